Source: an optimization exercise on an open RTL-to-GDS flow (aim: small area, a short achievable clock period and few clock cycles per item). Production flows keep margins and buffers that such runs may drop.
At most, simulation tests tie the RTL to the original design; equivalence was not proved.
Runs are listed by start time; runs that overlapped did not see each other's results, and the first one shown may already differ from the original design.
Some runs may be left out. An edit can pass the tests and still lose a function that they never use.
For runs 2 to 4, 8 to 15, 19, 20, 28 and 29, only the layout was checked, not whether the RTL still works.
Power figures rest on the tool's default switching activity, not on a simulated workload.

$ cat design/flow/design.v
module dffen(q,d,clk,reset,en);
   parameter N = 1;
   input logic [N-1:0] d;
   input logic 	       clk;
   input logic 	       reset;
   input logic 	       en;
   output logic [N-1:0] q;
   always_ff@(posedge clk)
     begin
	if(reset)
	  begin
	     q <= 1'b0;
	  end
	else
	  begin
	     q <= en ? d : q;
	  end
     end  
endmodule  
module shiftregbit(clk,reset,b,valid,out);
   input logic clk;
   input logic reset;
   input logic b;
   input logic valid;
   parameter W = 32;
   output logic [W-1:0] out;
   for(genvar i = 0; i < W; i = i + 1)
     begin : sr
	if(i==0)
	  begin
	     dffen #(.N(1)) ff (.clk(clk), .reset(reset), .en(valid), .d(b), .q(out[0]));
	  end
	else
	  begin
	     dffen #(.N(1)) ff (.clk(clk), .reset(reset), .en(valid), .d(out[i-1]), .q(out[i]));	     
	  end
     end
endmodule
module divider(clk,
	       reset,
	       srcA,
	       srcB,
	       rob_ptr_in,
	       hilo_prf_ptr_in,	     
	       is_signed_div,
	       start_div,
	       y,
	       rob_ptr_out,
	       hilo_prf_ptr_out,
	       ready,
	       complete
	       );
   parameter LG_W = 5;
   localparam W = 1<<LG_W;
   localparam W2 = 2*W;
   input logic clk;
   input logic reset;
   input logic [W-1:0] srcA;
   input logic [W-1:0] srcB;
   input logic [5-1:0] rob_ptr_in;
   input logic [2-1:0] hilo_prf_ptr_in;
   input logic 	      is_signed_div;
   input logic 	      start_div;
   output logic [W2-1:0] y;
   output logic [5-1:0] rob_ptr_out;
   output logic [2-1:0] hilo_prf_ptr_out;
   output logic        ready;
   output logic        complete;
   typedef enum logic [2:0] {IDLE = 'd0,
			     INPUT_SIGN = 'd1,
			     DIVIDE = 'd2,
			     PACK_OUTPUT = 'd3,
			     OUTPUT_SIGN = 'd4,
			     WAIT_FOR_WB = 'd5} state_t;
   state_t r_state, n_state;
   logic 	r_is_signed, n_is_signed;
   logic 	r_sign, n_sign;
   logic 	r_rem_sign, n_rem_sign;
   logic [5-1:0] r_rob_ptr, n_rob_ptr;
   logic [2-1:0] r_hilo_prf_ptr, n_hilo_prf_ptr;
   logic [W-1:0] 		    r_A, n_A, r_B, n_B;
   logic [W2-1:0] 		    r_Y, n_Y;
   logic [W2-1:0] 		    r_D, n_D, r_R, n_R;
   logic [W-1:0] 		    t_ss;
   logic [LG_W-1:0] 		    r_idx, n_idx;
   logic 			    t_bit,t_valid;
   always_ff@(posedge clk)
     begin
	if(reset)
	  begin
	     r_state <= IDLE;
	     r_rob_ptr <= 'd0;
	     r_hilo_prf_ptr <= 'd0;
	     r_is_signed <= 1'b0;
	     r_sign <= 1'b0;
	     r_rem_sign <= 1'b0;
	     r_A <= 'd0;
	     r_B <= 'd0;
	     r_Y <= 'd0;
	     r_D <= 'd0;
	     r_R <= 'd0;
	     r_idx <= 'd0;
	  end
	else
	  begin
	     r_state <= n_state;
	     r_rob_ptr <= n_rob_ptr;
	     r_hilo_prf_ptr <= n_hilo_prf_ptr;
	     r_is_signed <= n_is_signed;
	     r_sign <= n_sign;
	     r_rem_sign <= n_rem_sign;
	     r_A <= n_A;
	     r_B <= n_B;
	     r_Y <= n_Y;
	     r_D <= n_D;
	     r_R <= n_R;
	     r_idx <= n_idx;
	  end
     end
   shiftregbit #(.W(W)) ss
     (.clk(clk), .reset(reset), .b(t_bit), .valid(t_valid), .out(t_ss));
   always_comb
     begin
	n_rob_ptr = r_rob_ptr;
	n_hilo_prf_ptr = r_hilo_prf_ptr;
	n_state = r_state;
	n_is_signed = r_is_signed;
	n_sign = r_sign;
	n_rem_sign = r_rem_sign;
	n_A = r_A;
	n_B = r_B;
	n_Y = r_Y;
	n_D = r_D;
	n_R = r_R;
	n_idx = r_idx;
	t_bit = 1'b0;
	t_valid = 1'b0;
	ready = (r_state == IDLE) & !start_div;
	rob_ptr_out = r_rob_ptr;
	hilo_prf_ptr_out = r_hilo_prf_ptr;
	y = r_Y;
	complete = 1'b0;
	unique case (r_state)
	  IDLE:
	    begin
	       if(start_div)
		 begin
		    n_rob_ptr = rob_ptr_in;
		    n_hilo_prf_ptr = hilo_prf_ptr_in;
		    n_is_signed = is_signed_div;
		    n_state = INPUT_SIGN;
		    n_A = srcA;
		    n_B = srcB;
		 end
	    end
	  INPUT_SIGN:
	    begin
	       if(r_is_signed)
		 begin
		    n_sign = r_A[W-1] ^ r_B[W-1];
		    n_rem_sign = r_A[W-1];
		    n_A = r_A[W-1] ? ((~r_A) + 'd1) : r_A;
		    n_B = r_B[W-1] ? ((~r_B) + 'd1) : r_B;
		 end
	       else
		 begin
		    n_sign = 1'b0;
		    n_rem_sign = 1'b0;
		 end
	       n_D = {n_B, {W{1'b0}}};
	       n_R = {{W{1'b0}}, n_A};
	       n_idx = W-1;
	       n_state = DIVIDE;
	    end
	  DIVIDE:
	    begin
	       if({r_R[W2-2:0], 1'b0} >= r_D)
		 begin
		    n_R = {r_R[W2-2:0], 1'b0} - r_D;
		    t_bit = 1'b1;
		    t_valid = 1'b1;		    
		 end
	       else
		 begin
		    n_R = {r_R[W2-2:0], 1'b0};
		    t_bit = 1'b0;
		    t_valid = 1'b1;
		 end
	       n_state = (r_idx == 'd0) ? PACK_OUTPUT : DIVIDE;
	       n_idx = r_idx - 'd1;
	    end  
	  PACK_OUTPUT:
	    begin
	       n_state = OUTPUT_SIGN;
	       n_Y[W-1:0] = t_ss;
	       n_Y[W2-1:W] = n_R[W2-1:W];
	    end
	  OUTPUT_SIGN:
	    begin
	       if(r_is_signed && r_sign)
		 begin
		    n_Y[W-1:0] = ((~r_Y[W-1:0]) +'d1);
		 end
	       if(r_is_signed && r_rem_sign)
		 begin
		    n_Y[W2-1:W] = ((~r_Y[W2-1:W]) + 'd1);
		 end
	       n_state = WAIT_FOR_WB;
	    end
	  WAIT_FOR_WB:
	    begin
	       complete =1'b1;
	       n_state = IDLE;
	    end
	  default:
	    begin
	    end
	endcase  
     end  
endmodule  
module mips_div64(
  input  logic         clk,
  input  logic         reset,
  input  logic [63:0]  srcA,
  input  logic [63:0]  srcB,
  input  logic [4:0]   rob_ptr_in,
  input  logic [1:0]   hilo_prf_ptr_in,
  input  logic         is_signed_div,
  input  logic         start_div,
  output logic [127:0] y,
  output logic [4:0]   rob_ptr_out,
  output logic [1:0]   hilo_prf_ptr_out,
  output logic         ready,
  output logic         complete
);
   divider #(.LG_W(6)) d64 (
     .clk(clk),
     .reset(reset),
     .srcA(srcA),
     .srcB(srcB),
     .rob_ptr_in(rob_ptr_in),
     .hilo_prf_ptr_in(hilo_prf_ptr_in),
     .is_signed_div(is_signed_div),
     .start_div(start_div),
     .y(y),
     .rob_ptr_out(rob_ptr_out),
     .hilo_prf_ptr_out(hilo_prf_ptr_out),
     .ready(ready),
     .complete(complete)
   );
endmodule
$ cat design/flow/config.mk
export PLATFORM = sky130hd
export DESIGN_NAME = mips_div64
export DESIGN_NICKNAME = mips_div64
export VERILOG_FILES = /design/flow/design.v
export SDC_FILE = /design/flow/constraint.sdc
export NUM_CORES = 4
export LEC_CHECK = 0
export CAP_MARGIN = 20
export CORE_MARGIN = 2
export CORE_UTILIZATION = 40
export SLEW_MARGIN = 20
$ cat design/flow/run.sh
#!/bin/bash
# synth_recipe.tcl (not shown) runs the flow's synth.tcl, then flattens the netlist and writes it again
# the make line also repeats each setting of config.mk as NAME=value (left out here)
make -C /OpenROAD-flow-scripts/flow DESIGN_CONFIG=/design/flow/config.mk WORK_HOME=/design/flow/orfs CLKGATE_MAP_FILE= SYNTH_SCRIPT=/design/flow/synth_recipe.tcl finish
$ cat design/flow/constraint.sdc
create_clock -name core_clock -period 4.0 [get_ports {clk}]
set_input_delay 0.8000 -clock core_clock [delete_from_list [all_inputs] [get_ports {clk}]]
set_output_delay 0.8000 -clock core_clock [all_outputs]
set_load 0.01 [all_outputs]
==> impl_metrics.yaml, run 1 <==
min_path:
  hp-start: "d64.r_D[116]$_SDFFE_PP0P_"
  hold_depth: 2
  min_path_type: "register to register"
  hold_path_end: "d64.r_D[116]$_SDFFE_PP0P_"
timing:
  slew_viol_final: 0
  worst_clock_skew_ps: 24.1
  fin_hold_ws_ps: 450
  worstMarginPinSlew_ps: 937
  finalCritPeriodShare: 0.938
  period_needed_ps: 3750
  finalHoldViolations: 0
  tns_ps: 0
  setup-violations-final: 0
  fmax_ghz: 0.266
  relSlewSlack: 0.373
  rsz0062_at_grt: "no"
synth:
  ys_types: 75
  async_flop_share: 0
  synthFlopType: "dfxtp_1"
  synth_largest_area_cell: "dfxtp_1"
  ys.warnings.count: 2
  netlist_top_cells_count: "nor2_1 (645), nand2_1 (617), dfxtp_1 (531)"
  synth_edf_count: 0
  synthTopCellsByArea: "dfxtp_1 (35%), a21oi_1 (8.2%), nor2_1 (7.9%), nand2_1 (7.6%), o21ai_0 (3.9%)"
  ys_ff_latch: 531
  synth_cells: 4254
  synth_area_per_cell_um2: 7.21
  syn-cell-area_mm2: 0.0307
  synth_seq_area_share: 0.347
  yosys.area.top_type_share: 0.347
  synth_most_common_cell: "nor2_1"
power:
  finalPower_mw: 17.6
  ir_drop_v: 0.000394
  leakage_nw: 13.6
  p_per_area_mw_per_mm2: 483
detailed_routing:
  vias_per_cell: 5.79
  vias: 31500
  drtPass1Iterations: 8
  wl_um: 105000
  ant_nets: 0
  drc: 0
  wl_per_cell_um: 19.3
  drt-initial-drc-count: 2772
critical_path:
  worstPathCellList: "ha_1 -> nand4_1 -> nor2_1 -> a2111oi_0 -> o21ai_1 -> a311oi_1 -> o21bai_1 -> a21o_1 -> a41oi_1 -> buf_4 -> o21ai_0 -> a222oi_1 -> nand2_1"
  reg2reg_depth: 13
  crit_type: "register to register"
  cp_max_fo: 5
  worst_path_max_delay_cell: "dfxtp_1"
  r2r_end: "d64.r_R[119]$_SDFFE_PP0P_"
  cp_data_required_time_ps: 4510
  cp_slowest_stage_delay_ps: 490
  r2r_start: "d64.r_R[72]$_SDFFE_PP0P_"
  worstPathArrival_ps: 4270
  ff2ff_setup_slack_ps: 250
  endpoint_kind: "register"
  setup.worst_path.start_class: "register"
clocking:
  htreeDepth: 2
  numClockSinks: 531
  worstSkewPairLatency_ps: 650
  root_buffer: "clkbuf_16"
  tritoncts: "built"
  postCtsSetupBuffers: 0
  clk_path_buf_depth: 3
  path_clk_slew_ps: 60
  numCtsBuffers: 61
place:
  io_buffer_count: 275
  place_congestion: 0.945
  dpl.hpwl_um: 74800
final_layout:
  fillers: 7646
  final_layout_size_suffix_gt1_frac: 0.0551
  antenna_cells: 0
  final_nets: 4576
  syn_to_final_growth_pct: 19.3
run_status:
  status: "complete, no violations"
die:
  ios: 276
  start_util: 0.404
  core_mm2: 0.0759
  die_area_mm2: 0.0789
  die_y_um: 281
  row_count: 101
  die-width_um: 281
grt:
  grt_pass1_vias: 28600
  overflow: 0
  antenna_found_initial: 1
  grt_pass1_wl_um: 164000
  grtUsageTotal: 0.257
  grt_start_max_net_pins: 184
run:
  drv_cap: 0
final cells by class:
type	count	area [um2]	share of cell area
Timing Repair Buffer	362	3570	0.0977
Sequential cell	531	10600	0.291
Clock inverter	28	364	0.00996
Inverter	94	353	0.00965
Tap cell	1030	1290	0.0352
Multi-Input combinational cell	3317	18600	0.509
Clock buffer	82	1750	0.0477
timing repair:
| item | 4_1_cts | 5_1_grt |
|---|---|---|
| endpoints found under the setup margin | 2 | 39 |
| hold buffers | 0 | 0 |
| gates resized for setup | 2 | 10 |
registers in the layout (all words and copies together) (netlist names), 2 cells and up:
signal and flops:
d64.r_D 64, d64.r_idx 6, d64.ss.sr.genblk1.ff.q 64, d64.r_hilo_prf_ptr 2
d64.r_Y 128, d64.r_R 128, d64.r_B 64, d64.r_rob_ptr 5
d64.r_A 64, d64.r_state 3
per-layer routing:
layer  track usage  up-vias  wire (um)
met1         0.390    14900      51700
met4        0.0522        2       1720
li1              -    15500          -
met2         0.387     1038      45100
met5             0        -          8
met3        0.0304      116       6590
power breakdown:
| part | internal (mW) | switching [mW] | total (mW) |
|---|---|---|---|
| sequential | 5.58 | 0.377 | 5.96 |
| clock | 3.51 | 2.41 | 5.91 |
| combinational | 2.31 | 3.46 | 5.77 |
through the flow:
step / std cells / setup slack, ps / utilization / area, um2
CTS: 5444 / 130 / 0.481 / 36500
floorplan: 4254 / 410 / - / 30700
detailed placement: 5334 / -44.3 / 0.453 / 34400
finish: 5444 / 247 / 0.481 / 36600
global placement: 5334 / -108 / 0.453 / 34400
global route: 5444 / 27.2 / 0.481 / 36600
layout by cell type, fill, tap and decap left out, types with 99 or more instances in the layout:
master / netlist / layout
nor3_1: 149 / 146
nand2_1: 617 / 615
xnor2_1: 109 / 109
o21ai_0: 236 / 233
dfxtp_1: 531 / 531
a211oi_1: 99 / 99
a21oi_1: 500 / 500
nor2_1: 645 / 642
clkdlybuf4s50_1: 0 / 274
a22oi_1: 145 / 145
worst max-delay path, delay by kind of cell, from the launching register on:
family,cells,cell delay (ps)
fa+ha+maj,1,350
flops,1,490
simple gates,3,340
buf+inv,1,180
compound gates,8,2270
logic make-up after synthesis:
family | Yosys count | share of synthesized area
DFF | 531 | 0.347
buffers and inverters | 406 | 0.0500
and+or+nand+nor | 1747 | 0.252
adders and majority gates | 70 | 0.0288
xor gates and xnor gates | 179 | 0.0511
muxes | 31 | 0.0102
AOI/OAI and AO/OA | 1290 | 0.262
worst max path at each step:
stage / start / to / slack (ps)
after floorplan: d64.r_R[63]$_SDFFE_PP0P_ / d64.r_R[79]$_SDFFE_PP0P_ / 410
after global placement: d64.r_Y[64]$_SDFFE_PP0P_ / d64.r_Y[96]$_SDFFE_PP0P_ / -110
after detailed placement: d64.r_Y[64]$_SDFFE_PP0P_ / d64.r_Y[112]$_SDFFE_PP0P_ / -40
after CTS: d64.r_Y[64]$_SDFFE_PP0P_ / d64.r_Y[112]$_SDFFE_PP0P_ / 130
after global routing: d64.r_R[63]$_SDFFE_PP0P_ / d64.r_R[126]$_SDFFE_PP0P_ / 30
final: d64.r_R[72]$_SDFFE_PP0P_ / d64.r_R[119]$_SDFFE_PP0P_ / 250
Testbench counts, summed over its fixed seeds: cycles 165,600, items 2,400.
==> inputs of run 2 (changes only) <==
==> design/flow/design.v (replaced) <==
module mips_div64(
  input  logic         clk,
  input  logic         reset,
  input  logic [63:0]  srcA,
  input  logic [63:0]  srcB,
  input  logic [4:0]   rob_ptr_in,
  input  logic [1:0]   hilo_prf_ptr_in,
  input  logic         is_signed_div,
  input  logic         start_div,
  output logic [127:0] y,
  output logic [4:0]   rob_ptr_out,
  output logic [1:0]   hilo_prf_ptr_out,
  output logic         ready,
  output logic         complete
);
   localparam integer LG_G = 2;
   localparam integer G = 1 << LG_G;
   localparam integer DW = 66 + G - 1;
   localparam logic [1:0] IDLE = 2'd0, SETUP = 2'd1, ITER = 2'd2, DONE = 2'd3;
   logic [1:0]    r_state;
   logic [64:0]   r_R;        
   logic [DW-1:0] r_D;        
   logic [63:0]   r_Q;        
   logic [7:0]    r_k;        
   logic [5:0]    r_cnt;
   logic          r_negA, r_qneg, r_zf, r_bz;
   logic [4:0]    r_rob;
   logic [1:0]    r_hilo;
   function automatic logic [6:0] clz64(input logic [63:0] x);
      logic [31:0] z1, c1;
      logic [15:0] z2; logic [31:0] c2;
      logic [7:0]  z3; logic [23:0] c3;
      logic [3:0]  z4; logic [15:0] c4;
      logic [1:0]  z5; logic [9:0]  c5;
      logic        z6; logic [5:0]  c6;
      for (int i = 0; i < 32; i++) begin
         z1[i] = ~(x[2*i+1] | x[2*i]);
         c1[i] = ~x[2*i+1];
      end
      for (int i = 0; i < 16; i++) begin
         z2[i] = z1[2*i+1] & z1[2*i];
         c2[2*i +: 2] = z1[2*i+1] ? {1'b1, c1[2*i]} : {1'b0, c1[2*i+1]};
      end
      for (int i = 0; i < 8; i++) begin
         z3[i] = z2[2*i+1] & z2[2*i];
         c3[3*i +: 3] = z2[2*i+1] ? {1'b1, c2[4*i +: 2]} : {1'b0, c2[4*i+2 +: 2]};
      end
      for (int i = 0; i < 4; i++) begin
         z4[i] = z3[2*i+1] & z3[2*i];
         c4[4*i +: 4] = z3[2*i+1] ? {1'b1, c3[6*i +: 3]} : {1'b0, c3[6*i+3 +: 3]};
      end
      for (int i = 0; i < 2; i++) begin
         z5[i] = z4[2*i+1] & z4[2*i];
         c5[5*i +: 5] = z4[2*i+1] ? {1'b1, c4[8*i +: 4]} : {1'b0, c4[8*i+4 +: 4]};
      end
      z6 = z5[1] & z5[0];
      c6 = z5[1] ? {1'b1, c5[4:0]} : {1'b0, c5[9:5]};
      clz64 = z6 ? 7'd64 : {1'b0, c6};
   endfunction
   logic       sA, sB, qn, bz;
   logic [6:0] lsA, lsB, lsB63;
   assign sA  = is_signed_div & srcA[63];
   assign sB  = is_signed_div & srcB[63];
   assign qn  = sA ^ sB;
   assign bz  = ~|srcB;
   assign lsA = clz64(srcA ^ {64{sA}});
   assign lsB = clz64(srcB ^ {64{sB}});
   assign lsB63 = lsB[6] ? 7'd63 : lsB;
   logic [DW-1:0] d_lv [LG_G:6];
   logic          fill;
   assign fill = ~r_qneg;
   assign d_lv[LG_G] = r_D;
   for (genvar l = LG_G; l < 6; l++) begin : g_sh
      assign d_lv[l+1] = r_k[l] ? {d_lv[l][DW-1-(1<<l):0], {(1<<l){fill}}} : d_lv[l];
   end
   logic [DW-1:0] sum;
   logic          acc;
   assign sum = {{(DW-65){r_R[64]}}, r_R} + r_D + {{(DW-1){1'b0}}, ~r_qneg};
   assign acc = sum[DW-1] ^ ~r_negA;
   logic exit_now;
   assign exit_now = r_bz | r_k[7];
   always_ff @(posedge clk) begin
      if (reset) begin
         r_state <= IDLE;
      end else begin
         case (r_state)
           IDLE:  if (start_div) r_state <= SETUP;
           SETUP: r_state <= exit_now ? IDLE : ITER;
           ITER:  if (r_cnt == 6'd0) r_state <= DONE;
           DONE:  r_state <= IDLE;
         endcase
      end
   end
   always_ff @(posedge clk) begin
      case (r_state)
        IDLE: begin
           if (start_div) begin
              r_R    <= {sA, srcA};
              r_D    <= {{(DW-64-G+1){sB}}, srcB, {(G-1){1'b0}}} ^ {DW{~qn}};
              r_Q    <= {64{qn ^ bz}};
              r_k    <= {1'b0, lsB63} - {1'b0, lsA} + {7'd0, sA};
              r_negA <= sA;
              r_qneg <= qn;
              r_zf   <= 1'b0;
              r_bz   <= bz;
              r_rob  <= rob_ptr_in;
              r_hilo <= hilo_prf_ptr_in;
           end
        end
        SETUP: begin
           r_D   <= d_lv[6];
           r_cnt <= r_k[5:0] | (G - 1);
        end
        ITER: begin
           if (acc) r_R <= sum[64:0];
           r_Q   <= {r_Q[62:0], acc ^ r_qneg};
           r_D   <= {r_D[DW-1], r_D[DW-1:1]};
           r_cnt <= r_cnt - 6'd1;
           if (r_negA && (sum == '0)) r_zf <= 1'b1;
        end
        default: ;
      endcase
   end
   assign complete         = (r_state == DONE) | ((r_state == SETUP) & exit_now);
   assign ready            = (r_state == IDLE) & ~start_div;
   assign y[127:64]        = r_R[63:0] & {64{~r_zf}};
   assign y[63:0]          = r_Q + {63'd0, r_qneg ^ r_zf};
   assign rob_ptr_out      = r_rob;
   assign hilo_prf_ptr_out = r_hilo;
endmodule
==> run 2 against run 1 <==
  * First-iteration DRC count decreased by 17%
  * Non-clock buffer count increased by 633
  * Design area decreased by 12%
  * Sequential power decreased by 36%
  * Combinational power increased by 77%
  * The layout now fails its checks (negative setup slack)
  * Largest power group is now combinational cells
  * Power decreased by 5.7%
  * Sequential share of layout area decreased by 8.5 points
  * Largest cell class unchanged
  * Setup slack got worse by 830 ps
==> impl_metrics.yaml, run 2 <==
final_layout:
  antenna_cells: 0
  final_cell_mix: "buf_4 (684), nand2_1 (292), edfxtp_1 (220)"
  largest_reg_flops: 69
  final_common_cell: "buf_4"
  reg_top3: "r_D (69), r_R (65), r_Q (64)"
  largest_register: "r_D"
  final_nets: 3716
  utilization: 0.599
  syn_to_final_growth_pct: 48.1
  final_layout_size_suffix_gt1_frac: 0.303
critical_path:
  endpoint: "r_zf$_DFFE_PP_"
  ff2ff_setup_slack_ps: -590
  cp_max_fo: 3
  r2r_start: "r_qneg$_DFFE_PP_"
  reg2reg_depth: 18
  r2r_end: "r_zf$_DFFE_PP_"
  cp_data_required_time_ps: 4310
  endpoint_kind: "register"
  crit_type: "register to register"
  setup.worst_path.start_class: "register"
  worstPathArrival_ps: 4890
  setup.worst_path.start: "r_qneg$_DFFE_PP_"
die:
  die_y_um: 237
  start_util: 0.404
  die_area_mm2: 0.0563
  core_mm2: 0.0538
  ios: 276
  die-width_um: 237
  row_count: 85
run:
  drv_cap: 0
power:
  p_per_area_mw_per_mm2: 516
  leakage_nw: 13.7
  ir_drop_v: 0.000430
  finalPower_mw: 16.6
synth:
  synth_seq_area_share: 0.305
  async_flop_share: 0
  synth_most_common_cell: "nand2_1"
  synthTopCellsByArea: "edfxtp_1 (30%), xnor2_1 (5.9%), a21oi_1 (5.2%), nand2_1 (5.2%), ha_1 (5.1%)"
  ys_types: 89
  synth_cells: 2633
  syn-cell-area_mm2: 0.0218
  ys_ff_latch: 222
  yosys.area.top_type_share: 0.304
  synth_area_per_cell_um2: 8.27
  synth_largest_area_cell: "edfxtp_1"
  netlist_top_cells_count: "nand2_1 (301), a21oi_1 (228), edfxtp_1 (220)"
  ys.warnings.count: 2
  synthFlopType: "edfxtp_1"
  synth_edf_count: 220
detailed_routing:
  drt-initial-drc-count: 2296
  drc: 0
  wl_per_cell_um: 23.0
  vias: 24700
  vias_per_cell: 5.87
  wl_um: 96600
  ant_nets: 0
  drtPass1Iterations: 7
grt:
  antenna_found_initial: 1
  overflow: 0
  grt_pass1_wl_um: 143000
  grtUsageTotal: 0.328
  grt_start_max_net_pins: 88
  grt_pass1_vias: 23600
clocking:
  htreeDepth: 1
  worstSkewPairLatency_ps: 620
  numClockSinks: 222
  path_clk_slew_ps: 60
  clk_path_buf_depth: 3
  tritoncts: "built"
  numCtsBuffers: 30
  root_buffer: "clkbuf_16"
timing:
  fin_hold_ws_ps: 571
  finalWorstSetupSlack_ps: -586
  fmax_ghz: 0.218
  slew_viol_final: 0
  period_needed_ps: 4590
  setup-violations-final: 93
  rsz0062_at_grt: "yes"
  worst_clock_skew_ps: 18.4
  finalHoldViolations: 0
  finalCritPeriodShare: 1.15
  relSlewSlack: 0.234
  worstMarginPinSlew_ps: 1140
  tns_ps: -40050
place:
  pre_cts_slack_ps: -1490
  place_congestion: 1.02
  io_buffer_count: 275
  dpl.hpwl_um: 76400
run_status:
  so_faults: "negative setup slack"
  status: "finished with violations"
min_path:
  min_path_type: "register to register"
-- run 2: worst max-delay path, stage by stage (launching register included) --
cell,delay (ps)
edfxtp_1,410
buf_6,160
fa_2,360
inv_2,70
fa_2,200
a21o_1,180
a221oi_4,100
or3b_4,410
and3_4,190
xnor2_1,160
a211o_1,260
or4_4,430
nor4_2,230
buf_4,170
nand4_1,200
nor4_2,210
buf_4,160
nand4b_1,110
o31ai_2,260
-- run 2: layout make-up --
| type | instances | area (um2) |
|---|---|---|
| multi-input combinational | 2180 | 15200 |
| clock inverter | 21 | 166 |
| inverter | 58 | 220 |
| tap | 696 | 871 |
| clock buffer | 34 | 766 |
| timing repair buffer | 995 | 8350 |
| fill | 4824 | 21600 |
| sequential | 222 | 6650 |
-- run 2: metal layers --
layer | routed length, um | vias up | global-route usage
met2 | 43900 | 1090 | 0.532
met5 | 0 | - | 0
met3 | 7470 | 202 | 0.0447
li1 | - | 11600 | -
met1 | 41100 | 11800 | 0.448
met4 | 4090 | 0 | 0.117
-- run 2: cells by family (layout without fill, tap and decap cells) --
logic type | after synthesis | count (layout) | synth area share
AO/OA/AOI/OAI | 788 | 788 | 0.233
flip-flops | 222 | 222 | 0.305
buffers and inverters | 231 | 1108 | 0.0408
AND/OR/NAND/NOR | 984 | 984 | 0.220
multiplexers | 125 | 125 | 0.0694
adder cells (fa/ha/maj) | 90 | 90 | 0.0524
XOR/XNOR | 193 | 193 | 0.0786
-- run 2: stage by stage --
stage | instances | cell area [um2]
after floorplan | 2633 | 21900
after global placement | 4108 | 30100
after detailed placement | 4109 | 30100
after CTS | 4196 | 31700
after global routing | 4206 | 32200
final | 4206 | 32200
-- run 2: worst min-delay path by stage --
stage | start | endpoint | cells past startpoint | slack, ps
after floorplan | register | register | 2 | 460
after global placement | r_Q[0]$_DFFE_PP_ | r_Q[1]$_DFFE_PP_ | 1 | 550
after detailed placement | r_Q[0]$_DFFE_PP_ | r_Q[1]$_DFFE_PP_ | 1 | 560
after CTS | r_Q[0]$_DFFE_PP_ | r_Q[1]$_DFFE_PP_ | 1 | 580
after global routing | r_Q[0]$_DFFE_PP_ | r_Q[1]$_DFFE_PP_ | 1 | 590
final | r_Q[0]$_DFFE_PP_ | r_Q[1]$_DFFE_PP_ | 1 | 570
-- run 2: where the power goes --
| group | internal [mW] | switching (mW) | total [mW] |
|---|---|---|---|
| combinational | 4.76 | 5.44 | 10.2 |
| clock | 1.44 | 1.16 | 2.60 |
| sequential | 3.20 | 0.638 | 3.83 |
| total | 9.40 | 7.24 | 16.6 |
-- run 2: timing repair --
action | 4_1_cts | 5_1_grt
pin swaps | 49 | 54
cloned | 3 | 1
buffers inserted | 29 | 13
resized for setup | 252 | 142
endpoints found under the setup margin | 117 | 119
hold buffers | 0 | 0
==> inputs of run 3 (changes only) <==
--- a/design/flow/design.v
+++ b/design/flow/design.v
@@ -21,9 +21,9 @@
    logic [64:0]   r_R;        
    logic [DW-1:0] r_D;        
    logic [63:0]   r_Q;        
-   logic [7:0]    r_k;        
+   logic [6:0]    r_lsA, r_lsB;
    logic [5:0]    r_cnt;
-   logic          r_negA, r_qneg, r_zf, r_bz;
+   logic          r_negA, r_qneg, r_inv, r_bz;
    logic [4:0]    r_rob;
    logic [1:0]    r_hilo;
    function automatic logic [6:0] clz64(input logic [63:0] x);
@@ -58,27 +58,35 @@
       clz64 = z6 ? 7'd64 : {1'b0, c6};
    endfunction
    logic       sA, sB, qn, bz;
-   logic [6:0] lsA, lsB, lsB63;
+   logic [6:0] lsB;
    assign sA  = is_signed_div & srcA[63];
    assign sB  = is_signed_div & srcB[63];
    assign qn  = sA ^ sB;
    assign bz  = ~|srcB;
-   assign lsA = clz64(srcA ^ {64{sA}});
    assign lsB = clz64(srcB ^ {64{sB}});
-   assign lsB63 = lsB[6] ? 7'd63 : lsB;
+   logic [7:0]    k;
+   logic          exit_now;
    logic [DW-1:0] d_lv [LG_G:6];
    logic          fill;
-   assign fill = ~r_qneg;
-   assign d_lv[LG_G] = r_D;
+   assign k        = {1'b0, r_lsB} - {1'b0, r_lsA} + {7'd0, r_negA};
+   assign exit_now = r_bz | k[7];
+   assign fill     = ~r_qneg;
+   assign d_lv[LG_G] = {r_D[DW-G:0], {(G-1){fill}}};
    for (genvar l = LG_G; l < 6; l++) begin : g_sh
-      assign d_lv[l+1] = r_k[l] ? {d_lv[l][DW-1-(1<<l):0], {(1<<l){fill}}} : d_lv[l];
+      assign d_lv[l+1] = k[l] ? {d_lv[l][DW-1-(1<<l):0], {(1<<l){fill}}} : d_lv[l];
    end
-   logic [DW-1:0] sum;
-   logic          acc;
-   assign sum = {{(DW-65){r_R[64]}}, r_R} + r_D + {{(DW-1){1'b0}}, ~r_qneg};
-   assign acc = sum[DW-1] ^ ~r_negA;
-   logic exit_now;
-   assign exit_now = r_bz | r_k[7];
+   logic [DW-1:0] xs, sum;
+   logic          cin, zero, acc;
+   assign xs  = {{(DW-65){r_R[64]}}, r_R};
+   assign cin = ~r_qneg;
+   assign sum = xs + r_D + {{(DW-1){1'b0}}, cin};
+   logic [DW-1:0] zt;
+   assign zt   = (xs ^ r_D) ^ {(xs[DW-2:0] | r_D[DW-2:0]), cin};
+   assign zero = ~|zt;
+   assign acc  = r_negA ? (sum[DW-1] | zero) : ~sum[DW-1];
+   logic start, inv_n;
+   assign start = (r_state == IDLE) & start_div;
+   assign inv_n = r_qneg & acc;
    always_ff @(posedge clk) begin
       if (reset) begin
          r_state <= IDLE;
@@ -92,39 +100,43 @@
       end
    end
    always_ff @(posedge clk) begin
-      case (r_state)
-        IDLE: begin
-           if (start_div) begin
-              r_R    <= {sA, srcA};
-              r_D    <= {{(DW-64-G+1){sB}}, srcB, {(G-1){1'b0}}} ^ {DW{~qn}};
-              r_Q    <= {64{qn ^ bz}};
-              r_k    <= {1'b0, lsB63} - {1'b0, lsA} + {7'd0, sA};
-              r_negA <= sA;
-              r_qneg <= qn;
-              r_zf   <= 1'b0;
-              r_bz   <= bz;
-              r_rob  <= rob_ptr_in;
-              r_hilo <= hilo_prf_ptr_in;
-           end
-        end
-        SETUP: begin
-           r_D   <= d_lv[6];
-           r_cnt <= r_k[5:0] | (G - 1);
-        end
-        ITER: begin
-           if (acc) r_R <= sum[64:0];
-           r_Q   <= {r_Q[62:0], acc ^ r_qneg};
-           r_D   <= {r_D[DW-1], r_D[DW-1:1]};
-           r_cnt <= r_cnt - 6'd1;
-           if (r_negA && (sum == '0)) r_zf <= 1'b1;
-        end
-        default: ;
-      endcase
+      if (start) begin
+         r_lsA  <= clz64(srcA ^ {64{sA}});
+         r_lsB  <= lsB[6] ? 7'd63 : lsB;
+         r_negA <= sA;
+         r_qneg <= qn;
+         r_bz   <= bz;
+         r_rob  <= rob_ptr_in;
+         r_hilo <= hilo_prf_ptr_in;
+      end
+      if (start)
+        r_R <= {sA, srcA};
+      else if (((r_state == SETUP) & r_qneg | (r_state == ITER)) & acc)
+        r_R <= sum[64:0];
+      if (r_state == SETUP) begin
+         r_inv <= inv_n;
+         r_cnt <= k[5:0] | (G - 1);
+      end else begin
+         r_cnt <= r_cnt - 6'd1;
+      end
+   end
+   always_ff @(posedge clk) begin
+      if (start)
+        r_D <= {{(DW-64){sB}}, srcB} ^ {DW{~qn}};
+      else if (r_state == SETUP)
+        r_D <= d_lv[6];
+      else
+        r_D <= {r_D[DW-1], r_D[DW-1:1]};
+      if (start)
+        r_Q <= bz ? (qn ? 64'd1 : '1) : '0;
+      else if (r_state == SETUP)
+        r_Q <= {64{inv_n}};
+      else
+        r_Q <= {r_Q[62:0], acc ^ r_inv};
    end
    assign complete         = (r_state == DONE) | ((r_state == SETUP) & exit_now);
    assign ready            = (r_state == IDLE) & ~start_div;
-   assign y[127:64]        = r_R[63:0] & {64{~r_zf}};
-   assign y[63:0]          = r_Q + {63'd0, r_qneg ^ r_zf};
+   assign y                = {r_R[63:0], r_Q};
    assign rob_ptr_out      = r_rob;
    assign hilo_prf_ptr_out = r_hilo;
 endmodule
==> run 3 against run 2 <==
  * Still fails the layout checks on negative setup slack
  * Fmax increased by 14%
  * Clock power down 3%
  * Sequential power rose by 13%
  * Hold slack worse by 150 ps
  * Register-to-register slack improved by 580 ps
  * Core utilization decreased by 8.9 points
  * Wire length is 4.0% lower
  * Largest power group unchanged
  * First-iteration DRC count shrank 5.8%
  * Design area decreased by 17%
  * Area after synthesis down 1.6%
  * Sequential share of layout area down 0.16 points
  * Combinational power up 62%
==> impl_metrics.yaml, run 3 <==
critical_path:
  worstPathCellList: "inv_1 -> ha_1 -> ha_1 -> and3b_1 -> o21a_1 -> buf_4 -> buf_4 -> or2_4 -> buf_6 -> mux2i_1 -> mux2_2 -> nor2_1 -> a211oi_1 -> a21oi_1 -> nand3_1 -> o21ai_1"
  worst_path_max_delay_cell: "edfxtp_1"
  cp_data_required_time_ps: 4270
  cp_slowest_stage_delay_ps: 480
  setup.worst_path.start_class: "register"
  critPathTopFamily: "compound AO/OA/AOI/OAI gates"
  crit_type: "register to register"
  endpoint_kind: "register"
  cp_max_fo: 21
  r2r_start: "r_lsA[1]$_SDFFCE_PP0P_"
  worstPathArrival_ps: 4280
  setup.worst_path.start: "r_lsA[1]$_SDFFCE_PP0P_"
  crit_buf_inv: 4
place:
  place_area_mm2: 0.0259
  place_congestion: 1.04
  io_buffer_count: 275
  dpl.hpwl_um: 76300
detailed_routing:
  drtPass1Iterations: 6
  drt-initial-drc-count: 2163
  vias_per_cell: 5.87
  ant_nets: 0
  wl_um: 92700
  drc: 0
  vias: 22000
  wl_per_cell_um: 24.7
grt:
  grt_start_max_net_pins: 72
  grtUsageTotal: 0.320
  grt_pass1_wl_um: 135000
  overflow: 0
  antenna_found_initial: 0
  grt_pass1_vias: 20700
synth:
  ys.warnings.count: 2
  synth_area_per_cell_um2: 7.87
  synthTopCellsByArea: "dfxtp_1 (13%), edfxtp_1 (13%), ha_1 (9.0%), mux2i_1 (6.4%), a21oi_1 (5.3%)"
  netlist_top_cells_count: "a21oi_1 (228), nand2_1 (221), nor2_1 (212)"
  ys_ff_latch: 230
  synth_seq_area_share: 0.257
  synthFlopType: "dfxtp_1"
  synth_cells: 2723
  synth_edf_count: 90
  syn-cell-area_mm2: 0.0214
  ys_types: 83
  yosys.area.top_type_share: 0.131
  synth_most_common_cell: "a21oi_1"
  async_flop_share: 0
  synth_largest_area_cell: "dfxtp_1"
timing:
  fmax_ghz: 0.249
  period_needed_ps: 4010
  worstMarginPinSlew_ps: 840
  worst_clock_skew_ps: 34.2
  finalHoldViolations: 0
  slew_viol_final: 0
  relSlewSlack: 0.440
  finalCritPeriodShare: 1.00
  finalWorstSetupSlack_ps: -9.04
  tns_ps: -9.04
  fin_hold_ws_ps: 423
  setup-violations-final: 1
  rsz0062_at_grt: "yes"
power:
  leakage_nw: 11.9
  p_per_area_mw_per_mm2: 868
  ir_drop_v: 0.000418
final_layout:
  final_common_cell: "clkdlybuf4s50_1"
  stdcell_area_mm2: 0.0269
  syn_to_final_growth_pct: 25.6
  final_layout_size_suffix_gt1_frac: 0.123
  largest_reg_flops: 69
  fillers: 5170
  largest_register: "r_D"
  final_nets: 3334
  antenna_cells: 0
  final_cell_mix: "clkdlybuf4s50_1 (274), buf_4 (248), a21oi_1 (226)"
  reg_top3: "r_D (69), r_R (65), r_Q (64)"
die:
  die-width_um: 235
  start_util: 0.406
  row_count: 84
  ios: 276
  core_mm2: 0.0528
  die_area_mm2: 0.0554
  die_y_um: 235
run_status:
  so_faults: "negative setup slack"
  status: "finished with violations"
min_path:
  min_path_type: "register to register"
  hp-start: "r_cnt[0]$_SDFF_PP1_"
clocking:
  htreeDepth: 1
  path_clk_slew_ps: 60
  root_buffer: "clkbuf_16"
  tritoncts: "built"
  numCtsBuffers: 28
  numClockSinks: 230
  worstSkewPairLatency_ps: 600
  clk_path_buf_depth: 3
  cts_hold_buffers: 0
run:
  drv_cap: 0
[run 3: cell types whose count changed in the layout (fill, tap and decap cells not counted), sizes merged, moves of 47 or more]
cell           change
edfxtp           -130
mux2              -47
ha                +66
dfxtp            +138
o221ai            -56
nand2             -79
buf              -488
clkdlybuf4s50     +79
inv              +138
nor2b             -70
mux2i             +94
[run 3: report_power, final]
part / leakage (nW) / switching [mW] / internal (mW)
combinational: 9.48 / 9.70 / 6.79
sequential: 2.03 / 0.796 / 3.53
clock: 0.437 / 1.11 / 1.42
total: 11.9 / 11.6 / 11.8
[run 3: timing repair]
item                                    in CTS  in global routing
endpoints found under the setup margin       2                  7
resized for setup                            8                 11
buffers inserted                             1                  4
pin swaps                                    2                  6
[run 3: logic make-up (layout without fill, tap and decap cells)]
family	Yosys count	after routing	synth area share
and+or+nand+nor	785	785	0.173
DFF	230	230	0.257
buffers and inverters	443	780	0.0949
xor gates and xnor gates	183	183	0.0748
AOI/OAI and AO/OA	760	760	0.225
adders and majority gates	156	156	0.0918
muxes	166	166	0.0834
[run 3: area by class of cell]
class / count / area (um2) / share of cell area
multi-input combinational: 2050 / 14000 / 0.522
sequential: 230 / 5510 / 0.205
timing repair buffer: 537 / 4880 / 0.181
tap: 688 / 861 / 0.0320
clock buffer: 38 / 769 / 0.0286
inverter: 192 / 723 / 0.0269
clock inverter: 13 / 124 / 0.00460
[run 3: worst paths after layout]
check,to,slack [ps],cells past startpoint
worst min register to register,r_cnt[0]$_SDFF_PP1_,420,1
worst max register to register,r_D[68]$_DFFE_PP_,-9,16
worst min-delay path,r_cnt[0]$_SDFF_PP1_,420,1
worst max-delay path,r_D[68]$_DFFE_PP_,-9,16
[run 3: per-layer routing]
layer | share of wire | vias up | GRT usage
met4 | 0.042 | 0 | 0.121
li1 | - | 10300 | -
met2 | 0.46 | 928 | 0.528
met3 | 0.066 | 148 | 0.0365
met5 | 0 | - | 0
met1 | 0.43 | 10700 | 0.428
[run 3: through the flow]
step	util	power (mW)	std cells	worst slack (ps)
CTS	0.509	23.0	3744	-60.2
floorplan	-	14.0	2723	9.42
detailed placement	0.491	20.4	3692	-212
finish	0.510	23.4	3748	-9.04
global placement	0.491	20.3	3692	-231
global route	0.510	24.6	3748	-57.0
==> inputs of run 4 (changes only) <==
--- a/design/flow/design.v
+++ b/design/flow/design.v
@@ -79,7 +79,7 @@
    logic          cin, zero, acc;
    assign xs  = {{(DW-65){r_R[64]}}, r_R};
    assign cin = ~r_qneg;
-   assign sum = xs + r_D + {{(DW-1){1'b0}}, cin};
+   sk_add #(.W(DW)) u_add (.a(xs), .b(r_D), .cin(cin), .s(sum));
    logic [DW-1:0] zt;
    assign zt   = (xs ^ r_D) ^ {(xs[DW-2:0] | r_D[DW-2:0]), cin};
    assign zero = ~|zt;
@@ -140,3 +140,26 @@
    assign rob_ptr_out      = r_rob;
    assign hilo_prf_ptr_out = r_hilo;
 endmodule
+module sk_add #(parameter integer W = 8)
+  (input logic [W-1:0] a, input logic [W-1:0] b, input logic cin,
+   output logic [W-1:0] s);
+   localparam integer N = W + 1;            
+   localparam integer L = $clog2(N);
+   logic [N-1:0] g [0:L];
+   logic [N-1:0] p [0:L];
+   assign g[0] = {a & b, cin};
+   assign p[0] = {a ^ b, 1'b0};
+   for (genvar l = 0; l < L; l++) begin : g_lv
+      for (genvar i = 0; i < N; i++) begin : g_b
+         if ((i >> l) & 1) begin : g_n
+            localparam integer J = ((i >> l) << l) - 1;
+            assign g[l+1][i] = g[l][i] | (p[l][i] & g[l][J]);
+            assign p[l+1][i] = p[l][i] & p[l][J];
+         end else begin : g_c
+            assign g[l+1][i] = g[l][i];
+            assign p[l+1][i] = p[l][i];
+         end
+      end
+   end
+   assign s = (a ^ b) ^ g[L][W-1:0];
+endmodule
==> run 4 against run 3 <==
  * Now clean on timing, DRC and antenna
  * Design area decreased by 6.1%
  * Final cell count down 7.3%
  * Power decreased by 16%
  * Non-clock buffer count shrank 112
  * Register-to-register slack better by 140 ps
  * Fmax is 3.2% higher
  * Wire length fell by 7.9%
  * Combinational power shrank 25%
  * Core utilization decreased by 0.76 points
  * Clock power grew 5%
  * Critical endpoint is now complete
==> impl_metrics.yaml, run 4 <==
run_status:
  status: "complete, no violations"
synth:
  ys_types: 79
  synthTopCellsByArea: "dfxtp_1 (14%), edfxtp_1 (13%), ha_1 (9.4%), mux2i_1 (5.6%), nand2_1 (5.3%)"
  ys.warnings.count: 5
  netlist_top_cells_count: "nand2_1 (286), nor2_1 (193), inv_1 (191)"
  synth_seq_area_share: 0.269
  synthFlopType: "dfxtp_1"
  syn-cell-area_mm2: 0.0204
  ys_ff_latch: 230
  synth_cells: 2533
  synth_area_per_cell_um2: 8.07
  synth_most_common_cell: "nand2_1"
  synth_edf_count: 90
  async_flop_share: 0
  synth_largest_area_cell: "dfxtp_1"
  yosys.area.top_type_share: 0.137
min_path:
  hold_depth: 1
  min_path_type: "register to register"
timing:
  setup-violations-final: 0
  rsz0062_at_grt: "yes"
  worst_clock_skew_ps: 20.1
  tns_ps: 0
  finalHoldViolations: 0
  finalCritPeriodShare: 0.971
  fmax_ghz: 0.258
  worstMarginPinSlew_ps: 1000
  relSlewSlack: 0.333
  period_needed_ps: 3880
  slew_viol_final: 0
final_layout:
  stdcell_area_mm2: 0.0253
  final_nets: 3078
  final_common_cell: "nand2_1"
  largest_register: "r_D"
  layoutNonFillerInstCount: 3474
  final_cell_mix: "nand2_1 (284), clkdlybuf4s50_1 (274), nor2_1 (189)"
  largest_reg_flops: 69
  reg_top3: "r_D (69), r_R (65), r_Q (64)"
  syn_to_final_growth_pct: 23.6
  final_layout_size_suffix_gt1_frac: 0.112
power:
  power.share.clock: 0.135
  ir_drop_v: 0.000421
  leakage_nw: 11.1
  power.net_switching_mw: 9.34
  combPwrFrac: 0.636
  switching_share: 0.477
  finalPower_mw: 19.6
  p_int_mw: 10.2
  p_per_area_mw_per_mm2: 774
  seqPwrFrac: 0.229
die:
  die-width_um: 230
  start_util: 0.407
  die_y_um: 230
  row_count: 82
  core_mm2: 0.0503
  ios: 276
  die_area_mm2: 0.0529
place:
  place_area_mm2: 0.0242
  dpl.hpwl_um: 68500
  dp.cells: 3410
  io_buffer_count: 275
  place_congestion: 1.02
critical_path:
  crit_type: "register to output pin"
  worstPathArrival_ps: 3080
  endpoint: "complete"
  cp_max_fo: 3
  cp_slowest_stage_delay_ps: 480
  worst_path_max_delay_cell: "edfxtp_1"
  endpoint_kind: "output pin"
  worstPathCellList: "ha_4 -> inv_1 -> ha_1 -> and3b_1 -> o21a_1 -> o21a_1 -> o21a_2 -> o21a_1 -> o21ai_2 -> a21oi_2 -> o21bai_1 -> buf_2"
  ff2ff_setup_slack_ps: 130
  setup.worst_path.start: "r_lsA[0]$_SDFFCE_PP0P_"
  crit_top_cell: "o21a_1"
  r2r_start: "r_lsA[0]$_SDFFCE_PP0P_"
  setup.worst_path.start_class: "register"
  reg2reg_depth: 15
  r2r_end: "r_D[65]$_DFF_P_"
  cp_data_required_time_ps: 3200
detailed_routing:
  vias: 20500
  vias_per_cell: 5.89
  ant_nets: 0
  wl_um: 85400
  drc: 0
  drtPass1Iterations: 7
  drt-initial-drc-count: 1803
  wl_per_cell_um: 24.6
grt:
  antenna_found_initial: 2
  grtUsageTotal: 0.313
  grt_start_max_net_pins: 112
  grt_pass1_wl_um: 125000
  overflow: 0
  grt_pass1_vias: 19600
clocking:
  root_buffer: "clkbuf_16"
  htreeDepth: 1
  cts_hold_buffers: 0
  worstSkewPairLatency_ps: 600
  numCtsBuffers: 29
  path_clk_slew_ps: 60
  numClockSinks: 230
  clk_path_buf_depth: 3
  tritoncts: "built"
run:
  drv_cap: 0
## run 4: cell count changes after synthesis, sizes merged, moves of 13 or more
| cell | change |
|---|---|
| nor2 | -20 |
| o21ai | -53 |
| buf | -39 |
| o31ai | +13 |
| nand4 | -21 |
| mux2 | -17 |
| nand3 | +46 |
| a21o | -67 |
| nand2 | +64 |
| o211ai | -14 |
| a21oi | -70 |
| a31oi | +13 |
| xor2 | -28 |
| mux2i | -23 |
## run 4: cell families after synthesis
| group | after synthesis | synth area share |
|---|---|---|
| simple gates | 855 | 0.208 |
| compound gates | 603 | 0.194 |
| buf+inv | 404 | 0.0894 |
| flops | 230 | 0.269 |
| fa+ha+maj | 161 | 0.101 |
| xor+xnor | 146 | 0.0625 |
| mux | 134 | 0.0756 |
## run 4: how the worst min path moves through the flow
stage	start	to
floorplan	r_cnt[0]$_SDFF_PP1_	r_cnt[0]$_SDFF_PP1_
global placement	r_cnt[0]$_SDFF_PP1_	r_cnt[0]$_SDFF_PP1_
finish	r_cnt[0]$_SDFF_PP1_	r_cnt[0]$_SDFF_PP1_
global route	r_cnt[0]$_SDFF_PP1_	r_cnt[0]$_SDFF_PP1_
detailed placement	r_cnt[0]$_SDFF_PP1_	r_cnt[0]$_SDFF_PP1_
CTS	r_cnt[0]$_SDFF_PP1_	r_cnt[0]$_SDFF_PP1_
## run 4: final cells by class
| class | instances | area [um2] |
|---|---|---|
| inverters | 193 | 727 |
| clock inverters | 10 | 71.3 |
| diodes | 1 | 2.50 |
| well taps | 672 | 841 |
| flip-flops and latches | 230 | 5510 |
| fillers | 4908 | 25000 |
| multi-input cells | 1899 | 13200 |
| clock buffers | 44 | 875 |
| repair buffers | 425 | 4020 |
## run 4: worst max-delay path: cells and delay by family, from the launching register on
| family | cells | cell delay, ps |
|---|---|---|
| fa+ha+maj | 2 | 410 |
| flops | 1 | 480 |
| buf+inv | 2 | 200 |
| simple gates | 1 | 180 |
| compound gates | 7 | 1190 |
## run 4: per-layer routing
layer  part of all wire  track usage  wire length, um
met1               0.42        0.417            35500
met2               0.47        0.517            39800
met3              0.076       0.0427             6500
met4              0.042        0.116             3560
met5            0.00014            0               12
## run 4: power groups by stage
stage / registers (mW) / logic [mW] / clock network, mW
5_1_grt: 4.55 / 13.3 / 2.76
4_1_cts: 4.47 / 12.2 / 2.68
3_5_place_dp: 4.52 / 12.1 / 0
2_1_floorplan: 4.19 / 7.61 / 0
3_3_place_gp: 4.50 / 12.0 / 0
6_report: 4.47 / 12.4 / 2.65
## run 4: per-stage QoR
step	util	hold WS, ps	setup WS [ps]
after floorplan	-	379	-9.42
after detailed placement	0.482	414	48.0
after CTS	0.501	427	33.2
after global routing	0.502	431	-35.5
final	0.502	418	117
after global placement	0.482	394	123
## run 4: what timing repair did
action                                  CTS  global route
endpoints found under the setup margin    1             1
pin swaps                                 1             9
setup buffers                             2             7
resized for setup                         5             6
==> inputs of run 5 (changes only) <==
--- a/design/flow/design.v
+++ b/design/flow/design.v
@@ -144,7 +144,8 @@
   (input logic [W-1:0] a, input logic [W-1:0] b, input logic cin,
    output logic [W-1:0] s);
    localparam integer N = W + 1;            
-   localparam integer L = $clog2(N);
+   localparam integer L = (N > 128) ? 8 : (N > 64) ? 7 : (N > 32) ? 6 : (N > 16) ? 5 :
+                          (N > 8) ? 4 : (N > 4) ? 3 : (N > 2) ? 2 : 1;
    logic [N-1:0] g [0:L];
    logic [N-1:0] p [0:L];
    assign g[0] = {a & b, cin};
==> run 5 against run 4 <==
  * Design area unchanged
  * Non-clock buffer count did not move
  * Highest routed layer unchanged
  * Clock-buffer cell count did not move
  * First-iteration DRC count did not move
  * Via count unchanged
  * Largest power group unchanged
  * Critical path type unchanged
  * Core utilization did not move
==> impl_metrics.yaml, run 5 <==
die:
  die_area_mm2: 0.0529
  core_mm2: 0.0503
  row_count: 82
  start_util: 0.407
  die-width_um: 230
  die_y_um: 230
  ios: 276
final_layout:
  reg_top3: "r_D (69), r_R (65), r_Q (64)"
  syn_to_final_growth_pct: 23.6
  largest_reg_flops: 69
  largest_register: "r_D"
  utilization: 0.502
  final_cell_mix: "nand2_1 (284), clkdlybuf4s50_1 (274), nor2_1 (189)"
  final_nets: 3078
  final_layout_size_suffix_gt1_frac: 0.112
  final_common_cell: "nand2_1"
clocking:
  htreeDepth: 1
  clk_path_buf_depth: 3
  path_clk_slew_ps: 60
  worstSkewPairLatency_ps: 600
  cts_hold_buffers: 0
  tritoncts: "built"
  numClockSinks: 230
  numCtsBuffers: 29
  root_buffer: "clkbuf_16"
detailed_routing:
  drt-initial-drc-count: 1803
  drc: 0
  ant_nets: 0
  wl_per_cell_um: 24.6
  vias_per_cell: 5.89
  wl_um: 85400
  vias: 20500
  drtPass1Iterations: 7
synth:
  syn-cell-area_mm2: 0.0204
  synth_edf_count: 90
  async_flop_share: 0
  ys.warnings.count: 5
  netlist_top_cells_count: "nand2_1 (286), nor2_1 (193), inv_1 (191)"
  synth_most_common_cell: "nand2_1"
  yosys.area.top_type_share: 0.137
  synthFlopType: "dfxtp_1"
  synth_largest_area_cell: "dfxtp_1"
  synthTopCellsByArea: "dfxtp_1 (14%), edfxtp_1 (13%), ha_1 (9.4%), mux2i_1 (5.6%), nand2_1 (5.3%)"
  synth_seq_area_share: 0.269
  ys_types: 79
  synth_cells: 2533
  ys_ff_latch: 230
  synth_area_per_cell_um2: 8.07
timing:
  period_needed_ps: 3880
  worstMarginPinSlew_ps: 1000
  relSlewSlack: 0.333
  setup-violations-final: 0
  slew_viol_final: 0
  worst_clock_skew_ps: 20.1
  fmax_ghz: 0.258
  rsz0062_at_grt: "yes"
  finalCritPeriodShare: 0.971
  finalHoldViolations: 0
run:
  drv_cap: 0
critical_path:
  crit_buf_inv: 2
  cp_max_fo: 3
  worst_path_max_delay_cell: "edfxtp_1"
  cp_data_required_time_ps: 3200
  critPathTopFamily: "compound AO/OA/AOI/OAI gates"
  worstPathArrival_ps: 3080
  ff2ff_setup_slack_ps: 130
  cp_slowest_stage_delay_ps: 480
  setup.worst_path.start_class: "register"
  worstPathCellList: "ha_4 -> inv_1 -> ha_1 -> and3b_1 -> o21a_1 -> o21a_1 -> o21a_2 -> o21a_1 -> o21ai_2 -> a21oi_2 -> o21bai_1 -> buf_2"
  crit_type: "register to output pin"
  endpoint_kind: "output pin"
  crit_top_cell: "o21a_1"
power:
  p_int_mw: 10.2
  p_per_area_mw_per_mm2: 774
  leakage_nw: 11.1
  switching_share: 0.477
  combPwrFrac: 0.636
  seqPwrFrac: 0.229
  power.share.clock: 0.135
  finalPower_mw: 19.6
  power.net_switching_mw: 9.34
  ir_drop_v: 0.000421
place:
  place_congestion: 1.02
  dpl.hpwl_um: 68500
  io_buffer_count: 275
grt:
  overflow: 0
  grt_pass1_wl_um: 125000
  antenna_found_initial: 2
  grtUsageTotal: 0.313
  grt_pass1_vias: 19600
  grt_start_max_net_pins: 112
min_path:
  min_path_type: "register to register"
run_status:
  status: "complete, no violations"
## run 5: repair_timing
action / in CTS / in global routing
setup endpoints to repair: 1 / 1
pin swaps: 1 / 9
setup buffers: 2 / 7
gates resized for setup: 5 / 6
## run 5: final cells by class
cell class                      count  area (um2)
Antenna cell                        1        2.50
Clock buffer                       44         875
Clock inverter                     10        71.3
Fill cell                        4908       25000
Inverter                          193         727
Multi-Input combinational cell   1899       13200
Sequential cell                   230        5510
Tap cell                          672         841
Timing Repair Buffer              425        4020
## run 5: through the flow
step	instance area [um2]	TNS [ps]	hold slack [ps]	std cells	setup slack, ps
2_1_floorplan	20500	-612	379	2533	-9.42
3_3_place_gp	24200	0	394	3410	123
3_5_place_dp	24200	0	414	3410	48.0
4_1_cts	25200	0	427	3466	33.2
5_1_grt	25300	-43.5	431	3473	-35.5
6_report	25300	0	418	3474	117
## run 5: cells by family (layout without fill, tap and decap cells)
| kind of cell | count (synthesis) | after routing | share of synthesized area |
|---|---|---|---|
| flops | 230 | 230 | 0.269 |
| buf+inv | 404 | 672 | 0.0894 |
| compound gates | 603 | 603 | 0.194 |
| mux | 134 | 134 | 0.0756 |
| xor+xnor | 146 | 146 | 0.0625 |
| simple gates | 855 | 855 | 0.208 |
| fa+ha+maj | 161 | 161 | 0.101 |
| other cells | 0 | 1 | 0 |
## run 5: power by group through the flow
| stage | logic (mW) | clock network [mW] | registers (mW) |
|---|---|---|---|
| 6_report | 12.4 | 2.65 | 4.47 |
| 4_1_cts | 12.2 | 2.68 | 4.47 |
| 2_1_floorplan | 7.61 | 0 | 4.19 |
| 5_1_grt | 13.3 | 2.76 | 4.55 |
| 3_5_place_dp | 12.1 | 0 | 4.52 |
| 3_3_place_gp | 12.0 | 0 | 4.50 |
## run 5: worst paths after layout
kind | depth (start not counted) | start | to
setup / recovery | 12 | r_lsA[0]$_SDFFCE_PP0P_ | complete
setup reg to reg | 15 | r_lsA[0]$_SDFFCE_PP0P_ | r_D[65]$_DFF_P_
hold reg to reg | 1 | r_cnt[0]$_SDFF_PP1_ | r_cnt[0]$_SDFF_PP1_
hold / removal | 1 | r_cnt[0]$_SDFF_PP1_ | r_cnt[0]$_SDFF_PP1_
## run 5: per-layer routing
metal | vias up | GRT usage | wire length, um
met5 | - | 0 | 12
met3 | 154 | 0.0427 | 6500
met2 | 901 | 0.517 | 39800
li1 | 9489 | - | -
met4 | 2 | 0.116 | 3560
met1 | 9917 | 0.417 | 35500
Testbench counts for the RTL of run 5, summed over its fixed seeds: cycles 34,505, items 2,400.
==> inputs of run 6 (changes only) <==
--- a/design/flow/config.mk
+++ b/design/flow/config.mk
@@ -8,4 +8,5 @@
 export CAP_MARGIN = 20
 export CORE_MARGIN = 2
 export CORE_UTILIZATION = 40
+export SETUP_SLACK_MARGIN = 1.5
 export SLEW_MARGIN = 20
==> run 6 against run 5 <==
  * Still clean on timing, DRC and antenna
  * Setup slack got worse by 27 ps
  * Core utilization rose by 10 points
  * First-iteration DRC count rose by 23%
  * Sequential share of layout area fell by 3.7 points
  * Design area rose by 21%
  * Final cell count rose by 5.7%
  * Wire length rose by 7.8%
  * Non-clock buffer count rose by 200
  * Clock power rose by 12%
  * Clock-buffer cell count fell by 8
  * Clock skew rose by 15 ps
  * Critical path type unchanged
==> impl_metrics.yaml, run 6 <==
timing:
  relSlewSlack: 0.283
  finalHoldViolations: 0
  rsz0062_at_grt: "yes"
  tns_ps: 0
  slew_viol_final: 0
  worst_clock_skew_ps: 34.9
  fin_hold_ws_ps: 412
  worstMarginPinSlew_ps: 1080
  fmax_ghz: 0.256
  finalWorstSetupSlack_ps: 89.8
  finalCritPeriodShare: 0.978
  period_needed_ps: 3910
  setup-violations-final: 0
power:
  finalPower_mw: 24.4
  p_per_area_mw_per_mm2: 800
  ir_drop_v: 0.000457
  leakage_nw: 13.2
min_path:
  hold_path_end: "r_cnt[0]$_SDFF_PP1_"
  hp-start: "r_cnt[0]$_SDFF_PP1_"
  min_path_type: "register to register"
  hold_depth: 1
critical_path:
  worstPathArrival_ps: 3110
  ff2ff_setup_slack_ps: 360
  reg2reg_depth: 14
  crit_top_cell: "o21a_1"
  cp_max_fo: 2
  r2r_start: "r_R[0]$_DFFE_PP_"
  r2r_end: "r_R[35]$_DFFE_PP_"
  cp_data_required_time_ps: 3200
  endpoint_kind: "output pin"
  cp_slowest_stage_delay_ps: 370
  worst_path_max_delay_cell: "edfxtp_1"
  crit_type: "register to output pin"
  worstPathCellList: "inv_1 -> ha_1 -> ha_1 -> and3b_1 -> o21a_1 -> o21a_1 -> o21a_2 -> o21a_1 -> o21ai_2 -> a21oi_1 -> o21bai_1 -> buf_2"
  setup.worst_path.start_class: "register"
clocking:
  root_buffer: "clkbuf_16"
  numCtsBuffers: 28
  worstSkewPairLatency_ps: 600
  path_clk_slew_ps: 60
  tritoncts: "built"
  clk_path_buf_depth: 3
  numClockSinks: 230
  htreeDepth: 1
  cts_hold_buffers: 0
final_layout:
  largest_register: "r_D"
  utilization: 0.607
  final_common_cell: "nand2_1"
  reg_top3: "r_D (69), r_R (65), r_Q (64)"
  final_layout_size_suffix_gt1_frac: 0.289
  stdcell_area_mm2: 0.0305
  antenna_cells: 0
  final_nets: 3279
  fillers: 4302
  layoutNonFillerInstCount: 3673
  final_cell_mix: "nand2_1 (270), clkdlybuf4s50_1 (232), buf_4 (212)"
  largest_reg_flops: 69
  syn_to_final_growth_pct: 49.3
synth:
  synth_edf_count: 90
  yosys-mux-area-fraction: 0.0756
  synthAdderAreaFrac: 0.101
  synth_top_family_by_area: "simple AND/OR/NAND/NOR gates"
  ys_types: 79
  netlist_top_cells_count: "nand2_1 (286), nor2_1 (193), inv_1 (191)"
  synth_area_per_cell_um2: 8.07
  synthFlopType: "dfxtp_1"
  yosys.area.top_type_share: 0.137
  synth-compound-area-share: 0.194
  ys_ff_latch: 230
  ys.warnings.count: 5
  synth_cells: 2533
  synth_most_common_cell: "nand2_1"
  yosys.area_share.simple: 0.208
  syn-cell-area_mm2: 0.0204
  synthTopCellsByArea: "dfxtp_1 (14%), edfxtp_1 (13%), ha_1 (9.4%), mux2i_1 (5.6%), nand2_1 (5.3%)"
  synth_largest_area_cell: "dfxtp_1"
  async_flop_share: 0
  yosys.area_share.xor_xnor: 0.0625
  synth_seq_area_share: 0.269
run:
  drv_cap: 0
detailed_routing:
  wl_per_cell_um: 25.1
  vias_per_cell: 5.98
  wl_um: 92100
  drt-initial-drc-count: 2221
  drc: 0
  ant_nets: 0
  vias: 22000
  drtPass1Iterations: 6
die:
  die_area_mm2: 0.0529
  ios: 276
  row_count: 82
  start_util: 0.407
  die-width_um: 230
  core_mm2: 0.0503
  die_y_um: 230
run_status:
  status: "complete, no violations"
place:
  place_area_mm2: 0.0245
  pre_cts_slack_ps: 152
  place_congestion: 1.02
  dp.cells: 3403
  dpl.hpwl_um: 66400
  io_buffer_count: 275
grt:
  antenna_found_initial: 0
  grtUsageTotal: 0.322
  grt_start_max_net_pins: 89
  overflow: 0
  grt_pass1_vias: 20400
  grt_pass1_wl_um: 130000
run 6: changes by cell type in the layout (fill, tap and decap cells not counted), moves of 42 or more:
cell             change
mux2i_4             +51
buf_6               +73
o21ai_0             -47
mux2i_1             -76
clkdlybuf4s50_1     -42
buf_4               +74
run 6: power by group:
group / internal, mW / total [mW] / switching [mW] / leakage (nW)
clock network: 1.79 / 2.98 / 1.19 / 0.535
registers: 3.53 / 4.45 / 0.912 / 2.03
logic: 7.90 / 17.0 / 9.09 / 10.6
total: 13.2 / 24.4 / 11.2 / 13.2
run 6: worst max path at each step:
stage / startpoint / endpoint / slack (ps)
final: r_lsA[1]$_SDFFCE_PP0P_ / complete / 90
after global routing: r_lsA[1]$_SDFFCE_PP0P_ / complete / 0.4
after CTS: r_lsA[1]$_SDFFCE_PP0P_ / complete / 90
after detailed placement: r_negA$_DFFE_PP_ / complete / 150
after global placement: r_lsB[1]$_SDFFCE_PP1P_ / complete / 160
after floorplan: r_qneg$_DFFE_PP_ / r_R[0]$_DFFE_PP_ / -7
run 6: critical path: cells and delay by family (launching register included):
kind / cells / cell delay [ps]
AO/OA/AOI/OAI: 7 / 1220
adder cells (fa/ha/maj): 2 / 480
buffers and inverters: 2 / 240
flip-flops: 1 / 370
AND/OR/NAND/NOR: 1 / 190
run 6: kinds of logic after synthesis:
| family | Yosys count |
|---|---|
| mux | 134 |
| simple gates | 855 |
| xor+xnor | 146 |
| buf+inv | 404 |
| compound gates | 603 |
| fa+ha+maj | 161 |
| flops | 230 |
run 6: metal layers:
| layer | share of wire | vias up | global-route usage |
|---|---|---|---|
| met3 | 0.087 | 266 | 0.0413 |
| met2 | 0.45 | 1140 | 0.519 |
| li1 | - | 9887 | - |
| met5 | 0 | - | 0 |
| met1 | 0.39 | 10700 | 0.424 |
| met4 | 0.065 | 0 | 0.160 |
run 6: layout make-up:
class	count	area, um2	share of cell area
Tap cell	672	841	0.0275
Timing Repair inverter	1	11.3	0.000369
Sequential cell	230	5530	0.181
Inverter	193	753	0.0247
Clock buffer	36	890	0.0291
Multi-Input combinational cell	1900	15600	0.511
Clock inverter	16	200	0.00656
Timing Repair Buffer	625	6690	0.219
run 6: what timing repair did:
action	in CTS	in global routing
gates resized for setup	223	415
setup buffers	88	101
pin swaps	57	162
hold endpoints to repair	0	0
gates cloned	18	11
setup endpoints to repair	274	280
==> inputs of run 7 (changes only) <==
--- a/design/flow/config.mk
+++ b/design/flow/config.mk
@@ -8,5 +8,5 @@
 export CAP_MARGIN = 20
 export CORE_MARGIN = 2
 export CORE_UTILIZATION = 40
-export SETUP_SLACK_MARGIN = 1.5
+export SETUP_SLACK_MARGIN = 1.0
 export SLEW_MARGIN = 20
==> run 7 against run 6 <==
  * Still clean on timing, DRC and antenna
  * Critical path depth stayed put
  * Synthesized cell count stayed put
  * Clock skew is 1.2 ps higher
  * Power is 1.6% higher
  * Design area hardly changed
  * Sequential cell count stayed put
  * Clock-buffer cell count is 2 higher
  * Area after synthesis stayed put
  * Hold slack better by 1.5 ps
  * First-iteration DRC count is 8.4% lower
  * Critical path type unchanged
  * Largest power group unchanged
==> impl_metrics.yaml, run 7 <==
run_status:
  status: "complete, no violations"
min_path:
  min_path_type: "register to register"
clocking:
  cts_hold_buffers: 0
  numCtsBuffers: 29
  numClockSinks: 230
  clk_path_buf_depth: 3
  worstSkewPairLatency_ps: 610
  tritoncts: "built"
  htreeDepth: 1
  root_buffer: "clkbuf_16"
  path_clk_slew_ps: 60
grt:
  antenna_found_initial: 1
  overflow: 0
  grtUsageTotal: 0.332
  grt_start_max_net_pins: 103
  grt_pass1_wl_um: 133000
  grt_pass1_vias: 20800
detailed_routing:
  drtPass1Iterations: 6
  drt-initial-drc-count: 2034
  vias: 21700
  drc: 0
  vias_per_cell: 5.90
  wl_per_cell_um: 25.2
  ant_nets: 0
  wl_um: 92700
final_layout:
  largest_register: "r_D"
  final_cell_mix: "clkdlybuf4s50_1 (272), nand2_1 (267), buf_4 (204)"
  syn_to_final_growth_pct: 49.2
  reg_top3: "r_D (69), r_R (65), r_Q (64)"
  final_layout_size_suffix_gt1_frac: 0.286
  antenna_cells: 0
  largest_reg_flops: 69
  final_nets: 3284
  final_common_cell: "clkdlybuf4s50_1"
  layoutNonFillerInstCount: 3679
die:
  die_y_um: 230
  ios: 276
  core_mm2: 0.0503
  die-width_um: 230
  row_count: 82
  die_area_mm2: 0.0529
  start_util: 0.407
place:
  place_congestion: 1.04
  dp.cells: 3406
  dpl.hpwl_um: 67700
  io_buffer_count: 275
timing:
  finalCritPeriodShare: 0.972
  tns_ps: 0
  slew_viol_final: 0
  setup-violations-final: 0
  worst_clock_skew_ps: 36.2
  rsz0062_at_grt: "yes"
  period_needed_ps: 3890
  worstMarginPinSlew_ps: 1060
  relSlewSlack: 0.293
  fmax_ghz: 0.257
  finalHoldViolations: 0
critical_path:
  setup.worst_path.start_class: "register"
  worst_path_max_delay_cell: "edfxtp_1"
  cp_slowest_stage_delay_ps: 390
  cp_max_fo: 2
  worstPathCellList: "inv_2 -> ha_4 -> ha_4 -> and3b_1 -> o21a_1 -> o21a_1 -> o21a_2 -> o21a_1 -> o21ai_2 -> a21oi_2 -> o21bai_1 -> buf_2"
  worstPathArrival_ps: 3090
  crit_type: "register to output pin"
  cp_data_required_time_ps: 3200
  crit_top_cell: "o21a_1"
  endpoint_kind: "output pin"
synth:
  ys_ff_latch: 230
  ys_types: 79
  yosys.area.top_type_share: 0.137
  synth_seq_area_share: 0.269
  ys.warnings.count: 5
  synth_edf_count: 90
  synth_largest_area_cell: "dfxtp_1"
  syn-cell-area_mm2: 0.0204
  synth_area_per_cell_um2: 8.07
  synth_cells: 2533
  synthTopCellsByArea: "dfxtp_1 (14%), edfxtp_1 (13%), ha_1 (9.4%), mux2i_1 (5.6%), nand2_1 (5.3%)"
  synthFlopType: "dfxtp_1"
  netlist_top_cells_count: "nand2_1 (286), nor2_1 (193), inv_1 (191)"
  async_flop_share: 0
  synth_most_common_cell: "nand2_1"
run:
  drv_cap: 0
power:
  p_per_area_mw_per_mm2: 813
  leakage_nw: 12.8
  ir_drop_v: 0.000599
-- run 7: final cells by class --
type | count | area [um2]
Fill cell | 4337 | 19800
Multi-Input combinational cell | 1899 | 15600
Tap cell | 672 | 841
Sequential cell | 230 | 5540
Timing Repair Buffer | 631 | 6810
Inverter | 193 | 731
Clock inverter | 16 | 165
Clock buffer | 38 | 853
-- run 7: what timing repair did --
action,CTS,global route
pin swaps,123,159
gates cloned,20,4
resized for setup,400,262
setup buffers,133,62
setup endpoints to repair,244,256
-- run 7: power by group --
part           leakage (nW)  switching [mW]  total, mW  internal, mW
registers              2.03           0.897       4.43          3.54
logic                  10.3            9.36       17.6          8.20
clock network         0.507            1.17       2.81          1.65
-- run 7: worst paths after layout --
path                                             start             endpoint  slack (ps)  cells past startpoint
worst min-delay path               r_cnt[0]$_SDFF_PP1_  r_cnt[0]$_SDFF_PP1_         410                      1
worst min register to register     r_cnt[0]$_SDFF_PP1_  r_cnt[0]$_SDFF_PP1_         410                      1
worst max register to register         r_D[28]$_DFF_P_     r_R[7]$_DFFE_PP_         290                     15
worst max-delay path            r_lsA[1]$_SDFFCE_PP0P_             complete         110                     12
-- run 7: kinds of logic (layout without fill, tap and decap cells) --
group / count (synthesis) / after routing / synth area share
mux: 134 / 134 / 0.0756
flops: 230 / 230 / 0.269
fa+ha+maj: 161 / 161 / 0.101
xor+xnor: 146 / 146 / 0.0625
simple gates: 855 / 855 / 0.208
buf+inv: 404 / 878 / 0.0894
compound gates: 603 / 603 / 0.194
-- run 7: per-layer routing --
layer | vias up | global-route usage | wire length (um)
met3 | 217 | 0.0588 | 7430
li1 | 9919 | - | -
met2 | 1038 | 0.536 | 42800
met4 | 2 | 0.162 | 5510
met1 | 10500 | 0.429 | 37000
met5 | - | 0 | 13
-- run 7: through the flow --
| stage | hold slack (ps) | cell area (um2) | power, mW | setup WS [ps] | util |
|---|---|---|---|---|---|
| after floorplan | 379 | 20700 | 12.0 | -8.16 | - |
| after global placement | 390 | 24300 | 16.6 | 135 | 0.484 |
| after detailed placement | 401 | 24300 | 16.7 | 98.3 | 0.484 |
| after CTS | 416 | 28800 | 22.6 | 101 | 0.573 |
| after global routing | 438 | 30500 | 25.8 | 22.2 | 0.607 |
| final | 414 | 30500 | 24.8 | 114 | 0.607 |
-- run 7: worst max-delay path: cells and delay by family (launching register included) --
kind / cells / cell delay (ps)
AOI/OAI and AO/OA: 7 / 1230
adders and majority gates: 2 / 430
buffers and inverters: 2 / 260
DFF: 1 / 390
and+or+nand+nor: 1 / 170
==> inputs of run 8 (changes only) <==
==> design/flow/design.v (replaced) <==
module mips_div64(
  input  logic         clk,
  input  logic         reset,
  input  logic [63:0]  srcA,
  input  logic [63:0]  srcB,
  input  logic [4:0]   rob_ptr_in,
  input  logic [1:0]   hilo_prf_ptr_in,
  input  logic         is_signed_div,
  input  logic         start_div,
  output logic [127:0] y,
  output logic [4:0]   rob_ptr_out,
  output logic [1:0]   hilo_prf_ptr_out,
  output logic         ready,
  output logic         complete
);
   localparam integer LG_G = 2;
   localparam integer G = 1 << LG_G;
   localparam integer DW = 66 + G - 1;
   localparam logic [1:0] IDLE = 2'd0, SETUP = 2'd1, ITER = 2'd2, DONE = 2'd3;
   logic [1:0]    r_state;
   logic [64:0]   r_R;        
   logic [DW-1:0] r_D;        
   logic [63:0]   r_Q;        
   logic [6:0]    r_lsA, r_lsB;
   logic [5:0]    r_cnt;
   logic          r_negA, r_qneg, r_inv, r_exit;
   logic          r_zf;       
   logic          r_zs;       
   logic [4:0]    r_rob;
   logic [1:0]    r_hilo;
   logic       sA, sB, qn, bz;
   logic [6:0] lsA, lsB, lsB63;
   assign sA    = is_signed_div & srcA[63];
   assign sB    = is_signed_div & srcB[63];
   assign qn    = sA ^ sB;
   assign bz    = ~|srcB;
   clz64 u_clzA (.x(sA ? {~srcA[62:0], 1'b1} : srcA), .n(lsA));
   clz64 u_clzB (.x(srcB ^ {64{sB}}), .n(lsB));
   assign lsB63 = {1'b0, lsB[5:0] | {6{lsB[6]}}};
   logic [7:0]    k;
   logic [DW-1:0] d_al;
   sk_add #(.W(8)) u_k (.a({1'b0, r_lsB}), .b(~{1'b0, r_lsA}), .cin(1'b1), .s(k));
   align_shl #(.W(DW), .LG_G(LG_G)) u_sh (.d(r_D), .k(k[5:0]), .fill(~r_qneg), .q(d_al));
   logic [DW-1:0] xs, sum;
   logic          cin, zero, acc;
   assign xs  = {{(DW-65){r_R[64]}}, r_R};
   assign cin = ~r_qneg;
   sk_add_z #(.W(DW)) u_add (.a(xs), .b(r_D), .cin(cin), .s(sum), .z(zero));
   logic fix;
   assign fix = r_zf | r_zs;
   assign acc = (sum[DW-1] ^ ~r_negA) & ~fix;
   logic start, inv_n, setup_sub;
   assign start     = (r_state == IDLE) & start_div;
   assign inv_n     = r_qneg & acc;
   assign setup_sub = (r_state == SETUP) & r_qneg & ~r_exit;
   always_ff @(posedge clk) begin
      if (reset) begin
         r_state <= IDLE;
      end else begin
         case (r_state)
           IDLE:  if (start_div) r_state <= SETUP;
           SETUP: r_state <= r_exit ? IDLE : ITER;
           ITER:  if (r_cnt == 6'd0) r_state <= DONE;
           DONE:  if (!r_zf) r_state <= IDLE;
         endcase
      end
   end
   always_ff @(posedge clk) begin
      if (start) begin
         r_lsA  <= lsA;
         r_lsB  <= lsB63;
         r_exit <= bz | (lsA > lsB63);
         r_negA <= sA;
         r_qneg <= qn;
         r_rob  <= rob_ptr_in;
         r_hilo <= hilo_prf_ptr_in;
      end
      if (start)
        r_R <= {sA, srcA};
      else if (fix)
        r_R <= '0;
      else if ((setup_sub | (r_state == ITER)) & acc)
        r_R <= sum[64:0];
      r_zs <= setup_sub & r_negA & zero;
      r_zf <= (r_state == ITER) & r_negA & zero;
      if (r_state == SETUP) begin
         r_inv <= inv_n;
         r_cnt <= k[5:0] | (G - 1);
      end else begin
         if (r_zs) r_inv <= 1'b1;
         r_cnt <= r_cnt - 6'd1;
      end
   end
   always_ff @(posedge clk) begin
      if (start)
        r_D <= {{(DW-64){sB}}, srcB} ^ {DW{~qn}};
      else if (r_state == SETUP)
        r_D <= d_al;
      else
        r_D <= {r_D[DW-1], r_D[DW-1:1]};
      if (start)
        r_Q <= bz ? (qn ? 64'd1 : '1) : '0;
      else if (r_state == SETUP)
        r_Q <= {64{inv_n}};
      else if (r_zs)
        r_Q <= '1;
      else if (r_zf & (r_state == DONE))
        r_Q <= {r_Q[63:1], ~r_inv};
      else if (r_zf)
        r_Q <= {r_Q[62:1], ~r_inv, r_inv};
      else
        r_Q <= {r_Q[62:0], acc ^ r_inv};
   end
   assign complete         = (r_state == DONE) & ~r_zf | ((r_state == SETUP) & r_exit);
   assign ready            = (r_state == IDLE) & ~start_div;
   assign y                = {r_R[63:0], r_Q};
   assign rob_ptr_out      = r_rob;
   assign hilo_prf_ptr_out = r_hilo;
endmodule
module clz64(input logic [63:0] x, output logic [6:0] n);
   logic [31:0] z1, c1;
   logic [15:0] z2; logic [31:0] c2;
   logic [7:0]  z3; logic [23:0] c3;
   logic [3:0]  z4; logic [15:0] c4;
   logic [1:0]  z5; logic [9:0]  c5;
   logic        z6; logic [5:0]  c6;
   always_comb begin
      for (int i = 0; i < 32; i++) begin
         z1[i] = ~(x[2*i+1] | x[2*i]);
         c1[i] = ~x[2*i+1];
      end
      for (int i = 0; i < 16; i++) begin
         z2[i] = z1[2*i+1] & z1[2*i];
         c2[2*i +: 2] = z1[2*i+1] ? {1'b1, c1[2*i]} : {1'b0, c1[2*i+1]};
      end
      for (int i = 0; i < 8; i++) begin
         z3[i] = z2[2*i+1] & z2[2*i];
         c3[3*i +: 3] = z2[2*i+1] ? {1'b1, c2[4*i +: 2]} : {1'b0, c2[4*i+2 +: 2]};
      end
      for (int i = 0; i < 4; i++) begin
         z4[i] = z3[2*i+1] & z3[2*i];
         c4[4*i +: 4] = z3[2*i+1] ? {1'b1, c3[6*i +: 3]} : {1'b0, c3[6*i+3 +: 3]};
      end
      for (int i = 0; i < 2; i++) begin
         z5[i] = z4[2*i+1] & z4[2*i];
         c5[5*i +: 5] = z4[2*i+1] ? {1'b1, c4[8*i +: 4]} : {1'b0, c4[8*i+4 +: 4]};
      end
      z6 = z5[1] & z5[0];
      c6 = z5[1] ? {1'b1, c5[4:0]} : {1'b0, c5[9:5]};
      n  = z6 ? 7'd64 : {1'b0, c6};
   end
endmodule
module align_shl #(parameter integer W = 8, parameter integer LG_G = 2)
  (input logic [W-1:0] d, input logic [5:0] k, input logic fill,
   output logic [W-1:0] q);
   localparam integer G = 1 << LG_G;
   logic [W-1:0] lv [LG_G:6];
   assign lv[LG_G] = {d[W-G:0], {(G-1){fill}}};
   for (genvar l = LG_G; l < 6; l++) begin : g_sh
      assign lv[l+1] = k[l] ? {lv[l][W-1-(1<<l):0], {(1<<l){fill}}} : lv[l];
   end
   assign q = lv[6];
endmodule
module sk_add #(parameter integer W = 8)
  (input logic [W-1:0] a, input logic [W-1:0] b, input logic cin,
   output logic [W-1:0] s);
   localparam integer N = W + 1;            
   localparam integer L = (N > 128) ? 8 : (N > 64) ? 7 : (N > 32) ? 6 : (N > 16) ? 5 :
                          (N > 8) ? 4 : (N > 4) ? 3 : (N > 2) ? 2 : 1;
   logic [N-1:0] g [0:L];
   logic [N-1:0] p [0:L];
   assign g[0] = {a & b, cin};
   assign p[0] = {a ^ b, 1'b0};
   for (genvar l = 0; l < L; l++) begin : g_lv
      for (genvar i = 0; i < N; i++) begin : g_b
         if ((i >> l) & 1) begin : g_n
            localparam integer J = ((i >> l) << l) - 1;
            assign g[l+1][i] = g[l][i] | (p[l][i] & g[l][J]);
            assign p[l+1][i] = p[l][i] & p[l][J];
         end else begin : g_c
            assign g[l+1][i] = g[l][i];
            assign p[l+1][i] = p[l][i];
         end
      end
   end
   assign s = (a ^ b) ^ g[L][W-1:0];
endmodule
module sk_add_z #(parameter integer W = 8)
  (input logic [W-1:0] a, input logic [W-1:0] b, input logic cin,
   output logic [W-1:0] s, output logic z);
   localparam integer N = W + 1;            
   localparam integer L = (N > 128) ? 8 : (N > 64) ? 7 : (N > 32) ? 6 : (N > 16) ? 5 :
                          (N > 8) ? 4 : (N > 4) ? 3 : (N > 2) ? 2 : 1;
   logic [N-1:0] g [0:L];
   logic [N-1:0] p [0:L];
   assign g[0] = {a & b, cin};
   assign p[0] = {a ^ b, 1'b0};
   for (genvar l = 0; l < L; l++) begin : g_lv
      for (genvar i = 0; i < N; i++) begin : g_b
         if ((i >> l) & 1) begin : g_n
            localparam integer J = ((i >> l) << l) - 1;
            assign g[l+1][i] = g[l][i] | (p[l][i] & g[l][J]);
            assign p[l+1][i] = p[l][i] & p[l][J];
         end else begin : g_c
            assign g[l+1][i] = g[l][i];
            assign p[l+1][i] = p[l][i];
         end
      end
   end
   assign s = (a ^ b) ^ g[L][W-1:0];
   assign z = ~|s;
endmodule
--- a/design/flow/config.mk
+++ b/design/flow/config.mk
@@ -8,5 +8,5 @@
 export CAP_MARGIN = 20
 export CORE_MARGIN = 2
 export CORE_UTILIZATION = 40
-export SETUP_SLACK_MARGIN = 1.0
 export SLEW_MARGIN = 20
+export SYNTH_HIERARCHICAL = 1
==> run 8 against run 7 <==
  * The layout now fails its checks (negative setup slack)
  * Sequential cell count is 1 higher
  * Non-clock buffer count is 407 higher
  * Power is 11% higher
  * Clock-buffer cell count is 3 higher
  * Synthesized cell count is 5.7% lower
  * Fmax is 32% lower
  * Design area is 5.4% higher
  * Core utilization is 0.62 points higher
  * First-iteration DRC count is 5.3% lower
  * Highest routed layer is now met4
==> impl_metrics.yaml, run 8 <==
detailed_routing:
  drc: 0
  drt-initial-drc-count: 1926
  ant_nets: 0
  wl_per_cell_um: 23.4
  vias_per_cell: 5.79
  vias: 22800
  drtPass1Iterations: 6
  wl_um: 92100
synth:
  syn-cell-area_mm2: 0.0212
  ys.warnings.count: 16
  synth_area_per_cell_um2: 8.87
  synth_cells: 2388
critical_path:
  ff2ff_setup_slack_ps: -1740
  cp_data_required_time_ps: 4520
  setup.worst_path.start_class: "register"
  cp_max_fo: 4
  worstPathArrival_ps: 6270
  crit_type: "register to register"
  endpoint_kind: "register"
timing:
  period_needed_ps: 5740
  fmax_ghz: 0.174
  fin_hold_ws_ps: 418
  finalWorstSetupSlack_ps: -1740
  finalHoldViolations: 0
  finalCritPeriodShare: 1.44
  worst_clock_skew_ps: 20.0
  slew_viol_final: 0
  worstMarginPinSlew_ps: 911
  rsz0062_at_grt: "yes"
  relSlewSlack: 0.393
  setup-violations-final: 132
final_layout:
  final_layout_size_suffix_gt1_frac: 0.348
  final_common_cell: "buf_4"
  largest_reg_flops: 69
  antenna_cells: 0
  largest_register: "r_D"
  syn_to_final_growth_pct: 51.7
  reg_top3: "r_D (69), r_R (65), r_Q (64)"
  layoutNonFillerInstCount: 3931
  stdcell_area_mm2: 0.0321
  fillers: 4431
  final_nets: 3453
  final_cell_mix: "buf_4 (708), clkdlybuf4s50_1 (271), a21oi_1 (226)"
clocking:
  numClockSinks: 231
  root_buffer: "clkbuf_16"
  worstSkewPairLatency_ps: 590
  tritoncts: "built"
  path_clk_slew_ps: 60
  clk_path_buf_depth: 3
  numCtsBuffers: 28
  cts_hold_buffers: 0
  htreeDepth: 1
place:
  dpl.hpwl_um: 67900
  dp.cells: 3823
  place_area_mm2: 0.0293
  place_congestion: 0.981
  io_buffer_count: 275
die:
  start_util: 0.404
  core_mm2: 0.0524
  row_count: 84
  ios: 276
  die_area_mm2: 0.0548
  die_y_um: 234
  die-width_um: 234
power:
  p_per_area_mw_per_mm2: 857
  leakage_nw: 13.1
  ir_drop_v: 0.000520
grt:
  antenna_found_initial: 0
  overflow: 0
  grtUsageTotal: 0.326
  grt_pass1_vias: 22600
  grt_pass1_wl_um: 136000
  grt_start_max_net_pins: 176
run_status:
  status: "finished with violations"
  so_faults: "negative setup slack"
run:
  drv_cap: 0
min_path:
  min_path_type: "register to register"
==> run 8: cell types whose count changed in the layout (fill, tap and decap cells not counted), moves of 66 or more <==
cell | previous run | this run
buf_4 | 204 | 708
xnor2_1 | 84 | 150
a21oi_1 | 121 | 226
buf_6 | 74 | 8
nand2_1 | 267 | 143
a22o_1 | 1 | 71
inv_1 | 181 | 72
nor2_1 | 178 | 100
==> run 8: area by class of cell <==
class                   instances  area (um2)  share of cell area
multi-input cells            1848       14700               0.456
repair buffers               1038        9230               0.287
flip-flops and latches        231        6150               0.191
well taps                     688         861              0.0268
clock buffers                  41         852              0.0265
inverters                      74         283             0.00880
clock inverters                11         110             0.00342
==> run 8: worst paths after layout <==
path                             from                  end  cells after the start
setup / recovery    r_R[27]$_DFFE_PP_         r_zs$_DFF_P_                     22
hold / removal    r_cnt[0]$_SDFF_PP1_  r_cnt[0]$_SDFF_PP1_                      1
setup reg to reg    r_R[27]$_DFFE_PP_         r_zs$_DFF_P_                     22
hold reg to reg   r_cnt[0]$_SDFF_PP1_  r_cnt[0]$_SDFF_PP1_                      1
==> run 8: per-layer routing <==
layer / up-vias / share of wire / GRT usage
li1: 10700 / - / -
met1: 11100 / 0.40 / 0.406
met2: 832 / 0.48 / 0.552
met3: 197 / 0.056 / 0.0355
met4: 0 / 0.062 / 0.175
met5: - / 0 / 0
==> run 8: stage by stage <==
| step | util | setup WS, ps | TNS (ps) | power [mW] |
|---|---|---|---|---|
| global route | 0.613 | -1970 | -72310 | 29.1 |
| global placement | 0.558 | -1950 | -69480 | 22.5 |
| CTS | 0.603 | -1820 | -60730 | 26.8 |
| finish | 0.613 | -1740 | -55690 | 27.6 |
| detailed placement | 0.558 | -2070 | -80290 | 22.8 |
| floorplan | - | -1330 | -76710 | 14.3 |
==> run 8: where the power goes <==
group	switching, mW	internal, mW	leakage [nW]
clock	1.10	1.55	0.474
sequential	0.816	3.87	2.29
combinational	9.84	10.4	10.4
total	11.7	15.8	13.1
==> run 8: what timing repair did <==
action / CTS / global route
endpoints found under the hold margin: 0 / 0
buffers inserted: 32 / 11
setup endpoints to repair: 133 / 143
resized for setup: 146 / 102
cloned: 19 / 3
pin swaps: 32 / 28
==> run 8: critical path: stages, from the launching register on <==
cell and delay [ps]:
edfxtp_1 400, ha_1 340, and4_4 200, and2_1 170, a221o_1 350, o21ai_4 210
a21oi_2 80, o211ai_1 250, a21boi_2 90, or2_4 260, fa_2 480, or4_4 430
nor3_2 160, nand4_1 110, a2111oi_2 210, or4b_4 510, nor4_4 150, nand4b_1 180
nor4_2 240, buf_4 160, nand4_1 160, a2111oi_4 330, and3_1 200
==> inputs of run 9 (changes only) <==
--- a/design/flow/config.mk
+++ b/design/flow/config.mk
@@ -9,4 +9,3 @@
 export CORE_MARGIN = 2
 export CORE_UTILIZATION = 40
 export SLEW_MARGIN = 20
-export SYNTH_HIERARCHICAL = 1
==> run 9 against run 8 <==
  * Still fails the layout checks on negative setup slack
  * Area after synthesis is 9.2% lower
  * Synthesized cell count is 3.8% lower
  * Via count is 6.3% lower
  * Global-route usage is 0.071 points lower
  * Die area is 9.0% lower
  * Clock power hardly changed
  * Hold slack hardly changed
  * Register-to-register slack better by 810 ps
  * Setup slack better by 810 ps
  * Fmax is 16% higher
  * Sequential cell count stayed put
  * Sequential power is 4% higher
==> impl_metrics.yaml, run 9 <==
run_status:
  status: "finished with violations"
  so_faults: "negative setup slack"
timing:
  rsz0062_at_grt: "yes"
  setup-violations-final: 77
  worstMarginPinSlew_ps: 1060
  fin_hold_ws_ps: 417
  fmax_ghz: 0.203
  period_needed_ps: 4930
  finalWorstSetupSlack_ps: -930
  finalHoldViolations: 0
  worst_clock_skew_ps: 20.4
  finalCritPeriodShare: 1.23
  relSlewSlack: 0.277
  slew_viol_final: 0
  tns_ps: -12030
synth:
  synth_edf_count: 152
  ys_types: 85
  synth_largest_area_cell: "edfxtp_1"
  async_flop_share: 0
  synth_area_per_cell_um2: 8.38
  syn-cell-area_mm2: 0.0192
  synthFlopType: "edfxtp_1"
  synthTopCellsByArea: "edfxtp_1 (24%), dfxtp_1 (8.2%), a21oi_1 (6.2%), mux2i_1 (5.8%), ha_1 (5.5%)"
  synth_cells: 2297
  ys_ff_latch: 231
  ys.warnings.count: 10
  netlist_top_cells_count: "nand2_1 (254), a21oi_1 (238), o21ai_0 (153)"
  yosys.area.top_type_share: 0.237
  synth_most_common_cell: "nand2_1"
  synth_seq_area_share: 0.319
power:
  p_per_area_mw_per_mm2: 879
  ir_drop_v: 0.000733
  leakage_nw: 12.1
  finalPower_mw: 25.4
clocking:
  tritoncts: "built"
  numCtsBuffers: 28
  htreeDepth: 1
  numClockSinks: 231
  cts_hold_buffers: 0
  path_clk_slew_ps: 60
  clk_path_buf_depth: 3
  worstSkewPairLatency_ps: 570
  root_buffer: "clkbuf_16"
detailed_routing:
  drc: 0
  ant_nets: 0
  wl_um: 85500
  vias_per_cell: 5.77
  wl_per_cell_um: 23.1
  vias: 21300
  drtPass1Iterations: 6
  drt-initial-drc-count: 2115
min_path:
  min_path_type: "register to register"
critical_path:
  cp_data_required_time_ps: 4480
  cp_max_fo: 5
  crit_type: "register to register"
  worst_path_max_delay_cell: "fa_2"
  cp_slowest_stage_delay_ps: 530
  setup.worst_path.start_class: "register"
  endpoint_kind: "register"
  worstPathCellList: "ha_4 -> a21oi_1 -> o22ai_1 -> a221oi_1 -> buf_4 -> o211ai_1 -> a21oi_2 -> nand2_1 -> inv_1 -> fa_2 -> nand4_1 -> a21oi_2 -> o2111ai_1 -> nor4_2 -> o2111ai_1 -> a211o_1 -> nand4bb_4 -> a2111oi_4 -> buf_4 -> nand4_1 -> or4_4 -> nor4_2"
  worstPathArrival_ps: 5410
grt:
  use_met2: 0.537
  grt_pass1_wl_um: 124000
  overflow: 0
  grtUsageTotal: 0.325
  antenna_found_initial: 0
  grt_use_met1: 0.445
  grt_pass1_vias: 20200
  gr-usage-met3: 0.0375
  grt_start_max_net_pins: 98
  grt.busiest_layer: "met2"
final_layout:
  final_layout_size_suffix_gt1_frac: 0.276
  final_common_cell: "buf_4"
  antenna_cells: 0
  largest_register: "r_D"
  regArea_mm2: 0.00615
  fillers: 4200
  final_cell_mix: "buf_4 (629), clkdlybuf4s50_1 (271), nand2_1 (249)"
  syn_to_final_growth_pct: 50.0
  final_nets: 3293
  reg_top3: "r_D (69), r_R (65), r_Q (64)"
  multiInputGateArea_mm2: 0.0125
  largest_reg_flops: 69
place:
  io_buffer_count: 275
  place_congestion: 0.960
  dpl.hpwl_um: 65600
run:
  drv_cap: 0
die:
  core_mm2: 0.0476
  ios: 276
  row_count: 80
  die-width_um: 223
  start_util: 0.404
  die_area_mm2: 0.0499
  die_y_um: 223
## run 9: cells by family (layout without fill, tap and decap cells)
group,Yosys count,in the layout,synth area share
compound gates,750,750,0.252
xor+xnor,130,130,0.0592
fa+ha+maj,92,92,0.0629
buf+inv,282,1069,0.0681
flops,231,231,0.319
mux,122,122,0.0688
simple gates,690,690,0.170
## run 9: cell type report
cell class / instances / share of cell area
Multi-Input combinational cell: 1784 / 0.433
Tap cell: 615 / 0.0267
Inverter: 72 / 0.00988
Clock buffer: 38 / 0.0288
Clock inverter: 14 / 0.00364
Timing Repair Buffer: 945 / 0.285
Sequential cell: 231 / 0.213
## run 9: report_power, final
group | internal (mW) | total [mW] | switching [mW] | leakage [nW]
clock | 1.52 | 2.62 | 1.11 | 0.466
combinational | 8.67 | 17.9 | 9.19 | 9.38
sequential | 3.93 | 4.87 | 0.940 | 2.29
## run 9: worst max-delay path: cells and delay by family (launching register included)
| kind | cells | cell delay (ps) |
|---|---|---|
| compound gates | 10 | 1770 |
| fa+ha+maj | 2 | 850 |
| buf+inv | 3 | 390 |
| flops | 1 | 440 |
| simple gates | 7 | 1380 |
## run 9: metal layers
metal  wire [um]  share of wire
met5           0              0
met4        3020          0.035
met3        4830          0.057
met2       40300           0.47
met1       37300           0.44
## run 9: timing repair
item / CTS / global route
setup endpoints to repair: 3 / 133
cloned: 1 / 10
resized for setup: 106 / 33
pin swaps: 51 / 11
setup buffers: 20 / 12
## run 9: path summary, 6_finish.rpt
kind	slack [ps]	depth (start not counted)	endpoint	start
max	-930	22	r_zs$_DFF_P_	r_R[50]$_DFFE_PP_
min	420	1	r_cnt[0]$_SDFF_PP1_	r_cnt[0]$_SDFF_PP1_
max reg2reg	-930	22	r_zs$_DFF_P_	r_R[50]$_DFFE_PP_
min reg2reg	420	1	r_cnt[0]$_SDFF_PP1_	r_cnt[0]$_SDFF_PP1_
## run 9: stage by stage
step	area [um2]	utilization	setup slack, ps	instances
after floorplan	19300	-	-552	2297
after global placement	26800	0.563	-1340	3607
after detailed placement	26800	0.563	-1460	3607
after CTS	28400	0.596	-918	3679
after global routing	28900	0.606	-1170	3699
final	28900	0.606	-930	3699
==> inputs of run 10 (changes only) <==
==> design/flow/flow/run.sh (new file) <==
#!/bin/bash
# Standard ORFS layout (standard.sh), with two changes to how it is
# made: port buffers use the smallest buffer cell, and after global routing
# non-critical gates are downsized (ORFS's RECOVER_POWER step).
set -euo pipefail
export BUFFER_PORTS_ARGS="-buffer_cell sky130_fd_sc_hd__buf_1"
export RECOVER_POWER=100
bash standard.sh > standard_flow.log 2>&1
==> design/flow/standard.sh (new file) <==
#!/bin/bash
# synth_recipe.tcl (not shown) runs the flow's synth.tcl, then flattens the netlist and writes it again
# the make line also repeats each setting of config.mk as NAME=value (left out here)
make -C /OpenROAD-flow-scripts/flow DESIGN_CONFIG=/design/flow/config.mk WORK_HOME=/design/flow/orfs CLKGATE_MAP_FILE= SYNTH_SCRIPT=/design/flow/synth_recipe.tcl "${@:-finish}"
removed: design/flow/run.sh
==> run 10 against run 9 <==
  * Die area did not move
  * Highest routed layer is now met5
  * Critical path depth fell by 1
  * The layout fails its checks (max-capacitance violations, max-slew violations, negative setup slack)
  * Setup slack got worse by 99 ps
==> impl_metrics.yaml, run 10 <==
clocking:
  tritoncts: "built"
  worstSkewPairLatency_ps: 590
  root_buffer: "clkbuf_16"
  numClockSinks: 231
  numCtsBuffers: 28
  path_clk_slew_ps: 70
  cts_hold_buffers: 0
  htreeDepth: 1
  clk_path_buf_depth: 3
place:
  io_buffer_count: 275
  dp.cells: 3553
  place_congestion: 0.987
  dpl.hpwl_um: 63600
timing:
  finalHoldViolations: 0
  finalWorstSetupSlack_ps: -1030
  worstMarginPinSlew_ps: 1880
  tns_ps: -33180
  setup-violations-final: 158
  fin_hold_ws_ps: 386
  period_needed_ps: 5030
  rsz0062_at_grt: "yes"
  slew_viol_final: 156
  fmax_ghz: 0.199
  relSlewSlack: -0.255
  finalCritPeriodShare: 1.26
  worst_clock_skew_ps: 12.9
die:
  start_util: 0.404
  row_count: 80
  die_y_um: 223
  die_area_mm2: 0.0499
  ios: 276
  core_mm2: 0.0476
  die-width_um: 223
synth:
  synth_area_per_cell_um2: 8.38
  ys.warnings.count: 10
  synthTopCellsByArea: "edfxtp_1 (24%), dfxtp_1 (8.2%), a21oi_1 (6.2%), mux2i_1 (5.8%), ha_1 (5.5%)"
  syn-cell-area_mm2: 0.0192
  synth_seq_area_share: 0.319
  ys_ff_latch: 231
  async_flop_share: 0
  synthFlopType: "edfxtp_1"
  synth_edf_count: 152
  synth_most_common_cell: "nand2_1"
  yosys.area.top_type_share: 0.237
  netlist_top_cells_count: "nand2_1 (254), a21oi_1 (238), o21ai_0 (153)"
  ys_types: 85
  synth_largest_area_cell: "edfxtp_1"
  synth_cells: 2297
final_layout:
  syn_to_final_growth_pct: 39.7
  largest_register: "r_D"
  final_layout_size_suffix_gt1_frac: 0.259
  final_cell_mix: "buf_4 (518), buf_1 (273), nand2_1 (248)"
  utilization: 0.564
  largest_reg_flops: 69
  layoutNonFillerInstCount: 3673
  final_nets: 3267
  final_common_cell: "buf_4"
  reg_top3: "r_D (69), r_R (65), r_Q (64)"
  antenna_cells: 0
run_status:
  so_faults: "max-capacitance violations, max-slew violations, negative setup slack"
  status: "finished with violations"
grt:
  grtUsageTotal: 0.311
  grt_pass1_wl_um: 119000
  grt_start_max_net_pins: 65
  antenna_found_initial: 1
  overflow: 0
  grt_pass1_vias: 19900
critical_path:
  ff2ff_setup_slack_ps: -1030
  cp_data_required_time_ps: 4520
  r2r_end: "r_zf$_DFF_P_"
  cp_max_fo: 2
  reg2reg_depth: 21
  crit_type: "register to register"
  setup.worst_path.start_class: "register"
  worstPathArrival_ps: 5540
  r2r_start: "r_R[16]$_DFFE_PP_"
  endpoint_kind: "register"
detailed_routing:
  drt-initial-drc-count: 2194
  drtPass1Iterations: 5
  ant_nets: 0
  vias_per_cell: 5.83
  vias: 21400
  wl_per_cell_um: 23.0
  drc: 0
  wl_um: 84300
power:
  p_per_area_mw_per_mm2: 898
  ir_drop_v: 0.000535
  leakage_nw: 11.2
  finalPower_mw: 24.1
min_path:
  hp-start: "rob_ptr_in[1]"
  hold_depth: 1
  min_path_type: "primary input to register"
  hold_path_end: "r_rob[1]$_DFFE_PP_"
run:
  drv_cap: 3
run 10: cell counts after synthesis:
No cell type changed its count.
run 10: layer usage:
metal,up-vias,track usage,wire (um),share of wire
met4,2,0.130,3940,0.047
li1,10000,-,-,-
met2,954,0.515,39500,0.47
met3,151,0.0348,5850,0.069
met5,-,0,12,0.00014
met1,10300,0.413,35000,0.42
run 10: kinds of logic after synthesis:
kind of cell | after synthesis | synth area share
muxes | 122 | 0.0688
DFF | 231 | 0.319
xor gates and xnor gates | 130 | 0.0592
buffers and inverters | 282 | 0.0681
adders and majority gates | 92 | 0.0629
AOI/OAI and AO/OA | 750 | 0.252
and+or+nand+nor | 690 | 0.170
run 10: final cells by class:
class                           count  area, um2
Multi-Input combinational cell   1786      12300
Tap cell                          615        769
Sequential cell                   231       6150
Inverter                           72        284
Timing Repair Buffer              917       6410
Clock inverter                     18        198
Clock buffer                       34        744
Fill cell                        4417      20800
run 10: worst max path at each step:
stage	startpoint	to	slack, ps	cells after the start
6_report	r_R[16]$_DFFE_PP_	r_zf$_DFF_P_	-1030	21
5_1_grt	r_R[16]$_DFFE_PP_	r_zf$_DFF_P_	-1240	21
4_1_cts	r_R[16]$_DFFE_PP_	r_zs$_DFF_P_	-980	21
3_5_place_dp	r_R[16]$_DFFE_PP_	r_zf$_DFF_P_	-1210	21
3_3_place_gp	r_R[16]$_DFFE_PP_	r_zf$_DFF_P_	-1000	21
2_1_floorplan	r_qneg$_DFFE_PP_	r_zf$_DFF_P_	-550	22
run 10: report_power, final:
group / internal, mW / total (mW) / switching (mW)
combinational: 7.60 / 16.7 / 9.09
sequential: 3.93 / 4.77 / 0.841
clock: 1.53 / 2.68 / 1.15
total: 13.1 / 24.1 / 11.1
run 10: metrics by stage:
step                      area, um2  setup slack [ps]
final                         26900             -1030
after global routing          26900             -1240
after CTS                     25800              -976
after detailed placement      24700             -1210
after global placement        24700              -997
after floorplan               19300              -552
run 10: worst max-delay path: stages (launching register included):
cell,delay [ps]
edfxtp_1,430
ha_4,240
a21o_1,190
a311o_1,380
a211o_1,340
a21o_1,220
o211ai_1,240
nand2_1,120
inv_2,80
fa_2,210
nand4_1,130
a21oi_2,170
o2111ai_1,120
nor4_1,260
o2111ai_1,160
a211o_1,250
nand4bb_1,180
a2111oi_2,260
buf_4,200
nand4_1,90
or4_4,530
nor3_2,150
run 10: timing repair:
action / CTS / global route
pin swaps: 11 / 35
gates resized for setup: 27 / 95
setup buffers: 11 / 31
gates cloned: 1 / 25
hold endpoints to repair: 0 / 0
setup endpoints to repair: 5 / 135
==> inputs of run 11 (changes only) <==
--- a/design/flow/design.v
+++ b/design/flow/design.v
@@ -1,3 +1,1395 @@
+module pp_nand2(input logic a, input logic b, output logic y);
+   assign y = ~(a & b);
+endmodule
+module pp_nor2(input logic a, input logic b, output logic y);
+   assign y = ~(a | b);
+endmodule
+module pp_inv(input logic a, output logic y);
+   assign y = ~a;
+endmodule
+module pp_aoi21(input logic a1, input logic a2, input logic b1, output logic y);
+   assign y = ~((a1 & a2) | b1);
+endmodule
+module pp_oai21(input logic a1, input logic a2, input logic b1, output logic y);
+   assign y = ~((a1 | a2) & b1);
+endmodule
+module pp_xor2(input logic a, input logic b, output logic y);
+   assign y = a ^ b;
+endmodule
+module pp_xnor2(input logic a, input logic b, output logic y);
+   assign y = ~(a ^ b);
+endmodule
+module pp_nand3(input logic a, input logic b, input logic c, output logic y);
+   assign y = ~(a & b & c);
+endmodule
+module pp_nor3(input logic a, input logic b, input logic c, output logic y);
+   assign y = ~(a | b | c);
+endmodule
+module pp_add69(input logic [68:0] a, input logic [68:0] b, input logic cin,
+   output logic [68:0] s, output logic zn);
+   logic gn0_1;
+   logic tn0_1;
+   logic gn0_2;
+   logic tn0_2;
+   logic gn0_3;
+   logic tn0_3;
+   logic gn0_4;
+   logic tn0_4;
+   logic gn0_5;
+   logic tn0_5;
+   logic gn0_6;
+   logic tn0_6;
+   logic gn0_7;
+   logic tn0_7;
+   logic gn0_8;
+   logic tn0_8;
+   logic gn0_9;
+   logic tn0_9;
+   logic gn0_10;
+   logic tn0_10;
+   logic gn0_11;
+   logic tn0_11;
+   logic gn0_12;
+   logic tn0_12;
+   logic gn0_13;
+   logic tn0_13;
+   logic gn0_14;
+   logic tn0_14;
+   logic gn0_15;
+   logic tn0_15;
+   logic gn0_16;
+   logic tn0_16;
+   logic gn0_17;
+   logic tn0_17;
+   logic gn0_18;
+   logic tn0_18;
+   logic gn0_19;
+   logic tn0_19;
+   logic gn0_20;
+   logic tn0_20;
+   logic gn0_21;
+   logic tn0_21;
+   logic gn0_22;
+   logic tn0_22;
+   logic gn0_23;
+   logic tn0_23;
+   logic gn0_24;
+   logic tn0_24;
+   logic gn0_25;
+   logic tn0_25;
+   logic gn0_26;
+   logic tn0_26;
+   logic gn0_27;
+   logic tn0_27;
+   logic gn0_28;
+   logic tn0_28;
+   logic gn0_29;
+   logic tn0_29;
+   logic gn0_30;
+   logic tn0_30;
+   logic gn0_31;
+   logic tn0_31;
+   logic gn0_32;
+   logic tn0_32;
+   logic gn0_33;
+   logic tn0_33;
+   logic gn0_34;
+   logic tn0_34;
+   logic gn0_35;
+   logic tn0_35;
+   logic gn0_36;
+   logic tn0_36;
+   logic gn0_37;
+   logic tn0_37;
+   logic gn0_38;
+   logic tn0_38;
+   logic gn0_39;
+   logic tn0_39;
+   logic gn0_40;
+   logic tn0_40;
+   logic gn0_41;
+   logic tn0_41;
+   logic gn0_42;
+   logic tn0_42;
+   logic gn0_43;
+   logic tn0_43;
+   logic gn0_44;
+   logic tn0_44;
+   logic gn0_45;
+   logic tn0_45;
+   logic gn0_46;
+   logic tn0_46;
+   logic gn0_47;
+   logic tn0_47;
+   logic gn0_48;
+   logic tn0_48;
+   logic gn0_49;
+   logic tn0_49;
+   logic gn0_50;
+   logic tn0_50;
+   logic gn0_51;
+   logic tn0_51;
+   logic gn0_52;
+   logic tn0_52;
+   logic gn0_53;
+   logic tn0_53;
+   logic gn0_54;
+   logic tn0_54;
+   logic gn0_55;
+   logic tn0_55;
+   logic gn0_56;
+   logic tn0_56;
+   logic gn0_57;
+   logic tn0_57;
+   logic gn0_58;
+   logic tn0_58;
+   logic gn0_59;
+   logic tn0_59;
+   logic gn0_60;
+   logic tn0_60;
+   logic gn0_61;
+   logic tn0_61;
+   logic gn0_62;
+   logic tn0_62;
+   logic gn0_63;
+   logic tn0_63;
+   logic gn0_64;
+   logic tn0_64;
+   logic gn0_65;
+   logic tn0_65;
+   logic gn0_66;
+   logic tn0_66;
+   logic gn0_67;
+   logic tn0_67;
+   logic gn0_68;
+   logic tn0_68;
+   logic gn0_69;
+   logic tn0_69;
+   logic gi_138;
+   logic g1_1;
+   logic g1_3;
+   logic t1_3;
+   logic g1_5;
+   logic t1_5;
+   logic g1_7;
+   logic t1_7;
+   logic g1_9;
+   logic t1_9;
+   logic g1_11;
+   logic t1_11;
+   logic g1_13;
+   logic t1_13;
+   logic g1_15;
+   logic t1_15;
+   logic g1_17;
+   logic t1_17;
+   logic g1_19;
+   logic t1_19;
+   logic g1_21;
+   logic t1_21;
+   logic g1_23;
+   logic t1_23;
+   logic g1_25;
+   logic t1_25;
+   logic g1_27;
+   logic t1_27;
+   logic g1_29;
+   logic t1_29;
+   logic g1_31;
+   logic t1_31;
+   logic g1_33;
+   logic t1_33;
+   logic g1_35;
+   logic t1_35;
+   logic g1_37;
+   logic t1_37;
+   logic g1_39;
+   logic t1_39;
+   logic g1_41;
+   logic t1_41;
+   logic g1_43;
+   logic t1_43;
+   logic g1_45;
+   logic t1_45;
+   logic g1_47;
+   logic t1_47;
+   logic g1_49;
+   logic t1_49;
+   logic g1_51;
+   logic t1_51;
+   logic g1_53;
+   logic t1_53;
+   logic g1_55;
+   logic t1_55;
+   logic g1_57;
+   logic t1_57;
+   logic g1_59;
+   logic t1_59;
+   logic g1_61;
+   logic t1_61;
+   logic g1_63;
+   logic t1_63;
+   logic g1_65;
+   logic t1_65;
+   logic g1_67;
+   logic t1_67;
+   logic g1_69;
+   logic t1_69;
+   logic gi_208;
+   logic g2_2;
+   logic g2_3;
+   logic gi_211;
+   logic ti_212;
+   logic g2_6;
+   logic t2_6;
+   logic g2_7;
+   logic t2_7;
+   logic gi_217;
+   logic ti_218;
+   logic g2_10;
+   logic t2_10;
+   logic g2_11;
+   logic t2_11;
+   logic gi_223;
+   logic ti_224;
+   logic g2_14;
+   logic t2_14;
+   logic g2_15;
+   logic t2_15;
+   logic gi_229;
+   logic ti_230;
+   logic g2_18;
+   logic t2_18;
+   logic g2_19;
+   logic t2_19;
+   logic gi_235;
+   logic ti_236;
+   logic g2_22;
+   logic t2_22;
+   logic g2_23;
+   logic t2_23;
+   logic gi_241;
+   logic ti_242;
+   logic g2_26;
+   logic t2_26;
+   logic g2_27;
+   logic t2_27;
+   logic gi_247;
+   logic ti_248;
+   logic g2_30;
+   logic t2_30;
+   logic g2_31;
+   logic t2_31;
+   logic gi_253;
+   logic ti_254;
+   logic g2_34;
+   logic t2_34;
+   logic g2_35;
+   logic t2_35;
+   logic gi_259;
+   logic ti_260;
+   logic g2_38;
+   logic t2_38;
+   logic g2_39;
+   logic t2_39;
+   logic gi_265;
+   logic ti_266;
+   logic g2_42;
+   logic t2_42;
+   logic g2_43;
+   logic t2_43;
+   logic gi_271;
+   logic ti_272;
+   logic g2_46;
+   logic t2_46;
+   logic g2_47;
+   logic t2_47;
+   logic gi_277;
+   logic ti_278;
+   logic g2_50;
+   logic t2_50;
+   logic g2_51;
+   logic t2_51;
+   logic gi_283;
+   logic ti_284;
+   logic g2_54;
+   logic t2_54;
+   logic g2_55;
+   logic t2_55;
+   logic gi_289;
+   logic ti_290;
+   logic g2_58;
+   logic t2_58;
+   logic g2_59;
+   logic t2_59;
+   logic gi_295;
+   logic ti_296;
+   logic g2_62;
+   logic t2_62;
+   logic g2_63;
+   logic t2_63;
+   logic gi_301;
+   logic ti_302;
+   logic g2_66;
+   logic t2_66;
+   logic g2_67;
+   logic t2_67;
+   logic g3_4;
+   logic gi_308;
+   logic g3_5;
+   logic g3_6;
+   logic g3_7;
+   logic g3_12;
+   logic t3_12;
+   logic gi_314;
+   logic ti_315;
+   logic g3_13;
+   logic t3_13;
+   logic g3_14;
+   logic t3_14;
+   logic g3_15;
+   logic t3_15;
+   logic g3_20;
+   logic t3_20;
+   logic gi_324;
+   logic ti_325;
+   logic g3_21;
+   logic t3_21;
+   logic g3_22;
+   logic t3_22;
+   logic g3_23;
+   logic t3_23;
+   logic g3_28;
+   logic t3_28;
+   logic gi_334;
+   logic ti_335;
+   logic g3_29;
+   logic t3_29;
+   logic g3_30;
+   logic t3_30;
+   logic g3_31;
+   logic t3_31;
+   logic g3_36;
+   logic t3_36;
+   logic gi_344;
+   logic ti_345;
+   logic g3_37;
+   logic t3_37;
+   logic g3_38;
+   logic t3_38;
+   logic g3_39;
+   logic t3_39;
+   logic g3_44;
+   logic t3_44;
+   logic gi_354;
+   logic ti_355;
+   logic g3_45;
+   logic t3_45;
+   logic g3_46;
+   logic t3_46;
+   logic g3_47;
+   logic t3_47;
+   logic g3_52;
+   logic t3_52;
+   logic gi_364;
+   logic ti_365;
+   logic g3_53;
+   logic t3_53;
+   logic g3_54;
+   logic t3_54;
+   logic g3_55;
+   logic t3_55;
+   logic g3_60;
+   logic t3_60;
+   logic gi_374;
+   logic ti_375;
+   logic g3_61;
+   logic t3_61;
+   logic g3_62;
+   logic t3_62;
+   logic g3_63;
+   logic t3_63;
+   logic g3_68;
+   logic t3_68;
+   logic gi_384;
+   logic ti_385;
+   logic g3_69;
+   logic t3_69;
+   logic gi_388;
+   logic g4_8;
+   logic g4_9;
+   logic g4_10;
+   logic g4_11;
+   logic g4_12;
+   logic g4_13;
+   logic g4_14;
+   logic g4_15;
+   logic gi_397;
+   logic ti_398;
+   logic g4_24;
+   logic t4_24;
+   logic g4_25;
+   logic t4_25;
+   logic g4_26;
+   logic t4_26;
+   logic g4_27;
+   logic t4_27;
+   logic g4_28;
+   logic t4_28;
+   logic g4_29;
+   logic t4_29;
+   logic g4_30;
+   logic t4_30;
+   logic g4_31;
+   logic t4_31;
+   logic gi_415;
+   logic ti_416;
+   logic g4_40;
+   logic t4_40;
+   logic g4_41;
+   logic t4_41;
+   logic g4_42;
+   logic t4_42;
+   logic g4_43;
+   logic t4_43;
+   logic g4_44;
+   logic t4_44;
+   logic g4_45;
+   logic t4_45;
+   logic g4_46;
+   logic t4_46;
+   logic g4_47;
+   logic t4_47;
+   logic gi_433;
+   logic ti_434;
+   logic g4_56;
+   logic t4_56;
+   logic g4_57;
+   logic t4_57;
+   logic g4_58;
+   logic t4_58;
+   logic g4_59;
+   logic t4_59;
+   logic g4_60;
+   logic t4_60;
+   logic g4_61;
+   logic t4_61;
+   logic g4_62;
+   logic t4_62;
+   logic g4_63;
+   logic t4_63;
+   logic g5_16;
+   logic gi_452;
+   logic g5_17;
+   logic g5_18;
+   logic g5_19;
+   logic g5_20;
+   logic g5_21;
+   logic g5_22;
+   logic g5_23;
+   logic g5_24;
+   logic g5_25;
+   logic g5_26;
+   logic g5_27;
+   logic g5_28;
+   logic g5_29;
+   logic g5_30;
+   logic g5_31;
+   logic g5_48;
+   logic t5_48;
+   logic gi_470;
+   logic ti_471;
+   logic g5_49;
+   logic t5_49;
+   logic g5_50;
+   logic t5_50;
+   logic g5_51;
+   logic t5_51;
+   logic g5_52;
+   logic t5_52;
+   logic g5_53;
+   logic t5_53;
+   logic g5_54;
+   logic t5_54;
+   logic g5_55;
+   logic t5_55;
+   logic g5_56;
+   logic t5_56;
+   logic g5_57;
+   logic t5_57;
+   logic g5_58;
+   logic t5_58;
+   logic g5_59;
+   logic t5_59;
+   logic g5_60;
+   logic t5_60;
+   logic g5_61;
+   logic t5_61;
+   logic g5_62;
+   logic t5_62;
+   logic g5_63;
+   logic t5_63;
+   logic gi_502;
+   logic g6_32;
+   logic g6_33;
+   logic g6_34;
+   logic g6_35;
+   logic g6_36;
+   logic g6_37;
+   logic g6_38;
+   logic g6_39;
+   logic g6_40;
+   logic g6_41;
+   logic g6_42;
+   logic g6_43;
+   logic g6_44;
+   logic g6_45;
+   logic g6_46;
+   logic g6_47;
+   logic g6_48;
+   logic g6_49;
+   logic g6_50;
+   logic g6_51;
+   logic g6_52;
+   logic g6_53;
+   logic g6_54;
+   logic g6_55;
+   logic g6_56;
+   logic g6_57;
+   logic g6_58;
+   logic g6_59;
+   logic g6_60;
+   logic g6_61;
+   logic g6_62;
+   logic g6_63;
+   logic g7_64;
+   logic gi_536;
+   logic g7_65;
+   logic g7_66;
+   logic g7_67;
+   logic g7_68;
+   logic g7_69;
+   logic p_0;
+   logic p_1;
+   logic p_2;
+   logic p_3;
+   logic p_4;
+   logic p_5;
+   logic p_6;
+   logic p_7;
+   logic p_8;
+   logic p_9;
+   logic p_10;
+   logic p_11;
+   logic p_12;
+   logic p_13;
+   logic p_14;
+   logic p_15;
+   logic p_16;
+   logic p_17;
+   logic p_18;
+   logic p_19;
+   logic p_20;
+   logic p_21;
+   logic p_22;
+   logic p_23;
+   logic p_24;
+   logic p_25;
+   logic p_26;
+   logic p_27;
+   logic p_28;
+   logic p_29;
+   logic p_30;
+   logic p_31;
+   logic p_32;
+   logic p_33;
+   logic p_34;
+   logic p_35;
+   logic p_36;
+   logic p_37;
+   logic p_38;
+   logic p_39;
+   logic p_40;
+   logic p_41;
+   logic p_42;
+   logic p_43;
+   logic p_44;
+   logic p_45;
+   logic p_46;
+   logic p_47;
+   logic p_48;
+   logic p_49;
+   logic p_50;
+   logic p_51;
+   logic p_52;
+   logic p_53;
+   logic p_54;
+   logic p_55;
+   logic p_56;
+   logic p_57;
+   logic p_58;
+   logic p_59;
+   logic p_60;
+   logic p_61;
+   logic p_62;
+   logic p_63;
+   logic p_64;
+   logic p_65;
+   logic p_66;
+   logic p_67;
+   logic p_68;
+   logic zt_1;
+   logic zt_2;
+   logic zt_3;
+   logic zt_4;
+   logic zt_5;
+   logic zt_6;
+   logic zt_7;
+   logic zt_8;
+   logic zt_9;
+   logic zt_10;
+   logic zt_11;
+   logic zt_12;
+   logic zt_13;
+   logic zt_14;
+   logic zt_15;
+   logic zt_16;
+   logic zt_17;
+   logic zt_18;
+   logic zt_19;
+   logic zt_20;
+   logic zt_21;
+   logic zt_22;
+   logic zt_23;
+   logic zt_24;
+   logic zt_25;
+   logic zt_26;
+   logic zt_27;
+   logic zt_28;
+   logic zt_29;
+   logic zt_30;
+   logic zt_31;
+   logic zt_32;
+   logic zt_33;
+   logic zt_34;
+   logic zt_35;
+   pp_nand2 u_pp_nand2_1 (.a(a[0]), .b(b[0]), .y(gn0_1));
+   pp_nor2 u_pp_nor2_1 (.a(a[0]), .b(b[0]), .y(tn0_1));
+   pp_nand2 u_pp_nand2_2 (.a(a[1]), .b(b[1]), .y(gn0_2));
+   pp_nor2 u_pp_nor2_2 (.a(a[1]), .b(b[1]), .y(tn0_2));
+   pp_nand2 u_pp_nand2_3 (.a(a[2]), .b(b[2]), .y(gn0_3));
+   pp_nor2 u_pp_nor2_3 (.a(a[2]), .b(b[2]), .y(tn0_3));
+   pp_nand2 u_pp_nand2_4 (.a(a[3]), .b(b[3]), .y(gn0_4));
+   pp_nor2 u_pp_nor2_4 (.a(a[3]), .b(b[3]), .y(tn0_4));
+   pp_nand2 u_pp_nand2_5 (.a(a[4]), .b(b[4]), .y(gn0_5));
+   pp_nor2 u_pp_nor2_5 (.a(a[4]), .b(b[4]), .y(tn0_5));
+   pp_nand2 u_pp_nand2_6 (.a(a[5]), .b(b[5]), .y(gn0_6));
+   pp_nor2 u_pp_nor2_6 (.a(a[5]), .b(b[5]), .y(tn0_6));
+   pp_nand2 u_pp_nand2_7 (.a(a[6]), .b(b[6]), .y(gn0_7));
+   pp_nor2 u_pp_nor2_7 (.a(a[6]), .b(b[6]), .y(tn0_7));
+   pp_nand2 u_pp_nand2_8 (.a(a[7]), .b(b[7]), .y(gn0_8));
+   pp_nor2 u_pp_nor2_8 (.a(a[7]), .b(b[7]), .y(tn0_8));
+   pp_nand2 u_pp_nand2_9 (.a(a[8]), .b(b[8]), .y(gn0_9));
+   pp_nor2 u_pp_nor2_9 (.a(a[8]), .b(b[8]), .y(tn0_9));
+   pp_nand2 u_pp_nand2_10 (.a(a[9]), .b(b[9]), .y(gn0_10));
+   pp_nor2 u_pp_nor2_10 (.a(a[9]), .b(b[9]), .y(tn0_10));
+   pp_nand2 u_pp_nand2_11 (.a(a[10]), .b(b[10]), .y(gn0_11));
+   pp_nor2 u_pp_nor2_11 (.a(a[10]), .b(b[10]), .y(tn0_11));
+   pp_nand2 u_pp_nand2_12 (.a(a[11]), .b(b[11]), .y(gn0_12));
+   pp_nor2 u_pp_nor2_12 (.a(a[11]), .b(b[11]), .y(tn0_12));
+   pp_nand2 u_pp_nand2_13 (.a(a[12]), .b(b[12]), .y(gn0_13));
+   pp_nor2 u_pp_nor2_13 (.a(a[12]), .b(b[12]), .y(tn0_13));
+   pp_nand2 u_pp_nand2_14 (.a(a[13]), .b(b[13]), .y(gn0_14));
+   pp_nor2 u_pp_nor2_14 (.a(a[13]), .b(b[13]), .y(tn0_14));
+   pp_nand2 u_pp_nand2_15 (.a(a[14]), .b(b[14]), .y(gn0_15));
+   pp_nor2 u_pp_nor2_15 (.a(a[14]), .b(b[14]), .y(tn0_15));
+   pp_nand2 u_pp_nand2_16 (.a(a[15]), .b(b[15]), .y(gn0_16));
+   pp_nor2 u_pp_nor2_16 (.a(a[15]), .b(b[15]), .y(tn0_16));
+   pp_nand2 u_pp_nand2_17 (.a(a[16]), .b(b[16]), .y(gn0_17));
+   pp_nor2 u_pp_nor2_17 (.a(a[16]), .b(b[16]), .y(tn0_17));
+   pp_nand2 u_pp_nand2_18 (.a(a[17]), .b(b[17]), .y(gn0_18));
+   pp_nor2 u_pp_nor2_18 (.a(a[17]), .b(b[17]), .y(tn0_18));
+   pp_nand2 u_pp_nand2_19 (.a(a[18]), .b(b[18]), .y(gn0_19));
+   pp_nor2 u_pp_nor2_19 (.a(a[18]), .b(b[18]), .y(tn0_19));
+   pp_nand2 u_pp_nand2_20 (.a(a[19]), .b(b[19]), .y(gn0_20));
+   pp_nor2 u_pp_nor2_20 (.a(a[19]), .b(b[19]), .y(tn0_20));
+   pp_nand2 u_pp_nand2_21 (.a(a[20]), .b(b[20]), .y(gn0_21));
+   pp_nor2 u_pp_nor2_21 (.a(a[20]), .b(b[20]), .y(tn0_21));
+   pp_nand2 u_pp_nand2_22 (.a(a[21]), .b(b[21]), .y(gn0_22));
+   pp_nor2 u_pp_nor2_22 (.a(a[21]), .b(b[21]), .y(tn0_22));
+   pp_nand2 u_pp_nand2_23 (.a(a[22]), .b(b[22]), .y(gn0_23));
+   pp_nor2 u_pp_nor2_23 (.a(a[22]), .b(b[22]), .y(tn0_23));
+   pp_nand2 u_pp_nand2_24 (.a(a[23]), .b(b[23]), .y(gn0_24));
+   pp_nor2 u_pp_nor2_24 (.a(a[23]), .b(b[23]), .y(tn0_24));
+   pp_nand2 u_pp_nand2_25 (.a(a[24]), .b(b[24]), .y(gn0_25));
+   pp_nor2 u_pp_nor2_25 (.a(a[24]), .b(b[24]), .y(tn0_25));
+   pp_nand2 u_pp_nand2_26 (.a(a[25]), .b(b[25]), .y(gn0_26));
+   pp_nor2 u_pp_nor2_26 (.a(a[25]), .b(b[25]), .y(tn0_26));
+   pp_nand2 u_pp_nand2_27 (.a(a[26]), .b(b[26]), .y(gn0_27));
+   pp_nor2 u_pp_nor2_27 (.a(a[26]), .b(b[26]), .y(tn0_27));
+   pp_nand2 u_pp_nand2_28 (.a(a[27]), .b(b[27]), .y(gn0_28));
+   pp_nor2 u_pp_nor2_28 (.a(a[27]), .b(b[27]), .y(tn0_28));
+   pp_nand2 u_pp_nand2_29 (.a(a[28]), .b(b[28]), .y(gn0_29));
+   pp_nor2 u_pp_nor2_29 (.a(a[28]), .b(b[28]), .y(tn0_29));
+   pp_nand2 u_pp_nand2_30 (.a(a[29]), .b(b[29]), .y(gn0_30));
+   pp_nor2 u_pp_nor2_30 (.a(a[29]), .b(b[29]), .y(tn0_30));
+   pp_nand2 u_pp_nand2_31 (.a(a[30]), .b(b[30]), .y(gn0_31));
+   pp_nor2 u_pp_nor2_31 (.a(a[30]), .b(b[30]), .y(tn0_31));
+   pp_nand2 u_pp_nand2_32 (.a(a[31]), .b(b[31]), .y(gn0_32));
+   pp_nor2 u_pp_nor2_32 (.a(a[31]), .b(b[31]), .y(tn0_32));
+   pp_nand2 u_pp_nand2_33 (.a(a[32]), .b(b[32]), .y(gn0_33));
+   pp_nor2 u_pp_nor2_33 (.a(a[32]), .b(b[32]), .y(tn0_33));
+   pp_nand2 u_pp_nand2_34 (.a(a[33]), .b(b[33]), .y(gn0_34));
+   pp_nor2 u_pp_nor2_34 (.a(a[33]), .b(b[33]), .y(tn0_34));
+   pp_nand2 u_pp_nand2_35 (.a(a[34]), .b(b[34]), .y(gn0_35));
+   pp_nor2 u_pp_nor2_35 (.a(a[34]), .b(b[34]), .y(tn0_35));
+   pp_nand2 u_pp_nand2_36 (.a(a[35]), .b(b[35]), .y(gn0_36));
+   pp_nor2 u_pp_nor2_36 (.a(a[35]), .b(b[35]), .y(tn0_36));
+   pp_nand2 u_pp_nand2_37 (.a(a[36]), .b(b[36]), .y(gn0_37));
+   pp_nor2 u_pp_nor2_37 (.a(a[36]), .b(b[36]), .y(tn0_37));
+   pp_nand2 u_pp_nand2_38 (.a(a[37]), .b(b[37]), .y(gn0_38));
+   pp_nor2 u_pp_nor2_38 (.a(a[37]), .b(b[37]), .y(tn0_38));
+   pp_nand2 u_pp_nand2_39 (.a(a[38]), .b(b[38]), .y(gn0_39));
+   pp_nor2 u_pp_nor2_39 (.a(a[38]), .b(b[38]), .y(tn0_39));
+   pp_nand2 u_pp_nand2_40 (.a(a[39]), .b(b[39]), .y(gn0_40));
+   pp_nor2 u_pp_nor2_40 (.a(a[39]), .b(b[39]), .y(tn0_40));
+   pp_nand2 u_pp_nand2_41 (.a(a[40]), .b(b[40]), .y(gn0_41));
+   pp_nor2 u_pp_nor2_41 (.a(a[40]), .b(b[40]), .y(tn0_41));
+   pp_nand2 u_pp_nand2_42 (.a(a[41]), .b(b[41]), .y(gn0_42));
+   pp_nor2 u_pp_nor2_42 (.a(a[41]), .b(b[41]), .y(tn0_42));
+   pp_nand2 u_pp_nand2_43 (.a(a[42]), .b(b[42]), .y(gn0_43));
+   pp_nor2 u_pp_nor2_43 (.a(a[42]), .b(b[42]), .y(tn0_43));
+   pp_nand2 u_pp_nand2_44 (.a(a[43]), .b(b[43]), .y(gn0_44));
+   pp_nor2 u_pp_nor2_44 (.a(a[43]), .b(b[43]), .y(tn0_44));
+   pp_nand2 u_pp_nand2_45 (.a(a[44]), .b(b[44]), .y(gn0_45));
+   pp_nor2 u_pp_nor2_45 (.a(a[44]), .b(b[44]), .y(tn0_45));
+   pp_nand2 u_pp_nand2_46 (.a(a[45]), .b(b[45]), .y(gn0_46));
+   pp_nor2 u_pp_nor2_46 (.a(a[45]), .b(b[45]), .y(tn0_46));
+   pp_nand2 u_pp_nand2_47 (.a(a[46]), .b(b[46]), .y(gn0_47));
+   pp_nor2 u_pp_nor2_47 (.a(a[46]), .b(b[46]), .y(tn0_47));
+   pp_nand2 u_pp_nand2_48 (.a(a[47]), .b(b[47]), .y(gn0_48));
+   pp_nor2 u_pp_nor2_48 (.a(a[47]), .b(b[47]), .y(tn0_48));
+   pp_nand2 u_pp_nand2_49 (.a(a[48]), .b(b[48]), .y(gn0_49));
+   pp_nor2 u_pp_nor2_49 (.a(a[48]), .b(b[48]), .y(tn0_49));
+   pp_nand2 u_pp_nand2_50 (.a(a[49]), .b(b[49]), .y(gn0_50));
+   pp_nor2 u_pp_nor2_50 (.a(a[49]), .b(b[49]), .y(tn0_50));
+   pp_nand2 u_pp_nand2_51 (.a(a[50]), .b(b[50]), .y(gn0_51));
+   pp_nor2 u_pp_nor2_51 (.a(a[50]), .b(b[50]), .y(tn0_51));
+   pp_nand2 u_pp_nand2_52 (.a(a[51]), .b(b[51]), .y(gn0_52));
+   pp_nor2 u_pp_nor2_52 (.a(a[51]), .b(b[51]), .y(tn0_52));
+   pp_nand2 u_pp_nand2_53 (.a(a[52]), .b(b[52]), .y(gn0_53));
+   pp_nor2 u_pp_nor2_53 (.a(a[52]), .b(b[52]), .y(tn0_53));
+   pp_nand2 u_pp_nand2_54 (.a(a[53]), .b(b[53]), .y(gn0_54));
+   pp_nor2 u_pp_nor2_54 (.a(a[53]), .b(b[53]), .y(tn0_54));
+   pp_nand2 u_pp_nand2_55 (.a(a[54]), .b(b[54]), .y(gn0_55));
+   pp_nor2 u_pp_nor2_55 (.a(a[54]), .b(b[54]), .y(tn0_55));
+   pp_nand2 u_pp_nand2_56 (.a(a[55]), .b(b[55]), .y(gn0_56));
+   pp_nor2 u_pp_nor2_56 (.a(a[55]), .b(b[55]), .y(tn0_56));
+   pp_nand2 u_pp_nand2_57 (.a(a[56]), .b(b[56]), .y(gn0_57));
+   pp_nor2 u_pp_nor2_57 (.a(a[56]), .b(b[56]), .y(tn0_57));
+   pp_nand2 u_pp_nand2_58 (.a(a[57]), .b(b[57]), .y(gn0_58));
+   pp_nor2 u_pp_nor2_58 (.a(a[57]), .b(b[57]), .y(tn0_58));
+   pp_nand2 u_pp_nand2_59 (.a(a[58]), .b(b[58]), .y(gn0_59));
+   pp_nor2 u_pp_nor2_59 (.a(a[58]), .b(b[58]), .y(tn0_59));
+   pp_nand2 u_pp_nand2_60 (.a(a[59]), .b(b[59]), .y(gn0_60));
+   pp_nor2 u_pp_nor2_60 (.a(a[59]), .b(b[59]), .y(tn0_60));
+   pp_nand2 u_pp_nand2_61 (.a(a[60]), .b(b[60]), .y(gn0_61));
+   pp_nor2 u_pp_nor2_61 (.a(a[60]), .b(b[60]), .y(tn0_61));
+   pp_nand2 u_pp_nand2_62 (.a(a[61]), .b(b[61]), .y(gn0_62));
+   pp_nor2 u_pp_nor2_62 (.a(a[61]), .b(b[61]), .y(tn0_62));
+   pp_nand2 u_pp_nand2_63 (.a(a[62]), .b(b[62]), .y(gn0_63));
+   pp_nor2 u_pp_nor2_63 (.a(a[62]), .b(b[62]), .y(tn0_63));
+   pp_nand2 u_pp_nand2_64 (.a(a[63]), .b(b[63]), .y(gn0_64));
+   pp_nor2 u_pp_nor2_64 (.a(a[63]), .b(b[63]), .y(tn0_64));
+   pp_nand2 u_pp_nand2_65 (.a(a[64]), .b(b[64]), .y(gn0_65));
+   pp_nor2 u_pp_nor2_65 (.a(a[64]), .b(b[64]), .y(tn0_65));
+   pp_nand2 u_pp_nand2_66 (.a(a[65]), .b(b[65]), .y(gn0_66));
+   pp_nor2 u_pp_nor2_66 (.a(a[65]), .b(b[65]), .y(tn0_66));
+   pp_nand2 u_pp_nand2_67 (.a(a[66]), .b(b[66]), .y(gn0_67));
+   pp_nor2 u_pp_nor2_67 (.a(a[66]), .b(b[66]), .y(tn0_67));
+   pp_nand2 u_pp_nand2_68 (.a(a[67]), .b(b[67]), .y(gn0_68));
+   pp_nor2 u_pp_nor2_68 (.a(a[67]), .b(b[67]), .y(tn0_68));
+   pp_nand2 u_pp_nand2_69 (.a(a[68]), .b(b[68]), .y(gn0_69));
+   pp_nor2 u_pp_nor2_69 (.a(a[68]), .b(b[68]), .y(tn0_69));
+   pp_inv u_pp_inv_1 (.a(cin), .y(gi_138));
+   pp_oai21 u_pp_oai21_1 (.a1(tn0_1), .a2(gi_138), .b1(gn0_1), .y(g1_1));
+   pp_oai21 u_pp_oai21_2 (.a1(tn0_3), .a2(gn0_2), .b1(gn0_3), .y(g1_3));
+   pp_nor2 u_pp_nor2_70 (.a(tn0_3), .b(tn0_2), .y(t1_3));
+   pp_oai21 u_pp_oai21_3 (.a1(tn0_5), .a2(gn0_4), .b1(gn0_5), .y(g1_5));
+   pp_nor2 u_pp_nor2_71 (.a(tn0_5), .b(tn0_4), .y(t1_5));
+   pp_oai21 u_pp_oai21_4 (.a1(tn0_7), .a2(gn0_6), .b1(gn0_7), .y(g1_7));
+   pp_nor2 u_pp_nor2_72 (.a(tn0_7), .b(tn0_6), .y(t1_7));
+   pp_oai21 u_pp_oai21_5 (.a1(tn0_9), .a2(gn0_8), .b1(gn0_9), .y(g1_9));
+   pp_nor2 u_pp_nor2_73 (.a(tn0_9), .b(tn0_8), .y(t1_9));
+   pp_oai21 u_pp_oai21_6 (.a1(tn0_11), .a2(gn0_10), .b1(gn0_11), .y(g1_11));
+   pp_nor2 u_pp_nor2_74 (.a(tn0_11), .b(tn0_10), .y(t1_11));
+   pp_oai21 u_pp_oai21_7 (.a1(tn0_13), .a2(gn0_12), .b1(gn0_13), .y(g1_13));
+   pp_nor2 u_pp_nor2_75 (.a(tn0_13), .b(tn0_12), .y(t1_13));
+   pp_oai21 u_pp_oai21_8 (.a1(tn0_15), .a2(gn0_14), .b1(gn0_15), .y(g1_15));
+   pp_nor2 u_pp_nor2_76 (.a(tn0_15), .b(tn0_14), .y(t1_15));
+   pp_oai21 u_pp_oai21_9 (.a1(tn0_17), .a2(gn0_16), .b1(gn0_17), .y(g1_17));
+   pp_nor2 u_pp_nor2_77 (.a(tn0_17), .b(tn0_16), .y(t1_17));
+   pp_oai21 u_pp_oai21_10 (.a1(tn0_19), .a2(gn0_18), .b1(gn0_19), .y(g1_19));
+   pp_nor2 u_pp_nor2_78 (.a(tn0_19), .b(tn0_18), .y(t1_19));
+   pp_oai21 u_pp_oai21_11 (.a1(tn0_21), .a2(gn0_20), .b1(gn0_21), .y(g1_21));
+   pp_nor2 u_pp_nor2_79 (.a(tn0_21), .b(tn0_20), .y(t1_21));
+   pp_oai21 u_pp_oai21_12 (.a1(tn0_23), .a2(gn0_22), .b1(gn0_23), .y(g1_23));
+   pp_nor2 u_pp_nor2_80 (.a(tn0_23), .b(tn0_22), .y(t1_23));
+   pp_oai21 u_pp_oai21_13 (.a1(tn0_25), .a2(gn0_24), .b1(gn0_25), .y(g1_25));
+   pp_nor2 u_pp_nor2_81 (.a(tn0_25), .b(tn0_24), .y(t1_25));
+   pp_oai21 u_pp_oai21_14 (.a1(tn0_27), .a2(gn0_26), .b1(gn0_27), .y(g1_27));
+   pp_nor2 u_pp_nor2_82 (.a(tn0_27), .b(tn0_26), .y(t1_27));
+   pp_oai21 u_pp_oai21_15 (.a1(tn0_29), .a2(gn0_28), .b1(gn0_29), .y(g1_29));
+   pp_nor2 u_pp_nor2_83 (.a(tn0_29), .b(tn0_28), .y(t1_29));
+   pp_oai21 u_pp_oai21_16 (.a1(tn0_31), .a2(gn0_30), .b1(gn0_31), .y(g1_31));
+   pp_nor2 u_pp_nor2_84 (.a(tn0_31), .b(tn0_30), .y(t1_31));
+   pp_oai21 u_pp_oai21_17 (.a1(tn0_33), .a2(gn0_32), .b1(gn0_33), .y(g1_33));
+   pp_nor2 u_pp_nor2_85 (.a(tn0_33), .b(tn0_32), .y(t1_33));
+   pp_oai21 u_pp_oai21_18 (.a1(tn0_35), .a2(gn0_34), .b1(gn0_35), .y(g1_35));
+   pp_nor2 u_pp_nor2_86 (.a(tn0_35), .b(tn0_34), .y(t1_35));
+   pp_oai21 u_pp_oai21_19 (.a1(tn0_37), .a2(gn0_36), .b1(gn0_37), .y(g1_37));
+   pp_nor2 u_pp_nor2_87 (.a(tn0_37), .b(tn0_36), .y(t1_37));
+   pp_oai21 u_pp_oai21_20 (.a1(tn0_39), .a2(gn0_38), .b1(gn0_39), .y(g1_39));
+   pp_nor2 u_pp_nor2_88 (.a(tn0_39), .b(tn0_38), .y(t1_39));
+   pp_oai21 u_pp_oai21_21 (.a1(tn0_41), .a2(gn0_40), .b1(gn0_41), .y(g1_41));
+   pp_nor2 u_pp_nor2_89 (.a(tn0_41), .b(tn0_40), .y(t1_41));
+   pp_oai21 u_pp_oai21_22 (.a1(tn0_43), .a2(gn0_42), .b1(gn0_43), .y(g1_43));
+   pp_nor2 u_pp_nor2_90 (.a(tn0_43), .b(tn0_42), .y(t1_43));
+   pp_oai21 u_pp_oai21_23 (.a1(tn0_45), .a2(gn0_44), .b1(gn0_45), .y(g1_45));
+   pp_nor2 u_pp_nor2_91 (.a(tn0_45), .b(tn0_44), .y(t1_45));
+   pp_oai21 u_pp_oai21_24 (.a1(tn0_47), .a2(gn0_46), .b1(gn0_47), .y(g1_47));
+   pp_nor2 u_pp_nor2_92 (.a(tn0_47), .b(tn0_46), .y(t1_47));
+   pp_oai21 u_pp_oai21_25 (.a1(tn0_49), .a2(gn0_48), .b1(gn0_49), .y(g1_49));
+   pp_nor2 u_pp_nor2_93 (.a(tn0_49), .b(tn0_48), .y(t1_49));
+   pp_oai21 u_pp_oai21_26 (.a1(tn0_51), .a2(gn0_50), .b1(gn0_51), .y(g1_51));
+   pp_nor2 u_pp_nor2_94 (.a(tn0_51), .b(tn0_50), .y(t1_51));
+   pp_oai21 u_pp_oai21_27 (.a1(tn0_53), .a2(gn0_52), .b1(gn0_53), .y(g1_53));
+   pp_nor2 u_pp_nor2_95 (.a(tn0_53), .b(tn0_52), .y(t1_53));
+   pp_oai21 u_pp_oai21_28 (.a1(tn0_55), .a2(gn0_54), .b1(gn0_55), .y(g1_55));
+   pp_nor2 u_pp_nor2_96 (.a(tn0_55), .b(tn0_54), .y(t1_55));
+   pp_oai21 u_pp_oai21_29 (.a1(tn0_57), .a2(gn0_56), .b1(gn0_57), .y(g1_57));
+   pp_nor2 u_pp_nor2_97 (.a(tn0_57), .b(tn0_56), .y(t1_57));
+   pp_oai21 u_pp_oai21_30 (.a1(tn0_59), .a2(gn0_58), .b1(gn0_59), .y(g1_59));
+   pp_nor2 u_pp_nor2_98 (.a(tn0_59), .b(tn0_58), .y(t1_59));
+   pp_oai21 u_pp_oai21_31 (.a1(tn0_61), .a2(gn0_60), .b1(gn0_61), .y(g1_61));
+   pp_nor2 u_pp_nor2_99 (.a(tn0_61), .b(tn0_60), .y(t1_61));
+   pp_oai21 u_pp_oai21_32 (.a1(tn0_63), .a2(gn0_62), .b1(gn0_63), .y(g1_63));
+   pp_nor2 u_pp_nor2_100 (.a(tn0_63), .b(tn0_62), .y(t1_63));
+   pp_oai21 u_pp_oai21_33 (.a1(tn0_65), .a2(gn0_64), .b1(gn0_65), .y(g1_65));
+   pp_nor2 u_pp_nor2_101 (.a(tn0_65), .b(tn0_64), .y(t1_65));
+   pp_oai21 u_pp_oai21_34 (.a1(tn0_67), .a2(gn0_66), .b1(gn0_67), .y(g1_67));
+   pp_nor2 u_pp_nor2_102 (.a(tn0_67), .b(tn0_66), .y(t1_67));
+   pp_oai21 u_pp_oai21_35 (.a1(tn0_69), .a2(gn0_68), .b1(gn0_69), .y(g1_69));
+   pp_nor2 u_pp_nor2_103 (.a(tn0_69), .b(tn0_68), .y(t1_69));
+   pp_inv u_pp_inv_2 (.a(g1_1), .y(gi_208));
+   pp_oai21 u_pp_oai21_36 (.a1(tn0_2), .a2(gi_208), .b1(gn0_2), .y(g2_2));
+   pp_aoi21 u_pp_aoi21_1 (.a1(t1_3), .a2(g1_1), .b1(g1_3), .y(g2_3));
+   pp_inv u_pp_inv_3 (.a(g1_5), .y(gi_211));
+   pp_inv u_pp_inv_4 (.a(t1_5), .y(ti_212));
+   pp_oai21 u_pp_oai21_37 (.a1(tn0_6), .a2(gi_211), .b1(gn0_6), .y(g2_6));
+   pp_nor2 u_pp_nor2_104 (.a(tn0_6), .b(ti_212), .y(t2_6));
+   pp_aoi21 u_pp_aoi21_2 (.a1(t1_7), .a2(g1_5), .b1(g1_7), .y(g2_7));
+   pp_nand2 u_pp_nand2_70 (.a(t1_7), .b(t1_5), .y(t2_7));
+   pp_inv u_pp_inv_5 (.a(g1_9), .y(gi_217));
+   pp_inv u_pp_inv_6 (.a(t1_9), .y(ti_218));
+   pp_oai21 u_pp_oai21_38 (.a1(tn0_10), .a2(gi_217), .b1(gn0_10), .y(g2_10));
+   pp_nor2 u_pp_nor2_105 (.a(tn0_10), .b(ti_218), .y(t2_10));
+   pp_aoi21 u_pp_aoi21_3 (.a1(t1_11), .a2(g1_9), .b1(g1_11), .y(g2_11));
+   pp_nand2 u_pp_nand2_71 (.a(t1_11), .b(t1_9), .y(t2_11));
+   pp_inv u_pp_inv_7 (.a(g1_13), .y(gi_223));
+   pp_inv u_pp_inv_8 (.a(t1_13), .y(ti_224));
+   pp_oai21 u_pp_oai21_39 (.a1(tn0_14), .a2(gi_223), .b1(gn0_14), .y(g2_14));
+   pp_nor2 u_pp_nor2_106 (.a(tn0_14), .b(ti_224), .y(t2_14));
+   pp_aoi21 u_pp_aoi21_4 (.a1(t1_15), .a2(g1_13), .b1(g1_15), .y(g2_15));
+   pp_nand2 u_pp_nand2_72 (.a(t1_15), .b(t1_13), .y(t2_15));
+   pp_inv u_pp_inv_9 (.a(g1_17), .y(gi_229));
+   pp_inv u_pp_inv_10 (.a(t1_17), .y(ti_230));
+   pp_oai21 u_pp_oai21_40 (.a1(tn0_18), .a2(gi_229), .b1(gn0_18), .y(g2_18));
+   pp_nor2 u_pp_nor2_107 (.a(tn0_18), .b(ti_230), .y(t2_18));
+   pp_aoi21 u_pp_aoi21_5 (.a1(t1_19), .a2(g1_17), .b1(g1_19), .y(g2_19));
+   pp_nand2 u_pp_nand2_73 (.a(t1_19), .b(t1_17), .y(t2_19));
+   pp_inv u_pp_inv_11 (.a(g1_21), .y(gi_235));
+   pp_inv u_pp_inv_12 (.a(t1_21), .y(ti_236));
+   pp_oai21 u_pp_oai21_41 (.a1(tn0_22), .a2(gi_235), .b1(gn0_22), .y(g2_22));
+   pp_nor2 u_pp_nor2_108 (.a(tn0_22), .b(ti_236), .y(t2_22));
+   pp_aoi21 u_pp_aoi21_6 (.a1(t1_23), .a2(g1_21), .b1(g1_23), .y(g2_23));
+   pp_nand2 u_pp_nand2_74 (.a(t1_23), .b(t1_21), .y(t2_23));
+   pp_inv u_pp_inv_13 (.a(g1_25), .y(gi_241));
+   pp_inv u_pp_inv_14 (.a(t1_25), .y(ti_242));
+   pp_oai21 u_pp_oai21_42 (.a1(tn0_26), .a2(gi_241), .b1(gn0_26), .y(g2_26));
+   pp_nor2 u_pp_nor2_109 (.a(tn0_26), .b(ti_242), .y(t2_26));
+   pp_aoi21 u_pp_aoi21_7 (.a1(t1_27), .a2(g1_25), .b1(g1_27), .y(g2_27));
+   pp_nand2 u_pp_nand2_75 (.a(t1_27), .b(t1_25), .y(t2_27));
+   pp_inv u_pp_inv_15 (.a(g1_29), .y(gi_247));
+   pp_inv u_pp_inv_16 (.a(t1_29), .y(ti_248));
+   pp_oai21 u_pp_oai21_43 (.a1(tn0_30), .a2(gi_247), .b1(gn0_30), .y(g2_30));
+   pp_nor2 u_pp_nor2_110 (.a(tn0_30), .b(ti_248), .y(t2_30));
+   pp_aoi21 u_pp_aoi21_8 (.a1(t1_31), .a2(g1_29), .b1(g1_31), .y(g2_31));
+   pp_nand2 u_pp_nand2_76 (.a(t1_31), .b(t1_29), .y(t2_31));
+   pp_inv u_pp_inv_17 (.a(g1_33), .y(gi_253));
+   pp_inv u_pp_inv_18 (.a(t1_33), .y(ti_254));
+   pp_oai21 u_pp_oai21_44 (.a1(tn0_34), .a2(gi_253), .b1(gn0_34), .y(g2_34));
+   pp_nor2 u_pp_nor2_111 (.a(tn0_34), .b(ti_254), .y(t2_34));
+   pp_aoi21 u_pp_aoi21_9 (.a1(t1_35), .a2(g1_33), .b1(g1_35), .y(g2_35));
+   pp_nand2 u_pp_nand2_77 (.a(t1_35), .b(t1_33), .y(t2_35));
+   pp_inv u_pp_inv_19 (.a(g1_37), .y(gi_259));
+   pp_inv u_pp_inv_20 (.a(t1_37), .y(ti_260));
+   pp_oai21 u_pp_oai21_45 (.a1(tn0_38), .a2(gi_259), .b1(gn0_38), .y(g2_38));
+   pp_nor2 u_pp_nor2_112 (.a(tn0_38), .b(ti_260), .y(t2_38));
+   pp_aoi21 u_pp_aoi21_10 (.a1(t1_39), .a2(g1_37), .b1(g1_39), .y(g2_39));
+   pp_nand2 u_pp_nand2_78 (.a(t1_39), .b(t1_37), .y(t2_39));
+   pp_inv u_pp_inv_21 (.a(g1_41), .y(gi_265));
+   pp_inv u_pp_inv_22 (.a(t1_41), .y(ti_266));
+   pp_oai21 u_pp_oai21_46 (.a1(tn0_42), .a2(gi_265), .b1(gn0_42), .y(g2_42));
+   pp_nor2 u_pp_nor2_113 (.a(tn0_42), .b(ti_266), .y(t2_42));
+   pp_aoi21 u_pp_aoi21_11 (.a1(t1_43), .a2(g1_41), .b1(g1_43), .y(g2_43));
+   pp_nand2 u_pp_nand2_79 (.a(t1_43), .b(t1_41), .y(t2_43));
+   pp_inv u_pp_inv_23 (.a(g1_45), .y(gi_271));
+   pp_inv u_pp_inv_24 (.a(t1_45), .y(ti_272));
+   pp_oai21 u_pp_oai21_47 (.a1(tn0_46), .a2(gi_271), .b1(gn0_46), .y(g2_46));
+   pp_nor2 u_pp_nor2_114 (.a(tn0_46), .b(ti_272), .y(t2_46));
+   pp_aoi21 u_pp_aoi21_12 (.a1(t1_47), .a2(g1_45), .b1(g1_47), .y(g2_47));
+   pp_nand2 u_pp_nand2_80 (.a(t1_47), .b(t1_45), .y(t2_47));
+   pp_inv u_pp_inv_25 (.a(g1_49), .y(gi_277));
+   pp_inv u_pp_inv_26 (.a(t1_49), .y(ti_278));
+   pp_oai21 u_pp_oai21_48 (.a1(tn0_50), .a2(gi_277), .b1(gn0_50), .y(g2_50));
+   pp_nor2 u_pp_nor2_115 (.a(tn0_50), .b(ti_278), .y(t2_50));
+   pp_aoi21 u_pp_aoi21_13 (.a1(t1_51), .a2(g1_49), .b1(g1_51), .y(g2_51));
+   pp_nand2 u_pp_nand2_81 (.a(t1_51), .b(t1_49), .y(t2_51));
+   pp_inv u_pp_inv_27 (.a(g1_53), .y(gi_283));
+   pp_inv u_pp_inv_28 (.a(t1_53), .y(ti_284));
+   pp_oai21 u_pp_oai21_49 (.a1(tn0_54), .a2(gi_283), .b1(gn0_54), .y(g2_54));
+   pp_nor2 u_pp_nor2_116 (.a(tn0_54), .b(ti_284), .y(t2_54));
+   pp_aoi21 u_pp_aoi21_14 (.a1(t1_55), .a2(g1_53), .b1(g1_55), .y(g2_55));
+   pp_nand2 u_pp_nand2_82 (.a(t1_55), .b(t1_53), .y(t2_55));
+   pp_inv u_pp_inv_29 (.a(g1_57), .y(gi_289));
+   pp_inv u_pp_inv_30 (.a(t1_57), .y(ti_290));
+   pp_oai21 u_pp_oai21_50 (.a1(tn0_58), .a2(gi_289), .b1(gn0_58), .y(g2_58));
+   pp_nor2 u_pp_nor2_117 (.a(tn0_58), .b(ti_290), .y(t2_58));
+   pp_aoi21 u_pp_aoi21_15 (.a1(t1_59), .a2(g1_57), .b1(g1_59), .y(g2_59));
+   pp_nand2 u_pp_nand2_83 (.a(t1_59), .b(t1_57), .y(t2_59));
+   pp_inv u_pp_inv_31 (.a(g1_61), .y(gi_295));
+   pp_inv u_pp_inv_32 (.a(t1_61), .y(ti_296));
+   pp_oai21 u_pp_oai21_51 (.a1(tn0_62), .a2(gi_295), .b1(gn0_62), .y(g2_62));
+   pp_nor2 u_pp_nor2_118 (.a(tn0_62), .b(ti_296), .y(t2_62));
+   pp_aoi21 u_pp_aoi21_16 (.a1(t1_63), .a2(g1_61), .b1(g1_63), .y(g2_63));
+   pp_nand2 u_pp_nand2_84 (.a(t1_63), .b(t1_61), .y(t2_63));
+   pp_inv u_pp_inv_33 (.a(g1_65), .y(gi_301));
+   pp_inv u_pp_inv_34 (.a(t1_65), .y(ti_302));
+   pp_oai21 u_pp_oai21_52 (.a1(tn0_66), .a2(gi_301), .b1(gn0_66), .y(g2_66));
+   pp_nor2 u_pp_nor2_119 (.a(tn0_66), .b(ti_302), .y(t2_66));
+   pp_aoi21 u_pp_aoi21_17 (.a1(t1_67), .a2(g1_65), .b1(g1_67), .y(g2_67));
+   pp_nand2 u_pp_nand2_85 (.a(t1_67), .b(t1_65), .y(t2_67));
+   pp_oai21 u_pp_oai21_53 (.a1(tn0_4), .a2(g2_3), .b1(gn0_4), .y(g3_4));
+   pp_inv u_pp_inv_35 (.a(g2_3), .y(gi_308));
+   pp_aoi21 u_pp_aoi21_18 (.a1(t1_5), .a2(gi_308), .b1(g1_5), .y(g3_5));
+   pp_aoi21 u_pp_aoi21_19 (.a1(t2_6), .a2(gi_308), .b1(g2_6), .y(g3_6));
+   pp_oai21 u_pp_oai21_54 (.a1(t2_7), .a2(g2_3), .b1(g2_7), .y(g3_7));
+   pp_oai21 u_pp_oai21_55 (.a1(tn0_12), .a2(g2_11), .b1(gn0_12), .y(g3_12));
+   pp_nor2 u_pp_nor2_120 (.a(tn0_12), .b(t2_11), .y(t3_12));
+   pp_inv u_pp_inv_36 (.a(g2_11), .y(gi_314));
+   pp_inv u_pp_inv_37 (.a(t2_11), .y(ti_315));
+   pp_aoi21 u_pp_aoi21_20 (.a1(t1_13), .a2(gi_314), .b1(g1_13), .y(g3_13));
+   pp_nand2 u_pp_nand2_86 (.a(t1_13), .b(ti_315), .y(t3_13));
+   pp_aoi21 u_pp_aoi21_21 (.a1(t2_14), .a2(gi_314), .b1(g2_14), .y(g3_14));
+   pp_nand2 u_pp_nand2_87 (.a(t2_14), .b(ti_315), .y(t3_14));
+   pp_oai21 u_pp_oai21_56 (.a1(t2_15), .a2(g2_11), .b1(g2_15), .y(g3_15));
+   pp_nor2 u_pp_nor2_121 (.a(t2_15), .b(t2_11), .y(t3_15));
+   pp_oai21 u_pp_oai21_57 (.a1(tn0_20), .a2(g2_19), .b1(gn0_20), .y(g3_20));
+   pp_nor2 u_pp_nor2_122 (.a(tn0_20), .b(t2_19), .y(t3_20));
+   pp_inv u_pp_inv_38 (.a(g2_19), .y(gi_324));
+   pp_inv u_pp_inv_39 (.a(t2_19), .y(ti_325));
+   pp_aoi21 u_pp_aoi21_22 (.a1(t1_21), .a2(gi_324), .b1(g1_21), .y(g3_21));
+   pp_nand2 u_pp_nand2_88 (.a(t1_21), .b(ti_325), .y(t3_21));
+   pp_aoi21 u_pp_aoi21_23 (.a1(t2_22), .a2(gi_324), .b1(g2_22), .y(g3_22));
+   pp_nand2 u_pp_nand2_89 (.a(t2_22), .b(ti_325), .y(t3_22));
+   pp_oai21 u_pp_oai21_58 (.a1(t2_23), .a2(g2_19), .b1(g2_23), .y(g3_23));
+   pp_nor2 u_pp_nor2_123 (.a(t2_23), .b(t2_19), .y(t3_23));
+   pp_oai21 u_pp_oai21_59 (.a1(tn0_28), .a2(g2_27), .b1(gn0_28), .y(g3_28));
+   pp_nor2 u_pp_nor2_124 (.a(tn0_28), .b(t2_27), .y(t3_28));
+   pp_inv u_pp_inv_40 (.a(g2_27), .y(gi_334));
+   pp_inv u_pp_inv_41 (.a(t2_27), .y(ti_335));
+   pp_aoi21 u_pp_aoi21_24 (.a1(t1_29), .a2(gi_334), .b1(g1_29), .y(g3_29));
+   pp_nand2 u_pp_nand2_90 (.a(t1_29), .b(ti_335), .y(t3_29));
+   pp_aoi21 u_pp_aoi21_25 (.a1(t2_30), .a2(gi_334), .b1(g2_30), .y(g3_30));
+   pp_nand2 u_pp_nand2_91 (.a(t2_30), .b(ti_335), .y(t3_30));
+   pp_oai21 u_pp_oai21_60 (.a1(t2_31), .a2(g2_27), .b1(g2_31), .y(g3_31));
+   pp_nor2 u_pp_nor2_125 (.a(t2_31), .b(t2_27), .y(t3_31));
+   pp_oai21 u_pp_oai21_61 (.a1(tn0_36), .a2(g2_35), .b1(gn0_36), .y(g3_36));
+   pp_nor2 u_pp_nor2_126 (.a(tn0_36), .b(t2_35), .y(t3_36));
+   pp_inv u_pp_inv_42 (.a(g2_35), .y(gi_344));
+   pp_inv u_pp_inv_43 (.a(t2_35), .y(ti_345));
+   pp_aoi21 u_pp_aoi21_26 (.a1(t1_37), .a2(gi_344), .b1(g1_37), .y(g3_37));
+   pp_nand2 u_pp_nand2_92 (.a(t1_37), .b(ti_345), .y(t3_37));
+   pp_aoi21 u_pp_aoi21_27 (.a1(t2_38), .a2(gi_344), .b1(g2_38), .y(g3_38));
+   pp_nand2 u_pp_nand2_93 (.a(t2_38), .b(ti_345), .y(t3_38));
+   pp_oai21 u_pp_oai21_62 (.a1(t2_39), .a2(g2_35), .b1(g2_39), .y(g3_39));
+   pp_nor2 u_pp_nor2_127 (.a(t2_39), .b(t2_35), .y(t3_39));
+   pp_oai21 u_pp_oai21_63 (.a1(tn0_44), .a2(g2_43), .b1(gn0_44), .y(g3_44));
+   pp_nor2 u_pp_nor2_128 (.a(tn0_44), .b(t2_43), .y(t3_44));
+   pp_inv u_pp_inv_44 (.a(g2_43), .y(gi_354));
+   pp_inv u_pp_inv_45 (.a(t2_43), .y(ti_355));
+   pp_aoi21 u_pp_aoi21_28 (.a1(t1_45), .a2(gi_354), .b1(g1_45), .y(g3_45));
+   pp_nand2 u_pp_nand2_94 (.a(t1_45), .b(ti_355), .y(t3_45));
+   pp_aoi21 u_pp_aoi21_29 (.a1(t2_46), .a2(gi_354), .b1(g2_46), .y(g3_46));
+   pp_nand2 u_pp_nand2_95 (.a(t2_46), .b(ti_355), .y(t3_46));
+   pp_oai21 u_pp_oai21_64 (.a1(t2_47), .a2(g2_43), .b1(g2_47), .y(g3_47));
+   pp_nor2 u_pp_nor2_129 (.a(t2_47), .b(t2_43), .y(t3_47));
+   pp_oai21 u_pp_oai21_65 (.a1(tn0_52), .a2(g2_51), .b1(gn0_52), .y(g3_52));
+   pp_nor2 u_pp_nor2_130 (.a(tn0_52), .b(t2_51), .y(t3_52));
+   pp_inv u_pp_inv_46 (.a(g2_51), .y(gi_364));
+   pp_inv u_pp_inv_47 (.a(t2_51), .y(ti_365));
+   pp_aoi21 u_pp_aoi21_30 (.a1(t1_53), .a2(gi_364), .b1(g1_53), .y(g3_53));
+   pp_nand2 u_pp_nand2_96 (.a(t1_53), .b(ti_365), .y(t3_53));
+   pp_aoi21 u_pp_aoi21_31 (.a1(t2_54), .a2(gi_364), .b1(g2_54), .y(g3_54));
+   pp_nand2 u_pp_nand2_97 (.a(t2_54), .b(ti_365), .y(t3_54));
+   pp_oai21 u_pp_oai21_66 (.a1(t2_55), .a2(g2_51), .b1(g2_55), .y(g3_55));
+   pp_nor2 u_pp_nor2_131 (.a(t2_55), .b(t2_51), .y(t3_55));
+   pp_oai21 u_pp_oai21_67 (.a1(tn0_60), .a2(g2_59), .b1(gn0_60), .y(g3_60));
+   pp_nor2 u_pp_nor2_132 (.a(tn0_60), .b(t2_59), .y(t3_60));
+   pp_inv u_pp_inv_48 (.a(g2_59), .y(gi_374));
+   pp_inv u_pp_inv_49 (.a(t2_59), .y(ti_375));
+   pp_aoi21 u_pp_aoi21_32 (.a1(t1_61), .a2(gi_374), .b1(g1_61), .y(g3_61));
+   pp_nand2 u_pp_nand2_98 (.a(t1_61), .b(ti_375), .y(t3_61));
+   pp_aoi21 u_pp_aoi21_33 (.a1(t2_62), .a2(gi_374), .b1(g2_62), .y(g3_62));
+   pp_nand2 u_pp_nand2_99 (.a(t2_62), .b(ti_375), .y(t3_62));
+   pp_oai21 u_pp_oai21_68 (.a1(t2_63), .a2(g2_59), .b1(g2_63), .y(g3_63));
+   pp_nor2 u_pp_nor2_133 (.a(t2_63), .b(t2_59), .y(t3_63));
+   pp_oai21 u_pp_oai21_69 (.a1(tn0_68), .a2(g2_67), .b1(gn0_68), .y(g3_68));
+   pp_nor2 u_pp_nor2_134 (.a(tn0_68), .b(t2_67), .y(t3_68));
+   pp_inv u_pp_inv_50 (.a(g2_67), .y(gi_384));
+   pp_inv u_pp_inv_51 (.a(t2_67), .y(ti_385));
+   pp_aoi21 u_pp_aoi21_34 (.a1(t1_69), .a2(gi_384), .b1(g1_69), .y(g3_69));
+   pp_nand2 u_pp_nand2_100 (.a(t1_69), .b(ti_385), .y(t3_69));
+   pp_inv u_pp_inv_52 (.a(g3_7), .y(gi_388));
+   pp_oai21 u_pp_oai21_70 (.a1(tn0_8), .a2(gi_388), .b1(gn0_8), .y(g4_8));
+   pp_aoi21 u_pp_aoi21_35 (.a1(t1_9), .a2(g3_7), .b1(g1_9), .y(g4_9));
+   pp_aoi21 u_pp_aoi21_36 (.a1(t2_10), .a2(g3_7), .b1(g2_10), .y(g4_10));
+   pp_oai21 u_pp_oai21_71 (.a1(t2_11), .a2(gi_388), .b1(g2_11), .y(g4_11));
+   pp_aoi21 u_pp_aoi21_37 (.a1(t3_12), .a2(g3_7), .b1(g3_12), .y(g4_12));
+   pp_oai21 u_pp_oai21_72 (.a1(t3_13), .a2(gi_388), .b1(g3_13), .y(g4_13));
+   pp_oai21 u_pp_oai21_73 (.a1(t3_14), .a2(gi_388), .b1(g3_14), .y(g4_14));
+   pp_aoi21 u_pp_aoi21_38 (.a1(t3_15), .a2(g3_7), .b1(g3_15), .y(g4_15));
+   pp_inv u_pp_inv_53 (.a(g3_23), .y(gi_397));
+   pp_inv u_pp_inv_54 (.a(t3_23), .y(ti_398));
+   pp_oai21 u_pp_oai21_74 (.a1(tn0_24), .a2(gi_397), .b1(gn0_24), .y(g4_24));
+   pp_nor2 u_pp_nor2_135 (.a(tn0_24), .b(ti_398), .y(t4_24));
+   pp_aoi21 u_pp_aoi21_39 (.a1(t1_25), .a2(g3_23), .b1(g1_25), .y(g4_25));
+   pp_nand2 u_pp_nand2_101 (.a(t1_25), .b(t3_23), .y(t4_25));
+   pp_aoi21 u_pp_aoi21_40 (.a1(t2_26), .a2(g3_23), .b1(g2_26), .y(g4_26));
+   pp_nand2 u_pp_nand2_102 (.a(t2_26), .b(t3_23), .y(t4_26));
+   pp_oai21 u_pp_oai21_75 (.a1(t2_27), .a2(gi_397), .b1(g2_27), .y(g4_27));
+   pp_nor2 u_pp_nor2_136 (.a(t2_27), .b(ti_398), .y(t4_27));
+   pp_aoi21 u_pp_aoi21_41 (.a1(t3_28), .a2(g3_23), .b1(g3_28), .y(g4_28));
+   pp_nand2 u_pp_nand2_103 (.a(t3_28), .b(t3_23), .y(t4_28));
+   pp_oai21 u_pp_oai21_76 (.a1(t3_29), .a2(gi_397), .b1(g3_29), .y(g4_29));
+   pp_nor2 u_pp_nor2_137 (.a(t3_29), .b(ti_398), .y(t4_29));
+   pp_oai21 u_pp_oai21_77 (.a1(t3_30), .a2(gi_397), .b1(g3_30), .y(g4_30));
+   pp_nor2 u_pp_nor2_138 (.a(t3_30), .b(ti_398), .y(t4_30));
+   pp_aoi21 u_pp_aoi21_42 (.a1(t3_31), .a2(g3_23), .b1(g3_31), .y(g4_31));
+   pp_nand2 u_pp_nand2_104 (.a(t3_31), .b(t3_23), .y(t4_31));
+   pp_inv u_pp_inv_55 (.a(g3_39), .y(gi_415));
+   pp_inv u_pp_inv_56 (.a(t3_39), .y(ti_416));
+   pp_oai21 u_pp_oai21_78 (.a1(tn0_40), .a2(gi_415), .b1(gn0_40), .y(g4_40));
+   pp_nor2 u_pp_nor2_139 (.a(tn0_40), .b(ti_416), .y(t4_40));
+   pp_aoi21 u_pp_aoi21_43 (.a1(t1_41), .a2(g3_39), .b1(g1_41), .y(g4_41));
+   pp_nand2 u_pp_nand2_105 (.a(t1_41), .b(t3_39), .y(t4_41));
+   pp_aoi21 u_pp_aoi21_44 (.a1(t2_42), .a2(g3_39), .b1(g2_42), .y(g4_42));
+   pp_nand2 u_pp_nand2_106 (.a(t2_42), .b(t3_39), .y(t4_42));
+   pp_oai21 u_pp_oai21_79 (.a1(t2_43), .a2(gi_415), .b1(g2_43), .y(g4_43));
+   pp_nor2 u_pp_nor2_140 (.a(t2_43), .b(ti_416), .y(t4_43));
+   pp_aoi21 u_pp_aoi21_45 (.a1(t3_44), .a2(g3_39), .b1(g3_44), .y(g4_44));
+   pp_nand2 u_pp_nand2_107 (.a(t3_44), .b(t3_39), .y(t4_44));
+   pp_oai21 u_pp_oai21_80 (.a1(t3_45), .a2(gi_415), .b1(g3_45), .y(g4_45));
+   pp_nor2 u_pp_nor2_141 (.a(t3_45), .b(ti_416), .y(t4_45));
+   pp_oai21 u_pp_oai21_81 (.a1(t3_46), .a2(gi_415), .b1(g3_46), .y(g4_46));
+   pp_nor2 u_pp_nor2_142 (.a(t3_46), .b(ti_416), .y(t4_46));
+   pp_aoi21 u_pp_aoi21_46 (.a1(t3_47), .a2(g3_39), .b1(g3_47), .y(g4_47));
+   pp_nand2 u_pp_nand2_108 (.a(t3_47), .b(t3_39), .y(t4_47));
+   pp_inv u_pp_inv_57 (.a(g3_55), .y(gi_433));
+   pp_inv u_pp_inv_58 (.a(t3_55), .y(ti_434));
+   pp_oai21 u_pp_oai21_82 (.a1(tn0_56), .a2(gi_433), .b1(gn0_56), .y(g4_56));
+   pp_nor2 u_pp_nor2_143 (.a(tn0_56), .b(ti_434), .y(t4_56));
+   pp_aoi21 u_pp_aoi21_47 (.a1(t1_57), .a2(g3_55), .b1(g1_57), .y(g4_57));
+   pp_nand2 u_pp_nand2_109 (.a(t1_57), .b(t3_55), .y(t4_57));
+   pp_aoi21 u_pp_aoi21_48 (.a1(t2_58), .a2(g3_55), .b1(g2_58), .y(g4_58));
+   pp_nand2 u_pp_nand2_110 (.a(t2_58), .b(t3_55), .y(t4_58));
+   pp_oai21 u_pp_oai21_83 (.a1(t2_59), .a2(gi_433), .b1(g2_59), .y(g4_59));
+   pp_nor2 u_pp_nor2_144 (.a(t2_59), .b(ti_434), .y(t4_59));
+   pp_aoi21 u_pp_aoi21_49 (.a1(t3_60), .a2(g3_55), .b1(g3_60), .y(g4_60));
+   pp_nand2 u_pp_nand2_111 (.a(t3_60), .b(t3_55), .y(t4_60));
+   pp_oai21 u_pp_oai21_84 (.a1(t3_61), .a2(gi_433), .b1(g3_61), .y(g4_61));
+   pp_nor2 u_pp_nor2_145 (.a(t3_61), .b(ti_434), .y(t4_61));
+   pp_oai21 u_pp_oai21_85 (.a1(t3_62), .a2(gi_433), .b1(g3_62), .y(g4_62));
+   pp_nor2 u_pp_nor2_146 (.a(t3_62), .b(ti_434), .y(t4_62));
+   pp_aoi21 u_pp_aoi21_50 (.a1(t3_63), .a2(g3_55), .b1(g3_63), .y(g4_63));
+   pp_nand2 u_pp_nand2_112 (.a(t3_63), .b(t3_55), .y(t4_63));
+   pp_oai21 u_pp_oai21_86 (.a1(tn0_16), .a2(g4_15), .b1(gn0_16), .y(g5_16));
+   pp_inv u_pp_inv_59 (.a(g4_15), .y(gi_452));
+   pp_aoi21 u_pp_aoi21_51 (.a1(t1_17), .a2(gi_452), .b1(g1_17), .y(g5_17));
+   pp_aoi21 u_pp_aoi21_52 (.a1(t2_18), .a2(gi_452), .b1(g2_18), .y(g5_18));
+   pp_oai21 u_pp_oai21_87 (.a1(t2_19), .a2(g4_15), .b1(g2_19), .y(g5_19));
+   pp_aoi21 u_pp_aoi21_53 (.a1(t3_20), .a2(gi_452), .b1(g3_20), .y(g5_20));
+   pp_oai21 u_pp_oai21_88 (.a1(t3_21), .a2(g4_15), .b1(g3_21), .y(g5_21));
+   pp_oai21 u_pp_oai21_89 (.a1(t3_22), .a2(g4_15), .b1(g3_22), .y(g5_22));
+   pp_aoi21 u_pp_aoi21_54 (.a1(t3_23), .a2(gi_452), .b1(g3_23), .y(g5_23));
+   pp_aoi21 u_pp_aoi21_55 (.a1(t4_24), .a2(gi_452), .b1(g4_24), .y(g5_24));
+   pp_oai21 u_pp_oai21_90 (.a1(t4_25), .a2(g4_15), .b1(g4_25), .y(g5_25));
+   pp_oai21 u_pp_oai21_91 (.a1(t4_26), .a2(g4_15), .b1(g4_26), .y(g5_26));
+   pp_aoi21 u_pp_aoi21_56 (.a1(t4_27), .a2(gi_452), .b1(g4_27), .y(g5_27));
+   pp_oai21 u_pp_oai21_92 (.a1(t4_28), .a2(g4_15), .b1(g4_28), .y(g5_28));
+   pp_aoi21 u_pp_aoi21_57 (.a1(t4_29), .a2(gi_452), .b1(g4_29), .y(g5_29));
+   pp_aoi21 u_pp_aoi21_58 (.a1(t4_30), .a2(gi_452), .b1(g4_30), .y(g5_30));
+   pp_oai21 u_pp_oai21_93 (.a1(t4_31), .a2(g4_15), .b1(g4_31), .y(g5_31));
+   pp_oai21 u_pp_oai21_94 (.a1(tn0_48), .a2(g4_47), .b1(gn0_48), .y(g5_48));
+   pp_nor2 u_pp_nor2_147 (.a(tn0_48), .b(t4_47), .y(t5_48));
+   pp_inv u_pp_inv_60 (.a(g4_47), .y(gi_470));
+   pp_inv u_pp_inv_61 (.a(t4_47), .y(ti_471));
+   pp_aoi21 u_pp_aoi21_59 (.a1(t1_49), .a2(gi_470), .b1(g1_49), .y(g5_49));
+   pp_nand2 u_pp_nand2_113 (.a(t1_49), .b(ti_471), .y(t5_49));
+   pp_aoi21 u_pp_aoi21_60 (.a1(t2_50), .a2(gi_470), .b1(g2_50), .y(g5_50));
+   pp_nand2 u_pp_nand2_114 (.a(t2_50), .b(ti_471), .y(t5_50));
+   pp_oai21 u_pp_oai21_95 (.a1(t2_51), .a2(g4_47), .b1(g2_51), .y(g5_51));
+   pp_nor2 u_pp_nor2_148 (.a(t2_51), .b(t4_47), .y(t5_51));
+   pp_aoi21 u_pp_aoi21_61 (.a1(t3_52), .a2(gi_470), .b1(g3_52), .y(g5_52));
+   pp_nand2 u_pp_nand2_115 (.a(t3_52), .b(ti_471), .y(t5_52));
+   pp_oai21 u_pp_oai21_96 (.a1(t3_53), .a2(g4_47), .b1(g3_53), .y(g5_53));
+   pp_nor2 u_pp_nor2_149 (.a(t3_53), .b(t4_47), .y(t5_53));
+   pp_oai21 u_pp_oai21_97 (.a1(t3_54), .a2(g4_47), .b1(g3_54), .y(g5_54));
+   pp_nor2 u_pp_nor2_150 (.a(t3_54), .b(t4_47), .y(t5_54));
+   pp_aoi21 u_pp_aoi21_62 (.a1(t3_55), .a2(gi_470), .b1(g3_55), .y(g5_55));
+   pp_nand2 u_pp_nand2_116 (.a(t3_55), .b(ti_471), .y(t5_55));
+   pp_aoi21 u_pp_aoi21_63 (.a1(t4_56), .a2(gi_470), .b1(g4_56), .y(g5_56));
+   pp_nand2 u_pp_nand2_117 (.a(t4_56), .b(ti_471), .y(t5_56));
+   pp_oai21 u_pp_oai21_98 (.a1(t4_57), .a2(g4_47), .b1(g4_57), .y(g5_57));
+   pp_nor2 u_pp_nor2_151 (.a(t4_57), .b(t4_47), .y(t5_57));
+   pp_oai21 u_pp_oai21_99 (.a1(t4_58), .a2(g4_47), .b1(g4_58), .y(g5_58));
+   pp_nor2 u_pp_nor2_152 (.a(t4_58), .b(t4_47), .y(t5_58));
+   pp_aoi21 u_pp_aoi21_64 (.a1(t4_59), .a2(gi_470), .b1(g4_59), .y(g5_59));
+   pp_nand2 u_pp_nand2_118 (.a(t4_59), .b(ti_471), .y(t5_59));
+   pp_oai21 u_pp_oai21_100 (.a1(t4_60), .a2(g4_47), .b1(g4_60), .y(g5_60));
+   pp_nor2 u_pp_nor2_153 (.a(t4_60), .b(t4_47), .y(t5_60));
+   pp_aoi21 u_pp_aoi21_65 (.a1(t4_61), .a2(gi_470), .b1(g4_61), .y(g5_61));
+   pp_nand2 u_pp_nand2_119 (.a(t4_61), .b(ti_471), .y(t5_61));
+   pp_aoi21 u_pp_aoi21_66 (.a1(t4_62), .a2(gi_470), .b1(g4_62), .y(g5_62));
+   pp_nand2 u_pp_nand2_120 (.a(t4_62), .b(ti_471), .y(t5_62));
+   pp_oai21 u_pp_oai21_101 (.a1(t4_63), .a2(g4_47), .b1(g4_63), .y(g5_63));
+   pp_nor2 u_pp_nor2_154 (.a(t4_63), .b(t4_47), .y(t5_63));
+   pp_inv u_pp_inv_62 (.a(g5_31), .y(gi_502));
+   pp_oai21 u_pp_oai21_102 (.a1(tn0_32), .a2(gi_502), .b1(gn0_32), .y(g6_32));
+   pp_aoi21 u_pp_aoi21_67 (.a1(t1_33), .a2(g5_31), .b1(g1_33), .y(g6_33));
+   pp_aoi21 u_pp_aoi21_68 (.a1(t2_34), .a2(g5_31), .b1(g2_34), .y(g6_34));
+   pp_oai21 u_pp_oai21_103 (.a1(t2_35), .a2(gi_502), .b1(g2_35), .y(g6_35));
+   pp_aoi21 u_pp_aoi21_69 (.a1(t3_36), .a2(g5_31), .b1(g3_36), .y(g6_36));
+   pp_oai21 u_pp_oai21_104 (.a1(t3_37), .a2(gi_502), .b1(g3_37), .y(g6_37));
+   pp_oai21 u_pp_oai21_105 (.a1(t3_38), .a2(gi_502), .b1(g3_38), .y(g6_38));
+   pp_aoi21 u_pp_aoi21_70 (.a1(t3_39), .a2(g5_31), .b1(g3_39), .y(g6_39));
+   pp_aoi21 u_pp_aoi21_71 (.a1(t4_40), .a2(g5_31), .b1(g4_40), .y(g6_40));
+   pp_oai21 u_pp_oai21_106 (.a1(t4_41), .a2(gi_502), .b1(g4_41), .y(g6_41));
+   pp_oai21 u_pp_oai21_107 (.a1(t4_42), .a2(gi_502), .b1(g4_42), .y(g6_42));
+   pp_aoi21 u_pp_aoi21_72 (.a1(t4_43), .a2(g5_31), .b1(g4_43), .y(g6_43));
+   pp_oai21 u_pp_oai21_108 (.a1(t4_44), .a2(gi_502), .b1(g4_44), .y(g6_44));
+   pp_aoi21 u_pp_aoi21_73 (.a1(t4_45), .a2(g5_31), .b1(g4_45), .y(g6_45));
+   pp_aoi21 u_pp_aoi21_74 (.a1(t4_46), .a2(g5_31), .b1(g4_46), .y(g6_46));
+   pp_oai21 u_pp_oai21_109 (.a1(t4_47), .a2(gi_502), .b1(g4_47), .y(g6_47));
+   pp_aoi21 u_pp_aoi21_75 (.a1(t5_48), .a2(g5_31), .b1(g5_48), .y(g6_48));
+   pp_oai21 u_pp_oai21_110 (.a1(t5_49), .a2(gi_502), .b1(g5_49), .y(g6_49));
+   pp_oai21 u_pp_oai21_111 (.a1(t5_50), .a2(gi_502), .b1(g5_50), .y(g6_50));
+   pp_aoi21 u_pp_aoi21_76 (.a1(t5_51), .a2(g5_31), .b1(g5_51), .y(g6_51));
+   pp_oai21 u_pp_oai21_112 (.a1(t5_52), .a2(gi_502), .b1(g5_52), .y(g6_52));
+   pp_aoi21 u_pp_aoi21_77 (.a1(t5_53), .a2(g5_31), .b1(g5_53), .y(g6_53));
+   pp_aoi21 u_pp_aoi21_78 (.a1(t5_54), .a2(g5_31), .b1(g5_54), .y(g6_54));
+   pp_oai21 u_pp_oai21_113 (.a1(t5_55), .a2(gi_502), .b1(g5_55), .y(g6_55));
+   pp_oai21 u_pp_oai21_114 (.a1(t5_56), .a2(gi_502), .b1(g5_56), .y(g6_56));
+   pp_aoi21 u_pp_aoi21_79 (.a1(t5_57), .a2(g5_31), .b1(g5_57), .y(g6_57));
+   pp_aoi21 u_pp_aoi21_80 (.a1(t5_58), .a2(g5_31), .b1(g5_58), .y(g6_58));
+   pp_oai21 u_pp_oai21_115 (.a1(t5_59), .a2(gi_502), .b1(g5_59), .y(g6_59));
+   pp_aoi21 u_pp_aoi21_81 (.a1(t5_60), .a2(g5_31), .b1(g5_60), .y(g6_60));
+   pp_oai21 u_pp_oai21_116 (.a1(t5_61), .a2(gi_502), .b1(g5_61), .y(g6_61));
+   pp_oai21 u_pp_oai21_117 (.a1(t5_62), .a2(gi_502), .b1(g5_62), .y(g6_62));
+   pp_aoi21 u_pp_aoi21_82 (.a1(t5_63), .a2(g5_31), .b1(g5_63), .y(g6_63));
+   pp_oai21 u_pp_oai21_118 (.a1(tn0_64), .a2(g6_63), .b1(gn0_64), .y(g7_64));
+   pp_inv u_pp_inv_63 (.a(g6_63), .y(gi_536));
+   pp_aoi21 u_pp_aoi21_83 (.a1(t1_65), .a2(gi_536), .b1(g1_65), .y(g7_65));
+   pp_aoi21 u_pp_aoi21_84 (.a1(t2_66), .a2(gi_536), .b1(g2_66), .y(g7_66));
+   pp_oai21 u_pp_oai21_119 (.a1(t2_67), .a2(g6_63), .b1(g2_67), .y(g7_67));
+   pp_aoi21 u_pp_aoi21_85 (.a1(t3_68), .a2(gi_536), .b1(g3_68), .y(g7_68));
+   pp_oai21 u_pp_oai21_120 (.a1(t3_69), .a2(g6_63), .b1(g3_69), .y(g7_69));
+   pp_xor2 u_pp_xor2_1 (.a(a[0]), .b(b[0]), .y(p_0));
+   pp_xor2 u_pp_xor2_2 (.a(p_0), .b(cin), .y(s[0]));
+   pp_xor2 u_pp_xor2_3 (.a(a[1]), .b(b[1]), .y(p_1));
+   pp_xor2 u_pp_xor2_4 (.a(p_1), .b(g1_1), .y(s[1]));
+   pp_xor2 u_pp_xor2_5 (.a(a[2]), .b(b[2]), .y(p_2));
+   pp_xor2 u_pp_xor2_6 (.a(p_2), .b(g2_2), .y(s[2]));
+   pp_xor2 u_pp_xor2_7 (.a(a[3]), .b(b[3]), .y(p_3));
+   pp_xnor2 u_pp_xnor2_1 (.a(p_3), .b(g2_3), .y(s[3]));
+   pp_xor2 u_pp_xor2_8 (.a(a[4]), .b(b[4]), .y(p_4));
+   pp_xor2 u_pp_xor2_9 (.a(p_4), .b(g3_4), .y(s[4]));
+   pp_xor2 u_pp_xor2_10 (.a(a[5]), .b(b[5]), .y(p_5));
+   pp_xnor2 u_pp_xnor2_2 (.a(p_5), .b(g3_5), .y(s[5]));
+   pp_xor2 u_pp_xor2_11 (.a(a[6]), .b(b[6]), .y(p_6));
+   pp_xnor2 u_pp_xnor2_3 (.a(p_6), .b(g3_6), .y(s[6]));
+   pp_xor2 u_pp_xor2_12 (.a(a[7]), .b(b[7]), .y(p_7));
+   pp_xor2 u_pp_xor2_13 (.a(p_7), .b(g3_7), .y(s[7]));
+   pp_xor2 u_pp_xor2_14 (.a(a[8]), .b(b[8]), .y(p_8));
+   pp_xor2 u_pp_xor2_15 (.a(p_8), .b(g4_8), .y(s[8]));
+   pp_xor2 u_pp_xor2_16 (.a(a[9]), .b(b[9]), .y(p_9));
+   pp_xnor2 u_pp_xnor2_4 (.a(p_9), .b(g4_9), .y(s[9]));
+   pp_xor2 u_pp_xor2_17 (.a(a[10]), .b(b[10]), .y(p_10));
+   pp_xnor2 u_pp_xnor2_5 (.a(p_10), .b(g4_10), .y(s[10]));
+   pp_xor2 u_pp_xor2_18 (.a(a[11]), .b(b[11]), .y(p_11));
+   pp_xor2 u_pp_xor2_19 (.a(p_11), .b(g4_11), .y(s[11]));
+   pp_xor2 u_pp_xor2_20 (.a(a[12]), .b(b[12]), .y(p_12));
+   pp_xnor2 u_pp_xnor2_6 (.a(p_12), .b(g4_12), .y(s[12]));
+   pp_xor2 u_pp_xor2_21 (.a(a[13]), .b(b[13]), .y(p_13));
+   pp_xor2 u_pp_xor2_22 (.a(p_13), .b(g4_13), .y(s[13]));
+   pp_xor2 u_pp_xor2_23 (.a(a[14]), .b(b[14]), .y(p_14));
+   pp_xor2 u_pp_xor2_24 (.a(p_14), .b(g4_14), .y(s[14]));
+   pp_xor2 u_pp_xor2_25 (.a(a[15]), .b(b[15]), .y(p_15));
+   pp_xnor2 u_pp_xnor2_7 (.a(p_15), .b(g4_15), .y(s[15]));
+   pp_xor2 u_pp_xor2_26 (.a(a[16]), .b(b[16]), .y(p_16));
+   pp_xor2 u_pp_xor2_27 (.a(p_16), .b(g5_16), .y(s[16]));
+   pp_xor2 u_pp_xor2_28 (.a(a[17]), .b(b[17]), .y(p_17));
+   pp_xnor2 u_pp_xnor2_8 (.a(p_17), .b(g5_17), .y(s[17]));
+   pp_xor2 u_pp_xor2_29 (.a(a[18]), .b(b[18]), .y(p_18));
+   pp_xnor2 u_pp_xnor2_9 (.a(p_18), .b(g5_18), .y(s[18]));
+   pp_xor2 u_pp_xor2_30 (.a(a[19]), .b(b[19]), .y(p_19));
+   pp_xor2 u_pp_xor2_31 (.a(p_19), .b(g5_19), .y(s[19]));
+   pp_xor2 u_pp_xor2_32 (.a(a[20]), .b(b[20]), .y(p_20));
+   pp_xnor2 u_pp_xnor2_10 (.a(p_20), .b(g5_20), .y(s[20]));
+   pp_xor2 u_pp_xor2_33 (.a(a[21]), .b(b[21]), .y(p_21));
+   pp_xor2 u_pp_xor2_34 (.a(p_21), .b(g5_21), .y(s[21]));
+   pp_xor2 u_pp_xor2_35 (.a(a[22]), .b(b[22]), .y(p_22));
+   pp_xor2 u_pp_xor2_36 (.a(p_22), .b(g5_22), .y(s[22]));
+   pp_xor2 u_pp_xor2_37 (.a(a[23]), .b(b[23]), .y(p_23));
+   pp_xnor2 u_pp_xnor2_11 (.a(p_23), .b(g5_23), .y(s[23]));
+   pp_xor2 u_pp_xor2_38 (.a(a[24]), .b(b[24]), .y(p_24));
+   pp_xnor2 u_pp_xnor2_12 (.a(p_24), .b(g5_24), .y(s[24]));
+   pp_xor2 u_pp_xor2_39 (.a(a[25]), .b(b[25]), .y(p_25));
+   pp_xor2 u_pp_xor2_40 (.a(p_25), .b(g5_25), .y(s[25]));
+   pp_xor2 u_pp_xor2_41 (.a(a[26]), .b(b[26]), .y(p_26));
+   pp_xor2 u_pp_xor2_42 (.a(p_26), .b(g5_26), .y(s[26]));
+   pp_xor2 u_pp_xor2_43 (.a(a[27]), .b(b[27]), .y(p_27));
+   pp_xnor2 u_pp_xnor2_13 (.a(p_27), .b(g5_27), .y(s[27]));
+   pp_xor2 u_pp_xor2_44 (.a(a[28]), .b(b[28]), .y(p_28));
+   pp_xor2 u_pp_xor2_45 (.a(p_28), .b(g5_28), .y(s[28]));
+   pp_xor2 u_pp_xor2_46 (.a(a[29]), .b(b[29]), .y(p_29));
+   pp_xnor2 u_pp_xnor2_14 (.a(p_29), .b(g5_29), .y(s[29]));
+   pp_xor2 u_pp_xor2_47 (.a(a[30]), .b(b[30]), .y(p_30));
+   pp_xnor2 u_pp_xnor2_15 (.a(p_30), .b(g5_30), .y(s[30]));
+   pp_xor2 u_pp_xor2_48 (.a(a[31]), .b(b[31]), .y(p_31));
+   pp_xor2 u_pp_xor2_49 (.a(p_31), .b(g5_31), .y(s[31]));
+   pp_xor2 u_pp_xor2_50 (.a(a[32]), .b(b[32]), .y(p_32));
+   pp_xor2 u_pp_xor2_51 (.a(p_32), .b(g6_32), .y(s[32]));
+   pp_xor2 u_pp_xor2_52 (.a(a[33]), .b(b[33]), .y(p_33));
+   pp_xnor2 u_pp_xnor2_16 (.a(p_33), .b(g6_33), .y(s[33]));
+   pp_xor2 u_pp_xor2_53 (.a(a[34]), .b(b[34]), .y(p_34));
+   pp_xnor2 u_pp_xnor2_17 (.a(p_34), .b(g6_34), .y(s[34]));
+   pp_xor2 u_pp_xor2_54 (.a(a[35]), .b(b[35]), .y(p_35));
+   pp_xor2 u_pp_xor2_55 (.a(p_35), .b(g6_35), .y(s[35]));
+   pp_xor2 u_pp_xor2_56 (.a(a[36]), .b(b[36]), .y(p_36));
+   pp_xnor2 u_pp_xnor2_18 (.a(p_36), .b(g6_36), .y(s[36]));
+   pp_xor2 u_pp_xor2_57 (.a(a[37]), .b(b[37]), .y(p_37));
+   pp_xor2 u_pp_xor2_58 (.a(p_37), .b(g6_37), .y(s[37]));
+   pp_xor2 u_pp_xor2_59 (.a(a[38]), .b(b[38]), .y(p_38));
+   pp_xor2 u_pp_xor2_60 (.a(p_38), .b(g6_38), .y(s[38]));
+   pp_xor2 u_pp_xor2_61 (.a(a[39]), .b(b[39]), .y(p_39));
+   pp_xnor2 u_pp_xnor2_19 (.a(p_39), .b(g6_39), .y(s[39]));
+   pp_xor2 u_pp_xor2_62 (.a(a[40]), .b(b[40]), .y(p_40));
+   pp_xnor2 u_pp_xnor2_20 (.a(p_40), .b(g6_40), .y(s[40]));
+   pp_xor2 u_pp_xor2_63 (.a(a[41]), .b(b[41]), .y(p_41));
+   pp_xor2 u_pp_xor2_64 (.a(p_41), .b(g6_41), .y(s[41]));
+   pp_xor2 u_pp_xor2_65 (.a(a[42]), .b(b[42]), .y(p_42));
+   pp_xor2 u_pp_xor2_66 (.a(p_42), .b(g6_42), .y(s[42]));
+   pp_xor2 u_pp_xor2_67 (.a(a[43]), .b(b[43]), .y(p_43));
+   pp_xnor2 u_pp_xnor2_21 (.a(p_43), .b(g6_43), .y(s[43]));
+   pp_xor2 u_pp_xor2_68 (.a(a[44]), .b(b[44]), .y(p_44));
+   pp_xor2 u_pp_xor2_69 (.a(p_44), .b(g6_44), .y(s[44]));
+   pp_xor2 u_pp_xor2_70 (.a(a[45]), .b(b[45]), .y(p_45));
+   pp_xnor2 u_pp_xnor2_22 (.a(p_45), .b(g6_45), .y(s[45]));
+   pp_xor2 u_pp_xor2_71 (.a(a[46]), .b(b[46]), .y(p_46));
+   pp_xnor2 u_pp_xnor2_23 (.a(p_46), .b(g6_46), .y(s[46]));
+   pp_xor2 u_pp_xor2_72 (.a(a[47]), .b(b[47]), .y(p_47));
+   pp_xor2 u_pp_xor2_73 (.a(p_47), .b(g6_47), .y(s[47]));
+   pp_xor2 u_pp_xor2_74 (.a(a[48]), .b(b[48]), .y(p_48));
+   pp_xnor2 u_pp_xnor2_24 (.a(p_48), .b(g6_48), .y(s[48]));
+   pp_xor2 u_pp_xor2_75 (.a(a[49]), .b(b[49]), .y(p_49));
+   pp_xor2 u_pp_xor2_76 (.a(p_49), .b(g6_49), .y(s[49]));
+   pp_xor2 u_pp_xor2_77 (.a(a[50]), .b(b[50]), .y(p_50));
+   pp_xor2 u_pp_xor2_78 (.a(p_50), .b(g6_50), .y(s[50]));
+   pp_xor2 u_pp_xor2_79 (.a(a[51]), .b(b[51]), .y(p_51));
+   pp_xnor2 u_pp_xnor2_25 (.a(p_51), .b(g6_51), .y(s[51]));
+   pp_xor2 u_pp_xor2_80 (.a(a[52]), .b(b[52]), .y(p_52));
+   pp_xor2 u_pp_xor2_81 (.a(p_52), .b(g6_52), .y(s[52]));
+   pp_xor2 u_pp_xor2_82 (.a(a[53]), .b(b[53]), .y(p_53));
+   pp_xnor2 u_pp_xnor2_26 (.a(p_53), .b(g6_53), .y(s[53]));
+   pp_xor2 u_pp_xor2_83 (.a(a[54]), .b(b[54]), .y(p_54));
+   pp_xnor2 u_pp_xnor2_27 (.a(p_54), .b(g6_54), .y(s[54]));
+   pp_xor2 u_pp_xor2_84 (.a(a[55]), .b(b[55]), .y(p_55));
+   pp_xor2 u_pp_xor2_85 (.a(p_55), .b(g6_55), .y(s[55]));
+   pp_xor2 u_pp_xor2_86 (.a(a[56]), .b(b[56]), .y(p_56));
+   pp_xor2 u_pp_xor2_87 (.a(p_56), .b(g6_56), .y(s[56]));
+   pp_xor2 u_pp_xor2_88 (.a(a[57]), .b(b[57]), .y(p_57));
+   pp_xnor2 u_pp_xnor2_28 (.a(p_57), .b(g6_57), .y(s[57]));
+   pp_xor2 u_pp_xor2_89 (.a(a[58]), .b(b[58]), .y(p_58));
+   pp_xnor2 u_pp_xnor2_29 (.a(p_58), .b(g6_58), .y(s[58]));
+   pp_xor2 u_pp_xor2_90 (.a(a[59]), .b(b[59]), .y(p_59));
+   pp_xor2 u_pp_xor2_91 (.a(p_59), .b(g6_59), .y(s[59]));
+   pp_xor2 u_pp_xor2_92 (.a(a[60]), .b(b[60]), .y(p_60));
+   pp_xnor2 u_pp_xnor2_30 (.a(p_60), .b(g6_60), .y(s[60]));
+   pp_xor2 u_pp_xor2_93 (.a(a[61]), .b(b[61]), .y(p_61));
+   pp_xor2 u_pp_xor2_94 (.a(p_61), .b(g6_61), .y(s[61]));
+   pp_xor2 u_pp_xor2_95 (.a(a[62]), .b(b[62]), .y(p_62));
+   pp_xor2 u_pp_xor2_96 (.a(p_62), .b(g6_62), .y(s[62]));
+   pp_xor2 u_pp_xor2_97 (.a(a[63]), .b(b[63]), .y(p_63));
+   pp_xnor2 u_pp_xnor2_31 (.a(p_63), .b(g6_63), .y(s[63]));
+   pp_xor2 u_pp_xor2_98 (.a(a[64]), .b(b[64]), .y(p_64));
+   pp_xor2 u_pp_xor2_99 (.a(p_64), .b(g7_64), .y(s[64]));
+   pp_xor2 u_pp_xor2_100 (.a(a[65]), .b(b[65]), .y(p_65));
+   pp_xnor2 u_pp_xnor2_32 (.a(p_65), .b(g7_65), .y(s[65]));
+   pp_xor2 u_pp_xor2_101 (.a(a[66]), .b(b[66]), .y(p_66));
+   pp_xnor2 u_pp_xnor2_33 (.a(p_66), .b(g7_66), .y(s[66]));
+   pp_xor2 u_pp_xor2_102 (.a(a[67]), .b(b[67]), .y(p_67));
+   pp_xor2 u_pp_xor2_103 (.a(p_67), .b(g7_67), .y(s[67]));
+   pp_xor2 u_pp_xor2_104 (.a(a[68]), .b(b[68]), .y(p_68));
+   pp_xnor2 u_pp_xnor2_34 (.a(p_68), .b(g7_68), .y(s[68]));
+   pp_nor3 u_pp_nor3_1 (.a(s[0]), .b(s[1]), .c(s[2]), .y(zt_1));
+   pp_nor3 u_pp_nor3_2 (.a(s[3]), .b(s[4]), .c(s[5]), .y(zt_2));
+   pp_nor3 u_pp_nor3_3 (.a(s[6]), .b(s[7]), .c(s[8]), .y(zt_3));
+   pp_nor3 u_pp_nor3_4 (.a(s[9]), .b(s[10]), .c(s[11]), .y(zt_4));
+   pp_nor3 u_pp_nor3_5 (.a(s[12]), .b(s[13]), .c(s[14]), .y(zt_5));
+   pp_nor3 u_pp_nor3_6 (.a(s[15]), .b(s[16]), .c(s[17]), .y(zt_6));
+   pp_nor3 u_pp_nor3_7 (.a(s[18]), .b(s[19]), .c(s[20]), .y(zt_7));
+   pp_nor3 u_pp_nor3_8 (.a(s[21]), .b(s[22]), .c(s[23]), .y(zt_8));
+   pp_nor3 u_pp_nor3_9 (.a(s[24]), .b(s[25]), .c(s[26]), .y(zt_9));
+   pp_nor3 u_pp_nor3_10 (.a(s[27]), .b(s[28]), .c(s[29]), .y(zt_10));
+   pp_nor3 u_pp_nor3_11 (.a(s[30]), .b(s[31]), .c(s[32]), .y(zt_11));
+   pp_nor3 u_pp_nor3_12 (.a(s[33]), .b(s[34]), .c(s[35]), .y(zt_12));
+   pp_nor3 u_pp_nor3_13 (.a(s[36]), .b(s[37]), .c(s[38]), .y(zt_13));
+   pp_nor3 u_pp_nor3_14 (.a(s[39]), .b(s[40]), .c(s[41]), .y(zt_14));
+   pp_nor3 u_pp_nor3_15 (.a(s[42]), .b(s[43]), .c(s[44]), .y(zt_15));
+   pp_nor3 u_pp_nor3_16 (.a(s[45]), .b(s[46]), .c(s[47]), .y(zt_16));
+   pp_nor3 u_pp_nor3_17 (.a(s[48]), .b(s[49]), .c(s[50]), .y(zt_17));
+   pp_nor3 u_pp_nor3_18 (.a(s[51]), .b(s[52]), .c(s[53]), .y(zt_18));
+   pp_nor3 u_pp_nor3_19 (.a(s[54]), .b(s[55]), .c(s[56]), .y(zt_19));
+   pp_nor3 u_pp_nor3_20 (.a(s[57]), .b(s[58]), .c(s[59]), .y(zt_20));
+   pp_nor3 u_pp_nor3_21 (.a(s[60]), .b(s[61]), .c(s[62]), .y(zt_21));
+   pp_nor3 u_pp_nor3_22 (.a(s[63]), .b(s[64]), .c(s[65]), .y(zt_22));
+   pp_nor3 u_pp_nor3_23 (.a(s[66]), .b(s[67]), .c(s[68]), .y(zt_23));
+   pp_nand3 u_pp_nand3_1 (.a(zt_1), .b(zt_2), .c(zt_3), .y(zt_24));
+   pp_nand3 u_pp_nand3_2 (.a(zt_4), .b(zt_5), .c(zt_6), .y(zt_25));
+   pp_nand3 u_pp_nand3_3 (.a(zt_7), .b(zt_8), .c(zt_9), .y(zt_26));
+   pp_nand3 u_pp_nand3_4 (.a(zt_10), .b(zt_11), .c(zt_12), .y(zt_27));
+   pp_nand3 u_pp_nand3_5 (.a(zt_13), .b(zt_14), .c(zt_15), .y(zt_28));
+   pp_nand3 u_pp_nand3_6 (.a(zt_16), .b(zt_17), .c(zt_18), .y(zt_29));
+   pp_nand3 u_pp_nand3_7 (.a(zt_19), .b(zt_20), .c(zt_21), .y(zt_30));
+   pp_nand2 u_pp_nand2_121 (.a(zt_22), .b(zt_23), .y(zt_31));
+   pp_nor3 u_pp_nor3_24 (.a(zt_24), .b(zt_25), .c(zt_26), .y(zt_32));
+   pp_nor3 u_pp_nor3_25 (.a(zt_27), .b(zt_28), .c(zt_29), .y(zt_33));
+   pp_nor2 u_pp_nor2_155 (.a(zt_30), .b(zt_31), .y(zt_34));
+   pp_nand3 u_pp_nand3_8 (.a(zt_32), .b(zt_33), .c(zt_34), .y(zt_35));
+   assign zn = zt_35;
+endmodule
 module mips_div64(
   input  logic         clk,
   input  logic         reset,
@@ -45,7 +1437,9 @@
    logic          cin, zero, acc;
    assign xs  = {{(DW-65){r_R[64]}}, r_R};
    assign cin = ~r_qneg;
-   sk_add_z #(.W(DW)) u_add (.a(xs), .b(r_D), .cin(cin), .s(sum), .z(zero));
+   logic zero_n;
+   pp_add69 u_add (.a(xs), .b(r_D), .cin(cin), .s(sum), .zn(zero_n));
+   assign zero = ~zero_n;
    logic fix;
    assign fix = r_zf | r_zs;
    assign acc = (sum[DW-1] ^ ~r_negA) & ~fix;
@@ -185,28 +1579,3 @@
    end
    assign s = (a ^ b) ^ g[L][W-1:0];
 endmodule
-module sk_add_z #(parameter integer W = 8)
-  (input logic [W-1:0] a, input logic [W-1:0] b, input logic cin,
-   output logic [W-1:0] s, output logic z);
-   localparam integer N = W + 1;            
-   localparam integer L = (N > 128) ? 8 : (N > 64) ? 7 : (N > 32) ? 6 : (N > 16) ? 5 :
-                          (N > 8) ? 4 : (N > 4) ? 3 : (N > 2) ? 2 : 1;
-   logic [N-1:0] g [0:L];
-   logic [N-1:0] p [0:L];
-   assign g[0] = {a & b, cin};
-   assign p[0] = {a ^ b, 1'b0};
-   for (genvar l = 0; l < L; l++) begin : g_lv
-      for (genvar i = 0; i < N; i++) begin : g_b
-         if ((i >> l) & 1) begin : g_n
-            localparam integer J = ((i >> l) << l) - 1;
-            assign g[l+1][i] = g[l][i] | (p[l][i] & g[l][J]);
-            assign p[l+1][i] = p[l][i] & p[l][J];
-         end else begin : g_c
-            assign g[l+1][i] = g[l][i];
-            assign p[l+1][i] = p[l][i];
-         end
-      end
-   end
-   assign s = (a ^ b) ^ g[L][W-1:0];
-   assign z = ~|s;
-endmodule
==> design/flow/run.sh (new file) <==
#!/bin/bash
# synth_recipe.tcl (not shown) runs the flow's synth.tcl, then flattens the netlist and writes it again
# the make line also repeats each setting of config.mk as NAME=value (left out here)
make -C /OpenROAD-flow-scripts/flow DESIGN_CONFIG=/design/flow/config.mk WORK_HOME=/design/flow/orfs CLKGATE_MAP_FILE= SYNTH_SCRIPT=/design/flow/synth_recipe.tcl finish
--- a/design/flow/config.mk
+++ b/design/flow/config.mk
@@ -9,3 +9,4 @@
 export CORE_MARGIN = 2
 export CORE_UTILIZATION = 40
 export SLEW_MARGIN = 20
+export SYNTH_HIERARCHICAL = 1
removed: design/flow/flow/run.sh
removed: design/flow/standard.sh
==> run 11 against run 10 <==
  * Sequential power decreased by 3%
  * Die area rose by 11%
  * Core utilization down 3.0 points
  * Sequential cell count is the same
  * Now clean on timing, DRC and antenna
  * Design area up 4.6%
  * Clock-buffer cell count rose by 7
  * Clock skew down 1.7 ps
  * Wire length decreased by 1.7%
  * Largest cell class unchanged
==> impl_metrics.yaml, run 11 <==
run_status:
  status: "complete, no violations"
power:
  switching_share: 0.463
  ir_drop_v: 0.000401
  finalPower_mw: 20.7
  power.net_switching_mw: 9.58
  combPwrFrac: 0.641
  p_per_area_mw_per_mm2: 736
  leakage_nw: 11.2
  p_int_mw: 11.1
  seqPwrFrac: 0.223
  power.share.clock: 0.136
critical_path:
  ff2ff_setup_slack_ps: 120
  endpoint_kind: "register"
  crit_buf_inv: 3
  cp_max_fo: 4
  critPathTopFamily: "adder cells"
  cp_slowest_stage_delay_ps: 840
  setup.worst_path.start_class: "register"
  cp_data_required_time_ps: 4440
  r2r_end: "r_D[63]$_DFF_P_"
  reg2reg_depth: 13
  worst_path_max_delay_cell: "fa_4"
  crit_top_cell: "buf_12"
  r2r_start: "r_lsB[0]$_DFFE_PP_"
  worstPathCellList: "inv_1 -> fa_1 -> nand2b_4 -> nand2b_1 -> a21o_2 -> fa_4 -> buf_12 -> buf_12 -> mux4_2 -> mux2_2 -> a221o_1 -> mux2i_1 -> o21ai_0"
  worstPathArrival_ps: 4320
  crit_type: "register to register"
detailed_routing:
  drtPass1Iterations: 8
  wl_per_cell_um: 22.1
  wl_um: 82900
  vias: 21600
  vias_per_cell: 5.76
  drc: 0
  drt-initial-drc-count: 1862
  ant_nets: 0
synth:
  synth_area_per_cell_um2: 8.25
  synth_cells: 2583
  syn-cell-area_mm2: 0.0213
  ys.warnings.count: 13
die:
  ios: 276
  die_area_mm2: 0.0551
  core_mm2: 0.0527
  die-width_um: 235
  row_count: 84
  die_y_um: 235
  start_util: 0.405
place:
  dpl.hpwl_um: 62500
  place_congestion: 0.999
  dp.cells: 3685
  io_buffer_count: 275
final_layout:
  final_nets: 3194
  syn_to_final_growth_pct: 32.0
  largest_register: "r_D"
  layoutNonFillerInstCount: 3752
  reg_top3: "r_D (69), r_R (65), r_Q (64)"
  fillers: 4835
  final_common_cell: "nand2_1"
  regArea_mm2: 0.00615
  final_layout_size_suffix_gt1_frac: 0.241
  utilization: 0.534
  final_cell_mix: "nand2_1 (377), buf_4 (340), clkdlybuf4s50_1 (272)"
  largest_reg_flops: 69
  antenna_cells: 0
  multiInputGateArea_mm2: 0.0138
timing:
  slew_viol_final: 0
  finalHoldViolations: 0
  worst_clock_skew_ps: 11.2
  fmax_ghz: 0.258
  finalCritPeriodShare: 0.971
  setup-violations-final: 0
  relSlewSlack: 0.434
  worstMarginPinSlew_ps: 850
  fin_hold_ws_ps: 407
  period_needed_ps: 3880
grt:
  grt_start_max_net_pins: 152
  grtUsageTotal: 0.286
  overflow: 0
  grt_pass1_vias: 20700
  grt_pass1_wl_um: 124000
  antenna_found_initial: 0
min_path:
  hold_depth: 1
  hold_path_end: "r_cnt[0]$_SDFF_PP1_"
  hp-start: "r_cnt[0]$_SDFF_PP1_"
  min_path_type: "register to register"
clocking:
  clk_path_buf_depth: 3
  numCtsBuffers: 30
  root_buffer: "clkbuf_16"
  path_clk_slew_ps: 60
  numClockSinks: 231
  tritoncts: "built"
  worstSkewPairLatency_ps: 590
  htreeDepth: 1
run:
  drv_cap: 0
## run 11: cell count changes in the layout (fill, tap and decap cells not counted), moves of 48 or more
cell	change
a211oi_1	-53
buf_4	-178
o21ai_1	+113
nor2_1	+82
ha_1	-68
clkbuf_4	-51
clkdlybuf4s50_1	+272
nand2_1	+129
a21oi_2	+79
a21oi_1	-53
xnor2_1	+94
o22ai_2	+48
mux2i_1	-71
buf_1	-273
## run 11: area by class of cell
class                           count  area share
Timing Repair Buffer              643       0.208
Multi-Input combinational cell   2021       0.491
Tap cell                          688      0.0306
Sequential cell                   231       0.219
Clock buffer                       41      0.0319
Clock inverter                     14     0.00432
Inverter                          114      0.0153
## run 11: repair_timing
| action | CTS | global route |
|---|---|---|
| endpoints found under the setup margin | 2 | 98 |
| hold buffers | 0 | 0 |
| gates resized for setup | 0 | 35 |
| pin swaps | 1 | 15 |
| setup buffers | 2 | 10 |
## run 11: power groups by stage
stage / Clock, mW / Combinational (mW) / Sequential, mW
detailed placement: 0 / 12.8 / 4.62
CTS: 2.86 / 12.9 / 4.58
finish: 2.82 / 13.3 / 4.61
global placement: 0 / 12.7 / 4.61
global route: 2.95 / 14.2 / 4.70
floorplan: 0 / 8.78 / 4.42
## run 11: worst max path at each step
stage	startpoint	to	slack, ps	cells past startpoint
floorplan	r_qneg$_DFFE_PP_	r_R[0]$_DFFE_PP_	-1010	13
CTS	r_lsB[0]$_DFFE_PP_	r_D[52]$_DFF_P_	20	15
finish	r_lsB[0]$_DFFE_PP_	r_D[63]$_DFF_P_	120	13
global placement	srcA[63]	r_exit$_DFFE_PP_	-540	16
global route	r_lsB[0]$_DFFE_PP_	r_D[57]$_DFF_P_	-1	16
detailed placement	is_signed_div	r_exit$_DFFE_PP_	-570	16
## run 11: per-stage QoR
stage	TNS [ps]	setup WS, ps	cell area (um2)
CTS	0	16.7	27900
detailed placement	-595	-575	26800
finish	0	118	28100
global placement	-585	-536	26800
floorplan	-65840	-1010	21400
global route	-2.17	-1.42	28100
## run 11: layer usage
metal | up-vias | track usage | wire length [um]
li1 | 10100 | - | -
met1 | 10400 | 0.390 | 35500
met4 | 0 | 0.0932 | 2720
met2 | 940 | 0.463 | 38200
met5 | - | 0 | 0
met3 | 151 | 0.0414 | 6500
==> inputs of run 12 (changes only) <==
==> design/flow/flow/run.sh (new file) <==
#!/bin/bash
# Standard ORFS layout (standard.sh) with one change to how it is
# made: the port buffers use the smallest buffer cell instead of the delay
# buffer buffer_ports picks by default.  All of make's output goes to
# standard_flow.log here.
set -euo pipefail
export BUFFER_PORTS_ARGS="-buffer_cell sky130_fd_sc_hd__buf_1"
bash standard.sh > standard_flow.log 2>&1
==> design/flow/standard.sh (new file) <==
#!/bin/bash
# synth_recipe.tcl (not shown) runs the flow's synth.tcl, then flattens the netlist and writes it again
# the make line also repeats each setting of config.mk as NAME=value (left out here)
make -C /OpenROAD-flow-scripts/flow DESIGN_CONFIG=/design/flow/config.mk WORK_HOME=/design/flow/orfs CLKGATE_MAP_FILE= SYNTH_SCRIPT=/design/flow/synth_recipe.tcl "${@:-finish}"
--- a/design/flow/config.mk
+++ b/design/flow/config.mk
@@ -8,5 +8,6 @@
 export CAP_MARGIN = 20
 export CORE_MARGIN = 2
 export CORE_UTILIZATION = 40
+export SETUP_SLACK_MARGIN = 0.6
 export SLEW_MARGIN = 20
 export SYNTH_HIERARCHICAL = 1
removed: design/flow/run.sh
==> run 12 against run 11 <==
  * Sequential power about the same
  * Area after synthesis unchanged
  * Still clean on timing, DRC and antenna
  * Largest cell class unchanged
  * Global-route usage rose by 0.61 points
  * Power grew 7.5%
  * Register-to-register slack improved by 180 ps
  * Core utilization rose by 1.1 points
  * Sequential cell count stayed put
  * Setup slack better by 180 ps
==> impl_metrics.yaml, run 12 <==
timing:
  tns_ps: 0
  finalHoldViolations: 0
  fin_hold_ws_ps: 385
  worstMarginPinSlew_ps: 815
  worst_clock_skew_ps: 18.0
  setup-violations-final: 0
  slew_viol_final: 0
  fmax_ghz: 0.270
  rsz0062_at_grt: "yes"
  relSlewSlack: 0.457
  period_needed_ps: 3700
  finalCritPeriodShare: 0.925
critical_path:
  cp_max_fo: 8
  cp_slowest_stage_delay_ps: 640
  setup.worst_path.start_class: "register"
  worstPathCellList: "inv_2 -> inv_2 -> fa_2 -> nand2b_4 -> nand2b_1 -> a21o_2 -> fa_4 -> buf_12 -> buf_12 -> mux2_4 -> mux2i_4 -> mux2i_2 -> buf_4 -> a221o_1 -> nand2_1 -> and3_1 -> a21oi_1"
  worstPathArrival_ps: 4170
  endpoint_kind: "register"
  crit_type: "register to register"
  cp_data_required_time_ps: 4470
  critPathTopFamily: "adder cells"
  crit_buf_inv: 5
  worst_path_max_delay_cell: "fa_4"
clocking:
  path_clk_slew_ps: 70
  numCtsBuffers: 30
  tritoncts: "built"
  root_buffer: "clkbuf_16"
  clk_path_buf_depth: 3
  worstSkewPairLatency_ps: 600
  htreeDepth: 1
  numClockSinks: 231
power:
  p_per_area_mw_per_mm2: 775
  ir_drop_v: 0.000519
  leakage_nw: 11.2
detailed_routing:
  wl_um: 87600
  drc: 0
  ant_nets: 0
  drt-initial-drc-count: 2125
  vias_per_cell: 5.96
  vias: 22600
  wl_per_cell_um: 23.1
  drtPass1Iterations: 6
die:
  die_area_mm2: 0.0551
  ios: 276
  core_mm2: 0.0527
  die_y_um: 235
  row_count: 84
  die-width_um: 235
  start_util: 0.405
final_layout:
  final_common_cell: "nand2_1"
  final_layout_size_suffix_gt1_frac: 0.330
  final_nets: 3237
  syn_to_final_growth_pct: 34.8
  layoutNonFillerInstCount: 3793
  antenna_cells: 0
  fillers: 4716
  largest_reg_flops: 69
  final_cell_mix: "nand2_1 (359), buf_4 (338), buf_1 (272)"
  reg_top3: "r_D (69), r_R (65), r_Q (64)"
  stdcell_area_mm2: 0.0287
  largest_register: "r_D"
run:
  drv_cap: 0
place:
  io_buffer_count: 275
  dp.cells: 3605
  place_area_mm2: 0.0247
  place_congestion: 1.02
  dpl.hpwl_um: 62600
grt:
  grt_pass1_vias: 21400
  grt_start_max_net_pins: 80
  grt_pass1_wl_um: 127000
  antenna_found_initial: 0
  overflow: 0
  grtUsageTotal: 0.292
synth:
  syn-cell-area_mm2: 0.0213
  synth_cells: 2583
  ys.warnings.count: 13
  synth_area_per_cell_um2: 8.25
min_path:
  min_path_type: "primary input to register"
run_status:
  status: "complete, no violations"
## run 12: worst reg2reg max path, cell delays in order (launching register included)
cell,delay [ps]
edfxtp_1,420
inv_2,80
inv_2,40
fa_2,350
nand2b_4,150
nand2b_1,60
a21o_2,120
fa_4,640
buf_12,190
buf_12,140
mux2_4,320
mux2i_4,170
mux2i_2,110
buf_4,160
a221o_1,330
nand2_1,80
and3_1,160
a21oi_1,40
## run 12: path summary, 6_finish.rpt
check                       from                  end  slack, ps  cells after the start
min reg2reg  r_cnt[0]$_SDFF_PP1_  r_cnt[0]$_SDFF_PP1_        410                      1
min                rob_ptr_in[1]   r_rob[1]$_DFFE_PP_        380                      1
max reg2reg   r_lsA[0]$_DFFE_PP_      r_D[54]$_DFF_P_        300                     17
max           r_lsA[0]$_DFFE_PP_      r_D[54]$_DFF_P_        300                     17
## run 12: timing repair
item | in CTS | in global routing
setup buffers | 77 | 43
hold buffers | 0 | 0
gates cloned | 7 | 8
gates resized for setup | 166 | 214
pin swaps | 47 | 78
setup endpoints to repair | 197 | 198
## run 12: final cells by class
type	instances	area, um2	area share
multi-input cells	2021	15300	0.533
flip-flops and latches	231	6180	0.215
clock buffers	38	855	0.0298
repair buffers	686	4940	0.172
well taps	688	861	0.0300
clock inverters	15	144	0.00501
inverters	114	430	0.0150
## run 12: routing by layer
layer | vias up | wire length (um) | GRT usage
li1 | 10200 | - | -
met5 | - | 0 | 0
met1 | 10900 | 35900 | 0.389
met2 | 1171 | 40100 | 0.468
met4 | 0 | 4610 | 0.138
met3 | 260 | 7010 | 0.0379
## run 12: report_power, final
group | switching, mW | internal, mW
logic | 8.36 | 6.45
clock network | 1.17 | 1.63
registers | 1.02 | 3.62
## run 12: stage by stage
stage	setup WS, ps	utilization	total power, mW
5_1_grt	193	0.545	23.3
6_report	299	0.545	22.3
3_5_place_dp	-161	0.470	16.8
4_1_cts	312	0.516	21.0
2_1_floorplan	-1010	-	13.2
3_3_place_gp	-59.5	0.470	16.6
==> inputs of run 13 (changes only) <==
--- a/design/flow/config.mk
+++ b/design/flow/config.mk
@@ -8,6 +8,6 @@
 export CAP_MARGIN = 20
 export CORE_MARGIN = 2
 export CORE_UTILIZATION = 40
-export SETUP_SLACK_MARGIN = 0.6
+export SETUP_SLACK_MARGIN = 1.2
 export SLEW_MARGIN = 20
 export SYNTH_HIERARCHICAL = 1
==> run 13 against run 12 <==
  * Area after synthesis stayed put
  * Fmax is essentially flat
  * Largest power group unchanged
  * Core utilization grew 2.6 points
  * Critical endpoint is now r_D[63]$_DFF_P_
  * Sequential power about the same
  * Sequential cell count did not move
  * Critical path depth is 5 lower
  * First-iteration DRC count down 4.6%
==> impl_metrics.yaml, run 13 <==
critical_path:
  r2r_start: "r_lsB[0]$_DFFE_PP_"
  endpoint_kind: "register"
  r2r_end: "r_D[63]$_DFF_P_"
  ff2ff_setup_slack_ps: 300
  cp_data_required_time_ps: 4450
  endpoint: "r_D[63]$_DFF_P_"
  crit_type: "register to register"
  cp_max_fo: 7
  worstPathArrival_ps: 4150
  setup.worst_path.start: "r_lsB[0]$_DFFE_PP_"
  setup.worst_path.start_class: "register"
  reg2reg_depth: 12
timing:
  finalCritPeriodShare: 0.925
  worstMarginPinSlew_ps: 1100
  slew_viol_final: 0
  tns_ps: 0
  finalHoldViolations: 0
  period_needed_ps: 3700
  fmax_ghz: 0.270
  worst_clock_skew_ps: 21.2
  relSlewSlack: 0.267
  setup-violations-final: 0
  rsz0062_at_grt: "yes"
die:
  row_count: 84
  ios: 276
  die_area_mm2: 0.0551
  die_y_um: 235
  start_util: 0.405
  core_mm2: 0.0527
  die-width_um: 235
clocking:
  path_clk_slew_ps: 60
  clk_path_buf_depth: 3
  root_buffer: "clkbuf_16"
  worstSkewPairLatency_ps: 590
  numClockSinks: 231
  numCtsBuffers: 29
  tritoncts: "built"
  htreeDepth: 1
final_layout:
  layoutNonFillerInstCount: 3847
  regArea_mm2: 0.00618
  final_layout_size_suffix_gt1_frac: 0.368
  reg_top3: "r_D (69), r_R (65), r_Q (64)"
  final_cell_mix: "nand2_1 (358), buf_4 (351), buf_1 (273)"
  multiInputGateArea_mm2: 0.0160
  largest_reg_flops: 69
  antenna_cells: 0
  largest_register: "r_D"
  final_nets: 3289
  syn_to_final_growth_pct: 41.2
  fillers: 4613
  final_common_cell: "nand2_1"
synth:
  synth_cells: 2583
  synth_area_per_cell_um2: 8.25
  ys.warnings.count: 13
  syn-cell-area_mm2: 0.0213
grt:
  grtUsageTotal: 0.306
  grt_start_max_net_pins: 74
  grt_pass1_wl_um: 133000
  antenna_found_initial: 0
  grt_pass1_vias: 22200
  overflow: 0
place:
  io_buffer_count: 275
  dp.cells: 3623
  dpl.hpwl_um: 63900
  place_congestion: 1.02
detailed_routing:
  drc: 0
  drtPass1Iterations: 6
  vias: 22900
  drt-initial-drc-count: 2027
  wl_um: 91000
  wl_per_cell_um: 23.7
  vias_per_cell: 5.95
  ant_nets: 0
power:
  leakage_nw: 11.7
  ir_drop_v: 0.000507
  p_per_area_mw_per_mm2: 765
  finalPower_mw: 23.0
run:
  drv_cap: 0
run_status:
  status: "complete, no violations"
min_path:
  min_path_type: "primary input to register"
## run 13: where the power goes
group | internal, mW | switching (mW)
Sequential | 3.62 | 1.03
Combinational | 6.94 | 8.64
Clock | 1.63 | 1.16
## run 13: what timing repair did
| item | in CTS | in global routing |
|---|---|---|
| setup buffers | 90 | 58 |
| cloned | 17 | 5 |
| pin swaps | 80 | 72 |
| resized for setup | 328 | 212 |
| hold buffers | 0 | 0 |
| endpoints found under the setup margin | 210 | 207 |
## run 13: final cells by class
| type | count | area share |
|---|---|---|
| Clock inverter | 17 | 0.00661 |
| Multi-Input combinational cell | 2021 | 0.532 |
| Clock buffer | 37 | 0.0258 |
| Sequential cell | 231 | 0.206 |
| Tap cell | 688 | 0.0286 |
| Inverter | 114 | 0.0146 |
| Timing Repair Buffer | 739 | 0.187 |
## run 13: worst min-delay path by stage
stage                         from             endpoint  slack (ps)  cells past startpoint
2_1_floorplan  r_cnt[0]$_SDFF_PP1_  r_cnt[0]$_SDFF_PP1_         370                      1
3_3_place_gp   r_cnt[0]$_SDFF_PP1_  r_cnt[0]$_SDFF_PP1_         380                      1
3_5_place_dp   r_cnt[0]$_SDFF_PP1_  r_cnt[0]$_SDFF_PP1_         390                      1
4_1_cts              rob_ptr_in[1]   r_rob[1]$_DFFE_PP_         370                      1
5_1_grt              rob_ptr_in[2]   r_rob[2]$_DFFE_PP_         390                      1
6_report             rob_ptr_in[2]   r_rob[2]$_DFFE_PP_         390                      1
## run 13: metrics by stage
stage | hold WS (ps) | util | setup slack (ps) | instance area (um2)
after floorplan | 371 | - | -1010 | 21900
after global placement | 382 | 0.472 | -175 | 24900
after detailed placement | 386 | 0.472 | -165 | 24900
after CTS | 367 | 0.542 | 379 | 28500
after global routing | 388 | 0.571 | 253 | 30100
final | 393 | 0.571 | 299 | 30100
## run 13: worst max-delay path, stage by stage (launching register included)
cell      delay (ps)
edfxtp_1         400
inv_2             70
fa_2             200
nand2b_4         130
nand2b_1          50
a21o_2           190
fa_4             890
buf_6            150
mux4_2           520
mux2_4           300
a221o_1          400
mux2i_1          190
o21ai_1           80
## run 13: layer usage
metal | up-vias | wire length [um] | global-route usage
li1 | 10300 | - | -
met1 | 11200 | 36800 | 0.402
met2 | 1161 | 42500 | 0.507
met3 | 253 | 7440 | 0.0437
met4 | 0 | 4370 | 0.124
met5 | - | 0 | 0
==> inputs of run 14 (changes only) <==
--- a/design/flow/design.v
+++ b/design/flow/design.v
@@ -1390,6 +1390,113 @@
    pp_nand3 u_pp_nand3_8 (.a(zt_32), .b(zt_33), .c(zt_34), .y(zt_35));
    assign zn = zt_35;
 endmodule
+module pp_add8(input logic [7:0] a, input logic [7:0] b, input logic cin,
+   output logic [7:0] s);
+   logic gn0_1;
+   logic tn0_1;
+   logic gn0_2;
+   logic tn0_2;
+   logic gn0_3;
+   logic tn0_3;
+   logic gn0_4;
+   logic tn0_4;
+   logic gn0_5;
+   logic tn0_5;
+   logic gn0_6;
+   logic tn0_6;
+   logic gn0_7;
+   logic tn0_7;
+   logic gn0_8;
+   logic tn0_8;
+   logic gi_16;
+   logic g1_1;
+   logic g1_3;
+   logic t1_3;
+   logic g1_5;
+   logic t1_5;
+   logic g1_7;
+   logic t1_7;
+   logic gi_24;
+   logic g2_2;
+   logic g2_3;
+   logic gi_27;
+   logic ti_28;
+   logic g2_6;
+   logic t2_6;
+   logic g2_7;
+   logic t2_7;
+   logic g3_4;
+   logic gi_34;
+   logic g3_5;
+   logic g3_6;
+   logic g3_7;
+   logic gi_38;
+   logic g4_8;
+   logic p_0;
+   logic p_1;
+   logic p_2;
+   logic p_3;
+   logic p_4;
+   logic p_5;
+   logic p_6;
+   logic p_7;
+   pp_nand2 u_pp_nand2_1 (.a(a[0]), .b(b[0]), .y(gn0_1));
+   pp_nor2 u_pp_nor2_1 (.a(a[0]), .b(b[0]), .y(tn0_1));
+   pp_nand2 u_pp_nand2_2 (.a(a[1]), .b(b[1]), .y(gn0_2));
+   pp_nor2 u_pp_nor2_2 (.a(a[1]), .b(b[1]), .y(tn0_2));
+   pp_nand2 u_pp_nand2_3 (.a(a[2]), .b(b[2]), .y(gn0_3));
+   pp_nor2 u_pp_nor2_3 (.a(a[2]), .b(b[2]), .y(tn0_3));
+   pp_nand2 u_pp_nand2_4 (.a(a[3]), .b(b[3]), .y(gn0_4));
+   pp_nor2 u_pp_nor2_4 (.a(a[3]), .b(b[3]), .y(tn0_4));
+   pp_nand2 u_pp_nand2_5 (.a(a[4]), .b(b[4]), .y(gn0_5));
+   pp_nor2 u_pp_nor2_5 (.a(a[4]), .b(b[4]), .y(tn0_5));
+   pp_nand2 u_pp_nand2_6 (.a(a[5]), .b(b[5]), .y(gn0_6));
+   pp_nor2 u_pp_nor2_6 (.a(a[5]), .b(b[5]), .y(tn0_6));
+   pp_nand2 u_pp_nand2_7 (.a(a[6]), .b(b[6]), .y(gn0_7));
+   pp_nor2 u_pp_nor2_7 (.a(a[6]), .b(b[6]), .y(tn0_7));
+   pp_nand2 u_pp_nand2_8 (.a(a[7]), .b(b[7]), .y(gn0_8));
+   pp_nor2 u_pp_nor2_8 (.a(a[7]), .b(b[7]), .y(tn0_8));
+   pp_inv u_pp_inv_1 (.a(cin), .y(gi_16));
+   pp_oai21 u_pp_oai21_1 (.a1(tn0_1), .a2(gi_16), .b1(gn0_1), .y(g1_1));
+   pp_oai21 u_pp_oai21_2 (.a1(tn0_3), .a2(gn0_2), .b1(gn0_3), .y(g1_3));
+   pp_nor2 u_pp_nor2_9 (.a(tn0_3), .b(tn0_2), .y(t1_3));
+   pp_oai21 u_pp_oai21_3 (.a1(tn0_5), .a2(gn0_4), .b1(gn0_5), .y(g1_5));
+   pp_nor2 u_pp_nor2_10 (.a(tn0_5), .b(tn0_4), .y(t1_5));
+   pp_oai21 u_pp_oai21_4 (.a1(tn0_7), .a2(gn0_6), .b1(gn0_7), .y(g1_7));
+   pp_nor2 u_pp_nor2_11 (.a(tn0_7), .b(tn0_6), .y(t1_7));
+   pp_inv u_pp_inv_2 (.a(g1_1), .y(gi_24));
+   pp_oai21 u_pp_oai21_5 (.a1(tn0_2), .a2(gi_24), .b1(gn0_2), .y(g2_2));
+   pp_aoi21 u_pp_aoi21_1 (.a1(t1_3), .a2(g1_1), .b1(g1_3), .y(g2_3));
+   pp_inv u_pp_inv_3 (.a(g1_5), .y(gi_27));
+   pp_inv u_pp_inv_4 (.a(t1_5), .y(ti_28));
+   pp_oai21 u_pp_oai21_6 (.a1(tn0_6), .a2(gi_27), .b1(gn0_6), .y(g2_6));
+   pp_nor2 u_pp_nor2_12 (.a(tn0_6), .b(ti_28), .y(t2_6));
+   pp_aoi21 u_pp_aoi21_2 (.a1(t1_7), .a2(g1_5), .b1(g1_7), .y(g2_7));
+   pp_nand2 u_pp_nand2_9 (.a(t1_7), .b(t1_5), .y(t2_7));
+   pp_oai21 u_pp_oai21_7 (.a1(tn0_4), .a2(g2_3), .b1(gn0_4), .y(g3_4));
+   pp_inv u_pp_inv_5 (.a(g2_3), .y(gi_34));
+   pp_aoi21 u_pp_aoi21_3 (.a1(t1_5), .a2(gi_34), .b1(g1_5), .y(g3_5));
+   pp_aoi21 u_pp_aoi21_4 (.a1(t2_6), .a2(gi_34), .b1(g2_6), .y(g3_6));
+   pp_oai21 u_pp_oai21_8 (.a1(t2_7), .a2(g2_3), .b1(g2_7), .y(g3_7));
+   pp_inv u_pp_inv_6 (.a(g3_7), .y(gi_38));
+   pp_oai21 u_pp_oai21_9 (.a1(tn0_8), .a2(gi_38), .b1(gn0_8), .y(g4_8));
+   pp_xor2 u_pp_xor2_1 (.a(a[0]), .b(b[0]), .y(p_0));
+   pp_xor2 u_pp_xor2_2 (.a(p_0), .b(cin), .y(s[0]));
+   pp_xor2 u_pp_xor2_3 (.a(a[1]), .b(b[1]), .y(p_1));
+   pp_xor2 u_pp_xor2_4 (.a(p_1), .b(g1_1), .y(s[1]));
+   pp_xor2 u_pp_xor2_5 (.a(a[2]), .b(b[2]), .y(p_2));
+   pp_xor2 u_pp_xor2_6 (.a(p_2), .b(g2_2), .y(s[2]));
+   pp_xor2 u_pp_xor2_7 (.a(a[3]), .b(b[3]), .y(p_3));
+   pp_xnor2 u_pp_xnor2_1 (.a(p_3), .b(g2_3), .y(s[3]));
+   pp_xor2 u_pp_xor2_8 (.a(a[4]), .b(b[4]), .y(p_4));
+   pp_xor2 u_pp_xor2_9 (.a(p_4), .b(g3_4), .y(s[4]));
+   pp_xor2 u_pp_xor2_10 (.a(a[5]), .b(b[5]), .y(p_5));
+   pp_xnor2 u_pp_xnor2_2 (.a(p_5), .b(g3_5), .y(s[5]));
+   pp_xor2 u_pp_xor2_11 (.a(a[6]), .b(b[6]), .y(p_6));
+   pp_xnor2 u_pp_xnor2_3 (.a(p_6), .b(g3_6), .y(s[6]));
+   pp_xor2 u_pp_xor2_12 (.a(a[7]), .b(b[7]), .y(p_7));
+   pp_xor2 u_pp_xor2_13 (.a(p_7), .b(g3_7), .y(s[7]));
+endmodule
 module mips_div64(
   input  logic         clk,
   input  logic         reset,
@@ -1413,15 +1520,17 @@
    logic [64:0]   r_R;        
    logic [DW-1:0] r_D;        
    logic [63:0]   r_Q;        
-   logic [6:0]    r_lsA, r_lsB;
+   logic [7:0]    r_k;        
    logic [5:0]    r_cnt;
-   logic          r_negA, r_qneg, r_inv, r_exit;
+   logic          r_negA, r_qneg, r_exit;
+   logic          r_z0;       
    logic          r_zf;       
    logic          r_zs;       
    logic [4:0]    r_rob;
    logic [1:0]    r_hilo;
    logic       sA, sB, qn, bz;
    logic [6:0] lsA, lsB, lsB63;
+   logic [7:0] k_in;
    assign sA    = is_signed_div & srcA[63];
    assign sB    = is_signed_div & srcB[63];
    assign qn    = sA ^ sB;
@@ -1429,10 +1538,9 @@
    clz64 u_clzA (.x(sA ? {~srcA[62:0], 1'b1} : srcA), .n(lsA));
    clz64 u_clzB (.x(srcB ^ {64{sB}}), .n(lsB));
    assign lsB63 = {1'b0, lsB[5:0] | {6{lsB[6]}}};
-   logic [7:0]    k;
+   pp_add8 u_k (.a({1'b0, lsB63}), .b(~{1'b0, lsA}), .cin(1'b1), .s(k_in));
    logic [DW-1:0] d_al;
-   sk_add #(.W(8)) u_k (.a({1'b0, r_lsB}), .b(~{1'b0, r_lsA}), .cin(1'b1), .s(k));
-   align_shl #(.W(DW), .LG_G(LG_G)) u_sh (.d(r_D), .k(k[5:0]), .fill(~r_qneg), .q(d_al));
+   align_shl #(.W(DW), .LG_G(LG_G)) u_sh (.d(r_D), .k(r_k[5:0]), .fill(~r_qneg), .q(d_al));
    logic [DW-1:0] xs, sum;
    logic          cin, zero, acc;
    assign xs  = {{(DW-65){r_R[64]}}, r_R};
@@ -1442,10 +1550,9 @@
    assign zero = ~zero_n;
    logic fix;
    assign fix = r_zf | r_zs;
-   assign acc = (sum[DW-1] ^ ~r_negA) & ~fix;
-   logic start, inv_n, setup_sub;
+   assign acc = (sum[DW-1] ^ ~r_negA) & ~fix & ~r_z0;
+   logic start, setup_sub;
    assign start     = (r_state == IDLE) & start_div;
-   assign inv_n     = r_qneg & acc;
    assign setup_sub = (r_state == SETUP) & r_qneg & ~r_exit;
    always_ff @(posedge clk) begin
       if (reset) begin
@@ -1454,16 +1561,15 @@
          case (r_state)
            IDLE:  if (start_div) r_state <= SETUP;
            SETUP: r_state <= r_exit ? IDLE : ITER;
-           ITER:  if (r_cnt == 6'd0) r_state <= DONE;
+           ITER:  if (r_z0 | (r_cnt == 6'd0)) r_state <= DONE;
            DONE:  if (!r_zf) r_state <= IDLE;
          endcase
       end
    end
    always_ff @(posedge clk) begin
       if (start) begin
-         r_lsA  <= lsA;
-         r_lsB  <= lsB63;
-         r_exit <= bz | (lsA > lsB63);
+         r_k    <= k_in;
+         r_exit <= bz | k_in[7];
          r_negA <= sA;
          r_qneg <= qn;
          r_rob  <= rob_ptr_in;
@@ -1476,14 +1582,12 @@
       else if ((setup_sub | (r_state == ITER)) & acc)
         r_R <= sum[64:0];
       r_zs <= setup_sub & r_negA & zero;
+      r_z0 <= setup_sub & ~acc & ~(r_negA & zero);
       r_zf <= (r_state == ITER) & r_negA & zero;
-      if (r_state == SETUP) begin
-         r_inv <= inv_n;
-         r_cnt <= k[5:0] | (G - 1);
-      end else begin
-         if (r_zs) r_inv <= 1'b1;
-         r_cnt <= r_cnt - 6'd1;
-      end
+      if (r_state == SETUP)
+        r_cnt <= r_k[5:0] | (G - 1);
+      else
+        r_cnt <= r_cnt - 6'd1;
    end
    always_ff @(posedge clk) begin
       if (start)
@@ -1495,15 +1599,15 @@
       if (start)
         r_Q <= bz ? (qn ? 64'd1 : '1) : '0;
       else if (r_state == SETUP)
-        r_Q <= {64{inv_n}};
-      else if (r_zs)
-        r_Q <= '1;
+        r_Q <= {64{r_qneg}};
+      else if (r_z0)
+        r_Q <= '0;
       else if (r_zf & (r_state == DONE))
-        r_Q <= {r_Q[63:1], ~r_inv};
+        r_Q <= {r_Q[63:1], ~r_qneg};
       else if (r_zf)
-        r_Q <= {r_Q[62:1], ~r_inv, r_inv};
+        r_Q <= {r_Q[62:1], ~r_qneg, r_qneg};
       else
-        r_Q <= {r_Q[62:0], acc ^ r_inv};
+        r_Q <= {r_Q[62:0], acc ^ r_qneg};
    end
    assign complete         = (r_state == DONE) & ~r_zf | ((r_state == SETUP) & r_exit);
    assign ready            = (r_state == IDLE) & ~start_div;
@@ -1555,27 +1659,3 @@
    end
    assign q = lv[6];
 endmodule
-module sk_add #(parameter integer W = 8)
-  (input logic [W-1:0] a, input logic [W-1:0] b, input logic cin,
-   output logic [W-1:0] s);
-   localparam integer N = W + 1;            
-   localparam integer L = (N > 128) ? 8 : (N > 64) ? 7 : (N > 32) ? 6 : (N > 16) ? 5 :
-                          (N > 8) ? 4 : (N > 4) ? 3 : (N > 2) ? 2 : 1;
-   logic [N-1:0] g [0:L];
-   logic [N-1:0] p [0:L];
-   assign g[0] = {a & b, cin};
-   assign p[0] = {a ^ b, 1'b0};
-   for (genvar l = 0; l < L; l++) begin : g_lv
-      for (genvar i = 0; i < N; i++) begin : g_b
-         if ((i >> l) & 1) begin : g_n
-            localparam integer J = ((i >> l) << l) - 1;
-            assign g[l+1][i] = g[l][i] | (p[l][i] & g[l][J]);
-            assign p[l+1][i] = p[l][i] & p[l][J];
-         end else begin : g_c
-            assign g[l+1][i] = g[l][i];
-            assign p[l+1][i] = p[l][i];
-         end
-      end
-   end
-   assign s = (a ^ b) ^ g[L][W-1:0];
-endmodule
==> run 14 against run 13 <==
  * Design area decreased by 13%
  * Clock skew about the same
  * First-iteration DRC count decreased by 7.3%
  * Sequential cell count decreased by 8
  * Critical endpoint is now r_exit$_DFFE_PP_
  * Area after synthesis decreased by 3.7%
  * Still clean on timing, DRC and antenna
  * Clock-buffer cell count increased by 6
  * Final cell count decreased by 4.3%
  * Setup slack improved by 290 ps
  * Via count decreased by 6.7%
  * Synthesized cell count decreased by 0.39%
==> impl_metrics.yaml, run 14 <==
grt:
  overflow: 0
  grtUsageTotal: 0.290
  grt_pass1_vias: 20400
  antenna_found_initial: 0
  grt_pass1_wl_um: 120000
  grt_start_max_net_pins: 136
place:
  place_congestion: 0.977
  io_buffer_count: 275
  dpl.hpwl_um: 59500
synth:
  synth_area_per_cell_um2: 7.97
  syn-cell-area_mm2: 0.0205
  ys.warnings.count: 10
  synth_cells: 2573
detailed_routing:
  wl_um: 81000
  ant_nets: 0
  vias: 21300
  drc: 0
  drt-initial-drc-count: 1879
  drtPass1Iterations: 5
  vias_per_cell: 5.80
  wl_per_cell_um: 22.0
power:
  finalPower_mw: 18.7
  power.share.clock: 0.148
  p_int_mw: 9.83
  p_per_area_mw_per_mm2: 711
  switching_share: 0.474
  power.net_switching_mw: 8.85
  ir_drop_v: 0.000428
  combPwrFrac: 0.622
  seqPwrFrac: 0.230
  leakage_nw: 10.2
die:
  die_y_um: 230
  die-width_um: 230
  ios: 276
  row_count: 82
  die_area_mm2: 0.0531
  core_mm2: 0.0504
  start_util: 0.407
critical_path:
  ff2ff_setup_slack_ps: 620
  critPathTopFamily: "buffers and inverters"
  crit_buf_inv: 10
  worstPathCellList: "buf_6 -> buf_12 -> nand2_8 -> buf_12 -> buf_6 -> buf_16 -> nand2_1 -> o21ai_2 -> nor4_2 -> buf_4 -> buf_4 -> buf_4 -> buf_4 -> o311ai_0 -> a21oi_1 -> o31ai_2 -> inv_2 -> nand2_2 -> o21ai_2 -> a21oi_4 -> o21ai_2 -> xor2_1 -> or2_4"
  cp_slowest_stage_delay_ps: 280
  endpoint_kind: "register"
  r2r_start: "r_qneg$_DFFE_PP_"
  setup.worst_path.start_class: "primary input"
  crit_type: "primary input to register"
  worst_path_max_delay_cell: "a21oi_1"
  worstPathArrival_ps: 3760
  cp_data_required_time_ps: 4350
  reg2reg_depth: 18
  crit_top_cell: "buf_4"
  cp_max_fo: 11
  r2r_end: "r_zs$_DFF_P_"
clocking:
  numClockSinks: 223
  root_buffer: "clkbuf_16"
  clk_path_buf_depth: 3
  cts_hold_buffers: 0
  path_clk_slew_ps: 60
  worstSkewPairLatency_ps: 590
  tritoncts: "built"
  numCtsBuffers: 29
  htreeDepth: 1
final_layout:
  reg_top3: "r_D (69), r_R (65), r_Q (64)"
  final_common_cell: "nand2_1"
  utilization: 0.522
  final_nets: 3129
  final_layout_size_suffix_gt1_frac: 0.265
  final_cell_mix: "nand2_1 (378), buf_1 (272), buf_4 (267)"
  largest_reg_flops: 69
  syn_to_final_growth_pct: 28.1
  largest_register: "r_D"
  antenna_cells: 0
min_path:
  min_path_type: "primary input to register"
  hold_depth: 2
  hold_path_end: "r_state[0]$_SDFFE_PP0P_"
  hp-start: "reset"
timing:
  relSlewSlack: 0.321
  finalCritPeriodShare: 0.853
  worstMarginPinSlew_ps: 1020
  period_needed_ps: 3410
  slew_viol_final: 0
  fmax_ghz: 0.293
  setup-violations-final: 0
  tns_ps: 0
  finalHoldViolations: 0
  rsz0062_at_grt: "yes"
  worst_clock_skew_ps: 21.7
run:
  drv_cap: 0
run_status:
  status: "complete, no violations"
-- run 14: what timing repair did --
item | CTS | global route
buffers inserted | 73 | 34
endpoints found under the setup margin | 104 | 97
pin swaps | 60 | 54
cloned | 12 | 2
gates resized for setup | 146 | 77
-- run 14: worst register-to-register path, cell delays in order (launching register included) --
cell and delay, ps:
edfxtp_1 500, inv_8 120, inv_4 40, o21ai_4 180, a21oi_4 80, o21ai_4 230, a21oi_4 120, o21ai_4 160
buf_12 150, clkinvlp_4 90, buf_6 170, o21ai_2 160, xor2_1 110, nor3_2 240, nand3_2 140, nor3_4 340
nand3_4 150, nor2b_4 150, nor3b_2 160
-- run 14: worst max-delay path by stage --
stage / from / endpoint / cells after the start
after global placement: is_signed_div / r_k[5]$_DFFE_PP_ / 18
after CTS: r_qneg$_DFFE_PP_ / r_R[21]$_DFFE_PP_ / 19
after floorplan: is_signed_div / r_exit$_DFFE_PP_ / 18
after global routing: r_R[9]$_DFFE_PP_ / r_R[48]$_DFFE_PP_ / 18
after detailed placement: is_signed_div / r_k[5]$_DFFE_PP_ / 18
final: is_signed_div / r_exit$_DFFE_PP_ / 23
-- run 14: cell type report --
type	count	area [um2]
inverters	108	432
clock inverters	11	106
well taps	672	841
repair buffers	588	3960
flip-flops and latches	223	5920
clock buffers	43	902
fillers	4754	24100
multi-input cells	2038	14100
-- run 14: per-stage QoR --
stage / cell area [um2] / setup WS (ps) / hold WS [ps] / std cells
floorplan: 21100 / 492 / 371 / 2576
global route: 26300 / 489 / 365 / 3683
global placement: 23300 / -70.4 / 387 / 3508
finish: 26300 / 589 / 375 / 3683
detailed placement: 23300 / -69.6 / 393 / 3508
CTS: 25700 / 664 / 347 / 3647
-- run 14: power by group through the flow --
stage / registers [mW] / logic, mW / clock network (mW)
finish: 4.29 / 11.6 / 2.76
global route: 4.37 / 12.4 / 2.87
CTS: 4.26 / 10.9 / 2.81
detailed placement: 4.33 / 9.96 / 0
global placement: 4.30 / 9.82 / 0
floorplan: 4.06 / 7.62 / 0
-- run 14: metal layers --
metal	vias to the layer above	GRT usage	part of all wire
li1	9942	-	-
met1	10200	0.356	0.40
met2	976	0.490	0.47
met3	231	0.0378	0.067
met4	0	0.163	0.065
met5	-	0	0
==> inputs of run 15 (changes only) <==
==> design/flow/design.v (replaced) <==
module mips_div64(
  input  logic         clk,
  input  logic         reset,
  input  logic [63:0]  srcA,
  input  logic [63:0]  srcB,
  input  logic [4:0]   rob_ptr_in,
  input  logic [1:0]   hilo_prf_ptr_in,
  input  logic         is_signed_div,
  input  logic         start_div,
  output logic [127:0] y,
  output logic [4:0]   rob_ptr_out,
  output logic [1:0]   hilo_prf_ptr_out,
  output logic         ready,
  output logic         complete
);
   localparam integer LG_G = 2;
   localparam integer G = 1 << LG_G;
   localparam integer DW = 66 + G - 1;
   localparam logic [1:0] IDLE = 2'd0, SETUP = 2'd1, ITER = 2'd2, DONE = 2'd3;
   logic [1:0]    r_state;
   logic [64:0]   r_R;        
   logic [DW-1:0] r_D;        
   logic [63:0]   r_Q;        
   logic [6:0]    r_lsA, r_lsB;
   logic [5:0]    r_cnt;
   logic          r_negA, r_qneg, r_inv, r_exit;
   logic [4:0]    r_rob;
   logic [1:0]    r_hilo;
   function automatic logic [6:0] clz64(input logic [63:0] x);
      logic [31:0] z1, c1;
      logic [15:0] z2; logic [31:0] c2;
      logic [7:0]  z3; logic [23:0] c3;
      logic [3:0]  z4; logic [15:0] c4;
      logic [1:0]  z5; logic [9:0]  c5;
      logic        z6; logic [5:0]  c6;
      for (int i = 0; i < 32; i++) begin
         z1[i] = ~(x[2*i+1] | x[2*i]);
         c1[i] = ~x[2*i+1];
      end
      for (int i = 0; i < 16; i++) begin
         z2[i] = z1[2*i+1] & z1[2*i];
         c2[2*i +: 2] = z1[2*i+1] ? {1'b1, c1[2*i]} : {1'b0, c1[2*i+1]};
      end
      for (int i = 0; i < 8; i++) begin
         z3[i] = z2[2*i+1] & z2[2*i];
         c3[3*i +: 3] = z2[2*i+1] ? {1'b1, c2[4*i +: 2]} : {1'b0, c2[4*i+2 +: 2]};
      end
      for (int i = 0; i < 4; i++) begin
         z4[i] = z3[2*i+1] & z3[2*i];
         c4[4*i +: 4] = z3[2*i+1] ? {1'b1, c3[6*i +: 3]} : {1'b0, c3[6*i+3 +: 3]};
      end
      for (int i = 0; i < 2; i++) begin
         z5[i] = z4[2*i+1] & z4[2*i];
         c5[5*i +: 5] = z4[2*i+1] ? {1'b1, c4[8*i +: 4]} : {1'b0, c4[8*i+4 +: 4]};
      end
      z6 = z5[1] & z5[0];
      c6 = z5[1] ? {1'b1, c5[4:0]} : {1'b0, c5[9:5]};
      clz64 = z6 ? 7'd64 : {1'b0, c6};
   endfunction
   logic       sA, sB, qn, bz;
   logic [6:0] lsA, lsB, lsB63;
   assign sA    = is_signed_div & srcA[63];
   assign sB    = is_signed_div & srcB[63];
   assign qn    = sA ^ sB;
   assign bz    = ~|srcB;
   assign lsA   = clz64(sA ? {~srcA[62:0], 1'b1} : srcA);
   assign lsB   = clz64(srcB ^ {64{sB}});
   assign lsB63 = {1'b0, lsB[5:0] | {6{lsB[6]}}};
   logic [7:0]    k;
   logic [DW-1:0] d_lv [LG_G:6];
   logic          fill;
   sk_add #(.W(8)) u_k (.a({1'b0, r_lsB}), .b(~{1'b0, r_lsA}), .cin(1'b1), .s(k));
   assign fill     = ~r_qneg;
   assign d_lv[LG_G] = {r_D[DW-G:0], {(G-1){fill}}};
   for (genvar l = LG_G; l < 6; l++) begin : g_sh
      assign d_lv[l+1] = k[l] ? {d_lv[l][DW-1-(1<<l):0], {(1<<l){fill}}} : d_lv[l];
   end
   logic [DW-1:0] xs, sum;
   logic          cin, zero, acc;
   assign xs  = {{(DW-65){r_R[64]}}, r_R};
   assign cin = ~r_qneg;
   sk_add #(.W(DW)) u_add (.a(xs), .b(r_D), .cin(cin), .s(sum));
   logic [DW-1:0] zt;
   assign zt   = (xs ^ r_D) ^ {(xs[DW-2:0] | r_D[DW-2:0]), cin};
   assign zero = ~|zt;
   assign acc  = r_negA ? (sum[DW-1] | zero) : ~sum[DW-1];
   logic start, inv_n;
   assign start = (r_state == IDLE) & start_div;
   assign inv_n = r_qneg & acc;
   always_ff @(posedge clk) begin
      if (reset) begin
         r_state <= IDLE;
      end else begin
         case (r_state)
           IDLE:  if (start_div) r_state <= SETUP;
           SETUP: r_state <= r_exit ? IDLE : ITER;
           ITER:  if (r_cnt == 6'd0) r_state <= DONE;
           DONE:  r_state <= IDLE;
         endcase
      end
   end
   always_ff @(posedge clk) begin
      if (start) begin
         r_lsA  <= lsA;
         r_lsB  <= lsB63;
         r_exit <= bz | (lsA > lsB63);
         r_negA <= sA;
         r_qneg <= qn;
         r_rob  <= rob_ptr_in;
         r_hilo <= hilo_prf_ptr_in;
      end
      if (start)
        r_R <= {sA, srcA};
      else if (((r_state == SETUP) & r_qneg | (r_state == ITER)) & acc)
        r_R <= sum[64:0];
      if (r_state == SETUP) begin
         r_inv <= inv_n;
         r_cnt <= k[5:0] | (G - 1);
      end else begin
         r_cnt <= r_cnt - 6'd1;
      end
   end
   always_ff @(posedge clk) begin
      if (start)
        r_D <= {{(DW-64){sB}}, srcB} ^ {DW{~qn}};
      else if (r_state == SETUP)
        r_D <= d_lv[6];
      else
        r_D <= {r_D[DW-1], r_D[DW-1:1]};
      if (start)
        r_Q <= bz ? (qn ? 64'd1 : '1) : '0;
      else if (r_state == SETUP)
        r_Q <= {64{inv_n}};
      else
        r_Q <= {r_Q[62:0], acc ^ r_inv};
   end
   assign complete         = (r_state == DONE) | ((r_state == SETUP) & r_exit);
   assign ready            = (r_state == IDLE) & ~start_div;
   assign y                = {r_R[63:0], r_Q};
   assign rob_ptr_out      = r_rob;
   assign hilo_prf_ptr_out = r_hilo;
endmodule
module sk_add #(parameter integer W = 8)
  (input logic [W-1:0] a, input logic [W-1:0] b, input logic cin,
   output logic [W-1:0] s);
   localparam integer N = W + 1;            
   localparam integer L = (N > 128) ? 8 : (N > 64) ? 7 : (N > 32) ? 6 : (N > 16) ? 5 :
                          (N > 8) ? 4 : (N > 4) ? 3 : (N > 2) ? 2 : 1;
   logic [N-1:0] g [0:L];
   logic [N-1:0] p [0:L];
   assign g[0] = {a & b, cin};
   assign p[0] = {a ^ b, 1'b0};
   for (genvar l = 0; l < L; l++) begin : g_lv
      for (genvar i = 0; i < N; i++) begin : g_b
         if ((i >> l) & 1) begin : g_n
            localparam integer J = ((i >> l) << l) - 1;
            assign g[l+1][i] = g[l][i] | (p[l][i] & g[l][J]);
            assign p[l+1][i] = p[l][i] & p[l][J];
         end else begin : g_c
            assign g[l+1][i] = g[l][i];
            assign p[l+1][i] = p[l][i];
         end
      end
   end
   assign s = (a ^ b) ^ g[L][W-1:0];
endmodule
--- a/design/flow/config.mk
+++ b/design/flow/config.mk
@@ -8,6 +8,4 @@
 export CAP_MARGIN = 20
 export CORE_MARGIN = 2
 export CORE_UTILIZATION = 40
-export SETUP_SLACK_MARGIN = 1.2
 export SLEW_MARGIN = 20
-export SYNTH_HIERARCHICAL = 1
==> run 15 against run 14 <==
  * Register-to-register slack worse by 480 ps
  * Non-clock buffer count is 69 higher
  * Still clean on timing, DRC and antenna
  * Setup slack worse by 480 ps
  * Design area is 5.4% lower
  * Combinational power is 22% higher
  * Wire length is 3.2% higher
  * Sequential cell count is 6 higher
  * Critical path type unchanged
  * Clock power is 3% higher
  * First-iteration DRC count is 7.1% higher
  * Critical endpoint unchanged
  * Clock skew is 4.9 ps higher
  * Clock-buffer cell count is 1 higher
  * Area after synthesis is 3.6% lower
==> impl_metrics.yaml, run 15 <==
timing:
  finalCritPeriodShare: 0.973
  worstMarginPinSlew_ps: 897
  period_needed_ps: 3890
  rsz0062_at_grt: "yes"
  worst_clock_skew_ps: 26.6
  setup-violations-final: 0
  fmax_ghz: 0.257
  finalWorstSetupSlack_ps: 108
  slew_viol_final: 0
  tns_ps: 0
  relSlewSlack: 0.402
  finalHoldViolations: 0
die:
  die_y_um: 226
  row_count: 81
  die_area_mm2: 0.0512
  core_mm2: 0.0488
  start_util: 0.405
  ios: 276
  die-width_um: 226
power:
  ir_drop_v: 0.000544
  power.share.clock: 0.132
  switching_share: 0.486
  seqPwrFrac: 0.207
  leakage_nw: 11.0
  p_per_area_mw_per_mm2: 864
  power.net_switching_mw: 10.4
  combPwrFrac: 0.660
  p_int_mw: 11.0
synth:
  ys_ff_latch: 229
  async_flop_share: 0
  synth_seq_area_share: 0.277
  synth_area_per_cell_um2: 8.08
  yosys.area.top_type_share: 0.142
  ys_types: 92
  syn-cell-area_mm2: 0.0198
  synth_cells: 2448
  synth_edf_count: 89
  ys.warnings.count: 8
  netlist_top_cells_count: "nand2_1 (286), a21oi_1 (206), nor2_1 (200)"
  synthTopCellsByArea: "dfxtp_1 (14%), edfxtp_1 (14%), ha_1 (9.6%), nand2_1 (5.4%), a21oi_1 (5.2%)"
  synth_most_common_cell: "nand2_1"
  synthFlopType: "dfxtp_1"
  synth_largest_area_cell: "dfxtp_1"
detailed_routing:
  wl_met1_um: 34200
  drtPass1Iterations: 6
  drc: 0
  vias_per_cell: 5.62
  ant_nets: 0
  wl_met2_um: 39100
  vias: 20400
  wl_um: 83600
  dr_wl_met3_um: 5980
  drt-initial-drc-count: 2013
  wl_per_cell_um: 23.0
  maxUsedRoutingLayer: "met4"
critical_path:
  crit_type: "primary input to register"
  cp_max_fo: 13
  worstPathArrival_ps: 4210
  cp_data_required_time_ps: 4320
  endpoint_kind: "register"
  setup.worst_path.start_class: "primary input"
  worstPathCellList: "buf_2 -> nand2_1 -> inv_4 -> buf_4 -> and3_1 -> a32oi_1 -> nand4b_1 -> buf_4 -> nand2_1 -> a21boi_0 -> o21ai_0 -> a21oi_1 -> ha_1 -> and3_1 -> a221o_1 -> a21oi_1 -> o31ai_1"
  worst_path_max_delay_cell: "a21boi_0"
  cp_slowest_stage_delay_ps: 490
  crit_buf_inv: 4
  critPathTopFamily: "compound AO/OA/AOI/OAI gates"
final_layout:
  stdcell_area_mm2: 0.0248
  final_common_cell: "buf_4"
  syn_to_final_growth_pct: 25.6
  final_nets: 3245
  largest_register: "r_D"
  utilization: 0.509
  fillers: 4855
  largest_reg_flops: 69
  final_layout_size_suffix_gt1_frac: 0.181
  antenna_cells: 0
  final_cell_mix: "buf_4 (369), nand2_1 (285), buf_1 (274)"
  reg_top3: "r_D (69), r_R (65), r_Q (64)"
  layoutNonFillerInstCount: 3633
clocking:
  worstSkewPairLatency_ps: 590
  numCtsBuffers: 29
  htreeDepth: 1
  clk_path_buf_depth: 3
  tritoncts: "built"
  numClockSinks: 229
  root_buffer: "clkbuf_16"
  path_clk_slew_ps: 60
grt:
  overflow: 0
  grtUsageTotal: 0.320
  grt_start_max_net_pins: 94
  grt_pass1_wl_um: 123000
  grt_pass1_vias: 19600
  antenna_found_initial: 1
run:
  drv_cap: 0
place:
  place_congestion: 1.05
  io_buffer_count: 275
  dpl.hpwl_um: 68200
  place_area_mm2: 0.0238
  dp.cells: 3578
  pre_cts_slack_ps: -674
run_status:
  status: "complete, no violations"
min_path:
  min_path_type: "primary input to register"
run 15: repair_timing:
item	in CTS	in global routing
gates resized for setup	1	12
pin swaps	0	6
setup endpoints to repair	1	90
hold buffers	0	0
setup buffers	0	1
run 15: logic make-up (layout without fill, tap and decap cells):
family,count (synthesis),count (layout),share of synthesized area
simple gates,770,770,0.178
compound gates,615,615,0.198
buf+inv,374,895,0.0864
flops,229,229,0.277
xor+xnor,171,171,0.0757
fa+ha+maj,160,160,0.104
mux,129,129,0.0805
run 15: power by group through the flow:
stage	clock (mW)	sequential [mW]	combinational, mW
2_1_floorplan	0	4.39	8.58
3_3_place_gp	0	4.48	13.6
3_5_place_dp	0	4.50	13.7
4_1_cts	2.87	4.46	13.9
5_1_grt	2.96	4.54	15.2
6_report	2.84	4.46	14.2
run 15: final timing paths:
| kind | slack, ps | startpoint | endpoint | cells after the start |
|---|---|---|---|---|
| hold reg to reg | 420 | r_cnt[0]$_SDFF_PP1_ | r_cnt[0]$_SDFF_PP1_ | 1 |
| setup reg to reg | 140 | r_D[50]$_DFF_P_ | r_R[49]$_DFFE_PP_ | 13 |
| hold / removal | 400 | hilo_prf_ptr_in[1] | r_hilo[1]$_DFFE_PP_ | 1 |
| setup / recovery | 110 | is_signed_div | r_exit$_DFFE_PP_ | 17 |
run 15: per-layer routing:
metal,GRT usage,up-vias
met3,0.0426,164
li1,-,9573
met2,0.524,850
met4,0.146,0
met5,0,-
met1,0.419,9832
run 15: area by class of cell:
cell class / count / area, um2 / share of cell area
inverters: 184 / 696 / 0.0280
multi-input cells: 1845 / 12800 / 0.514
well taps: 664 / 831 / 0.0334
repair buffers: 657 / 4060 / 0.163
flip-flops and latches: 229 / 5480 / 0.220
clock inverters: 10 / 143 / 0.00574
clock buffers: 44 / 885 / 0.0356
run 15: per-stage QoR:
step / hold WS [ps] / power, mW
after floorplan: 371 / 13.0
after global placement: 383 / 18.1
after detailed placement: 407 / 18.2
after CTS: 386 / 21.2
after global routing: 394 / 22.7
final: 403 / 21.5
--- run 16: outline of the changes from run 15 ---
design/flow/design.v: 166 -> 1667 lines; modules unchanged: 0
  pp_nand2: new, 3 lines
  pp_nor2: new, 3 lines
  pp_inv: new, 3 lines
  pp_aoi21: new, 3 lines
  pp_oai21: new, 3 lines
  pp_xor2: new, 3 lines
  pp_xnor2: new, 3 lines
  pp_nand3: new, 3 lines
  pp_nor3: new, 3 lines
  pp_mux2: new, 3 lines
  pp_add69: new, 1365 lines, shown in part
  pp_add8: new, 107 lines
  mips_div64: edited, 142 -> 121 lines
  clz64: new, 33 lines
  align_shl: new, 11 lines
  removed: sk_add
==> module pp_nand2 as of run 16 <==
module pp_nand2(input logic a, input logic b, output logic y);
   assign y = ~(a & b);
endmodule
==> module pp_nor2 as of run 16 <==
module pp_nor2(input logic a, input logic b, output logic y);
   assign y = ~(a | b);
endmodule
==> module pp_inv as of run 16 <==
module pp_inv(input logic a, output logic y);
   assign y = ~a;
endmodule
==> module pp_aoi21 as of run 16 <==
module pp_aoi21(input logic a1, input logic a2, input logic b1, output logic y);
   assign y = ~((a1 & a2) | b1);
endmodule
==> module pp_oai21 as of run 16 <==
module pp_oai21(input logic a1, input logic a2, input logic b1, output logic y);
   assign y = ~((a1 | a2) & b1);
endmodule
==> module pp_xor2 as of run 16 <==
module pp_xor2(input logic a, input logic b, output logic y);
   assign y = a ^ b;
endmodule
==> module pp_xnor2 as of run 16 <==
module pp_xnor2(input logic a, input logic b, output logic y);
   assign y = ~(a ^ b);
endmodule
==> module pp_nand3 as of run 16 <==
module pp_nand3(input logic a, input logic b, input logic c, output logic y);
   assign y = ~(a & b & c);
endmodule
==> module pp_nor3 as of run 16 <==
module pp_nor3(input logic a, input logic b, input logic c, output logic y);
   assign y = ~(a | b | c);
endmodule
==> module pp_mux2 as of run 16 <==
module pp_mux2(input logic s, input logic a, input logic b, output logic y);
   assign y = s ? a : b;
endmodule
==> module pp_add69 as of run 16, first 101 of 1365 lines <==
module pp_add69(input logic [68:0] a, input logic [68:0] b, input logic cin,
   output logic [68:0] s, output logic zn);
   logic gn0_1;
   logic tn0_1;
   logic gn0_2;
   logic tn0_2;
   logic gn0_3;
   logic tn0_3;
   logic gn0_4;
   logic tn0_4;
   logic gn0_5;
   logic tn0_5;
   logic gn0_6;
   logic tn0_6;
   logic gn0_7;
   logic tn0_7;
   logic gn0_8;
   logic tn0_8;
   logic gn0_9;
   logic tn0_9;
   logic gn0_10;
   logic tn0_10;
   logic gn0_11;
   logic tn0_11;
   logic gn0_12;
   logic tn0_12;
   logic gn0_13;
   logic tn0_13;
   logic gn0_14;
   logic tn0_14;
   logic gn0_15;
   logic tn0_15;
   logic gn0_16;
   logic tn0_16;
   logic gn0_17;
   logic tn0_17;
   logic gn0_18;
   logic tn0_18;
   logic gn0_19;
   logic tn0_19;
   logic gn0_20;
   logic tn0_20;
   logic gn0_21;
   logic tn0_21;
   logic gn0_22;
   logic tn0_22;
   logic gn0_23;
   logic tn0_23;
   logic gn0_24;
   logic tn0_24;
   logic gn0_25;
   logic tn0_25;
   logic gn0_26;
   logic tn0_26;
   logic gn0_27;
   logic tn0_27;
   logic gn0_28;
   logic tn0_28;
   logic gn0_29;
   logic tn0_29;
   logic gn0_30;
   logic tn0_30;
   logic gn0_31;
   logic tn0_31;
   logic gn0_32;
   logic tn0_32;
   logic gn0_33;
   logic tn0_33;
   logic gn0_34;
   logic tn0_34;
   logic gn0_35;
   logic tn0_35;
   logic gn0_36;
   logic tn0_36;
   logic gn0_37;
   logic tn0_37;
   logic gn0_38;
   logic tn0_38;
   logic gn0_39;
   logic tn0_39;
   logic gn0_40;
   logic tn0_40;
   logic gn0_41;
   logic tn0_41;
   logic gn0_42;
   logic tn0_42;
   logic gn0_43;
   logic tn0_43;
   logic gn0_44;
   logic tn0_44;
   logic gn0_45;
   logic tn0_45;
   logic gn0_46;
   logic tn0_46;
   logic gn0_47;
   logic tn0_47;
   logic gn0_48;
   logic tn0_48;
   logic gn0_49;
   logic tn0_49;
   logic gn0_50;
==> module pp_add8 as of run 16 <==
module pp_add8(input logic [7:0] a, input logic [7:0] b, input logic cin,
   output logic [7:0] s);
   logic gn0_1;
   logic tn0_1;
   logic gn0_2;
   logic tn0_2;
   logic gn0_3;
   logic tn0_3;
   logic gn0_4;
   logic tn0_4;
   logic gn0_5;
   logic tn0_5;
   logic gn0_6;
   logic tn0_6;
   logic gn0_7;
   logic tn0_7;
   logic gn0_8;
   logic tn0_8;
   logic gi_16;
   logic g1_1;
   logic g1_3;
   logic t1_3;
   logic g1_5;
   logic t1_5;
   logic g1_7;
   logic t1_7;
   logic gi_24;
   logic g2_2;
   logic g2_3;
   logic gi_27;
   logic ti_28;
   logic g2_6;
   logic t2_6;
   logic g2_7;
   logic t2_7;
   logic g3_4;
   logic gi_34;
   logic g3_5;
   logic g3_6;
   logic g3_7;
   logic gi_38;
   logic g4_8;
   logic p_0;
   logic p_1;
   logic p_2;
   logic p_3;
   logic p_4;
   logic p_5;
   logic p_6;
   logic p_7;
   pp_nand2 u_pp_nand2_1 (.a(a[0]), .b(b[0]), .y(gn0_1));
   pp_nor2 u_pp_nor2_1 (.a(a[0]), .b(b[0]), .y(tn0_1));
   pp_nand2 u_pp_nand2_2 (.a(a[1]), .b(b[1]), .y(gn0_2));
   pp_nor2 u_pp_nor2_2 (.a(a[1]), .b(b[1]), .y(tn0_2));
   pp_nand2 u_pp_nand2_3 (.a(a[2]), .b(b[2]), .y(gn0_3));
   pp_nor2 u_pp_nor2_3 (.a(a[2]), .b(b[2]), .y(tn0_3));
   pp_nand2 u_pp_nand2_4 (.a(a[3]), .b(b[3]), .y(gn0_4));
   pp_nor2 u_pp_nor2_4 (.a(a[3]), .b(b[3]), .y(tn0_4));
   pp_nand2 u_pp_nand2_5 (.a(a[4]), .b(b[4]), .y(gn0_5));
   pp_nor2 u_pp_nor2_5 (.a(a[4]), .b(b[4]), .y(tn0_5));
   pp_nand2 u_pp_nand2_6 (.a(a[5]), .b(b[5]), .y(gn0_6));
   pp_nor2 u_pp_nor2_6 (.a(a[5]), .b(b[5]), .y(tn0_6));
   pp_nand2 u_pp_nand2_7 (.a(a[6]), .b(b[6]), .y(gn0_7));
   pp_nor2 u_pp_nor2_7 (.a(a[6]), .b(b[6]), .y(tn0_7));
   pp_nand2 u_pp_nand2_8 (.a(a[7]), .b(b[7]), .y(gn0_8));
   pp_nor2 u_pp_nor2_8 (.a(a[7]), .b(b[7]), .y(tn0_8));
   pp_inv u_pp_inv_1 (.a(cin), .y(gi_16));
   pp_oai21 u_pp_oai21_1 (.a1(tn0_1), .a2(gi_16), .b1(gn0_1), .y(g1_1));
   pp_oai21 u_pp_oai21_2 (.a1(tn0_3), .a2(gn0_2), .b1(gn0_3), .y(g1_3));
   pp_nor2 u_pp_nor2_9 (.a(tn0_3), .b(tn0_2), .y(t1_3));
   pp_oai21 u_pp_oai21_3 (.a1(tn0_5), .a2(gn0_4), .b1(gn0_5), .y(g1_5));
   pp_nor2 u_pp_nor2_10 (.a(tn0_5), .b(tn0_4), .y(t1_5));
   pp_oai21 u_pp_oai21_4 (.a1(tn0_7), .a2(gn0_6), .b1(gn0_7), .y(g1_7));
   pp_nor2 u_pp_nor2_11 (.a(tn0_7), .b(tn0_6), .y(t1_7));
   pp_inv u_pp_inv_2 (.a(g1_1), .y(gi_24));
   pp_oai21 u_pp_oai21_5 (.a1(tn0_2), .a2(gi_24), .b1(gn0_2), .y(g2_2));
   pp_aoi21 u_pp_aoi21_1 (.a1(t1_3), .a2(g1_1), .b1(g1_3), .y(g2_3));
   pp_inv u_pp_inv_3 (.a(g1_5), .y(gi_27));
   pp_inv u_pp_inv_4 (.a(t1_5), .y(ti_28));
   pp_oai21 u_pp_oai21_6 (.a1(tn0_6), .a2(gi_27), .b1(gn0_6), .y(g2_6));
   pp_nor2 u_pp_nor2_12 (.a(tn0_6), .b(ti_28), .y(t2_6));
   pp_aoi21 u_pp_aoi21_2 (.a1(t1_7), .a2(g1_5), .b1(g1_7), .y(g2_7));
   pp_nand2 u_pp_nand2_9 (.a(t1_7), .b(t1_5), .y(t2_7));
   pp_oai21 u_pp_oai21_7 (.a1(tn0_4), .a2(g2_3), .b1(gn0_4), .y(g3_4));
   pp_inv u_pp_inv_5 (.a(g2_3), .y(gi_34));
   pp_aoi21 u_pp_aoi21_3 (.a1(t1_5), .a2(gi_34), .b1(g1_5), .y(g3_5));
   pp_aoi21 u_pp_aoi21_4 (.a1(t2_6), .a2(gi_34), .b1(g2_6), .y(g3_6));
   pp_oai21 u_pp_oai21_8 (.a1(t2_7), .a2(g2_3), .b1(g2_7), .y(g3_7));
   pp_inv u_pp_inv_6 (.a(g3_7), .y(gi_38));
   pp_oai21 u_pp_oai21_9 (.a1(tn0_8), .a2(gi_38), .b1(gn0_8), .y(g4_8));
   pp_xor2 u_pp_xor2_1 (.a(a[0]), .b(b[0]), .y(p_0));
   pp_xor2 u_pp_xor2_2 (.a(p_0), .b(cin), .y(s[0]));
   pp_xor2 u_pp_xor2_3 (.a(a[1]), .b(b[1]), .y(p_1));
   pp_xor2 u_pp_xor2_4 (.a(p_1), .b(g1_1), .y(s[1]));
   pp_xor2 u_pp_xor2_5 (.a(a[2]), .b(b[2]), .y(p_2));
   pp_xor2 u_pp_xor2_6 (.a(p_2), .b(g2_2), .y(s[2]));
   pp_xor2 u_pp_xor2_7 (.a(a[3]), .b(b[3]), .y(p_3));
   pp_xnor2 u_pp_xnor2_1 (.a(p_3), .b(g2_3), .y(s[3]));
   pp_xor2 u_pp_xor2_8 (.a(a[4]), .b(b[4]), .y(p_4));
   pp_xor2 u_pp_xor2_9 (.a(p_4), .b(g3_4), .y(s[4]));
   pp_xor2 u_pp_xor2_10 (.a(a[5]), .b(b[5]), .y(p_5));
   pp_xnor2 u_pp_xnor2_2 (.a(p_5), .b(g3_5), .y(s[5]));
   pp_xor2 u_pp_xor2_11 (.a(a[6]), .b(b[6]), .y(p_6));
   pp_xnor2 u_pp_xnor2_3 (.a(p_6), .b(g3_6), .y(s[6]));
   pp_xor2 u_pp_xor2_12 (.a(a[7]), .b(b[7]), .y(p_7));
   pp_xor2 u_pp_xor2_13 (.a(p_7), .b(g3_7), .y(s[7]));
endmodule
==> module mips_div64 as of run 16 <==
module mips_div64(
  input  logic         clk,
  input  logic         reset,
  input  logic [63:0]  srcA,
  input  logic [63:0]  srcB,
  input  logic [4:0]   rob_ptr_in,
  input  logic [1:0]   hilo_prf_ptr_in,
  input  logic         is_signed_div,
  input  logic         start_div,
  output logic [127:0] y,
  output logic [4:0]   rob_ptr_out,
  output logic [1:0]   hilo_prf_ptr_out,
  output logic         ready,
  output logic         complete
);
   localparam integer LG_G = 2;
   localparam integer G = 1 << LG_G;
   localparam integer DW = 66 + G - 1;
   localparam logic [1:0] IDLE = 2'd0, SETUP = 2'd1, ITER = 2'd2, DONE = 2'd3;
   logic [1:0]    r_state;
   logic [64:0]   r_R;        
   logic [DW-1:0] r_D;        
   logic [63:0]   r_Q;        
   logic [7:0]    r_k;        
   logic [5:0]    r_cnt;
   logic          r_negA, r_qneg, r_exit;
   logic          r_z0;       
   logic          r_zf;       
   logic          r_zs;       
   logic [4:0]    r_rob;
   logic [1:0]    r_hilo;
   logic       sA, sB, qn, bz;
   logic [6:0] lsA, lsB, lsB63;
   logic [7:0] k_in;
   assign sA    = is_signed_div & srcA[63];
   assign sB    = is_signed_div & srcB[63];
   assign qn    = sA ^ sB;
   assign bz    = ~|srcB;
   clz64 u_clzA (.x(sA ? {~srcA[62:0], 1'b1} : srcA), .n(lsA));
   clz64 u_clzB (.x(srcB ^ {64{sB}}), .n(lsB));
   assign lsB63 = {1'b0, lsB[5:0] | {6{lsB[6]}}};
   pp_add8 u_k (.a({1'b0, lsB63}), .b(~{1'b0, lsA}), .cin(1'b1), .s(k_in));
   logic [DW-1:0] d_al;
   align_shl #(.W(DW), .LG_G(LG_G)) u_sh (.d(r_D), .k(r_k[5:0]), .fill(~r_qneg), .q(d_al));
   logic [DW-1:0] xs, sum;
   logic          cin, zero, acc;
   assign xs  = {{(DW-65){r_R[64]}}, r_R};
   assign cin = ~r_qneg;
   logic zero_n;
   pp_add69 u_add (.a(xs), .b(r_D), .cin(cin), .s(sum), .zn(zero_n));
   assign zero = ~zero_n;
   logic fix;
   assign fix = r_zf | r_zs;
   assign acc = (sum[DW-1] ^ ~r_negA) & ~fix & ~r_z0;
   logic start, setup_sub;
   assign start     = (r_state == IDLE) & start_div;
   assign setup_sub = (r_state == SETUP) & r_qneg & ~r_exit;
   always_ff @(posedge clk) begin
      if (reset) begin
         r_state <= IDLE;
      end else begin
         case (r_state)
           IDLE:  if (start_div) r_state <= SETUP;
           SETUP: r_state <= r_exit ? IDLE : ITER;
           ITER:  if (r_z0 | (r_cnt == 6'd0)) r_state <= DONE;
           DONE:  if (!r_zf) r_state <= IDLE;
         endcase
      end
   end
   logic upd, en_neg, en_pos, en_R;
   assign upd    = (setup_sub | (r_state == ITER)) & ~fix & ~r_z0;
   assign en_neg = start | fix | (upd & r_negA);
   assign en_pos = start | fix | (upd & ~r_negA);
   pp_mux2 u_en (.s(sum[DW-1]), .a(en_neg), .b(en_pos), .y(en_R));
   always_ff @(posedge clk) begin
      r_k    <= k_in;
      r_exit <= bz | k_in[7];
   end
   always_ff @(posedge clk) begin
      if (start) begin
         r_negA <= sA;
         r_qneg <= qn;
         r_rob  <= rob_ptr_in;
         r_hilo <= hilo_prf_ptr_in;
      end
      if (en_R)
        r_R <= start ? {sA, srcA} : fix ? '0 : sum[64:0];
      r_zs <= setup_sub & r_negA & zero;
      r_zf <= (r_state == ITER) & r_negA & zero;
      r_z0 <= setup_sub & ~acc & ~(r_negA & zero);
      if (r_state == SETUP)
        r_cnt <= r_k[5:0] | (G - 1);
      else
        r_cnt <= r_cnt - 6'd1;
   end
   always_ff @(posedge clk) begin
      if (start)
        r_D <= {{(DW-64){sB}}, srcB} ^ {DW{~qn}};
      else if (r_state == SETUP)
        r_D <= d_al;
      else
        r_D <= {r_D[DW-1], r_D[DW-1:1]};
      if (start)
        r_Q <= bz ? (qn ? 64'd1 : '1) : '0;
      else if (r_state == SETUP)
        r_Q <= {64{r_qneg}};
      else if (r_z0)
        r_Q <= '0;
      else if (r_zf & (r_state == DONE))
        r_Q <= {r_Q[63:1], ~r_qneg};
      else if (r_zf)
        r_Q <= {r_Q[62:1], ~r_qneg, r_qneg};
      else
        r_Q <= {r_Q[62:0], acc ^ r_qneg};
   end
   assign complete         = (r_state == DONE) & ~r_zf | ((r_state == SETUP) & r_exit);
   assign ready            = (r_state == IDLE) & ~start_div;
   assign y                = {r_R[63:0], r_Q};
   assign rob_ptr_out      = r_rob;
   assign hilo_prf_ptr_out = r_hilo;
endmodule
==> module clz64 as of run 16 <==
module clz64(input logic [63:0] x, output logic [6:0] n);
   logic [31:0] z1, c1;
   logic [15:0] z2; logic [31:0] c2;
   logic [7:0]  z3; logic [23:0] c3;
   logic [3:0]  z4; logic [15:0] c4;
   logic [1:0]  z5; logic [9:0]  c5;
   logic        z6; logic [5:0]  c6;
   always_comb begin
      for (int i = 0; i < 32; i++) begin
         z1[i] = ~(x[2*i+1] | x[2*i]);
         c1[i] = ~x[2*i+1];
      end
      for (int i = 0; i < 16; i++) begin
         z2[i] = z1[2*i+1] & z1[2*i];
         c2[2*i +: 2] = z1[2*i+1] ? {1'b1, c1[2*i]} : {1'b0, c1[2*i+1]};
      end
      for (int i = 0; i < 8; i++) begin
         z3[i] = z2[2*i+1] & z2[2*i];
         c3[3*i +: 3] = z2[2*i+1] ? {1'b1, c2[4*i +: 2]} : {1'b0, c2[4*i+2 +: 2]};
      end
      for (int i = 0; i < 4; i++) begin
         z4[i] = z3[2*i+1] & z3[2*i];
         c4[4*i +: 4] = z3[2*i+1] ? {1'b1, c3[6*i +: 3]} : {1'b0, c3[6*i+3 +: 3]};
      end
      for (int i = 0; i < 2; i++) begin
         z5[i] = z4[2*i+1] & z4[2*i];
         c5[5*i +: 5] = z4[2*i+1] ? {1'b1, c4[8*i +: 4]} : {1'b0, c4[8*i+4 +: 4]};
      end
      z6 = z5[1] & z5[0];
      c6 = z5[1] ? {1'b1, c5[4:0]} : {1'b0, c5[9:5]};
      n  = z6 ? 7'd64 : {1'b0, c6};
   end
endmodule
==> module align_shl as of run 16 <==
module align_shl #(parameter integer W = 8, parameter integer LG_G = 2)
  (input logic [W-1:0] d, input logic [5:0] k, input logic fill,
   output logic [W-1:0] q);
   localparam integer G = 1 << LG_G;
   logic [W-1:0] lv [LG_G:6];
   assign lv[LG_G] = {d[W-G:0], {(G-1){fill}}};
   for (genvar l = LG_G; l < 6; l++) begin : g_sh
      assign lv[l+1] = k[l] ? {lv[l][W-1-(1<<l):0], {(1<<l){fill}}} : lv[l];
   end
   assign q = lv[6];
endmodule
--- a/design/flow/config.mk
+++ b/design/flow/config.mk
@@ -8,4 +8,6 @@
 export CAP_MARGIN = 20
 export CORE_MARGIN = 2
 export CORE_UTILIZATION = 40
+export SETUP_SLACK_MARGIN = 1.8
 export SLEW_MARGIN = 20
+export SYNTH_HIERARCHICAL = 1
==> run 16 against run 15 <==
  * Sequential cell count decreased by 6
  * Design area is 11% higher
  * Global-route usage decreased by 1.0 points
  * Final cell count shrank 0.33%
  * Core utilization up 3.3 points
  * Non-clock buffer count is 85 lower
  * Clock skew is 7.3 ps lower
  * Still clean
  * Largest cell class unchanged
  * Sequential share of layout area is 0.72 points lower
  * Die area increased by 4.1%
  * Setup slack gained 540 ps
  * Clock power decreased by 13%
==> impl_metrics.yaml, run 16 <==
run_status:
  status: "complete, no violations"
power:
  finalPower_mw: 22.0
  seqPwrFrac: 0.210
  p_per_area_mw_per_mm2: 795
  ir_drop_v: 0.000509
  power.net_switching_mw: 10.6
  combPwrFrac: 0.677
  leakage_nw: 10.2
  p_int_mw: 11.4
  power.share.clock: 0.112
  switching_share: 0.480
grt:
  grt_pass1_vias: 20800
  grt.busiest_layer: "met2"
  gr-usage-met3: 0.0419
  use_met2: 0.501
  grt_start_max_net_pins: 100
  overflow: 0
  grtUsageTotal: 0.310
  grt_pass1_wl_um: 127000
  antenna_found_initial: 1
  grt_use_met1: 0.381
final_layout:
  final_cell_mix: "buf_1 (242), nand2_1 (238), buf_4 (227)"
  antenna_cells: 0
  final_layout_size_suffix_gt1_frac: 0.323
  largest_register: "r_D"
  final_common_cell: "buf_1"
  final_nets: 3061
  syn_to_final_growth_pct: 34.5
  reg_top3: "r_D (69), r_R (65), r_Q (64)"
  largest_reg_flops: 69
timing:
  worst_clock_skew_ps: 19.3
  period_needed_ps: 3350
  finalCritPeriodShare: 0.837
  worstMarginPinSlew_ps: 825
  rsz0062_at_grt: "yes"
  fmax_ghz: 0.299
  relSlewSlack: 0.450
  fin_hold_ws_ps: 390
  slew_viol_final: 0
  finalWorstSetupSlack_ps: 650
  finalHoldViolations: 0
  setup-violations-final: 0
clocking:
  worstSkewPairLatency_ps: 580
  tritoncts: "built"
  path_clk_slew_ps: 60
  cts_hold_buffers: 0
  clk_path_buf_depth: 3
  htreeDepth: 1
  root_buffer: "clkbuf_16"
  numCtsBuffers: 27
  numClockSinks: 223
critical_path:
  endpoint_kind: "register"
  worstPathArrival_ps: 3800
  crit_buf_inv: 4
  crit_type: "register to register"
  cp_slowest_stage_delay_ps: 410
  worst_path_max_delay_cell: "dfxtp_1"
  worstPathCellList: "nor2_1 -> nor2_2 -> nand2_1 -> o21ai_4 -> a21oi_4 -> buf_12 -> o21ai_4 -> clkinvlp_4 -> buf_12 -> buf_6 -> o21ai_4 -> xor2_1 -> nor3_2 -> nand3_2 -> nor3_4 -> nand3_2 -> nand2b_4 -> nor4b_4"
  cp_data_required_time_ps: 4450
  crit_top_cell: "o21ai_4"
  setup.worst_path.start_class: "register"
  ff2ff_setup_slack_ps: 650
  critPathTopFamily: "simple AND/OR/NAND/NOR gates"
  cp_max_fo: 5
die:
  start_util: 0.403
  core_mm2: 0.0511
  ios: 276
  row_count: 83
  die_y_um: 231
  die_area_mm2: 0.0533
  die-width_um: 231
synth:
  synth_cells: 2519
  synth_area_per_cell_um2: 8.17
  ys.warnings.count: 10
  syn-cell-area_mm2: 0.0206
run:
  drv_cap: 0
detailed_routing:
  wl_per_cell_um: 23.9
  vias: 21800
  drc: 0
  wl_um: 86500
  vias_per_cell: 6.03
  ant_nets: 0
  drt-initial-drc-count: 2136
  drtPass1Iterations: 7
place:
  io_buffer_count: 275
  dpl.hpwl_um: 60900
  pre_cts_slack_ps: -93.8
  place_congestion: 0.964
min_path:
  min_path_type: "primary input to register"
-- run 16: final cells by class --
class	count	area [um2]
clock buffers	37	754
clock inverters	13	113
fillers	4643	23400
inverters	107	445
multi-input cells	1989	15500
flip-flops and latches	223	5910
well taps	680	851
repair buffers	572	4100
-- run 16: power by group through the flow --
| stage | Sequential, mW | Combinational [mW] | Clock, mW |
|---|---|---|---|
| 3_5_place_dp | 4.72 | 11.5 | 0 |
| 5_1_grt | 4.69 | 15.8 | 2.59 |
| 4_1_cts | 4.60 | 13.6 | 2.51 |
| 6_report | 4.63 | 14.9 | 2.47 |
| 2_1_floorplan | 4.28 | 8.82 | 0 |
| 3_3_place_gp | 4.69 | 11.3 | 0 |
-- run 16: worst paths after layout --
path	start	endpoint	cells past startpoint
hold reg to reg	r_cnt[0]$_SDFF_PN1_	r_cnt[0]$_SDFF_PN1_	1
setup reg to reg	r_D[3]$_DFF_P_	r_z0$_DFF_P_	18
setup / recovery	r_D[3]$_DFF_P_	r_z0$_DFF_P_	18
hold / removal	rob_ptr_in[4]	r_rob[4]$_DFFE_PP_	1
-- run 16: repair_timing --
item,CTS,global route
setup buffers,103,49
setup endpoints to repair,270,232
gates cloned,24,2
gates resized for setup,331,224
pin swaps,116,92
-- run 16: routing by layer --
layer  up-vias  wire length [um]
met5         -                11
met4         2              6950
met3       311              5970
met2      1113             40000
met1     10500             33600
li1       9910                 -
-- run 16: metrics by stage --
stage / cells / area (um2) / setup TNS (ps) / utilization
floorplan: 2522 / 21200 / 0 / -
global placement: 3393 / 22900 / -39.8 / 0.448
detailed placement: 3393 / 22900 / -193 / 0.448
CTS: 3570 / 26300 / 0 / 0.516
global route: 3621 / 27700 / 0 / 0.542
finish: 3621 / 27700 / 0 / 0.542
Testbench counts for the RTL of run 16, summed over its fixed seeds: cycles 34,487, items 2,400.
==> inputs of run 17 (changes only) <==
--- a/design/flow/config.mk
+++ b/design/flow/config.mk
@@ -8,6 +8,6 @@
 export CAP_MARGIN = 20
 export CORE_MARGIN = 2
 export CORE_UTILIZATION = 40
-export SETUP_SLACK_MARGIN = 1.8
+export SETUP_SLACK_MARGIN = 1.4
 export SLEW_MARGIN = 20
 export SYNTH_HIERARCHICAL = 1
==> run 17 against run 16 <==
  * Hold slack got worse by 21 ps
  * Sequential share of layout area grew 0.72 points
  * Power up 1.2%
  * Non-clock buffer count up 39
  * Fmax increased by 0.98%
  * Core utilization shrank 1.8 points
  * Clock power is about 20% higher
  * Design area is 3.4% lower
==> impl_metrics.yaml, run 17 <==
final_layout:
  final_layout_size_suffix_gt1_frac: 0.277
  utilization: 0.524
  fillers: 4804
  regArea_mm2: 0.00590
  multiInputGateArea_mm2: 0.0145
  final_common_cell: "buf_4"
  largest_register: "r_D"
  final_cell_mix: "buf_4 (283), buf_1 (272), nand2_1 (244)"
  reg_top3: "r_D (69), r_R (65), r_Q (64)"
  antenna_cells: 0
  syn_to_final_growth_pct: 29.9
  final_nets: 3100
  largest_reg_flops: 69
detailed_routing:
  drc: 0
  vias_per_cell: 5.93
  drtPass1Iterations: 6
  ant_nets: 0
  wl_per_cell_um: 23.0
  vias: 21700
  drt-initial-drc-count: 2226
  wl_um: 84400
timing:
  rsz0062_at_grt: "yes"
  worstMarginPinSlew_ps: 1130
  slew_viol_final: 0
  finalCritPeriodShare: 0.829
  finalHoldViolations: 0
  setup-violations-final: 0
  tns_ps: 0
  worst_clock_skew_ps: 12.1
  fin_hold_ws_ps: 369
  fmax_ghz: 0.301
  period_needed_ps: 3320
  relSlewSlack: 0.246
clocking:
  numCtsBuffers: 29
  tritoncts: "built"
  path_clk_slew_ps: 60
  numClockSinks: 223
  root_buffer: "clkbuf_16"
  clk_path_buf_depth: 3
  htreeDepth: 1
  worstSkewPairLatency_ps: 600
  cts_hold_buffers: 0
synth:
  synth_area_per_cell_um2: 8.17
  ys.warnings.count: 10
  synth_cells: 2519
  syn-cell-area_mm2: 0.0206
die:
  ios: 276
  die_y_um: 231
  core_mm2: 0.0511
  start_util: 0.403
  row_count: 83
  die_area_mm2: 0.0533
  die-width_um: 231
grt:
  grt_pass1_vias: 20100
  overflow: 0
  grt_start_max_net_pins: 163
  antenna_found_initial: 1
  grtUsageTotal: 0.298
  grt_pass1_wl_um: 123000
place:
  io_buffer_count: 275
  place_congestion: 0.994
  dpl.hpwl_um: 60200
power:
  p_per_area_mw_per_mm2: 833
  ir_drop_v: 0.000472
  leakage_nw: 10.1
critical_path:
  cp_max_fo: 6
  crit_type: "register to register"
  setup.worst_path.start_class: "register"
  endpoint_kind: "register"
  cp_data_required_time_ps: 4480
  worstPathArrival_ps: 3790
run_status:
  status: "complete, no violations"
run:
  drv_cap: 0
min_path:
  min_path_type: "primary input to register"
## run 17: worst max-delay path: stages, from the launching register on
cell and delay (ps):
dfxtp_1 430, nor2_1 120, nor2_2 220, nand2_1 120, nor2_1 210, a21oi_4 90
buf_12 140, o21ai_4 180, buf_12 170, buf_6 150, a21oi_2 70, xnor2_2 170
nor3_2 240, nand3_2 140, nor3_4 260, nand3_2 140, nand2b_4 180, nor4b_1 140
## run 17: worst paths after layout
check | start | slack, ps | end | depth (start not counted)
worst max register to register | r_D[11]$_DFF_P_ | 680 | r_z0$_DFF_P_ | 17
worst min register to register | r_cnt[0]$_SDFF_PN1_ | 410 | r_cnt[0]$_SDFF_PN1_ | 1
worst min-delay path | rob_ptr_in[3] | 370 | r_rob[3]$_DFFE_PP_ | 1
worst max-delay path | r_D[11]$_DFF_P_ | 680 | r_z0$_DFF_P_ | 17
## run 17: cell type report
class	count	share of cell area
multi-input combinational	1987	0.541
sequential	223	0.220
inverter	107	0.0161
clock inverter	19	0.0111
clock buffer	35	0.0280
tap	680	0.0318
timing repair buffer	611	0.152
## run 17: power by group
part           internal [mW]  switching [mW]
logic                   6.31            8.33
clock network           1.79            1.17
registers               3.56            1.14
total                   11.7            10.6
## run 17: stage by stage
stage | total power, mW | std cells | cell area (um2) | setup WS [ps]
final | 22.3 | 3662 | 26800 | 683
after global routing | 23.5 | 3662 | 26800 | 529
after CTS | 21.0 | 3601 | 25800 | 689
after detailed placement | 16.4 | 3474 | 23400 | -395
after global placement | 16.2 | 3474 | 23400 | -443
after floorplan | 13.1 | 2522 | 21100 | 587
## run 17: what timing repair did
action / in CTS / in global routing
pin swaps: 46 / 52
gates resized for setup: 166 / 123
setup buffers: 62 / 57
setup endpoints to repair: 131 / 210
cloned: 11 / 4
## run 17: metal layers
layer	GRT usage	up-vias	wire length, um
met5	0	-	0
met4	0.113	0	3800
met3	0.0500	207	7350
met2	0.476	1107	38000
met1	0.401	10400	35200
li1	-	9955	-
==> inputs of run 18 (changes only) <==
--- a/design/flow/config.mk
+++ b/design/flow/config.mk
@@ -7,7 +7,7 @@
 export LEC_CHECK = 0
 export CAP_MARGIN = 20
 export CORE_MARGIN = 2
-export CORE_UTILIZATION = 40
+export CORE_UTILIZATION = 60
 export SETUP_SLACK_MARGIN = 1.4
 export SLEW_MARGIN = 20
 export SYNTH_HIERARCHICAL = 1
==> run 18 against run 17 <==
  * Wire length fell by 5.6%
  * Final cell count fell by 8.9%
  * Clock-buffer cell count rose by 4
  * Clock skew fell by 0.53 ps
  * First-iteration DRC count rose by 15%
  * Critical path depth rose by 1
  * Synthesized cell count did not move
  * Combinational power fell by 7%
  * Sequential cell count did not move
==> impl_metrics.yaml, run 18 <==
clocking:
  path_clk_slew_ps: 60
  clk_path_buf_depth: 3
  root_buffer: "clkbuf_16"
  numClockSinks: 223
  worstSkewPairLatency_ps: 580
  numCtsBuffers: 27
  tritoncts: "built"
  cts_hold_buffers: 0
  htreeDepth: 1
final_layout:
  regArea_mm2: 0.00589
  utilization: 0.765
  final_cell_mix: "buf_1 (272), nand2_1 (247), buf_4 (201)"
  final_common_cell: "buf_1"
  multiInputGateArea_mm2: 0.0146
  largest_register: "r_D"
  layoutNonFillerInstCount: 3336
  syn_to_final_growth_pct: 25.2
  final_layout_size_suffix_gt1_frac: 0.253
  final_nets: 3006
  fillers: 2451
  stdcell_area_mm2: 0.0258
  largest_reg_flops: 69
  reg_top3: "r_D (69), r_R (65), r_Q (64)"
place:
  io_buffer_count: 275
  place_congestion: 0.986
  dpl.hpwl_um: 54200
  dp.cells: 3158
  place_area_mm2: 0.0225
  pre_cts_slack_ps: -106
die:
  die_area_mm2: 0.0358
  row_count: 67
  start_util: 0.611
  core_mm2: 0.0337
  die-width_um: 189
  ios: 276
  die_y_um: 189
detailed_routing:
  wl_per_cell_um: 23.9
  vias: 21900
  drc: 0
  drt-initial-drc-count: 2552
  vias_per_cell: 6.55
  drtPass1Iterations: 6
  ant_nets: 0
  wl_um: 79600
critical_path:
  crit_top_cell: "a21oi_4"
  r2r_end: "r_z0$_DFF_P_"
  cp_slowest_stage_delay_ps: 470
  setup.worst_path.start_class: "register"
  r2r_start: "r_R[1]$_DFFE_PP_"
  cp_data_required_time_ps: 4440
  worstPathCellList: "nor2_2 -> nor2_2 -> a21oi_4 -> o21ai_4 -> a21oi_4 -> o21ai_4 -> buf_12 -> a21oi_4 -> inv_2 -> a21oi_4 -> xnor2_4 -> buf_4 -> nor3_2 -> nand2_1 -> nor2_1 -> nand3_1 -> nand2b_4 -> nor4b_2"
  critPathTopFamily: "compound AO/OA/AOI/OAI gates"
  worstPathArrival_ps: 3840
  cp.depth: 18
  worst_path_max_delay_cell: "edfxtp_1"
  endpoint_kind: "register"
  crit_buf_inv: 3
  crit_type: "register to register"
  cp_max_fo: 9
  ff2ff_setup_slack_ps: 600
  reg2reg_depth: 18
run_status:
  status: "complete, no violations"
min_path:
  hold_path_end: "r_rob[3]$_DFFE_PP_"
  hp-start: "rob_ptr_in[3]"
  hold_depth: 1
  min_path_type: "primary input to register"
synth:
  synth_area_per_cell_um2: 8.17
  syn-cell-area_mm2: 0.0206
  ys.warnings.count: 10
  synth_cells: 2519
timing:
  rsz0062_at_grt: "yes"
  relSlewSlack: 0.315
  finalHoldViolations: 0
  slew_viol_final: 0
  tns_ps: 0
  worstMarginPinSlew_ps: 1030
  finalWorstSetupSlack_ps: 604
  fmax_ghz: 0.294
  period_needed_ps: 3400
  setup-violations-final: 0
  fin_hold_ws_ps: 391
  finalCritPeriodShare: 0.849
  worst_clock_skew_ps: 11.6
grt:
  grtUsageTotal: 0.411
  antenna_found_initial: 2
  overflow: 0
  grt_pass1_vias: 20100
  grt_start_max_net_pins: 102
  grt_pass1_wl_um: 115000
power:
  ir_drop_v: 0.000654
  p_per_area_mw_per_mm2: 810
  leakage_nw: 9.70
  finalPower_mw: 20.9
run:
  drv_cap: 0
-- run 18: cell count changes in the layout (fill, tap and decap cells not counted), moves of 9 or more --
| cell | before | now |
|---|---|---|
| buf_4 | 283 | 201 |
| o21ai_0 | 58 | 49 |
| xnor2_1 | 145 | 132 |
| o21ai_1 | 124 | 143 |
-- run 18: final cells by class --
type	count	area share
clock inverters	11	0.00476
flip-flops and latches	223	0.228
repair buffers	522	0.132
clock buffers	39	0.0312
inverters	107	0.0165
well taps	448	0.0217
diodes	2	0.000194
multi-input cells	1984	0.565
-- run 18: repair_timing --
item	CTS	global route
pin swaps	52	42
setup endpoints to repair	124	194
buffers inserted	85	25
resized for setup	176	104
cloned	10	6
-- run 18: power breakdown --
| group | switching (mW) | internal [mW] |
|---|---|---|
| clock network | 1.08 | 1.53 |
| registers | 1.09 | 3.55 |
| logic | 7.83 | 5.79 |
| total | 10.0 | 10.9 |
-- run 18: worst max-delay path by stage --
stage / slack, ps / start / end
2_1_floorplan: 590 / r_qneg$_DFFE_PP_ / r_z0$_DFF_P_
3_3_place_gp: -90 / is_signed_div / r_k[5]$_DFF_P_
3_5_place_dp: -110 / is_signed_div / r_exit$_DFF_P_
4_1_cts: 800 / r_qneg$_DFFE_PP_ / r_z0$_DFF_P_
5_1_grt: 560 / r_R[1]$_DFFE_PP_ / r_Q[0]$_DFF_P_
6_report: 600 / r_R[1]$_DFFE_PP_ / r_z0$_DFF_P_
-- run 18: routing by layer --
layer	wire [um]	vias to the layer above	track usage
met2	36300	1400	0.655
met5	27	-	0
li1	-	9780	-
met1	30200	10400	0.537
met4	4720	4	0.212
met3	8470	248	0.0730
==> inputs of run 19 (changes only) <==
--- a/design/flow/design.v
+++ b/design/flow/design.v
@@ -1531,6 +1531,29 @@
    logic          r_zs;       
    logic [4:0]    r_rob;
    logic [1:0]    r_hilo;
+   function automatic logic [6:0] clz64(input logic [63:0] x);
+      logic [15:0] v1; logic [31:0] c1;    
+      logic [3:0]  v2; logic [15:0] c2;    
+      logic        v3; logic [5:0]  c3;
+      for (int i = 0; i < 16; i++) begin
+         v1[i] = |x[4*i +: 4];
+         c1[2*i+1] = ~x[4*i+3] & ~x[4*i+2];
+         c1[2*i]   = ~x[4*i+3] & (x[4*i+2] | ~x[4*i+1]);
+      end
+      for (int i = 0; i < 4; i++) begin
+         v2[i] = |v1[4*i +: 4];
+         c2[4*i+3] = ~v1[4*i+3] & ~v1[4*i+2];
+         c2[4*i+2] = ~v1[4*i+3] & (v1[4*i+2] | ~v1[4*i+1]);
+         c2[4*i +: 2] = v1[4*i+3] ? c1[2*(4*i+3) +: 2] :
+                        v1[4*i+2] ? c1[2*(4*i+2) +: 2] :
+                        v1[4*i+1] ? c1[2*(4*i+1) +: 2] : c1[2*(4*i) +: 2];
+      end
+      v3 = |v2;
+      c3[5] = ~v2[3] & ~v2[2];
+      c3[4] = ~v2[3] & (v2[2] | ~v2[1]);
+      c3[3:0] = v2[3] ? c2[12 +: 4] : v2[2] ? c2[8 +: 4] : v2[1] ? c2[4 +: 4] : c2[0 +: 4];
+      clz64 = v3 ? {1'b0, c3} : 7'd64;
+   endfunction
    logic       sA, sB, qn, bz;
    logic [6:0] lsA, lsB, lsB63;
    logic [7:0] k_in;
@@ -1538,12 +1561,17 @@
    assign sB    = is_signed_div & srcB[63];
    assign qn    = sA ^ sB;
    assign bz    = ~|srcB;
-   clz64 u_clzA (.x(sA ? {~srcA[62:0], 1'b1} : srcA), .n(lsA));
-   clz64 u_clzB (.x(srcB ^ {64{sB}}), .n(lsB));
+   assign lsA   = clz64(sA ? {~srcA[62:0], 1'b1} : srcA);
+   assign lsB   = clz64(srcB ^ {64{sB}});
    assign lsB63 = {1'b0, lsB[5:0] | {6{lsB[6]}}};
    pp_add8 u_k (.a({1'b0, lsB63}), .b(~{1'b0, lsA}), .cin(1'b1), .s(k_in));
-   logic [DW-1:0] d_al;
-   align_shl #(.W(DW), .LG_G(LG_G)) u_sh (.d(r_D), .k(r_k[5:0]), .fill(~r_qneg), .q(d_al));
+   logic [DW-1:0] d_lv [LG_G:6];
+   logic          fill;
+   assign fill       = ~r_qneg;
+   assign d_lv[LG_G] = {r_D[DW-G:0], {(G-1){fill}}};
+   for (genvar l = LG_G; l < 6; l++) begin : g_sh
+      assign d_lv[l+1] = r_k[l] ? {d_lv[l][DW-1-(1<<l):0], {(1<<l){fill}}} : d_lv[l];
+   end
    logic [DW-1:0] xs, sum;
    logic          cin, zero, acc;
    assign xs  = {{(DW-65){r_R[64]}}, r_R};
@@ -1599,7 +1627,7 @@
       if (start)
         r_D <= {{(DW-64){sB}}, srcB} ^ {DW{~qn}};
       else if (r_state == SETUP)
-        r_D <= d_al;
+        r_D <= d_lv[6];
       else
         r_D <= {r_D[DW-1], r_D[DW-1:1]};
       if (start)
@@ -1621,47 +1649,3 @@
    assign rob_ptr_out      = r_rob;
    assign hilo_prf_ptr_out = r_hilo;
 endmodule
-module clz64(input logic [63:0] x, output logic [6:0] n);
-   logic [31:0] z1, c1;
-   logic [15:0] z2; logic [31:0] c2;
-   logic [7:0]  z3; logic [23:0] c3;
-   logic [3:0]  z4; logic [15:0] c4;
-   logic [1:0]  z5; logic [9:0]  c5;
-   logic        z6; logic [5:0]  c6;
-   always_comb begin
-      for (int i = 0; i < 32; i++) begin
-         z1[i] = ~(x[2*i+1] | x[2*i]);
-         c1[i] = ~x[2*i+1];
-      end
-      for (int i = 0; i < 16; i++) begin
-         z2[i] = z1[2*i+1] & z1[2*i];
-         c2[2*i +: 2] = z1[2*i+1] ? {1'b1, c1[2*i]} : {1'b0, c1[2*i+1]};
-      end
-      for (int i = 0; i < 8; i++) begin
-         z3[i] = z2[2*i+1] & z2[2*i];
-         c3[3*i +: 3] = z2[2*i+1] ? {1'b1, c2[4*i +: 2]} : {1'b0, c2[4*i+2 +: 2]};
-      end
-      for (int i = 0; i < 4; i++) begin
-         z4[i] = z3[2*i+1] & z3[2*i];
-         c4[4*i +: 4] = z3[2*i+1] ? {1'b1, c3[6*i +: 3]} : {1'b0, c3[6*i+3 +: 3]};
-      end
-      for (int i = 0; i < 2; i++) begin
-         z5[i] = z4[2*i+1] & z4[2*i];
-         c5[5*i +: 5] = z4[2*i+1] ? {1'b1, c4[8*i +: 4]} : {1'b0, c4[8*i+4 +: 4]};
-      end
-      z6 = z5[1] & z5[0];
-      c6 = z5[1] ? {1'b1, c5[4:0]} : {1'b0, c5[9:5]};
-      n  = z6 ? 7'd64 : {1'b0, c6};
-   end
-endmodule
-module align_shl #(parameter integer W = 8, parameter integer LG_G = 2)
-  (input logic [W-1:0] d, input logic [5:0] k, input logic fill,
-   output logic [W-1:0] q);
-   localparam integer G = 1 << LG_G;
-   logic [W-1:0] lv [LG_G:6];
-   assign lv[LG_G] = {d[W-G:0], {(G-1){fill}}};
-   for (genvar l = LG_G; l < 6; l++) begin : g_sh
-      assign lv[l+1] = k[l] ? {lv[l][W-1-(1<<l):0], {(1<<l){fill}}} : lv[l];
-   end
-   assign q = lv[6];
-endmodule
--- a/design/flow/config.mk
+++ b/design/flow/config.mk
@@ -7,7 +7,7 @@
 export LEC_CHECK = 0
 export CAP_MARGIN = 20
 export CORE_MARGIN = 2
-export CORE_UTILIZATION = 60
+export CORE_UTILIZATION = 40
 export SETUP_SLACK_MARGIN = 1.4
 export SLEW_MARGIN = 20
 export SYNTH_HIERARCHICAL = 1
==> run 19 against run 18 <==
  * Still clean
  * Critical path depth is 2 lower
  * Area after synthesis decreased by 2.7%
  * Clock-buffer cell count decreased by 6
  * Via count down 2.3%
  * Sequential share of layout area grew 0.46 points
  * Non-clock buffer count rose by 12
  * Power is 5.5% lower
  * Largest power group unchanged
==> impl_metrics.yaml, run 19 <==
run_status:
  status: "complete, no violations"
power:
  leakage_nw: 9.61
  ir_drop_v: 0.000486
  p_per_area_mw_per_mm2: 778
detailed_routing:
  drc: 0
  wl_per_cell_um: 23.4
  vias: 21400
  drt-initial-drc-count: 2154
  ant_nets: 0
  vias_per_cell: 6.02
  drtPass1Iterations: 6
  wl_um: 83100
timing:
  setup-violations-final: 0
  slew_viol_final: 0
  worstMarginPinSlew_ps: 1020
  tns_ps: 0
  finalWorstSetupSlack_ps: 669
  worst_clock_skew_ps: 19.6
  fmax_ghz: 0.300
  finalCritPeriodShare: 0.833
  finalHoldViolations: 0
  rsz0062_at_grt: "yes"
  relSlewSlack: 0.322
  period_needed_ps: 3330
place:
  dp.cells: 3375
  place_congestion: 0.983
  pre_cts_slack_ps: 115
  dpl.hpwl_um: 59600
  io_buffer_count: 275
final_layout:
  final_common_cell: "nand2_1"
  final_layout_size_suffix_gt1_frac: 0.255
  layoutNonFillerInstCount: 3545
  antenna_cells: 0
  reg_top3: "r_D (69), r_R (65), r_Q (64)"
  largest_reg_flops: 69
  largest_register: "r_D"
  utilization: 0.509
  multiInputGateArea_mm2: 0.0136
  final_cell_mix: "nand2_1 (267), buf_1 (262), nor2_1 (234)"
  syn_to_final_growth_pct: 26.6
  final_nets: 2992
  fillers: 4725
  regArea_mm2: 0.00591
clocking:
  root_buffer: "clkbuf_16"
  numClockSinks: 223
  worstSkewPairLatency_ps: 590
  tritoncts: "built"
  path_clk_slew_ps: 60
  clk_path_buf_depth: 3
  htreeDepth: 1
  numCtsBuffers: 28
critical_path:
  cp_slowest_stage_delay_ps: 470
  r2r_start: "r_R[5]$_DFFE_PP_"
  cp_data_required_time_ps: 4470
  worstPathCellList: "nor2_2 -> nor2_2 -> a21oi_2 -> o21ai_4 -> a21oi_4 -> buf_6 -> clkinvlp_4 -> buf_6 -> a21oi_4 -> xnor2_2 -> nor3_2 -> nand3_2 -> nor3_4 -> nand3_2 -> nand2b_4 -> and4b_1"
  setup.worst_path.start_class: "register"
  worstPathArrival_ps: 3810
  ff2ff_setup_slack_ps: 670
  worst_path_max_delay_cell: "edfxtp_1"
  endpoint_kind: "register"
  crit_type: "register to register"
  r2r_end: "r_z0$_DFF_P_"
  reg2reg_depth: 16
  cp_max_fo: 5
die:
  ios: 276
  die_area_mm2: 0.0519
  die_y_um: 228
  row_count: 82
  core_mm2: 0.0498
  start_util: 0.403
  die-width_um: 228
grt:
  grt_pass1_vias: 20300
  grtUsageTotal: 0.302
  grt_start_max_net_pins: 220
  antenna_found_initial: 0
  overflow: 0
  grt_pass1_wl_um: 123000
synth:
  synth_area_per_cell_um2: 8.03
  ys.warnings.count: 8
  synth_cells: 2494
  syn-cell-area_mm2: 0.0200
min_path:
  hold_path_end: "r_rob[2]$_DFFE_PP_"
  min_path_type: "primary input to register"
  hp-start: "rob_ptr_in[2]"
  hold_depth: 1
run:
  drv_cap: 0
[run 19: cell count changes in the layout (fill, tap and decap cells not counted), moves of 30 or more]
cell and change:
a31oi_1 +30, and2_1 -62, nor2_1 +42, o21ai_0 +78
o21ai_1 -40, o22ai_1 -65, xnor2_1 -37
[run 19: cell type report]
class,instances,area share
multi-input cells,1964,0.537
flip-flops and latches,223,0.233
repair buffers,534,0.139
well taps,672,0.0332
clock buffers,33,0.0308
inverters,99,0.0157
clock inverters,19,0.0104
repair inverters,1,0.000346
[run 19: how the worst max path moves through the flow]
stage,slack [ps],end,from
floorplan,630,r_z0$_DFF_P_,r_qneg$_DFFE_PP_
global placement,130,r_exit$_DFF_P_,is_signed_div
detailed placement,120,r_exit$_DFF_P_,is_signed_div
CTS,770,r_z0$_DFF_P_,r_R[8]$_DFFE_PP_
global route,630,r_z0$_DFF_P_,r_R[31]$_DFFE_PP_
finish,670,r_z0$_DFF_P_,r_R[5]$_DFFE_PP_
[run 19: repair_timing]
action                     4_1_cts  5_1_grt
pin swaps                       70       34
hold buffers                     0        0
setup endpoints to repair      214      117
gates resized for setup        169       89
cloned                          10        2
buffers inserted                60       44
[run 19: power by group]
group	total (mW)	switching [mW]	internal, mW
Combinational	12.3	7.22	5.12
Clock	2.89	1.16	1.74
Sequential	4.49	0.969	3.52
Total	19.7	9.34	10.4
[run 19: stage by stage]
step | hold slack, ps | total power [mW] | area (um2)
floorplan | 372 | 12.1 | 20300
global placement | 386 | 14.7 | 22100
detailed placement | 400 | 14.9 | 22100
CTS | 366 | 18.9 | 24500
global route | 382 | 20.8 | 25300
finish | 391 | 19.7 | 25300
[run 19: worst max-delay path: cells and delay by family, from the launching register on]
kind	cells	cell delay, ps
AO/OA/AOI/OAI	4	700
XOR/XNOR	1	100
buffers and inverters	3	470
flip-flops	1	470
AND/OR/NAND/NOR	8	1470
[run 19: metal layers]
metal  wire [um]  GRT usage  vias up  share of wire
li1            -          -     9759              -
met1       33100      0.380    10300           0.40
met2       38300      0.493     1045           0.46
met3        5520     0.0369      291          0.066
met4        6150      0.190        0          0.074
met5           0          0        -              0
==> inputs of run 20 (changes only) <==
--- a/design/flow/design.v
+++ b/design/flow/design.v
@@ -25,8 +25,8 @@
 module pp_nor3(input logic a, input logic b, input logic c, output logic y);
    assign y = ~(a | b | c);
 endmodule
-module pp_mux2(input logic s, input logic a, input logic b, output logic y);
-   assign y = s ? a : b;
+module pp_mux2i(input logic s, input logic a, input logic b, output logic y);
+   assign y = ~(s ? a : b);
 endmodule
 module pp_add69(input logic [68:0] a, input logic [68:0] b, input logic cin,
    output logic [68:0] s, output logic zn);
@@ -1601,7 +1601,7 @@
    assign upd    = (setup_sub | (r_state == ITER)) & ~fix & ~r_z0;
    assign en_neg = start | fix | (upd & r_negA);
    assign en_pos = start | fix | (upd & ~r_negA);
-   pp_mux2 u_en (.s(sum[DW-1]), .a(en_neg), .b(en_pos), .y(en_R));
+   pp_mux2i u_en (.s(sum[DW-1]), .a(~en_neg), .b(~en_pos), .y(en_R));
    always_ff @(posedge clk) begin
       r_k    <= k_in;
       r_exit <= bz | k_in[7];
==> run 20 against run 19 <==
  * Still clean
  * Final cell count grew 1.3%
  * Synthesized cell count is essentially flat
  * Wire length grew 2.2%
  * Core utilization grew 1.0 points
  * Register-to-register slack gained 20 ps
  * Non-clock buffer count grew 43
  * Sequential share of layout area shrank 0.52 points
  * Fmax grew 0.50%
  * Hold slack lost 1.2 ps
  * Sequential power grew 0.9%
  * Clock-buffer cell count grew 7
  * Critical path type unchanged
  * Largest power group unchanged
==> impl_metrics.yaml, run 20 <==
run_status:
  status: "complete, no violations"
clocking:
  numClockSinks: 223
  clk_path_buf_depth: 3
  numCtsBuffers: 29
  worstSkewPairLatency_ps: 600
  path_clk_slew_ps: 60
  htreeDepth: 1
  root_buffer: "clkbuf_16"
  cts_hold_buffers: 0
  tritoncts: "built"
run:
  drv_cap: 0
final_layout:
  largest_reg_flops: 69
  final_cell_mix: "nand2_1 (262), buf_1 (261), buf_4 (245)"
  final_layout_size_suffix_gt1_frac: 0.284
  largest_register: "r_D"
  syn_to_final_growth_pct: 28.6
  final_nets: 3036
  final_common_cell: "nand2_1"
  reg_top3: "r_D (69), r_R (65), r_Q (64)"
power:
  seqPwrFrac: 0.217
  power.net_switching_mw: 9.80
  combPwrFrac: 0.653
  ir_drop_v: 0.000615
  leakage_nw: 9.89
  p_int_mw: 11.0
  p_per_area_mw_per_mm2: 802
  power.share.clock: 0.129
  switching_share: 0.470
  finalPower_mw: 20.8
detailed_routing:
  wl_per_cell_um: 23.6
  vias_per_cell: 6.07
  drtPass1Iterations: 6
  drt-initial-drc-count: 2466
  wl_um: 84900
  ant_nets: 0
  drc: 0
  vias: 21800
die:
  die_y_um: 229
  row_count: 82
  start_util: 0.404
  die_area_mm2: 0.0523
  ios: 276
  die-width_um: 229
  core_mm2: 0.0500
critical_path:
  cp_max_fo: 6
  ff2ff_setup_slack_ps: 690
  worstPathArrival_ps: 3790
  cp_data_required_time_ps: 4470
  endpoint_kind: "register"
  r2r_start: "r_R[5]$_DFFE_PP_"
  crit_type: "register to register"
  r2r_end: "r_z0$_DFF_P_"
  reg2reg_depth: 17
  setup.worst_path.start_class: "register"
synth:
  synth_cells: 2495
  ys.warnings.count: 8
  syn-cell-area_mm2: 0.0202
  synth_area_per_cell_um2: 8.09
grt:
  antenna_found_initial: 1
  grtUsageTotal: 0.304
  grt_pass1_wl_um: 124000
  overflow: 0
  grt_pass1_vias: 20600
  grt_start_max_net_pins: 120
timing:
  fmax_ghz: 0.302
  fin_hold_ws_ps: 389
  worst_clock_skew_ps: 24.5
  period_needed_ps: 3310
  tns_ps: 0
  worstMarginPinSlew_ps: 1030
  rsz0062_at_grt: "yes"
  relSlewSlack: 0.310
  setup-violations-final: 0
  finalCritPeriodShare: 0.828
  finalHoldViolations: 0
  slew_viol_final: 0
min_path:
  min_path_type: "primary input to register"
  hold_depth: 1
  hp-start: "rob_ptr_in[2]"
  hold_path_end: "r_rob[2]$_DFFE_PP_"
place:
  dpl.hpwl_um: 59700
  io_buffer_count: 275
  place_congestion: 0.950
## run 20: layout make-up
type                       count  area, um2
fill                        4696      24000
timing repair inverter         1       7.51
sequential                   223       5910
inverter                     100        409
multi-input combinational   1963      13800
clock buffer                  40        818
clock inverter                14        133
timing repair buffer         577       3990
tap                          672        841
antenna                        2       5.00
## run 20: critical path, cell delays in order, from the launching register on
cell	delay, ps
edfxtp_1	390
nor2_2	70
nor2_1	180
nand2_1	140
o21ai_4	230
a21oi_4	90
buf_12	140
o21ai_4	210
clkinvlp_4	270
buf_6	220
o21ai_2	150
xor2_1	100
nor3_2	240
nand3_1	140
nor2_1	140
nand3_2	120
nand2b_4	180
and4b_1	190
## run 20: worst max path at each step
stage | cells past startpoint | from | to
6_report | 17 | r_R[5]$_DFFE_PP_ | r_z0$_DFF_P_
5_1_grt | 17 | r_R[9]$_DFFE_PP_ | r_z0$_DFF_P_
4_1_cts | 18 | r_qneg$_DFFE_PP_ | r_z0$_DFF_P_
3_5_place_dp | 14 | is_signed_div | r_exit$_DFF_P_
3_3_place_gp | 14 | is_signed_div | r_exit$_DFF_P_
2_1_floorplan | 12 | r_qneg$_DFFE_PP_ | r_R[0]$_DFFE_PP_
## run 20: power groups by stage
stage	combinational [mW]	sequential, mW	clock (mW)
after CTS	12.5	4.52	2.71
final	13.6	4.53	2.69
after detailed placement	10.3	4.59	0
after floorplan	7.84	4.25	0
after global routing	14.5	4.61	2.82
after global placement	10.1	4.57	0
## run 20: per-layer routing
layer	track usage	vias up	wire, um
li1	-	9847	-
met1	0.378	10500	33200
met2	0.500	1190	39300
met3	0.0413	294	6400
met4	0.191	0	6060
met5	0	-	0
## run 20: per-stage QoR
stage	instances	utilization	setup WS, ps	area, um2
detailed placement	3360	0.444	-108	22200
global route	3591	0.520	584	26000
CTS	3531	0.500	707	25000
global placement	3360	0.444	-30.7	22200
finish	3592	0.520	686	26000
floorplan	2498	-	-51.1	20400
## run 20: timing repair
action	4_1_cts	5_1_grt
gates cloned	14	1
resized for setup	188	116
setup buffers	103	58
pin swaps	79	57
endpoints found under the setup margin	179	120
==> inputs of run 21 (changes only) <==
--- a/design/flow/design.v
+++ b/design/flow/design.v
@@ -641,6 +641,75 @@
    logic p_66;
    logic p_67;
    logic p_68;
+   logic zb_0;
+   logic zb_1;
+   logic zb_2;
+   logic zb_3;
+   logic zb_4;
+   logic zb_5;
+   logic zb_6;
+   logic zb_7;
+   logic zb_8;
+   logic zb_9;
+   logic zb_10;
+   logic zb_11;
+   logic zb_12;
+   logic zb_13;
+   logic zb_14;
+   logic zb_15;
+   logic zb_16;
+   logic zb_17;
+   logic zb_18;
+   logic zb_19;
+   logic zb_20;
+   logic zb_21;
+   logic zb_22;
+   logic zb_23;
+   logic zb_24;
+   logic zb_25;
+   logic zb_26;
+   logic zb_27;
+   logic zb_28;
+   logic zb_29;
+   logic zb_30;
+   logic zb_31;
+   logic zb_32;
+   logic zb_33;
+   logic zb_34;
+   logic zb_35;
+   logic zb_36;
+   logic zb_37;
+   logic zb_38;
+   logic zb_39;
+   logic zb_40;
+   logic zb_41;
+   logic zb_42;
+   logic zb_43;
+   logic zb_44;
+   logic zb_45;
+   logic zb_46;
+   logic zb_47;
+   logic zb_48;
+   logic zb_49;
+   logic zb_50;
+   logic zb_51;
+   logic zb_52;
+   logic zb_53;
+   logic zb_54;
+   logic zb_55;
+   logic zb_56;
+   logic zb_57;
+   logic zb_58;
+   logic zb_59;
+   logic zb_60;
+   logic zb_61;
+   logic zb_62;
+   logic zb_63;
+   logic zb_64;
+   logic zb_65;
+   logic zb_66;
+   logic zb_67;
+   logic zb_68;
    logic zt_1;
    logic zt_2;
    logic zt_3;
@@ -1356,29 +1425,98 @@
    pp_xor2 u_pp_xor2_103 (.a(p_67), .b(g7_67), .y(s[67]));
    pp_xor2 u_pp_xor2_104 (.a(a[68]), .b(b[68]), .y(p_68));
    pp_xnor2 u_pp_xnor2_34 (.a(p_68), .b(g7_68), .y(s[68]));
-   pp_nor3 u_pp_nor3_1 (.a(s[0]), .b(s[1]), .c(s[2]), .y(zt_1));
-   pp_nor3 u_pp_nor3_2 (.a(s[3]), .b(s[4]), .c(s[5]), .y(zt_2));
-   pp_nor3 u_pp_nor3_3 (.a(s[6]), .b(s[7]), .c(s[8]), .y(zt_3));
-   pp_nor3 u_pp_nor3_4 (.a(s[9]), .b(s[10]), .c(s[11]), .y(zt_4));
-   pp_nor3 u_pp_nor3_5 (.a(s[12]), .b(s[13]), .c(s[14]), .y(zt_5));
-   pp_nor3 u_pp_nor3_6 (.a(s[15]), .b(s[16]), .c(s[17]), .y(zt_6));
-   pp_nor3 u_pp_nor3_7 (.a(s[18]), .b(s[19]), .c(s[20]), .y(zt_7));
-   pp_nor3 u_pp_nor3_8 (.a(s[21]), .b(s[22]), .c(s[23]), .y(zt_8));
-   pp_nor3 u_pp_nor3_9 (.a(s[24]), .b(s[25]), .c(s[26]), .y(zt_9));
-   pp_nor3 u_pp_nor3_10 (.a(s[27]), .b(s[28]), .c(s[29]), .y(zt_10));
-   pp_nor3 u_pp_nor3_11 (.a(s[30]), .b(s[31]), .c(s[32]), .y(zt_11));
-   pp_nor3 u_pp_nor3_12 (.a(s[33]), .b(s[34]), .c(s[35]), .y(zt_12));
-   pp_nor3 u_pp_nor3_13 (.a(s[36]), .b(s[37]), .c(s[38]), .y(zt_13));
-   pp_nor3 u_pp_nor3_14 (.a(s[39]), .b(s[40]), .c(s[41]), .y(zt_14));
-   pp_nor3 u_pp_nor3_15 (.a(s[42]), .b(s[43]), .c(s[44]), .y(zt_15));
-   pp_nor3 u_pp_nor3_16 (.a(s[45]), .b(s[46]), .c(s[47]), .y(zt_16));
-   pp_nor3 u_pp_nor3_17 (.a(s[48]), .b(s[49]), .c(s[50]), .y(zt_17));
-   pp_nor3 u_pp_nor3_18 (.a(s[51]), .b(s[52]), .c(s[53]), .y(zt_18));
-   pp_nor3 u_pp_nor3_19 (.a(s[54]), .b(s[55]), .c(s[56]), .y(zt_19));
-   pp_nor3 u_pp_nor3_20 (.a(s[57]), .b(s[58]), .c(s[59]), .y(zt_20));
-   pp_nor3 u_pp_nor3_21 (.a(s[60]), .b(s[61]), .c(s[62]), .y(zt_21));
-   pp_nor3 u_pp_nor3_22 (.a(s[63]), .b(s[64]), .c(s[65]), .y(zt_22));
-   pp_nor3 u_pp_nor3_23 (.a(s[66]), .b(s[67]), .c(s[68]), .y(zt_23));
+   pp_xor2 u_pp_xor2_105 (.a(p_0), .b(cin), .y(zb_0));
+   pp_xnor2 u_pp_xnor2_35 (.a(p_1), .b(tn0_1), .y(zb_1));
+   pp_xnor2 u_pp_xnor2_36 (.a(p_2), .b(tn0_2), .y(zb_2));
+   pp_xnor2 u_pp_xnor2_37 (.a(p_3), .b(tn0_3), .y(zb_3));
+   pp_xnor2 u_pp_xnor2_38 (.a(p_4), .b(tn0_4), .y(zb_4));
+   pp_xnor2 u_pp_xnor2_39 (.a(p_5), .b(tn0_5), .y(zb_5));
+   pp_xnor2 u_pp_xnor2_40 (.a(p_6), .b(tn0_6), .y(zb_6));
+   pp_xnor2 u_pp_xnor2_41 (.a(p_7), .b(tn0_7), .y(zb_7));
+   pp_xnor2 u_pp_xnor2_42 (.a(p_8), .b(tn0_8), .y(zb_8));
+   pp_xnor2 u_pp_xnor2_43 (.a(p_9), .b(tn0_9), .y(zb_9));
+   pp_xnor2 u_pp_xnor2_44 (.a(p_10), .b(tn0_10), .y(zb_10));
+   pp_xnor2 u_pp_xnor2_45 (.a(p_11), .b(tn0_11), .y(zb_11));
+   pp_xnor2 u_pp_xnor2_46 (.a(p_12), .b(tn0_12), .y(zb_12));
+   pp_xnor2 u_pp_xnor2_47 (.a(p_13), .b(tn0_13), .y(zb_13));
+   pp_xnor2 u_pp_xnor2_48 (.a(p_14), .b(tn0_14), .y(zb_14));
+   pp_xnor2 u_pp_xnor2_49 (.a(p_15), .b(tn0_15), .y(zb_15));
+   pp_xnor2 u_pp_xnor2_50 (.a(p_16), .b(tn0_16), .y(zb_16));
+   pp_xnor2 u_pp_xnor2_51 (.a(p_17), .b(tn0_17), .y(zb_17));
+   pp_xnor2 u_pp_xnor2_52 (.a(p_18), .b(tn0_18), .y(zb_18));
+   pp_xnor2 u_pp_xnor2_53 (.a(p_19), .b(tn0_19), .y(zb_19));
+   pp_xnor2 u_pp_xnor2_54 (.a(p_20), .b(tn0_20), .y(zb_20));
+   pp_xnor2 u_pp_xnor2_55 (.a(p_21), .b(tn0_21), .y(zb_21));
+   pp_xnor2 u_pp_xnor2_56 (.a(p_22), .b(tn0_22), .y(zb_22));
+   pp_xnor2 u_pp_xnor2_57 (.a(p_23), .b(tn0_23), .y(zb_23));
+   pp_xnor2 u_pp_xnor2_58 (.a(p_24), .b(tn0_24), .y(zb_24));
+   pp_xnor2 u_pp_xnor2_59 (.a(p_25), .b(tn0_25), .y(zb_25));
+   pp_xnor2 u_pp_xnor2_60 (.a(p_26), .b(tn0_26), .y(zb_26));
+   pp_xnor2 u_pp_xnor2_61 (.a(p_27), .b(tn0_27), .y(zb_27));
+   pp_xnor2 u_pp_xnor2_62 (.a(p_28), .b(tn0_28), .y(zb_28));
+   pp_xnor2 u_pp_xnor2_63 (.a(p_29), .b(tn0_29), .y(zb_29));
+   pp_xnor2 u_pp_xnor2_64 (.a(p_30), .b(tn0_30), .y(zb_30));
+   pp_xnor2 u_pp_xnor2_65 (.a(p_31), .b(tn0_31), .y(zb_31));
+   pp_xnor2 u_pp_xnor2_66 (.a(p_32), .b(tn0_32), .y(zb_32));
+   pp_xnor2 u_pp_xnor2_67 (.a(p_33), .b(tn0_33), .y(zb_33));
+   pp_xnor2 u_pp_xnor2_68 (.a(p_34), .b(tn0_34), .y(zb_34));
+   pp_xnor2 u_pp_xnor2_69 (.a(p_35), .b(tn0_35), .y(zb_35));
+   pp_xnor2 u_pp_xnor2_70 (.a(p_36), .b(tn0_36), .y(zb_36));
+   pp_xnor2 u_pp_xnor2_71 (.a(p_37), .b(tn0_37), .y(zb_37));
+   pp_xnor2 u_pp_xnor2_72 (.a(p_38), .b(tn0_38), .y(zb_38));
+   pp_xnor2 u_pp_xnor2_73 (.a(p_39), .b(tn0_39), .y(zb_39));
+   pp_xnor2 u_pp_xnor2_74 (.a(p_40), .b(tn0_40), .y(zb_40));
+   pp_xnor2 u_pp_xnor2_75 (.a(p_41), .b(tn0_41), .y(zb_41));
+   pp_xnor2 u_pp_xnor2_76 (.a(p_42), .b(tn0_42), .y(zb_42));
+   pp_xnor2 u_pp_xnor2_77 (.a(p_43), .b(tn0_43), .y(zb_43));
+   pp_xnor2 u_pp_xnor2_78 (.a(p_44), .b(tn0_44), .y(zb_44));
+   pp_xnor2 u_pp_xnor2_79 (.a(p_45), .b(tn0_45), .y(zb_45));
+   pp_xnor2 u_pp_xnor2_80 (.a(p_46), .b(tn0_46), .y(zb_46));
+   pp_xnor2 u_pp_xnor2_81 (.a(p_47), .b(tn0_47), .y(zb_47));
+   pp_xnor2 u_pp_xnor2_82 (.a(p_48), .b(tn0_48), .y(zb_48));
+   pp_xnor2 u_pp_xnor2_83 (.a(p_49), .b(tn0_49), .y(zb_49));
+   pp_xnor2 u_pp_xnor2_84 (.a(p_50), .b(tn0_50), .y(zb_50));
+   pp_xnor2 u_pp_xnor2_85 (.a(p_51), .b(tn0_51), .y(zb_51));
+   pp_xnor2 u_pp_xnor2_86 (.a(p_52), .b(tn0_52), .y(zb_52));
+   pp_xnor2 u_pp_xnor2_87 (.a(p_53), .b(tn0_53), .y(zb_53));
+   pp_xnor2 u_pp_xnor2_88 (.a(p_54), .b(tn0_54), .y(zb_54));
+   pp_xnor2 u_pp_xnor2_89 (.a(p_55), .b(tn0_55), .y(zb_55));
+   pp_xnor2 u_pp_xnor2_90 (.a(p_56), .b(tn0_56), .y(zb_56));
+   pp_xnor2 u_pp_xnor2_91 (.a(p_57), .b(tn0_57), .y(zb_57));
+   pp_xnor2 u_pp_xnor2_92 (.a(p_58), .b(tn0_58), .y(zb_58));
+   pp_xnor2 u_pp_xnor2_93 (.a(p_59), .b(tn0_59), .y(zb_59));
+   pp_xnor2 u_pp_xnor2_94 (.a(p_60), .b(tn0_60), .y(zb_60));
+   pp_xnor2 u_pp_xnor2_95 (.a(p_61), .b(tn0_61), .y(zb_61));
+   pp_xnor2 u_pp_xnor2_96 (.a(p_62), .b(tn0_62), .y(zb_62));
+   pp_xnor2 u_pp_xnor2_97 (.a(p_63), .b(tn0_63), .y(zb_63));
+   pp_xnor2 u_pp_xnor2_98 (.a(p_64), .b(tn0_64), .y(zb_64));
+   pp_xnor2 u_pp_xnor2_99 (.a(p_65), .b(tn0_65), .y(zb_65));
+   pp_xnor2 u_pp_xnor2_100 (.a(p_66), .b(tn0_66), .y(zb_66));
+   pp_xnor2 u_pp_xnor2_101 (.a(p_67), .b(tn0_67), .y(zb_67));
+   pp_xnor2 u_pp_xnor2_102 (.a(p_68), .b(tn0_68), .y(zb_68));
+   pp_nor3 u_pp_nor3_1 (.a(zb_0), .b(zb_1), .c(zb_2), .y(zt_1));
+   pp_nor3 u_pp_nor3_2 (.a(zb_3), .b(zb_4), .c(zb_5), .y(zt_2));
+   pp_nor3 u_pp_nor3_3 (.a(zb_6), .b(zb_7), .c(zb_8), .y(zt_3));
+   pp_nor3 u_pp_nor3_4 (.a(zb_9), .b(zb_10), .c(zb_11), .y(zt_4));
+   pp_nor3 u_pp_nor3_5 (.a(zb_12), .b(zb_13), .c(zb_14), .y(zt_5));
+   pp_nor3 u_pp_nor3_6 (.a(zb_15), .b(zb_16), .c(zb_17), .y(zt_6));
+   pp_nor3 u_pp_nor3_7 (.a(zb_18), .b(zb_19), .c(zb_20), .y(zt_7));
+   pp_nor3 u_pp_nor3_8 (.a(zb_21), .b(zb_22), .c(zb_23), .y(zt_8));
+   pp_nor3 u_pp_nor3_9 (.a(zb_24), .b(zb_25), .c(zb_26), .y(zt_9));
+   pp_nor3 u_pp_nor3_10 (.a(zb_27), .b(zb_28), .c(zb_29), .y(zt_10));
+   pp_nor3 u_pp_nor3_11 (.a(zb_30), .b(zb_31), .c(zb_32), .y(zt_11));
+   pp_nor3 u_pp_nor3_12 (.a(zb_33), .b(zb_34), .c(zb_35), .y(zt_12));
+   pp_nor3 u_pp_nor3_13 (.a(zb_36), .b(zb_37), .c(zb_38), .y(zt_13));
+   pp_nor3 u_pp_nor3_14 (.a(zb_39), .b(zb_40), .c(zb_41), .y(zt_14));
+   pp_nor3 u_pp_nor3_15 (.a(zb_42), .b(zb_43), .c(zb_44), .y(zt_15));
+   pp_nor3 u_pp_nor3_16 (.a(zb_45), .b(zb_46), .c(zb_47), .y(zt_16));
+   pp_nor3 u_pp_nor3_17 (.a(zb_48), .b(zb_49), .c(zb_50), .y(zt_17));
+   pp_nor3 u_pp_nor3_18 (.a(zb_51), .b(zb_52), .c(zb_53), .y(zt_18));
+   pp_nor3 u_pp_nor3_19 (.a(zb_54), .b(zb_55), .c(zb_56), .y(zt_19));
+   pp_nor3 u_pp_nor3_20 (.a(zb_57), .b(zb_58), .c(zb_59), .y(zt_20));
+   pp_nor3 u_pp_nor3_21 (.a(zb_60), .b(zb_61), .c(zb_62), .y(zt_21));
+   pp_nor3 u_pp_nor3_22 (.a(zb_63), .b(zb_64), .c(zb_65), .y(zt_22));
+   pp_nor3 u_pp_nor3_23 (.a(zb_66), .b(zb_67), .c(zb_68), .y(zt_23));
    pp_nand3 u_pp_nand3_1 (.a(zt_1), .b(zt_2), .c(zt_3), .y(zt_24));
    pp_nand3 u_pp_nand3_2 (.a(zt_4), .b(zt_5), .c(zt_6), .y(zt_25));
    pp_nand3 u_pp_nand3_3 (.a(zt_7), .b(zt_8), .c(zt_9), .y(zt_26));
@@ -1527,8 +1665,6 @@
    logic [5:0]    r_cnt;
    logic          r_negA, r_qneg, r_exit;
    logic          r_z0;       
-   logic          r_zf;       
-   logic          r_zs;       
    logic [4:0]    r_rob;
    logic [1:0]    r_hilo;
    function automatic logic [6:0] clz64(input logic [63:0] x);
@@ -1579,9 +1715,7 @@
    logic zero_n;
    pp_add69 u_add (.a(xs), .b(r_D), .cin(cin), .s(sum), .zn(zero_n));
    assign zero = ~zero_n;
-   logic fix;
-   assign fix = r_zf | r_zs;
-   assign acc = (sum[DW-1] ^ ~r_negA) & ~fix & ~r_z0;
+   assign acc = (r_negA ? (sum[DW-1] | zero) : ~sum[DW-1]) & ~r_z0;
    logic start, setup_sub;
    assign start     = (r_state == IDLE) & start_div;
    assign setup_sub = (r_state == SETUP) & r_qneg & ~r_exit;
@@ -1593,14 +1727,14 @@
            IDLE:  if (start_div) r_state <= SETUP;
            SETUP: r_state <= r_exit ? IDLE : ITER;
            ITER:  if (r_z0 | (r_cnt == 6'd0)) r_state <= DONE;
-           DONE:  if (!r_zf) r_state <= IDLE;
+           DONE:  r_state <= IDLE;
          endcase
       end
    end
    logic upd, en_neg, en_pos, en_R;
-   assign upd    = (setup_sub | (r_state == ITER)) & ~fix & ~r_z0;
-   assign en_neg = start | fix | (upd & r_negA);
-   assign en_pos = start | fix | (upd & ~r_negA);
+   assign upd    = (setup_sub | (r_state == ITER)) & ~r_z0;
+   assign en_neg = start | (upd & r_negA);
+   assign en_pos = start | (upd & (~r_negA | zero));
    pp_mux2i u_en (.s(sum[DW-1]), .a(~en_neg), .b(~en_pos), .y(en_R));
    always_ff @(posedge clk) begin
       r_k    <= k_in;
@@ -1614,10 +1748,8 @@
          r_hilo <= hilo_prf_ptr_in;
       end
       if (en_R)
-        r_R <= start ? {sA, srcA} : fix ? '0 : sum[64:0];
-      r_zs <= setup_sub & r_negA & zero;
-      r_zf <= (r_state == ITER) & r_negA & zero;
-      r_z0 <= setup_sub & ~acc & ~(r_negA & zero);
+        r_R <= start ? {sA, srcA} : sum[64:0];
+      r_z0 <= setup_sub & ~acc;
       if (r_state == SETUP)
         r_cnt <= r_k[5:0] | (G - 1);
       else
@@ -1636,14 +1768,10 @@
         r_Q <= {64{r_qneg}};
       else if (r_z0)
         r_Q <= '0;
-      else if (r_zf & (r_state == DONE))
-        r_Q <= {r_Q[63:1], ~r_qneg};
-      else if (r_zf)
-        r_Q <= {r_Q[62:1], ~r_qneg, r_qneg};
       else
         r_Q <= {r_Q[62:0], acc ^ r_qneg};
    end
-   assign complete         = (r_state == DONE) & ~r_zf | ((r_state == SETUP) & r_exit);
+   assign complete         = (r_state == DONE) | ((r_state == SETUP) & r_exit);
    assign ready            = (r_state == IDLE) & ~start_div;
    assign y                = {r_R[63:0], r_Q};
    assign rob_ptr_out      = r_rob;
--- a/design/flow/config.mk
+++ b/design/flow/config.mk
@@ -8,6 +8,6 @@
 export CAP_MARGIN = 20
 export CORE_MARGIN = 2
 export CORE_UTILIZATION = 40
-export SETUP_SLACK_MARGIN = 1.4
+export SETUP_SLACK_MARGIN = 1.0
 export SLEW_MARGIN = 20
 export SYNTH_HIERARCHICAL = 1
==> run 21 against run 20 <==
  * First-iteration DRC count shrank 20%
  * Final cell count grew 2.5%
  * Sequential share of layout area shrank 2.0 points
  * Power grew 9.0%
  * Clock-buffer cell count grew 4
  * Synthesized cell count grew 6.3%
  * Sequential power grew 11%
  * Register-to-register slack gained 140 ps
  * Core utilization shrank 1.3 points
  * Combinational power grew about 10%
  * Largest cell class unchanged
  * Highest routed layer unchanged
==> impl_metrics.yaml, run 21 <==
final_layout:
  syn_to_final_growth_pct: 25.8
  fillers: 4874
  final_layout_size_suffix_gt1_frac: 0.250
  reg_top3: "r_D (69), r_R (65), r_Q (64)"
  stdcell_area_mm2: 0.0253
  final_cell_mix: "nand2_1 (437), buf_1 (269), buf_4 (209)"
  largest_reg_flops: 69
  largest_register: "r_D"
  final_common_cell: "nand2_1"
  layoutNonFillerInstCount: 3682
  antenna_cells: 0
  final_nets: 3128
die:
  ios: 276
  core_mm2: 0.0499
  die_area_mm2: 0.0520
  start_util: 0.403
  row_count: 82
  die-width_um: 228
  die_y_um: 228
place:
  io_buffer_count: 275
  dp.cells: 3514
  place_area_mm2: 0.0221
  dpl.hpwl_um: 59300
  place_congestion: 0.951
power:
  p_per_area_mw_per_mm2: 899
  ir_drop_v: 0.000678
  leakage_nw: 9.50
clocking:
  worstSkewPairLatency_ps: 600
  tritoncts: "built"
  htreeDepth: 1
  clk_path_buf_depth: 3
  root_buffer: "clkbuf_16"
  numCtsBuffers: 29
  path_clk_slew_ps: 60
  cts_hold_buffers: 0
  numClockSinks: 221
timing:
  worstMarginPinSlew_ps: 798
  tns_ps: 0
  finalCritPeriodShare: 0.793
  slew_viol_final: 0
  period_needed_ps: 3170
  worst_clock_skew_ps: 17.2
  setup-violations-final: 0
  relSlewSlack: 0.466
  finalHoldViolations: 0
  rsz0062_at_grt: "yes"
  fmax_ghz: 0.315
run:
  drv_cap: 0
critical_path:
  worstPathArrival_ps: 3480
  cp_max_fo: 9
  crit_type: "register to register"
  reg2reg_depth: 13
  endpoint_kind: "register"
  cp_data_required_time_ps: 4310
  setup.worst_path.start_class: "register"
detailed_routing:
  wl_per_cell_um: 22.0
  wl_um: 81100
  drt-initial-drc-count: 1971
  ant_nets: 0
  vias: 21600
  vias_per_cell: 5.87
  drtPass1Iterations: 5
  drc: 0
synth:
  ys.warnings.count: 8
  synth_area_per_cell_um2: 7.58
  syn-cell-area_mm2: 0.0201
  synth_cells: 2651
run_status:
  status: "complete, no violations"
grt:
  grt_pass1_vias: 20600
  antenna_found_initial: 0
  overflow: 0
  grt_pass1_wl_um: 121000
  grtUsageTotal: 0.293
  grt_start_max_net_pins: 79
min_path:
  min_path_type: "primary input to register"
  hold_depth: 1
run 21: area by class of cell:
| cell class | instances | area (um2) | area share |
|---|---|---|---|
| clock inverter | 10 | 85.1 | 0.00337 |
| tap | 672 | 841 | 0.0333 |
| sequential | 221 | 5240 | 0.207 |
| inverter | 88 | 344 | 0.0136 |
| timing repair buffer | 516 | 3320 | 0.131 |
| clock buffer | 44 | 905 | 0.0358 |
| multi-input combinational | 2131 | 14500 | 0.575 |
run 21: per-layer routing:
metal  wire length (um)  GRT usage  up-vias
met2              38000      0.492      995
met1              32700      0.367    10300
li1                   -          -    10000
met4               4820      0.155        0
met5                  0          0        -
met3               5540     0.0381      235
run 21: power breakdown:
group | internal [mW] | switching, mW | total [mW]
Sequential | 3.62 | 1.41 | 5.02
Combinational | 6.45 | 8.52 | 15.0
Clock | 1.57 | 1.14 | 2.71
Total | 11.6 | 11.1 | 22.7
run 21: repair_timing:
| action | CTS | global route |
|---|---|---|
| pin swaps | 28 | 52 |
| setup endpoints to repair | 88 | 88 |
| endpoints found under the hold margin | 0 | 0 |
| setup buffers | 67 | 36 |
| cloned | 9 | 2 |
| resized for setup | 186 | 96 |
run 21: stage by stage:
stage / hold WS, ps / utilization / total power, mW / worst slack [ps]
after detailed placement: 392 / 0.443 / 17.2 / 38.3
after floorplan: 372 / - / 14.0 / -114
after CTS: 350 / 0.491 / 21.7 / 902
final: 374 / 0.507 / 22.7 / 826
after global routing: 366 / 0.507 / 24.0 / 722
after global placement: 384 / 0.443 / 17.0 / 95.7
run 21: critical path, cell delays in order, from the launching register on:
cell,delay (ps)
dfxtp_1,400
buf_4,210
xor2_1,290
xnor2_1,140
nor3_2,170
nand3_1,200
nor3_4,350
nand3_2,160
nand2_1,140
a21oi_1,110
mux2i_4,220
buf_12,210
buf_12,140
buf_16,130
run 21: final timing paths:
path,from,slack [ps],to
worst max-delay path,r_D[26]$_DFF_P_,830,r_R[10]$_DFFE_PP_
worst min-delay path,rob_ptr_in[0],370,r_rob[0]$_DFFE_PP_
worst max register to register,r_D[26]$_DFF_P_,830,r_R[10]$_DFFE_PP_
worst min register to register,r_cnt[0]$_SDFF_PN1_,400,r_cnt[0]$_SDFF_PN1_
Testbench counts for the RTL of run 21, summed over its fixed seeds: cycles 34,475, items 2,400.
==> inputs of run 22 (changes only) <==
--- a/design/flow/config.mk
+++ b/design/flow/config.mk
@@ -8,6 +8,6 @@
 export CAP_MARGIN = 20
 export CORE_MARGIN = 2
 export CORE_UTILIZATION = 40
-export SETUP_SLACK_MARGIN = 1.0
+export SETUP_SLACK_MARGIN = 1.4
 export SLEW_MARGIN = 20
 export SYNTH_HIERARCHICAL = 1
==> run 22 against run 21 <==
  * Critical path depth grew 1
  * Core utilization grew 1.3 points
  * Clock power is essentially flat
  * Clock-buffer cell count shrank 1
==> impl_metrics.yaml, run 22 <==
clocking:
  tritoncts: "built"
  numCtsBuffers: 29
  htreeDepth: 1
  path_clk_slew_ps: 70
  numClockSinks: 221
  worstSkewPairLatency_ps: 600
  root_buffer: "clkbuf_16"
  clk_path_buf_depth: 3
die:
  die-width_um: 228
  row_count: 82
  core_mm2: 0.0499
  die_y_um: 228
  start_util: 0.403
  ios: 276
  die_area_mm2: 0.0520
timing:
  relSlewSlack: 0.428
  slew_viol_final: 0
  worst_clock_skew_ps: 37.8
  fmax_ghz: 0.316
  worstMarginPinSlew_ps: 856
  finalCritPeriodShare: 0.791
  finalHoldViolations: 0
  fin_hold_ws_ps: 365
  setup-violations-final: 0
  period_needed_ps: 3160
  rsz0062_at_grt: "yes"
grt:
  grt_pass1_wl_um: 122000
  grt_start_max_net_pins: 99
  grtUsageTotal: 0.299
  antenna_found_initial: 2
  grt_pass1_vias: 20500
  overflow: 0
detailed_routing:
  drc: 0
  wl_met1_um: 33700
  maxUsedRoutingLayer: "met4"
  vias: 21900
  vias_per_cell: 5.92
  drtPass1Iterations: 6
  wl_per_cell_um: 22.7
  wl_met2_um: 39200
  dr_wl_met3_um: 6180
  drt-initial-drc-count: 2345
  ant_nets: 0
  wl_um: 84200
final_layout:
  reg_top3: "r_D (69), r_R (65), r_Q (64)"
  syn_to_final_growth_pct: 29.0
  largest_register: "r_D"
  final_common_cell: "nand2_1"
  final_layout_size_suffix_gt1_frac: 0.262
  final_cell_mix: "nand2_1 (436), buf_1 (264), buf_4 (210)"
  final_nets: 3154
  fillers: 4864
  regArea_mm2: 0.00526
  utilization: 0.520
  multiInputGateArea_mm2: 0.0147
  largest_reg_flops: 69
min_path:
  min_path_type: "primary input to register"
  hold_path_end: "r_rob[4]$_DFFE_PP_"
  hp-start: "rob_ptr_in[4]"
  hold_depth: 1
critical_path:
  endpoint_kind: "register"
  cp_slowest_stage_delay_ps: 500
  cp_data_required_time_ps: 4310
  worstPathArrival_ps: 3470
  cp_max_fo: 6
  worst_path_max_delay_cell: "dfxtp_1"
  worstPathCellList: "buf_4 -> xor2_1 -> xnor2_1 -> nor3_2 -> nand3_2 -> nor3_4 -> nand3_2 -> nand2_2 -> a21oi_1 -> mux2i_4 -> buf_6 -> buf_6 -> buf_16 -> buf_6"
  reg2reg_depth: 14
  r2r_end: "r_R[33]$_DFFE_PP_"
  r2r_start: "r_D[28]$_DFF_P_"
  ff2ff_setup_slack_ps: 840
  crit_type: "register to register"
  setup.worst_path.start_class: "register"
  crit_top_cell: "buf_6"
place:
  place_congestion: 0.979
  dpl.hpwl_um: 59400
  io_buffer_count: 275
run_status:
  status: "complete, no violations"
power:
  p_per_area_mw_per_mm2: 886
  ir_drop_v: 0.000657
  leakage_nw: 9.80
synth:
  synth_cells: 2651
  ys.warnings.count: 8
  syn-cell-area_mm2: 0.0201
  synth_area_per_cell_um2: 7.58
run:
  drv_cap: 0
[run 22: per-stage QoR]
step	TNS, ps	cells	worst slack [ps]	power, mW	instance area [um2]
after floorplan	-7420	2654	-114	14.0	20500
after global placement	0	3507	260	17.1	22200
after detailed placement	0	3507	81.9	17.3	22200
after CTS	0	3652	941	21.8	24800
after global routing	0	3708	778	24.2	25900
final	0	3708	835	23.0	25900
[run 22: what timing repair did]
action                                  in CTS  in global routing
resized for setup                          240                117
endpoints found under the setup margin     187                166
hold buffers                                 0                  0
cloned                                       5                 13
pin swaps                                   67                 43
setup buffers                               88                 41
[run 22: cell type report]
cell class                      count  area share
Sequential cell                   221       0.203
Tap cell                          672      0.0324
Timing Repair Buffer              542       0.147
Clock buffer                       43      0.0345
Clock inverter                      9     0.00352
Inverter                           88      0.0137
Antenna cell                        2    0.000193
Multi-Input combinational cell   2131       0.566
[run 22: routing by layer]
layer	track usage	vias up
met3	0.0405	234
met5	0	-
met2	0.494	1082
met4	0.158	0
met1	0.380	10500
li1	-	10100
[run 22: power by group]
part	leakage [nW]	switching, mW	internal, mW
Clock	0.486	1.13	1.61
Combinational	7.37	8.79	6.48
Sequential	1.95	1.34	3.63
Total	9.80	11.3	11.7
[run 22: worst max-delay path, delay by kind of cell (launching register included)]
family	cells	cell delay, ps
and+or+nand+nor	5	920
buffers and inverters	5	730
DFF	1	500
xor gates and xnor gates	2	410
muxes	1	220
AOI/OAI and AO/OA	1	110
[run 22: worst max-delay path by stage]
stage / startpoint / to / slack (ps) / cells after the start
global placement: srcB[21] / r_exit$_DFF_P_ / 260 / 15
CTS: is_signed_div / r_exit$_DFF_P_ / 940 / 17
finish: r_D[28]$_DFF_P_ / r_R[33]$_DFFE_PP_ / 840 / 14
global route: is_signed_div / r_k[5]$_DFF_P_ / 780 / 18
floorplan: r_qneg$_DFFE_PP_ / r_R[0]$_DFFE_PP_ / -110 / 13
detailed placement: is_signed_div / r_k[5]$_DFF_P_ / 80 / 15
==> inputs of run 23 (changes only) <==
--- a/design/flow/design.v
+++ b/design/flow/design.v
@@ -1690,17 +1690,19 @@
       c3[3:0] = v2[3] ? c2[12 +: 4] : v2[2] ? c2[8 +: 4] : v2[1] ? c2[4 +: 4] : c2[0 +: 4];
       clz64 = v3 ? {1'b0, c3} : 7'd64;
    endfunction
-   logic       sA, sB, qn, bz;
-   logic [6:0] lsA, lsB, lsB63;
-   logic [7:0] k_in;
+   logic        sA, sB, qn, bz, ubigA, ubigB;
+   logic [6:0]  cA, lsB0, lsB;
+   logic [7:0]  k_in;
    assign sA    = is_signed_div & srcA[63];
    assign sB    = is_signed_div & srcB[63];
    assign qn    = sA ^ sB;
    assign bz    = ~|srcB;
-   assign lsA   = clz64(sA ? {~srcA[62:0], 1'b1} : srcA);
-   assign lsB   = clz64(srcB ^ {64{sB}});
-   assign lsB63 = {1'b0, lsB[5:0] | {6{lsB[6]}}};
-   pp_add8 u_k (.a({1'b0, lsB63}), .b(~{1'b0, lsA}), .cin(1'b1), .s(k_in));
+   assign ubigA = ~is_signed_div & srcA[63];
+   assign ubigB = ~is_signed_div & srcB[63];
+   assign cA    = clz64({srcA[63:1] ^ srcA[62:0], 1'b1});
+   assign lsB0  = clz64({1'b0, srcB[63:1] ^ srcB[62:0]});
+   assign lsB   = ubigB ? 7'd0 : {1'b0, lsB0[5:0] | {6{lsB0[6]}}};
+   pp_add8 u_k (.a({1'b0, lsB}), .b(~{1'b0, cA & {7{~ubigA}}}), .cin(srcA[63]), .s(k_in));
    logic [DW-1:0] d_lv [LG_G:6];
    logic          fill;
    assign fill       = ~r_qneg;
@@ -1731,11 +1733,14 @@
          endcase
       end
    end
-   logic upd, en_neg, en_pos, en_R;
+   logic upd, en_neg, en_pos;
+   logic [3:0] en_R;
    assign upd    = (setup_sub | (r_state == ITER)) & ~r_z0;
    assign en_neg = start | (upd & r_negA);
    assign en_pos = start | (upd & (~r_negA | zero));
-   pp_mux2i u_en (.s(sum[DW-1]), .a(~en_neg), .b(~en_pos), .y(en_R));
+   for (genvar i = 0; i < 4; i++) begin : g_en
+      pp_mux2i u_en (.s(sum[DW-1]), .a(~en_neg), .b(~en_pos), .y(en_R[i]));
+   end
    always_ff @(posedge clk) begin
       r_k    <= k_in;
       r_exit <= bz | k_in[7];
@@ -1747,8 +1752,11 @@
          r_rob  <= rob_ptr_in;
          r_hilo <= hilo_prf_ptr_in;
       end
-      if (en_R)
-        r_R <= start ? {sA, srcA} : sum[64:0];
+      for (int i = 0; i < 4; i++)
+        if (en_R[i])
+          r_R[16*i +: 16] <= start ? srcA[16*i +: 16] : sum[16*i +: 16];
+      if (en_R[3])
+        r_R[64] <= start ? sA : sum[64];
       r_z0 <= setup_sub & ~acc;
       if (r_state == SETUP)
         r_cnt <= r_k[5:0] | (G - 1);
--- a/design/flow/config.mk
+++ b/design/flow/config.mk
@@ -8,6 +8,6 @@
 export CAP_MARGIN = 20
 export CORE_MARGIN = 2
 export CORE_UTILIZATION = 40
-export SETUP_SLACK_MARGIN = 1.4
+export SETUP_SLACK_MARGIN = 1.0
 export SLEW_MARGIN = 20
 export SYNTH_HIERARCHICAL = 1
==> run 23 against run 22 <==
  * Critical endpoint is now r_exit$_DFF_P_
  * Die area increased by 0.25%
  * Via count decreased by 5.9%
  * Sequential share of layout area increased by 0.57 points
  * Combinational power decreased by 16%
  * Fmax increased by 3.3%
  * Hold slack improved by 18 ps
  * Largest power group unchanged
  * First-iteration DRC count decreased by 35%
  * Critical path type is now primary input to register
  * Sequential cell count unchanged
  * Clock skew decreased by 21 ps
  * Final cell count decreased by 2.3%
  * Global-route usage decreased by 2.5 points
==> impl_metrics.yaml, run 23 <==
synth:
  synth_area_per_cell_um2: 7.80
  synth_cells: 2582
  ys.warnings.count: 8
  syn-cell-area_mm2: 0.0201
die:
  ios: 276
  start_util: 0.403
  row_count: 82
  core_mm2: 0.0500
  die_y_um: 228
  die-width_um: 228
  die_area_mm2: 0.0522
critical_path:
  worstPathCellList: "buf_1 -> or4_1 -> mux2_2 -> o32ai_1 -> a21oi_1 -> o21ai_1 -> buf_4 -> nand2_1 -> o21ai_2 -> a21oi_2 -> o21ai_1 -> xor2_1 -> nand2b_1"
  cp_data_required_time_ps: 4470
  critPathTopFamily: "compound AO/OA/AOI/OAI gates"
  crit_top_cell: "o21ai_1"
  setup.worst_path.start: "srcA[59]"
  cp_max_fo: 4
  crit_type: "primary input to register"
  worstPathArrival_ps: 3540
  crit_buf_inv: 2
  endpoint_kind: "register"
  worst_path_max_delay_cell: "or4_1"
  setup.worst_path.start_class: "primary input"
  r2r_start: "r_R[3]$_DFFE_PP_"
  cp_slowest_stage_delay_ps: 600
min_path:
  min_path_type: "primary input to register"
  hp-start: "rob_ptr_in[3]"
timing:
  slew_viol_final: 0
  rsz0062_at_grt: "yes"
  finalCritPeriodShare: 0.766
  worstMarginPinSlew_ps: 962
  fmax_ghz: 0.326
  setup-violations-final: 0
  relSlewSlack: 0.359
  period_needed_ps: 3060
  finalWorstSetupSlack_ps: 937
  worst_clock_skew_ps: 17.3
  finalHoldViolations: 0
detailed_routing:
  drtPass1Iterations: 6
  vias_per_cell: 5.70
  drc: 0
  wl_per_cell_um: 20.9
  ant_nets: 0
  wl_um: 75600
  vias: 20700
  drt-initial-drc-count: 1525
power:
  combPwrFrac: 0.644
  p_int_mw: 10.4
  power.share.clock: 0.123
  seqPwrFrac: 0.233
  p_per_area_mw_per_mm2: 789
  ir_drop_v: 0.000480
  switching_share: 0.479
  power.net_switching_mw: 9.52
  leakage_nw: 9.61
final_layout:
  utilization: 0.504
  final_nets: 3101
  final_cell_mix: "nand2_1 (402), buf_1 (259), buf_4 (214)"
  antenna_cells: 0
  syn_to_final_growth_pct: 25.0
  fillers: 4833
  largest_reg_flops: 69
  final_layout_size_suffix_gt1_frac: 0.254
  reg_top3: "r_D (69), r_R (65), r_Q (64)"
  largest_register: "r_D"
  final_common_cell: "nand2_1"
clocking:
  numCtsBuffers: 27
  root_buffer: "clkbuf_16"
  cts_hold_buffers: 0
  path_clk_slew_ps: 60
  numClockSinks: 221
  clk_path_buf_depth: 3
  tritoncts: "built"
  htreeDepth: 1
  worstSkewPairLatency_ps: 590
grt:
  grt_start_max_net_pins: 128
  antenna_found_initial: 0
  grtUsageTotal: 0.274
  grt_pass1_vias: 19700
  overflow: 0
  grt_pass1_wl_um: 113000
place:
  pre_cts_slack_ps: -23.7
  place_congestion: 0.938
  io_buffer_count: 275
  dpl.hpwl_um: 56200
run:
  drv_cap: 0
run_status:
  status: "complete, no violations"
==> run 23: power by group through the flow <==
stage | logic, mW | clock network, mW | registers (mW)
CTS | 11.9 | 2.47 | 4.58
global placement | 10.8 | 0 | 4.57
global route | 13.8 | 2.56 | 4.71
floorplan | 8.64 | 0 | 4.11
detailed placement | 11.0 | 0 | 4.60
finish | 12.8 | 2.44 | 4.63
==> run 23: per-layer routing <==
metal | wire [um] | share of wire | vias up | global-route usage
li1 | - | - | 9665 | -
met1 | 30100 | 0.40 | 9970 | 0.336
met2 | 36900 | 0.49 | 828 | 0.474
met3 | 4490 | 0.059 | 189 | 0.0326
met4 | 4100 | 0.054 | 0 | 0.136
met5 | 0 | 0 | - | 0
==> run 23: cell type report <==
type	count	area, um2	area share
repair buffers	510	3060	0.122
inverters	162	639	0.0254
well taps	672	841	0.0334
clock buffers	43	816	0.0324
flip-flops and latches	221	5250	0.209
multi-input cells	2007	14500	0.577
clock inverters	6	45.0	0.00179
==> run 23: worst paths after layout <==
kind	to	slack [ps]	cells after the start
max	r_exit$_DFF_P_	940	13
min	r_rob[3]$_DFFE_PP_	380	1
max reg2reg	r_R[14]$_DFFE_PP_	1010	14
min reg2reg	r_cnt[0]$_SDFF_PN1_	410	1
==> run 23: timing repair <==
action	CTS	global route
setup buffers	53	58
gates resized for setup	145	143
pin swaps	30	49
cloned	1	0
setup endpoints to repair	87	95
==> run 23: per-stage QoR <==
step	std cells	area, um2	power (mW)	TNS [ps]	hold slack (ps)
2_1_floorplan	2586	20500	12.8	0	371
3_3_place_gp	3458	22400	15.4	0	384
3_5_place_dp	3458	22400	15.6	-23.7	386
4_1_cts	3561	24200	18.9	0	356
5_1_grt	3621	25200	21.1	0	381
6_report	3621	25200	19.9	0	382
Testbench counts for the RTL of run 23, summed over its fixed seeds: cycles 34,475, items 2,400.
==> inputs of run 24 (changes only) <==
--- a/design/flow/config.mk
+++ b/design/flow/config.mk
@@ -8,6 +8,7 @@
 export CAP_MARGIN = 20
 export CORE_MARGIN = 2
 export CORE_UTILIZATION = 40
+export CTS_BUF_LIST = sky130_fd_sc_hd__clkbuf_4 sky130_fd_sc_hd__clkbuf_8
 export SETUP_SLACK_MARGIN = 1.0
 export SLEW_MARGIN = 20
 export SYNTH_HIERARCHICAL = 1
==> run 24 against run 23 <==
  * Still clean on timing, DRC and antenna
  * Clock skew rose by 30 ps
  * Sequential share of layout area decreased by 0.11 points
  * Non-clock buffer count fell by 1
  * First-iteration DRC count increased by 3.5%
  * Design area rose by 0.21%
  * Largest cell class unchanged
==> impl_metrics.yaml, run 24 <==
run_status:
  status: "complete, no violations"
timing:
  slew_viol_final: 0
  fmax_ghz: 0.329
  worst_clock_skew_ps: 47.7
  finalWorstSetupSlack_ps: 958
  rsz0062_at_grt: "yes"
  period_needed_ps: 3040
  finalHoldViolations: 0
  finalCritPeriodShare: 0.761
  worstMarginPinSlew_ps: 970
  relSlewSlack: 0.353
  tns_ps: 0
  setup-violations-final: 0
clocking:
  worstSkewPairLatency_ps: 640
  tritoncts: "built"
  root_buffer: "clkbuf_8"
  clk_path_buf_depth: 3
  numClockSinks: 221
  path_clk_slew_ps: 70
  htreeDepth: 2
  numCtsBuffers: 43
final_layout:
  reg_top3: "r_D (69), r_R (65), r_Q (64)"
  final_nets: 3116
  stdcell_area_mm2: 0.0252
  largest_register: "r_D"
  syn_to_final_growth_pct: 25.3
  final_common_cell: "nand2_1"
  utilization: 0.505
  final_layout_size_suffix_gt1_frac: 0.268
  final_cell_mix: "nand2_1 (405), buf_1 (246), buf_4 (217)"
  largest_reg_flops: 69
die:
  core_mm2: 0.0500
  die_y_um: 228
  row_count: 82
  die-width_um: 228
  ios: 276
  start_util: 0.403
  die_area_mm2: 0.0522
detailed_routing:
  ant_nets: 0
  wl_um: 76000
  drtPass1Iterations: 6
  drt-initial-drc-count: 1578
  drc: 0
  vias: 20700
  vias_per_cell: 5.68
  wl_per_cell_um: 20.8
grt:
  grt_start_max_net_pins: 128
  overflow: 0
  grt_pass1_vias: 19800
  antenna_found_initial: 2
  grtUsageTotal: 0.274
  grt_pass1_wl_um: 113000
power:
  p_per_area_mw_per_mm2: 784
  finalPower_mw: 19.8
  ir_drop_v: 0.000537
  leakage_nw: 9.68
place:
  place_area_mm2: 0.0224
  io_buffer_count: 275
  pre_cts_slack_ps: -23.7
  dpl.hpwl_um: 56200
  place_congestion: 0.938
critical_path:
  cp_slowest_stage_delay_ps: 480
  crit_buf_inv: 5
  worstPathArrival_ps: 3520
  r2r_end: "r_R[3]$_DFFE_PP_"
  cp_data_required_time_ps: 4480
  reg2reg_depth: 14
  crit_top_cell: "buf_4"
  worst_path_max_delay_cell: "or4_4"
  setup.worst_path.start_class: "primary input"
  worstPathCellList: "clkbuf_2 -> or4_4 -> o22a_1 -> nor4_4 -> buf_4 -> o311a_1 -> a32oi_2 -> a22oi_2 -> buf_6 -> nor2_4 -> o21ai_2 -> a21oi_2 -> buf_4 -> buf_4 -> xnor2_1"
  critPathTopFamily: "compound AO/OA/AOI/OAI gates"
  r2r_start: "r_R[16]$_DFFE_PP_"
  crit_type: "primary input to register"
  endpoint_kind: "register"
  cp_max_fo: 6
  ff2ff_setup_slack_ps: 970
min_path:
  hold_depth: 1
  hold_path_end: "r_rob[3]$_DFFE_PP_"
  hp-start: "rob_ptr_in[3]"
  min_path_type: "primary input to register"
run:
  drv_cap: 0
synth:
  synth_area_per_cell_um2: 7.80
  ys.warnings.count: 8
  syn-cell-area_mm2: 0.0201
  synth_cells: 2582
==> run 24: repair_timing <==
action / in CTS / in global routing
hold buffers: 0 / 0
hold endpoints to repair: 0 / 0
setup buffers: 56 / 54
resized for setup: 106 / 189
cloned: 1 / 0
endpoints found under the setup margin: 87 / 95
pin swaps: 17 / 47
==> run 24: how the worst max path moves through the flow <==
stage | start | endpoint | slack (ps) | cells after the start
after floorplan | r_qneg$_DFFE_PP_ | r_R[48]$_DFFE_PP_ | 710 | 12
after global placement | srcA[6] | r_exit$_DFF_P_ | 40 | 14
after detailed placement | srcA[6] | r_exit$_DFF_P_ | -20 | 14
after CTS | srcB[32] | r_exit$_DFF_P_ | 900 | 14
after global routing | srcB[55] | r_exit$_DFF_P_ | 840 | 15
final | srcA[33] | r_k[3]$_DFF_P_ | 960 | 15
==> run 24: layout make-up <==
class | count | area, um2
Inverter | 162 | 637
Tap cell | 672 | 841
Antenna cell | 1 | 2.50
Clock inverter | 13 | 111
Sequential cell | 221 | 5240
Multi-Input combinational cell | 2007 | 14500
Fill cell | 4862 | 24700
Clock buffer | 66 | 808
Timing Repair Buffer | 509 | 3060
==> run 24: power breakdown <==
part	switching (mW)	internal (mW)	leakage (nW)
Clock	1.11	1.37	0.497
Combinational	7.19	5.48	7.24
Sequential	1.23	3.40	1.95
Total	9.52	10.3	9.68
==> run 24: worst reg2reg max path: stages, from the launching register on <==
cell      delay, ps
edfxtp_1        450
nor2_4          190
o21ai_2         110
a21oi_2         180
o21ai_1         140
a21oi_2         200
o21ai_4         120
a21oi_4         170
inv_2            60
a21oi_4         200
xnor2_4         150
buf_6           140
mux2i_4         310
buf_6           150
buf_12          120
==> run 24: per-layer routing <==
layer  wire, um  vias to the layer above  GRT usage
li1           -                     9700          -
met1      29900                     9950      0.330
met2      36600                      867      0.470
met3       4850                      210     0.0399
met4       4600                        2      0.150
met5         13                        -          0
==> run 24: metrics by stage <==
stage               instances  hold slack, ps
global route             3650             330
CTS                      3594             288
global placement         3458             384
detailed placement       3458             386
finish                   3651             338
floorplan                2586             371
==> inputs of run 25 (changes only) <==
--- a/design/flow/config.mk
+++ b/design/flow/config.mk
@@ -8,7 +8,6 @@
 export CAP_MARGIN = 20
 export CORE_MARGIN = 2
 export CORE_UTILIZATION = 40
-export CTS_BUF_LIST = sky130_fd_sc_hd__clkbuf_4 sky130_fd_sc_hd__clkbuf_8
-export SETUP_SLACK_MARGIN = 1.0
+export SETUP_SLACK_MARGIN = 0.45
 export SLEW_MARGIN = 20
 export SYNTH_HIERARCHICAL = 1
==> run 25 against run 24 <==
  * Still clean on timing, DRC and antenna
  * First-iteration DRC count rose by 14%
  * Power shrank 7.8%
  * Synthesized cell count unchanged
  * Non-clock buffer count down 87
  * Critical endpoint is now r_exit$_DFF_P_
==> impl_metrics.yaml, run 25 <==
clocking:
  worstSkewPairLatency_ps: 570
  tritoncts: "built"
  path_clk_slew_ps: 60
  clk_path_buf_depth: 3
  cts_hold_buffers: 0
  htreeDepth: 1
  root_buffer: "clkbuf_16"
  numClockSinks: 221
  numCtsBuffers: 28
final_layout:
  largest_register: "r_D"
  largest_reg_flops: 69
  reg_top3: "r_D (69), r_R (65), r_Q (64)"
  layoutNonFillerInstCount: 3535
  syn_to_final_growth_pct: 15.5
  final_common_cell: "nand2_1"
  final_cell_mix: "nand2_1 (408), buf_1 (275), nor2_1 (240)"
  final_layout_size_suffix_gt1_frac: 0.153
  antenna_cells: 0
  final_nets: 3014
power:
  ir_drop_v: 0.000460
  p_per_area_mw_per_mm2: 783
  leakage_nw: 8.98
  finalPower_mw: 18.2
timing:
  tns_ps: 0
  worst_clock_skew_ps: 12.8
  relSlewSlack: 0.272
  slew_viol_final: 0
  period_needed_ps: 3400
  rsz0062_at_grt: "no"
  fmax_ghz: 0.294
  setup-violations-final: 0
  finalWorstSetupSlack_ps: 597
  worstMarginPinSlew_ps: 1090
  finalHoldViolations: 0
  finalCritPeriodShare: 0.851
grt:
  grt_pass1_vias: 19400
  grt_use_met1: 0.327
  grt_start_max_net_pins: 84
  grt.busiest_layer: "met2"
  use_met2: 0.458
  grtUsageTotal: 0.268
  antenna_found_initial: 0
  overflow: 0
  grt_pass1_wl_um: 111000
  gr-usage-met3: 0.0353
synth:
  synth_area_per_cell_um2: 7.80
  synth_cells: 2582
  ys.warnings.count: 8
  syn-cell-area_mm2: 0.0201
critical_path:
  cp_slowest_stage_delay_ps: 480
  reg2reg_depth: 13
  r2r_end: "r_R[37]$_DFFE_PP_"
  crit_type: "primary input to register"
  crit_buf_inv: 2
  worst_path_max_delay_cell: "or4_1"
  ff2ff_setup_slack_ps: 620
  worstPathArrival_ps: 3860
  cp_data_required_time_ps: 4450
  endpoint_kind: "register"
  r2r_start: "r_R[0]$_DFFE_PP_"
  crit_top_cell: "o21ai_1"
  setup.worst_path.start_class: "primary input"
  critPathTopFamily: "compound AO/OA/AOI/OAI gates"
  worstPathCellList: "buf_1 -> or4_1 -> o22ai_1 -> o21ai_0 -> o311ai_0 -> buf_4 -> a32oi_1 -> a22oi_2 -> nor2_1 -> o21ai_1 -> a21oi_2 -> o21ai_1 -> xor2_1 -> nand2b_1"
  cp_max_fo: 7
die:
  start_util: 0.403
  row_count: 82
  die-width_um: 228
  core_mm2: 0.0500
  die_y_um: 228
  ios: 276
  die_area_mm2: 0.0522
place:
  io_buffer_count: 275
  pre_cts_slack_ps: 82.2
  dp.cells: 3482
  place_congestion: 0.992
  dpl.hpwl_um: 56700
run_status:
  status: "complete, no violations"
detailed_routing:
  drc: 0
  vias: 20100
  wl_per_cell_um: 20.6
  wl_um: 72900
  vias_per_cell: 5.67
  ant_nets: 0
  drt-initial-drc-count: 1799
  drtPass1Iterations: 6
min_path:
  hold_depth: 1
  hp-start: "hilo_prf_ptr_in[0]"
  min_path_type: "primary input to register"
  hold_path_end: "r_hilo[0]$_DFFE_PP_"
run:
  drv_cap: 0
## run 25: per-layer routing
layer,share of wire,wire length [um]
met5,0,0
met4,0.061,4410
met3,0.064,4690
met2,0.48,34700
met1,0.40,29000
## run 25: stage by stage
stage                     cell area (um2)  utilization  hold WS [ps]
after floorplan                     20200            -           371
after global placement              22300        0.446           383
after detailed placement            22300        0.446           392
after CTS                           23200        0.465           356
after global routing                23300        0.466           372
final                               23300        0.466           395
## run 25: cell type report
type / instances / area (um2)
inverters: 162 / 611
fillers: 4999 / 26700
clock inverters: 9 / 90.1
multi-input cells: 2007 / 13500
well taps: 672 / 841
repair buffers: 422 / 2220
flip-flops and latches: 221 / 5180
clock buffers: 42 / 845
## run 25: worst max path at each step
stage,cells past startpoint,endpoint,startpoint,slack [ps]
after floorplan,12,r_R[48]$_DFFE_PP_,r_qneg$_DFFE_PP_,520
after global placement,14,r_exit$_DFF_P_,srcA[15],140
after detailed placement,14,r_exit$_DFF_P_,srcA[9],80
after CTS,16,r_Q[0]$_DFF_P_,r_R[0]$_DFFE_PP_,520
after global routing,16,r_Q[0]$_DFF_P_,r_R[5]$_DFFE_PP_,450
final,14,r_exit$_DFF_P_,srcA[9],600
## run 25: report_power, final
part           switching, mW  total (mW)  internal, mW
Combinational           6.66        11.2          4.53
Sequential              1.10        4.48          3.37
Clock                   1.03        2.56          1.52
Total                   8.80        18.2          9.43
## run 25: worst register-to-register path: stages (launching register included)
cell and delay [ps]:
edfxtp_1 470, nor2_1 200, o21ai_1 150, a21oi_2 270, o21ai_4 150, a21oi_2 280, o21ai_4 120, a21oi_2 230
inv_1 80, a21oi_2 240, xnor2_4 180, buf_4 210, mux2i_4 220, buf_4 270
## run 25: repair_timing
action,in CTS,in global routing
gates resized for setup,0,6
buffers inserted,0,2
setup endpoints to repair,0,13
==> inputs of run 26 (changes only) <==
--- a/design/flow/config.mk
+++ b/design/flow/config.mk
@@ -8,6 +8,7 @@
 export CAP_MARGIN = 20
 export CORE_MARGIN = 2
 export CORE_UTILIZATION = 40
-export SETUP_SLACK_MARGIN = 0.45
+export CTS_BUF_LIST = sky130_fd_sc_hd__clkbuf_4 sky130_fd_sc_hd__clkbuf_8
+export SETUP_SLACK_MARGIN = 0.7
 export SLEW_MARGIN = 20
 export SYNTH_HIERARCHICAL = 1
==> run 26 against run 25 <==
  * Sequential power rose by 2%
  * Core utilization rose by 0.83 points
  * Still clean on timing, DRC and antenna
  * Sequential share of layout area fell by 0.35 points
  * Non-clock buffer count fell by 3
  * Area after synthesis did not move
  * Power rose by 3.2%
  * Clock power rose by 5%
  * Largest cell class unchanged
  * First-iteration DRC count fell by 12%
  * Via count rose by 0.19%
==> impl_metrics.yaml, run 26 <==
min_path:
  hp-start: "hilo_prf_ptr_in[0]"
  hold_depth: 1
  min_path_type: "primary input to register"
  hold_path_end: "r_hilo[0]$_DFFE_PP_"
detailed_routing:
  vias_per_cell: 5.64
  ant_nets: 0
  drtPass1Iterations: 5
  wl_per_cell_um: 20.8
  drt-initial-drc-count: 1584
  wl_um: 73900
  drc: 0
  vias: 20100
critical_path:
  cp_max_fo: 4
  cp.depth: 14
  reg2reg_depth: 14
  crit_buf_inv: 2
  critPathTopFamily: "compound AO/OA/AOI/OAI gates"
  setup.worst_path.start_class: "primary input"
  worstPathArrival_ps: 3730
  crit_top_cell: "o21ai_1"
  r2r_start: "r_qneg$_DFFE_PP_"
  crit_type: "primary input to register"
  endpoint_kind: "register"
  cp_slowest_stage_delay_ps: 600
  ff2ff_setup_slack_ps: 830
  worstPathCellList: "buf_1 -> inv_1 -> ha_4 -> or4_1 -> a2111oi_2 -> o221ai_1 -> o211ai_1 -> a32o_1 -> nor2_1 -> o21ai_1 -> a21oi_2 -> o21ai_1 -> xor2_1 -> nand2b_1"
  cp_data_required_time_ps: 4520
  worst_path_max_delay_cell: "or4_1"
  r2r_end: "r_R[14]$_DFFE_PP_"
timing:
  worst_clock_skew_ps: 33.8
  setup-violations-final: 0
  finalHoldViolations: 0
  slew_viol_final: 0
  finalCritPeriodShare: 0.803
  rsz0062_at_grt: "no"
  tns_ps: 0
  fmax_ghz: 0.311
  period_needed_ps: 3210
  worstMarginPinSlew_ps: 1020
  relSlewSlack: 0.316
power:
  finalPower_mw: 18.8
  seqPwrFrac: 0.242
  power.share.clock: 0.143
  switching_share: 0.484
  ir_drop_v: 0.000469
  combPwrFrac: 0.615
  power.net_switching_mw: 9.11
  p_per_area_mw_per_mm2: 794
  leakage_nw: 9.05
  p_int_mw: 9.70
die:
  ios: 276
  die_y_um: 228
  start_util: 0.403
  die_area_mm2: 0.0522
  row_count: 82
  core_mm2: 0.0500
  die-width_um: 228
final_layout:
  final_nets: 3026
  antenna_cells: 0
  final_common_cell: "nand2_1"
  final_layout_size_suffix_gt1_frac: 0.185
  largest_reg_flops: 69
  final_cell_mix: "nand2_1 (408), buf_1 (274), nor2_1 (207)"
  reg_top3: "r_D (69), r_R (65), r_Q (64)"
  syn_to_final_growth_pct: 17.6
  largest_register: "r_D"
  utilization: 0.474
clocking:
  root_buffer: "clkbuf_8"
  worstSkewPairLatency_ps: 630
  cts_hold_buffers: 0
  numCtsBuffers: 43
  htreeDepth: 2
  numClockSinks: 221
  path_clk_slew_ps: 60
  clk_path_buf_depth: 3
  tritoncts: "built"
synth:
  ys.warnings.count: 8
  synth_area_per_cell_um2: 7.80
  syn-cell-area_mm2: 0.0201
  synth_cells: 2582
grt:
  grtUsageTotal: 0.272
  overflow: 0
  grt_start_max_net_pins: 152
  grt_pass1_wl_um: 111000
  antenna_found_initial: 1
  grt_pass1_vias: 19200
run_status:
  status: "complete, no violations"
run:
  drv_cap: 0
place:
  dpl.hpwl_um: 56400
  io_buffer_count: 275
  place_congestion: 0.939
[run 26: cell count changes in the layout (fill, tap and decap cells not counted), moves of 14 or more]
cell,before,now
clkbuf_4,0,14
nor2_2,1,29
nor2_1,240,207
clkbuf_8,7,51
clkbuf_16,29,0
[run 26: worst max path at each step]
stage                     start                end  slack (ps)
2_1_floorplan          srcB[46]     r_exit$_DFF_P_         710
3_3_place_gp            srcA[7]     r_exit$_DFF_P_         200
3_5_place_dp            srcB[4]     r_exit$_DFF_P_         130
4_1_cts        r_R[2]$_DFFE_PP_  r_R[11]$_DFFE_PP_         700
5_1_grt                srcB[55]     r_exit$_DFF_P_         690
6_report               srcB[24]     r_exit$_DFF_P_         790
[run 26: layout make-up]
type                            count  area [um2]
Timing Repair Buffer              419        2230
Clock inverter                     14         194
Multi-Input combinational cell   2007       13800
Inverter                          162         622
Sequential cell                   221        5190
Fill cell                        5025       26300
Clock buffer                       65         807
Tap cell                          672         841
[run 26: per-layer routing]
metal	routed length (um)	GRT usage	up-vias
li1	-	-	9523
met1	29700	0.330	9628
met2	35600	0.463	747
met3	4480	0.0419	194
met4	4130	0.146	0
met5	0	0	-
[run 26: power groups by stage]
stage | Sequential, mW | Combinational [mW] | Clock (mW)
after global routing | 4.63 | 12.6 | 2.85
final | 4.55 | 11.6 | 2.69
after global placement | 4.52 | 10.9 | 0
after CTS | 4.50 | 11.2 | 2.74
after detailed placement | 4.54 | 11.1 | 0
after floorplan | 4.11 | 8.62 | 0
[run 26: repair_timing]
| item | 4_1_cts | 5_1_grt |
|---|---|---|
| gates resized for setup | 3 | 58 |
| pin swaps | 0 | 10 |
| buffers inserted | 1 | 20 |
| endpoints found under the setup margin | 48 | 85 |
[run 26: metrics by stage]
step	cells	area [um2]	hold slack [ps]	setup slack, ps
2_1_floorplan	2586	20400	371	706
3_3_place_gp	3460	22300	387	202
3_5_place_dp	3460	22300	387	125
4_1_cts	3540	23400	292	702
5_1_grt	3560	23700	328	690
6_report	3560	23700	337	788
==> inputs of run 27 (changes only) <==
--- a/design/flow/config.mk
+++ b/design/flow/config.mk
@@ -8,7 +8,6 @@
 export CAP_MARGIN = 20
 export CORE_MARGIN = 2
 export CORE_UTILIZATION = 40
-export CTS_BUF_LIST = sky130_fd_sc_hd__clkbuf_4 sky130_fd_sc_hd__clkbuf_8
 export SETUP_SLACK_MARGIN = 0.7
 export SLEW_MARGIN = 20
 export SYNTH_HIERARCHICAL = 1
==> run 27 against run 26 <==
  * Synthesized cell count stayed put
  * Register-to-register slack hardly changed
  * Combinational power hardly changed
  * Critical endpoint unchanged
==> impl_metrics.yaml, run 27 <==
run_status:
  status: "complete, no violations"
critical_path:
  cp_max_fo: 4
  reg2reg_depth: 13
  crit_top_cell: "nor2_1"
  cp_data_required_time_ps: 4480
  ff2ff_setup_slack_ps: 840
  worstPathCellList: "buf_1 -> inv_1 -> ha_1 -> nor4_4 -> nand3_2 -> or4_4 -> mux2_4 -> a21oi_4 -> nor2_1 -> nor2_1 -> a21oi_2 -> o21ai_1 -> xor2_1 -> nand2b_1"
  crit_type: "primary input to register"
  crit_buf_inv: 2
  r2r_start: "r_D[3]$_DFF_P_"
  critPathTopFamily: "simple AND/OR/NAND/NOR gates"
  worst_path_max_delay_cell: "or4_4"
  r2r_end: "r_R[4]$_DFFE_PP_"
  cp_slowest_stage_delay_ps: 580
  worstPathArrival_ps: 3670
  setup.worst_path.start_class: "primary input"
  endpoint_kind: "register"
final_layout:
  layoutNonFillerInstCount: 3535
  final_cell_mix: "nand2_1 (408), buf_1 (274), nor2_1 (206)"
  largest_reg_flops: 69
  final_common_cell: "nand2_1"
  reg_top3: "r_D (69), r_R (65), r_Q (64)"
  regArea_mm2: 0.00520
  stdcell_area_mm2: 0.0237
  fillers: 5009
  multiInputGateArea_mm2: 0.0138
  final_layout_size_suffix_gt1_frac: 0.179
  largest_register: "r_D"
  final_nets: 3011
  syn_to_final_growth_pct: 17.5
die:
  row_count: 82
  die-width_um: 228
  start_util: 0.403
  die_y_um: 228
  die_area_mm2: 0.0522
  ios: 276
  core_mm2: 0.0500
place:
  dp.cells: 3460
  place_area_mm2: 0.0223
  place_congestion: 0.939
  dpl.hpwl_um: 56400
  io_buffer_count: 275
clocking:
  numCtsBuffers: 29
  worstSkewPairLatency_ps: 590
  path_clk_slew_ps: 60
  root_buffer: "clkbuf_16"
  numClockSinks: 221
  tritoncts: "built"
  htreeDepth: 1
  clk_path_buf_depth: 3
timing:
  setup-violations-final: 0
  worstMarginPinSlew_ps: 1050
  worst_clock_skew_ps: 18.2
  rsz0062_at_grt: "yes"
  finalHoldViolations: 0
  tns_ps: 0
  slew_viol_final: 0
  period_needed_ps: 3190
  finalCritPeriodShare: 0.798
  relSlewSlack: 0.298
  fmax_ghz: 0.313
synth:
  synth_cells: 2582
  syn-cell-area_mm2: 0.0201
  synth_area_per_cell_um2: 7.80
  ys.warnings.count: 8
power:
  p_int_mw: 9.68
  leakage_nw: 8.99
  ir_drop_v: 0.000457
  switching_share: 0.484
  p_per_area_mw_per_mm2: 792
  combPwrFrac: 0.615
  power.net_switching_mw: 9.07
  power.share.clock: 0.142
  seqPwrFrac: 0.243
min_path:
  hold_depth: 1
  hold_path_end: "r_hilo[0]$_DFFE_PP_"
  min_path_type: "primary input to register"
  hp-start: "hilo_prf_ptr_in[0]"
grt:
  overflow: 0
  grt_pass1_wl_um: 111000
  grt_start_max_net_pins: 152
  grt_pass1_vias: 19100
  antenna_found_initial: 1
  grtUsageTotal: 0.269
detailed_routing:
  wl_per_cell_um: 20.8
  wl_met2_um: 35700
  dr_wl_met3_um: 4490
  wl_met1_um: 29200
  drc: 0
  drt-initial-drc-count: 1601
  vias_per_cell: 5.66
  wl_um: 73400
  vias: 20000
  ant_nets: 0
  drtPass1Iterations: 5
  maxUsedRoutingLayer: "met5"
run:
  drv_cap: 0
[run 27: layout make-up]
| cell class | instances | area share |
|---|---|---|
| Multi-Input combinational cell | 2007 | 0.584 |
| Inverter | 162 | 0.0263 |
| Clock buffer | 38 | 0.0351 |
| Sequential cell | 221 | 0.220 |
| Timing Repair Buffer | 418 | 0.0939 |
| Clock inverter | 16 | 0.00592 |
| Tap cell | 672 | 0.0355 |
| Antenna cell | 1 | 0.000106 |
[run 27: timing repair]
item                       4_1_cts  5_1_grt
gates resized for setup          3       65
hold buffers                     0        0
buffers inserted                 1       19
setup endpoints to repair       48       87
pin swaps                        0       10
[run 27: power by group through the flow]
stage | combinational, mW | clock (mW) | sequential [mW]
floorplan | 8.62 | 0 | 4.11
global placement | 10.9 | 0 | 4.52
detailed placement | 11.1 | 0 | 4.54
CTS | 11.2 | 2.71 | 4.50
global route | 12.5 | 2.80 | 4.64
finish | 11.5 | 2.66 | 4.56
[run 27: per-layer routing]
layer  up-vias  track usage
li1       9507            -
met1      9560        0.330
met2       755        0.462
met3       174       0.0368
met4         2        0.136
met5         -            0
[run 27: stage by stage]
step / total power [mW] / setup WS (ps) / hold slack [ps] / utilization
finish: 18.8 / 809 / 372 / 0.474
global route: 20.0 / 665 / 375 / 0.474
CTS: 18.4 / 713 / 349 / 0.467
detailed placement: 15.6 / 125 / 387 / 0.447
global placement: 15.4 / 202 / 387 / 0.447
floorplan: 12.7 / 706 / 371 / -
[run 27: worst max path at each step]
stage / depth (start not counted) / endpoint / slack [ps] / from
6_report: 14 / r_exit$_DFF_P_ / 810 / srcB[15]
5_1_grt: 14 / r_exit$_DFF_P_ / 660 / srcB[55]
4_1_cts: 13 / r_R[6]$_DFFE_PP_ / 710 / r_D[15]$_DFF_P_
3_5_place_dp: 14 / r_exit$_DFF_P_ / 130 / srcB[4]
3_3_place_gp: 16 / r_exit$_DFF_P_ / 200 / srcA[7]
2_1_floorplan: 13 / r_exit$_DFF_P_ / 710 / srcB[46]
==> inputs of run 28 (changes only) <==
--- a/design/flow/design.v
+++ b/design/flow/design.v
@@ -1667,29 +1667,6 @@
    logic          r_z0;       
    logic [4:0]    r_rob;
    logic [1:0]    r_hilo;
-   function automatic logic [6:0] clz64(input logic [63:0] x);
-      logic [15:0] v1; logic [31:0] c1;    
-      logic [3:0]  v2; logic [15:0] c2;    
-      logic        v3; logic [5:0]  c3;
-      for (int i = 0; i < 16; i++) begin
-         v1[i] = |x[4*i +: 4];
-         c1[2*i+1] = ~x[4*i+3] & ~x[4*i+2];
-         c1[2*i]   = ~x[4*i+3] & (x[4*i+2] | ~x[4*i+1]);
-      end
-      for (int i = 0; i < 4; i++) begin
-         v2[i] = |v1[4*i +: 4];
-         c2[4*i+3] = ~v1[4*i+3] & ~v1[4*i+2];
-         c2[4*i+2] = ~v1[4*i+3] & (v1[4*i+2] | ~v1[4*i+1]);
-         c2[4*i +: 2] = v1[4*i+3] ? c1[2*(4*i+3) +: 2] :
-                        v1[4*i+2] ? c1[2*(4*i+2) +: 2] :
-                        v1[4*i+1] ? c1[2*(4*i+1) +: 2] : c1[2*(4*i) +: 2];
-      end
-      v3 = |v2;
-      c3[5] = ~v2[3] & ~v2[2];
-      c3[4] = ~v2[3] & (v2[2] | ~v2[1]);
-      c3[3:0] = v2[3] ? c2[12 +: 4] : v2[2] ? c2[8 +: 4] : v2[1] ? c2[4 +: 4] : c2[0 +: 4];
-      clz64 = v3 ? {1'b0, c3} : 7'd64;
-   endfunction
    logic        sA, sB, qn, bz, ubigA, ubigB;
    logic [6:0]  cA, lsB0, lsB;
    logic [7:0]  k_in;
@@ -1699,8 +1676,8 @@
    assign bz    = ~|srcB;
    assign ubigA = ~is_signed_div & srcA[63];
    assign ubigB = ~is_signed_div & srcB[63];
-   assign cA    = clz64({srcA[63:1] ^ srcA[62:0], 1'b1});
-   assign lsB0  = clz64({1'b0, srcB[63:1] ^ srcB[62:0]});
+   clz64 u_clzA (.x({srcA[63:1] ^ srcA[62:0], 1'b1}), .n(cA));
+   clz64 u_clzB (.x({1'b0, srcB[63:1] ^ srcB[62:0]}), .n(lsB0));
    assign lsB   = ubigB ? 7'd0 : {1'b0, lsB0[5:0] | {6{lsB0[6]}}};
    pp_add8 u_k (.a({1'b0, lsB}), .b(~{1'b0, cA & {7{~ubigA}}}), .cin(srcA[63]), .s(k_in));
    logic [DW-1:0] d_lv [LG_G:6];
@@ -1785,3 +1762,28 @@
    assign rob_ptr_out      = r_rob;
    assign hilo_prf_ptr_out = r_hilo;
 endmodule
+module clz64(input logic [63:0] x, output logic [6:0] n);
+always_comb begin : b
+   logic [15:0] v1; logic [31:0] c1;    
+   logic [3:0]  v2; logic [15:0] c2;    
+   logic        v3; logic [5:0]  c3;
+   for (int i = 0; i < 16; i++) begin
+      v1[i] = |x[4*i +: 4];
+      c1[2*i+1] = ~x[4*i+3] & ~x[4*i+2];
+      c1[2*i]   = ~x[4*i+3] & (x[4*i+2] | ~x[4*i+1]);
+   end
+   for (int i = 0; i < 4; i++) begin
+      v2[i] = |v1[4*i +: 4];
+      c2[4*i+3] = ~v1[4*i+3] & ~v1[4*i+2];
+      c2[4*i+2] = ~v1[4*i+3] & (v1[4*i+2] | ~v1[4*i+1]);
+      c2[4*i +: 2] = v1[4*i+3] ? c1[2*(4*i+3) +: 2] :
+                     v1[4*i+2] ? c1[2*(4*i+2) +: 2] :
+                     v1[4*i+1] ? c1[2*(4*i+1) +: 2] : c1[2*(4*i) +: 2];
+   end
+   v3 = |v2;
+   c3[5] = ~v2[3] & ~v2[2];
+   c3[4] = ~v2[3] & (v2[2] | ~v2[1]);
+   c3[3:0] = v2[3] ? c2[12 +: 4] : v2[2] ? c2[8 +: 4] : v2[1] ? c2[4 +: 4] : c2[0 +: 4];
+   n = v3 ? {1'b0, c3} : 7'd64;
+end
+endmodule
==> run 28 against run 27 <==
  * Still clean
  * Clock power shrank 2%
  * Largest cell class unchanged
  * Combinational power grew 22%
  * Design area grew 0.12%
  * Fmax grew 0.16%
  * Core utilization is essentially flat
==> impl_metrics.yaml, run 28 <==
die:
  die-width_um: 229
  row_count: 82
  start_util: 0.404
  die_y_um: 229
  ios: 276
  core_mm2: 0.0501
  die_area_mm2: 0.0524
place:
  io_buffer_count: 275
  place_congestion: 0.971
  dp.cells: 3452
  dpl.hpwl_um: 58200
  place_area_mm2: 0.0222
detailed_routing:
  drtPass1Iterations: 6
  wl_per_cell_um: 21.3
  drt-initial-drc-count: 1643
  ant_nets: 0
  vias_per_cell: 5.68
  vias: 20100
  wl_um: 75300
  drc: 0
timing:
  slew_viol_final: 0
  worst_clock_skew_ps: 28.7
  worstMarginPinSlew_ps: 1100
  fin_hold_ws_ps: 373
  period_needed_ps: 3190
  fmax_ghz: 0.314
  finalCritPeriodShare: 0.797
  setup-violations-final: 0
  relSlewSlack: 0.265
  finalHoldViolations: 0
  rsz0062_at_grt: "no"
final_layout:
  largest_reg_flops: 69
  layoutNonFillerInstCount: 3535
  fillers: 5078
  stdcell_area_mm2: 0.0237
  syn_to_final_growth_pct: 17.1
  final_common_cell: "nand2_1"
  final_nets: 3015
  reg_top3: "r_D (69), r_R (65), r_Q (64)"
  final_cell_mix: "nand2_1 (408), buf_1 (271), o21ai_1 (217)"
  antenna_cells: 0
  largest_register: "r_D"
  final_layout_size_suffix_gt1_frac: 0.174
power:
  p_per_area_mw_per_mm2: 913
  finalPower_mw: 21.6
  leakage_nw: 9.20
  ir_drop_v: 0.000632
critical_path:
  cp_max_fo: 16
  setup.worst_path.start_class: "register"
  r2r_start: "r_D[4]$_DFF_P_"
  cp_data_required_time_ps: 4290
  endpoint_kind: "register"
  worst_path_max_delay_cell: "dfxtp_1"
  worstPathCellList: "nor2_2 -> nor2_1 -> nand2_1 -> o21ai_4 -> a21oi_4 -> o21ai_4 -> a21oi_4 -> inv_1 -> a21oi_4 -> xnor2_4 -> buf_6 -> mux2i_4 -> buf_12"
  crit_type: "register to register"
  r2r_end: "r_R[29]$_DFFE_PP_"
  ff2ff_setup_slack_ps: 810
  cp_slowest_stage_delay_ps: 530
  crit_top_cell: "a21oi_4"
  reg2reg_depth: 13
  worstPathArrival_ps: 3470
synth:
  synth_cells: 2569
  ys.warnings.count: 9
  syn-cell-area_mm2: 0.0202
  synth_area_per_cell_um2: 7.88
clocking:
  tritoncts: "built"
  htreeDepth: 1
  clk_path_buf_depth: 3
  root_buffer: "clkbuf_16"
  path_clk_slew_ps: 60
  worstSkewPairLatency_ps: 600
  numCtsBuffers: 29
  numClockSinks: 221
  cts_hold_buffers: 0
grt:
  grt_pass1_vias: 19400
  grtUsageTotal: 0.274
  overflow: 0
  antenna_found_initial: 0
  grt_start_max_net_pins: 143
  grt_pass1_wl_um: 113000
min_path:
  hold_depth: 1
  hold_path_end: "r_rob[3]$_DFFE_PP_"
  min_path_type: "primary input to register"
  hp-start: "rob_ptr_in[3]"
run_status:
  status: "complete, no violations"
run:
  drv_cap: 0
-- run 28: per-layer routing --
| layer | part of all wire | up-vias | global-route usage |
|---|---|---|---|
| met5 | 0 | - | 0 |
| met4 | 0.067 | 0 | 0.155 |
| met3 | 0.063 | 209 | 0.0323 |
| met2 | 0.47 | 872 | 0.464 |
| met1 | 0.40 | 9614 | 0.338 |
| li1 | - | 9394 | - |
-- run 28: how the worst max path moves through the flow --
stage,start,endpoint,slack [ps],cells after the start
3_3_place_gp,srcA[30],r_exit$_DFF_P_,-250,16
4_1_cts,r_D[3]$_DFF_P_,r_R[30]$_DFFE_PP_,710,13
6_report,r_D[4]$_DFF_P_,r_R[29]$_DFFE_PP_,810,13
5_1_grt,r_R[12]$_DFFE_PP_,r_Q[0]$_DFF_P_,680,15
3_5_place_dp,srcA[30],r_exit$_DFF_P_,-200,16
2_1_floorplan,r_qneg$_DFFE_PP_,r_R[48]$_DFFE_PP_,610,12
-- run 28: metrics by stage --
step / setup TNS, ps / utilization / setup slack (ps)
after detailed placement: -626 / 0.442 / -197
after global routing: 0 / 0.473 / 676
final: 0 / 0.473 / 814
after CTS: 0 / 0.462 / 710
after global placement: -737 / 0.442 / -246
after floorplan: 0 / - / 614
-- run 28: layout make-up --
type                    count  area, um2  share of cell area
inverters                 161        609              0.0257
clock buffers              39        846              0.0357
flip-flops and latches    221       5210               0.220
well taps                 672        841              0.0355
repair buffers            413       2140              0.0904
clock inverters            13        100             0.00422
multi-input cells        2016      14000               0.589
-- run 28: report_power, final --
group	internal, mW	total, mW	switching, mW
registers	3.62	5.03	1.41
logic	5.65	14.0	8.36
clock network	1.49	2.60	1.11
-- run 28: timing repair --
item                       CTS  global route
buffers inserted             2            29
setup endpoints to repair   73            82
pin swaps                    2            19
gates resized for setup      9            94
-- run 28: critical path, delay by kind of cell (launching register included) --
family                    cells  cell delay (ps)
DFF                           1              530
muxes                         1              290
AOI/OAI and AO/OA             5              900
and+or+nand+nor               3              460
buffers and inverters         3              490
xor gates and xnor gates      1              190
==> run 29: too many edits to list; what changed since run 28 <==
design/flow/design.v: 1789 -> 1751 lines; modules unchanged: 12
  pp_add67: new, 1465 lines, shown in part
  mips_div64: edited, 124 -> 124 lines
  removed: pp_add69
==> module pp_add67 as of run 29, first 101 of 1465 lines <==
module pp_add67(input logic [66:0] a, input logic [66:0] b, input logic cin,
   output logic [66:0] s, output logic zn);
   logic gn0_1;
   logic tn0_1;
   logic gn0_2;
   logic tn0_2;
   logic gn0_3;
   logic tn0_3;
   logic gn0_4;
   logic tn0_4;
   logic gn0_5;
   logic tn0_5;
   logic gn0_6;
   logic tn0_6;
   logic gn0_7;
   logic tn0_7;
   logic gn0_8;
   logic tn0_8;
   logic gn0_9;
   logic tn0_9;
   logic gn0_10;
   logic tn0_10;
   logic gn0_11;
   logic tn0_11;
   logic gn0_12;
   logic tn0_12;
   logic gn0_13;
   logic tn0_13;
   logic gn0_14;
   logic tn0_14;
   logic gn0_15;
   logic tn0_15;
   logic gn0_16;
   logic tn0_16;
   logic gn0_17;
   logic tn0_17;
   logic gn0_18;
   logic tn0_18;
   logic gn0_19;
   logic tn0_19;
   logic gn0_20;
   logic tn0_20;
   logic gn0_21;
   logic tn0_21;
   logic gn0_22;
   logic tn0_22;
   logic gn0_23;
   logic tn0_23;
   logic gn0_24;
   logic tn0_24;
   logic gn0_25;
   logic tn0_25;
   logic gn0_26;
   logic tn0_26;
   logic gn0_27;
   logic tn0_27;
   logic gn0_28;
   logic tn0_28;
   logic gn0_29;
   logic tn0_29;
   logic gn0_30;
   logic tn0_30;
   logic gn0_31;
   logic tn0_31;
   logic gn0_32;
   logic tn0_32;
   logic gn0_33;
   logic tn0_33;
   logic gn0_34;
   logic tn0_34;
   logic gn0_35;
   logic tn0_35;
   logic gn0_36;
   logic tn0_36;
   logic gn0_37;
   logic tn0_37;
   logic gn0_38;
   logic tn0_38;
   logic gn0_39;
   logic tn0_39;
   logic gn0_40;
   logic tn0_40;
   logic gn0_41;
   logic tn0_41;
   logic gn0_42;
   logic tn0_42;
   logic gn0_43;
   logic tn0_43;
   logic gn0_44;
   logic tn0_44;
   logic gn0_45;
   logic tn0_45;
   logic gn0_46;
   logic tn0_46;
   logic gn0_47;
   logic tn0_47;
   logic gn0_48;
   logic tn0_48;
   logic gn0_49;
   logic tn0_49;
   logic gn0_50;
==> module mips_div64, changes in run 29 <==
@@ -13,7 +13,7 @@
   output logic         ready,
   output logic         complete
 );
-   localparam integer LG_G = 2;
+   localparam integer LG_G = 1;
    localparam integer G = 1 << LG_G;
    localparam integer DW = 66 + G - 1;
    localparam logic [1:0] IDLE = 2'd0, SETUP = 2'd1, ITER = 2'd2, DONE = 2'd3;
@@ -52,7 +52,7 @@
    assign xs  = {{(DW-65){r_R[64]}}, r_R};
    assign cin = ~r_qneg;
    logic zero_n;
-   pp_add69 u_add (.a(xs), .b(r_D), .cin(cin), .s(sum), .zn(zero_n));
+   pp_add67 u_add (.a(xs), .b(r_D), .cin(cin), .s(sum), .zn(zero_n));
    assign zero = ~zero_n;
    assign acc = (r_negA ? (sum[DW-1] | zero) : ~sum[DW-1]) & ~r_z0;
    logic start, setup_sub;
==> run 29 against run 28 <==
  * Critical endpoint is now r_D[53]$_DFF_P_
  * Via count grew 1.3%
  * Die area grew 3.1%
  * Register-to-register slack lost 50 ps
  * Global-route usage grew 0.49 points
  * Sequential share of layout area shrank 0.76 points
  * Non-clock buffer count grew 11
  * Largest cell class unchanged
  * Highest routed layer unchanged
  * Combinational power grew 5%
  * Clock power shrank 4%
  * Hold slack lost 8.1 ps
  * Clock-buffer cell count grew 2
  * Sequential power grew 0.8%
==> impl_metrics.yaml, run 29 <==
critical_path:
  r2r_start: "r_k[1]$_DFF_P_"
  crit_top_cell: "mux2i_1"
  setup.worst_path.start: "r_k[1]$_DFF_P_"
  cp_max_fo: 50
  setup.worst_path.start_class: "register"
  cp_data_required_time_ps: 4420
  worst_path_max_delay_cell: "dfxtp_4"
  endpoint_kind: "register"
  cp_slowest_stage_delay_ps: 910
  ff2ff_setup_slack_ps: 770
  worstPathCellList: "buf_12 -> mux2_2 -> mux2i_1 -> mux2i_1 -> a211oi_1 -> a22oi_1"
  worstPathArrival_ps: 3660
  crit_type: "register to register"
final_layout:
  final_nets: 3049
  syn_to_final_growth_pct: 16.9
  antenna_cells: 0
  reg_top3: "r_D (67), r_R (65), r_Q (64)"
  final_common_cell: "nand2_1"
  largest_register: "r_D"
  largest_reg_flops: 67
  stdcell_area_mm2: 0.0244
  final_cell_mix: "nand2_1 (390), buf_1 (270), nor2_1 (210)"
  final_layout_size_suffix_gt1_frac: 0.176
clocking:
  path_clk_slew_ps: 60
  clk_path_buf_depth: 3
  htreeDepth: 1
  numCtsBuffers: 28
  root_buffer: "clkbuf_16"
  cts_hold_buffers: 0
  worstSkewPairLatency_ps: 610
  tritoncts: "built"
  numClockSinks: 220
synth:
  synth_area_per_cell_um2: 8.04
  synth_cells: 2598
  syn-cell-area_mm2: 0.0209
  ys.warnings.count: 9
die:
  row_count: 83
  core_mm2: 0.0515
  start_util: 0.405
  ios: 276
  die-width_um: 232
  die_y_um: 232
  die_area_mm2: 0.0540
timing:
  relSlewSlack: 0.300
  finalHoldViolations: 0
  worst_clock_skew_ps: 46.0
  finalCritPeriodShare: 0.808
  setup-violations-final: 0
  finalWorstSetupSlack_ps: 767
  fmax_ghz: 0.309
  slew_viol_final: 0
  period_needed_ps: 3230
  worstMarginPinSlew_ps: 1050
  rsz0062_at_grt: "no"
  fin_hold_ws_ps: 365
power:
  combPwrFrac: 0.659
  leakage_nw: 9.58
  power.share.clock: 0.112
  power.net_switching_mw: 11.3
  p_per_area_mw_per_mm2: 911
  switching_share: 0.506
  finalPower_mw: 22.2
  seqPwrFrac: 0.228
  ir_drop_v: 0.000670
  p_int_mw: 11.0
place:
  place_congestion: 1.03
  pre_cts_slack_ps: -147
  dpl.hpwl_um: 61200
  place_area_mm2: 0.0231
  io_buffer_count: 275
grt:
  grt_start_max_net_pins: 70
  grtUsageTotal: 0.279
  grt_pass1_vias: 20000
  grt_pass1_wl_um: 117000
  overflow: 0
  antenna_found_initial: 1
detailed_routing:
  drtPass1Iterations: 6
  wl_per_cell_um: 21.8
  wl_um: 78100
  vias_per_cell: 5.69
  ant_nets: 0
  drc: 0
  drt-initial-drc-count: 2172
  vias: 20300
run:
  drv_cap: 0
min_path:
  min_path_type: "primary input to register"
  hp-start: "rob_ptr_in[1]"
run_status:
  status: "complete, no violations"
## run 29: metal layers
layer | GRT usage | up-vias | part of all wire
met3 | 0.0418 | 221 | 0.069
met5 | 0 | - | 0
met4 | 0.154 | 0 | 0.064
met1 | 0.337 | 9651 | 0.39
met2 | 0.475 | 893 | 0.48
li1 | - | 9579 | -
## run 29: area by class of cell
cell class,instances,area (um2)
clock buffer,41,801
clock inverter,11,100
fill,5073,27100
inverter,163,619
multi-input combinational,2039,14600
sequential,220,5180
tap,680,851
timing repair buffer,424,2270
## run 29: per-stage QoR
step            util  instances  TNS, ps
2_1_floorplan      -       2604        0
3_3_place_gp   0.448       3512     -422
3_5_place_dp   0.448       3512     -357
4_1_cts        0.466       3565        0
5_1_grt        0.474       3578        0
6_report       0.474       3578        0
## run 29: final timing paths
kind                               to  cells past startpoint
setup / recovery      r_D[53]$_DFF_P_                      6
hold / removal     r_rob[1]$_DFFE_PP_                      1
setup reg to reg      r_D[53]$_DFF_P_                      6
hold reg to reg   r_cnt[0]$_SDFF_PN1_                      1
## run 29: power groups by stage
stage	sequential (mW)	clock, mW	combinational, mW
2_1_floorplan	4.54	0	10.8
3_3_place_gp	5.01	0	14.0
3_5_place_dp	5.04	0	14.2
4_1_cts	5.02	2.53	14.3
5_1_grt	5.18	2.61	15.9
6_report	5.07	2.50	14.7
## run 29: what timing repair did
item | CTS | global route
gates resized for setup | 15 | 78
setup buffers | 1 | 13
setup endpoints to repair | 70 | 71
pin swaps | 0 | 15
## run 29: critical path: cells and delay by family (launching register included)
family / cells / cell delay (ps)
buffers and inverters: 1 / 300
AOI/OAI and AO/OA: 2 / 780
muxes: 3 / 1000
DFF: 1 / 910
==> inputs of run 30 (changes only) <==
--- a/design/flow/design.v
+++ b/design/flow/design.v
@@ -1629,6 +1629,29 @@
    logic          r_z0;       
    logic [4:0]    r_rob;
    logic [1:0]    r_hilo;
+   function automatic logic [6:0] clz64(input logic [63:0] x);
+      logic [15:0] v1; logic [31:0] c1;    
+      logic [3:0]  v2; logic [15:0] c2;    
+      logic        v3; logic [5:0]  c3;
+      for (int i = 0; i < 16; i++) begin
+         v1[i] = |x[4*i +: 4];
+         c1[2*i+1] = ~x[4*i+3] & ~x[4*i+2];
+         c1[2*i]   = ~x[4*i+3] & (x[4*i+2] | ~x[4*i+1]);
+      end
+      for (int i = 0; i < 4; i++) begin
+         v2[i] = |v1[4*i +: 4];
+         c2[4*i+3] = ~v1[4*i+3] & ~v1[4*i+2];
+         c2[4*i+2] = ~v1[4*i+3] & (v1[4*i+2] | ~v1[4*i+1]);
+         c2[4*i +: 2] = v1[4*i+3] ? c1[2*(4*i+3) +: 2] :
+                        v1[4*i+2] ? c1[2*(4*i+2) +: 2] :
+                        v1[4*i+1] ? c1[2*(4*i+1) +: 2] : c1[2*(4*i) +: 2];
+      end
+      v3 = |v2;
+      c3[5] = ~v2[3] & ~v2[2];
+      c3[4] = ~v2[3] & (v2[2] | ~v2[1]);
+      c3[3:0] = v2[3] ? c2[12 +: 4] : v2[2] ? c2[8 +: 4] : v2[1] ? c2[4 +: 4] : c2[0 +: 4];
+      clz64 = v3 ? {1'b0, c3} : 7'd64;
+   endfunction
    logic        sA, sB, qn, bz, ubigA, ubigB;
    logic [6:0]  cA, lsB0, lsB;
    logic [7:0]  k_in;
@@ -1638,8 +1661,8 @@
    assign bz    = ~|srcB;
    assign ubigA = ~is_signed_div & srcA[63];
    assign ubigB = ~is_signed_div & srcB[63];
-   clz64 u_clzA (.x({srcA[63:1] ^ srcA[62:0], 1'b1}), .n(cA));
-   clz64 u_clzB (.x({1'b0, srcB[63:1] ^ srcB[62:0]}), .n(lsB0));
+   assign cA    = clz64({srcA[63:1] ^ srcA[62:0], 1'b1});
+   assign lsB0  = clz64({1'b0, srcB[63:1] ^ srcB[62:0]});
    assign lsB   = ubigB ? 7'd0 : {1'b0, lsB0[5:0] | {6{lsB0[6]}}};
    pp_add8 u_k (.a({1'b0, lsB}), .b(~{1'b0, cA & {7{~ubigA}}}), .cin(srcA[63]), .s(k_in));
    logic [DW-1:0] d_lv [LG_G:6];
@@ -1724,28 +1747,3 @@
    assign rob_ptr_out      = r_rob;
    assign hilo_prf_ptr_out = r_hilo;
 endmodule
-module clz64(input logic [63:0] x, output logic [6:0] n);
-always_comb begin : b
-   logic [15:0] v1; logic [31:0] c1;    
-   logic [3:0]  v2; logic [15:0] c2;    
-   logic        v3; logic [5:0]  c3;
-   for (int i = 0; i < 16; i++) begin
-      v1[i] = |x[4*i +: 4];
-      c1[2*i+1] = ~x[4*i+3] & ~x[4*i+2];
-      c1[2*i]   = ~x[4*i+3] & (x[4*i+2] | ~x[4*i+1]);
-   end
-   for (int i = 0; i < 4; i++) begin
-      v2[i] = |v1[4*i +: 4];
-      c2[4*i+3] = ~v1[4*i+3] & ~v1[4*i+2];
-      c2[4*i+2] = ~v1[4*i+3] & (v1[4*i+2] | ~v1[4*i+1]);
-      c2[4*i +: 2] = v1[4*i+3] ? c1[2*(4*i+3) +: 2] :
-                     v1[4*i+2] ? c1[2*(4*i+2) +: 2] :
-                     v1[4*i+1] ? c1[2*(4*i+1) +: 2] : c1[2*(4*i) +: 2];
-   end
-   v3 = |v2;
-   c3[5] = ~v2[3] & ~v2[2];
-   c3[4] = ~v2[3] & (v2[2] | ~v2[1]);
-   c3[3:0] = v2[3] ? c2[12 +: 4] : v2[2] ? c2[8 +: 4] : v2[1] ? c2[4 +: 4] : c2[0 +: 4];
-   n = v3 ? {1'b0, c3} : 7'd64;
-end
-endmodule
==> run 30 against run 29 <==
  * Highest routed layer unchanged
  * Still clean
  * Non-clock buffer count increased by 41
  * First-iteration DRC count decreased by 17%
  * Clock skew fell by 36 ps
  * Critical path type is now primary input to register
  * Largest cell class unchanged
  * Largest power group unchanged
==> impl_metrics.yaml, run 30 <==
critical_path:
  r2r_end: "r_R[3]$_DFFE_PP_"
  crit_top_cell: "o21ai_1"
  endpoint_kind: "register"
  r2r_start: "r_R[48]$_DFFE_PP_"
  setup.worst_path.start: "srcB[60]"
  cp_data_required_time_ps: 4510
  worstPathCellList: "buf_1 -> inv_1 -> ha_1 -> or3_1 -> or3_4 -> nor4_2 -> o21ai_1 -> o22ai_2 -> nand2_1 -> o21ai_1 -> a21oi_2 -> buf_4 -> o21ai_1 -> xor2_1"
  worstPathArrival_ps: 3680
  cp_max_fo: 5
  worst_path_max_delay_cell: "or3_1"
  reg2reg_depth: 14
  ff2ff_setup_slack_ps: 840
  setup.worst_path.start_class: "primary input"
  cp_slowest_stage_delay_ps: 450
  crit_type: "primary input to register"
detailed_routing:
  wl_um: 76100
  vias_per_cell: 5.67
  drc: 0
  wl_per_cell_um: 20.6
  drtPass1Iterations: 6
  drt-initial-drc-count: 1801
  ant_nets: 0
  vias: 20900
grt:
  grt_start_max_net_pins: 194
  overflow: 0
  grtUsageTotal: 0.274
  grt_pass1_wl_um: 114000
  grt_pass1_vias: 19600
  antenna_found_initial: 1
clocking:
  numClockSinks: 220
  worstSkewPairLatency_ps: 580
  path_clk_slew_ps: 60
  clk_path_buf_depth: 3
  numCtsBuffers: 27
  htreeDepth: 1
  tritoncts: "built"
  root_buffer: "clkbuf_16"
synth:
  synth_cells: 2700
  syn-cell-area_mm2: 0.0205
  synth_area_per_cell_um2: 7.58
  ys.warnings.count: 8
die:
  die_area_mm2: 0.0530
  die-width_um: 230
  core_mm2: 0.0504
  start_util: 0.406
  die_y_um: 230
  row_count: 82
  ios: 276
timing:
  relSlewSlack: 0.282
  slew_viol_final: 0
  finalWorstSetupSlack_ps: 828
  setup-violations-final: 0
  rsz0062_at_grt: "yes"
  worst_clock_skew_ps: 10.0
  period_needed_ps: 3170
  tns_ps: 0
  finalCritPeriodShare: 0.793
  worstMarginPinSlew_ps: 1070
  fmax_ghz: 0.315
  finalHoldViolations: 0
min_path:
  hp-start: "rob_ptr_in[4]"
  min_path_type: "primary input to register"
  hold_path_end: "r_rob[4]$_DFFE_PP_"
  hold_depth: 1
run_status:
  status: "complete, no violations"
power:
  ir_drop_v: 0.000470
  leakage_nw: 9.29
  p_per_area_mw_per_mm2: 811
final_layout:
  final_common_cell: "nand2_1"
  syn_to_final_growth_pct: 18.0
  largest_reg_flops: 67
  reg_top3: "r_D (67), r_R (65), r_Q (64)"
  final_layout_size_suffix_gt1_frac: 0.171
  final_nets: 3165
  layoutNonFillerInstCount: 3686
  largest_register: "r_D"
  final_cell_mix: "nand2_1 (407), buf_1 (273), nor2_1 (247)"
  stdcell_area_mm2: 0.0242
place:
  dpl.hpwl_um: 58600
  dp.cells: 3605
  place_congestion: 0.981
  io_buffer_count: 275
  pre_cts_slack_ps: 42.1
  place_area_mm2: 0.0228
run:
  drv_cap: 0
run 30: cell types whose count changed in the layout (fill, tap and decap cells not counted), moves of 17 or more:
| cell | delta |
|---|---|
| o21ai_0 | +20 |
| nand2_1 | +17 |
| xor2_1 | -66 |
| buf_4 | +43 |
| o211ai_1 | +29 |
| nor2_1 | +37 |
| a221oi_1 | -18 |
| nor4_4 | -20 |
| nand3_1 | +24 |
| o22ai_1 | +19 |
| o21ai_1 | +96 |
run 30: worst max path at each step:
stage                                    to  slack, ps  depth (start not counted)
final                        r_k[4]$_DFF_P_        830                         14
after global routing         r_k[4]$_DFF_P_        670                         15
after CTS                    r_k[4]$_DFF_P_        710                         16
after detailed placement     r_k[4]$_DFF_P_         40                         15
after global placement       r_exit$_DFF_P_        140                         15
after floorplan           r_R[48]$_DFFE_PP_        700                         12
run 30: power by group:
group | switching [mW] | total (mW) | internal (mW) | leakage, nW
Sequential | 1.14 | 4.54 | 3.40 | 1.94
Clock | 1.07 | 2.54 | 1.47 | 0.458
Combinational | 7.42 | 12.5 | 5.10 | 6.90
Total | 9.63 | 19.6 | 9.96 | 9.29
run 30: final cells by class:
type,instances,area [um2]
clock buffers,40,842
clock inverters,9,70.1
multi-input cells,2115,14000
well taps,672,841
diodes,1,2.50
flip-flops and latches,220,5180
fillers,5061,26200
inverters,164,618
repair buffers,465,2560
run 30: metrics by stage:
| step | power [mW] | util | hold slack, ps |
|---|---|---|---|
| 3_3_place_gp | 16.4 | 0.452 | 388 |
| 4_1_cts | 19.2 | 0.471 | 361 |
| 5_1_grt | 20.9 | 0.479 | 377 |
| 6_report | 19.6 | 0.479 | 386 |
| 3_5_place_dp | 16.5 | 0.452 | 395 |
| 2_1_floorplan | 13.4 | - | 371 |
run 30: per-layer routing:
metal	up-vias	wire length, um	global-route usage
met5	-	0	0
met4	0	4290	0.133
met3	184	4720	0.0293
met2	893	36300	0.465
met1	9892	30800	0.347
li1	9924	-	-
run 30: timing repair:
item,in CTS,in global routing
resized for setup,12,59
buffers inserted,0,31
pin swaps,0,13
setup endpoints to repair,69,70
hold buffers,0,0
endpoints found under the hold margin,0,0
run 30: critical path, delay by kind of cell:
| kind | cells | cell delay, ps |
|---|---|---|
| AND/OR/NAND/NOR | 4 | 1220 |
| AO/OA/AOI/OAI | 5 | 770 |
| buffers and inverters | 3 | 400 |
| adder cells (fa/ha/maj) | 1 | 320 |
| XOR/XNOR | 1 | 150 |
Testbench counts for the RTL of run 30, summed over its fixed seeds: cycles 33,279, items 2,400.
==> inputs of run 31 (changes only) <==
--- a/design/flow/config.mk
+++ b/design/flow/config.mk
@@ -7,7 +7,7 @@
 export LEC_CHECK = 0
 export CAP_MARGIN = 20
 export CORE_MARGIN = 2
-export CORE_UTILIZATION = 40
-export SETUP_SLACK_MARGIN = 0.7
+export CORE_UTILIZATION = 50
+export SETUP_SLACK_MARGIN = 0.85
 export SLEW_MARGIN = 20
 export SYNTH_HIERARCHICAL = 1
==> run 31 against run 30 <==
  * Fmax is 1.9% higher
  * Power is 0.69% higher
  * Setup slack better by 59 ps
  * Sequential power is 2% higher
  * Die area is 20% lower
  * Critical path depth is 2 higher
  * Hold slack better by 0.75 ps
  * Critical path type unchanged
  * Largest power group unchanged
  * Highest routed layer unchanged
==> impl_metrics.yaml, run 31 <==
min_path:
  hold_depth: 1
  hold_path_end: "r_rob[4]$_DFFE_PP_"
  min_path_type: "primary input to register"
  hp-start: "rob_ptr_in[4]"
run:
  drv_cap: 0
clocking:
  cts_hold_buffers: 0
  clk_path_buf_depth: 3
  worstSkewPairLatency_ps: 580
  htreeDepth: 1
  tritoncts: "built"
  numClockSinks: 220
  path_clk_slew_ps: 60
  numCtsBuffers: 27
  root_buffer: "clkbuf_16"
critical_path:
  endpoint_kind: "register"
  r2r_end: "r_R[22]$_DFFE_PP_"
  setup.worst_path.start: "srcA[13]"
  cp_data_required_time_ps: 4520
  worstPathArrival_ps: 3640
  ff2ff_setup_slack_ps: 930
  r2r_start: "r_D[15]$_DFF_P_"
  setup.worst_path.start_class: "primary input"
  reg2reg_depth: 13
  cp_max_fo: 6
  crit_type: "primary input to register"
die:
  ios: 276
  die-width_um: 206
  row_count: 74
  die_area_mm2: 0.0426
  core_mm2: 0.0406
  die_y_um: 206
  start_util: 0.503
synth:
  synth_cells: 2700
  ys.warnings.count: 8
  synth_area_per_cell_um2: 7.58
  syn-cell-area_mm2: 0.0205
timing:
  setup-violations-final: 0
  relSlewSlack: 0.381
  tns_ps: 0
  worst_clock_skew_ps: 12.3
  rsz0062_at_grt: "yes"
  worstMarginPinSlew_ps: 922
  slew_viol_final: 0
  finalCritPeriodShare: 0.778
  fmax_ghz: 0.321
  finalHoldViolations: 0
  period_needed_ps: 3110
detailed_routing:
  vias_per_cell: 5.89
  ant_nets: 0
  drt-initial-drc-count: 2046
  drc: 0
  wl_per_cell_um: 20.9
  drtPass1Iterations: 6
  vias: 20800
  wl_um: 73900
grt:
  grtUsageTotal: 0.332
  grt_start_max_net_pins: 194
  antenna_found_initial: 0
  overflow: 0
  grt_pass1_wl_um: 109000
  grt_pass1_vias: 19200
final_layout:
  stdcell_area_mm2: 0.0244
  reg_top3: "r_D (67), r_R (65), r_Q (64)"
  final_cell_mix: "nand2_1 (405), buf_1 (252), nor2_1 (225)"
  final_common_cell: "nand2_1"
  fillers: 3810
  layoutNonFillerInstCount: 3534
  antenna_cells: 0
  final_layout_size_suffix_gt1_frac: 0.203
  final_nets: 3154
  utilization: 0.601
  syn_to_final_growth_pct: 19.3
  largest_reg_flops: 67
  largest_register: "r_D"
place:
  place_area_mm2: 0.0226
  dpl.hpwl_um: 56300
  io_buffer_count: 275
  dp.cells: 3445
  place_congestion: 0.977
power:
  ir_drop_v: 0.000620
  finalPower_mw: 19.7
  p_per_area_mw_per_mm2: 808
  leakage_nw: 9.42
run_status:
  status: "complete, no violations"
## run 31: power by group
part	total [mW]	leakage (nW)	switching (mW)	internal (mW)
clock network	2.48	0.443	1.09	1.39
logic	12.6	7.03	7.46	5.16
registers	4.62	1.94	1.21	3.41
## run 31: final cells by class
| cell class | count | area, um2 | share of cell area |
|---|---|---|---|
| clock inverter | 15 | 114 | 0.00466 |
| clock buffer | 34 | 777 | 0.0318 |
| multi-input combinational | 2115 | 14500 | 0.594 |
| sequential | 220 | 5200 | 0.213 |
| timing repair buffer | 454 | 2530 | 0.104 |
| tap | 532 | 666 | 0.0273 |
| inverter | 164 | 618 | 0.0253 |
## run 31: how the worst max path moves through the flow
stage,slack [ps],depth (start not counted),endpoint
3_3_place_gp,-20,16,r_exit$_DFF_P_
6_report,890,16,r_exit$_DFF_P_
4_1_cts,850,16,r_Q[0]$_DFF_P_
2_1_floorplan,700,12,r_R[48]$_DFFE_PP_
5_1_grt,760,16,r_exit$_DFF_P_
3_5_place_dp,-120,16,r_exit$_DFF_P_
## run 31: metal layers
layer	up-vias	routed length, um	GRT usage
met5	-	0	0
met4	0	4810	0.202
met3	216	5440	0.0484
met2	901	34100	0.536
met1	9770	29600	0.419
li1	9919	-	-
## run 31: repair_timing
item	CTS	global route
setup buffers	12	28
gates resized for setup	52	140
setup endpoints to repair	70	72
pin swaps	8	45
## run 31: worst max-delay path: stages
cell	delay, ps
buf_1	150
or4_1	540
o22ai_2	160
o21ai_0	140
a31oi_2	240
nor4_4	70
o31ai_1	240
buf_4	180
a41oi_4	140
nor2_2	160
o21ai_2	80
a21oi_2	240
buf_6	160
o21ai_4	60
xor2_1	160
a21o_1	100
## run 31: per-stage QoR
stage                     setup WS, ps  hold WS (ps)
after global placement           -21.9           389
after global routing               764           381
after floorplan                    697           371
after CTS                          851           367
final                              887           387
after detailed placement          -116           394
==> inputs of run 32 (changes only) <==
--- a/design/flow/config.mk
+++ b/design/flow/config.mk
@@ -8,6 +8,6 @@
 export CAP_MARGIN = 20
 export CORE_MARGIN = 2
 export CORE_UTILIZATION = 50
-export SETUP_SLACK_MARGIN = 0.85
+export SETUP_SLACK_MARGIN = 0.7
 export SLEW_MARGIN = 20
 export SYNTH_HIERARCHICAL = 1
==> run 32 against run 31 <==
  * Fmax is 2.7% lower
  * Sequential power down 2%
  * Non-clock buffer count decreased by 42
  * Critical endpoint unchanged
==> impl_metrics.yaml, run 32 <==
critical_path:
  ff2ff_setup_slack_ps: 820
  r2r_end: "r_R[7]$_DFFE_PP_"
  r2r_start: "r_D[17]$_DFF_P_"
  worstPathArrival_ps: 3670
  crit_type: "primary input to register"
  cp_data_required_time_ps: 4470
  cp_max_fo: 4
  endpoint_kind: "register"
  reg2reg_depth: 13
  setup.worst_path.start_class: "primary input"
clocking:
  worstSkewPairLatency_ps: 580
  clk_path_buf_depth: 3
  root_buffer: "clkbuf_16"
  numClockSinks: 220
  numCtsBuffers: 27
  htreeDepth: 1
  cts_hold_buffers: 0
  tritoncts: "built"
  path_clk_slew_ps: 60
detailed_routing:
  ant_nets: 0
  drt-initial-drc-count: 1929
  wl_um: 71800
  drtPass1Iterations: 5
  drc: 0
  vias_per_cell: 5.90
  wl_per_cell_um: 20.5
  vias: 20600
timing:
  finalHoldViolations: 0
  setup-violations-final: 0
  worst_clock_skew_ps: 11.5
  rsz0062_at_grt: "yes"
  relSlewSlack: 0.355
  worstMarginPinSlew_ps: 967
  slew_viol_final: 0
  finalCritPeriodShare: 0.799
  tns_ps: 0
  period_needed_ps: 3200
  fmax_ghz: 0.313
place:
  io_buffer_count: 275
  dpl.hpwl_um: 55200
  place_congestion: 0.986
final_layout:
  reg_top3: "r_D (67), r_R (65), r_Q (64)"
  final_nets: 3112
  regArea_mm2: 0.00518
  final_common_cell: "nand2_1"
  largest_register: "r_D"
  antenna_cells: 0
  multiInputGateArea_mm2: 0.0141
  fillers: 3946
  syn_to_final_growth_pct: 15.3
  final_cell_mix: "nand2_1 (407), buf_1 (271), nor2_1 (256)"
  final_layout_size_suffix_gt1_frac: 0.154
  largest_reg_flops: 67
synth:
  ys.warnings.count: 8
  syn-cell-area_mm2: 0.0205
  synth_cells: 2700
  synth_area_per_cell_um2: 7.58
die:
  start_util: 0.503
  row_count: 74
  die-width_um: 206
  ios: 276
  die_y_um: 206
  core_mm2: 0.0406
  die_area_mm2: 0.0426
power:
  combPwrFrac: 0.632
  leakage_nw: 9.04
  power.net_switching_mw: 9.52
  switching_share: 0.491
  ir_drop_v: 0.000442
  finalPower_mw: 19.4
  power.share.clock: 0.133
  p_int_mw: 9.88
  p_per_area_mw_per_mm2: 822
  seqPwrFrac: 0.234
min_path:
  min_path_type: "primary input to register"
  hold_path_end: "r_rob[0]$_DFFE_PP_"
  hold_depth: 1
  hp-start: "rob_ptr_in[0]"
grt:
  grtUsageTotal: 0.326
  grt_start_max_net_pins: 194
  grt_use_met1: 0.422
  grt_pass1_vias: 18800
  overflow: 0
  use_met2: 0.541
  grt.busiest_layer: "met2"
  gr-usage-met3: 0.0405
  antenna_found_initial: 0
  grt_pass1_wl_um: 108000
run:
  drv_cap: 0
run_status:
  status: "complete, no violations"
-- run 32: worst max path at each step --
| stage | startpoint | end | slack [ps] | depth (start not counted) |
|---|---|---|---|---|
| detailed placement | srcA[30] | r_exit$_DFF_P_ | 120 | 14 |
| floorplan | r_qneg$_DFFE_PP_ | r_R[48]$_DFFE_PP_ | 700 | 12 |
| global placement | srcA[26] | r_exit$_DFF_P_ | 150 | 14 |
| finish | srcA[30] | r_exit$_DFF_P_ | 800 | 14 |
| global route | r_D[17]$_DFF_P_ | r_Q[0]$_DFF_P_ | 650 | 17 |
| CTS | r_D[15]$_DFF_P_ | r_R[30]$_DFFE_PP_ | 700 | 13 |
-- run 32: layout make-up --
| cell class | count | area share |
|---|---|---|
| tap | 532 | 0.0282 |
| multi-input combinational | 2115 | 0.596 |
| inverter | 164 | 0.0262 |
| timing repair buffer | 412 | 0.0907 |
| sequential | 220 | 0.219 |
| clock inverter | 11 | 0.00541 |
| clock buffer | 39 | 0.0340 |
-- run 32: timing repair --
action / in CTS / in global routing
endpoints found under the hold margin: 0 / 0
gates resized for setup: 3 / 60
setup endpoints to repair: 66 / 74
gates cloned: 0 / 0
pin swaps: 0 / 15
setup buffers: 0 / 11
-- run 32: layer usage --
metal  up-vias  wire (um)
met1      9743      29500
met3       163       4860
met4         0       3640
met5         -          0
li1       9819          -
met2       878      33800
-- run 32: metrics by stage --
step	cell area, um2	hold WS (ps)	utilization	worst slack (ps)	cells
after floorplan	20600	371	-	697	2704
after global placement	22300	386	0.549	155	3432
after detailed placement	22300	395	0.549	116	3432
after CTS	23300	364	0.572	702	3482
after global routing	23600	375	0.580	653	3493
final	23600	390	0.580	803	3493
-- run 32: power groups by stage --
| stage | Clock [mW] | Combinational (mW) | Sequential (mW) |
|---|---|---|---|
| floorplan | 0 | 9.27 | 4.13 |
| detailed placement | 0 | 11.9 | 4.55 |
| global route | 2.72 | 13.3 | 4.66 |
| global placement | 0 | 11.8 | 4.52 |
| finish | 2.59 | 12.3 | 4.55 |
| CTS | 2.63 | 12.0 | 4.51 |
-- run 32: critical path, cell delays in order --
cell and delay, ps:
buf_1 80, or4_1 560, o22a_1 250, nor2_4 200, nand2_2 110, o221ai_1 430, a221oi_2 120, o221ai_2 330
nor2_1 120, o21ai_1 160, a21oi_2 50, o21ai_1 190, xor2_1 90, a21o_1 160
==> inputs of run 33 (changes only) <==
--- a/design/flow/config.mk
+++ b/design/flow/config.mk
@@ -7,7 +7,7 @@
 export LEC_CHECK = 0
 export CAP_MARGIN = 20
 export CORE_MARGIN = 2
-export CORE_UTILIZATION = 50
+export CORE_UTILIZATION = 60
 export SETUP_SLACK_MARGIN = 0.7
 export SLEW_MARGIN = 20
 export SYNTH_HIERARCHICAL = 1
==> run 33 against run 32 <==
  * Still clean
  * Area after synthesis unchanged
  * Hold slack worse by 8.4 ps
  * Non-clock buffer count decreased by 8
  * Final cell count is 2.7% lower
  * Register-to-register slack lost 60 ps
  * Critical path depth down 1
  * Fmax fell by 3.8%
  * Global-route usage rose by 4.5 points
  * Setup slack worse by 130 ps
  * Clock skew is 2.4 ps higher
  * Largest cell class unchanged
  * Largest power group unchanged
==> impl_metrics.yaml, run 33 <==
final_layout:
  final_common_cell: "nand2_1"
  reg_top3: "r_D (67), r_R (65), r_Q (64)"
  final_nets: 3104
  syn_to_final_growth_pct: 14.7
  final_cell_mix: "nand2_1 (407), buf_1 (272), nor2_1 (250)"
  largest_register: "r_D"
  stdcell_area_mm2: 0.0235
  largest_reg_flops: 67
  final_layout_size_suffix_gt1_frac: 0.159
  layoutNonFillerInstCount: 3400
  antenna_cells: 0
power:
  switching_share: 0.491
  power.net_switching_mw: 9.59
  ir_drop_v: 0.000553
  combPwrFrac: 0.639
  p_int_mw: 9.92
  leakage_nw: 9.02
  p_per_area_mw_per_mm2: 831
  seqPwrFrac: 0.235
  power.share.clock: 0.126
critical_path:
  ff2ff_setup_slack_ps: 760
  reg2reg_depth: 14
  worstPathArrival_ps: 3850
  crit_type: "primary input to register"
  endpoint_kind: "register"
  r2r_start: "r_R[8]$_DFFE_PP_"
  endpoint: "r_exit$_DFF_P_"
  cp_data_required_time_ps: 4520
  setup.worst_path.start_class: "primary input"
  cp_max_fo: 4
  r2r_end: "r_R[1]$_DFFE_PP_"
  setup.worst_path.start: "srcA[14]"
clocking:
  worstSkewPairLatency_ps: 580
  numClockSinks: 220
  path_clk_slew_ps: 70
  numCtsBuffers: 27
  htreeDepth: 1
  tritoncts: "built"
  root_buffer: "clkbuf_16"
  clk_path_buf_depth: 3
  cts_hold_buffers: 0
die:
  start_util: 0.610
  core_mm2: 0.0335
  die_y_um: 189
  row_count: 67
  ios: 276
  die-width_um: 189
  die_area_mm2: 0.0356
detailed_routing:
  wl_per_cell_um: 20.3
  drc: 0
  ant_nets: 0
  drt-initial-drc-count: 2088
  vias: 20700
  vias_per_cell: 6.10
  drtPass1Iterations: 6
  wl_um: 69200
timing:
  worst_clock_skew_ps: 13.9
  finalWorstSetupSlack_ps: 676
  finalCritPeriodShare: 0.831
  finalHoldViolations: 0
  rsz0062_at_grt: "no"
  period_needed_ps: 3320
  relSlewSlack: 0.363
  slew_viol_final: 0
  tns_ps: 0
  setup-violations-final: 0
  worstMarginPinSlew_ps: 955
  fin_hold_ws_ps: 381
  fmax_ghz: 0.301
synth:
  synth_cells: 2700
  ys.warnings.count: 8
  syn-cell-area_mm2: 0.0205
  synth_area_per_cell_um2: 7.58
place:
  io_buffer_count: 275
  pre_cts_slack_ps: 41.8
  place_area_mm2: 0.0221
  dp.cells: 3332
  place_congestion: 1.03
  dpl.hpwl_um: 51900
grt:
  antenna_found_initial: 0
  grt_start_max_net_pins: 194
  grt_pass1_wl_um: 105000
  grtUsageTotal: 0.371
  grt_pass1_vias: 19400
  overflow: 0
min_path:
  min_path_type: "primary input to register"
run_status:
  status: "complete, no violations"
run:
  drv_cap: 0
[run 33: changes by cell type in the layout (fill, tap and decap cells not counted), sizes merged]
cell	previous run	this run
clkbuf	43	41
bufinv	2	0
inv	169	168
clkinv	3	7
buf	408	400
[run 33: repair_timing]
| action | 4_1_cts | 5_1_grt |
|---|---|---|
| gates resized for setup | 12 | 76 |
| buffers inserted | 3 | 15 |
| cloned | 0 | 1 |
| pin swaps | 1 | 12 |
| endpoints found under the setup margin | 79 | 86 |
[run 33: area by class of cell]
class	count	area [um2]
multi-input combinational	2115	14100
fill	2922	10100
sequential	220	5190
timing repair buffer	404	2130
clock buffer	37	774
inverter	164	622
tap	448	561
clock inverter	12	101
[run 33: worst max-delay path: stages]
cell	delay (ps)
buf_1	80
or4_1	500
o22ai_1	240
a21boi_1	360
o221ai_1	290
a221oi_2	360
o221ai_2	220
nor2_1	250
nor2_1	100
a21oi_2	250
o21ai_1	130
xor2_1	160
a21o_1	110
[run 33: power groups by stage]
stage / sequential, mW / clock, mW / combinational, mW
floorplan: 4.13 / 0 / 9.27
global placement: 4.50 / 0 / 11.5
detailed placement: 4.54 / 0 / 11.6
CTS: 4.50 / 2.48 / 11.8
global route: 4.68 / 2.56 / 13.5
finish: 4.58 / 2.46 / 12.5
[run 33: metal layers]
metal / vias to the layer above / wire (um) / GRT usage
li1: 9813 / - / -
met1: 9736 / 27200 / 0.471
met2: 996 / 32200 / 0.617
met3: 204 / 5650 / 0.0505
met4: 0 / 4130 / 0.197
met5: - / 0 / 0
[run 33: worst min path at each step]
stage / cells after the start / from / slack (ps) / endpoint
after detailed placement: 1 / r_cnt[0]$_SDFF_PN1_ / 390 / r_cnt[0]$_SDFF_PN1_
final: 1 / rob_ptr_in[1] / 380 / r_rob[1]$_DFFE_PP_
after floorplan: 1 / r_cnt[0]$_SDFF_PN1_ / 370 / r_cnt[0]$_SDFF_PN1_
after global placement: 1 / r_cnt[0]$_SDFF_PN1_ / 380 / r_cnt[0]$_SDFF_PN1_
after global routing: 1 / rob_ptr_in[1] / 370 / r_rob[1]$_DFFE_PP_
after CTS: 1 / rob_ptr_in[1] / 370 / r_rob[1]$_DFFE_PP_
[run 33: metrics by stage]
step | total power, mW | utilization
finish | 19.5 | 0.700
global route | 20.7 | 0.700
CTS | 18.8 | 0.688
detailed placement | 16.2 | 0.659
global placement | 16.0 | 0.659
floorplan | 13.4 | -
==> inputs of run 34 (changes only) <==
--- a/design/flow/config.mk
+++ b/design/flow/config.mk
@@ -7,7 +7,8 @@
 export LEC_CHECK = 0
 export CAP_MARGIN = 20
 export CORE_MARGIN = 2
-export CORE_UTILIZATION = 60
+export CORE_UTILIZATION = 50
+export PLACE_DENSITY = 0.7
 export SETUP_SLACK_MARGIN = 0.7
 export SLEW_MARGIN = 20
 export SYNTH_HIERARCHICAL = 1
==> run 34 against run 33 <==
  * Still clean on timing, DRC and antenna
  * Fmax rose by 2.4%
  * Die area rose by 20%
  * First-iteration DRC count fell by 4.9%
  * Register-to-register slack improved by 40 ps
  * Wire length rose by 5.0%
  * Clock power rose by 3%
  * Non-clock buffer count rose by 34
  * Clock skew rose by 12 ps
  * Via count rose by 0.85%
  * Power rose by 0.17%
  * Global-route usage fell by 4.0 points
  * Final cell count rose by 3.5%
  * Critical endpoint is now r_k[5]$_DFF_P_
  * Largest power group unchanged
==> impl_metrics.yaml, run 34 <==
die:
  start_util: 0.503
  die_area_mm2: 0.0426
  die-width_um: 206
  row_count: 74
  ios: 276
  core_mm2: 0.0406
  die_y_um: 206
timing:
  setup-violations-final: 0
  slew_viol_final: 0
  tns_ps: 0
  relSlewSlack: 0.291
  period_needed_ps: 3250
  finalCritPeriodShare: 0.812
  fmax_ghz: 0.308
  worst_clock_skew_ps: 25.6
  finalHoldViolations: 0
  rsz0062_at_grt: "yes"
  worstMarginPinSlew_ps: 1060
clocking:
  numCtsBuffers: 27
  clk_path_buf_depth: 3
  htreeDepth: 1
  root_buffer: "clkbuf_16"
  numClockSinks: 220
  path_clk_slew_ps: 60
  tritoncts: "built"
  worstSkewPairLatency_ps: 580
final_layout:
  reg_top3: "r_D (67), r_R (65), r_Q (64)"
  syn_to_final_growth_pct: 16.5
  layoutNonFillerInstCount: 3519
  largest_reg_flops: 67
  final_layout_size_suffix_gt1_frac: 0.172
  final_cell_mix: "nand2_1 (405), buf_1 (269), nor2_1 (240)"
  final_nets: 3138
  fillers: 3855
  multiInputGateArea_mm2: 0.0141
  largest_register: "r_D"
  stdcell_area_mm2: 0.0238
  regArea_mm2: 0.00519
  final_common_cell: "nand2_1"
run_status:
  status: "complete, no violations"
min_path:
  hp-start: "rob_ptr_in[1]"
  min_path_type: "primary input to register"
critical_path:
  cp_data_required_time_ps: 4490
  r2r_start: "r_R[9]$_DFFE_PP_"
  worstPathArrival_ps: 3740
  setup.worst_path.start: "srcA[13]"
  crit_type: "primary input to register"
  worstPathCellList: "buf_1 -> or4_1 -> o22ai_2 -> a21boi_1 -> o221ai_1 -> a221oi_2 -> o221ai_2 -> nor2_1 -> nor2_1 -> a21oi_2 -> buf_4 -> inv_1 -> a21oi_2 -> xnor2_1"
  setup.worst_path.start_class: "primary input"
  cp_slowest_stage_delay_ps: 530
  endpoint_kind: "register"
  worst_path_max_delay_cell: "or4_1"
  cp_max_fo: 6
  ff2ff_setup_slack_ps: 800
grt:
  overflow: 0
  grt_pass1_vias: 19500
  grt_start_max_net_pins: 104
  grtUsageTotal: 0.331
  grt_pass1_wl_um: 109000
  antenna_found_initial: 1
place:
  dp.cells: 3444
  place_congestion: 1.04
  io_buffer_count: 275
  dpl.hpwl_um: 55900
  place_area_mm2: 0.0224
detailed_routing:
  vias: 20900
  ant_nets: 0
  drtPass1Iterations: 6
  drt-initial-drc-count: 1985
  wl_um: 72600
  drc: 0
  vias_per_cell: 5.95
  wl_per_cell_um: 20.6
power:
  p_per_area_mw_per_mm2: 820
  ir_drop_v: 0.000454
  leakage_nw: 9.16
synth:
  synth_area_per_cell_um2: 7.58
  ys.warnings.count: 8
  synth_cells: 2700
  syn-cell-area_mm2: 0.0205
run:
  drv_cap: 0
==> run 34: routing by layer <==
metal  global-route usage  part of all wire
met5                    0                 0
met4                0.220             0.073
met3               0.0429             0.071
met2                0.528              0.46
met1                0.419              0.40
==> run 34: area by class of cell <==
type | count | area share
antenna | 1 | 0.000105
tap | 532 | 0.0279
sequential | 220 | 0.218
inverter | 164 | 0.0263
timing repair buffer | 438 | 0.0967
clock inverter | 10 | 0.00399
multi-input combinational | 2115 | 0.593
clock buffer | 39 | 0.0346
==> run 34: worst paths after layout <==
kind | to | cells past startpoint
max | r_k[5]$_DFF_P_ | 14
min | r_rob[1]$_DFFE_PP_ | 1
max reg2reg | r_R[3]$_DFFE_PP_ | 13
min reg2reg | r_cnt[0]$_SDFF_PN1_ | 1
==> run 34: what timing repair did <==
item | in CTS | in global routing
hold buffers | 0 | 0
endpoints found under the setup margin | 67 | 85
pin swaps | 0 | 14
resized for setup | 15 | 85
setup buffers | 2 | 23
==> run 34: power breakdown <==
group / internal, mW / switching, mW
registers: 3.40 / 1.09
logic: 5.06 / 7.45
clock network: 1.50 / 1.04
==> run 34: worst max-delay path, delay by kind of cell <==
kind / cells / cell delay, ps
buffers and inverters: 3 / 320
XOR/XNOR: 1 / 120
AND/OR/NAND/NOR: 3 / 810
AO/OA/AOI/OAI: 7 / 1680
==> run 34: stage by stage <==
stage                      util  power [mW]  hold WS [ps]  worst slack, ps
after floorplan               -        13.4           371              697
after global placement    0.550        16.1           384              145
after detailed placement  0.550        16.4           393             94.8
after CTS                 0.575        19.1           384              701
after global routing      0.586        20.8           395              661
final                     0.586        19.5           405              753

## what the ideal ports hide
The results above use ideal ports. As a check the final layouts listed here were re-extracted and re-timed, cells and wires unchanged. Step 1 assumes that a clkbuf_16 drives the clock port and a buf_2 every other input. Step 2 adds t to the input delays and takes it off the output delays; t is the mean of the earliest and latest rising clock arrival at the registers after step 1. Input paths then give back, and output paths get back, about the clock's delay inside the block. a / b / c = no drivers / after step 1 / after step 2; a / b = the first two.
run	shift t [ns]	setup WS [ns]	worst setup path at the end	slew at the worst register clock pin (ns)
run 1	0.693	0.247 / 0.247 / 0.247	register to register	0.06 / 0.06
run 2	0.666	-0.586 / -0.586 / -0.717	input to register	0.06 / 0.06
run 3	0.644	-0.009 / -0.009 / -0.187	input to register	0.07 / 0.07
run 4	0.649	0.117 / 0.060 / 0.013	input to register	0.07 / 0.07
run 5	0.649	0.117 / 0.060 / 0.013	input to register	0.07 / 0.07
run 6	0.645	0.090 / 0.030 / 0.363	register to register	0.07 / 0.07
run 7	0.646	0.114 / 0.056 / 0.287	register to register	0.07 / 0.07
run 8	0.635	-1.741 / -1.741 / -1.741	register to register	0.07 / 0.07
run 9	0.613	-0.930 / -0.930 / -0.930	register to register	0.07 / 0.07
run 10	0.639	-1.029 / -1.029 / -1.029	register to register	0.07 / 0.07
run 11	0.639	0.118 / 0.118 / -0.293	input to register	0.06 / 0.06
run 12	0.651	0.299 / 0.299 / -0.058	input to register	0.07 / 0.07
run 13	0.643	0.299 / 0.299 / -0.114	input to register	0.07 / 0.07
run 14	0.640	0.589 / 0.565 / -0.075	input to register	0.07 / 0.07
run 15	0.631	0.108 / 0.137 / -0.486	input to register	0.07 / 0.07
run 16	0.639	0.650 / 0.650 / 0.152	input to register	0.07 / 0.07
run 17	0.657	0.683 / 0.683 / 0.031	input to register	0.07 / 0.07
run 18	0.635	0.604 / 0.604 / 0.125	input to register	0.07 / 0.07
run 19	0.637	0.669 / 0.669 / 0.323	input to register	0.07 / 0.07
run 20	0.647	0.686 / 0.686 / 0.332	input to register	0.07 / 0.07
run 21	0.651	0.826 / 0.826 / 0.303	input to register	0.07 / 0.07
run 22	0.646	0.835 / 0.835 / 0.221	input to register	0.07 / 0.07
run 23	0.636	0.937 / 0.938 / 0.302	input to register	0.07 / 0.07
run 24	0.665	0.958 / 0.973 / 0.325	input to register	0.07 / 0.07
run 25	0.623	0.597 / 0.622 / 0.009	input to register	0.06 / 0.06
run 26	0.671	0.788 / 0.818 / 0.147	input to register	0.07 / 0.07
run 27	0.639	0.809 / 0.838 / 0.200	input to register	0.06 / 0.06
run 28	0.647	0.814 / 0.814 / 0.227	input to register	0.06 / 0.06
run 29	0.651	0.767 / 0.767 / 0.229	input to register	0.07 / 0.07
run 30	0.632	0.828 / 0.838 / 0.222	input to register	0.07 / 0.07
run 31	0.636	0.887 / 0.927 / 0.291	input to register	0.07 / 0.07
run 32	0.635	0.803 / 0.820 / 0.206	input to register	0.06 / 0.06
run 33	0.632	0.676 / 0.712 / 0.080	input to register	0.07 / 0.07
run 34	0.629	0.753 / 0.792 / 0.163	input to register	0.06 / 0.06
Met with ideal ports but missed after step 2: setup timing in 5 of these runs. For run 14, which loses most, drivers alone change the setup slack by -0.024 ns; drivers and shift together by -0.664 ns.
